Context: an optimization exercise on an open-source flow, tuned for a short achievable clock period and few clock cycles per item. The choices shown serve that exercise and are no tape-out recipe.
RTL that was checked went through simulation tests only; none was proved equivalent to the original.
Runs are listed by start time; runs that overlapped did not see each other's results, and the first one shown may already differ from the original design.
Some runs may be left out. An edit can pass the tests and still lose a function that they never use.
Only the layout flow was run in runs 4 to 11 and 13 to 15; the RTL was not checked for function there.

$ cat flow/run.sh
#!/bin/bash
# synth_recipe.tcl (not shown) runs the flow's synth.tcl, then flattens the netlist and writes it again
# the make line also repeats each setting of config.mk as NAME=value (left out here)
make -C /OpenROAD-flow-scripts/flow DESIGN_CONFIG=/design/flow/config.mk WORK_HOME=/design/flow/orfs CLKGATE_MAP_FILE= SYNTH_SCRIPT=/design/flow/synth_recipe.tcl finish
$ cat flow/config.mk
export PLATFORM = sky130hd
export DESIGN_NAME = draw_fpv
export DESIGN_NICKNAME = draw_fpv
export VERILOG_FILES = /design/flow/design.v
export SDC_FILE = /design/flow/constraint.sdc
export NUM_CORES = 4
export LEC_CHECK = 0
export CAP_MARGIN = 20
export CORE_MARGIN = 2
export CORE_UTILIZATION = 40
export PLACE_DENSITY = 0.6
export SLEW_MARGIN = 20
export SYNTH_MEMORY_MAX_BITS = 16384
$ cat flow/constraint.sdc
create_clock -name core_clock -period 4.5 [get_ports {clock}]
set_input_delay 0.9000 -clock core_clock [delete_from_list [all_inputs] [get_ports {clock}]]
set_output_delay 0.9000 -clock core_clock [all_outputs]
set_load 0.01 [all_outputs]
$ cat flow/design.v
module coordinate_to_grid(coord_x, coord_y, grid_x, grid_y);
    input [13:0] coord_x;
    input [12:0] coord_y;
    assign grid_x = coord_x[13:8];
    assign grid_y = coord_y[12:8];
    output [5:0] grid_x;
    output [4:0] grid_y;
endmodule
module bytian_to_vector(bytian, x, y);
    input [7:0] bytian;
    output [14:0] x;
    output [13:0] y;
    reg [14:0] x;
    reg [13:0] y;
    always @(*) begin
        case (bytian)
        8'd0:
        begin
            x[14:0] = 15'd0;
            y[13:0] = 14'd50;
        end
        8'd1:
        begin
            x[14:0] = 15'd1;
            y[13:0] = 14'd49;
        end
        8'd2:
        begin
            x[14:0] = 15'd2;
            y[13:0] = 14'd49;
        end
        8'd3:
        begin
            x[14:0] = 15'd3;
            y[13:0] = 14'd49;
        end
        8'd4:
        begin
            x[14:0] = 15'd4;
            y[13:0] = 14'd49;
        end
        8'd5:
        begin
            x[14:0] = 15'd6;
            y[13:0] = 14'd49;
        end
        8'd6:
        begin
            x[14:0] = 15'd7;
            y[13:0] = 14'd49;
        end
        8'd7:
        begin
            x[14:0] = 15'd8;
            y[13:0] = 14'd49;
        end
        8'd8:
        begin
            x[14:0] = 15'd9;
            y[13:0] = 14'd49;
        end
        8'd9:
        begin
            x[14:0] = 15'd10;
            y[13:0] = 14'd48;
        end
        8'd10:
        begin
            x[14:0] = 15'd12;
            y[13:0] = 14'd48;
        end
        8'd11:
        begin
            x[14:0] = 15'd13;
            y[13:0] = 14'd48;
        end
        8'd12:
        begin
            x[14:0] = 15'd14;
            y[13:0] = 14'd47;
        end
        8'd13:
        begin
            x[14:0] = 15'd15;
            y[13:0] = 14'd47;
        end
        8'd14:
        begin
            x[14:0] = 15'd16;
            y[13:0] = 14'd47;
        end
        8'd15:
        begin
            x[14:0] = 15'd17;
            y[13:0] = 14'd46;
        end
        8'd16:
        begin
            x[14:0] = 15'd19;
            y[13:0] = 14'd46;
        end
        8'd17:
        begin
            x[14:0] = 15'd20;
            y[13:0] = 14'd45;
        end
        8'd18:
        begin
            x[14:0] = 15'd21;
            y[13:0] = 14'd45;
        end
        8'd19:
        begin
            x[14:0] = 15'd22;
            y[13:0] = 14'd44;
        end
        8'd20:
        begin
            x[14:0] = 15'd23;
            y[13:0] = 14'd44;
        end
        8'd21:
        begin
            x[14:0] = 15'd24;
            y[13:0] = 14'd43;
        end
        8'd22:
        begin
            x[14:0] = 15'd25;
            y[13:0] = 14'd42;
        end
        8'd23:
        begin
            x[14:0] = 15'd26;
            y[13:0] = 14'd42;
        end
        8'd24:
        begin
            x[14:0] = 15'd27;
            y[13:0] = 14'd41;
        end
        8'd25:
        begin
            x[14:0] = 15'd28;
            y[13:0] = 14'd40;
        end
        8'd26:
        begin
            x[14:0] = 15'd29;
            y[13:0] = 14'd40;
        end
        8'd27:
        begin
            x[14:0] = 15'd30;
            y[13:0] = 14'd39;
        end
        8'd28:
        begin
            x[14:0] = 15'd31;
            y[13:0] = 14'd38;
        end
        8'd29:
        begin
            x[14:0] = 15'd32;
            y[13:0] = 14'd37;
        end
        8'd30:
        begin
            x[14:0] = 15'd33;
            y[13:0] = 14'd37;
        end
        8'd31:
        begin
            x[14:0] = 15'd34;
            y[13:0] = 14'd36;
        end
        8'd32:
        begin
            x[14:0] = 15'd35;
            y[13:0] = 14'd35;
        end
        8'd33:
        begin
            x[14:0] = 15'd36;
            y[13:0] = 14'd34;
        end
        8'd34:
        begin
            x[14:0] = 15'd37;
            y[13:0] = 14'd33;
        end
        8'd35:
        begin
            x[14:0] = 15'd37;
            y[13:0] = 14'd32;
        end
        8'd36:
        begin
            x[14:0] = 15'd38;
            y[13:0] = 14'd31;
        end
        8'd37:
        begin
            x[14:0] = 15'd39;
            y[13:0] = 14'd30;
        end
        8'd38:
        begin
            x[14:0] = 15'd40;
            y[13:0] = 14'd29;
        end
        8'd39:
        begin
            x[14:0] = 15'd40;
            y[13:0] = 14'd28;
        end
        8'd40:
        begin
            x[14:0] = 15'd41;
            y[13:0] = 14'd27;
        end
        8'd41:
        begin
            x[14:0] = 15'd42;
            y[13:0] = 14'd26;
        end
        8'd42:
        begin
            x[14:0] = 15'd42;
            y[13:0] = 14'd25;
        end
        8'd43:
        begin
            x[14:0] = 15'd43;
            y[13:0] = 14'd24;
        end
        8'd44:
        begin
            x[14:0] = 15'd44;
            y[13:0] = 14'd23;
        end
        8'd45:
        begin
            x[14:0] = 15'd44;
            y[13:0] = 14'd22;
        end
        8'd46:
        begin
            x[14:0] = 15'd45;
            y[13:0] = 14'd21;
        end
        8'd47:
        begin
            x[14:0] = 15'd45;
            y[13:0] = 14'd20;
        end
        8'd48:
        begin
            x[14:0] = 15'd46;
            y[13:0] = 14'd19;
        end
        8'd49:
        begin
            x[14:0] = 15'd46;
            y[13:0] = 14'd17;
        end
        8'd50:
        begin
            x[14:0] = 15'd47;
            y[13:0] = 14'd16;
        end
        8'd51:
        begin
            x[14:0] = 15'd47;
            y[13:0] = 14'd15;
        end
        8'd52:
        begin
            x[14:0] = 15'd47;
            y[13:0] = 14'd14;
        end
        8'd53:
        begin
            x[14:0] = 15'd48;
            y[13:0] = 14'd13;
        end
        8'd54:
        begin
            x[14:0] = 15'd48;
            y[13:0] = 14'd12;
        end
        8'd55:
        begin
            x[14:0] = 15'd48;
            y[13:0] = 14'd10;
        end
        8'd56:
        begin
            x[14:0] = 15'd49;
            y[13:0] = 14'd9;
        end
        8'd57:
        begin
            x[14:0] = 15'd49;
            y[13:0] = 14'd8;
        end
        8'd58:
        begin
            x[14:0] = 15'd49;
            y[13:0] = 14'd7;
        end
        8'd59:
        begin
            x[14:0] = 15'd49;
            y[13:0] = 14'd6;
        end
        8'd60:
        begin
            x[14:0] = 15'd49;
            y[13:0] = 14'd4;
        end
        8'd61:
        begin
            x[14:0] = 15'd49;
            y[13:0] = 14'd3;
        end
        8'd62:
        begin
            x[14:0] = 15'd49;
            y[13:0] = 14'd2;
        end
        8'd63:
        begin
            x[14:0] = 15'd49;
            y[13:0] = 14'd1;
        end
        8'd64:
        begin
            x[14:0] = 15'd50;
            y[13:0] = 14'd0;
        end
        8'd65:
        begin
            x[14:0] = 15'd49;
            y[13:0] = -14'd1;
        end
        8'd66:
        begin
            x[14:0] = 15'd49;
            y[13:0] = -14'd2;
        end
        8'd67:
        begin
            x[14:0] = 15'd49;
            y[13:0] = -14'd3;
        end
        8'd68:
        begin
            x[14:0] = 15'd49;
            y[13:0] = -14'd4;
        end
        8'd69:
        begin
            x[14:0] = 15'd49;
            y[13:0] = -14'd6;
        end
        8'd70:
        begin
            x[14:0] = 15'd49;
            y[13:0] = -14'd7;
        end
        8'd71:
        begin
            x[14:0] = 15'd49;
            y[13:0] = -14'd8;
        end
        8'd72:
        begin
            x[14:0] = 15'd49;
            y[13:0] = -14'd9;
        end
        8'd73:
        begin
            x[14:0] = 15'd48;
            y[13:0] = -14'd10;
        end
        8'd74:
        begin
            x[14:0] = 15'd48;
            y[13:0] = -14'd12;
        end
        8'd75:
        begin
            x[14:0] = 15'd48;
            y[13:0] = -14'd13;
        end
        8'd76:
        begin
            x[14:0] = 15'd47;
            y[13:0] = -14'd14;
        end
        8'd77:
        begin
            x[14:0] = 15'd47;
            y[13:0] = -14'd15;
        end
        8'd78:
        begin
            x[14:0] = 15'd47;
            y[13:0] = -14'd16;
        end
        8'd79:
        begin
            x[14:0] = 15'd46;
            y[13:0] = -14'd17;
        end
        8'd80:
        begin
            x[14:0] = 15'd46;
            y[13:0] = -14'd19;
        end
        8'd81:
        begin
            x[14:0] = 15'd45;
            y[13:0] = -14'd20;
        end
        8'd82:
        begin
            x[14:0] = 15'd45;
            y[13:0] = -14'd21;
        end
        8'd83:
        begin
            x[14:0] = 15'd44;
            y[13:0] = -14'd22;
        end
        8'd84:
        begin
            x[14:0] = 15'd44;
            y[13:0] = -14'd23;
        end
        8'd85:
        begin
            x[14:0] = 15'd43;
            y[13:0] = -14'd24;
        end
        8'd86:
        begin
            x[14:0] = 15'd42;
            y[13:0] = -14'd25;
        end
        8'd87:
        begin
            x[14:0] = 15'd42;
            y[13:0] = -14'd26;
        end
        8'd88:
        begin
            x[14:0] = 15'd41;
            y[13:0] = -14'd27;
        end
        8'd89:
        begin
            x[14:0] = 15'd40;
            y[13:0] = -14'd28;
        end
        8'd90:
        begin
            x[14:0] = 15'd40;
            y[13:0] = -14'd29;
        end
        8'd91:
        begin
            x[14:0] = 15'd39;
            y[13:0] = -14'd30;
        end
        8'd92:
        begin
            x[14:0] = 15'd38;
            y[13:0] = -14'd31;
        end
        8'd93:
        begin
            x[14:0] = 15'd37;
            y[13:0] = -14'd32;
        end
        8'd94:
        begin
            x[14:0] = 15'd37;
            y[13:0] = -14'd33;
        end
        8'd95:
        begin
            x[14:0] = 15'd36;
            y[13:0] = -14'd34;
        end
        8'd96:
        begin
            x[14:0] = 15'd35;
            y[13:0] = -14'd35;
        end
        8'd97:
        begin
            x[14:0] = 15'd34;
            y[13:0] = -14'd36;
        end
        8'd98:
        begin
            x[14:0] = 15'd33;
            y[13:0] = -14'd37;
        end
        8'd99:
        begin
            x[14:0] = 15'd32;
            y[13:0] = -14'd37;
        end
        8'd100:
        begin
            x[14:0] = 15'd31;
            y[13:0] = -14'd38;
        end
        8'd101:
        begin
            x[14:0] = 15'd30;
            y[13:0] = -14'd39;
        end
        8'd102:
        begin
            x[14:0] = 15'd29;
            y[13:0] = -14'd40;
        end
        8'd103:
        begin
            x[14:0] = 15'd28;
            y[13:0] = -14'd40;
        end
        8'd104:
        begin
            x[14:0] = 15'd27;
            y[13:0] = -14'd41;
        end
        8'd105:
        begin
            x[14:0] = 15'd26;
            y[13:0] = -14'd42;
        end
        8'd106:
        begin
            x[14:0] = 15'd25;
            y[13:0] = -14'd42;
        end
        8'd107:
        begin
            x[14:0] = 15'd24;
            y[13:0] = -14'd43;
        end
        8'd108:
        begin
            x[14:0] = 15'd23;
            y[13:0] = -14'd44;
        end
        8'd109:
        begin
            x[14:0] = 15'd22;
            y[13:0] = -14'd44;
        end
        8'd110:
        begin
            x[14:0] = 15'd21;
            y[13:0] = -14'd45;
        end
        8'd111:
        begin
            x[14:0] = 15'd20;
            y[13:0] = -14'd45;
        end
        8'd112:
        begin
            x[14:0] = 15'd19;
            y[13:0] = -14'd46;
        end
        8'd113:
        begin
            x[14:0] = 15'd17;
            y[13:0] = -14'd46;
        end
        8'd114:
        begin
            x[14:0] = 15'd16;
            y[13:0] = -14'd47;
        end
        8'd115:
        begin
            x[14:0] = 15'd15;
            y[13:0] = -14'd47;
        end
        8'd116:
        begin
            x[14:0] = 15'd14;
            y[13:0] = -14'd47;
        end
        8'd117:
        begin
            x[14:0] = 15'd13;
            y[13:0] = -14'd48;
        end
        8'd118:
        begin
            x[14:0] = 15'd12;
            y[13:0] = -14'd48;
        end
        8'd119:
        begin
            x[14:0] = 15'd10;
            y[13:0] = -14'd48;
        end
        8'd120:
        begin
            x[14:0] = 15'd9;
            y[13:0] = -14'd49;
        end
        8'd121:
        begin
            x[14:0] = 15'd8;
            y[13:0] = -14'd49;
        end
        8'd122:
        begin
            x[14:0] = 15'd7;
            y[13:0] = -14'd49;
        end
        8'd123:
        begin
            x[14:0] = 15'd6;
            y[13:0] = -14'd49;
        end
        8'd124:
        begin
            x[14:0] = 15'd4;
            y[13:0] = -14'd49;
        end
        8'd125:
        begin
            x[14:0] = 15'd3;
            y[13:0] = -14'd49;
        end
        8'd126:
        begin
            x[14:0] = 15'd2;
            y[13:0] = -14'd49;
        end
        8'd127:
        begin
            x[14:0] = 15'd1;
            y[13:0] = -14'd49;
        end
        8'd128:
        begin
            x[14:0] = 15'd0;
            y[13:0] = -14'd50;
        end
        8'd129:
        begin
            x[14:0] = -15'd1;
            y[13:0] = -14'd49;
        end
        8'd130:
        begin
            x[14:0] = -15'd2;
            y[13:0] = -14'd49;
        end
        8'd131:
        begin
            x[14:0] = -15'd3;
            y[13:0] = -14'd49;
        end
        8'd132:
        begin
            x[14:0] = -15'd4;
            y[13:0] = -14'd49;
        end
        8'd133:
        begin
            x[14:0] = -15'd6;
            y[13:0] = -14'd49;
        end
        8'd134:
        begin
            x[14:0] = -15'd7;
            y[13:0] = -14'd49;
        end
        8'd135:
        begin
            x[14:0] = -15'd8;
            y[13:0] = -14'd49;
        end
        8'd136:
        begin
            x[14:0] = -15'd9;
            y[13:0] = -14'd49;
        end
        8'd137:
        begin
            x[14:0] = -15'd10;
            y[13:0] = -14'd48;
        end
        8'd138:
        begin
            x[14:0] = -15'd12;
            y[13:0] = -14'd48;
        end
        8'd139:
        begin
            x[14:0] = -15'd13;
            y[13:0] = -14'd48;
        end
        8'd140:
        begin
            x[14:0] = -15'd14;
            y[13:0] = -14'd47;
        end
        8'd141:
        begin
            x[14:0] = -15'd15;
            y[13:0] = -14'd47;
        end
        8'd142:
        begin
            x[14:0] = -15'd16;
            y[13:0] = -14'd47;
        end
        8'd143:
        begin
            x[14:0] = -15'd17;
            y[13:0] = -14'd46;
        end
        8'd144:
        begin
            x[14:0] = -15'd19;
            y[13:0] = -14'd46;
        end
        8'd145:
        begin
            x[14:0] = -15'd20;
            y[13:0] = -14'd45;
        end
        8'd146:
        begin
            x[14:0] = -15'd21;
            y[13:0] = -14'd45;
        end
        8'd147:
        begin
            x[14:0] = -15'd22;
            y[13:0] = -14'd44;
        end
        8'd148:
        begin
            x[14:0] = -15'd23;
            y[13:0] = -14'd44;
        end
        8'd149:
        begin
            x[14:0] = -15'd24;
            y[13:0] = -14'd43;
        end
        8'd150:
        begin
            x[14:0] = -15'd25;
            y[13:0] = -14'd42;
        end
        8'd151:
        begin
            x[14:0] = -15'd26;
            y[13:0] = -14'd42;
        end
        8'd152:
        begin
            x[14:0] = -15'd27;
            y[13:0] = -14'd41;
        end
        8'd153:
        begin
            x[14:0] = -15'd28;
            y[13:0] = -14'd40;
        end
        8'd154:
        begin
            x[14:0] = -15'd29;
            y[13:0] = -14'd40;
        end
        8'd155:
        begin
            x[14:0] = -15'd30;
            y[13:0] = -14'd39;
        end
        8'd156:
        begin
            x[14:0] = -15'd31;
            y[13:0] = -14'd38;
        end
        8'd157:
        begin
            x[14:0] = -15'd32;
            y[13:0] = -14'd37;
        end
        8'd158:
        begin
            x[14:0] = -15'd33;
            y[13:0] = -14'd37;
        end
        8'd159:
        begin
            x[14:0] = -15'd34;
            y[13:0] = -14'd36;
        end
        8'd160:
        begin
            x[14:0] = -15'd35;
            y[13:0] = -14'd35;
        end
        8'd161:
        begin
            x[14:0] = -15'd36;
            y[13:0] = -14'd34;
        end
        8'd162:
        begin
            x[14:0] = -15'd37;
            y[13:0] = -14'd33;
        end
        8'd163:
        begin
            x[14:0] = -15'd37;
            y[13:0] = -14'd32;
        end
        8'd164:
        begin
            x[14:0] = -15'd38;
            y[13:0] = -14'd31;
        end
        8'd165:
        begin
            x[14:0] = -15'd39;
            y[13:0] = -14'd30;
        end
        8'd166:
        begin
            x[14:0] = -15'd40;
            y[13:0] = -14'd29;
        end
        8'd167:
        begin
            x[14:0] = -15'd40;
            y[13:0] = -14'd28;
        end
        8'd168:
        begin
            x[14:0] = -15'd41;
            y[13:0] = -14'd27;
        end
        8'd169:
        begin
            x[14:0] = -15'd42;
            y[13:0] = -14'd26;
        end
        8'd170:
        begin
            x[14:0] = -15'd42;
            y[13:0] = -14'd25;
        end
        8'd171:
        begin
            x[14:0] = -15'd43;
            y[13:0] = -14'd24;
        end
        8'd172:
        begin
            x[14:0] = -15'd44;
            y[13:0] = -14'd23;
        end
        8'd173:
        begin
            x[14:0] = -15'd44;
            y[13:0] = -14'd22;
        end
        8'd174:
        begin
            x[14:0] = -15'd45;
            y[13:0] = -14'd21;
        end
        8'd175:
        begin
            x[14:0] = -15'd45;
            y[13:0] = -14'd20;
        end
        8'd176:
        begin
            x[14:0] = -15'd46;
            y[13:0] = -14'd19;
        end
        8'd177:
        begin
            x[14:0] = -15'd46;
            y[13:0] = -14'd17;
        end
        8'd178:
        begin
            x[14:0] = -15'd47;
            y[13:0] = -14'd16;
        end
        8'd179:
        begin
            x[14:0] = -15'd47;
            y[13:0] = -14'd15;
        end
        8'd180:
        begin
            x[14:0] = -15'd47;
            y[13:0] = -14'd14;
        end
        8'd181:
        begin
            x[14:0] = -15'd48;
            y[13:0] = -14'd13;
        end
        8'd182:
        begin
            x[14:0] = -15'd48;
            y[13:0] = -14'd12;
        end
        8'd183:
        begin
            x[14:0] = -15'd48;
            y[13:0] = -14'd10;
        end
        8'd184:
        begin
            x[14:0] = -15'd49;
            y[13:0] = -14'd9;
        end
        8'd185:
        begin
            x[14:0] = -15'd49;
            y[13:0] = -14'd8;
        end
        8'd186:
        begin
            x[14:0] = -15'd49;
            y[13:0] = -14'd7;
        end
        8'd187:
        begin
            x[14:0] = -15'd49;
            y[13:0] = -14'd6;
        end
        8'd188:
        begin
            x[14:0] = -15'd49;
            y[13:0] = -14'd4;
        end
        8'd189:
        begin
            x[14:0] = -15'd49;
            y[13:0] = -14'd3;
        end
        8'd190:
        begin
            x[14:0] = -15'd49;
            y[13:0] = -14'd2;
        end
        8'd191:
        begin
            x[14:0] = -15'd49;
            y[13:0] = -14'd1;
        end
        8'd192:
        begin
            x[14:0] = -15'd50;
            y[13:0] = 14'd0;
        end
        8'd193:
        begin
            x[14:0] = -15'd49;
            y[13:0] = 14'd1;
        end
        8'd194:
        begin
            x[14:0] = -15'd49;
            y[13:0] = 14'd2;
        end
        8'd195:
        begin
            x[14:0] = -15'd49;
            y[13:0] = 14'd3;
        end
        8'd196:
        begin
            x[14:0] = -15'd49;
            y[13:0] = 14'd4;
        end
        8'd197:
        begin
            x[14:0] = -15'd49;
            y[13:0] = 14'd6;
        end
        8'd198:
        begin
            x[14:0] = -15'd49;
            y[13:0] = 14'd7;
        end
        8'd199:
        begin
            x[14:0] = -15'd49;
            y[13:0] = 14'd8;
        end
        8'd200:
        begin
            x[14:0] = -15'd49;
            y[13:0] = 14'd9;
        end
        8'd201:
        begin
            x[14:0] = -15'd48;
            y[13:0] = 14'd10;
        end
        8'd202:
        begin
            x[14:0] = -15'd48;
            y[13:0] = 14'd12;
        end
        8'd203:
        begin
            x[14:0] = -15'd48;
            y[13:0] = 14'd13;
        end
        8'd204:
        begin
            x[14:0] = -15'd47;
            y[13:0] = 14'd14;
        end
        8'd205:
        begin
            x[14:0] = -15'd47;
            y[13:0] = 14'd15;
        end
        8'd206:
        begin
            x[14:0] = -15'd47;
            y[13:0] = 14'd16;
        end
        8'd207:
        begin
            x[14:0] = -15'd46;
            y[13:0] = 14'd17;
        end
        8'd208:
        begin
            x[14:0] = -15'd46;
            y[13:0] = 14'd19;
        end
        8'd209:
        begin
            x[14:0] = -15'd45;
            y[13:0] = 14'd20;
        end
        8'd210:
        begin
            x[14:0] = -15'd45;
            y[13:0] = 14'd21;
        end
        8'd211:
        begin
            x[14:0] = -15'd44;
            y[13:0] = 14'd22;
        end
        8'd212:
        begin
            x[14:0] = -15'd44;
            y[13:0] = 14'd23;
        end
        8'd213:
        begin
            x[14:0] = -15'd43;
            y[13:0] = 14'd24;
        end
        8'd214:
        begin
            x[14:0] = -15'd42;
            y[13:0] = 14'd25;
        end
        8'd215:
        begin
            x[14:0] = -15'd42;
            y[13:0] = 14'd26;
        end
        8'd216:
        begin
            x[14:0] = -15'd41;
            y[13:0] = 14'd27;
        end
        8'd217:
        begin
            x[14:0] = -15'd40;
            y[13:0] = 14'd28;
        end
        8'd218:
        begin
            x[14:0] = -15'd40;
            y[13:0] = 14'd29;
        end
        8'd219:
        begin
            x[14:0] = -15'd39;
            y[13:0] = 14'd30;
        end
        8'd220:
        begin
            x[14:0] = -15'd38;
            y[13:0] = 14'd31;
        end
        8'd221:
        begin
            x[14:0] = -15'd37;
            y[13:0] = 14'd32;
        end
        8'd222:
        begin
            x[14:0] = -15'd37;
            y[13:0] = 14'd33;
        end
        8'd223:
        begin
            x[14:0] = -15'd36;
            y[13:0] = 14'd34;
        end
        8'd224:
        begin
            x[14:0] = -15'd35;
            y[13:0] = 14'd35;
        end
        8'd225:
        begin
            x[14:0] = -15'd34;
            y[13:0] = 14'd36;
        end
        8'd226:
        begin
            x[14:0] = -15'd33;
            y[13:0] = 14'd37;
        end
        8'd227:
        begin
            x[14:0] = -15'd32;
            y[13:0] = 14'd37;
        end
        8'd228:
        begin
            x[14:0] = -15'd31;
            y[13:0] = 14'd38;
        end
        8'd229:
        begin
            x[14:0] = -15'd30;
            y[13:0] = 14'd39;
        end
        8'd230:
        begin
            x[14:0] = -15'd29;
            y[13:0] = 14'd40;
        end
        8'd231:
        begin
            x[14:0] = -15'd28;
            y[13:0] = 14'd40;
        end
        8'd232:
        begin
            x[14:0] = -15'd27;
            y[13:0] = 14'd41;
        end
        8'd233:
        begin
            x[14:0] = -15'd26;
            y[13:0] = 14'd42;
        end
        8'd234:
        begin
            x[14:0] = -15'd25;
            y[13:0] = 14'd42;
        end
        8'd235:
        begin
            x[14:0] = -15'd24;
            y[13:0] = 14'd43;
        end
        8'd236:
        begin
            x[14:0] = -15'd23;
            y[13:0] = 14'd44;
        end
        8'd237:
        begin
            x[14:0] = -15'd22;
            y[13:0] = 14'd44;
        end
        8'd238:
        begin
            x[14:0] = -15'd21;
            y[13:0] = 14'd45;
        end
        8'd239:
        begin
            x[14:0] = -15'd20;
            y[13:0] = 14'd45;
        end
        8'd240:
        begin
            x[14:0] = -15'd19;
            y[13:0] = 14'd46;
        end
        8'd241:
        begin
            x[14:0] = -15'd17;
            y[13:0] = 14'd46;
        end
        8'd242:
        begin
            x[14:0] = -15'd16;
            y[13:0] = 14'd47;
        end
        8'd243:
        begin
            x[14:0] = -15'd15;
            y[13:0] = 14'd47;
        end
        8'd244:
        begin
            x[14:0] = -15'd14;
            y[13:0] = 14'd47;
        end
        8'd245:
        begin
            x[14:0] = -15'd13;
            y[13:0] = 14'd48;
        end
        8'd246:
        begin
            x[14:0] = -15'd12;
            y[13:0] = 14'd48;
        end
        8'd247:
        begin
            x[14:0] = -15'd10;
            y[13:0] = 14'd48;
        end
        8'd248:
        begin
            x[14:0] = -15'd9;
            y[13:0] = 14'd49;
        end
        8'd249:
        begin
            x[14:0] = -15'd8;
            y[13:0] = 14'd49;
        end
        8'd250:
        begin
            x[14:0] = -15'd7;
            y[13:0] = 14'd49;
        end
        8'd251:
        begin
            x[14:0] = -15'd6;
            y[13:0] = 14'd49;
        end
        8'd252:
        begin
            x[14:0] = -15'd4;
            y[13:0] = 14'd49;
        end
        8'd253:
        begin
            x[14:0] = -15'd3;
            y[13:0] = 14'd49;
        end
        8'd254:
        begin
            x[14:0] = -15'd2;
            y[13:0] = 14'd49;
        end
        8'd255:
        begin
            x[14:0] = -15'd1;
            y[13:0] = 14'd49;
        end
        default:
        begin
            x[14:0] = 15'd0;
            y[13:0] = 14'd50;
        end
        endcase
    end
endmodule
module raytracer(clock, reset,
                 start, done,
                 x, y, angle,
                 result_x, result_y, result_dir,
                 grid_x, grid_y, grid_out);
    input clock;
    input reset;
    input start;
    output done;
    input [13:0] x;
    input [12:0] y;
    input [7:0] angle;
    output [5:0] result_x;
    output [4:0] result_y;
    output result_dir;
    output [5:0] grid_x;
    output [4:0] grid_y;
    input [2:0] grid_out;
    wire load_values, go_to_next_pos, on_obstacle;
    _raytracer_fsm rf0 (.clock(clock),
                        .reset(reset),
                        .start(start),
                        .done(done),
                        .load_values(load_values),
                        .go_to_next_pos(go_to_next_pos),
                        .on_obstacle(on_obstacle));
    _raytracer_datapath rd0 (.clock(clock),
                             .reset(reset),
                             .x(x),
                             .y(y),
                             .angle(angle),
                             .grid_x(grid_x),
                             .grid_y(grid_y),
                             .grid_out(grid_out),
                             .result_x(result_x),
                             .result_y(result_y),
                             .result_dir(result_dir),
                             .load_values(load_values),
                             .go_to_next_pos(go_to_next_pos),
                             .on_obstacle(on_obstacle));
endmodule
module _raytracer_fsm(clock, reset,
                      start, done,
                      load_values, go_to_next_pos, on_obstacle);
    input clock;
    input reset;
    input start;
    output done;
    output load_values;
    output go_to_next_pos;
    input on_obstacle;
    reg [2:0] state;
    localparam WAIT            = 3'd0,
               INITIALIZE      = 3'd1,
               CHECK_OBSTACLE  = 3'd2,
               GO_TO_NEXT_POS  = 3'd3,
               DONE            = 3'd4;
    always @(posedge clock) begin
        if (reset)
            state <= WAIT;
        else begin
            case (state)
                WAIT:            state <= start ? INITIALIZE : WAIT;
                INITIALIZE:      state <= CHECK_OBSTACLE;
                CHECK_OBSTACLE:  state <= on_obstacle ? DONE : GO_TO_NEXT_POS;
                GO_TO_NEXT_POS:  state <= CHECK_OBSTACLE;
                DONE:            state <= WAIT;
                default:         state <= WAIT;
            endcase
        end
    end
    assign load_values = state == INITIALIZE;
    assign go_to_next_pos = state == GO_TO_NEXT_POS;
    assign done = state == DONE;
endmodule
module _raytracer_datapath(clock, reset,
                           x, y, angle,
                           grid_x, grid_y, grid_out,
                           result_x, result_y, result_dir,
                           load_values, go_to_next_pos, on_obstacle);
    input clock;
    input reset;
    output [5:0] grid_x;
    output [4:0] grid_y;
    input [2:0] grid_out;
    input [13:0] x;
    input [12:0] y;
    input [7:0] angle;
    output [5:0] result_x;
    output [4:0] result_y;
    output result_dir;
    input load_values;
    input go_to_next_pos;
    output on_obstacle;
    reg [14:0] dir_x;
    reg [13:0] dir_y;
    reg [13:0] pos_x;
    reg [12:0] pos_y;
    reg [13:0] prev_pos_x;
    reg [12:0] prev_pos_y;
    wire [14:0] angle_vector_x;
    wire [13:0] angle_vector_y;
    bytian_to_vector btv0 (.bytian(angle),
                           .x(angle_vector_x),
                           .y(angle_vector_y));
    wire [5:0] grid_coord_x;
    wire [4:0] grid_coord_y;
    coordinate_to_grid ctg0 (.coord_x(pos_x),
                             .coord_y(pos_y),
                             .grid_x(grid_coord_x),
                             .grid_y(grid_coord_y));
    wire [5:0] prev_grid_coord_x;
    wire [4:0] prev_grid_coord_y;
    coordinate_to_grid ctg1 (.coord_x(prev_pos_x),
                             .coord_y(prev_pos_y),
                             .grid_x(prev_grid_coord_x),
                             .grid_y(prev_grid_coord_y));
    wire [14:0] next_pos_x;
    wire [13:0] next_pos_y;
    assign next_pos_x = {1'b0, pos_x} + dir_x;
    assign next_pos_y = {1'b0, pos_y} + dir_y;
    always @(posedge clock) begin
        if (reset) begin
            dir_x <= 15'b0;
            dir_y <= 14'b0;
            pos_x <= 14'b0;
            pos_y <= 13'b0;
            prev_pos_x <= 14'b0;
            prev_pos_y <= 13'b0;
        end
        else begin
            if (load_values) begin
                pos_x <= x;
                pos_y <= y;
                prev_pos_x <= x;
                prev_pos_y <= y;
                dir_x <= angle_vector_x;
                dir_y <= angle_vector_y;
            end
            if (go_to_next_pos) begin
                pos_x <= next_pos_x[13:0];
                pos_y <= next_pos_y[12:0];
                prev_pos_x <= pos_x;
                prev_pos_y <= pos_y;
            end
        end
    end
    assign result_x = grid_coord_x;
    assign result_y = grid_coord_y;
    assign grid_x = grid_coord_x;
    assign grid_y = grid_coord_y;
    assign on_obstacle = grid_out != 3'b0;
    wire [14:0] abs_dir_x;
    wire [13:0] abs_dir_y;
    assign abs_dir_x = dir_x[14] ? (-dir_x) : dir_x;
    assign abs_dir_y = dir_y[13] ? (-dir_y) : dir_y;
    assign result_dir = ((prev_grid_coord_x != grid_coord_x & prev_grid_coord_y == grid_coord_y) |
                         (prev_grid_coord_x != grid_coord_x & prev_grid_coord_y != grid_coord_y & abs_dir_x > {1'b0, abs_dir_y}) |
                         (prev_grid_coord_x == grid_coord_x & prev_grid_coord_y == grid_coord_y & abs_dir_x > {1'b0, abs_dir_y}));
endmodule
module draw_vertical_line(clock, reset,
                          start, done,
                          x, min_y, max_y, colour,
                          vga_x, vga_y, vga_colour, vga_write);
    input clock;
    input reset;
    input start;
    output done;
    input [7:0] x;         
    input [6:0] max_y;     
    input [6:0] min_y;     
    input [17:0] colour;   
    output reg [7:0] vga_x;
    output reg [6:0] vga_y;
    output reg [17:0] vga_colour;
    output vga_write;
    reg [2:0] state;
    localparam WAIT          = 3'd0,
               INITIALIZE    = 3'd1,
               UPDATE        = 3'd2,  
               DRAW          = 3'd3,
               INCREMENT     = 3'd4,  
               DONE          = 3'd5;
    always @(posedge clock) begin
        if (reset)
            state <= WAIT;
        else begin
            case (state)
                WAIT:            state <= start ? INITIALIZE : WAIT;
                INITIALIZE:      state <= UPDATE;
                UPDATE:          state <= DRAW;
                DRAW:            state <= INCREMENT;
                INCREMENT:       state <= (curr_y < max_y) ? UPDATE : DONE;
                DONE:            state <= WAIT;
                default:         state <= WAIT;
            endcase
        end
    end
    reg [6:0] curr_y;
    assign done = state == DONE;
    assign vga_write = state == DRAW;
    always @(posedge clock) begin
        case (state)
        INITIALIZE:
            begin
                curr_y <= min_y;
            end
        UPDATE:
            begin
                vga_x[7:0] <= x;
                vga_y[6:0] <= curr_y;
                vga_colour <= colour;
            end
        INCREMENT:
            begin
                 curr_y <= curr_y + 1;
            end
        default:
            begin
                vga_x <= x;
                vga_y <= curr_y;
                vga_colour <= colour;
            end
        endcase
    end
endmodule
module draw_fpv(clock, reset,
                start, done,
                player_pos_x, player_pos_y, player_angle,
                grid_x, grid_y, grid_out,
                vga_x, vga_y, vga_colour, vga_write);
    input clock;
    input reset;
    input start;
    output done;
    input [13:0] player_pos_x;
    input [12:0] player_pos_y;
    input [7:0] player_angle;
    output [5:0] grid_x;
    output [4:0] grid_y;
    input [2:0] grid_out;
    output [7:0] vga_x;
    output [6:0] vga_y;
    output [17:0] vga_colour;
    output vga_write;
    wire draw_line_start;
    wire draw_line_done;
    wire raytracer_start;
    wire raytracer_done;
    wire reset_x;
    wire increment_x;
    wire x_at_max;
    wire rt_grid_access;
    draw_fpv_fsm dfpvfsm0 (.clock(clock),
                           .reset(reset),
                           .start(start),
                           .done(done),
                           .draw_line_start(draw_line_start),
                           .draw_line_done(draw_line_done),
                           .raytracer_start(raytracer_start),
                           .raytracer_done(raytracer_done),
                           .reset_x(reset_x),
                           .increment_x(increment_x),
                           .x_at_max(x_at_max),
                           .rt_grid_access(rt_grid_access));
    draw_fpv_datapath dfpvdp0 (.clock(clock),
                               .reset(reset),
                               .draw_line_start(draw_line_start),
                               .draw_line_done(draw_line_done),
                               .raytracer_start(raytracer_start),
                               .raytracer_done(raytracer_done),
                               .reset_x(reset_x),
                               .increment_x(increment_x),
                               .x_at_max(x_at_max),
                               .rt_grid_access(rt_grid_access),
                               .player_pos_x(player_pos_x),
                               .player_pos_y(player_pos_y),
                               .player_angle(player_angle),
                               .grid_x(grid_x),
                               .grid_y(grid_y),
                               .grid_out(grid_out),
                               .vga_x(vga_x),
                               .vga_y(vga_y),
                               .vga_colour(vga_colour),
                               .vga_write(vga_write));
endmodule
module draw_fpv_fsm(clock, reset,
                    start, done,
                    draw_line_start, draw_line_done, raytracer_start, raytracer_done,
                    reset_x, increment_x, x_at_max, rt_grid_access);
    input clock;
    input reset;
    input start;
    output done;
    output draw_line_start;
    input draw_line_done;
    output raytracer_start;
    input raytracer_done;
    output reset_x;
    output increment_x;
    input x_at_max;
    output rt_grid_access;
    reg [2:0] state;
    localparam WAIT                    = 3'd0,
               INITIALIZE              = 3'd1,
               RAYTRACER               = 3'd2,
               WAIT_FOR_RAYTRACER_DONE = 3'd3,
               DRAW_LINE               = 3'd4,
               WAIT_FOR_DRAW_LINE_DONE = 3'd5,
               INCREMENT_X             = 3'd6,
               DONE                    = 3'd7;
    always @(posedge clock) begin
        if (reset)
            state <= WAIT;
        else begin
            case (state)
                WAIT:                     state <= start ? INITIALIZE : WAIT;
                INITIALIZE:               state <= RAYTRACER;
                RAYTRACER:                state <= WAIT_FOR_RAYTRACER_DONE;
                WAIT_FOR_RAYTRACER_DONE:  state <= raytracer_done ? DRAW_LINE : WAIT_FOR_RAYTRACER_DONE;
                DRAW_LINE:                state <= WAIT_FOR_DRAW_LINE_DONE;
                WAIT_FOR_DRAW_LINE_DONE:  state <= draw_line_done ? (x_at_max ? DONE : INCREMENT_X) : WAIT_FOR_DRAW_LINE_DONE;
                INCREMENT_X:              state <= RAYTRACER;
                DONE:                     state <= WAIT;
                default:                  state <= WAIT;
            endcase
        end
    end
    assign raytracer_start = state == RAYTRACER;
    assign draw_line_start = state == DRAW_LINE;
    assign reset_x = state == INITIALIZE;
    assign increment_x = state == INCREMENT_X;
    assign rt_grid_access = (state == RAYTRACER) | (state == WAIT_FOR_RAYTRACER_DONE);
    assign done = state == DONE;
endmodule
module draw_fpv_datapath(clock, reset,
                         draw_line_start, draw_line_done, raytracer_start, raytracer_done,
                         reset_x, increment_x, x_at_max, rt_grid_access,
                         player_pos_x, player_pos_y, player_angle,
                         grid_x, grid_y, grid_out,
                         vga_x, vga_y, vga_colour, vga_write);
    input clock;
    input reset;
    input [13:0] player_pos_x;
    input [12:0] player_pos_y;
    input [7:0] player_angle;
    output reg [5:0] grid_x;
    output reg [4:0] grid_y;
    input [2:0] grid_out;
    output [7:0] vga_x;
    output [6:0] vga_y;
    output [17:0] vga_colour;
    output vga_write;
    input draw_line_start;
    output draw_line_done;
    input raytracer_start;
    output raytracer_done;
    input reset_x;
    input increment_x;
    output x_at_max;
    input rt_grid_access;
    reg [7:0] x;
    reg [17:0] colour;
    draw_vertical_line dvl0 (.clock(clock),
                             .reset(reset),
                             .start(draw_line_start),
                             .done(draw_line_done),
                             .x(x),
                             .min_y(7'd0),
                             .max_y(7'd119),
                             .colour(colour),
                             .vga_x(vga_x),
                             .vga_y(vga_y),
                             .vga_colour(vga_colour),
                             .vga_write(vga_write));
    wire [7:0] angle;
    wire [5:0] rt_grid_x;
    wire [4:0] rt_grid_y;
    wire [5:0] rt_result_x;
    wire [4:0] rt_result_y;
    wire vertical;
    raytracer rt1 (.clock(clock),
                   .reset(reset),
                   .start(raytracer_start),
                   .done(raytracer_done),
                   .x(player_pos_x),
                   .y(player_pos_y),
                   .angle(angle),
                   .result_x(rt_result_x),
                   .result_y(rt_result_y),
                   .result_dir(vertical),
                   .grid_x(rt_grid_x),
                   .grid_y(rt_grid_y),
                   .grid_out(grid_out));
    wire [8:0] angle_base;
    wire [8:0] angle_base_signed = {1'b0, x} - 9'd80;
    assign angle_base = angle_base_signed[8] ? (angle_base_signed + 9'd256) : angle_base_signed;
    assign angle = angle_base[7:0] + player_angle;
    always @(posedge clock) begin
        if (reset | reset_x)
            x <= 8'b0;
        else if (increment_x)
            x <= x + 1;
    end
    assign x_at_max = x == 8'd119;
    always @(*) begin
        if (rt_grid_access) begin
            grid_x = rt_grid_x;
            grid_y = rt_grid_y;
        end
        else begin
            grid_x = rt_result_x;
            grid_y = rt_result_y;
        end
    end
    always @(*) begin
        if (vertical)
            colour = { {6{grid_out[2]}} , {6{grid_out[1]}} , {6{grid_out[0]}} };
        else
            colour = { {2{grid_out[2]}},4'b0 , {2{grid_out[1]}},4'b0 , {2{grid_out[0]}},4'b0 };
    end
endmodule
==> summary.txt, run 1 <==
Status: complete, no violations
Core area: 0.01946 mm^2
DR top layer: met4
Critical-path cell list: clkdlybuf4s50_1, ha_1, fa_1, clkinv_1, ha_1, nor4_1, nor3_1, nor4b_2, a211oi_1, mux4_2, a22o_1
Synth Warn #: 6
Diode count: 0
Cell accounting for the most synthesized area: dfxtp_1
I/O pins: 87
Cell Rows: 51
Port-buffer cells: 86
Vert. Die Dim: 144.7 um
Wirelength per Cell: 16.34 um
Post-synthesis sequential area ratio: 0.2807
CP max stage delay: 0.53 ns
Grt ovf: 0
Setup TNS: 0 ns
CTS resizes: 0
Async SR Flop Fraction: 0
CTS sink count: 97
Seq cells post-synth: 97
Max frequency: 248.7 MHz
Final setup fails: 0
H-tree Lvls: 3
Drt first pass iters: 7
Hold-fix buffers, CTS: 0
Yosys cell types: 85
Clock Skew: 0.01266 ns
Root Driver: clkbuf_16
Arr. time, crit path: 4.28 ns
Clk Latency, worst-skew pair: 0.36 ns
Crit. End Element: flop
Ys flop type: dfxtp_1
DRT antenna net count: 0
Area Growth Syn to Fin: 18.43%
Netlist Area Pre-Place: 0.007915 mm^2
Critical Path RT: 4.76 ns
Largest net degree at the start of global routing: 72
Worst min path class: flop to flop
Clock transition at the registers of the reported paths: 0.07 ns
RSZ-0062 raised after global routing: no
CTS Buf Count: 9
Worst-Margin Slew: 1.001 ns
Nets: 1141
Routed vias/inst: 5.589
Max-slew violation count: 0
Fraction of layout cells with a size suffix above 1: 0.08189
Die ar.: 0.02093 mm^2
Initial core utilization: 0.4067
First-pass GRT wire length: 34.52 mm
DRC viols: 0
Top cell type's share of synthesized area: 0.1745
Slowest cell on crit path: fa_1
Final Hold Viols: 0
Max FO, Critical Path: 5
Mapped Avg Cell Area: 8.202 um^2
Vias in the first global route: 6734
Die Width: 144.7 um
Startpoint Class: primary input
M1 WL: 10.01 mm
Min Tclk post-route: 4.020 ns
Initial antenna violation count: 0
Clock Tree Buf Depth: 2
GR Util All Layers: 0.2058
Post-route clock period utilization: 0.8934
Mapped Cells: 965
Buf/Inv on CP: 2
WL met2: 9.836 mm
Critical path's top delay family: adder cells
Wire length on met3: 961 um
First DRT Iteration DRCs: 332
Max_slew headroom: 0.3268
GP Congestion: 0.9151
Routed WL: 21.29 mm
Routed via count: 7282
CTS tree: yes
Critical path's most frequent cell: ha_1
Postcts setup bufs: 0
Synth top area cells: dfxtp_1 (17%), edfxtp_1 (11%), ha_1 (10%), a21oi_1 (5.5%), nor2_1 (4.3%)
Post-synth EDFFs: 28
Kind of critical path: primary input to flop
Max Cap Violations: 0
DP HPWL: 15.55 mm
## worst paths after layout
kind / slack [ns] / end / cells after the start / from
max reg2reg: 1.00 / dfpvdp0.rt1.rd0.dir_x[1] / 10 / dfpvdp0.x[0]
max: 0.48 / dfpvdp0.rt1.rd0.dir_x[1] / 11 / player_angle[0]
min: 0.51 / dfpvdp0.rt1.rd0.pos_x[4] / 2 / dfpvdp0.rt1.rd0.pos_x[4]
min reg2reg: 0.51 / dfpvdp0.rt1.rd0.pos_x[4] / 2 / dfpvdp0.rt1.rd0.pos_x[4]
## cell usage after synthesis (all sizes together) (4+ instances only)
cell,instances
nand2,70
o211ai,14
nor2,90
o21bai,4
o21a,10
clkbuf,35
a2111oi,12
nand4,5
nand2b,8
inv,34
o21ai,59
edfxtp,28
mux2i,23
dfxtp,69
ha,64
nand3,20
a32oi,4
a221oi,8
a211oi,30
o2111ai,6
buf,44
o221ai,4
a21oi,87
nor3,38
xor2,18
a31oi,13
or3,10
a21o,12
nor2b,14
o31ai,15
or2,4
and3,10
xnor2,38
## worst register-to-register path: cells and delay by family, from the launching register on
kind | cells | cell delay, ns
AO/OA/AOI/OAI | 5 | 0.97
adder cells (fa/ha/maj) | 3 | 1.21
buffers and inverters | 1 | 0.23
flip-flops | 1 | 0.46
multiplexers | 1 | 0.52
## layout make-up
| class | count | area [um^2] |
|---|---|---|
| clock buffer | 10 | 250.2 |
| clock inverter | 6 | 55.05 |
| fill | 1903 | 10090 |
| inverter | 36 | 137.6 |
| multi-input combinational | 761 | 5187 |
| sequential | 97 | 2223 |
| tap | 265 | 331.6 |
| timing repair buffer | 128 | 1189 |
## stage by stage
stage	setup WS [ns]	cells	utilization	hold slack (ns)	area, um^2
after floorplan	0.2373	973	-	0.4594	7945
after global placement	0.2103	1287	0.4660	0.4926	9069
after detailed placement	0.1379	1287	0.4660	0.4968	9069
after CTS	0.5174	1303	0.4816	0.5069	9374
after global routing	0.2911	1303	0.4816	0.5319	9374
final	0.4796	1303	0.4816	0.5062	9374
## registers in the layout, summed over array words and instances (netlist names), 7 cells and up
signal,flops
dfpvdp0.dvl0.vga_y,7
dfpvdp0.rt1.rd0.pos_y,13
dfpvdp0.rt1.rd0.dir_x,7
dfpvdp0.dvl0.vga_x,8
dfpvdp0.rt1.rd0.dir_y,7
dfpvdp0.dvl0.curr_y,7
dfpvdp0.rt1.rd0.pos_x,14
dfpvdp0.x,8
## placed cells by master, fill, tap and decap left out, types with 12 or more instances in the layout
master and n:
o31ai_1 15, o21ai_0 58, a211oi_1 29, a21oi_1 87
nor2b_1 13, edfxtp_1 28, nand2_1 69, nor3_1 35
dfxtp_1 68, inv_1 32, buf_4 41, mux2i_1 23
nand3_1 20, xor2_1 18, ha_1 64, clkdlybuf4s50_1 86
a31oi_1 13, nor2_1 90, o211ai_1 14, a21o_1 12
xnor2_1 37
## cells by family (layout without fill, tap and decap cells)
family	Yosys count	after routing	synth area share
AND/OR/NAND/NOR	285	285	0.1726
flip-flops	97	97	0.2807
XOR/XNOR	56	56	0.06292
buffers and inverters	115	180	0.06861
multiplexers	26	26	0.03762
adder cells (fa/ha/maj)	67	67	0.1088
AO/OA/AOI/OAI	317	317	0.2678
other	2	10	0.0009488
## per-layer routing
| layer | global-route usage | vias up |
|---|---|---|
| met1 | 0.2826 | 3361 |
| met2 | 0.3350 | 198 |
| met5 | 0 | - |
| met3 | 0.01941 | 35 |
| met4 | 0.08074 | 0 |
| li1 | - | 3688 |
Testbench counts, summed over its fixed seeds: cycles 3,214,074, frames 64.
Power of run 1 is not shown: the default activity estimate is doubtful for this run.
==> run 2: changes to the inputs <==
==> flow/design.v (replaced) <==
module coordinate_to_grid(coord_x, coord_y, grid_x, grid_y);
    input [13:0] coord_x;
    input [12:0] coord_y;
    output [5:0] grid_x;
    output [4:0] grid_y;
    assign grid_x = coord_x[13:8];
    assign grid_y = coord_y[12:8];
endmodule
module bytian_to_vector(bytian, dx, dy, wide);
    input [7:0] bytian;
    output reg [6:0] dx;
    output reg [6:0] dy;
    output reg wide;
    always @(*) begin
        case (bytian)
        8'd0: begin dx = 7'h00; dy = 7'h32; wide = 1'b0; end
        8'd1: begin dx = 7'h01; dy = 7'h31; wide = 1'b0; end
        8'd2: begin dx = 7'h02; dy = 7'h31; wide = 1'b0; end
        8'd3: begin dx = 7'h03; dy = 7'h31; wide = 1'b0; end
        8'd4: begin dx = 7'h04; dy = 7'h31; wide = 1'b0; end
        8'd5: begin dx = 7'h06; dy = 7'h31; wide = 1'b0; end
        8'd6: begin dx = 7'h07; dy = 7'h31; wide = 1'b0; end
        8'd7: begin dx = 7'h08; dy = 7'h31; wide = 1'b0; end
        8'd8: begin dx = 7'h09; dy = 7'h31; wide = 1'b0; end
        8'd9: begin dx = 7'h0a; dy = 7'h30; wide = 1'b0; end
        8'd10: begin dx = 7'h0c; dy = 7'h30; wide = 1'b0; end
        8'd11: begin dx = 7'h0d; dy = 7'h30; wide = 1'b0; end
        8'd12: begin dx = 7'h0e; dy = 7'h2f; wide = 1'b0; end
        8'd13: begin dx = 7'h0f; dy = 7'h2f; wide = 1'b0; end
        8'd14: begin dx = 7'h10; dy = 7'h2f; wide = 1'b0; end
        8'd15: begin dx = 7'h11; dy = 7'h2e; wide = 1'b0; end
        8'd16: begin dx = 7'h13; dy = 7'h2e; wide = 1'b0; end
        8'd17: begin dx = 7'h14; dy = 7'h2d; wide = 1'b0; end
        8'd18: begin dx = 7'h15; dy = 7'h2d; wide = 1'b0; end
        8'd19: begin dx = 7'h16; dy = 7'h2c; wide = 1'b0; end
        8'd20: begin dx = 7'h17; dy = 7'h2c; wide = 1'b0; end
        8'd21: begin dx = 7'h18; dy = 7'h2b; wide = 1'b0; end
        8'd22: begin dx = 7'h19; dy = 7'h2a; wide = 1'b0; end
        8'd23: begin dx = 7'h1a; dy = 7'h2a; wide = 1'b0; end
        8'd24: begin dx = 7'h1b; dy = 7'h29; wide = 1'b0; end
        8'd25: begin dx = 7'h1c; dy = 7'h28; wide = 1'b0; end
        8'd26: begin dx = 7'h1d; dy = 7'h28; wide = 1'b0; end
        8'd27: begin dx = 7'h1e; dy = 7'h27; wide = 1'b0; end
        8'd28: begin dx = 7'h1f; dy = 7'h26; wide = 1'b0; end
        8'd29: begin dx = 7'h20; dy = 7'h25; wide = 1'b0; end
        8'd30: begin dx = 7'h21; dy = 7'h25; wide = 1'b0; end
        8'd31: begin dx = 7'h22; dy = 7'h24; wide = 1'b0; end
        8'd32: begin dx = 7'h23; dy = 7'h23; wide = 1'b0; end
        8'd33: begin dx = 7'h24; dy = 7'h22; wide = 1'b1; end
        8'd34: begin dx = 7'h25; dy = 7'h21; wide = 1'b1; end
        8'd35: begin dx = 7'h25; dy = 7'h20; wide = 1'b1; end
        8'd36: begin dx = 7'h26; dy = 7'h1f; wide = 1'b1; end
        8'd37: begin dx = 7'h27; dy = 7'h1e; wide = 1'b1; end
        8'd38: begin dx = 7'h28; dy = 7'h1d; wide = 1'b1; end
        8'd39: begin dx = 7'h28; dy = 7'h1c; wide = 1'b1; end
        8'd40: begin dx = 7'h29; dy = 7'h1b; wide = 1'b1; end
        8'd41: begin dx = 7'h2a; dy = 7'h1a; wide = 1'b1; end
        8'd42: begin dx = 7'h2a; dy = 7'h19; wide = 1'b1; end
        8'd43: begin dx = 7'h2b; dy = 7'h18; wide = 1'b1; end
        8'd44: begin dx = 7'h2c; dy = 7'h17; wide = 1'b1; end
        8'd45: begin dx = 7'h2c; dy = 7'h16; wide = 1'b1; end
        8'd46: begin dx = 7'h2d; dy = 7'h15; wide = 1'b1; end
        8'd47: begin dx = 7'h2d; dy = 7'h14; wide = 1'b1; end
        8'd48: begin dx = 7'h2e; dy = 7'h13; wide = 1'b1; end
        8'd49: begin dx = 7'h2e; dy = 7'h11; wide = 1'b1; end
        8'd50: begin dx = 7'h2f; dy = 7'h10; wide = 1'b1; end
        8'd51: begin dx = 7'h2f; dy = 7'h0f; wide = 1'b1; end
        8'd52: begin dx = 7'h2f; dy = 7'h0e; wide = 1'b1; end
        8'd53: begin dx = 7'h30; dy = 7'h0d; wide = 1'b1; end
        8'd54: begin dx = 7'h30; dy = 7'h0c; wide = 1'b1; end
        8'd55: begin dx = 7'h30; dy = 7'h0a; wide = 1'b1; end
        8'd56: begin dx = 7'h31; dy = 7'h09; wide = 1'b1; end
        8'd57: begin dx = 7'h31; dy = 7'h08; wide = 1'b1; end
        8'd58: begin dx = 7'h31; dy = 7'h07; wide = 1'b1; end
        8'd59: begin dx = 7'h31; dy = 7'h06; wide = 1'b1; end
        8'd60: begin dx = 7'h31; dy = 7'h04; wide = 1'b1; end
        8'd61: begin dx = 7'h31; dy = 7'h03; wide = 1'b1; end
        8'd62: begin dx = 7'h31; dy = 7'h02; wide = 1'b1; end
        8'd63: begin dx = 7'h31; dy = 7'h01; wide = 1'b1; end
        8'd64: begin dx = 7'h32; dy = 7'h00; wide = 1'b1; end
        8'd65: begin dx = 7'h31; dy = 7'h7f; wide = 1'b1; end
        8'd66: begin dx = 7'h31; dy = 7'h7e; wide = 1'b1; end
        8'd67: begin dx = 7'h31; dy = 7'h7d; wide = 1'b1; end
        8'd68: begin dx = 7'h31; dy = 7'h7c; wide = 1'b1; end
        8'd69: begin dx = 7'h31; dy = 7'h7a; wide = 1'b1; end
        8'd70: begin dx = 7'h31; dy = 7'h79; wide = 1'b1; end
        8'd71: begin dx = 7'h31; dy = 7'h78; wide = 1'b1; end
        8'd72: begin dx = 7'h31; dy = 7'h77; wide = 1'b1; end
        8'd73: begin dx = 7'h30; dy = 7'h76; wide = 1'b1; end
        8'd74: begin dx = 7'h30; dy = 7'h74; wide = 1'b1; end
        8'd75: begin dx = 7'h30; dy = 7'h73; wide = 1'b1; end
        8'd76: begin dx = 7'h2f; dy = 7'h72; wide = 1'b1; end
        8'd77: begin dx = 7'h2f; dy = 7'h71; wide = 1'b1; end
        8'd78: begin dx = 7'h2f; dy = 7'h70; wide = 1'b1; end
        8'd79: begin dx = 7'h2e; dy = 7'h6f; wide = 1'b1; end
        8'd80: begin dx = 7'h2e; dy = 7'h6d; wide = 1'b1; end
        8'd81: begin dx = 7'h2d; dy = 7'h6c; wide = 1'b1; end
        8'd82: begin dx = 7'h2d; dy = 7'h6b; wide = 1'b1; end
        8'd83: begin dx = 7'h2c; dy = 7'h6a; wide = 1'b1; end
        8'd84: begin dx = 7'h2c; dy = 7'h69; wide = 1'b1; end
        8'd85: begin dx = 7'h2b; dy = 7'h68; wide = 1'b1; end
        8'd86: begin dx = 7'h2a; dy = 7'h67; wide = 1'b1; end
        8'd87: begin dx = 7'h2a; dy = 7'h66; wide = 1'b1; end
        8'd88: begin dx = 7'h29; dy = 7'h65; wide = 1'b1; end
        8'd89: begin dx = 7'h28; dy = 7'h64; wide = 1'b1; end
        8'd90: begin dx = 7'h28; dy = 7'h63; wide = 1'b1; end
        8'd91: begin dx = 7'h27; dy = 7'h62; wide = 1'b1; end
        8'd92: begin dx = 7'h26; dy = 7'h61; wide = 1'b1; end
        8'd93: begin dx = 7'h25; dy = 7'h60; wide = 1'b1; end
        8'd94: begin dx = 7'h25; dy = 7'h5f; wide = 1'b1; end
        8'd95: begin dx = 7'h24; dy = 7'h5e; wide = 1'b1; end
        8'd96: begin dx = 7'h23; dy = 7'h5d; wide = 1'b0; end
        8'd97: begin dx = 7'h22; dy = 7'h5c; wide = 1'b0; end
        8'd98: begin dx = 7'h21; dy = 7'h5b; wide = 1'b0; end
        8'd99: begin dx = 7'h20; dy = 7'h5b; wide = 1'b0; end
        8'd100: begin dx = 7'h1f; dy = 7'h5a; wide = 1'b0; end
        8'd101: begin dx = 7'h1e; dy = 7'h59; wide = 1'b0; end
        8'd102: begin dx = 7'h1d; dy = 7'h58; wide = 1'b0; end
        8'd103: begin dx = 7'h1c; dy = 7'h58; wide = 1'b0; end
        8'd104: begin dx = 7'h1b; dy = 7'h57; wide = 1'b0; end
        8'd105: begin dx = 7'h1a; dy = 7'h56; wide = 1'b0; end
        8'd106: begin dx = 7'h19; dy = 7'h56; wide = 1'b0; end
        8'd107: begin dx = 7'h18; dy = 7'h55; wide = 1'b0; end
        8'd108: begin dx = 7'h17; dy = 7'h54; wide = 1'b0; end
        8'd109: begin dx = 7'h16; dy = 7'h54; wide = 1'b0; end
        8'd110: begin dx = 7'h15; dy = 7'h53; wide = 1'b0; end
        8'd111: begin dx = 7'h14; dy = 7'h53; wide = 1'b0; end
        8'd112: begin dx = 7'h13; dy = 7'h52; wide = 1'b0; end
        8'd113: begin dx = 7'h11; dy = 7'h52; wide = 1'b0; end
        8'd114: begin dx = 7'h10; dy = 7'h51; wide = 1'b0; end
        8'd115: begin dx = 7'h0f; dy = 7'h51; wide = 1'b0; end
        8'd116: begin dx = 7'h0e; dy = 7'h51; wide = 1'b0; end
        8'd117: begin dx = 7'h0d; dy = 7'h50; wide = 1'b0; end
        8'd118: begin dx = 7'h0c; dy = 7'h50; wide = 1'b0; end
        8'd119: begin dx = 7'h0a; dy = 7'h50; wide = 1'b0; end
        8'd120: begin dx = 7'h09; dy = 7'h4f; wide = 1'b0; end
        8'd121: begin dx = 7'h08; dy = 7'h4f; wide = 1'b0; end
        8'd122: begin dx = 7'h07; dy = 7'h4f; wide = 1'b0; end
        8'd123: begin dx = 7'h06; dy = 7'h4f; wide = 1'b0; end
        8'd124: begin dx = 7'h04; dy = 7'h4f; wide = 1'b0; end
        8'd125: begin dx = 7'h03; dy = 7'h4f; wide = 1'b0; end
        8'd126: begin dx = 7'h02; dy = 7'h4f; wide = 1'b0; end
        8'd127: begin dx = 7'h01; dy = 7'h4f; wide = 1'b0; end
        8'd128: begin dx = 7'h00; dy = 7'h4e; wide = 1'b0; end
        8'd129: begin dx = 7'h7f; dy = 7'h4f; wide = 1'b0; end
        8'd130: begin dx = 7'h7e; dy = 7'h4f; wide = 1'b0; end
        8'd131: begin dx = 7'h7d; dy = 7'h4f; wide = 1'b0; end
        8'd132: begin dx = 7'h7c; dy = 7'h4f; wide = 1'b0; end
        8'd133: begin dx = 7'h7a; dy = 7'h4f; wide = 1'b0; end
        8'd134: begin dx = 7'h79; dy = 7'h4f; wide = 1'b0; end
        8'd135: begin dx = 7'h78; dy = 7'h4f; wide = 1'b0; end
        8'd136: begin dx = 7'h77; dy = 7'h4f; wide = 1'b0; end
        8'd137: begin dx = 7'h76; dy = 7'h50; wide = 1'b0; end
        8'd138: begin dx = 7'h74; dy = 7'h50; wide = 1'b0; end
        8'd139: begin dx = 7'h73; dy = 7'h50; wide = 1'b0; end
        8'd140: begin dx = 7'h72; dy = 7'h51; wide = 1'b0; end
        8'd141: begin dx = 7'h71; dy = 7'h51; wide = 1'b0; end
        8'd142: begin dx = 7'h70; dy = 7'h51; wide = 1'b0; end
        8'd143: begin dx = 7'h6f; dy = 7'h52; wide = 1'b0; end
        8'd144: begin dx = 7'h6d; dy = 7'h52; wide = 1'b0; end
        8'd145: begin dx = 7'h6c; dy = 7'h53; wide = 1'b0; end
        8'd146: begin dx = 7'h6b; dy = 7'h53; wide = 1'b0; end
        8'd147: begin dx = 7'h6a; dy = 7'h54; wide = 1'b0; end
        8'd148: begin dx = 7'h69; dy = 7'h54; wide = 1'b0; end
        8'd149: begin dx = 7'h68; dy = 7'h55; wide = 1'b0; end
        8'd150: begin dx = 7'h67; dy = 7'h56; wide = 1'b0; end
        8'd151: begin dx = 7'h66; dy = 7'h56; wide = 1'b0; end
        8'd152: begin dx = 7'h65; dy = 7'h57; wide = 1'b0; end
        8'd153: begin dx = 7'h64; dy = 7'h58; wide = 1'b0; end
        8'd154: begin dx = 7'h63; dy = 7'h58; wide = 1'b0; end
        8'd155: begin dx = 7'h62; dy = 7'h59; wide = 1'b0; end
        8'd156: begin dx = 7'h61; dy = 7'h5a; wide = 1'b0; end
        8'd157: begin dx = 7'h60; dy = 7'h5b; wide = 1'b0; end
        8'd158: begin dx = 7'h5f; dy = 7'h5b; wide = 1'b0; end
        8'd159: begin dx = 7'h5e; dy = 7'h5c; wide = 1'b0; end
        8'd160: begin dx = 7'h5d; dy = 7'h5d; wide = 1'b0; end
        8'd161: begin dx = 7'h5c; dy = 7'h5e; wide = 1'b1; end
        8'd162: begin dx = 7'h5b; dy = 7'h5f; wide = 1'b1; end
        8'd163: begin dx = 7'h5b; dy = 7'h60; wide = 1'b1; end
        8'd164: begin dx = 7'h5a; dy = 7'h61; wide = 1'b1; end
        8'd165: begin dx = 7'h59; dy = 7'h62; wide = 1'b1; end
        8'd166: begin dx = 7'h58; dy = 7'h63; wide = 1'b1; end
        8'd167: begin dx = 7'h58; dy = 7'h64; wide = 1'b1; end
        8'd168: begin dx = 7'h57; dy = 7'h65; wide = 1'b1; end
        8'd169: begin dx = 7'h56; dy = 7'h66; wide = 1'b1; end
        8'd170: begin dx = 7'h56; dy = 7'h67; wide = 1'b1; end
        8'd171: begin dx = 7'h55; dy = 7'h68; wide = 1'b1; end
        8'd172: begin dx = 7'h54; dy = 7'h69; wide = 1'b1; end
        8'd173: begin dx = 7'h54; dy = 7'h6a; wide = 1'b1; end
        8'd174: begin dx = 7'h53; dy = 7'h6b; wide = 1'b1; end
        8'd175: begin dx = 7'h53; dy = 7'h6c; wide = 1'b1; end
        8'd176: begin dx = 7'h52; dy = 7'h6d; wide = 1'b1; end
        8'd177: begin dx = 7'h52; dy = 7'h6f; wide = 1'b1; end
        8'd178: begin dx = 7'h51; dy = 7'h70; wide = 1'b1; end
        8'd179: begin dx = 7'h51; dy = 7'h71; wide = 1'b1; end
        8'd180: begin dx = 7'h51; dy = 7'h72; wide = 1'b1; end
        8'd181: begin dx = 7'h50; dy = 7'h73; wide = 1'b1; end
        8'd182: begin dx = 7'h50; dy = 7'h74; wide = 1'b1; end
        8'd183: begin dx = 7'h50; dy = 7'h76; wide = 1'b1; end
        8'd184: begin dx = 7'h4f; dy = 7'h77; wide = 1'b1; end
        8'd185: begin dx = 7'h4f; dy = 7'h78; wide = 1'b1; end
        8'd186: begin dx = 7'h4f; dy = 7'h79; wide = 1'b1; end
        8'd187: begin dx = 7'h4f; dy = 7'h7a; wide = 1'b1; end
        8'd188: begin dx = 7'h4f; dy = 7'h7c; wide = 1'b1; end
        8'd189: begin dx = 7'h4f; dy = 7'h7d; wide = 1'b1; end
        8'd190: begin dx = 7'h4f; dy = 7'h7e; wide = 1'b1; end
        8'd191: begin dx = 7'h4f; dy = 7'h7f; wide = 1'b1; end
        8'd192: begin dx = 7'h4e; dy = 7'h00; wide = 1'b1; end
        8'd193: begin dx = 7'h4f; dy = 7'h01; wide = 1'b1; end
        8'd194: begin dx = 7'h4f; dy = 7'h02; wide = 1'b1; end
        8'd195: begin dx = 7'h4f; dy = 7'h03; wide = 1'b1; end
        8'd196: begin dx = 7'h4f; dy = 7'h04; wide = 1'b1; end
        8'd197: begin dx = 7'h4f; dy = 7'h06; wide = 1'b1; end
        8'd198: begin dx = 7'h4f; dy = 7'h07; wide = 1'b1; end
        8'd199: begin dx = 7'h4f; dy = 7'h08; wide = 1'b1; end
        8'd200: begin dx = 7'h4f; dy = 7'h09; wide = 1'b1; end
        8'd201: begin dx = 7'h50; dy = 7'h0a; wide = 1'b1; end
        8'd202: begin dx = 7'h50; dy = 7'h0c; wide = 1'b1; end
        8'd203: begin dx = 7'h50; dy = 7'h0d; wide = 1'b1; end
        8'd204: begin dx = 7'h51; dy = 7'h0e; wide = 1'b1; end
        8'd205: begin dx = 7'h51; dy = 7'h0f; wide = 1'b1; end
        8'd206: begin dx = 7'h51; dy = 7'h10; wide = 1'b1; end
        8'd207: begin dx = 7'h52; dy = 7'h11; wide = 1'b1; end
        8'd208: begin dx = 7'h52; dy = 7'h13; wide = 1'b1; end
        8'd209: begin dx = 7'h53; dy = 7'h14; wide = 1'b1; end
        8'd210: begin dx = 7'h53; dy = 7'h15; wide = 1'b1; end
        8'd211: begin dx = 7'h54; dy = 7'h16; wide = 1'b1; end
        8'd212: begin dx = 7'h54; dy = 7'h17; wide = 1'b1; end
        8'd213: begin dx = 7'h55; dy = 7'h18; wide = 1'b1; end
        8'd214: begin dx = 7'h56; dy = 7'h19; wide = 1'b1; end
        8'd215: begin dx = 7'h56; dy = 7'h1a; wide = 1'b1; end
        8'd216: begin dx = 7'h57; dy = 7'h1b; wide = 1'b1; end
        8'd217: begin dx = 7'h58; dy = 7'h1c; wide = 1'b1; end
        8'd218: begin dx = 7'h58; dy = 7'h1d; wide = 1'b1; end
        8'd219: begin dx = 7'h59; dy = 7'h1e; wide = 1'b1; end
        8'd220: begin dx = 7'h5a; dy = 7'h1f; wide = 1'b1; end
        8'd221: begin dx = 7'h5b; dy = 7'h20; wide = 1'b1; end
        8'd222: begin dx = 7'h5b; dy = 7'h21; wide = 1'b1; end
        8'd223: begin dx = 7'h5c; dy = 7'h22; wide = 1'b1; end
        8'd224: begin dx = 7'h5d; dy = 7'h23; wide = 1'b0; end
        8'd225: begin dx = 7'h5e; dy = 7'h24; wide = 1'b0; end
        8'd226: begin dx = 7'h5f; dy = 7'h25; wide = 1'b0; end
        8'd227: begin dx = 7'h60; dy = 7'h25; wide = 1'b0; end
        8'd228: begin dx = 7'h61; dy = 7'h26; wide = 1'b0; end
        8'd229: begin dx = 7'h62; dy = 7'h27; wide = 1'b0; end
        8'd230: begin dx = 7'h63; dy = 7'h28; wide = 1'b0; end
        8'd231: begin dx = 7'h64; dy = 7'h28; wide = 1'b0; end
        8'd232: begin dx = 7'h65; dy = 7'h29; wide = 1'b0; end
        8'd233: begin dx = 7'h66; dy = 7'h2a; wide = 1'b0; end
        8'd234: begin dx = 7'h67; dy = 7'h2a; wide = 1'b0; end
        8'd235: begin dx = 7'h68; dy = 7'h2b; wide = 1'b0; end
        8'd236: begin dx = 7'h69; dy = 7'h2c; wide = 1'b0; end
        8'd237: begin dx = 7'h6a; dy = 7'h2c; wide = 1'b0; end
        8'd238: begin dx = 7'h6b; dy = 7'h2d; wide = 1'b0; end
        8'd239: begin dx = 7'h6c; dy = 7'h2d; wide = 1'b0; end
        8'd240: begin dx = 7'h6d; dy = 7'h2e; wide = 1'b0; end
        8'd241: begin dx = 7'h6f; dy = 7'h2e; wide = 1'b0; end
        8'd242: begin dx = 7'h70; dy = 7'h2f; wide = 1'b0; end
        8'd243: begin dx = 7'h71; dy = 7'h2f; wide = 1'b0; end
        8'd244: begin dx = 7'h72; dy = 7'h2f; wide = 1'b0; end
        8'd245: begin dx = 7'h73; dy = 7'h30; wide = 1'b0; end
        8'd246: begin dx = 7'h74; dy = 7'h30; wide = 1'b0; end
        8'd247: begin dx = 7'h76; dy = 7'h30; wide = 1'b0; end
        8'd248: begin dx = 7'h77; dy = 7'h31; wide = 1'b0; end
        8'd249: begin dx = 7'h78; dy = 7'h31; wide = 1'b0; end
        8'd250: begin dx = 7'h79; dy = 7'h31; wide = 1'b0; end
        8'd251: begin dx = 7'h7a; dy = 7'h31; wide = 1'b0; end
        8'd252: begin dx = 7'h7c; dy = 7'h31; wide = 1'b0; end
        8'd253: begin dx = 7'h7d; dy = 7'h31; wide = 1'b0; end
        8'd254: begin dx = 7'h7e; dy = 7'h31; wide = 1'b0; end
        8'd255: begin dx = 7'h7f; dy = 7'h31; wide = 1'b0; end
        default: begin dx = 7'h00; dy = 7'h00; wide = 1'b0; end
        endcase
    end
endmodule
module raytracer(clock, reset,
                 start, pos_x, pos_y, angle,
                 grid_x, grid_y, grid_out,
                 room, push, push_cell, push_vert);
    input clock;
    input reset;
    input start;
    input [13:0] pos_x;
    input [12:0] pos_y;
    input [7:0] angle;
    output [5:0] grid_x;
    output [4:0] grid_y;
    input [2:0] grid_out;
    input room;                  
    output push;                 
    output [2:0] push_cell;      
    output push_vert;            
    reg [13:0] p0x;
    reg [12:0] p0y;
    reg running;
    reg [6:0] ncols;             
    reg [7:0] an;
    reg [6:0] dnx, dny;
    reg wn;
    reg dn_ok;
    wire [6:0] rom_dx, rom_dy;
    wire rom_wide;
    bytian_to_vector btv0 (.bytian(an), .dx(rom_dx), .dy(rom_dy), .wide(rom_wide));
    reg act;                     
    reg [6:0] dx, dy;
    reg wide;
    reg [13:0] px;
    reg [12:0] py;
    reg [5:0] ptx;               
    reg [4:0] pty;
    reg rv;
    reg [2:0] gq;
    reg exq, eyq;
    wire [5:0] tx;
    wire [4:0] ty;
    coordinate_to_grid ctg0 (.coord_x(px), .coord_y(py), .grid_x(tx), .grid_y(ty));
    assign grid_x = tx;
    assign grid_y = ty;
    wire hit = rv & (gq != 3'd0);
    wire free = ~act | hit;
    wire cstart = free & running & (ncols != 7'd120) & room & dn_ok;
    assign push = hit;
    assign push_cell = gq;
    assign push_vert = (exq & ~eyq) | (wide & ~(exq ^ eyq));
    always @(posedge clock) begin
        dnx <= rom_dx;
        dny <= rom_dy;
        wn <= rom_wide;
        if (reset) begin
            running <= 1'b0;
            act <= 1'b0;
            rv <= 1'b0;
            dn_ok <= 1'b0;
        end
        else if (start) begin
            p0x <= pos_x;
            p0y <= pos_y;
            an <= angle + 8'd176;
            running <= 1'b1;
            ncols <= 7'd0;
            act <= 1'b0;
            rv <= 1'b0;
            dn_ok <= 1'b0;
        end
        else begin
            dn_ok <= ~cstart;
            if (cstart) begin
                px <= p0x;
                py <= p0y;
                ptx <= p0x[13:8];
                pty <= p0y[12:8];
                dx <= dnx;
                dy <= dny;
                wide <= wn;
                an <= an + 8'd1;
                ncols <= ncols + 7'd1;
                act <= 1'b1;
                rv <= 1'b0;
            end
            else if (act & ~hit) begin
                px <= px + {{7{dx[6]}}, dx};
                py <= py + {{6{dy[6]}}, dy};
                ptx <= tx;
                pty <= ty;
                rv <= 1'b1;
                gq <= grid_out;
                exq <= tx != ptx;
                eyq <= ty != pty;
            end
            else begin
                act <= 1'b0;
                rv <= 1'b0;
            end
        end
    end
endmodule
module draw_vertical_line(clock, reset,
                          start, have, wcell, vert, pop,
                          done, vga_x, vga_y, vga_colour, vga_write);
    input clock;
    input reset;
    input start;
    input have;                  
    input [2:0] wcell;            
    input vert;                  
    output pop;                  
    output reg done;
    output reg [7:0] vga_x;
    output reg [6:0] vga_y;
    output reg [17:0] vga_colour;
    output reg vga_write;
    reg [6:0] wcol;
    reg [6:0] wy;
    wire col_end = wy == 7'd119;
    assign pop = have & col_end;
    always @(posedge clock) begin
        vga_x <= {1'b0, wcol};
        vga_y <= wy;
        if (vert)
            vga_colour <= { {6{wcell[2]}}, {6{wcell[1]}}, {6{wcell[0]}} };
        else
            vga_colour <= { {2{wcell[2]}}, 4'b0, {2{wcell[1]}}, 4'b0, {2{wcell[0]}}, 4'b0 };
        if (reset | start) begin
            wcol <= 7'd0;
            wy <= 7'd0;
            vga_write <= 1'b0;
            done <= 1'b0;
        end
        else begin
            vga_write <= have;
            done <= pop & (wcol == 7'd119);
            if (have) begin
                if (col_end) begin
                    wy <= 7'd0;
                    wcol <= wcol + 7'd1;
                end
                else
                    wy <= wy + 7'd1;
            end
        end
    end
endmodule
module draw_fpv(clock, reset,
                start, done,
                player_pos_x, player_pos_y, player_angle,
                grid_x, grid_y, grid_out,
                vga_x, vga_y, vga_colour, vga_write);
    input clock;
    input reset;
    input start;
    output done;
    input [13:0] player_pos_x;
    input [12:0] player_pos_y;
    input [7:0] player_angle;
    output [5:0] grid_x;
    output [4:0] grid_y;
    input [2:0] grid_out;
    output [7:0] vga_x;
    output [6:0] vga_y;
    output [17:0] vga_colour;
    output vga_write;
    reg [3:0] q [0:7];
    reg [2:0] wp, rp;
    reg [3:0] cnt;
    wire push, pop;
    wire [2:0] push_cell;
    wire push_vert;
    wire room = cnt < 4'd7;
    wire have = cnt != 4'd0;
    wire [3:0] head = q[rp];
    raytracer rt0 (.clock(clock),
                   .reset(reset),
                   .start(start),
                   .pos_x(player_pos_x),
                   .pos_y(player_pos_y),
                   .angle(player_angle),
                   .grid_x(grid_x),
                   .grid_y(grid_y),
                   .grid_out(grid_out),
                   .room(room),
                   .push(push),
                   .push_cell(push_cell),
                   .push_vert(push_vert));
    draw_vertical_line dvl0 (.clock(clock),
                             .reset(reset),
                             .start(start),
                             .have(have),
                             .wcell(head[3:1]),
                             .vert(head[0]),
                             .pop(pop),
                             .done(done),
                             .vga_x(vga_x),
                             .vga_y(vga_y),
                             .vga_colour(vga_colour),
                             .vga_write(vga_write));
    always @(posedge clock) begin
        if (push)
            q[wp] <= {push_cell, push_vert};
        if (reset | start) begin
            wp <= 3'd0;
            rp <= 3'd0;
            cnt <= 4'd0;
        end
        else begin
            if (push)
                wp <= wp + 3'd1;
            if (pop)
                rp <= rp + 3'd1;
            cnt <= cnt + {3'd0, push} - {3'd0, pop};
        end
    end
endmodule
==> run 2 against run 1 <==
  * Still clean
  * Count of clock-buffer cells in the layout increased by 9
  * Clock skew grew 0.0029 ns
  * Largest cell class is now registers
  * Fmax up 40%
  * Core utilization is 1.1 points lower
  * Wire length fell by 4.3%
==> summary.txt, run 2 <==
Routed via count: 6886
Grt ovf: 0
Core area: 0.02518 mm^2
Slowest cell on crit path: o311a_1
Synth top area cells: edfxtp_1 (39%), dfxtp_1 (13%), ha_1 (7.6%), nand2_1 (3.8%), nor2_1 (3.1%)
Die Width: 164.1 um
DRT antenna net count: 0
Port-buffer cells: 85
Hold-fix buffers, CTS: 0
Post-synthesis sequential area ratio: 0.5191
Status: complete, no violations
Place WS: 1.371 ns
CTS Buf Count: 17
Vias in the first global route: 6520
Hold_sp: dvl0.wcol[6]
DP Cell Count: 1301
RSZ-0062 raised after global routing: no
I/O pins: 87
Clock transition at the registers of the reported paths: 0.07 ns
Final Hold Viols: 0
Largest regs: q: 32 flops, rt0.p0x: 14 flops, rt0.px: 14 flops
Initial antenna violation count: 0
Max-slew violation count: 0
Flop-to-flop setup slack: 1.63 ns
Worst min path class: flop to flop
Clock Skew: 0.01555 ns
Fraction of layout cells with a size suffix above 1: 0.07577
DRC viols: 0
CTS resizes: 0
Critical-path cell list: o31a_1, inv_1, nand2_1, o311a_1, nor2_1, nor2_1, buf_4
Initial core utilization: 0.4074
Met3 track demand over resource: 0.02753
Nets: 1096
Critical Path Stages: 7
H-tree Lvls: 4
Routed vias/inst: 5.166
Arr. time, crit path: 3.00 ns
Setup TNS: 0 ns
Min Tclk post-route: 2.875 ns
Reg2reg path depth: 7
Ys flop type: edfxtp_1
Most frequent cell after synthesis: edfxtp_1
Post-Layout Cell Count: 1333
Clk Latency, worst-skew pair: 0.44 ns
Drt first pass iters: 5
Root Driver: clkbuf_16
Post-synth top cells: edfxtp_1 (132), nand2_1 (104), nor2_1 (86)
Global-route met1 utilization: 0.2162
Wirelength per Cell: 15.28 um
Netlist Area Pre-Place: 0.01026 mm^2
Max_slew headroom: 0.3293
Diode count: 0
Cell Rows: 58
Max FO, Critical Path: 24
CTS tree: yes
Post-route clock period utilization: 0.6389
Most used routing layer: met2
Yosys cell types: 66
Max frequency: 347.8 MHz
Die ar.: 0.02694 mm^2
Mapped Avg Cell Area: 10.91 um^2
DP HPWL: 14.21 mm
Post-synth EDFFs: 132
Max Cap Violations: 0
Routed WL: 20.37 mm
Worst hold stages: 0
Async SR Flop Fraction: 0
Cell accounting for the most synthesized area: edfxtp_1
Seq cells post-synth: 200
Final setup fails: 0
Max FFs per register: 32
CP max stage delay: 0.89 ns
Area Growth Syn to Fin: 15.44%
Synth Warn #: 4
Worst r2r src: rt0.gq[0]
Setup ws final: 1.625 ns
GP Congestion: 0.8918
Most frequent cells in the layout: edfxtp_1 (132), nand2_1 (104), nor2_1 (86)
Largest net degree at the start of global routing: 49
Hold Path End: dvl0.vga_x[6]
First-pass GRT wire length: 33.15 mm
Mapped Cells: 940
Kind of critical path: flop to flop
GR Util All Layers: 0.1557
Worst-Margin Slew: 1.006 ns
Startpoint Class: flop
CTS sink count: 200
Critical path's top delay family: compound AO/OA/AOI/OAI gates
Buf/Inv on CP: 2
First DRT Iteration DRCs: 516
Crit. End Element: flop
Vert. Die Dim: 164.1 um
Postcts setup bufs: 0
GR Util met2: 0.2436
Critical Path RT: 4.63 ns
Top cell type's share of synthesized area: 0.3864
Most common cell after layout, fill and taps aside: edfxtp_1
Capturing point of the worst reg2reg path: rt0.an[0]
Largest Register: q
Clock Tree Buf Depth: 2
Critical path's most frequent cell: nor2_1
run 2: worst max-delay path by stage:
stage / slack, ns / to / from
after global placement: 1.38 / rt0.pty[0] / start
after floorplan: 0.62 / rt0.ptx[0] / start
after CTS: 1.61 / rt0.an[2] / rt0.gq[0]
after detailed placement: 1.37 / rt0.py[8] / start
after global routing: 1.35 / rt0.an[7] / rt0.gq[1]
final: 1.63 / rt0.an[0] / rt0.gq[0]
run 2: area by class of cell:
cell class / instances / area (um^2)
flip-flops and latches: 200 / 5325
clock inverters: 13 / 115.1
repair buffers: 100 / 963.4
fillers: 2315 / 13340
clock buffers: 19 / 454.2
multi-input cells: 642 / 4463
inverters: 29 / 108.9
well taps: 330 / 412.9
run 2: logic make-up (layout without fill, tap and decap cells):
logic type | Yosys count | count (layout) | synth area share
flops | 200 | 200 | 0.5191
mux | 36 | 36 | 0.05257
xor+xnor | 64 | 64 | 0.05464
simple gates | 279 | 279 | 0.1212
compound gates | 197 | 197 | 0.1221
other cells | 1 | 1 | 0.0003655
buf+inv | 98 | 161 | 0.04854
fa+ha+maj | 65 | 65 | 0.08147
run 2: metal layers:
metal / routed length (um) / up-vias / share of wire
li1: - / 3466 / -
met1: 9848 / 3246 / 0.48
met2: 9281 / 153 / 0.46
met3: 885 / 21 / 0.043
met4: 356 / 0 / 0.017
met5: 0 / - / 0
run 2: metrics by stage:
stage                       util  hold WS (ns)  area, um^2
after CTS                 0.4703        0.3680       11840
final                     0.4703        0.3620       11840
after global routing      0.4703        0.3684       11840
after detailed placement  0.4477        0.3575       11270
after global placement    0.4477        0.3466       11270
after floorplan                -        0.3308       10260
Testbench counts for the RTL of run 2, summed over its fixed seeds: cycles 923,563, frames 64.
Power of run 2 is not shown: the default activity estimate is doubtful for this run.
==> run 3: changes to the inputs <==
--- a/flow/config.mk
+++ b/flow/config.mk
@@ -5,9 +5,11 @@
 export SDC_FILE = /design/flow/constraint.sdc
 export NUM_CORES = 4
 export LEC_CHECK = 0
+export ABC_CLOCK_PERIOD_IN_PS = 1800
 export CAP_MARGIN = 20
 export CORE_MARGIN = 2
 export CORE_UTILIZATION = 40
 export PLACE_DENSITY = 0.6
+export SETUP_SLACK_MARGIN = 2.7
 export SLEW_MARGIN = 20
 export SYNTH_MEMORY_MAX_BITS = 16384
==> run 3 against run 2 <==
  * Still clean
  * Register-to-register slack improved by 0.54 ns
  * Sequential share of layout area decreased by 8.9 points
  * Count of clock-buffer cells in the layout unchanged
  * Final area increased by 25%
  * Die area unchanged
  * Cell count increased by 13%
  * Global-route usage increased by 4.0 points
  * Clock skew decreased by 0.0013 ns
  * Critical path depth increased by 5
  * Worst setup slack improved by 0.54 ns
==> summary.txt, run 3 <==
Worst min path class: flop to flop
Drt first pass iters: 6
Largest regs: q: 32 flops, rt0.p0x: 14 flops, rt0.px: 14 flops
Post-synthesis sequential area ratio: 0.5191
Wirelength per Cell: 17.89 um
Mapped Avg Cell Area: 10.91 um^2
I/O pins: 87
Core area: 0.02518 mm^2
Final Hold Viols: 0
Clock Skew: 0.01423 ns
Vias in the first global route: 7597
Buf/Inv on CP: 5
CTS tree: yes
RSZ-0062 raised after global routing: yes
Top cell type's share of synthesized area: 0.3864
CTS Buf Count: 17
Netlist Area Pre-Place: 0.01026 mm^2
Grt ovf: 0
Routed vias/inst: 5.387
Kind of critical path: flop to flop
Min Tclk post-route: 2.336 ns
Routed WL: 26.86 mm
Status: complete, no violations
Yosys cell types: 66
H-tree Lvls: 4
Largest Register: q
Critical path's most frequent cell: buf_6
Post-synth top cells: edfxtp_1 (132), nand2_1 (104), nor2_1 (86)
Cell Rows: 58
Most frequent cell after synthesis: edfxtp_1
Critical Path RT: 4.82 ns
Setup ws final: 2.164 ns
GR Util All Layers: 0.1960
Fraction of layout cells with a size suffix above 1: 0.3848
Critical path's top delay family: buffers and inverters
Hold-fix buffers, CTS: 0
Die ar.: 0.02694 mm^2
Synth top area cells: edfxtp_1 (39%), dfxtp_1 (13%), ha_1 (7.6%), nand2_1 (3.8%), nor2_1 (3.1%)
Critical-path cell list: buf_6, inv_8, ha_4, buf_6, buf_12, ha_1, mux2i_1, a21oi_1, nor2_1, a21oi_4, buf_4, a221o_1
Most used routing layer: met2
Arr. time, crit path: 2.65 ns
GP Congestion: 0.8491
Post-route clock period utilization: 0.5192
Nets: 1265
GR Util met2: 0.3250
Clock Tree Buf Depth: 2
Mapped Cells: 940
Max frequency: 428.0 MHz
Global-route met1 utilization: 0.2481
Most frequent cells in the layout: edfxtp_1 (132), buf_4 (99), nor2_1 (76)
Post-synth EDFFs: 132
Root Driver: clkbuf_16
Slowest cell on crit path: edfxtp_1
Clk Latency, worst-skew pair: 0.44 ns
Max FFs per register: 32
Clock transition at the registers of the reported paths: 0.08 ns
Max FO, Critical Path: 5
Ys flop type: edfxtp_1
Most common cell after layout, fill and taps aside: edfxtp_1
Largest net degree at the start of global routing: 49
Cell accounting for the most synthesized area: edfxtp_1
Met3 track demand over resource: 0.04747
First DRT Iteration DRCs: 654
DRT antenna net count: 0
Routed via count: 8091
Seq cells post-synth: 200
Post-Layout Cell Count: 1502
Max-slew violation count: 0
Port-buffer cells: 85
Max_slew headroom: 0.5503
Crit. End Element: flop
CP max stage delay: 0.42 ns
Initial core utilization: 0.4074
Area Growth Syn to Fin: 44.71%
CTS sink count: 200
DRC viols: 0
Diode count: 0
Startpoint Class: flop
Initial antenna violation count: 0
Final setup fails: 0
Place WS: 1.591 ns
DP Cell Count: 1297
Max Cap Violations: 0
First-pass GRT wire length: 40.48 mm
Post-route cell area: 0.01485 mm^2
Placed inst area: 0.01156 mm^2
Async SR Flop Fraction: 0
Die Width: 164.1 um
Synth Warn #: 4
Worst-Margin Slew: 0.6745 ns
DP HPWL: 14.25 mm
Vert. Die Dim: 164.1 um
Setup TNS: 0 ns
run 3: cell counts after synthesis:
Identical to the previous run, type by type.
run 3: path summary, 6_finish.rpt:
path / to / slack, ns / cells past startpoint / start
max: rt0.dny[1] / 2.16 / 12 / rt0.an[0]
max reg2reg: rt0.dny[1] / 2.16 / 12 / rt0.an[0]
min reg2reg: dvl0.vga_x[6] / 0.35 / 0 / dvl0.wcol[6]
min: dvl0.vga_x[6] / 0.35 / 0 / dvl0.wcol[6]
run 3: stage by stage:
stage | hold slack [ns] | util
2_1_floorplan | 0.3308 | -
3_3_place_gp | 0.3425 | 0.4590
3_5_place_dp | 0.3531 | 0.4590
4_1_cts | 0.3614 | 0.5586
5_1_grt | 0.3646 | 0.5895
6_report | 0.3533 | 0.5895
run 3: cells by family after synthesis:
| logic type | synth area share |
|---|---|
| simple gates | 0.1212 |
| flops | 0.5191 |
| compound gates | 0.1221 |
| buf+inv | 0.04854 |
| fa+ha+maj | 0.08147 |
| xor+xnor | 0.05464 |
| mux | 0.05257 |
| other cells | 0.0003655 |
run 3: cell type report:
cell class	count	area, um^2
Timing Repair Buffer	265	2887
Fill cell	1948	10340
Sequential cell	200	5349
Tap cell	330	412.9
Inverter	29	133.9
Multi-Input combinational cell	646	5492
Clock buffer	19	442.9
Clock inverter	13	128.9
run 3: worst register-to-register path, delay by kind of cell, from the launching register on:
family	cells	cell delay (ns)
mux	1	0.16
buf+inv	5	0.57
flops	1	0.42
fa+ha+maj	2	0.38
simple gates	1	0.24
compound gates	3	0.43
run 3: layer usage:
layer | share of wire | wire, um
met3 | 0.053 | 1434
met5 | 0 | 0
met2 | 0.50 | 13310
met1 | 0.42 | 11340
met4 | 0.029 | 772
run 3: timing repair:
| action | CTS | global route |
|---|---|---|
| setup endpoints to repair | 228 | 212 |
| cloned | 19 | 1 |
| setup buffers | 119 | 34 |
| pin swaps | 68 | 73 |
| resized for setup | 362 | 111 |
Power of run 3 is not shown: the default activity estimate is doubtful for this run.
==> run 4: changes to the inputs <==
--- a/flow/design.v
+++ b/flow/design.v
@@ -294,10 +294,10 @@
     reg [12:0] p0y;
     reg running;
     reg [6:0] ncols;             
+    reg okr;                     
     reg [7:0] an;
     reg [6:0] dnx, dny;
     reg wn;
-    reg dn_ok;
     wire [6:0] rom_dx, rom_dy;
     wire rom_wide;
     bytian_to_vector btv0 (.bytian(an), .dx(rom_dx), .dy(rom_dy), .wide(rom_wide));
@@ -317,8 +317,7 @@
     assign grid_x = tx;
     assign grid_y = ty;
     wire hit = rv & (gq != 3'd0);
-    wire free = ~act | hit;
-    wire cstart = free & running & (ncols != 7'd120) & room & dn_ok;
+    wire cstart = okr & (~act | hit);
     assign push = hit;
     assign push_cell = gq;
     assign push_vert = (exq & ~eyq) | (wide & ~(exq ^ eyq));
@@ -326,11 +325,29 @@
         dnx <= rom_dx;
         dny <= rom_dy;
         wn <= rom_wide;
+        gq <= grid_out;
+        exq <= tx != ptx;
+        eyq <= ty != pty;
+        if (cstart) begin
+            px <= p0x;
+            py <= p0y;
+            ptx <= p0x[13:8];
+            pty <= p0y[12:8];
+            dx <= dnx;
+            dy <= dny;
+            wide <= wn;
+        end
+        else begin
+            px <= px + {{7{dx[6]}}, dx};
+            py <= py + {{6{dy[6]}}, dy};
+            ptx <= tx;
+            pty <= ty;
+        end
         if (reset) begin
             running <= 1'b0;
             act <= 1'b0;
             rv <= 1'b0;
-            dn_ok <= 1'b0;
+            okr <= 1'b0;
         end
         else if (start) begin
             p0x <= pos_x;
@@ -340,37 +357,16 @@
             ncols <= 7'd0;
             act <= 1'b0;
             rv <= 1'b0;
-            dn_ok <= 1'b0;
+            okr <= 1'b0;
         end
         else begin
-            dn_ok <= ~cstart;
             if (cstart) begin
-                px <= p0x;
-                py <= p0y;
-                ptx <= p0x[13:8];
-                pty <= p0y[12:8];
-                dx <= dnx;
-                dy <= dny;
-                wide <= wn;
                 an <= an + 8'd1;
                 ncols <= ncols + 7'd1;
-                act <= 1'b1;
-                rv <= 1'b0;
-            end
-            else if (act & ~hit) begin
-                px <= px + {{7{dx[6]}}, dx};
-                py <= py + {{6{dy[6]}}, dy};
-                ptx <= tx;
-                pty <= ty;
-                rv <= 1'b1;
-                gq <= grid_out;
-                exq <= tx != ptx;
-                eyq <= ty != pty;
-            end
-            else begin
-                act <= 1'b0;
-                rv <= 1'b0;
             end
+            act <= cstart | (act & ~hit);
+            rv <= act & ~hit;
+            okr <= running & (ncols != 7'd120) & room;
         end
     end
 endmodule
@@ -445,7 +441,7 @@
     wire push, pop;
     wire [2:0] push_cell;
     wire push_vert;
-    wire room = cnt < 4'd7;
+    wire room = cnt < 4'd6;
     wire have = cnt != 4'd0;
     wire [3:0] head = q[rp];
     raytracer rt0 (.clock(clock),
==> run 4 against run 3 <==
  * Highest routed layer unchanged
  * Fmax grew 1.1%
  * Core utilization shrank 1.8 points
  * Clock skew is essentially flat
  * Flip-flop and latch count is the same
  * Critical path depth shrank 4
==> summary.txt, run 4 <==
Cell Rows: 57
Die Width: 161.0 um
Largest Register: q
GR Util met2: 0.3057
Startpoint Class: flop
Slowest cell on crit path: edfxtp_1
Ys flop type: dfxtp_1
Wirelength per Cell: 17.21 um
Max Cap Violations: 0
DRT antenna net count: 0
Initial core utilization: 0.4063
Crit. End Element: flop
Capturing point of the worst reg2reg path: rt0.py[12]
Worst Setup SP: rt0.dy[0]
Max FO, Critical Path: 2
Max_slew headroom: 0.5958
GP Congestion: 0.8774
Arr. time, crit path: 2.63 ns
Top cell type's share of synthesized area: 0.2712
Final Hold Viols: 0
RSZ-0062 raised after global routing: yes
Max FFs per register: 32
Routed vias/inst: 5.261
Yosys cell types: 73
GR Util All Layers: 0.1819
Critical-path cell list: ha_4, fa_2, a211oi_2, nor2_2, or3_4, a311o_1, xnor2_1, a21oi_1
Setup ws final: 2.189 ns
Largest regs: q: 32 flops, rt0.p0x: 14 flops, rt0.px: 14 flops
Mapped Avg Cell Area: 10.52 um^2
Vias in the first global route: 7364
Worst r2r src: rt0.dy[0]
Critical Path RT: 4.82 ns
Worst-Margin Slew: 0.6013 ns
Routed WL: 25.22 mm
Diode count: 0
Reg2reg path depth: 8
Area Growth Syn to Fin: 40.74%
Root Driver: clkbuf_16
Post-synthesis sequential area ratio: 0.4968
DP HPWL: 13.30 mm
First DRT Iteration DRCs: 538
Fraction of layout cells with a size suffix above 1: 0.3672
Post-synth EDFFs: 89
Core area: 0.02425 mm^2
CTS Buf Count: 17
DRC viols: 0
Initial antenna violation count: 0
I/O pins: 87
Max frequency: 432.8 MHz
CTS sink count: 200
Nets: 1233
Drt first pass iters: 6
Met3 track demand over resource: 0.03306
Port-buffer cells: 85
Vert. Die Dim: 161.0 um
Clock transition at the registers of the reported paths: 0.08 ns
Final setup fails: 0
Max-slew violation count: 0
Netlist Area Pre-Place: 0.009853 mm^2
Final hold slack: 0.3885 ns
Status: complete, no violations
Most used routing layer: met2
Flop-to-flop setup slack: 2.19 ns
Clk Latency, worst-skew pair: 0.44 ns
Place WS: 1.645 ns
Largest net degree at the start of global routing: 47
First-pass GRT wire length: 37.55 mm
Worst min path class: flop to flop
CTS tree: yes
CP max stage delay: 0.42 ns
Clock Tree Buf Depth: 2
Cell accounting for the most synthesized area: edfxtp_1
Post-synth top cells: dfxtp_1 (111), nand2_1 (98), edfxtp_1 (89)
Setup TNS: 0 ns
Synth top area cells: edfxtp_1 (27%), dfxtp_1 (23%), ha_1 (7.7%), nand2_1 (3.7%), o21ai_0 (3.1%)
Most frequent cell after synthesis: dfxtp_1
Seq cells post-synth: 200
H-tree Lvls: 4
Synth Warn #: 4
Async SR Flop Fraction: 0
Most frequent cells in the layout: nand2_1 (93), buf_4 (93), edfxtp_1 (89)
Min Tclk post-route: 2.311 ns
Worst Setup EP: rt0.py[12]
Global-route met1 utilization: 0.2359
Post-route clock period utilization: 0.5135
Kind of critical path: flop to flop
Mapped Cells: 937
Routed via count: 7707
Clock Skew: 0.01414 ns
Die ar.: 0.02590 mm^2
Grt ovf: 0
run 4: worst min-delay path by stage:
stage,cells past startpoint,slack (ns),from,to
after CTS,0,0.38,dvl0.wy[1],dvl0.vga_y[1]
after global placement,0,0.37,dvl0.wcol[6],dvl0.vga_x[6]
after floorplan,0,0.35,dvl0.wcol[6],dvl0.vga_x[6]
final,0,0.39,dvl0.wy[6],dvl0.vga_y[6]
after global routing,0,0.40,dvl0.wcol[6],dvl0.vga_x[6]
after detailed placement,0,0.37,dvl0.wcol[6],dvl0.vga_x[6]
run 4: routing by layer:
metal | vias to the layer above | wire (um)
met5 | - | 0
met4 | 0 | 575
met3 | 42 | 1011
met2 | 228 | 12600
met1 | 3707 | 11030
li1 | 3730 | -
run 4: cell type report:
class                   instances  area [um^2]
fillers                      2013        10380
multi-input cells             636         5304
flip-flops and latches        200         4952
repair buffers                240         2412
clock buffers                  19        452.9
well taps                     324        405.4
inverters                      32        180.2
clock inverters                13        151.4
repair inverters                1        8.758
run 4: through the flow:
stage,utilization,area [um^2],std cells
6_report,0.5719,13870,1465
5_1_grt,0.5719,13870,1465
4_1_cts,0.5400,13090,1423
3_5_place_dp,0.4525,10970,1280
3_3_place_gp,0.4525,10970,1280
2_1_floorplan,-,10140,937
run 4: critical path: cells and delay by family, from the launching register on:
family,cells,cell delay [ns]
AOI/OAI and AO/OA,3,0.67
xor gates and xnor gates,1,0.15
adders and majority gates,2,0.55
DFF,1,0.42
and+or+nand+nor,2,0.41
run 4: kinds of logic (layout without fill, tap and decap cells):
group                      Yosys count  in the layout  share of synthesized area
DFF                                200            200                     0.4968
muxes                               42             42                    0.05740
and+or+nand+nor                    251            255                     0.1162
other                                1              1                  0.0003806
buffers and inverters              105            305                    0.05308
xor gates and xnor gates            60             60                    0.05333
adders and majority gates           65             65                    0.08457
AOI/OAI and AO/OA                  213            213                     0.1383
run 4: what timing repair did:
| item | 4_1_cts | 5_1_grt |
|---|---|---|
| endpoints found under the hold margin | 0 | 0 |
| gates resized for setup | 362 | 98 |
| endpoints found under the setup margin | 196 | 114 |
| hold buffers | 0 | 0 |
| pin swaps | 61 | 71 |
| gates cloned | 7 | 5 |
| buffers inserted | 104 | 37 |
Power of run 4 is not shown: the default activity estimate is doubtful for this run.
==> run 5: changes to the inputs <==
==> flow/design.v (replaced) <==
module coordinate_to_grid(coord_x, coord_y, grid_x, grid_y);
    input [13:0] coord_x;
    input [12:0] coord_y;
    output [5:0] grid_x;
    output [4:0] grid_y;
    assign grid_x = coord_x[13:8];
    assign grid_y = coord_y[12:8];
endmodule
module bytian_to_vector(r, px, py, nx, ny, w0, w1);
    input [5:0] r;
    output reg [6:0] px, py, nx, ny;
    output reg w0, w1;
    always @(*) begin
        case (r)
        6'd0: begin px = 7'h00; py = 7'h32; nx = 7'h00; ny = 7'h4e; w0 = 1'b0; w1 = 1'b1; end
        6'd1: begin px = 7'h01; py = 7'h31; nx = 7'h7f; ny = 7'h4f; w0 = 1'b0; w1 = 1'b1; end
        6'd2: begin px = 7'h02; py = 7'h31; nx = 7'h7e; ny = 7'h4f; w0 = 1'b0; w1 = 1'b1; end
        6'd3: begin px = 7'h03; py = 7'h31; nx = 7'h7d; ny = 7'h4f; w0 = 1'b0; w1 = 1'b1; end
        6'd4: begin px = 7'h04; py = 7'h31; nx = 7'h7c; ny = 7'h4f; w0 = 1'b0; w1 = 1'b1; end
        6'd5: begin px = 7'h06; py = 7'h31; nx = 7'h7a; ny = 7'h4f; w0 = 1'b0; w1 = 1'b1; end
        6'd6: begin px = 7'h07; py = 7'h31; nx = 7'h79; ny = 7'h4f; w0 = 1'b0; w1 = 1'b1; end
        6'd7: begin px = 7'h08; py = 7'h31; nx = 7'h78; ny = 7'h4f; w0 = 1'b0; w1 = 1'b1; end
        6'd8: begin px = 7'h09; py = 7'h31; nx = 7'h77; ny = 7'h4f; w0 = 1'b0; w1 = 1'b1; end
        6'd9: begin px = 7'h0a; py = 7'h30; nx = 7'h76; ny = 7'h50; w0 = 1'b0; w1 = 1'b1; end
        6'd10: begin px = 7'h0c; py = 7'h30; nx = 7'h74; ny = 7'h50; w0 = 1'b0; w1 = 1'b1; end
        6'd11: begin px = 7'h0d; py = 7'h30; nx = 7'h73; ny = 7'h50; w0 = 1'b0; w1 = 1'b1; end
        6'd12: begin px = 7'h0e; py = 7'h2f; nx = 7'h72; ny = 7'h51; w0 = 1'b0; w1 = 1'b1; end
        6'd13: begin px = 7'h0f; py = 7'h2f; nx = 7'h71; ny = 7'h51; w0 = 1'b0; w1 = 1'b1; end
        6'd14: begin px = 7'h10; py = 7'h2f; nx = 7'h70; ny = 7'h51; w0 = 1'b0; w1 = 1'b1; end
        6'd15: begin px = 7'h11; py = 7'h2e; nx = 7'h6f; ny = 7'h52; w0 = 1'b0; w1 = 1'b1; end
        6'd16: begin px = 7'h13; py = 7'h2e; nx = 7'h6d; ny = 7'h52; w0 = 1'b0; w1 = 1'b1; end
        6'd17: begin px = 7'h14; py = 7'h2d; nx = 7'h6c; ny = 7'h53; w0 = 1'b0; w1 = 1'b1; end
        6'd18: begin px = 7'h15; py = 7'h2d; nx = 7'h6b; ny = 7'h53; w0 = 1'b0; w1 = 1'b1; end
        6'd19: begin px = 7'h16; py = 7'h2c; nx = 7'h6a; ny = 7'h54; w0 = 1'b0; w1 = 1'b1; end
        6'd20: begin px = 7'h17; py = 7'h2c; nx = 7'h69; ny = 7'h54; w0 = 1'b0; w1 = 1'b1; end
        6'd21: begin px = 7'h18; py = 7'h2b; nx = 7'h68; ny = 7'h55; w0 = 1'b0; w1 = 1'b1; end
        6'd22: begin px = 7'h19; py = 7'h2a; nx = 7'h67; ny = 7'h56; w0 = 1'b0; w1 = 1'b1; end
        6'd23: begin px = 7'h1a; py = 7'h2a; nx = 7'h66; ny = 7'h56; w0 = 1'b0; w1 = 1'b1; end
        6'd24: begin px = 7'h1b; py = 7'h29; nx = 7'h65; ny = 7'h57; w0 = 1'b0; w1 = 1'b1; end
        6'd25: begin px = 7'h1c; py = 7'h28; nx = 7'h64; ny = 7'h58; w0 = 1'b0; w1 = 1'b1; end
        6'd26: begin px = 7'h1d; py = 7'h28; nx = 7'h63; ny = 7'h58; w0 = 1'b0; w1 = 1'b1; end
        6'd27: begin px = 7'h1e; py = 7'h27; nx = 7'h62; ny = 7'h59; w0 = 1'b0; w1 = 1'b1; end
        6'd28: begin px = 7'h1f; py = 7'h26; nx = 7'h61; ny = 7'h5a; w0 = 1'b0; w1 = 1'b1; end
        6'd29: begin px = 7'h20; py = 7'h25; nx = 7'h60; ny = 7'h5b; w0 = 1'b0; w1 = 1'b1; end
        6'd30: begin px = 7'h21; py = 7'h25; nx = 7'h5f; ny = 7'h5b; w0 = 1'b0; w1 = 1'b1; end
        6'd31: begin px = 7'h22; py = 7'h24; nx = 7'h5e; ny = 7'h5c; w0 = 1'b0; w1 = 1'b1; end
        6'd32: begin px = 7'h23; py = 7'h23; nx = 7'h5d; ny = 7'h5d; w0 = 1'b0; w1 = 1'b0; end
        6'd33: begin px = 7'h24; py = 7'h22; nx = 7'h5c; ny = 7'h5e; w0 = 1'b1; w1 = 1'b0; end
        6'd34: begin px = 7'h25; py = 7'h21; nx = 7'h5b; ny = 7'h5f; w0 = 1'b1; w1 = 1'b0; end
        6'd35: begin px = 7'h25; py = 7'h20; nx = 7'h5b; ny = 7'h60; w0 = 1'b1; w1 = 1'b0; end
        6'd36: begin px = 7'h26; py = 7'h1f; nx = 7'h5a; ny = 7'h61; w0 = 1'b1; w1 = 1'b0; end
        6'd37: begin px = 7'h27; py = 7'h1e; nx = 7'h59; ny = 7'h62; w0 = 1'b1; w1 = 1'b0; end
        6'd38: begin px = 7'h28; py = 7'h1d; nx = 7'h58; ny = 7'h63; w0 = 1'b1; w1 = 1'b0; end
        6'd39: begin px = 7'h28; py = 7'h1c; nx = 7'h58; ny = 7'h64; w0 = 1'b1; w1 = 1'b0; end
        6'd40: begin px = 7'h29; py = 7'h1b; nx = 7'h57; ny = 7'h65; w0 = 1'b1; w1 = 1'b0; end
        6'd41: begin px = 7'h2a; py = 7'h1a; nx = 7'h56; ny = 7'h66; w0 = 1'b1; w1 = 1'b0; end
        6'd42: begin px = 7'h2a; py = 7'h19; nx = 7'h56; ny = 7'h67; w0 = 1'b1; w1 = 1'b0; end
        6'd43: begin px = 7'h2b; py = 7'h18; nx = 7'h55; ny = 7'h68; w0 = 1'b1; w1 = 1'b0; end
        6'd44: begin px = 7'h2c; py = 7'h17; nx = 7'h54; ny = 7'h69; w0 = 1'b1; w1 = 1'b0; end
        6'd45: begin px = 7'h2c; py = 7'h16; nx = 7'h54; ny = 7'h6a; w0 = 1'b1; w1 = 1'b0; end
        6'd46: begin px = 7'h2d; py = 7'h15; nx = 7'h53; ny = 7'h6b; w0 = 1'b1; w1 = 1'b0; end
        6'd47: begin px = 7'h2d; py = 7'h14; nx = 7'h53; ny = 7'h6c; w0 = 1'b1; w1 = 1'b0; end
        6'd48: begin px = 7'h2e; py = 7'h13; nx = 7'h52; ny = 7'h6d; w0 = 1'b1; w1 = 1'b0; end
        6'd49: begin px = 7'h2e; py = 7'h11; nx = 7'h52; ny = 7'h6f; w0 = 1'b1; w1 = 1'b0; end
        6'd50: begin px = 7'h2f; py = 7'h10; nx = 7'h51; ny = 7'h70; w0 = 1'b1; w1 = 1'b0; end
        6'd51: begin px = 7'h2f; py = 7'h0f; nx = 7'h51; ny = 7'h71; w0 = 1'b1; w1 = 1'b0; end
        6'd52: begin px = 7'h2f; py = 7'h0e; nx = 7'h51; ny = 7'h72; w0 = 1'b1; w1 = 1'b0; end
        6'd53: begin px = 7'h30; py = 7'h0d; nx = 7'h50; ny = 7'h73; w0 = 1'b1; w1 = 1'b0; end
        6'd54: begin px = 7'h30; py = 7'h0c; nx = 7'h50; ny = 7'h74; w0 = 1'b1; w1 = 1'b0; end
        6'd55: begin px = 7'h30; py = 7'h0a; nx = 7'h50; ny = 7'h76; w0 = 1'b1; w1 = 1'b0; end
        6'd56: begin px = 7'h31; py = 7'h09; nx = 7'h4f; ny = 7'h77; w0 = 1'b1; w1 = 1'b0; end
        6'd57: begin px = 7'h31; py = 7'h08; nx = 7'h4f; ny = 7'h78; w0 = 1'b1; w1 = 1'b0; end
        6'd58: begin px = 7'h31; py = 7'h07; nx = 7'h4f; ny = 7'h79; w0 = 1'b1; w1 = 1'b0; end
        6'd59: begin px = 7'h31; py = 7'h06; nx = 7'h4f; ny = 7'h7a; w0 = 1'b1; w1 = 1'b0; end
        6'd60: begin px = 7'h31; py = 7'h04; nx = 7'h4f; ny = 7'h7c; w0 = 1'b1; w1 = 1'b0; end
        6'd61: begin px = 7'h31; py = 7'h03; nx = 7'h4f; ny = 7'h7d; w0 = 1'b1; w1 = 1'b0; end
        6'd62: begin px = 7'h31; py = 7'h02; nx = 7'h4f; ny = 7'h7e; w0 = 1'b1; w1 = 1'b0; end
        6'd63: begin px = 7'h31; py = 7'h01; nx = 7'h4f; ny = 7'h7f; w0 = 1'b1; w1 = 1'b0; end
        default: begin px = 7'h00; py = 7'h00; nx = 7'h00; ny = 7'h00; w0 = 1'b0; w1 = 1'b0; end
        endcase
    end
endmodule
module raytracer(clock, reset,
                 start, pos_x, pos_y, angle,
                 grid_x, grid_y, grid_out,
                 room, push, push_cell, push_vert);
    input clock;
    input reset;
    input start;
    input [13:0] pos_x;
    input [12:0] pos_y;
    input [7:0] angle;
    output [5:0] grid_x;
    output [4:0] grid_y;
    input [2:0] grid_out;
    input room;                  
    output push;                 
    output [2:0] push_cell;      
    output push_vert;            
    reg [13:0] p0x;
    reg [12:0] p0y;
    reg running;
    reg [6:0] ncols;             
    reg okr;                     
    reg [7:0] an;
    reg [6:0] rx, ry, rnx, rny;
    reg rw0, rw1;
    wire [6:0] rom_x, rom_y, rom_nx, rom_ny;
    wire rom_w0, rom_w1;
    bytian_to_vector btv0 (.r(an[5:0]), .px(rom_x), .py(rom_y), .nx(rom_nx), .ny(rom_ny),
                           .w0(rom_w0), .w1(rom_w1));
    reg [6:0] ndx, ndy;
    reg nwide;
    always @(*) begin
        case (an[7:6])
            2'd0: begin ndx = rx;  ndy = ry;  end
            2'd1: begin ndx = ry;  ndy = rnx; end
            2'd2: begin ndx = rnx; ndy = rny; end
            default: begin ndx = rny; ndy = rx; end
        endcase
        nwide = an[6] ? rw1 : rw0;
    end
    reg act;                     
    reg [6:0] dx, dy;
    reg wide;
    reg [13:0] px;
    reg [12:0] py;
    reg [5:0] ptx;               
    reg [4:0] pty;
    reg rv;
    reg [2:0] gq;
    reg exq, eyq;
    wire [5:0] tx;
    wire [4:0] ty;
    coordinate_to_grid ctg0 (.coord_x(px), .coord_y(py), .grid_x(tx), .grid_y(ty));
    assign grid_x = tx;
    assign grid_y = ty;
    wire [8:0] sumx = {1'b0, px[7:0]} + {1'b0, dx[6], dx};
    wire [8:0] sumy = {1'b0, py[7:0]} + {1'b0, dy[6], dy};
    wire [7:0] nlx = sumx[7:0];
    wire [7:0] nly = sumy[7:0];
    wire [5:0] tx_inc = tx + 6'd1;
    wire [5:0] tx_dec = tx - 6'd1;
    wire [4:0] ty_inc = ty + 5'd1;
    wire [4:0] ty_dec = ty - 5'd1;
    wire [5:0] nhx = (sumx[8] == dx[6]) ? tx : (sumx[8] ? tx_inc : tx_dec);
    wire [4:0] nhy = (sumy[8] == dy[6]) ? ty : (sumy[8] ? ty_inc : ty_dec);
    wire hit = rv & (gq != 3'd0);
    wire cstart = okr & (~act | hit);
    assign push = hit;
    assign push_cell = gq;
    assign push_vert = (exq & ~eyq) | (wide & ~(exq ^ eyq));
    always @(posedge clock) begin
        rx <= rom_x;
        ry <= rom_y;
        rnx <= rom_nx;
        rny <= rom_ny;
        rw0 <= rom_w0;
        rw1 <= rom_w1;
        gq <= grid_out;
        exq <= tx != ptx;
        eyq <= ty != pty;
        if (cstart) begin
            px <= p0x;
            py <= p0y;
            ptx <= p0x[13:8];
            pty <= p0y[12:8];
            dx <= ndx;
            dy <= ndy;
            wide <= nwide;
        end
        else begin
            px <= {nhx, nlx};
            py <= {nhy, nly};
            ptx <= tx;
            pty <= ty;
        end
        if (reset) begin
            running <= 1'b0;
            act <= 1'b0;
            rv <= 1'b0;
            okr <= 1'b0;
        end
        else if (start) begin
            p0x <= pos_x;
            p0y <= pos_y;
            an <= angle + 8'd176;
            running <= 1'b1;
            ncols <= 7'd0;
            act <= 1'b0;
            rv <= 1'b0;
            okr <= 1'b0;
        end
        else begin
            if (cstart) begin
                an <= an + 8'd1;
                ncols <= ncols + 7'd1;
            end
            act <= cstart | (act & ~hit);
            rv <= act & ~hit;
            okr <= running & (ncols != 7'd120) & room;
        end
    end
endmodule
module draw_vertical_line(clock, reset,
                          start, have, wcell, vert, pop,
                          done, vga_x, vga_y, vga_colour, vga_write);
    input clock;
    input reset;
    input start;
    input have;                  
    input [2:0] wcell;            
    input vert;                  
    output pop;                  
    output reg done;
    output reg [7:0] vga_x;
    output reg [6:0] vga_y;
    output reg [17:0] vga_colour;
    output reg vga_write;
    reg [6:0] wcol;
    reg [6:0] wy;
    wire col_end = wy == 7'd119;
    assign pop = have & col_end;
    always @(posedge clock) begin
        vga_x <= {1'b0, wcol};
        vga_y <= wy;
        if (vert)
            vga_colour <= { {6{wcell[2]}}, {6{wcell[1]}}, {6{wcell[0]}} };
        else
            vga_colour <= { {2{wcell[2]}}, 4'b0, {2{wcell[1]}}, 4'b0, {2{wcell[0]}}, 4'b0 };
        if (reset | start) begin
            wcol <= 7'd0;
            wy <= 7'd0;
            vga_write <= 1'b0;
            done <= 1'b0;
        end
        else begin
            vga_write <= have;
            done <= pop & (wcol == 7'd119);
            if (have) begin
                if (col_end) begin
                    wy <= 7'd0;
                    wcol <= wcol + 7'd1;
                end
                else
                    wy <= wy + 7'd1;
            end
        end
    end
endmodule
module draw_fpv(clock, reset,
                start, done,
                player_pos_x, player_pos_y, player_angle,
                grid_x, grid_y, grid_out,
                vga_x, vga_y, vga_colour, vga_write);
    input clock;
    input reset;
    input start;
    output done;
    input [13:0] player_pos_x;
    input [12:0] player_pos_y;
    input [7:0] player_angle;
    output [5:0] grid_x;
    output [4:0] grid_y;
    input [2:0] grid_out;
    output [7:0] vga_x;
    output [6:0] vga_y;
    output [17:0] vga_colour;
    output vga_write;
    reg [3:0] q [0:7];
    reg [2:0] wp, rp;
    reg [3:0] cnt;
    wire push, pop;
    wire [2:0] push_cell;
    wire push_vert;
    wire room = cnt < 4'd6;
    wire have = cnt != 4'd0;
    wire [3:0] head = q[rp];
    raytracer rt0 (.clock(clock),
                   .reset(reset),
                   .start(start),
                   .pos_x(player_pos_x),
                   .pos_y(player_pos_y),
                   .angle(player_angle),
                   .grid_x(grid_x),
                   .grid_y(grid_y),
                   .grid_out(grid_out),
                   .room(room),
                   .push(push),
                   .push_cell(push_cell),
                   .push_vert(push_vert));
    draw_vertical_line dvl0 (.clock(clock),
                             .reset(reset),
                             .start(start),
                             .have(have),
                             .wcell(head[3:1]),
                             .vert(head[0]),
                             .pop(pop),
                             .done(done),
                             .vga_x(vga_x),
                             .vga_y(vga_y),
                             .vga_colour(vga_colour),
                             .vga_write(vga_write));
    always @(posedge clock) begin
        if (push)
            q[wp] <= {push_cell, push_vert};
        if (reset | start) begin
            wp <= 3'd0;
            rp <= 3'd0;
            cnt <= 4'd0;
        end
        else begin
            if (push)
                wp <= wp + 3'd1;
            if (pop)
                rp <= rp + 3'd1;
            cnt <= cnt + {3'd0, push} - {3'd0, pop};
        end
    end
endmodule
==> run 5 against run 4 <==
  * Wire length shrank 14%
  * Worst setup slack lost 0.57 ns
  * Final area shrank 3.5%
  * Global-route usage shrank 2.2 points
  * Count of clock-buffer cells in the layout grew 13
  * Still clean
  * Register-to-register slack lost 0.57 ns
  * Synthesized cell count shrank 5.1%
  * Clock skew is essentially flat
  * Sequential share of layout area grew 3.5 points
==> summary.txt, run 5 <==
Arr. time, crit path: 3.13 ns
Hold-fix buffers, CTS: 0
Initial antenna violation count: 0
First-pass GRT wire length: 33.55 mm
Core area: 0.02425 mm^2
Clock Skew: 0.01441 ns
RSZ-0062 raised after global routing: yes
Post-route clock period utilization: 0.6402
Diode count: 0
First DRT Iteration DRCs: 469
Largest net degree at the start of global routing: 51
Top cell type's share of synthesized area: 0.3042
Min Tclk post-route: 2.881 ns
Vias in the first global route: 6453
Routed WL: 21.70 mm
Mapped Avg Cell Area: 11.10 um^2
Clk Latency, worst-skew pair: 0.51 ns
DP HPWL: 12.51 mm
Grt ovf: 0
GR Util All Layers: 0.1596
Ys flop type: dfxtp_1
Port-buffer cells: 85
Max Cap Violations: 0
Fillcell total: 2067
Mapped Cells: 889
Die ar.: 0.02595 mm^2
CTS tree: yes
Max_slew headroom: 0.6101
Setup ws final: 1.619 ns
Nets: 1160
Vert. Die Dim: 161.1 um
Yosys cell types: 59
Post-synth EDFFs: 100
Startpoint Class: flop
Setup TNS: 0 ns
I/O pins: 87
Kind of critical path: flop to flop
Status: complete, no violations
CTS sink count: 210
Die Width: 161.1 um
Routed vias/inst: 5.011
Synth top area cells: edfxtp_1 (30%), dfxtp_1 (22%), ha_1 (7.6%), mux4_2 (4.6%), nand2_1 (4.1%)
DRC viols: 0
Area Growth Syn to Fin: 35.50%
Clock transition at the registers of the reported paths: 0.06 ns
Fraction of layout cells with a size suffix above 1: 0.3324
Seq cells post-synth: 210
DP Cell Count: 1241
Most common cell after layout, fill and taps aside: nand2_1
Clock Tree Buf Depth: 3
Largest Register: q
Post-synthesis sequential area ratio: 0.5272
H-tree Lvls: 1
Max FO, Critical Path: 5
Max FFs per register: 32
Wirelength per Cell: 15.55 um
Flop-to-flop setup slack: 1.62 ns
Most frequent cells in the layout: nand2_1 (102), edfxtp_1 (100), dfxtp_1 (86)
Final setup fails: 0
Async SR Flop Fraction: 0
Root Driver: clkbuf_16
Post-Layout Cell Count: 1395
CTS Buf Count: 23
Largest regs: q: 32 flops, rt0.p0x: 14 flops, rt0.px: 14 flops
Critical Path RT: 4.75 ns
Max-slew violation count: 0
Max frequency: 347.1 MHz
Routed via count: 6990
Worst min path class: flop to flop
Crit. End Element: flop
DRT antenna net count: 0
Place WS: 1.369 ns
Post-synth top cells: dfxtp_1 (110), nand2_1 (107), edfxtp_1 (100)
Most frequent cell after synthesis: dfxtp_1
Netlist Area Pre-Place: 0.009872 mm^2
Cell Rows: 57
Cell accounting for the most synthesized area: edfxtp_1
Worst-Margin Slew: 0.5848 ns
Initial core utilization: 0.4071
Final Hold Viols: 0
Drt first pass iters: 6
Final hold slack: 0.3714 ns
GP Congestion: 0.7690
Synth Warn #: 4
run 5: changes by cell type in the layout (fill, tap and decap cells not counted), sizes merged, moves of 7 or more:
cell,delta
buf,-36
xnor2,-8
o211ai,+7
o31ai,-7
mux2i,-8
nor2,-10
mux4,+9
clkbuf,+13
o21a,-7
edfxtp,+11
nand2,+7
run 5: worst max-delay path, cell delays in order, from the launching register on:
cell and delay [ns]:
edfxtp_1 0.33, ha_2 0.19, fa_2 0.21, a21o_1 0.16, a41oi_2 0.12, and3_4 0.20
or2_4 0.27, fa_2 0.43, a21o_1 0.18, a21oi_2 0.14, xor2_1 0.20, nand2b_1 0.13
o211ai_1 0.08
run 5: final cells by class:
| cell class | instances | area [um^2] | share of cell area |
|---|---|---|---|
| clock inverters | 10 | 63.81 | 0.004770 |
| flip-flops and latches | 210 | 5250 | 0.3925 |
| clock buffers | 32 | 649.4 | 0.04855 |
| repair buffers | 203 | 1962 | 0.1467 |
| well taps | 324 | 405.4 | 0.03031 |
| multi-input cells | 579 | 4875 | 0.3644 |
| inverters | 37 | 171.4 | 0.01281 |
run 5: final timing paths:
path,from,endpoint,cells after the start
worst max-delay path,rt0.dy[0],rt0.py[12],12
worst min-delay path,dvl0.wcol[5],dvl0.vga_x[5],0
worst max register to register,rt0.dy[0],rt0.py[12],12
worst min register to register,dvl0.wcol[5],dvl0.vga_x[5],0
run 5: what timing repair did:
action,4_1_cts,5_1_grt
pin swaps,29,33
setup endpoints to repair,229,148
buffers inserted,69,36
hold endpoints to repair,0,0
gates resized for setup,274,84
gates cloned,4,3
run 5: stage by stage:
stage,util,cell area [um^2]
final,0.5517,13380
after global routing,0.5517,13380
after CTS,0.5231,12680
after detailed placement,0.4598,11150
after global placement,0.4598,11150
after floorplan,-,10270
run 5: cells by family (layout without fill, tap and decap cells):
group                    after synthesis  after routing  share of synthesized area
multiplexers                          48             48                    0.07541
other                                  1              1                  0.0003799
flip-flops                           210            210                     0.5272
AO/OA/AOI/OAI                        162            162                     0.1006
buffers and inverters                103            282                    0.04943
XOR/XNOR                              57             57                    0.05209
AND/OR/NAND/NOR                      243            246                     0.1086
adder cells (fa/ha/maj)               65             65                    0.08619
run 5: layer usage:
layer  up-vias  global-route usage  routed length [um]
met1      3346              0.2183                9741
met4         0             0.03612                 342
met3        21             0.02363                 971
met5         -                   0                   0
met2       157              0.2698               10640
li1       3466                   -                   -
Power of run 5 is not shown: the default activity estimate is doubtful for this run.
==> run 6: changes to the inputs <==
--- a/flow/design.v
+++ b/flow/design.v
@@ -209,7 +209,7 @@
     input reset;
     input start;
     input have;                  
-    input [2:0] wcell;            
+    input [2:0] wcell;           
     input vert;                  
     output pop;                  
     output reg done;
@@ -219,7 +219,8 @@
     output reg vga_write;
     reg [6:0] wcol;
     reg [6:0] wy;
-    wire col_end = wy == 7'd119;
+    reg col_end;                 
+    reg last_col;                
     assign pop = have & col_end;
     always @(posedge clock) begin
         vga_x <= {1'b0, wcol};
@@ -231,19 +232,25 @@
         if (reset | start) begin
             wcol <= 7'd0;
             wy <= 7'd0;
+            col_end <= 1'b0;
+            last_col <= 1'b0;
             vga_write <= 1'b0;
             done <= 1'b0;
         end
         else begin
             vga_write <= have;
-            done <= pop & (wcol == 7'd119);
+            done <= pop & last_col;
             if (have) begin
                 if (col_end) begin
                     wy <= 7'd0;
+                    col_end <= 1'b0;
                     wcol <= wcol + 7'd1;
+                    last_col <= wcol == 7'd118;
                 end
-                else
+                else begin
                     wy <= wy + 7'd1;
+                    col_end <= wy == 7'd118;
+                end
             end
         end
     end
@@ -269,12 +276,12 @@
     output vga_write;
     reg [3:0] q [0:7];
     reg [2:0] wp, rp;
-    reg [3:0] cnt;
+    reg [7:0] occ;               
     wire push, pop;
     wire [2:0] push_cell;
     wire push_vert;
-    wire room = cnt < 4'd6;
-    wire have = cnt != 4'd0;
+    wire room = ~occ[5];
+    wire have = occ[0];
     wire [3:0] head = q[rp];
     raytracer rt0 (.clock(clock),
                    .reset(reset),
@@ -307,14 +314,17 @@
         if (reset | start) begin
             wp <= 3'd0;
             rp <= 3'd0;
-            cnt <= 4'd0;
+            occ <= 8'd0;
         end
         else begin
             if (push)
                 wp <= wp + 3'd1;
             if (pop)
                 rp <= rp + 3'd1;
-            cnt <= cnt + {3'd0, push} - {3'd0, pop};
+            if (push & ~pop)
+                occ <= {occ[6:0], 1'b1};
+            else if (pop & ~push)
+                occ <= {1'b0, occ[7:1]};
         end
     end
 endmodule
==> run 6 against run 5 <==
  * First-iteration DRC count down 16%
  * Critical path type unchanged
  * Worst hold slack better by 0.0048 ns
  * Synthesized area up 1.7%
  * Core utilization down 1.5 points
  * Synthesized cell count up 3.0%
  * Critical endpoint is now rt0.px[13]
  * Flip-flop and latch count up 6
  * Non-clock buffer count down 36
  * Wire length down 1.4%
  * Clock skew up 0.0043 ns
  * Register-to-register slack worse by 0.07 ns
==> summary.txt, run 6 <==
Arr. time, crit path: 3.32 ns
Max-slew violation count: 0
Register area: 0.005350 mm^2
First-pass GRT wire length: 34.49 mm
Worst-Margin Slew: 0.5647 ns
Status: complete, no violations
First DRT Iteration DRCs: 394
Mapped Avg Cell Area: 10.96 um^2
Root Driver: clkbuf_16
Routed via count: 6947
Grt ovf: 0
Initial core utilization: 0.4104
Max frequency: 338.7 MHz
Routed vias/inst: 5.012
Setup TNS: 0 ns
Final setup fails: 0
RSZ-0062 raised after global routing: yes
DRC viols: 0
Post-synthesis sequential area ratio: 0.5304
Slowest cell on crit path: edfxtp_1
I/O pins: 87
Max_slew headroom: 0.6235
Clock Tree Buf Depth: 3
Crit. End Element: flop
Startpoint Class: flop
Most frequent cells in the layout: nand2_1 (101), edfxtp_1 (100), dfxtp_1 (98)
Netlist Area Pre-Place: 0.01004 mm^2
Hold-fix buffers, CTS: 0
Placed inst area: 0.01119 mm^2
Post-route clock period utilization: 0.6562
Ys flop type: dfxtp_1
Kind of critical path: flop to flop
Max FFs per register: 32
Max Cap Violations: 0
Mapped Cells: 916
Largest regs: q: 32 flops, rt0.p0x: 14 flops, rt0.px: 14 flops
Most frequent cell after synthesis: dfxtp_1
Synth top area cells: edfxtp_1 (30%), dfxtp_1 (23%), ha_1 (7.4%), mux4_2 (4.7%), nand2_1 (4.0%)
Seq cells post-synth: 216
CTS tree: yes
CTS sink count: 216
Clock Skew: 0.01872 ns
Port-buffer cells: 85
Clk Latency, worst-skew pair: 0.52 ns
Die ar.: 0.02638 mm^2
Nets: 1148
Vert. Die Dim: 162.4 um
Largest Register: q
Critical Path RT: 4.87 ns
DP HPWL: 13.12 mm
Min Tclk post-route: 2.953 ns
Initial antenna violation count: 0
Max FO, Critical Path: 5
Wirelength per Cell: 15.43 um
Cell accounting for the most synthesized area: edfxtp_1
Diode count: 0
CP max stage delay: 0.40 ns
Core area: 0.02446 mm^2
Critical-path cell list: ha_4, fa_2, a211oi_4, nor4b_4, a2111oi_4, buf_4, ha_4, a211oi_2, o21bai_1, a21oi_1, xor3_1, a21oi_1
Top cell type's share of synthesized area: 0.2991
Final Hold Viols: 0
Drt first pass iters: 5
Post-synth EDFFs: 100
Async SR Flop Fraction: 0
Die Width: 162.4 um
Post-route cell area: 0.01312 mm^2
Fraction of layout cells with a size suffix above 1: 0.2919
Most common cell after layout, fill and taps aside: nand2_1
Largest net degree at the start of global routing: 56
Worst min path class: flop to flop
Cell Rows: 57
GR Util All Layers: 0.1607
Routed WL: 21.39 mm
Vias in the first global route: 6863
Clock transition at the registers of the reported paths: 0.06 ns
Area Growth Syn to Fin: 30.65%
DRT antenna net count: 0
Synth Warn #: 4
CTS Buf Count: 24
Fillcell total: 2068
GP Congestion: 0.7855
Post-synth top cells: dfxtp_1 (116), nand2_1 (106), edfxtp_1 (100)
Area of the multi-input gates: 0.004882 mm^2
H-tree Lvls: 1
Yosys cell types: 54
[run 6: cell types whose count changed after synthesis, sizes merged, moves of 5 or more]
cell,delta
a211oi,+6
a21oi,+17
nor2,+24
dfxtp,+6
nand3,-5
nand2b,+6
[run 6: cells by family (layout without fill, tap and decap cells)]
kind of cell,after synthesis,in the layout,synth area share
and+or+nand+nor,260,262,0.1118
DFF,216,216,0.5304
AOI/OAI and AO/OA,178,178,0.1073
buffers and inverters,97,241,0.04624
adders and majority gates,63,63,0.08151
xor gates and xnor gates,55,55,0.04948
muxes,46,46,0.07291
other,1,1,0.0003735
[run 6: through the flow]
stage	hold slack, ns	utilization	setup WS, ns	cells
after global placement	0.3726	0.4574	1.397	1265
after floorplan	0.3520	-	1.601	916
after CTS	0.3818	0.5181	1.486	1373
final	0.3763	0.5362	1.547	1386
after global routing	0.3898	0.5362	1.380	1386
after detailed placement	0.3754	0.4574	1.326	1265
[run 6: cell type report]
type / instances / area share
Sequential cell: 216 / 0.4079
Clock inverter: 9 / 0.004865
Multi-Input combinational cell: 605 / 0.3722
Tap cell: 324 / 0.03091
Timing Repair Buffer: 167 / 0.1203
Clock buffer: 35 / 0.05371
Inverter: 30 / 0.01011
[run 6: worst paths after layout]
path / from / to / slack [ns] / depth (start not counted)
setup / recovery: rt0.dx[0] / rt0.px[13] / 1.55 / 12
hold / removal: dvl0.wcol[6] / dvl0.vga_x[6] / 0.38 / 0
setup reg to reg: rt0.dx[0] / rt0.px[13] / 1.55 / 12
hold reg to reg: dvl0.wcol[6] / dvl0.vga_x[6] / 0.38 / 0
[run 6: critical path, delay by kind of cell, from the launching register on]
kind	cells	cell delay (ns)
buffers and inverters	1	0.20
adders and majority gates	3	0.79
DFF	1	0.40
and+or+nand+nor	1	0.08
AOI/OAI and AO/OA	6	1.10
xor gates and xnor gates	1	0.23
[run 6: layer usage]
metal	GRT usage	share of wire	wire length [um]	up-vias
met5	0	0	0	-
met4	0.04586	0.025	534	0
met3	0.02979	0.054	1155	39
met2	0.2741	0.48	10210	149
met1	0.2097	0.44	9484	3290
li1	-	-	-	3469
[run 6: what timing repair did]
| item | in CTS | in global routing |
|---|---|---|
| gates resized for setup | 271 | 84 |
| gates cloned | 2 | 1 |
| setup buffers | 62 | 12 |
| pin swaps | 33 | 25 |
| setup endpoints to repair | 216 | 145 |
Power of run 6 is not shown: the default activity estimate is doubtful for this run.
==> run 7: changes to the inputs <==
--- a/flow/design.v
+++ b/flow/design.v
@@ -6,6 +6,34 @@
     assign grid_x = coord_x[13:8];
     assign grid_y = coord_y[12:8];
 endmodule
+module ks_adder(a, b, sum, cout);
+    parameter W = 8;
+    input [W-1:0] a, b;
+    output [W-1:0] sum;
+    output cout;
+    localparam L = $clog2(W);
+    wire [W-1:0] g [0:L];
+    wire [W-1:0] p [0:L];
+    assign g[0] = a & b;
+    assign p[0] = a ^ b;
+    genvar i, k;
+    generate
+        for (k = 0; k < L; k = k + 1) begin : lvl
+            for (i = 0; i < W; i = i + 1) begin : bi
+                if (i >= (1 << k)) begin : comb
+                    assign g[k+1][i] = g[k][i] | (p[k][i] & g[k][i - (1 << k)]);
+                    assign p[k+1][i] = p[k][i] & p[k][i - (1 << k)];
+                end
+                else begin : thru
+                    assign g[k+1][i] = g[k][i];
+                    assign p[k+1][i] = p[k][i];
+                end
+            end
+        end
+    endgenerate
+    assign sum = p[0] ^ {g[L][W-2:0], 1'b0};
+    assign cout = g[L][W-1];
+endmodule
 module bytian_to_vector(r, px, py, nx, ny, w0, w1);
     input [5:0] r;
     output reg [6:0] px, py, nx, ny;
@@ -135,16 +163,11 @@
     coordinate_to_grid ctg0 (.coord_x(px), .coord_y(py), .grid_x(tx), .grid_y(ty));
     assign grid_x = tx;
     assign grid_y = ty;
-    wire [8:0] sumx = {1'b0, px[7:0]} + {1'b0, dx[6], dx};
-    wire [8:0] sumy = {1'b0, py[7:0]} + {1'b0, dy[6], dy};
-    wire [7:0] nlx = sumx[7:0];
-    wire [7:0] nly = sumy[7:0];
-    wire [5:0] tx_inc = tx + 6'd1;
-    wire [5:0] tx_dec = tx - 6'd1;
-    wire [4:0] ty_inc = ty + 5'd1;
-    wire [4:0] ty_dec = ty - 5'd1;
-    wire [5:0] nhx = (sumx[8] == dx[6]) ? tx : (sumx[8] ? tx_inc : tx_dec);
-    wire [4:0] nhy = (sumy[8] == dy[6]) ? ty : (sumy[8] ? ty_inc : ty_dec);
+    wire [13:0] nx;
+    wire [12:0] ny;
+    wire ncx, ncy;
+    ks_adder #(.W(14)) addx (.a(px), .b({{7{dx[6]}}, dx}), .sum(nx), .cout(ncx));
+    ks_adder #(.W(13)) addy (.a(py), .b({{6{dy[6]}}, dy}), .sum(ny), .cout(ncy));
     wire hit = rv & (gq != 3'd0);
     wire cstart = okr & (~act | hit);
     assign push = hit;
@@ -170,8 +193,8 @@
             wide <= nwide;
         end
         else begin
-            px <= {nhx, nlx};
-            py <= {nhy, nly};
+            px <= nx;
+            py <= ny;
             ptx <= tx;
             pty <= ty;
         end
==> run 7 against run 6 <==
  * Synthesized cell count up 5.0%
  * Register-to-register slack improved by 0.99 ns
  * Worst setup slack improved by 0.99 ns
  * Critical path depth decreased by 5
  * Count of clock-buffer cells in the layout fell by 8
  * Sequential share of layout area down 1.9 points
  * Via count grew 6.9%
  * Core utilization up 0.46 points
  * Critical path type unchanged
  * Largest cell class unchanged
==> summary.txt, run 7 <==
Wirelength per Cell: 15.55 um
Crit. End Element: flop
Arr. time, crit path: 2.36 ns
Mapped Cells: 962
Clock transition at the registers of the reported paths: 0.06 ns
Ys flop type: dfxtp_1
Worst-Margin Slew: 0.6320 ns
Grt ovf: 0
Routed WL: 22.49 mm
Cell Rows: 58
Startpoint Class: flop
Cell accounting for the most synthesized area: edfxtp_1
CTS tree: yes
Initial antenna violation count: 1
Post-route clock period utilization: 0.4370
First DRT Iteration DRCs: 320
Worst min path class: flop to flop
Clock Tree Buf Depth: 3
Status: complete, no violations
Synth top area cells: edfxtp_1 (26%), dfxtp_1 (25%), ha_1 (7.1%), mux4_2 (4.4%), nand2_1 (3.9%)
Most common cell after layout, fill and taps aside: nand2_1
Async SR Flop Fraction: 0
Diode count: 0
Min Tclk post-route: 1.966 ns
Die Width: 163.5 um
Final setup fails: 0
Most frequent cell after synthesis: dfxtp_1
Initial core utilization: 0.4051
Core area: 0.02511 mm^2
Fraction of layout cells with a size suffix above 1: 0.3020
Routed via count: 7428
Max Cap Violations: 0
CP max stage delay: 0.42 ns
Hold-fix buffers, CTS: 0
Root Driver: clkbuf_16
GP Congestion: 0.8129
Port-buffer cells: 85
Mapped Avg Cell Area: 10.57 um^2
Routed vias/inst: 5.137
Drt first pass iters: 5
Yosys cell types: 63
Max frequency: 508.6 MHz
H-tree Lvls: 1
CTS sink count: 216
Largest Register: q
Clk Latency, worst-skew pair: 0.52 ns
Largest regs: q: 32 flops, rt0.p0x: 14 flops, rt0.px: 14 flops
Netlist Area Pre-Place: 0.01017 mm^2
Die ar.: 0.02672 mm^2
Synth Warn #: 6
GR Util All Layers: 0.1662
Critical-path cell list: ha_4, fa_2, a211oi_4, o21ai_2, a31oi_1, xor2_1, o21ai_0
RSZ-0062 raised after global routing: yes
First-pass GRT wire length: 35.96 mm
Top cell type's share of synthesized area: 0.2628
Max FFs per register: 32
Final Hold Viols: 0
Vert. Die Dim: 163.5 um
Seq cells post-synth: 216
Post-synth top cells: dfxtp_1 (127), nand2_1 (105), edfxtp_1 (89)
Critical Path RT: 4.89 ns
Post-synth EDFFs: 89
DP HPWL: 13.64 mm
DRC viols: 0
Nets: 1199
Largest net degree at the start of global routing: 48
Kind of critical path: flop to flop
Clock Skew: 0.02298 ns
CTS Buf Count: 24
Post-synthesis sequential area ratio: 0.5127
Area Growth Syn to Fin: 33.51%
I/O pins: 87
Slowest cell on crit path: edfxtp_1
Max FO, Critical Path: 3
Most frequent cells in the layout: nand2_1 (102), dfxtp_1 (99), edfxtp_1 (89)
Max_slew headroom: 0.5787
Max-slew violation count: 0
DRT antenna net count: 0
Setup TNS: 0 ns
Vias in the first global route: 7109
run 7: final timing paths:
| kind | cells past startpoint | endpoint | start | slack, ns |
|---|---|---|---|---|
| min reg2reg | 0 | dvl0.vga_x[5] | dvl0.wcol[5] | 0.38 |
| min | 0 | dvl0.vga_x[5] | dvl0.wcol[5] | 0.38 |
| max reg2reg | 7 | rt0.px[8] | rt0.dx[0] | 2.53 |
| max | 7 | rt0.px[8] | rt0.dx[0] | 2.53 |
run 7: kinds of logic (layout without fill, tap and decap cells):
group	count (synthesis)	in the layout	share of synthesized area
mux	49	49	0.07369
simple gates	288	289	0.1262
fa+ha+maj	60	60	0.07529
compound gates	200	200	0.1236
buf+inv	100	253	0.04675
other cells	1	1	0.0003687
flops	216	216	0.5127
xor+xnor	48	48	0.04133
run 7: through the flow:
step           setup WS [ns]    util  cells  instance area (um^2)  hold WS (ns)
2_1_floorplan          2.620       -    962                 10370        0.3520
3_3_place_gp           1.657  0.4469   1311                 11220        0.3744
3_5_place_dp           1.635  0.4469   1311                 11220        0.3681
4_1_cts                2.557  0.5169   1419                 12980        0.3741
5_1_grt                2.449  0.5408   1446                 13580        0.3843
6_report               2.534  0.5408   1446                 13580        0.3793
run 7: repair_timing:
action | CTS | global route
pin swaps | 27 | 39
cloned | 3 | 1
gates resized for setup | 325 | 86
endpoints found under the setup margin | 206 | 150
buffers inserted | 61 | 26
run 7: area by class of cell:
type / count / area (um^2)
Clock buffer: 27 / 621.8
Clock inverter: 17 / 201.4
Fill cell: 2179 / 11530
Inverter: 27 / 130.1
Multi-Input combinational cell: 647 / 5190
Sequential cell: 216 / 5283
Tap cell: 330 / 412.9
Timing Repair Buffer: 180 / 1728
Timing Repair inverter: 2 / 12.51
run 7: layer usage:
layer | vias to the layer above | share of wire | global-route usage
met5 | - | 0.00053 | 0
met4 | 2 | 0.022 | 0.05144
met3 | 36 | 0.041 | 0.02666
met2 | 149 | 0.47 | 0.2699
met1 | 3519 | 0.47 | 0.2284
li1 | 3722 | - | -
run 7: critical path: cells and delay by family, from the launching register on:
| family | cells | cell delay, ns |
|---|---|---|
| AO/OA/AOI/OAI | 4 | 0.67 |
| adder cells (fa/ha/maj) | 2 | 0.59 |
| flip-flops | 1 | 0.42 |
| XOR/XNOR | 1 | 0.17 |
Power of run 7 is not shown: the default activity estimate is doubtful for this run.
==> run 8: changes to the inputs <==
==> flow/design.v (replaced) <==
module coordinate_to_grid(coord_x, coord_y, grid_x, grid_y);
    input [13:0] coord_x;
    input [12:0] coord_y;
    output [5:0] grid_x;
    output [4:0] grid_y;
    assign grid_x = coord_x[13:8];
    assign grid_y = coord_y[12:8];
endmodule
module ks_adder(a, b, sum, cout);
    parameter W = 8;
    input [W-1:0] a, b;
    output [W-1:0] sum;
    output cout;
    localparam L = $clog2(W);
    wire [W-1:0] g [0:L];
    wire [W-1:0] p [0:L];
    assign g[0] = a & b;
    assign p[0] = a ^ b;
    genvar i, k;
    generate
        for (k = 0; k < L; k = k + 1) begin : lvl
            for (i = 0; i < W; i = i + 1) begin : bi
                if (i >= (1 << k)) begin : comb
                    assign g[k+1][i] = g[k][i] | (p[k][i] & g[k][i - (1 << k)]);
                    assign p[k+1][i] = p[k][i] & p[k][i - (1 << k)];
                end
                else begin : thru
                    assign g[k+1][i] = g[k][i];
                    assign p[k+1][i] = p[k][i];
                end
            end
        end
    endgenerate
    assign sum = p[0] ^ {g[L][W-2:0], 1'b0};
    assign cout = g[L][W-1];
endmodule
module step_one(a, up, dn);
    parameter W = 7;
    input [W-1:0] a;
    output [W-1:0] up, dn;
    genvar i;
    generate
        for (i = 0; i < W; i = i + 1) begin : bi
            if (i == 0) begin : b0
                assign up[0] = ~a[0];
                assign dn[0] = ~a[0];
            end
            else begin : bn
                assign up[i] = a[i] ^ (&a[i-1:0]);
                assign dn[i] = a[i] ^ ~(|a[i-1:0]);
            end
        end
    endgenerate
endmodule
module bytian_to_vector(hi, lo, px, py, nx, ny, w0, w1);
    input [7:0] hi, lo;
    output [6:0] px, py, nx, ny;
    output w0, w1;
    wire [29:0] v;
    assign {w1, w0, ny, nx, py, px} = v;
    assign v[0] = (hi[0] & (lo[1] | lo[3] | lo[6])) |
                  (hi[1] & (lo[0] | lo[3] | lo[5] | lo[7])) |
                  (hi[2] & (lo[0] | lo[2] | lo[4] | lo[6])) |
                  (hi[3] & (lo[0] | lo[2] | lo[4] | lo[6])) |
                  (hi[4] & (lo[0] | lo[2] | lo[3] | lo[5])) |
                  (hi[5] & (lo[0] | lo[3] | lo[6] | lo[7])) |
                  (hi[6] & (lo[2] | lo[3] | lo[4])) |
                  hi[7];
    assign v[1] = (hi[0] & (lo[2] | lo[3] | lo[5] | lo[6])) |
                  (hi[1] & (lo[1] | lo[4] | lo[5])) |
                  (hi[2] & (lo[0] | lo[3] | lo[4] | lo[7])) |
                  (hi[3] & (lo[0] | lo[3] | lo[4] | lo[7])) |
                  (hi[4] & (lo[0] | lo[4] | lo[5])) |
                  (hi[5] & (lo[1] | lo[2] | lo[3])) |
                  (hi[6] & (lo[0] | lo[1] | lo[2] | lo[3] | lo[4]));
    assign v[2] = (hi[0] & (lo[4] | lo[5] | lo[6])) |
                  (hi[1] & (lo[2] | lo[3] | lo[4] | lo[5])) |
                  (hi[2] & (lo[1] | lo[2] | lo[3] | lo[4])) |
                  (hi[3] & (lo[1] | lo[2] | lo[3] | lo[4])) |
                  (hi[4] & (lo[1] | lo[2] | lo[3] | lo[4] | lo[5])) |
                  (hi[5] & (lo[4] | lo[5] | lo[6] | lo[7])) |
                  (hi[6] & (lo[0] | lo[1] | lo[2] | lo[3] | lo[4]));
    assign v[3] = (hi[0] & (lo[7])) |
                  (hi[1] & (lo[0] | lo[1] | lo[2] | lo[3] | lo[4] | lo[5])) |
                  (hi[2] & (lo[5] | lo[6] | lo[7])) |
                  (hi[3] & (lo[0] | lo[1] | lo[2] | lo[3] | lo[4])) |
                  (hi[4] & (lo[6] | lo[7])) |
                  hi[5] |
                  (hi[6] & (lo[0] | lo[1] | lo[2] | lo[3] | lo[4]));
    assign v[4] = (hi[1] & (lo[6] | lo[7])) |
                  hi[2] |
                  (hi[3] & (lo[0] | lo[1] | lo[2] | lo[3] | lo[4])) |
                  (hi[6] & (lo[5] | lo[6] | lo[7])) |
                  hi[7];
    assign v[5] = (hi[3] & (lo[5] | lo[6] | lo[7])) |
                  hi[4] |
                  hi[5] |
                  hi[6] |
                  hi[7];
    assign v[6] = 1'b0;
    assign v[7] = (hi[0] & (lo[1] | lo[2] | lo[3] | lo[4] | lo[5] | lo[6] | lo[7])) |
                  (hi[1] & (lo[0] | lo[4] | lo[5] | lo[6])) |
                  (hi[2] & (lo[1] | lo[2] | lo[5])) |
                  (hi[3] & (lo[0] | lo[3] | lo[5] | lo[6])) |
                  (hi[4] & (lo[0] | lo[2] | lo[4] | lo[6])) |
                  (hi[5] & (lo[0] | lo[2] | lo[4] | lo[6])) |
                  (hi[6] & (lo[0] | lo[1] | lo[3] | lo[5])) |
                  (hi[7] & (lo[0] | lo[2] | lo[5] | lo[7]));
    assign v[8] = (hi[0] & (lo[0])) |
                  (hi[1] & (lo[4] | lo[5] | lo[6] | lo[7])) |
                  (hi[2] & (lo[0] | lo[5] | lo[6] | lo[7])) |
                  (hi[3] & (lo[3] | lo[4])) |
                  (hi[4] & (lo[0] | lo[1] | lo[4] | lo[5])) |
                  (hi[5] & (lo[0] | lo[1] | lo[4] | lo[5])) |
                  (hi[6] & (lo[0] | lo[3] | lo[4] | lo[7])) |
                  (hi[7] & (lo[2] | lo[3] | lo[5] | lo[6]));
    assign v[9] = (hi[1] & (lo[4] | lo[5] | lo[6] | lo[7])) |
                  (hi[2] & (lo[0] | lo[1] | lo[2] | lo[3] | lo[4])) |
                  (hi[3] & (lo[3] | lo[4] | lo[5] | lo[6] | lo[7])) |
                  (hi[4] & (lo[4] | lo[5] | lo[6] | lo[7])) |
                  (hi[5] & (lo[4] | lo[5] | lo[6] | lo[7])) |
                  (hi[6] & (lo[3] | lo[4] | lo[5] | lo[6])) |
                  (hi[7] & (lo[2] | lo[3] | lo[4]));
    assign v[10] = (hi[1] & (lo[4] | lo[5] | lo[6] | lo[7])) |
                  hi[2] |
                  (hi[3] & (lo[0] | lo[1] | lo[2])) |
                  (hi[4] & (lo[4] | lo[5] | lo[6] | lo[7])) |
                  (hi[5] & (lo[0] | lo[1] | lo[2] | lo[3])) |
                  (hi[6] & (lo[3] | lo[4] | lo[5] | lo[6] | lo[7])) |
                  (hi[7] & (lo[0] | lo[1]));
    assign v[11] = hi[0] |
                  (hi[1] & (lo[0] | lo[1] | lo[2] | lo[3])) |
                  (hi[4] & (lo[4] | lo[5] | lo[6] | lo[7])) |
                  hi[5] |
                  (hi[6] & (lo[0] | lo[1] | lo[2]));
    assign v[12] = hi[0] |
                  hi[1] |
                  hi[2] |
                  hi[3] |
                  (hi[4] & (lo[0] | lo[1] | lo[2] | lo[3]));
    assign v[13] = 1'b0;
    assign v[14] = (hi[0] & (lo[1] | lo[3] | lo[6])) |
                  (hi[1] & (lo[0] | lo[3] | lo[5] | lo[7])) |
                  (hi[2] & (lo[0] | lo[2] | lo[4] | lo[6])) |
                  (hi[3] & (lo[0] | lo[2] | lo[4] | lo[6])) |
                  (hi[4] & (lo[0] | lo[2] | lo[3] | lo[5])) |
                  (hi[5] & (lo[0] | lo[3] | lo[6] | lo[7])) |
                  (hi[6] & (lo[2] | lo[3] | lo[4])) |
                  hi[7];
    assign v[15] = (hi[0] & (lo[1] | lo[2] | lo[5])) |
                  (hi[1] & (lo[0] | lo[1] | lo[3] | lo[4] | lo[7])) |
                  (hi[2] & (lo[2] | lo[3] | lo[6] | lo[7])) |
                  (hi[3] & (lo[2] | lo[3] | lo[6] | lo[7])) |
                  (hi[4] & (lo[2] | lo[3] | lo[4])) |
                  (hi[5] & (lo[0] | lo[1] | lo[2] | lo[6] | lo[7])) |
                  (hi[6] & (lo[0] | lo[1])) |
                  hi[7];
    assign v[16] = (hi[0] & (lo[1] | lo[2] | lo[3] | lo[4])) |
                  (hi[1] & (lo[0] | lo[1] | lo[2] | lo[7])) |
                  (hi[2] & (lo[0] | lo[1] | lo[6] | lo[7])) |
                  (hi[3] & (lo[0] | lo[1] | lo[6] | lo[7])) |
                  (hi[4] & (lo[0] | lo[1])) |
                  (hi[5] & (lo[0] | lo[1] | lo[2] | lo[3] | lo[4] | lo[5])) |
                  hi[7];
    assign v[17] = (hi[0] & (lo[1] | lo[2] | lo[3] | lo[4] | lo[5] | lo[6] | lo[7])) |
                  (hi[1] & (lo[7])) |
                  (hi[2] & (lo[0] | lo[1] | lo[2] | lo[3] | lo[4] | lo[5])) |
                  (hi[3] & (lo[6] | lo[7])) |
                  hi[4] |
                  hi[7];
    assign v[18] = (hi[0] & (lo[1] | lo[2] | lo[3] | lo[4] | lo[5] | lo[6] | lo[7])) |
                  (hi[1] & (lo[0] | lo[1] | lo[2] | lo[3] | lo[4] | lo[5] | lo[6])) |
                  (hi[3] & (lo[6] | lo[7])) |
                  hi[4] |
                  hi[5] |
                  hi[6];
    assign v[19] = (hi[0] & (lo[1] | lo[2] | lo[3] | lo[4] | lo[5] | lo[6] | lo[7])) |
                  hi[1] |
                  hi[2] |
                  (hi[3] & (lo[0] | lo[1] | lo[2] | lo[3] | lo[4] | lo[5]));
    assign v[20] = (hi[0] & (lo[1] | lo[2] | lo[3] | lo[4] | lo[5] | lo[6] | lo[7])) |
                  hi[1] |
                  hi[2] |
                  hi[3] |
                  hi[4] |
                  hi[5] |
                  hi[6] |
                  hi[7];
    assign v[21] = (hi[0] & (lo[1] | lo[2] | lo[3] | lo[4] | lo[5] | lo[6] | lo[7])) |
                  (hi[1] & (lo[0] | lo[4] | lo[5] | lo[6])) |
                  (hi[2] & (lo[1] | lo[2] | lo[5])) |
                  (hi[3] & (lo[0] | lo[3] | lo[5] | lo[6])) |
                  (hi[4] & (lo[0] | lo[2] | lo[4] | lo[6])) |
                  (hi[5] & (lo[0] | lo[2] | lo[4] | lo[6])) |
                  (hi[6] & (lo[0] | lo[1] | lo[3] | lo[5])) |
                  (hi[7] & (lo[0] | lo[2] | lo[5] | lo[7]));
    assign v[22] = hi[0] |
                  (hi[1] & (lo[0] | lo[7])) |
                  (hi[2] & (lo[0] | lo[1] | lo[2] | lo[6] | lo[7])) |
                  (hi[3] & (lo[0] | lo[4] | lo[5] | lo[6])) |
                  (hi[4] & (lo[1] | lo[2] | lo[5] | lo[6])) |
                  (hi[5] & (lo[1] | lo[2] | lo[5] | lo[6])) |
                  (hi[6] & (lo[1] | lo[4] | lo[5] | lo[7])) |
                  (hi[7] & (lo[0] | lo[3] | lo[6] | lo[7]));
    assign v[23] = hi[0] |
                  (hi[1] & (lo[0])) |
                  (hi[2] & (lo[3] | lo[4] | lo[5] | lo[6] | lo[7])) |
                  (hi[3] & (lo[0] | lo[7])) |
                  (hi[4] & (lo[0] | lo[1] | lo[2] | lo[7])) |
                  (hi[5] & (lo[0] | lo[1] | lo[2] | lo[7])) |
                  (hi[6] & (lo[0] | lo[1] | lo[6] | lo[7])) |
                  (hi[7] & (lo[0] | lo[4] | lo[5] | lo[6] | lo[7]));
    assign v[24] = hi[0] |
                  (hi[1] & (lo[0])) |
                  (hi[3] & (lo[1] | lo[2] | lo[3] | lo[4] | lo[5] | lo[6] | lo[7])) |
                  (hi[4] & (lo[0] | lo[1] | lo[2])) |
                  (hi[5] & (lo[3] | lo[4] | lo[5] | lo[6] | lo[7])) |
                  (hi[6] & (lo[0] | lo[1])) |
                  (hi[7] & (lo[1] | lo[2] | lo[3] | lo[4] | lo[5] | lo[6] | lo[7]));
    assign v[25] = (hi[1] & (lo[1] | lo[2] | lo[3] | lo[4] | lo[5] | lo[6] | lo[7])) |
                  hi[2] |
                  hi[3] |
                  (hi[4] & (lo[0] | lo[1] | lo[2])) |
                  (hi[6] & (lo[2] | lo[3] | lo[4] | lo[5] | lo[6] | lo[7])) |
                  hi[7];
    assign v[26] = (hi[4] & (lo[3] | lo[4] | lo[5] | lo[6] | lo[7])) |
                  hi[5] |
                  hi[6] |
                  hi[7];
    assign v[27] = hi[0] |
                  hi[1] |
                  hi[2] |
                  hi[3] |
                  hi[4] |
                  hi[5] |
                  hi[6] |
                  hi[7];
    assign v[28] = (hi[4] & (lo[1] | lo[2] | lo[3] | lo[4] | lo[5] | lo[6] | lo[7])) |
                  hi[5] |
                  hi[6] |
                  hi[7];
    assign v[29] = hi[0] |
                  hi[1] |
                  hi[2] |
                  hi[3];
endmodule
module raytracer(clock, reset,
                 start, pos_x, pos_y, angle,
                 grid_x, grid_y, grid_out,
                 room, push, push_cell, push_vert);
    input clock;
    input reset;
    input start;
    input [13:0] pos_x;
    input [12:0] pos_y;
    input [7:0] angle;
    output [5:0] grid_x;
    output [4:0] grid_y;
    input [2:0] grid_out;
    input room;                  
    output push;                 
    output [2:0] push_cell;      
    output push_vert;            
    reg [13:0] p0x;
    reg [12:0] p0y;
    reg [7:0] a0;
    reg boot;                    
    reg running;
    reg [6:0] ncols;             
    reg okr;                     
    reg [1:0] aq;
    reg [7:0] ah, al;
    reg [6:0] rx, ry, rnx, rny;
    reg rw0, rw1;
    wire [6:0] rom_x, rom_y, rom_nx, rom_ny;
    wire rom_w0, rom_w1;
    bytian_to_vector btv0 (.hi(ah), .lo(al), .px(rom_x), .py(rom_y), .nx(rom_nx), .ny(rom_ny),
                           .w0(rom_w0), .w1(rom_w1));
    reg [6:0] ndx, ndy;
    reg nwide;
    always @(*) begin
        case (aq)
            2'd0: begin ndx = rx;  ndy = ry;  end
            2'd1: begin ndx = ry;  ndy = rnx; end
            2'd2: begin ndx = rnx; ndy = rny; end
            default: begin ndx = rny; ndy = rx; end
        endcase
        nwide = aq[0] ? rw1 : rw0;
    end
    wire [7:0] afirst = a0 + 8'd176;     
    reg act;                     
    reg [6:0] dx, dy;
    reg wide;
    reg [6:0] xa, ya;            
    reg incx, decx;              
    reg incy, decy;
    reg [6:0] xb;                
    reg [5:0] yb;                
    reg [5:0] ptx;               
    reg [4:0] pty;
    reg rv;
    reg [2:0] gq;
    reg wq;                      
    reg exq, eyq;
    wire [5:0] tx = xb[6:1];
    wire [4:0] ty = yb[5:1];
    assign grid_x = tx;
    assign grid_y = ty;
    wire [6:0] nxa, nya;
    wire ncxa, ncya;
    ks_adder #(.W(7)) addxa (.a(xa), .b(dx), .sum(nxa), .cout(ncxa));
    ks_adder #(.W(7)) addya (.a(ya), .b(dy), .sum(nya), .cout(ncya));
    wire [6:0] xb_up, xb_dn;
    wire [5:0] yb_up, yb_dn;
    step_one #(.W(7)) sox (.a(xb), .up(xb_up), .dn(xb_dn));
    step_one #(.W(6)) soy (.a(yb), .up(yb_up), .dn(yb_dn));
    wire [6:0] nxb = incx ? xb_up : (decx ? xb_dn : xb);
    wire [5:0] nyb = incy ? yb_up : (decy ? yb_dn : yb);
    wire hit = rv & wq;
    wire cstart = okr & (~act | hit);
    assign push = hit;
    assign push_cell = gq;
    assign push_vert = (exq & ~eyq) | (wide & ~(exq ^ eyq));
    always @(posedge clock) begin
        rx <= rom_x;
        ry <= rom_y;
        rnx <= rom_nx;
        rny <= rom_ny;
        rw0 <= rom_w0;
        rw1 <= rom_w1;
        gq <= grid_out;
        wq <= grid_out != 3'd0;
        exq <= tx != ptx;
        eyq <= ty != pty;
        if (cstart) begin
            xa <= p0x[6:0];
            ya <= p0y[6:0];
            xb <= p0x[13:7];
            yb <= p0y[12:7];
            incx <= 1'b0;
            decx <= 1'b0;
            incy <= 1'b0;
            decy <= 1'b0;
            ptx <= p0x[13:8];
            pty <= p0y[12:8];
            dx <= ndx;
            dy <= ndy;
            wide <= nwide;
        end
        else begin
            xa <= nxa;
            ya <= nya;
            incx <= ncxa & ~dx[6];
            decx <= ~ncxa & dx[6];
            incy <= ncya & ~dy[6];
            decy <= ~ncya & dy[6];
            xb <= nxb;
            yb <= nyb;
            ptx <= tx;
            pty <= ty;
        end
        if (boot) begin
            aq <= afirst[7:6];
            ah <= 8'd1 << afirst[5:3];
            al <= 8'd1 << afirst[2:0];
        end
        else if (cstart) begin
            al <= {al[6:0], al[7]};
            if (al[7])
                ah <= {ah[6:0], ah[7]};
            if (al[7] & ah[7])
                aq <= aq + 2'd1;
        end
        if (reset) begin
            running <= 1'b0;
            boot <= 1'b0;
            act <= 1'b0;
            rv <= 1'b0;
            okr <= 1'b0;
        end
        else if (start) begin
            p0x <= pos_x;
            p0y <= pos_y;
            a0 <= angle;
            boot <= 1'b1;
            running <= 1'b1;
            ncols <= 7'd0;
            act <= 1'b0;
            rv <= 1'b0;
            okr <= 1'b0;
        end
        else begin
            boot <= 1'b0;
            if (cstart)
                ncols <= ncols + 7'd1;
            act <= cstart | (act & ~hit);
            rv <= act & ~hit;
            okr <= running & ~boot & (ncols != 7'd120) & room;
        end
    end
endmodule
module draw_vertical_line(clock, reset,
                          start, have, wcell, vert, pop,
                          done, vga_x, vga_y, vga_colour, vga_write);
    input clock;
    input reset;
    input start;
    input have;                  
    input [2:0] wcell;           
    input vert;                  
    output pop;                  
    output reg done;
    output reg [7:0] vga_x;
    output reg [6:0] vga_y;
    output reg [17:0] vga_colour;
    output reg vga_write;
    reg [6:0] wcol;
    reg [6:0] wy;
    reg col_end;                 
    reg last_col;                
    assign pop = have & col_end;
    always @(posedge clock) begin
        vga_x <= {1'b0, wcol};
        vga_y <= wy;
        if (vert)
            vga_colour <= { {6{wcell[2]}}, {6{wcell[1]}}, {6{wcell[0]}} };
        else
            vga_colour <= { {2{wcell[2]}}, 4'b0, {2{wcell[1]}}, 4'b0, {2{wcell[0]}}, 4'b0 };
        if (reset | start) begin
            wcol <= 7'd0;
            wy <= 7'd0;
            col_end <= 1'b0;
            last_col <= 1'b0;
            vga_write <= 1'b0;
            done <= 1'b0;
        end
        else begin
            vga_write <= have;
            done <= pop & last_col;
            if (have) begin
                if (col_end) begin
                    wy <= 7'd0;
                    col_end <= 1'b0;
                    wcol <= wcol + 7'd1;
                    last_col <= wcol == 7'd118;
                end
                else begin
                    wy <= wy + 7'd1;
                    col_end <= wy == 7'd118;
                end
            end
        end
    end
endmodule
module draw_fpv(clock, reset,
                start, done,
                player_pos_x, player_pos_y, player_angle,
                grid_x, grid_y, grid_out,
                vga_x, vga_y, vga_colour, vga_write);
    input clock;
    input reset;
    input start;
    output done;
    input [13:0] player_pos_x;
    input [12:0] player_pos_y;
    input [7:0] player_angle;
    output [5:0] grid_x;
    output [4:0] grid_y;
    input [2:0] grid_out;
    output [7:0] vga_x;
    output [6:0] vga_y;
    output [17:0] vga_colour;
    output vga_write;
    reg [3:0] q [0:7];
    reg [2:0] wp, rp;
    reg [7:0] occ;               
    wire push, pop;
    wire [2:0] push_cell;
    wire push_vert;
    wire room = ~occ[5];
    wire have = occ[0];
    wire [3:0] head = q[rp];
    raytracer rt0 (.clock(clock),
                   .reset(reset),
                   .start(start),
                   .pos_x(player_pos_x),
                   .pos_y(player_pos_y),
                   .angle(player_angle),
                   .grid_x(grid_x),
                   .grid_y(grid_y),
                   .grid_out(grid_out),
                   .room(room),
                   .push(push),
                   .push_cell(push_cell),
                   .push_vert(push_vert));
    draw_vertical_line dvl0 (.clock(clock),
                             .reset(reset),
                             .start(start),
                             .have(have),
                             .wcell(head[3:1]),
                             .vert(head[0]),
                             .pop(pop),
                             .done(done),
                             .vga_x(vga_x),
                             .vga_y(vga_y),
                             .vga_colour(vga_colour),
                             .vga_write(vga_write));
    always @(posedge clock) begin
        if (push)
            q[wp] <= {push_cell, push_vert};
        if (reset | start) begin
            wp <= 3'd0;
            rp <= 3'd0;
            occ <= 8'd0;
        end
        else begin
            if (push)
                wp <= wp + 3'd1;
            if (pop)
                rp <= rp + 3'd1;
            if (push & ~pop)
                occ <= {occ[6:0], 1'b1};
            else if (pop & ~push)
                occ <= {1'b0, occ[7:1]};
        end
    end
endmodule
==> run 8 against run 7 <==
  * Still clean
  * Via count rose by 1.8%
  * Final area down 3.0%
  * Core utilization shrank 3.4 points
  * Cell count decreased by 0.97%
==> summary.txt, run 8 <==
Status: complete, no violations
DRC viols: 0
Die ar.: 0.02772 mm^2
Netlist Area Pre-Place: 0.01056 mm^2
Synth top area cells: edfxtp_1 (34%), dfxtp_1 (23%), ha_1 (3.4%), nand2_1 (3.2%), nor2_1 (3.2%)
H-tree Lvls: 1
Multiplexer share of the synthesized area: 0.04407
Max FFs per register: 32
Hold-fix buffers, CTS: 0
Cell accounting for the most synthesized area: edfxtp_1
Synth Area in Compound Gates: 0.1127
Vert. Die Dim: 166.5 um
Mapped Cells: 975
Yosys cell types: 62
Register area: 0.006051 mm^2
Root Driver: clkbuf_16
RSZ-0062 raised after global routing: yes
Post-synth EDFFs: 120
Fillcell total: 2328
First DRT Iteration DRCs: 738
Worst min path class: flop to flop
Post-Layout Cell Count: 1432
Largest Register: q
Clock Skew: 0.01176 ns
CP max stage delay: 0.41 ns
Post-route clock period utilization: 0.4479
Most common cell after layout, fill and taps aside: edfxtp_1
CTS Buf Count: 27
Routed via count: 7558
Critical path's top delay family: flip-flops
Core area: 0.02598 mm^2
Post-synth top cells: dfxtp_1 (121), edfxtp_1 (120), nand2_1 (91)
Synth Warn #: 4
Worst-Margin Slew: 0.6887 ns
Arr. time, crit path: 1.12 ns
Async SR Flop Fraction: 0
CTS sink count: 241
Clock transition at the registers of the reported paths: 0.06 ns
I/O pins: 87
Max Cap Violations: 0
Min Tclk post-route: 2.016 ns
Fraction of layout cells with a size suffix above 1: 0.2215
Slowest cell on crit path: edfxtp_1
Cell Rows: 59
Kind of critical path: flop to output pin
First-pass GRT wire length: 36.85 mm
Mapped Avg Cell Area: 10.83 um^2
Max_slew headroom: 0.5409
Clock Tree Buf Depth: 3
Routed WL: 22.98 mm
Wirelength per Cell: 16.05 um
Initial antenna violation count: 0
Largest net degree at the start of global routing: 43
DRT antenna net count: 0
Most frequent cells in the layout: edfxtp_1 (120), dfxtp_1 (107), nand2_1 (89)
Crit. End Element: output pin
Port-buffer cells: 85
Largest family of logic cells by synthesized area: simple AND/OR/NAND/NOR gates
Startpoint Class: flop
Nets: 1148
Ys flop type: dfxtp_1
CTS tree: yes
Die Width: 166.5 um
Synth Area in Simple Gates: 0.1391
GP Congestion: 0.8978
Area Growth Syn to Fin: 24.71%
Largest regs: q: 32 flops, rt0.p0x: 14 flops, rt0.p0y: 13 flops
GR Util All Layers: 0.1602
Critical-path cell list: buf_2
Vias in the first global route: 7277
Buf/Inv on CP: 1
Drt first pass iters: 8
Final Hold Viols: 0
Final setup fails: 0
Synth Area in Adders: 0.03815
Most frequent cell after synthesis: dfxtp_1
Routed vias/inst: 5.278
Diode count: 0
Initial core utilization: 0.4064
Max frequency: 496.1 MHz
Max-slew violation count: 0
Max FO, Critical Path: 2
DP Cell Count: 1317
Setup TNS: 0 ns
Post-synthesis sequential area ratio: 0.5705
Grt ovf: 0
Top cell type's share of synthesized area: 0.3412
DP HPWL: 14.35 mm
Critical Path RT: 3.60 ns
Clk Latency, worst-skew pair: 0.54 ns
Seq cells post-synth: 241
Xor/xnor share of the synthesized area: 0.03732
Flop-to-flop setup slack: 2.59 ns
Area of the multi-input gates: 0.004163 mm^2
[run 8: final timing paths]
check | startpoint | to | depth (start not counted)
max reg2reg | rt0.xb[2] | rt0.xb[4] | 6
max | rt0.xb[2] | grid_x[1] | 1
min reg2reg | dvl0.wcol[6] | dvl0.vga_x[6] | 0
min | dvl0.wcol[6] | dvl0.vga_x[6] | 0
[run 8: through the flow]
step                      utilization  cell area, um^2  hold slack, ns  worst slack [ns]
after floorplan                     -            10600          0.3560             2.499
after global placement         0.4406            11450          0.3730             1.474
after detailed placement       0.4406            11450          0.3768             1.432
after CTS                      0.4957            12880          0.3911             2.462
after global routing           0.5069            13170          0.3967             2.445
final                          0.5069            13170          0.3870             2.484
[run 8: logic make-up after synthesis]
kind of cell | Yosys count
compound gates | 177
mux | 36
other cells | 1
xor+xnor | 45
fa+ha+maj | 31
buf+inv | 134
simple gates | 310
flops | 241
[run 8: timing repair]
item,4_1_cts,5_1_grt
resized for setup,245,42
pin swaps,16,21
setup buffers,47,15
endpoints found under the setup margin,214,121
gates cloned,3,0
[run 8: routing by layer]
layer / track usage / wire length [um] / share of wire / up-vias
met5: 0 / 0 / 0 / -
met4: 0.04648 / 552 / 0.024 / 0
met3: 0.03066 / 1471 / 0.064 / 55
met2: 0.2733 / 10990 / 0.48 / 271
met1: 0.2080 / 9963 / 0.43 / 3548
li1: - / - / - / 3684
[run 8: final cells by class]
class,instances,area share
clock buffer,40,0.06374
clock inverter,10,0.009024
inverter,54,0.01662
multi-input combinational,601,0.3160
sequential,241,0.4594
tap,335,0.03182
timing repair buffer,151,0.1034
Power of run 8 is not shown: the default activity estimate is doubtful for this run.
==> run 9: changes to the inputs <==
--- a/flow/design.v
+++ b/flow/design.v
@@ -34,24 +34,6 @@
     assign sum = p[0] ^ {g[L][W-2:0], 1'b0};
     assign cout = g[L][W-1];
 endmodule
-module step_one(a, up, dn);
-    parameter W = 7;
-    input [W-1:0] a;
-    output [W-1:0] up, dn;
-    genvar i;
-    generate
-        for (i = 0; i < W; i = i + 1) begin : bi
-            if (i == 0) begin : b0
-                assign up[0] = ~a[0];
-                assign dn[0] = ~a[0];
-            end
-            else begin : bn
-                assign up[i] = a[i] ^ (&a[i-1:0]);
-                assign dn[i] = a[i] ^ ~(|a[i-1:0]);
-            end
-        end
-    endgenerate
-endmodule
 module bytian_to_vector(hi, lo, px, py, nx, ny, w0, w1);
     input [7:0] hi, lo;
     output [6:0] px, py, nx, ny;
@@ -261,33 +243,30 @@
     output push;                 
     output [2:0] push_cell;      
     output push_vert;            
-    reg [13:0] p0x;
-    reg [12:0] p0y;
-    reg [7:0] a0;
     reg boot;                    
     reg running;
     reg [6:0] ncols;             
     reg okr;                     
     reg [1:0] aq;
     reg [7:0] ah, al;
-    reg [6:0] rx, ry, rnx, rny;
-    reg rw0, rw1;
     wire [6:0] rom_x, rom_y, rom_nx, rom_ny;
     wire rom_w0, rom_w1;
     bytian_to_vector btv0 (.hi(ah), .lo(al), .px(rom_x), .py(rom_y), .nx(rom_nx), .ny(rom_ny),
                            .w0(rom_w0), .w1(rom_w1));
-    reg [6:0] ndx, ndy;
-    reg nwide;
+    reg [6:0] qdx, qdy;
+    reg qwide;
     always @(*) begin
         case (aq)
-            2'd0: begin ndx = rx;  ndy = ry;  end
-            2'd1: begin ndx = ry;  ndy = rnx; end
-            2'd2: begin ndx = rnx; ndy = rny; end
-            default: begin ndx = rny; ndy = rx; end
+            2'd0: begin qdx = rom_x;  qdy = rom_y;  end
+            2'd1: begin qdx = rom_y;  qdy = rom_nx; end
+            2'd2: begin qdx = rom_nx; qdy = rom_ny; end
+            default: begin qdx = rom_ny; qdy = rom_x; end
         endcase
-        nwide = aq[0] ? rw1 : rw0;
+        qwide = aq[0] ? rom_w1 : rom_w0;
     end
-    wire [7:0] afirst = a0 + 8'd176;     
+    reg [6:0] ndx, ndy;
+    reg nwide;
+    wire [7:0] afirst = angle + 8'd176;     
     reg act;                     
     reg [6:0] dx, dy;
     reg wide;
@@ -310,39 +289,35 @@
     wire ncxa, ncya;
     ks_adder #(.W(7)) addxa (.a(xa), .b(dx), .sum(nxa), .cout(ncxa));
     ks_adder #(.W(7)) addya (.a(ya), .b(dy), .sum(nya), .cout(ncya));
-    wire [6:0] xb_up, xb_dn;
-    wire [5:0] yb_up, yb_dn;
-    step_one #(.W(7)) sox (.a(xb), .up(xb_up), .dn(xb_dn));
-    step_one #(.W(6)) soy (.a(yb), .up(yb_up), .dn(yb_dn));
-    wire [6:0] nxb = incx ? xb_up : (decx ? xb_dn : xb);
-    wire [5:0] nyb = incy ? yb_up : (decy ? yb_dn : yb);
+    wire [6:0] nxb;
+    wire [5:0] nyb;
+    wire unused_cx, unused_cy;
+    ks_adder #(.W(7)) addxb (.a(xb), .b({{6{decx}}, incx | decx}), .sum(nxb), .cout(unused_cx));
+    ks_adder #(.W(6)) addyb (.a(yb), .b({{5{decy}}, incy | decy}), .sum(nyb), .cout(unused_cy));
     wire hit = rv & wq;
     wire cstart = okr & (~act | hit);
     assign push = hit;
     assign push_cell = gq;
     assign push_vert = (exq & ~eyq) | (wide & ~(exq ^ eyq));
     always @(posedge clock) begin
-        rx <= rom_x;
-        ry <= rom_y;
-        rnx <= rom_nx;
-        rny <= rom_ny;
-        rw0 <= rom_w0;
-        rw1 <= rom_w1;
+        ndx <= qdx;
+        ndy <= qdy;
+        nwide <= qwide;
         gq <= grid_out;
         wq <= grid_out != 3'd0;
         exq <= tx != ptx;
         eyq <= ty != pty;
         if (cstart) begin
-            xa <= p0x[6:0];
-            ya <= p0y[6:0];
-            xb <= p0x[13:7];
-            yb <= p0y[12:7];
+            xa <= pos_x[6:0];
+            ya <= pos_y[6:0];
+            xb <= pos_x[13:7];
+            yb <= pos_y[12:7];
             incx <= 1'b0;
             decx <= 1'b0;
             incy <= 1'b0;
             decy <= 1'b0;
-            ptx <= p0x[13:8];
-            pty <= p0y[12:8];
+            ptx <= pos_x[13:8];
+            pty <= pos_y[12:8];
             dx <= ndx;
             dy <= ndy;
             wide <= nwide;
@@ -379,9 +354,6 @@
             okr <= 1'b0;
         end
         else if (start) begin
-            p0x <= pos_x;
-            p0y <= pos_y;
-            a0 <= angle;
             boot <= 1'b1;
             running <= 1'b1;
             ncols <= 7'd0;
==> run 9 against run 8 <==
  * Sequential share of layout area is 6.9 points lower
  * Via count down 4.5%
  * First-iteration DRC count decreased by 15%
  * Core utilization increased by 2.2 points
  * Wire length decreased by 8.3%
  * Largest cell class unchanged
  * Critical path type is now flop to flop
  * Final area is 9.1% lower
  * Critical endpoint is now rt0.ndy[3]
  * Synthesized cell count down 4.0%
  * Still clean on timing, DRC and antenna
  * Count of clock-buffer cells in the layout fell by 22
==> summary.txt, run 9 <==
Status: complete, no violations
Routed WL: 21.08 mm
Arr. time, crit path: 2.30 ns
Max_slew headroom: 0.4194
Routed vias/inst: 5.310
Max-slew violation count: 0
Clock transition at the registers of the reported paths: 0.07 ns
Synth Warn #: 5
Die ar.: 0.02428 mm^2
DRC viols: 0
Kind of critical path: flop to flop
Final setup fails: 0
Port-buffer cells: 85
Final Hold Viols: 0
Setup ws final: 2.451 ns
First-pass GRT wire length: 34.19 mm
DP HPWL: 13.22 mm
H-tree Lvls: 4
Worst-Margin Slew: 0.8709 ns
Largest Register: q
Post-synth top cells: dfxtp_1 (123), nand2_1 (98), nor2_1 (90)
Nets: 1146
Post-synth EDFFs: 72
Initial antenna violation count: 0
Most common cell after layout, fill and taps aside: dfxtp_1
Grt ovf: 0
Seq cells post-synth: 195
Ys flop type: dfxtp_1
Crit. End Element: flop
Mapped Cells: 936
Post-route cell area: 0.01197 mm^2
CTS Buf Count: 17
Final hold slack: 0.3895 ns
Setup TNS: 0 ns
Wirelength per Cell: 15.51 um
Initial core utilization: 0.4072
Root Driver: clkbuf_16
Async SR Flop Fraction: 0
Post-route clock period utilization: 0.4553
Top cell type's share of synthesized area: 0.2671
CTS sink count: 195
Critical Path RT: 4.75 ns
Mapped Avg Cell Area: 9.849 um^2
Slowest cell on crit path: or4_4
Largest net degree at the start of global routing: 59
Place WS: 1.980 ns
Post-synthesis sequential area ratio: 0.5016
Routed via count: 7216
DRT antenna net count: 0
Max FO, Critical Path: 4
Clock Tree Buf Depth: 2
Cell accounting for the most synthesized area: dfxtp_1
Min Tclk post-route: 2.049 ns
Clock Skew: 0.01359 ns
Area Growth Syn to Fin: 29.83%
Vias in the first global route: 7017
Die Width: 155.8 um
RSZ-0062 raised after global routing: yes
Clk Latency, worst-skew pair: 0.43 ns
Worst min path class: flop to flop
Max Cap Violations: 0
Max frequency: 488.1 MHz
Most frequent cell after synthesis: dfxtp_1
I/O pins: 87
GR Util All Layers: 0.1755
First DRT Iteration DRCs: 627
CTS tree: yes
Core area: 0.02264 mm^2
CP max stage delay: 0.55 ns
Vert. Die Dim: 155.8 um
Yosys cell types: 71
Diode count: 0
Startpoint Class: flop
Hold-fix buffers, CTS: 0
Fraction of layout cells with a size suffix above 1: 0.2896
Most frequent cells in the layout: dfxtp_1 (98), nand2_1 (94), nor2_1 (81)
Netlist Area Pre-Place: 0.009219 mm^2
Placed inst area: 0.01008 mm^2
Critical-path cell list: buf_6, or4_4, nor2_4, buf_4, nor2_2, a2111oi_4, nand2b_1, a32oi_1
Drt first pass iters: 6
Cell Rows: 55
Synth top area cells: dfxtp_1 (27%), edfxtp_1 (23%), ha_1 (5.4%), nand2_1 (4.0%), nor2_1 (3.7%)
Max FFs per register: 32
GP Congestion: 0.9332
## run 9: changes by cell type after synthesis, sizes merged, moves of 8 or more
cell and delta:
nand2 +8, nand3 -17, ha +11, a21oi +12, edfxtp -48, mux2i -10
o21ai +18, clkbuf -10, a222oi -13
## run 9: per-stage QoR
| step | instances | util |
|---|---|---|
| 6_report | 1359 | 0.5287 |
| 5_1_grt | 1359 | 0.5287 |
| 4_1_cts | 1347 | 0.5109 |
| 3_5_place_dp | 1234 | 0.4452 |
| 3_3_place_gp | 1234 | 0.4452 |
| 2_1_floorplan | 936 | - |
## run 9: metal layers
layer | up-vias | track usage | routed length, um
li1 | 3549 | - | -
met1 | 3317 | 0.2368 | 9761
met2 | 289 | 0.2771 | 9514
met3 | 61 | 0.03611 | 1279
met4 | 0 | 0.07034 | 521
met5 | - | 0 | 0
## run 9: worst paths after layout
check / start / end / slack, ns / cells after the start
min: dvl0.wy[6] / dvl0.vga_y[6] / 0.39 / 0
min reg2reg: dvl0.wy[6] / dvl0.vga_y[6] / 0.39 / 0
max reg2reg: rt0.al[4] / rt0.ndy[3] / 2.45 / 8
max: rt0.al[4] / rt0.ndy[3] / 2.45 / 8
## run 9: area by class of cell
type,count,area (um^2)
Clock inverter,14,145.1
Tap cell,285,356.6
Sequential cell,195,4676
Multi-Input combinational cell,611,4496
Inverter,58,250.2
Fill cell,2019,10670
Timing Repair Buffer,178,1607
Clock buffer,18,439.2
## run 9: cells by family (layout without fill, tap and decap cells)
| logic type | count (synthesis) | in the layout | synth area share |
|---|---|---|---|
| AND/OR/NAND/NOR | 296 | 297 | 0.1519 |
| AO/OA/AOI/OAI | 203 | 203 | 0.1414 |
| flip-flops | 195 | 195 | 0.5016 |
| buffers and inverters | 131 | 268 | 0.06460 |
| adder cells (fa/ha/maj) | 44 | 44 | 0.06298 |
| XOR/XNOR | 42 | 42 | 0.03990 |
| multiplexers | 24 | 24 | 0.03719 |
| other | 1 | 1 | 0.0004068 |
## run 9: critical path: cells and delay by family (launching register included)
family	cells	cell delay, ns
and+or+nand+nor	4	0.87
DFF	1	0.41
AOI/OAI and AO/OA	2	0.30
buffers and inverters	2	0.28
## run 9: repair_timing
action                     in CTS  in global routing
setup endpoints to repair     182                110
pin swaps                      46                 30
gates cloned                    0                  1
resized for setup             311                 76
buffers inserted               81                 11
hold endpoints to repair        0                  0
Power of run 9 is not shown: the default activity estimate is doubtful for this run.
==> run 10: changes to the inputs <==
==> flow/design.v (replaced) <==
module coordinate_to_grid(coord_x, coord_y, grid_x, grid_y);
    input [13:0] coord_x;
    input [12:0] coord_y;
    output [5:0] grid_x;
    output [4:0] grid_y;
    assign grid_x = coord_x[13:8];
    assign grid_y = coord_y[12:8];
endmodule
module ks_adder(a, b, sum, cout);
    parameter W = 8;
    input [W-1:0] a, b;
    output [W-1:0] sum;
    output cout;
    localparam L = $clog2(W);
    wire [W-1:0] g [0:L];
    wire [W-1:0] p [0:L];
    assign g[0] = a & b;
    assign p[0] = a ^ b;
    genvar i, k;
    generate
        for (k = 0; k < L; k = k + 1) begin : lvl
            for (i = 0; i < W; i = i + 1) begin : bi
                if (i >= (1 << k)) begin : comb
                    assign g[k+1][i] = g[k][i] | (p[k][i] & g[k][i - (1 << k)]);
                    assign p[k+1][i] = p[k][i] & p[k][i - (1 << k)];
                end
                else begin : thru
                    assign g[k+1][i] = g[k][i];
                    assign p[k+1][i] = p[k][i];
                end
            end
        end
    endgenerate
    assign sum = p[0] ^ {g[L][W-2:0], 1'b0};
    assign cout = g[L][W-1];
endmodule
module step_one(a, inc, dec, y);
    parameter W = 7;
    input [W-1:0] a;
    input inc, dec;
    output [W-1:0] y;
    genvar i;
    generate
        for (i = 0; i < W; i = i + 1) begin : bi
            if (i == 0) begin : b0
                assign y[0] = a[0] ^ (inc | dec);
            end
            else begin : bn
                assign y[i] = a[i] ^ ((inc & (&a[i-1:0])) | (dec & ~(|a[i-1:0])));
            end
        end
    endgenerate
endmodule
module negate(a, y);
    parameter W = 7;
    input [W-1:0] a;
    output [W-1:0] y;
    genvar i;
    generate
        for (i = 0; i < W; i = i + 1) begin : bi
            if (i == 0) begin : b0
                assign y[0] = a[0];
            end
            else begin : bn
                assign y[i] = a[i] ^ (|a[i-1:0]);
            end
        end
    endgenerate
endmodule
module bytian_to_vector(r, x, y, w0, w1);
    input [5:0] r;
    output reg [5:0] x, y;
    output reg w0, w1;
    always @(*) begin
        case (r)
        6'd0: begin x = 6'd0; y = 6'd50; w0 = 1'b0; w1 = 1'b1; end
        6'd1: begin x = 6'd1; y = 6'd49; w0 = 1'b0; w1 = 1'b1; end
        6'd2: begin x = 6'd2; y = 6'd49; w0 = 1'b0; w1 = 1'b1; end
        6'd3: begin x = 6'd3; y = 6'd49; w0 = 1'b0; w1 = 1'b1; end
        6'd4: begin x = 6'd4; y = 6'd49; w0 = 1'b0; w1 = 1'b1; end
        6'd5: begin x = 6'd6; y = 6'd49; w0 = 1'b0; w1 = 1'b1; end
        6'd6: begin x = 6'd7; y = 6'd49; w0 = 1'b0; w1 = 1'b1; end
        6'd7: begin x = 6'd8; y = 6'd49; w0 = 1'b0; w1 = 1'b1; end
        6'd8: begin x = 6'd9; y = 6'd49; w0 = 1'b0; w1 = 1'b1; end
        6'd9: begin x = 6'd10; y = 6'd48; w0 = 1'b0; w1 = 1'b1; end
        6'd10: begin x = 6'd12; y = 6'd48; w0 = 1'b0; w1 = 1'b1; end
        6'd11: begin x = 6'd13; y = 6'd48; w0 = 1'b0; w1 = 1'b1; end
        6'd12: begin x = 6'd14; y = 6'd47; w0 = 1'b0; w1 = 1'b1; end
        6'd13: begin x = 6'd15; y = 6'd47; w0 = 1'b0; w1 = 1'b1; end
        6'd14: begin x = 6'd16; y = 6'd47; w0 = 1'b0; w1 = 1'b1; end
        6'd15: begin x = 6'd17; y = 6'd46; w0 = 1'b0; w1 = 1'b1; end
        6'd16: begin x = 6'd19; y = 6'd46; w0 = 1'b0; w1 = 1'b1; end
        6'd17: begin x = 6'd20; y = 6'd45; w0 = 1'b0; w1 = 1'b1; end
        6'd18: begin x = 6'd21; y = 6'd45; w0 = 1'b0; w1 = 1'b1; end
        6'd19: begin x = 6'd22; y = 6'd44; w0 = 1'b0; w1 = 1'b1; end
        6'd20: begin x = 6'd23; y = 6'd44; w0 = 1'b0; w1 = 1'b1; end
        6'd21: begin x = 6'd24; y = 6'd43; w0 = 1'b0; w1 = 1'b1; end
        6'd22: begin x = 6'd25; y = 6'd42; w0 = 1'b0; w1 = 1'b1; end
        6'd23: begin x = 6'd26; y = 6'd42; w0 = 1'b0; w1 = 1'b1; end
        6'd24: begin x = 6'd27; y = 6'd41; w0 = 1'b0; w1 = 1'b1; end
        6'd25: begin x = 6'd28; y = 6'd40; w0 = 1'b0; w1 = 1'b1; end
        6'd26: begin x = 6'd29; y = 6'd40; w0 = 1'b0; w1 = 1'b1; end
        6'd27: begin x = 6'd30; y = 6'd39; w0 = 1'b0; w1 = 1'b1; end
        6'd28: begin x = 6'd31; y = 6'd38; w0 = 1'b0; w1 = 1'b1; end
        6'd29: begin x = 6'd32; y = 6'd37; w0 = 1'b0; w1 = 1'b1; end
        6'd30: begin x = 6'd33; y = 6'd37; w0 = 1'b0; w1 = 1'b1; end
        6'd31: begin x = 6'd34; y = 6'd36; w0 = 1'b0; w1 = 1'b1; end
        6'd32: begin x = 6'd35; y = 6'd35; w0 = 1'b0; w1 = 1'b0; end
        6'd33: begin x = 6'd36; y = 6'd34; w0 = 1'b1; w1 = 1'b0; end
        6'd34: begin x = 6'd37; y = 6'd33; w0 = 1'b1; w1 = 1'b0; end
        6'd35: begin x = 6'd37; y = 6'd32; w0 = 1'b1; w1 = 1'b0; end
        6'd36: begin x = 6'd38; y = 6'd31; w0 = 1'b1; w1 = 1'b0; end
        6'd37: begin x = 6'd39; y = 6'd30; w0 = 1'b1; w1 = 1'b0; end
        6'd38: begin x = 6'd40; y = 6'd29; w0 = 1'b1; w1 = 1'b0; end
        6'd39: begin x = 6'd40; y = 6'd28; w0 = 1'b1; w1 = 1'b0; end
        6'd40: begin x = 6'd41; y = 6'd27; w0 = 1'b1; w1 = 1'b0; end
        6'd41: begin x = 6'd42; y = 6'd26; w0 = 1'b1; w1 = 1'b0; end
        6'd42: begin x = 6'd42; y = 6'd25; w0 = 1'b1; w1 = 1'b0; end
        6'd43: begin x = 6'd43; y = 6'd24; w0 = 1'b1; w1 = 1'b0; end
        6'd44: begin x = 6'd44; y = 6'd23; w0 = 1'b1; w1 = 1'b0; end
        6'd45: begin x = 6'd44; y = 6'd22; w0 = 1'b1; w1 = 1'b0; end
        6'd46: begin x = 6'd45; y = 6'd21; w0 = 1'b1; w1 = 1'b0; end
        6'd47: begin x = 6'd45; y = 6'd20; w0 = 1'b1; w1 = 1'b0; end
        6'd48: begin x = 6'd46; y = 6'd19; w0 = 1'b1; w1 = 1'b0; end
        6'd49: begin x = 6'd46; y = 6'd17; w0 = 1'b1; w1 = 1'b0; end
        6'd50: begin x = 6'd47; y = 6'd16; w0 = 1'b1; w1 = 1'b0; end
        6'd51: begin x = 6'd47; y = 6'd15; w0 = 1'b1; w1 = 1'b0; end
        6'd52: begin x = 6'd47; y = 6'd14; w0 = 1'b1; w1 = 1'b0; end
        6'd53: begin x = 6'd48; y = 6'd13; w0 = 1'b1; w1 = 1'b0; end
        6'd54: begin x = 6'd48; y = 6'd12; w0 = 1'b1; w1 = 1'b0; end
        6'd55: begin x = 6'd48; y = 6'd10; w0 = 1'b1; w1 = 1'b0; end
        6'd56: begin x = 6'd49; y = 6'd9; w0 = 1'b1; w1 = 1'b0; end
        6'd57: begin x = 6'd49; y = 6'd8; w0 = 1'b1; w1 = 1'b0; end
        6'd58: begin x = 6'd49; y = 6'd7; w0 = 1'b1; w1 = 1'b0; end
        6'd59: begin x = 6'd49; y = 6'd6; w0 = 1'b1; w1 = 1'b0; end
        6'd60: begin x = 6'd49; y = 6'd4; w0 = 1'b1; w1 = 1'b0; end
        6'd61: begin x = 6'd49; y = 6'd3; w0 = 1'b1; w1 = 1'b0; end
        6'd62: begin x = 6'd49; y = 6'd2; w0 = 1'b1; w1 = 1'b0; end
        6'd63: begin x = 6'd49; y = 6'd1; w0 = 1'b1; w1 = 1'b0; end
        default: begin x = 6'd0; y = 6'd0; w0 = 1'b0; w1 = 1'b0; end
        endcase
    end
endmodule
module raytracer(clock, reset,
                 start, pos_x, pos_y, angle,
                 grid_x, grid_y, grid_out,
                 room, push, push_cell, push_vert);
    input clock;
    input reset;
    input start;
    input [13:0] pos_x;
    input [12:0] pos_y;
    input [7:0] angle;
    output [5:0] grid_x;
    output [4:0] grid_y;
    input [2:0] grid_out;
    input room;                  
    output push;                 
    output [2:0] push_cell;      
    output push_vert;            
    reg boot;                    
    reg running;
    reg [6:0] ncols;             
    reg okr;                     
    reg c1;                      
    reg [7:0] an;
    reg [5:0] rx, ry;
    reg rw0, rw1;
    wire [5:0] rom_x, rom_y;
    wire rom_w0, rom_w1;
    bytian_to_vector btv0 (.r(an[5:0]), .x(rom_x), .y(rom_y), .w0(rom_w0), .w1(rom_w1));
    wire [6:0] px = {1'b0, rx};
    wire [6:0] py = {1'b0, ry};
    wire [6:0] mx, my;
    negate #(.W(7)) ngx (.a(px), .y(mx));
    negate #(.W(7)) ngy (.a(py), .y(my));
    reg [6:0] qdx, qdy;
    always @(*) begin
        case (an[7:6])
            2'd0: begin qdx = px; qdy = py; end
            2'd1: begin qdx = py; qdy = mx; end
            2'd2: begin qdx = mx; qdy = my; end
            default: begin qdx = my; qdy = px; end
        endcase
    end
    reg [6:0] ndx, ndy;
    reg nwide;
    reg act;                     
    reg [6:0] dx, dy;
    reg wide;
    reg [6:0] xa, ya;            
    reg incx, decx;              
    reg incy, decy;
    reg [6:0] xb;                
    reg [5:0] yb;                
    reg tcx, tcy;                
    reg rv;
    reg [2:0] gq;
    reg wq;                      
    reg exq, eyq;
    assign grid_x = xb[6:1];
    assign grid_y = yb[5:1];
    wire [6:0] nxa, nya;
    wire ncxa, ncya;
    ks_adder #(.W(7)) addxa (.a(xa), .b(dx), .sum(nxa), .cout(ncxa));
    ks_adder #(.W(7)) addya (.a(ya), .b(dy), .sum(nya), .cout(ncya));
    wire [6:0] nxb;
    wire [5:0] nyb;
    step_one #(.W(7)) sox (.a(xb), .inc(incx), .dec(decx), .y(nxb));
    step_one #(.W(6)) soy (.a(yb), .inc(incy), .dec(decy), .y(nyb));
    wire hit = rv & wq;
    wire cstart = okr & (~act | hit);
    assign push = hit;
    assign push_cell = gq;
    assign push_vert = (exq & ~eyq) | (wide & ~(exq ^ eyq));
    always @(posedge clock) begin
        rx <= rom_x;
        ry <= rom_y;
        rw0 <= rom_w0;
        rw1 <= rom_w1;
        ndx <= qdx;
        ndy <= qdy;
        nwide <= an[6] ? rw1 : rw0;
        gq <= grid_out;
        wq <= grid_out != 3'd0;
        exq <= tcx;
        eyq <= tcy;
        if (cstart) begin
            xa <= pos_x[6:0];
            ya <= pos_y[6:0];
            xb <= pos_x[13:7];
            yb <= pos_y[12:7];
            incx <= 1'b0;
            decx <= 1'b0;
            incy <= 1'b0;
            decy <= 1'b0;
            tcx <= 1'b0;
            tcy <= 1'b0;
            dx <= ndx;
            dy <= ndy;
            wide <= nwide;
        end
        else begin
            xa <= nxa;
            ya <= nya;
            incx <= ncxa & ~dx[6];
            decx <= ~ncxa & dx[6];
            incy <= ncya & ~dy[6];
            decy <= ~ncya & dy[6];
            xb <= nxb;
            yb <= nyb;
            tcx <= (incx & xb[0]) | (decx & ~xb[0]);
            tcy <= (incy & yb[0]) | (decy & ~yb[0]);
        end
        if (start)
            an <= angle + 8'd176;        
        else if (cstart)
            an <= an + 8'd1;
        if (reset) begin
            running <= 1'b0;
            boot <= 1'b0;
            act <= 1'b0;
            rv <= 1'b0;
            okr <= 1'b0;
            c1 <= 1'b0;
        end
        else if (start) begin
            boot <= 1'b1;
            running <= 1'b1;
            ncols <= 7'd0;
            act <= 1'b0;
            rv <= 1'b0;
            okr <= 1'b0;
            c1 <= 1'b0;
        end
        else begin
            boot <= 1'b0;
            c1 <= cstart;
            if (cstart)
                ncols <= ncols + 7'd1;
            act <= cstart | (act & ~hit);
            rv <= act & ~hit;
            okr <= running & ~boot & ~c1 & (ncols != 7'd120) & room;
        end
    end
endmodule
module draw_vertical_line(clock, reset,
                          start, have, wcell, vert, pop,
                          done, vga_x, vga_y, vga_colour, vga_write);
    input clock;
    input reset;
    input start;
    input have;                  
    input [2:0] wcell;           
    input vert;                  
    output pop;                  
    output reg done;
    output reg [7:0] vga_x;
    output reg [6:0] vga_y;
    output reg [17:0] vga_colour;
    output reg vga_write;
    reg [6:0] wcol;
    reg [6:0] wy;
    reg col_end;                 
    reg last_col;                
    assign pop = have & col_end;
    always @(posedge clock) begin
        vga_x <= {1'b0, wcol};
        vga_y <= wy;
        if (vert)
            vga_colour <= { {6{wcell[2]}}, {6{wcell[1]}}, {6{wcell[0]}} };
        else
            vga_colour <= { {2{wcell[2]}}, 4'b0, {2{wcell[1]}}, 4'b0, {2{wcell[0]}}, 4'b0 };
        if (reset | start) begin
            wcol <= 7'd0;
            wy <= 7'd0;
            col_end <= 1'b0;
            last_col <= 1'b0;
            vga_write <= 1'b0;
            done <= 1'b0;
        end
        else begin
            vga_write <= have;
            done <= pop & last_col;
            if (have) begin
                if (col_end) begin
                    wy <= 7'd0;
                    col_end <= 1'b0;
                    wcol <= wcol + 7'd1;
                    last_col <= wcol == 7'd118;
                end
                else begin
                    wy <= wy + 7'd1;
                    col_end <= wy == 7'd118;
                end
            end
        end
    end
endmodule
module draw_fpv(clock, reset,
                start, done,
                player_pos_x, player_pos_y, player_angle,
                grid_x, grid_y, grid_out,
                vga_x, vga_y, vga_colour, vga_write);
    input clock;
    input reset;
    input start;
    output done;
    input [13:0] player_pos_x;
    input [12:0] player_pos_y;
    input [7:0] player_angle;
    output [5:0] grid_x;
    output [4:0] grid_y;
    input [2:0] grid_out;
    output [7:0] vga_x;
    output [6:0] vga_y;
    output [17:0] vga_colour;
    output vga_write;
    reg [3:0] q [0:7];
    reg [2:0] wp, rp;
    reg [7:0] occ;               
    wire push, pop;
    wire [2:0] push_cell;
    wire push_vert;
    wire room = ~occ[5];
    wire have = occ[0];
    wire [3:0] head = q[rp];
    raytracer rt0 (.clock(clock),
                   .reset(reset),
                   .start(start),
                   .pos_x(player_pos_x),
                   .pos_y(player_pos_y),
                   .angle(player_angle),
                   .grid_x(grid_x),
                   .grid_y(grid_y),
                   .grid_out(grid_out),
                   .room(room),
                   .push(push),
                   .push_cell(push_cell),
                   .push_vert(push_vert));
    draw_vertical_line dvl0 (.clock(clock),
                             .reset(reset),
                             .start(start),
                             .have(have),
                             .wcell(head[3:1]),
                             .vert(head[0]),
                             .pop(pop),
                             .done(done),
                             .vga_x(vga_x),
                             .vga_y(vga_y),
                             .vga_colour(vga_colour),
                             .vga_write(vga_write));
    always @(posedge clock) begin
        if (push)
            q[wp] <= {push_cell, push_vert};
        if (reset | start) begin
            wp <= 3'd0;
            rp <= 3'd0;
            occ <= 8'd0;
        end
        else begin
            if (push)
                wp <= wp + 3'd1;
            if (pop)
                rp <= rp + 3'd1;
            if (push & ~pop)
                occ <= {occ[6:0], 1'b1};
            else if (pop & ~push)
                occ <= {1'b0, occ[7:1]};
        end
    end
endmodule
==> run 10 against run 9 <==
  * Still clean
  * Worst hold slack worse by 0.061 ns
  * Synthesized area down 4.8%
  * Synthesized cell count decreased by 11%
  * Fmax up 6.3%
  * Core utilization shrank 2.8 points
  * Wire length shrank 20%
  * Die area fell by 4.7%
  * First-iteration DRC count decreased by 42%
  * Via count down 16%
  * Final area is 9.3% lower
  * Highest routed layer unchanged
==> summary.txt, run 10 <==
Root Driver: clkbuf_16
Min Tclk post-route: 1.927 ns
Max_slew headroom: 0.4990
GR Util All Layers: 0.1493
Max-slew violation count: 0
Clk Latency, worst-skew pair: 0.44 ns
Status: complete, no violations
Fraction of layout cells with a size suffix above 1: 0.2269
DRC viols: 0
Largest Register: q
Post-route clock period utilization: 0.4282
Post-synthesis sequential area ratio: 0.5066
Post-synth EDFFs: 62
Netlist Area Pre-Place: 0.008772 mm^2
Arr. time, crit path: 1.03 ns
Die Width: 152.1 um
Max FO, Critical Path: 4
Max FFs per register: 32
Die ar.: 0.02313 mm^2
Post-synth top cells: dfxtp_1 (129), nand2_1 (81), nor2_1 (78)
First-pass GRT wire length: 28.30 mm
Clock transition at the registers of the reported paths: 0.07 ns
Mapped Cells: 837
Largest regs: q: 32 flops, occ: 8 flops, rt0.an: 8 flops
CTS Buf Count: 17
Worst Setup SP: dvl0.vga_colour[3]
Slowest cell on crit path: dfxtp_4
Critical path's most frequent cell: buf_6
Cell Rows: 54
Routed WL: 16.90 mm
Hold_sp: rt0.tcx
Critical-path cell list: buf_6, buf_6
DRT antenna net count: 0
Mapped Avg Cell Area: 10.48 um^2
Initial antenna violation count: 0
Synth Warn #: 5
Startpoint Class: flop
Cell accounting for the most synthesized area: dfxtp_1
Most common cell after layout, fill and taps aside: dfxtp_1
Top cell type's share of synthesized area: 0.2944
Area Growth Syn to Fin: 23.71%
Final hold slack: 0.3284 ns
Setup TNS: 0 ns
Clock Skew: 0.01297 ns
CTS tree: yes
Vias in the first global route: 5816
Synth top area cells: dfxtp_1 (29%), edfxtp_1 (21%), ha_1 (7.3%), mux4_2 (3.6%), nand2_1 (3.5%)
GP Congestion: 0.8357
RSZ-0062 raised after global routing: yes
Worst-Margin Slew: 0.7458 ns
Hold-fix buffers, CTS: 0
Final setup fails: 0
Drt first pass iters: 5
Yosys cell types: 68
Async SR Flop Fraction: 0
Worst Setup EP: vga_colour[1]
Most frequent cells in the layout: dfxtp_1 (105), nand2_1 (81), nor2_1 (74)
Flop-to-flop setup slack: 2.71 ns
Diode count: 0
Nets: 1011
CP max stage delay: 0.37 ns
Max Cap Violations: 0
Core area: 0.02169 mm^2
Port-buffer cells: 85
DP HPWL: 10.83 mm
Max frequency: 519.0 MHz
I/O pins: 87
Crit. End Element: output pin
Kind of critical path: flop to output pin
Capturing point of the worst reg2reg path: rt0.ya[6]
Most frequent cell after synthesis: dfxtp_1
H-tree Lvls: 4
First DRT Iteration DRCs: 361
Clock Tree Buf Depth: 2
Vert. Die Dim: 152.1 um
Initial core utilization: 0.4045
Routed vias/inst: 5.031
Largest net degree at the start of global routing: 62
Routed via count: 6087
Worst hold stages: 0
Reg2reg path depth: 6
Grt ovf: 0
Critical Path RT: 3.60 ns
Seq cells post-synth: 191
Wirelength per Cell: 13.97 um
CTS sink count: 191
Worst min path class: flop to flop
Final Hold Viols: 0
Ys flop type: dfxtp_1
Worst r2r src: rt0.dy[0]
## run 10: cell count changes after synthesis, moves of 7 or more
cell / delta
a21oi_1: -16
nor2_1: -12
o22ai_1: -11
nor4_1: -7
mux2i_1: +10
clkbuf_1: -11
a211oi_1: +8
ha_1: +11
nand2_1: -17
edfxtp_1: -10
xor2_1: -10
inv_1: -27
xnor2_1: +9
## run 10: what timing repair did
action                                  in CTS  in global routing
gates cloned                                 3                  0
buffers inserted                            27                  8
pin swaps                                   14                 11
endpoints found under the setup margin     154                 89
gates resized for setup                    255                 40
## run 10: per-stage QoR
stage | cell area [um^2] | setup slack (ns) | util | instances
after floorplan | 8862 | 2.722 | - | 837
after detailed placement | 9691 | 2.149 | 0.4468 | 1140
final | 10850 | 2.573 | 0.5003 | 1210
after global placement | 9691 | 2.169 | 0.4468 | 1140
after global routing | 10850 | 2.540 | 0.5003 | 1210
after CTS | 10620 | 2.519 | 0.4898 | 1202
## run 10: cells by family after synthesis
kind of cell / Yosys count / synth area share
muxes: 42 / 0.06846
DFF: 191 / 0.5066
other: 1 / 0.0004275
xor gates and xnor gates: 41 / 0.04094
and+or+nand+nor: 263 / 0.1451
adders and majority gates: 53 / 0.07731
AOI/OAI and AO/OA: 150 / 0.1073
buffers and inverters: 96 / 0.05391
## run 10: worst min path at each step
stage	end	slack, ns
after floorplan	rt0.exq	0.31
after global placement	rt0.exq	0.31
after detailed placement	rt0.exq	0.32
after CTS	rt0.exq	0.33
after global routing	rt0.exq	0.33
final	rt0.exq	0.33
## run 10: area by class of cell
| type | count | area, um^2 |
|---|---|---|
| inverter | 32 | 136.4 |
| timing repair buffer | 123 | 1174 |
| multi-input combinational | 552 | 4095 |
| fill | 1998 | 10840 |
| sequential | 191 | 4494 |
| clock inverter | 12 | 133.9 |
| tap | 280 | 350.3 |
| clock buffer | 20 | 467.9 |
## run 10: metal layers
layer  track usage  share of wire  wire length, um
met1        0.1959           0.48             8096
met2        0.2426           0.47             7881
met3       0.03622          0.039              656
met4       0.05073          0.016              264
met5             0              0                0
## run 10: worst max-delay path, delay by kind of cell (launching register included)
kind,cells,cell delay [ns]
flip-flops,1,0.37
buffers and inverters,2,0.22
Power of run 10 is not shown: the default activity estimate is doubtful for this run.
==> run 11: changes to the inputs <==
--- a/flow/config.mk
+++ b/flow/config.mk
@@ -9,6 +9,7 @@
 export CAP_MARGIN = 20
 export CORE_MARGIN = 2
 export CORE_UTILIZATION = 40
+export CTS_BUF_LIST = sky130_fd_sc_hd__clkbuf_8
 export PLACE_DENSITY = 0.6
 export SETUP_SLACK_MARGIN = 2.7
 export SLEW_MARGIN = 20
==> run 11 against run 10 <==
  * Final area fell by 2.2%
  * Synthesized cell count did not move
  * Register-to-register slack barely moved
  * Critical path depth did not move
  * Worst hold slack improved by 0.0057 ns
  * Via count fell by 1.2%
  * Die area did not move
  * Non-clock buffer count fell by 3
  * Sequential share of layout area rose by 0.94 points
  * Core utilization fell by 1.1 points
  * Count of clock-buffer cells in the layout fell by 2
==> summary.txt, run 11 <==
Status: complete, no violations
Capturing point of the worst reg2reg path: rt0.ya[6]
Clk Latency, worst-skew pair: 0.47 ns
Routed vias/inst: 4.984
Kind of critical path: flop to output pin
Arr. time, crit path: 1.05 ns
Initial antenna violation count: 0
Yosys cell types: 68
Die Width: 152.1 um
Startpoint Class: flop
Die ar.: 0.02313 mm^2
I/O pins: 87
H-tree Lvls: 4
Routed WL: 16.71 mm
Buf/Inv on CP: 2
Top cell type's share of synthesized area: 0.2944
Most frequent cell after synthesis: dfxtp_1
Worst r2r src: rt0.dy[0]
Root Driver: clkbuf_8
Min Tclk post-route: 1.951 ns
Worst hold stages: 0
DR top layer: met4
Post-layout util: 0.4892
Port-buffer cells: 85
Hold-fix buffers, CTS: 0
Max-slew violation count: 0
Worst-Margin Slew: 0.7309 ns
M1 WL: 8.127 mm
Post-route clock period utilization: 0.4336
Post-Layout Cell Count: 1207
Max FFs per register: 32
Fraction of layout cells with a size suffix above 1: 0.2244
Final Hold Viols: 0
Worst min path class: flop to flop
DP Cell Count: 1140
Clock Tree Buf Depth: 2
Seq cells post-synth: 191
Drt first pass iters: 5
GP Congestion: 0.8357
Clock transition at the registers of the reported paths: 0.10 ns
Core area: 0.02169 mm^2
Synth Warn #: 5
Max Cap Violations: 0
Routed via count: 6016
Diode count: 0
Wire length on met3: 576 um
Vert. Die Dim: 152.1 um
DRC viols: 0
Most frequent cells in the layout: dfxtp_1 (105), nand2_1 (80), nor2_1 (74)
Clock Skew: 0.01270 ns
Max FO, Critical Path: 4
Wirelength per Cell: 13.85 um
Ys flop type: dfxtp_1
Crit. End Element: output pin
Mapped Cells: 837
Nets: 1008
Critical-path cell list: buf_6, buf_6
Setup TNS: 0 ns
Critical Path RT: 3.60 ns
Most common cell after layout, fill and taps aside: dfxtp_1
Vias in the first global route: 5761
Largest net degree at the start of global routing: 62
RSZ-0062 raised after global routing: yes
Critical path's top delay family: flip-flops
GR Util All Layers: 0.1463
CTS tree: yes
Critical Path Stages: 2
Hold_sp: rt0.tcx
WL met2: 7.771 mm
Post-synth top cells: dfxtp_1 (129), nand2_1 (81), nor2_1 (78)
Netlist Area Pre-Place: 0.008772 mm^2
Post-synth EDFFs: 62
CTS Buf Count: 17
Initial core utilization: 0.4045
Final setup fails: 0
Cell Rows: 54
First DRT Iteration DRCs: 354
DRT antenna net count: 0
First-pass GRT wire length: 27.85 mm
Largest Register: q
Max_slew headroom: 0.5090
Area Growth Syn to Fin: 20.95%
Async SR Flop Fraction: 0
DP HPWL: 10.83 mm
Flop-to-flop setup slack: 2.71 ns
Critical path's most frequent cell: buf_6
CTS sink count: 191
Grt ovf: 0
Slowest cell on crit path: dfxtp_4
Largest regs: q: 32 flops, occ: 8 flops, rt0.an: 8 flops
Mapped Avg Cell Area: 10.48 um^2
Reg2reg path depth: 6
CP max stage delay: 0.37 ns
Synth top area cells: dfxtp_1 (29%), edfxtp_1 (21%), ha_1 (7.3%), mux4_2 (3.6%), nand2_1 (3.5%)
Cell accounting for the most synthesized area: dfxtp_1
Max frequency: 512.5 MHz
Post-synthesis sequential area ratio: 0.5066
Hold Path End: rt0.exq
## run 11: cell counts after synthesis
Identical to the previous run, type by type.
## run 11: stage by stage
step / setup WS [ns] / area [um^2] / hold slack, ns
global route: 2.488 / 10610 / 0.3375
global placement: 2.169 / 9691 / 0.3103
detailed placement: 2.149 / 9691 / 0.3151
CTS: 2.503 / 10370 / 0.3368
floorplan: 2.722 / 8862 / 0.3096
finish: 2.549 / 10610 / 0.3341
## run 11: final cells by class
cell class                      instances  area, um^2
Clock buffer                           18       247.7
Clock inverter                         14       167.7
Fill cell                            2022       11080
Inverter                               32       136.4
Multi-Input combinational cell        552        4101
Sequential cell                       191        4494
Tap cell                              280       350.3
Timing Repair Buffer                  120        1112
## run 11: cells by family (layout without fill, tap and decap cells)
logic type / count (synthesis) / count (layout) / synth area share
compound gates: 150 / 150 / 0.1073
fa+ha+maj: 53 / 53 / 0.07731
simple gates: 263 / 265 / 0.1451
mux: 42 / 42 / 0.06846
flops: 191 / 191 / 0.5066
buf+inv: 96 / 184 / 0.05391
xor+xnor: 41 / 41 / 0.04094
other cells: 1 / 1 / 0.0004275
## run 11: worst max-delay path by stage
| stage | slack (ns) | endpoint | from |
|---|---|---|---|
| 3_3_place_gp | 2.17 | rt0.rx[2] | rt0.an[2] |
| 4_1_cts | 2.50 | vga_colour[16] | dvl0.vga_colour[16] |
| 5_1_grt | 2.49 | vga_colour[9] | dvl0.vga_colour[9] |
| 3_5_place_dp | 2.15 | dvl0.wcol[1] | start |
| 6_report | 2.55 | vga_colour[9] | dvl0.vga_colour[9] |
| 2_1_floorplan | 2.72 | rt0.ry[1] | rt0.an[0] |
## run 11: per-layer routing
metal,vias up,track usage
met5,-,0
met4,0,0.04628
met3,21,0.03851
met2,114,0.2357
met1,2800,0.1932
li1,3081,-
## run 11: repair_timing
item                                    CTS  global route
resized for setup                       231            60
setup buffers                            27             6
pin swaps                                14            10
gates cloned                              1             1
endpoints found under the hold margin     0             0
endpoints found under the setup margin  128            96
Power of run 11 is not shown: the default activity estimate is doubtful for this run.
==> run 12: changes to the inputs <==
--- a/flow/design.v
+++ b/flow/design.v
@@ -11,7 +11,7 @@
     input [W-1:0] a, b;
     output [W-1:0] sum;
     output cout;
-    localparam L = $clog2(W);
+    localparam L = (W > 16) ? 5 : (W > 8) ? 4 : (W > 4) ? 3 : (W > 2) ? 2 : 1;
     wire [W-1:0] g [0:L];
     wire [W-1:0] p [0:L];
     assign g[0] = a & b;
--- a/flow/config.mk
+++ b/flow/config.mk
@@ -9,7 +9,6 @@
 export CAP_MARGIN = 20
 export CORE_MARGIN = 2
 export CORE_UTILIZATION = 40
-export CTS_BUF_LIST = sky130_fd_sc_hd__clkbuf_8
 export PLACE_DENSITY = 0.6
 export SETUP_SLACK_MARGIN = 2.7
 export SLEW_MARGIN = 20
==> run 12 against run 11 <==
  * Clock skew about the same
  * Non-clock buffer count up 3
  * Worst setup slack better by 0.024 ns
  * Core utilization up 1.1 points
  * Die area unchanged
  * Synthesized area unchanged
  * Cell count up 0.25%
  * Sequential share of layout area down 0.94 points
  * Fmax up 1.3%
  * Highest routed layer unchanged
==> summary.txt, run 12 <==
Largest net degree at the start of global routing: 62
Place WS: 2.149 ns
Startpoint Class: flop
CTS sink count: 191
CTS tree: yes
Post-route clock period utilization: 0.4282
DRC viols: 0
Fillcell total: 1998
Die ar.: 0.02313 mm^2
Slowest cell on crit path: dfxtp_4
Async SR Flop Fraction: 0
Drt first pass iters: 5
Largest regs: q: 32 flops, occ: 8 flops, rt0.an: 8 flops
DRT antenna net count: 0
Diode count: 0
Setup TNS: 0 ns
Vert. Die Dim: 152.1 um
Worst r2r src: rt0.dy[0]
GP Congestion: 0.8357
Die Width: 152.1 um
CP max stage delay: 0.37 ns
Post-synthesis sequential area ratio: 0.5066
Worst-Margin Slew: 0.7458 ns
Grt ovf: 0
Wirelength per Cell: 13.97 um
H-tree Lvls: 4
Routed WL: 16.90 mm
Final setup fails: 0
Max Cap Violations: 0
Hold_sp: rt0.tcx
Synth top area cells: dfxtp_1 (29%), edfxtp_1 (21%), ha_1 (7.3%), mux4_2 (3.6%), nand2_1 (3.5%)
Worst min path class: flop to flop
Clock Skew: 0.01297 ns
Yosys cell types: 68
Max-slew violation count: 0
Max_slew headroom: 0.4990
I/O pins: 87
Netlist Area Pre-Place: 0.008772 mm^2
Area Growth Syn to Fin: 23.71%
Most used routing layer: met2
Clk Latency, worst-skew pair: 0.44 ns
First-pass GRT wire length: 28.30 mm
Mapped Cells: 837
Initial core utilization: 0.4045
Port-buffer cells: 85
Routed vias/inst: 5.031
Ys flop type: dfxtp_1
Seq cells post-synth: 191
Max FFs per register: 32
Setup ws final: 2.573 ns
Register area: 0.004494 mm^2
Root Driver: clkbuf_16
Worst Setup SP: dvl0.vga_colour[3]
Hold-fix buffers, CTS: 0
Vias in the first global route: 5816
Post-synth EDFFs: 62
Met3 track demand over resource: 0.03622
Most frequent cells in the layout: dfxtp_1 (105), nand2_1 (81), nor2_1 (74)
Post-synth top cells: dfxtp_1 (129), nand2_1 (81), nor2_1 (78)
Area of the multi-input gates: 0.004095 mm^2
RSZ-0062 raised after global routing: yes
Cell accounting for the most synthesized area: dfxtp_1
Cell Rows: 54
DP HPWL: 10.83 mm
Nets: 1011
Largest Register: q
Crit. End Element: output pin
Final Hold Viols: 0
GR Util met2: 0.2426
Global-route met1 utilization: 0.1959
Status: complete, no violations
Min Tclk post-route: 1.927 ns
Critical path's top delay family: flip-flops
Buf/Inv on CP: 2
Critical path's most frequent cell: buf_6
Critical-path cell list: buf_6, buf_6
Core area: 0.02169 mm^2
GR Util All Layers: 0.1493
Fraction of layout cells with a size suffix above 1: 0.2269
Arr. time, crit path: 1.03 ns
Clock Tree Buf Depth: 2
Max frequency: 519.0 MHz
Most frequent cell after synthesis: dfxtp_1
Most common cell after layout, fill and taps aside: dfxtp_1
Clock transition at the registers of the reported paths: 0.07 ns
Max FO, Critical Path: 4
First DRT Iteration DRCs: 361
Critical Path RT: 3.60 ns
Routed via count: 6087
Initial antenna violation count: 0
Mapped Avg Cell Area: 10.48 um^2
Synth Warn #: 5
CTS Buf Count: 17
Kind of critical path: flop to output pin
Top cell type's share of synthesized area: 0.2944
-- run 12: cell counts after synthesis --
No cell type changed its count.
-- run 12: kinds of logic (layout without fill, tap and decap cells) --
kind of cell / after synthesis / in the layout / share of synthesized area
buffers and inverters: 96 / 187 / 0.05391
AND/OR/NAND/NOR: 263 / 265 / 0.1451
multiplexers: 42 / 42 / 0.06846
flip-flops: 191 / 191 / 0.5066
adder cells (fa/ha/maj): 53 / 53 / 0.07731
XOR/XNOR: 41 / 41 / 0.04094
AO/OA/AOI/OAI: 150 / 150 / 0.1073
other: 1 / 1 / 0.0004275
-- run 12: path summary, 6_finish.rpt --
check	end	slack (ns)	cells after the start
hold / removal	rt0.exq	0.33	0
hold reg to reg	rt0.exq	0.33	0
setup / recovery	vga_colour[1]	2.57	2
setup reg to reg	rt0.ya[6]	2.71	6
-- run 12: metal layers --
| layer | vias up | wire, um |
|---|---|---|
| li1 | 3097 | - |
| met4 | 0 | 264 |
| met5 | - | 0 |
| met1 | 2843 | 8096 |
| met3 | 21 | 656 |
| met2 | 126 | 7881 |
-- run 12: timing repair --
| action | in CTS | in global routing |
|---|---|---|
| endpoints found under the setup margin | 154 | 89 |
| pin swaps | 14 | 11 |
| cloned | 3 | 0 |
| setup buffers | 27 | 8 |
| endpoints found under the hold margin | 0 | 0 |
| gates resized for setup | 255 | 40 |
-- run 12: cell type report --
class | count | area share
clock inverter | 12 | 0.01234
tap | 280 | 0.03228
inverter | 32 | 0.01257
clock buffer | 20 | 0.04312
sequential | 191 | 0.4142
timing repair buffer | 123 | 0.1082
multi-input combinational | 552 | 0.3774
-- run 12: stage by stage --
stage                     instance area (um^2)    util  instances  hold slack [ns]
after floorplan                           8862       -        837           0.3096
after global placement                    9691  0.4468       1140           0.3103
after detailed placement                  9691  0.4468       1140           0.3151
after CTS                                10620  0.4898       1202           0.3306
after global routing                     10850  0.5003       1210           0.3313
final                                    10850  0.5003       1210           0.3284
Testbench counts for the RTL of run 12, summed over its fixed seeds: cycles 923,715, frames 64.
Power of run 12 is not shown: the default activity estimate is doubtful for this run.
==> run 13: changes to the inputs <==
--- a/flow/design.v
+++ b/flow/design.v
@@ -158,11 +158,9 @@
     output push;                 
     output [2:0] push_cell;      
     output push_vert;            
-    reg boot;                    
-    reg running;
     reg [6:0] ncols;             
     reg okr;                     
-    reg c1;                      
+    reg h1;                      
     reg [7:0] an;
     reg [5:0] rx, ry;
     reg rw0, rw1;
@@ -198,8 +196,10 @@
     reg [2:0] gq;
     reg wq;                      
     reg exq, eyq;
-    assign grid_x = xb[6:1];
-    assign grid_y = yb[5:1];
+    reg [5:0] gx;
+    reg [4:0] gy;
+    assign grid_x = gx;
+    assign grid_y = gy;
     wire [6:0] nxa, nya;
     wire ncxa, ncya;
     ks_adder #(.W(7)) addxa (.a(xa), .b(dx), .sum(nxa), .cout(ncxa));
@@ -210,6 +210,7 @@
     step_one #(.W(6)) soy (.a(yb), .inc(incy), .dec(decy), .y(nyb));
     wire hit = rv & wq;
     wire cstart = okr & (~act | hit);
+    wire act_next = cstart | (act & ~hit);
     assign push = hit;
     assign push_cell = gq;
     assign push_vert = (exq & ~eyq) | (wide & ~(exq ^ eyq));
@@ -252,35 +253,39 @@
             tcx <= (incx & xb[0]) | (decx & ~xb[0]);
             tcy <= (incy & yb[0]) | (decy & ~yb[0]);
         end
+        if (reset | ~act_next) begin
+            gx <= 6'd0;
+            gy <= 5'd0;
+        end
+        else begin
+            gx <= cstart ? pos_x[13:8] : nxb[6:1];
+            gy <= cstart ? pos_y[12:8] : nyb[5:1];
+        end
         if (start)
             an <= angle + 8'd176;        
         else if (cstart)
             an <= an + 8'd1;
         if (reset) begin
-            running <= 1'b0;
-            boot <= 1'b0;
+            ncols <= 7'd120;
             act <= 1'b0;
             rv <= 1'b0;
             okr <= 1'b0;
-            c1 <= 1'b0;
+            h1 <= 1'b0;
         end
         else if (start) begin
-            boot <= 1'b1;
-            running <= 1'b1;
             ncols <= 7'd0;
             act <= 1'b0;
             rv <= 1'b0;
             okr <= 1'b0;
-            c1 <= 1'b0;
+            h1 <= 1'b1;
         end
         else begin
-            boot <= 1'b0;
-            c1 <= cstart;
+            h1 <= cstart;
             if (cstart)
                 ncols <= ncols + 7'd1;
-            act <= cstart | (act & ~hit);
+            act <= act_next;
             rv <= act & ~hit;
-            okr <= running & ~boot & ~c1 & (ncols != 7'd120) & room;
+            okr <= ~h1 & (ncols != 7'd120) & room;
         end
     end
 endmodule
==> run 13 against run 12 <==
  * First-iteration DRC count shrank 3.9%
  * Count of clock-buffer cells in the layout grew 2
  * Critical path depth is the same
  * Clock skew grew 0.0046 ns
  * Core utilization shrank 0.10 points
  * Worst hold slack lost 0.0035 ns
  * Synthesized cell count grew 2.5%
  * Global-route usage is essentially flat
  * Largest cell class unchanged
==> summary.txt, run 13 <==
Status: complete, no violations
Routed WL: 17.47 mm
Critical Path RT: 3.60 ns
Final setup fails: 0
Global-route met1 utilization: 0.2111
DRC viols: 0
Post-synth top cells: dfxtp_1 (145), nor2_1 (84), nand2_1 (78)
Setup TNS: 0 ns
Vert. Die Dim: 152.8 um
GR Util All Layers: 0.1490
Hold-fix buffers, CTS: 0
Port-buffer cells: 85
Post-synth EDFFs: 55
Area Growth Syn to Fin: 22.64%
Worst r2r src: rt0.dy[0]
Flop-to-flop setup slack: 2.66 ns
Die ar.: 0.02335 mm^2
Max frequency: 524.5 MHz
Initial antenna violation count: 0
Max_slew headroom: 0.4467
Cell Rows: 54
H-tree Lvls: 4
Worst min path class: flop to flop
Final Hold Viols: 0
Synth Warn #: 5
Largest family of logic cells by synthesized area: simple AND/OR/NAND/NOR gates
Vias in the first global route: 5826
Max-slew violation count: 0
Cell accounting for the most synthesized area: dfxtp_1
CTS tree: yes
GR Util met2: 0.2257
Largest Register: q
Most frequent cell after synthesis: dfxtp_1
Die Width: 152.8 um
Netlist Area Pre-Place: 0.008857 mm^2
Min Tclk post-route: 1.907 ns
Grt ovf: 0
I/O pins: 87
Met3 track demand over resource: 0.03441
Largest regs: q: 32 flops, occ: 8 flops, rt0.an: 8 flops
First DRT Iteration DRCs: 347
Max Cap Violations: 0
Initial core utilization: 0.4071
Synth Area in Adders: 0.07656
Async SR Flop Fraction: 0
Max FFs per register: 32
Worst hold stages: 0
Fraction of layout cells with a size suffix above 1: 0.1985
Mapped Avg Cell Area: 10.32 um^2
First-pass GRT wire length: 28.60 mm
Post-layout util: 0.4993
Clock Skew: 0.01754 ns
Yosys cell types: 55
Clock transition at the registers of the reported paths: 0.07 ns
Capturing point of the worst reg2reg path: rt0.ya[6]
CTS Buf Count: 17
Diode count: 0
Largest net degree at the start of global routing: 36
Most used routing layer: met2
Startpoint Class: flop
Synth Area in Simple Gates: 0.1408
Clock Tree Buf Depth: 2
Wirelength per Cell: 14.12 um
Root Driver: clkbuf_16
Nets: 1038
Clk Latency, worst-skew pair: 0.43 ns
Synth top area cells: dfxtp_1 (33%), edfxtp_1 (19%), ha_1 (7.2%), mux4_2 (3.6%), nor2_1 (3.6%)
Most frequent cells in the layout: dfxtp_1 (122), nor2_1 (84), nand2_1 (78)
Multiplexer share of the synthesized area: 0.06442
Hold Path End: rt0.eyq
DRT antenna net count: 0
Reg2reg path depth: 6
Xor/xnor share of the synthesized area: 0.05043
Drt first pass iters: 4
CTS sink count: 200
RSZ-0062 raised after global routing: yes
Max FO, Critical Path: 4
DP HPWL: 11.45 mm
Arr. time, crit path: 1.01 ns
Post-synthesis sequential area ratio: 0.5142
Most common cell after layout, fill and taps aside: dfxtp_1
Mapped Cells: 858
Routed vias/inst: 4.973
Routed via count: 6151
Crit. End Element: output pin
Kind of critical path: flop to output pin
Top cell type's share of synthesized area: 0.3277
Worst-Margin Slew: 0.8226 ns
Post-route clock period utilization: 0.4237
Seq cells post-synth: 200
Hold_sp: rt0.tcy
Core area: 0.02176 mm^2
GP Congestion: 0.8491
Synth Area in Compound Gates: 0.1076
Ys flop type: dfxtp_1
==> run 13: changes by cell type in the layout (fill, tap and decap cells not counted), sizes merged, moves of 7 or more <==
cell    previous run  this run
a21oi             41        49
dfxtp            129       145
nand3             13        20
edfxtp            62        55
xnor2             25        32
==> run 13: cells by family (layout without fill, tap and decap cells) <==
kind of cell             count (synthesis)  count (layout)
flip-flops                             200             200
multiplexers                            39              39
other                                    1               1
AND/OR/NAND/NOR                        264             264
buffers and inverters                   93             192
AO/OA/AOI/OAI                          157             157
XOR/XNOR                                51              51
adder cells (fa/ha/maj)                 53              53
==> run 13: routing by layer <==
layer	vias to the layer above	wire length, um
li1	3154	-
met1	2847	8767
met2	128	7768
met3	22	695
met4	0	238
met5	-	0
==> run 13: area by class of cell <==
cell class                 instances  area, um^2
fill                            1987       10890
sequential                       200        4588
multi-input combinational        565        4058
timing repair buffer             124        1156
clock buffer                      22       465.4
tap                              280       350.3
inverter                          36       148.9
clock inverter                    10       96.34
==> run 13: repair_timing <==
action / 4_1_cts / 5_1_grt
gates resized for setup: 219 / 70
setup endpoints to repair: 161 / 85
buffers inserted: 12 / 22
gates cloned: 0 / 1
pin swaps: 5 / 9
==> run 13: worst max-delay path, stage by stage (launching register included) <==
cell     delay [ns]
dfxtp_2        0.34
buf_4          0.13
buf_6          0.11
==> run 13: per-stage QoR <==
| stage | setup WS (ns) | hold slack [ns] | instance area [um^2] | instances |
|---|---|---|---|---|
| floorplan | 2.588 | 0.3096 | 8876 | 858 |
| global placement | 1.665 | 0.3124 | 9833 | 1170 |
| detailed placement | 1.663 | 0.3143 | 9833 | 1170 |
| CTS | 2.572 | 0.3290 | 10380 | 1214 |
| global route | 2.541 | 0.3324 | 10860 | 1237 |
| finish | 2.593 | 0.3249 | 10860 | 1237 |
==> run 13: worst max-delay path by stage <==
| stage | startpoint | endpoint | slack (ns) | cells past startpoint |
|---|---|---|---|---|
| 3_5_place_dp | start | rt0.okr | 1.66 | 3 |
| 2_1_floorplan | rt0.an[1] | rt0.ry[1] | 2.59 | 8 |
| 4_1_cts | dvl0.vga_colour[9] | vga_colour[6] | 2.57 | 2 |
| 5_1_grt | dvl0.vga_colour[9] | vga_colour[6] | 2.54 | 2 |
| 6_report | dvl0.vga_colour[9] | vga_colour[6] | 2.59 | 2 |
| 3_3_place_gp | start | rt0.okr | 1.66 | 3 |
Power of run 13 is not shown: the default activity estimate is doubtful for this run.
==> run 14: changes to the inputs <==
--- a/flow/config.mk
+++ b/flow/config.mk
@@ -10,6 +10,6 @@
 export CORE_MARGIN = 2
 export CORE_UTILIZATION = 40
 export PLACE_DENSITY = 0.6
-export SETUP_SLACK_MARGIN = 2.7
+export SETUP_SLACK_MARGIN = 2.6
 export SLEW_MARGIN = 20
 export SYNTH_MEMORY_MAX_BITS = 16384
==> run 14 against run 13 <==
  * Final area fell by 2.5%
  * Clock skew fell by 0.0055 ns
  * Cell count fell by 0.73%
  * First-iteration DRC count fell by 5.2%
  * Fmax rose by 1.6%
  * Non-clock buffer count fell by 12
==> summary.txt, run 14 <==
Most frequent cell after synthesis: dfxtp_1
Most common cell after layout, fill and taps aside: dfxtp_1
Root Driver: clkbuf_16
Crit. End Element: output pin
Async SR Flop Fraction: 0
DP HPWL: 11.38 mm
Most frequent cells in the layout: dfxtp_1 (136), nor2_1 (84), nand2_1 (78)
Max_slew headroom: 0.3694
Ys flop type: dfxtp_1
CTS tree: yes
Mapped Cells: 858
Post-synthesis sequential area ratio: 0.5142
Clock Skew: 0.01205 ns
Max frequency: 533.1 MHz
Post-route clock period utilization: 0.4169
Post-synth top cells: dfxtp_1 (145), nor2_1 (84), nand2_1 (78)
H-tree Lvls: 4
GR Util All Layers: 0.1465
Mapped Avg Cell Area: 10.32 um^2
Startpoint Class: flop
Synth Warn #: 5
Initial antenna violation count: 1
Yosys cell types: 55
Largest Register: q
Final Hold Viols: 0
Largest regs: q: 32 flops, occ: 8 flops, rt0.an: 8 flops
Hold_sp: rt0.tcy
Arr. time, crit path: 0.98 ns
Area Growth Syn to Fin: 19.57%
DRC viols: 0
Setup TNS: 0 ns
Hold Path End: rt0.eyq
CTS Buf Count: 17
Flop-to-flop setup slack: 2.64 ns
Kind of critical path: flop to output pin
Fraction of layout cells with a size suffix above 1: 0.1753
First DRT Iteration DRCs: 329
Final setup fails: 0
Cell Rows: 54
DRT antenna net count: 0
Clock transition at the registers of the reported paths: 0.07 ns
Post-synth EDFFs: 55
Synth top area cells: dfxtp_1 (33%), edfxtp_1 (19%), ha_1 (7.2%), mux4_2 (3.6%), nor2_1 (3.6%)
Critical Path RT: 3.60 ns
I/O pins: 87
Max Cap Violations: 0
Routed via count: 6136
Clock Tree Buf Depth: 2
Clk Latency, worst-skew pair: 0.43 ns
Port-buffer cells: 85
Routed WL: 17.56 mm
Min Tclk post-route: 1.876 ns
Status: complete, no violations
Vert. Die Dim: 152.8 um
CTS sink count: 200
Cell accounting for the most synthesized area: dfxtp_1
Routed vias/inst: 4.997
Seq cells post-synth: 200
Vias in the first global route: 5694
Worst hold stages: 0
Max FFs per register: 32
Largest net degree at the start of global routing: 41
Worst r2r src: rt0.dy[0]
Drt first pass iters: 4
GP Congestion: 0.7788
Core area: 0.02176 mm^2
Grt ovf: 0
Hold-fix buffers, CTS: 0
Top cell type's share of synthesized area: 0.3277
Wirelength per Cell: 14.30 um
RSZ-0062 raised after global routing: yes
Nets: 1028
Worst-Margin Slew: 0.9373 ns
Reg2reg path depth: 6
Die Width: 152.8 um
Netlist Area Pre-Place: 0.008857 mm^2
Initial core utilization: 0.4071
First-pass GRT wire length: 27.90 mm
Capturing point of the worst reg2reg path: rt0.ya[6]
Die ar.: 0.02335 mm^2
Worst min path class: flop to flop
Max FO, Critical Path: 3
Max-slew violation count: 0
==> run 14: stage by stage <==
stage	instances	hold slack [ns]	utilization	instance area (um^2)	worst slack, ns
6_report	1228	0.3302	0.4868	10590	2.624
3_3_place_gp	1169	0.3100	0.4511	9813	1.681
2_1_floorplan	858	0.3096	-	8862	2.493
5_1_grt	1228	0.3347	0.4868	10590	2.537
4_1_cts	1210	0.3297	0.4825	10500	2.455
3_5_place_dp	1169	0.3135	0.4511	9813	1.632
==> run 14: layer usage <==
metal | part of all wire | vias up | GRT usage | routed length (um)
li1 | - | 3153 | - | -
met4 | 0.0097 | 0 | 0.03924 | 171
met5 | 0 | - | 0 | 0
met3 | 0.040 | 7 | 0.03356 | 701
met2 | 0.46 | 113 | 0.2332 | 8058
met1 | 0.49 | 2863 | 0.2018 | 8628
==> run 14: worst max-delay path by stage <==
stage | slack (ns) | endpoint | startpoint
after floorplan | 2.49 | rt0.ry[1] | rt0.an[2]
after global placement | 1.68 | rt0.okr | start
after detailed placement | 1.63 | rt0.okr | start
after CTS | 2.45 | rt0.ya[6] | rt0.dy[0]
after global routing | 2.54 | rt0.ya[6] | rt0.dy[0]
final | 2.62 | vga_colour[9] | dvl0.vga_colour[9]
==> run 14: repair_timing <==
item,4_1_cts,5_1_grt
pin swaps,1,6
setup buffers,8,15
cloned,1,2
endpoints found under the setup margin,162,60
resized for setup,149,66
==> run 14: cells by family (layout without fill, tap and decap cells) <==
kind of cell | after synthesis | in the layout | synth area share
AND/OR/NAND/NOR | 264 | 266 | 0.1408
other | 1 | 2 | 0.0004234
AO/OA/AOI/OAI | 157 | 157 | 0.1076
XOR/XNOR | 51 | 51 | 0.05043
flip-flops | 200 | 200 | 0.5142
adder cells (fa/ha/maj) | 53 | 53 | 0.07656
buffers and inverters | 93 | 180 | 0.04549
multiplexers | 39 | 39 | 0.06442
==> run 14: final cells by class <==
| class | instances | area [um^2] |
|---|---|---|
| antenna | 1 | 2.502 |
| clock buffer | 21 | 484.2 |
| clock inverter | 11 | 95.09 |
| fill | 2042 | 11170 |
| inverter | 36 | 148.9 |
| multi-input combinational | 567 | 4038 |
| sequential | 200 | 4566 |
| tap | 280 | 350.3 |
| timing repair buffer | 112 | 905.9 |
==> run 14: critical path: stages (launching register included) <==
cell	delay, ns
dfxtp_2	0.33
buf_6	0.11
buf_6	0.11
Power of run 14 is not shown: the default activity estimate is doubtful for this run.
==> run 15: changes to the inputs <==
--- a/flow/config.mk
+++ b/flow/config.mk
@@ -10,6 +10,6 @@
 export CORE_MARGIN = 2
 export CORE_UTILIZATION = 40
 export PLACE_DENSITY = 0.6
-export SETUP_SLACK_MARGIN = 2.6
+export SETUP_SLACK_MARGIN = 3.0
 export SLEW_MARGIN = 20
 export SYNTH_MEMORY_MAX_BITS = 16384
==> run 15 against run 14 <==
  * Wire length rose by 12%
  * Non-clock buffer count rose by 61
  * Global-route usage rose by 1.8 points
  * Synthesized area did not move
  * Count of clock-buffer cells in the layout fell by 2
  * Critical path depth rose by 6
  * Sequential share of layout area fell by 4.8 points
  * Largest cell class unchanged
==> summary.txt, run 15 <==
Initial core utilization: 0.4071
Largest regs: q: 32 flops, occ: 8 flops, rt0.an: 8 flops
Max_slew headroom: 0.6148
Max FFs per register: 32
Drt first pass iters: 5
Clk Latency, worst-skew pair: 0.43 ns
Largest net degree at the start of global routing: 31
H-tree Lvls: 4
Hold-fix buffers, CTS: 0
Wirelength per Cell: 15.21 um
Die ar.: 0.02335 mm^2
First DRT Iteration DRCs: 347
Area of the multi-input gates: 0.004616 mm^2
Cell Rows: 54
Largest Register: q
CTS Buf Count: 17
Diode count: 0
Yosys cell types: 55
Nets: 1092
GP Congestion: 0.8008
Most frequent cell after synthesis: dfxtp_1
Min Tclk post-route: 1.845 ns
Setup ws final: 2.655 ns
I/O pins: 87
Area Growth Syn to Fin: 36.15%
Synth Warn #: 5
Max-slew violation count: 0
Core area: 0.02176 mm^2
Synth top area cells: dfxtp_1 (33%), edfxtp_1 (19%), ha_1 (7.2%), mux4_2 (3.6%), nor2_1 (3.6%)
Routed via count: 6480
Critical-path cell list: inv_2, buf_4, buf_6, buf_6, ha_4, o221ai_2, o31ai_1, a221oi_1
Place WS: 1.805 ns
Final Hold Viols: 0
Setup TNS: 0 ns
Routed vias/inst: 5.019
Top cell type's share of synthesized area: 0.3277
Routed WL: 19.63 mm
Slowest cell on crit path: edfxtp_1
Post-Layout Cell Count: 1291
Most common cell after layout, fill and taps aside: dfxtp_1
Clock Skew: 0.008454 ns
Critical path's top delay family: compound AO/OA/AOI/OAI gates
Die Width: 152.8 um
Most frequent cells in the layout: dfxtp_1 (107), nor2_1 (80), nand2_1 (73)
Final setup fails: 0
Cell accounting for the most synthesized area: dfxtp_1
Clock Tree Buf Depth: 2
Port-buffer cells: 85
CP max stage delay: 0.45 ns
Post-route clock period utilization: 0.4100
CTS sink count: 200
Mapped Avg Cell Area: 10.32 um^2
Max FO, Critical Path: 9
Fillcell total: 1837
Critical Path RT: 4.82 ns
Max Cap Violations: 0
Post-synth top cells: dfxtp_1 (145), nor2_1 (84), nand2_1 (78)
GR Util All Layers: 0.1645
Netlist Area Pre-Place: 0.008857 mm^2
Register area: 0.004622 mm^2
Mapped Cells: 858
Vias in the first global route: 6134
Kind of critical path: flop to flop
Buf/Inv on CP: 4
Root Driver: clkbuf_16
Post-layout util: 0.5543
Post-synth EDFFs: 55
Initial antenna violation count: 0
Grt ovf: 0
CTS tree: yes
DRT antenna net count: 0
First-pass GRT wire length: 31.02 mm
Max frequency: 542.1 MHz
Seq cells post-synth: 200
Fraction of layout cells with a size suffix above 1: 0.3373
Status: complete, no violations
Post-synthesis sequential area ratio: 0.5142
RSZ-0062 raised after global routing: yes
DP HPWL: 11.47 mm
Vert. Die Dim: 152.8 um
DRC viols: 0
DP Cell Count: 1168
Startpoint Class: flop
Clock transition at the registers of the reported paths: 0.07 ns
Async SR Flop Fraction: 0
Ys flop type: dfxtp_1
Worst min path class: flop to flop
Crit. End Element: flop
Critical path's most frequent cell: buf_6
Worst-Margin Slew: 0.5778 ns
Arr. time, crit path: 2.16 ns
==> run 15: cell counts after synthesis <==
No cell type changed its count.
==> run 15: metal layers <==
layer,vias up,routed length [um],GRT usage
met5,-,0,0
met4,0,268,0.05115
met3,18,799,0.03441
met2,141,9058,0.2620
met1,3027,9502,0.2257
li1,3294,-,-
==> run 15: cells by family (layout without fill, tap and decap cells) <==
family,count (synthesis),after routing,synth area share
AOI/OAI and AO/OA,157,157,0.1076
xor gates and xnor gates,51,51,0.05043
adders and majority gates,53,53,0.07656
buffers and inverters,93,243,0.04549
DFF,200,200,0.5142
muxes,39,39,0.06442
other,1,1,0.0004234
and+or+nand+nor,264,267,0.1408
==> run 15: what timing repair did <==
action                                  4_1_cts  5_1_grt
endpoints found under the setup margin      215      161
gates cloned                                  5        1
pin swaps                                    34       41
gates resized for setup                     310      117
setup buffers                                49       36
==> run 15: area by class of cell <==
| class | instances | area share |
|---|---|---|
| Inverter | 36 | 0.01525 |
| Sequential cell | 200 | 0.3833 |
| Tap cell | 280 | 0.02905 |
| Clock buffer | 19 | 0.03943 |
| Timing Repair Buffer | 173 | 0.1382 |
| Clock inverter | 13 | 0.01038 |
| Multi-Input combinational cell | 568 | 0.3828 |
| Timing Repair inverter | 2 | 0.001660 |
==> run 15: path summary, 6_finish.rpt <==
check,start,end,slack [ns],cells past startpoint
max reg2reg,rt0.an[1],rt0.ry[1],2.66,8
min reg2reg,rt0.tcy,rt0.eyq,0.33,0
min,rt0.tcy,rt0.eyq,0.33,0
max,rt0.an[1],rt0.ry[1],2.66,8
==> run 15: metrics by stage <==
| stage | hold WS (ns) | area, um^2 |
|---|---|---|
| floorplan | 0.3096 | 9183 |
| global route | 0.3476 | 12060 |
| global placement | 0.3134 | 9986 |
| finish | 0.3327 | 12060 |
| CTS | 0.3380 | 11260 |
| detailed placement | 0.3212 | 9986 |
Power of run 15 is not shown: the default activity estimate is doubtful for this run.
==> run 16: changes to the inputs <==
--- a/flow/design.v
+++ b/flow/design.v
@@ -361,7 +361,8 @@
     output [6:0] vga_y;
     output [17:0] vga_colour;
     output vga_write;
-    reg [3:0] q [0:7];
+    reg [31:0] q;                
+    integer i;
     reg [2:0] wp, rp;
     reg [7:0] occ;               
     wire push, pop;
@@ -369,7 +370,7 @@
     wire push_vert;
     wire room = ~occ[5];
     wire have = occ[0];
-    wire [3:0] head = q[rp];
+    wire [3:0] head = q[{rp, 2'b00} +: 4];
     raytracer rt0 (.clock(clock),
                    .reset(reset),
                    .start(start),
@@ -396,8 +397,9 @@
                              .vga_colour(vga_colour),
                              .vga_write(vga_write));
     always @(posedge clock) begin
-        if (push)
-            q[wp] <= {push_cell, push_vert};
+        for (i = 0; i < 8; i = i + 1)
+            if (push && wp == i)
+                q[4*i +: 4] <= {push_cell, push_vert};
         if (reset | start) begin
             wp <= 3'd0;
             rp <= 3'd0;
==> flow/flow/run.sh (new file) <==
#!/bin/bash
# The standard layout (standard.sh, every step), with the platform's
# full and half adder cells added to DONT_USE_CELLS: synthesis then leaves
# adders as plain gates for abc to map for speed, and no later step places
# an adder cell. Registers are synthesized exactly as in the standard flow.
set -euo pipefail
PLATFORM_CONFIG="$FLOW_HOME/platforms/$FLOW_PLATFORM/config.mk"
# the platform's own list: the words after "export DONT_USE_CELLS +=" up to
# the end of that continued line
PLATFORM_DONT_USE=$(awk '/^export DONT_USE_CELLS/{f=1} f{print} f && !/\\$/{exit}' "$PLATFORM_CONFIG" \
    | sed 's/export DONT_USE_CELLS += //; s/\\//g' | tr -s ' \n' ' ')
ADDERS="sky130_fd_sc_hd__fa_1 sky130_fd_sc_hd__fa_2 sky130_fd_sc_hd__fa_4 sky130_fd_sc_hd__fah_1 sky130_fd_sc_hd__fahcin_1 sky130_fd_sc_hd__fahcon_1 sky130_fd_sc_hd__ha_1 sky130_fd_sc_hd__ha_2 sky130_fd_sc_hd__ha_4"
echo "DONT_USE_CELLS=$PLATFORM_DONT_USE $ADDERS" > dont_use.log
bash standard.sh "DONT_USE_CELLS=$PLATFORM_DONT_USE $ADDERS" finish > standard.log 2>&1
==> flow/standard.sh (new file) <==
#!/bin/bash
# synth_recipe.tcl (not shown) runs the flow's synth.tcl, then flattens the netlist and writes it again
# the make line also repeats each setting of config.mk as NAME=value (left out here)
make -C /OpenROAD-flow-scripts/flow DESIGN_CONFIG=/design/flow/config.mk WORK_HOME=/design/flow/orfs CLKGATE_MAP_FILE= SYNTH_SCRIPT=/design/flow/synth_recipe.tcl "${@:-finish}"
--- a/flow/config.mk
+++ b/flow/config.mk
@@ -10,6 +10,6 @@
 export CORE_MARGIN = 2
 export CORE_UTILIZATION = 40
 export PLACE_DENSITY = 0.6
-export SETUP_SLACK_MARGIN = 3.0
+export SETUP_SLACK_MARGIN = 2.6
 export SLEW_MARGIN = 20
 export SYNTH_MEMORY_MAX_BITS = 16384
removed: flow/run.sh
==> run 16 against run 15 <==
  * Still clean
  * Synthesized cell count down 3.1%
  * Fmax fell by 1.5%
  * Flip-flop and latch count is 3 lower
  * Core utilization shrank 6.6 points
  * Critical path type is now flop to output pin
  * Highest routed layer unchanged
==> summary.txt, run 16 <==
Worst hold stages: 0
Clock transition at the registers of the reported paths: 0.07 ns
Worst-Margin Slew: 0.8519 ns
Mapped Cells: 831
Area of the multi-input gates: 0.003497 mm^2
Mapped Avg Cell Area: 9.996 um^2
Crit. End Element: output pin
First-pass GRT wire length: 26.36 mm
Async SR Flop Fraction: 0
Routed WL: 15.93 mm
Largest regs: q: 32 flops, occ: 8 flops, rt0.an: 8 flops
Max frequency: 534.1 MHz
Clk Latency, worst-skew pair: 0.43 ns
Final setup fails: 0
Kind of critical path: flop to output pin
GR Util All Layers: 0.1476
Place WS: 2.015 ns
Worst Setup SP: dvl0.vga_colour[3]
Final Hold Viols: 0
Synth top area cells: dfxtp_1 (34%), edfxtp_1 (20%), xnor2_1 (5.8%), nand2_1 (3.9%), nor2_1 (3.9%)
Post-synth EDFFs: 55
Drt first pass iters: 5
Most common cell after layout, fill and taps aside: dfxtp_1
First DRT Iteration DRCs: 539
Max-slew violation count: 0
Die ar.: 0.02194 mm^2
Fillcell total: 1918
DP HPWL: 10.22 mm
Routed via count: 5918
Cell Rows: 52
Post-route cell area: 0.009911 mm^2
Post-synthesis sequential area ratio: 0.5410
Max Cap Violations: 0
Synth Area in Simple Gates: 0.1577
Clock Tree Buf Depth: 2
Initial core utilization: 0.4092
Seq cells post-synth: 197
Area Growth Syn to Fin: 19.31%
Xor/xnor share of the synthesized area: 0.08857
I/O pins: 87
Setup TNS: 0 ns
Register area: 0.004506 mm^2
Initial antenna violation count: 0
GP Congestion: 0.8251
Arr. time, crit path: 0.97 ns
Wirelength per Cell: 13.47 um
Ys flop type: dfxtp_1
Largest family of logic cells by synthesized area: simple AND/OR/NAND/NOR gates
Startpoint Class: flop
Reg2reg path depth: 5
Synth Area in Adders: 0.002410
Capturing point of the worst reg2reg path: rt0.ry[0]
Min Tclk post-route: 1.872 ns
Max FFs per register: 32
DRT antenna net count: 0
Max FO, Critical Path: 3
Synth Warn #: 5
Vias in the first global route: 5401
Fraction of layout cells with a size suffix above 1: 0.1490
Post-route clock period utilization: 0.4161
Post-synth top cells: dfxtp_1 (142), nand2_1 (87), nor2_1 (87)
H-tree Lvls: 4
Largest Register: q
Worst Setup EP: vga_colour[3]
Setup ws final: 2.628 ns
Grt ovf: 0
Status: complete, no violations
Routed vias/inst: 5.003
Yosys cell types: 65
Diode count: 0
Largest net degree at the start of global routing: 32
Core area: 0.02030 mm^2
RSZ-0062 raised after global routing: yes
Nets: 941
CTS tree: yes
Max_slew headroom: 0.4321
Vert. Die Dim: 148.1 um
Placed inst area: 0.009230 mm^2
Die Width: 148.1 um
CTS sink count: 197
Netlist Area Pre-Place: 0.008307 mm^2
CTS Buf Count: 17
Port-buffer cells: 85
Critical Path RT: 3.60 ns
Root Driver: clkbuf_16
Most frequent cell after synthesis: dfxtp_1
Clock Skew: 0.01390 ns
Worst min path class: flop to flop
Top cell type's share of synthesized area: 0.3422
Most frequent cells in the layout: dfxtp_1 (133), nand2_1 (87), nor2_1 (87)
Synth Area in Compound Gates: 0.1199
Flop-to-flop setup slack: 2.69 ns
DRC viols: 0
Worst r2r src: rt0.an[3]
Cell accounting for the most synthesized area: dfxtp_1
Multiplexer share of the synthesized area: 0.04669
==> run 16: logic make-up after synthesis <==
| logic type | after synthesis |
|---|---|
| compound gates | 162 |
| xor+xnor | 84 |
| fa+ha+maj | 2 |
| simple gates | 280 |
| buf+inv | 78 |
| flops | 197 |
| other cells | 1 |
| mux | 27 |
==> run 16: layout make-up <==
| cell class | instances | area share |
|---|---|---|
| clock buffer | 18 | 0.04545 |
| clock inverter | 14 | 0.01831 |
| inverter | 19 | 0.007954 |
| multi-input combinational | 557 | 0.3529 |
| sequential | 197 | 0.4546 |
| tap | 270 | 0.03409 |
| timing repair buffer | 108 | 0.08673 |
==> run 16: timing repair <==
item	4_1_cts	5_1_grt
cloned	0	1
hold buffers	0	0
resized for setup	137	40
setup endpoints to repair	126	73
setup buffers	6	14
hold endpoints to repair	0	0
==> run 16: layer usage <==
metal / global-route usage / share of wire / vias to the layer above
met1: 0.2100 / 0.50 / 2704
met3: 0.03344 / 0.046 / 23
li1: - / - / 3027
met2: 0.2222 / 0.44 / 164
met5: 0 / 0 / -
met4: 0.05190 / 0.014 / 0
==> run 16: worst max-delay path: stages, from the launching register on <==
cell and delay, ns:
dfxtp_2 0.33, buf_6 0.11, buf_6 0.11
==> run 16: worst min-delay path by stage <==
stage          startpoint      end  slack, ns
6_report          rt0.tcx  rt0.exq       0.33
5_1_grt           rt0.tcx  rt0.exq       0.35
2_1_floorplan     rt0.tcx  rt0.exq       0.31
4_1_cts           rt0.tcx  rt0.exq       0.33
3_3_place_gp      rt0.tcx  rt0.exq       0.31
3_5_place_dp      rt0.tcx  rt0.exq       0.32
==> run 16: per-stage QoR <==
| step | utilization | instances | hold WS, ns |
|---|---|---|---|
| after CTS | 0.4865 | 1168 | 0.3318 |
| after global placement | 0.4547 | 1130 | 0.3123 |
| after global routing | 0.4882 | 1183 | 0.3484 |
| after floorplan | - | 831 | 0.3096 |
| final | 0.4882 | 1183 | 0.3305 |
| after detailed placement | 0.4547 | 1130 | 0.3157 |
Testbench counts for the RTL of run 16, summed over its fixed seeds: cycles 923,715, frames 64.
Power of run 16 is not shown: the default activity estimate is doubtful for this run.
==> run 17: changes to the inputs <==
==> flow/run.sh (new file) <==
#!/bin/bash
# synth_recipe.tcl (not shown) runs the flow's synth.tcl, then flattens the netlist and writes it again
# the make line also repeats each setting of config.mk as NAME=value (left out here)
make -C /OpenROAD-flow-scripts/flow DESIGN_CONFIG=/design/flow/config.mk WORK_HOME=/design/flow/orfs CLKGATE_MAP_FILE= SYNTH_SCRIPT=/design/flow/synth_recipe.tcl finish
removed: flow/flow/run.sh
removed: flow/standard.sh
==> run 17 against run 16 <==
  * Critical path type is now flop to flop
  * Still clean on timing, DRC and antenna
  * Wire length rose by 6.3%
  * Register-to-register slack got worse by 0.08 ns
  * Sequential share of layout area fell by 2.4 points
  * Critical endpoint is now rt0.ya[6]
  * Clock skew down 0.0025 ns
==> summary.txt, run 17 <==
Status: complete, no violations
Die Width: 152.4 um
Critical path's top delay family: adder cells
DP Cell Count: 1150
Worst-Margin Slew: 0.8350 ns
Area Growth Syn to Fin: 18.78%
GR Util All Layers: 0.1527
Most frequent cells in the layout: dfxtp_1 (129), nand2_1 (71), nor2_1 (69)
Wirelength per Cell: 14.10 um
Nets: 1006
Kind of critical path: flop to flop
Max FO, Critical Path: 3
Top cell type's share of synthesized area: 0.3225
Clock Skew: 0.01142 ns
Mapped Avg Cell Area: 10.58 um^2
Die ar.: 0.02324 mm^2
Arr. time, crit path: 2.26 ns
Cell Rows: 54
Crit. End Element: flop
Cell accounting for the most synthesized area: dfxtp_1
Routed WL: 16.93 mm
Yosys cell types: 64
H-tree Lvls: 4
Fraction of layout cells with a size suffix above 1: 0.1783
Port-buffer cells: 85
RSZ-0062 raised after global routing: yes
Slowest cell on crit path: or4_1
Routed vias/inst: 5.027
I/O pins: 87
First-pass GRT wire length: 29.53 mm
Max FFs per register: 32
Setup TNS: 0 ns
CP max stage delay: 0.40 ns
Post-synthesis sequential area ratio: 0.5099
Max Cap Violations: 0
Largest Register: q
Routed via count: 6038
Critical-path cell list: ha_1, fa_2, a211oi_2, o21ai_1, or4_1, nand3_1
First DRT Iteration DRCs: 317
Post-Layout Cell Count: 1201
Initial antenna violation count: 1
Worst min path class: flop to flop
Vias in the first global route: 5977
Most common cell after layout, fill and taps aside: dfxtp_1
Grt ovf: 0
Final setup fails: 0
Synth top area cells: dfxtp_1 (32%), edfxtp_1 (19%), ha_1 (7.9%), mux4_2 (4.1%), nand2_1 (3.0%)
Max frequency: 529.0 MHz
Max-slew violation count: 0
Ys flop type: dfxtp_1
Drt first pass iters: 4
CTS tree: yes
DRT antenna net count: 0
Synth Warn #: 5
Min Tclk post-route: 1.890 ns
Largest net degree at the start of global routing: 59
Final Hold Viols: 0
Vert. Die Dim: 152.4 um
Netlist Area Pre-Place: 0.008815 mm^2
DRC viols: 0
Post-route clock period utilization: 0.4200
Initial core utilization: 0.4052
CTS sink count: 197
Clk Latency, worst-skew pair: 0.43 ns
Core area: 0.02176 mm^2
Async SR Flop Fraction: 0
Post-synth EDFFs: 55
Clock Tree Buf Depth: 2
CTS Buf Count: 17
Critical Path RT: 4.87 ns
Startpoint Class: flop
Clock transition at the registers of the reported paths: 0.07 ns
Post-synth top cells: dfxtp_1 (142), nand2_1 (71), nor2_1 (70)
Hold-fix buffers, CTS: 0
Root Driver: clkbuf_16
Buf/Inv on CP: 0
DP HPWL: 11.35 mm
Max_slew headroom: 0.4433
Seq cells post-synth: 197
Largest regs: q: 32 flops, occ: 8 flops, rt0.an: 8 flops
GP Congestion: 0.8045
Mapped Cells: 833
Most frequent cell after synthesis: dfxtp_1
==> run 17: logic make-up (layout without fill, tap and decap cells) <==
group,count (synthesis),after routing,share of synthesized area
compound gates,154,154,0.1104
xor+xnor,47,47,0.04670
fa+ha+maj,58,58,0.08403
buf+inv,92,178,0.04485
flops,197,197,0.5099
mux,40,40,0.06870
other cells,1,2,0.0004254
simple gates,244,245,0.1350
==> run 17: final timing paths <==
path	depth (start not counted)	end	from	slack [ns]
worst max-delay path	6	rt0.ya[6]	rt0.dy[0]	2.61
worst min-delay path	0	rt0.exq	rt0.tcx	0.33
worst max register to register	6	rt0.ya[6]	rt0.dy[0]	2.61
worst min register to register	0	rt0.exq	rt0.tcx	0.33
==> run 17: per-stage QoR <==
stage	util	cell area (um^2)	hold WS, ns	setup slack (ns)
floorplan	-	8837	0.3096	2.618
global placement	0.4514	9821	0.3113	1.937
detailed placement	0.4514	9821	0.3138	1.917
CTS	0.4818	10480	0.3297	2.539
global route	0.4813	10470	0.3374	2.493
finish	0.4813	10470	0.3283	2.610
==> run 17: area by class of cell <==
type | instances | area (um^2)
Fill cell | 2061 | 11290
Sequential cell | 197 | 4513
Timing Repair Buffer | 106 | 847.1
Antenna cell | 1 | 2.502
Multi-Input combinational cell | 545 | 4039
Clock inverter | 14 | 118.9
Clock buffer | 18 | 429.2
Inverter | 40 | 170.2
Tap cell | 280 | 350.3
==> run 17: timing repair <==
| action | CTS | global route |
|---|---|---|
| pin swaps | 10 | 5 |
| cloned | 1 | 0 |
| setup endpoints to repair | 145 | 70 |
| buffers inserted | 12 | 5 |
| endpoints found under the hold margin | 0 | 0 |
| resized for setup | 166 | 49 |
==> run 17: routing by layer <==
layer	up-vias	wire (um)	track usage
met2	87	7455	0.2340
met5	-	0	0
met1	2842	8704	0.2166
met3	17	515	0.03242
li1	3092	-	-
met4	0	257	0.05026
Power of run 17 is not shown: the default activity estimate is doubtful for this run.
==> run 18: changes to the inputs <==
==> flow/flow/run.sh (new file) <==
#!/bin/bash
# The standard layout (standard.sh, every step), with the platform's
# full and half adder cells added to DONT_USE_CELLS: synthesis then leaves
# adders as plain gates for abc to map for speed, and no later step places
# an adder cell. Registers are synthesized exactly as in the standard flow.
set -euo pipefail
PLATFORM_CONFIG="$FLOW_HOME/platforms/$FLOW_PLATFORM/config.mk"
# the platform's own list: the words after "export DONT_USE_CELLS +=" up to
# the end of that continued line
PLATFORM_DONT_USE=$(awk '/^export DONT_USE_CELLS/{f=1} f{print} f && !/\\$/{exit}' "$PLATFORM_CONFIG" \
    | sed 's/export DONT_USE_CELLS += //; s/\\//g' | tr -s ' \n' ' ')
ADDERS="sky130_fd_sc_hd__fa_1 sky130_fd_sc_hd__fa_2 sky130_fd_sc_hd__fa_4 sky130_fd_sc_hd__fah_1 sky130_fd_sc_hd__fahcin_1 sky130_fd_sc_hd__fahcon_1 sky130_fd_sc_hd__ha_1 sky130_fd_sc_hd__ha_2 sky130_fd_sc_hd__ha_4"
echo "DONT_USE_CELLS=$PLATFORM_DONT_USE $ADDERS" > dont_use.log
bash standard.sh "DONT_USE_CELLS=$PLATFORM_DONT_USE $ADDERS" MATCH_CELL_FOOTPRINT=0 finish > standard.log 2>&1
==> flow/standard.sh (new file) <==
#!/bin/bash
# synth_recipe.tcl (not shown) runs the flow's synth.tcl, then flattens the netlist and writes it again
# the make line also repeats each setting of config.mk as NAME=value (left out here)
make -C /OpenROAD-flow-scripts/flow DESIGN_CONFIG=/design/flow/config.mk WORK_HOME=/design/flow/orfs CLKGATE_MAP_FILE= SYNTH_SCRIPT=/design/flow/synth_recipe.tcl "${@:-finish}"
removed: flow/run.sh
==> run 18 against run 17 <==
  * Still clean
  * Die area down 5.6%
  * Final area down 3.1%
  * Worst setup slack better by 0.041 ns
  * Wire length down 5.3%
  * Fmax up 2.2%
  * Worst hold slack better by 0.0022 ns
  * Global-route usage down 0.44 points
  * Count of clock-buffer cells in the layout unchanged
  * Clock skew down 0.0033 ns
  * Critical path depth down 5
==> summary.txt, run 18 <==
Kind of critical path: flop to output pin
RSZ-0062 raised after global routing: yes
Max_slew headroom: 0.4222
Root Driver: clkbuf_16
Critical Path RT: 3.60 ns
Clock Tree Buf Depth: 2
CTS Buf Count: 17
Drt first pass iters: 5
Top cell type's share of synthesized area: 0.3422
Largest net degree at the start of global routing: 32
Routed WL: 16.03 mm
Final Hold Viols: 0
Post-synthesis sequential area ratio: 0.5410
Setup TNS: 0 ns
Vert. Die Dim: 148.1 um
CTS sink count: 197
Netlist Area Pre-Place: 0.008307 mm^2
Yosys cell types: 65
Port-buffer cells: 85
Post-synth top cells: dfxtp_1 (142), nand2_1 (87), nor2_1 (87)
Max frequency: 540.9 MHz
Startpoint Class: flop
Mapped Avg Cell Area: 9.996 um^2
Area Growth Syn to Fin: 22.19%
Grt ovf: 0
Nets: 940
Arr. time, crit path: 0.95 ns
Post-route clock period utilization: 0.4109
Wirelength per Cell: 13.56 um
Diode count: 0
Final setup fails: 0
DP HPWL: 10.22 mm
Most common cell after layout, fill and taps aside: dfxtp_1
Critical-path cell list: dlymetal6s2s_1
CP max stage delay: 0.34 ns
Max Cap Violations: 0
Clock transition at the registers of the reported paths: 0.07 ns
GP Congestion: 0.8251
Buf/Inv on CP: 1
Fraction of layout cells with a size suffix above 1: 0.1020
First DRT Iteration DRCs: 553
Max-slew violation count: 0
Status: complete, no violations
Synth top area cells: dfxtp_1 (34%), edfxtp_1 (20%), xnor2_1 (5.8%), nand2_1 (3.9%), nor2_1 (3.9%)
Flop-to-flop setup slack: 2.66 ns
Initial core utilization: 0.4092
Cell Rows: 52
Largest Register: q
Min Tclk post-route: 1.849 ns
Seq cells post-synth: 197
Ys flop type: dfxtp_1
Crit. End Element: output pin
CTS tree: yes
Clock Skew: 0.008162 ns
Largest regs: q: 32 flops, occ: 8 flops, rt0.an: 8 flops
Most frequent cells in the layout: dfxtp_1 (139), nand2_1 (87), nor2_1 (87)
Max FFs per register: 32
Post-synth EDFFs: 55
Die Width: 148.1 um
Slowest cell on crit path: dfxtp_1
Clk Latency, worst-skew pair: 0.43 ns
DRC viols: 0
Async SR Flop Fraction: 0
Initial antenna violation count: 0
H-tree Lvls: 4
Synth Warn #: 5
Critical path's top delay family: flip-flops
Most frequent cell after synthesis: dfxtp_1
Routed via count: 5916
DRT antenna net count: 0
First-pass GRT wire length: 26.46 mm
Worst-Margin Slew: 0.8667 ns
Vias in the first global route: 5432
Worst min path class: flop to flop
I/O pins: 87
Core area: 0.02030 mm^2
Mapped Cells: 831
Die ar.: 0.02194 mm^2
Max FO, Critical Path: 1
GR Util All Layers: 0.1483
Routed vias/inst: 5.005
Cell accounting for the most synthesized area: dfxtp_1
Fillcell total: 1873
==> run 18: cell count changes in the layout (fill, tap and decap cells not counted), sizes merged, moves of 17 or more <==
cell	before	now
nor2	70	87
xnor2	24	55
buf	48	22
ha	56	0
inv	44	25
o21ai	42	59
dlymetal6s2s	0	41
==> run 18: kinds of logic (layout without fill, tap and decap cells) <==
| logic type | after synthesis | after routing | share of synthesized area |
|---|---|---|---|
| simple gates | 280 | 281 | 0.1577 |
| flops | 197 | 197 | 0.5410 |
| compound gates | 162 | 162 | 0.1199 |
| xor+xnor | 84 | 84 | 0.08857 |
| buf+inv | 78 | 158 | 0.04323 |
| mux | 27 | 27 | 0.04669 |
| fa+ha+maj | 2 | 2 | 0.002410 |
| other cells | 1 | 1 | 0.0004514 |
==> run 18: worst paths after layout <==
| kind | from | endpoint | depth (start not counted) |
|---|---|---|---|
| setup / recovery | dvl0.vga_x[5] | vga_x[5] | 1 |
| hold / removal | rt0.tcx | rt0.exq | 0 |
| setup reg to reg | rt0.an[3] | rt0.ry[0] | 5 |
| hold reg to reg | rt0.tcx | rt0.exq | 0 |
==> run 18: per-layer routing <==
metal  track usage  share of wire  vias up
met4       0.05190          0.014        0
met2        0.2243           0.44      179
met1        0.2098           0.49     2692
li1              -              -     3026
met3       0.03436          0.056       19
met5             0              0        -
==> run 18: metrics by stage <==
step	util	area, um^2	setup WS, ns	instances	hold slack (ns)
after floorplan	-	8307	2.827	831	0.3096
after global placement	0.4547	9230	2.059	1130	0.3123
after detailed placement	0.4547	9230	2.015	1130	0.3157
after CTS	0.4938	10020	2.455	1167	0.3318
after global routing	0.5000	10150	2.549	1182	0.3484
final	0.5000	10150	2.651	1182	0.3305
==> run 18: cell type report <==
type | instances | area [um^2] | area share
well taps | 270 | 337.8 | 0.03328
repair buffers | 107 | 1106 | 0.1090
clock inverters | 14 | 181.4 | 0.01787
flip-flops and latches | 197 | 4498 | 0.4432
multi-input cells | 557 | 3497 | 0.3446
inverters | 19 | 78.83 | 0.007766
clock buffers | 18 | 450.4 | 0.04438
==> run 18: repair_timing <==
item / CTS / global route
buffers inserted: 5 / 14
setup endpoints to repair: 126 / 55
pin swaps: 0 / 0
resized for setup: 50 / 14
hold buffers: 0 / 0
gates cloned: 0 / 1
Power of run 18 is not shown: the default activity estimate is doubtful for this run.
==> run 19: changes to the inputs <==
--- a/flow/flow/run.sh
+++ b/flow/flow/run.sh
@@ -11,4 +11,4 @@
     | sed 's/export DONT_USE_CELLS += //; s/\\//g' | tr -s ' \n' ' ')
 ADDERS="sky130_fd_sc_hd__fa_1 sky130_fd_sc_hd__fa_2 sky130_fd_sc_hd__fa_4 sky130_fd_sc_hd__fah_1 sky130_fd_sc_hd__fahcin_1 sky130_fd_sc_hd__fahcon_1 sky130_fd_sc_hd__ha_1 sky130_fd_sc_hd__ha_2 sky130_fd_sc_hd__ha_4"
 echo "DONT_USE_CELLS=$PLATFORM_DONT_USE $ADDERS" > dont_use.log
-bash standard.sh "DONT_USE_CELLS=$PLATFORM_DONT_USE $ADDERS" MATCH_CELL_FOOTPRINT=0 finish > standard.log 2>&1
+bash standard.sh "DONT_USE_CELLS=$PLATFORM_DONT_USE $ADDERS" MATCH_CELL_FOOTPRINT=0 "BUFFER_PORTS_ARGS=-buffer_cell sky130_fd_sc_hd__buf_6" finish > standard.log 2>&1
==> run 19 against run 18 <==
  * Flip-flop and latch count is the same
  * Core utilization down 0.75 points
  * Synthesized cell count unchanged
  * Still clean on timing, DRC and antenna
  * Register-to-register slack improved by 0.02 ns
  * Worst setup slack improved by 0.025 ns
  * Count of clock-buffer cells in the layout up 3
==> summary.txt, run 19 <==
Routed vias/inst: 5.006
Root Driver: clkbuf_16
Clock transition at the registers of the reported paths: 0.07 ns
Post-synth EDFFs: 55
Final setup fails: 0
Worst min path class: flop to flop
Grt ovf: 0
Crit. End Element: flop
Ys flop type: dfxtp_1
Buf/Inv on CP: 1
I/O pins: 87
Hold_sp: rt0.tcx
Synth top area cells: dfxtp_1 (34%), edfxtp_1 (20%), xnor2_1 (5.8%), nand2_1 (3.9%), nor2_1 (3.9%)
Largest net degree at the start of global routing: 61
H-tree Lvls: 4
CP max stage delay: 0.62 ns
Die Width: 148.1 um
Nets: 924
Cell Rows: 52
Max FFs per register: 32
CTS sink count: 197
Setup TNS: 0 ns
Cell accounting for the most synthesized area: dfxtp_1
Startpoint Class: flop
Clock Tree Buf Depth: 2
Mapped Cells: 831
Async SR Flop Fraction: 0
Port-buffer cells: 85
Seq cells post-synth: 197
Max Cap Violations: 0
Critical Path RT: 4.80 ns
Largest regs: q: 32 flops, occ: 8 flops, rt0.an: 8 flops
Yosys cell types: 65
Fillcell total: 1868
First DRT Iteration DRCs: 330
Area Growth Syn to Fin: 20.35%
DRT antenna net count: 0
Initial core utilization: 0.4092
Top cell type's share of synthesized area: 0.3422
Wirelength per Cell: 13.63 um
Core area: 0.02030 mm^2
Final Hold Viols: 0
GP Congestion: 0.8177
Most common cell after layout, fill and taps aside: dfxtp_1
Setup ws final: 2.677 ns
Synth Warn #: 5
Diode count: 0
GR Util All Layers: 0.1456
Most frequent cells in the layout: dfxtp_1 (138), nand2_1 (87), nor2_1 (87)
Slowest cell on crit path: edfxtp_1
Max_slew headroom: 0.4274
Arr. time, crit path: 2.13 ns
Vert. Die Dim: 148.1 um
Critical-path cell list: inv_1, nor2_1, a31oi_1, o32ai_1, a211o_1
Final hold slack: 0.3281 ns
Vias in the first global route: 5312
Initial antenna violation count: 0
Placed inst area: 0.009321 mm^2
Post-route clock period utilization: 0.4052
Drt first pass iters: 5
CTS tree: yes
Max-slew violation count: 0
Routed WL: 15.89 mm
Routed via count: 5837
Status: complete, no violations
Clk Latency, worst-skew pair: 0.43 ns
Worst Setup SP: rt0.an[5]
Kind of critical path: flop to flop
RSZ-0062 raised after global routing: yes
Min Tclk post-route: 1.823 ns
Die ar.: 0.02194 mm^2
CTS Buf Count: 17
First-pass GRT wire length: 25.94 mm
DRC viols: 0
Netlist Area Pre-Place: 0.008307 mm^2
Worst r2r src: rt0.an[5]
Clock Skew: 0.01180 ns
Post-synthesis sequential area ratio: 0.5410
Largest Register: q
Post-synth top cells: dfxtp_1 (142), nand2_1 (87), nor2_1 (87)
Worst-Margin Slew: 0.8588 ns
Max FO, Critical Path: 15
Mapped Avg Cell Area: 9.996 um^2
Max frequency: 548.4 MHz
Most frequent cell after synthesis: dfxtp_1
DP HPWL: 10.50 mm
Place WS: 2.143 ns
Post-route cell area: 0.009997 mm^2
Fraction of layout cells with a size suffix above 1: 0.1719
Critical path's top delay family: flip-flops
run 19: cell counts after synthesis:
No cell type changed its count.
run 19: layout make-up:
cell class / count / area [um^2] / area share
clock buffer: 21 / 450.4 / 0.04506
clock inverter: 11 / 126.4 / 0.01264
inverter: 19 / 82.58 / 0.008260
multi-input combinational: 556 / 3478 / 0.3479
sequential: 197 / 4499 / 0.4501
tap: 270 / 337.8 / 0.03379
timing repair buffer: 92 / 1022 / 0.1023
run 19: worst paths after layout:
path,slack [ns],cells past startpoint,endpoint
setup / recovery,2.68,5,rt0.ry[1]
hold / removal,0.33,0,rt0.exq
hold reg to reg,0.33,0,rt0.exq
setup reg to reg,2.68,5,rt0.ry[1]
run 19: worst register-to-register path, cell delays in order (launching register included):
cell      delay (ns)
edfxtp_1        0.62
inv_1           0.42
nor2_1          0.09
a31oi_1         0.14
o32ai_1         0.10
a211o_1         0.33
run 19: through the flow:
stage	util	std cells
floorplan	-	831
global placement	0.4592	1128
detailed placement	0.4592	1128
CTS	0.4906	1164
global route	0.4925	1166
finish	0.4925	1166
run 19: per-layer routing:
layer | vias to the layer above | share of wire | GRT usage
li1 | 2995 | - | -
met1 | 2680 | 0.49 | 0.2040
met2 | 143 | 0.44 | 0.2243
met3 | 19 | 0.051 | 0.03098
met4 | 0 | 0.014 | 0.05143
met5 | - | 0 | 0
run 19: cells by family (layout without fill, tap and decap cells):
group | after synthesis | after routing | synth area share
and+or+nand+nor | 280 | 280 | 0.1577
DFF | 197 | 197 | 0.5410
muxes | 27 | 27 | 0.04669
xor gates and xnor gates | 84 | 84 | 0.08857
buffers and inverters | 78 | 143 | 0.04323
adders and majority gates | 2 | 2 | 0.002410
other | 1 | 1 | 0.0004514
AOI/OAI and AO/OA | 162 | 162 | 0.1199
run 19: timing repair:
| item | 4_1_cts | 5_1_grt |
|---|---|---|
| setup buffers | 4 | 2 |
| endpoints found under the setup margin | 82 | 32 |
| hold buffers | 0 | 0 |
| gates resized for setup | 10 | 7 |
Power of run 19 is not shown: the default activity estimate is doubtful for this run.
==> run 20: changes to the inputs <==
--- a/flow/design.v
+++ b/flow/design.v
@@ -194,7 +194,6 @@
     reg tcx, tcy;                
     reg rv;
     reg [2:0] gq;
-    reg wq;                      
     reg exq, eyq;
     reg [5:0] gx;
     reg [4:0] gy;
@@ -208,9 +207,13 @@
     wire [5:0] nyb;
     step_one #(.W(7)) sox (.a(xb), .inc(incx), .dec(decx), .y(nxb));
     step_one #(.W(6)) soy (.a(yb), .inc(incy), .dec(decy), .y(nyb));
-    wire hit = rv & wq;
-    wire cstart = okr & (~act | hit);
+    reg hit;                     
+    reg cstart;
     wire act_next = cstart | (act & ~hit);
+    wire rv_next = act & ~hit;
+    wire okr_next = ~h1 & (ncols != 7'd120) & room;
+    wire hit_next = rv_next & (grid_out != 3'd0);
+    wire cstart_next = okr_next & (~act_next | hit_next);
     assign push = hit;
     assign push_cell = gq;
     assign push_vert = (exq & ~eyq) | (wide & ~(exq ^ eyq));
@@ -223,7 +226,6 @@
         ndy <= qdy;
         nwide <= an[6] ? rw1 : rw0;
         gq <= grid_out;
-        wq <= grid_out != 3'd0;
         exq <= tcx;
         eyq <= tcy;
         if (cstart) begin
@@ -261,16 +263,15 @@
             gx <= cstart ? pos_x[13:8] : nxb[6:1];
             gy <= cstart ? pos_y[12:8] : nyb[5:1];
         end
-        if (start)
-            an <= angle + 8'd176;        
-        else if (cstart)
-            an <= an + 8'd1;
+        an <= start ? angle + 8'd176 : an + {7'd0, cstart};     
         if (reset) begin
             ncols <= 7'd120;
             act <= 1'b0;
             rv <= 1'b0;
             okr <= 1'b0;
             h1 <= 1'b0;
+            hit <= 1'b0;
+            cstart <= 1'b0;
         end
         else if (start) begin
             ncols <= 7'd0;
@@ -278,14 +279,17 @@
             rv <= 1'b0;
             okr <= 1'b0;
             h1 <= 1'b1;
+            hit <= 1'b0;
+            cstart <= 1'b0;
         end
         else begin
             h1 <= cstart;
-            if (cstart)
-                ncols <= ncols + 7'd1;
+            ncols <= ncols + {6'd0, cstart};
             act <= act_next;
-            rv <= act & ~hit;
-            okr <= ~h1 & (ncols != 7'd120) & room;
+            rv <= rv_next;
+            okr <= okr_next;
+            hit <= hit_next;
+            cstart <= cstart_next;
         end
     end
 endmodule
==> run 20 against run 19 <==
  * Clock skew about the same
  * Sequential share of layout area shrank 0.82 points
  * Worst setup slack got worse by 0.025 ns
  * Synthesized area increased by 0.78%
  * Fmax is 1.3% lower
  * Via count shrank 0.94%
  * First-iteration DRC count grew 28%
  * Wire length grew 0.28%
  * Non-clock buffer count decreased by 5
  * Core utilization decreased by 0.13 points
  * Flip-flop and latch count decreased by 1
  * Die area rose by 0.76%
==> summary.txt, run 20 <==
Status: complete, no violations
Initial core utilization: 0.4111
Clk Latency, worst-skew pair: 0.43 ns
Post-synth EDFFs: 47
Async SR Flop Fraction: 0
Diode count: 0
Setup TNS: 0 ns
Max FO, Critical Path: 1
Clock Tree Buf Depth: 2
Kind of critical path: flop to output pin
Mapped Cells: 855
Routed vias/inst: 4.904
Drt first pass iters: 5
H-tree Lvls: 4
Critical-path cell list: buf_6
Cell Rows: 52
RSZ-0062 raised after global routing: no
GR Util All Layers: 0.1484
Post-route clock period utilization: 0.4107
Critical path's top delay family: flip-flops
Clock Skew: 0.01146 ns
First DRT Iteration DRCs: 422
Max frequency: 541.1 MHz
Vias in the first global route: 5324
CTS tree: yes
Largest regs: q: 32 flops, occ: 8 flops, rt0.an: 8 flops
Initial antenna violation count: 0
Root Driver: clkbuf_16
Wirelength per Cell: 13.51 um
Final setup fails: 0
GP Congestion: 0.8215
Grt ovf: 0
Post-layout util: 0.4912
Routed WL: 15.93 mm
DRC viols: 0
Clock transition at the registers of the reported paths: 0.07 ns
Max_slew headroom: 0.5143
Routed via count: 5782
Synth Warn #: 5
Yosys cell types: 57
Die ar.: 0.02210 mm^2
Crit. End Element: output pin
Worst-Margin Slew: 0.7230 ns
Max FFs per register: 32
Core area: 0.02036 mm^2
Max Cap Violations: 0
Vert. Die Dim: 148.7 um
Final hold slack: 0.3342 ns
Buf/Inv on CP: 1
Max-slew violation count: 0
CTS sink count: 196
Critical Path RT: 3.60 ns
Die Width: 148.7 um
Ys flop type: dfxtp_1
DP HPWL: 10.31 mm
Largest Register: q
Fraction of layout cells with a size suffix above 1: 0.1749
Slowest cell on crit path: dfxtp_1
CTS Buf Count: 17
Seq cells post-synth: 196
Synth top area cells: dfxtp_1 (36%), edfxtp_1 (17%), xor2_1 (4.4%), xnor2_1 (4.2%), nand2_1 (4.2%)
Arr. time, crit path: 0.95 ns
Top cell type's share of synthesized area: 0.3563
Most frequent cells in the layout: dfxtp_1 (136), nand2_1 (93), nor2_1 (87)
Port-buffer cells: 85
Post-synthesis sequential area ratio: 0.5249
I/O pins: 87
Nets: 937
Final Hold Viols: 0
Min Tclk post-route: 1.848 ns
Most frequent cell after synthesis: dfxtp_1
Cell accounting for the most synthesized area: dfxtp_1
Netlist Area Pre-Place: 0.008372 mm^2
CP max stage delay: 0.40 ns
Most common cell after layout, fill and taps aside: dfxtp_1
First-pass GRT wire length: 26.52 mm
Area Growth Syn to Fin: 19.49%
Startpoint Class: flop
Post-synth top cells: dfxtp_1 (149), nand2_1 (93), nor2_1 (87)
Largest net degree at the start of global routing: 50
DRT antenna net count: 0
Mapped Avg Cell Area: 9.792 um^2
Worst min path class: flop to flop
==> run 20: area by class of cell <==
cell class / instances / area, um^2
clock buffers: 17 / 425.4
clock inverters: 15 / 142.6
fillers: 1890 / 10360
inverters: 17 / 63.81
multi-input cells: 577 / 3616
flip-flops and latches: 196 / 4420
well taps: 270 / 337.8
repair buffers: 87 / 997.2
==> run 20: worst paths after layout <==
kind | from | end | slack (ns) | cells past startpoint
max | rt0.gx[0] | grid_x[0] | 2.65 | 1
min | rt0.tcx | rt0.exq | 0.33 | 0
max reg2reg | rt0.rx[1] | rt0.ndx[6] | 2.78 | 4
min reg2reg | rt0.tcx | rt0.exq | 0.33 | 0
==> run 20: through the flow <==
| step | area (um^2) | setup WS, ns | std cells |
|---|---|---|---|
| floorplan | 8373 | 2.565 | 855 |
| global placement | 9363 | 2.405 | 1145 |
| finish | 10000 | 2.652 | 1179 |
| CTS | 9972 | 2.622 | 1178 |
| global route | 10000 | 2.617 | 1179 |
| detailed placement | 9363 | 2.312 | 1145 |
==> run 20: what timing repair did <==
item	CTS	global route
hold endpoints to repair	0	0
setup endpoints to repair	42	18
setup buffers	1	1
pin swaps	0	0
hold buffers	0	0
gates resized for setup	12	6
==> run 20: metal layers <==
layer	GRT usage	routed length, um	share of wire	up-vias
li1	-	-	-	3033
met1	0.2233	8494	0.53	2618
met2	0.2116	6613	0.42	119
met3	0.03497	665	0.042	12
met4	0.04333	161	0.010	0
met5	0	0	0	-
==> run 20: worst register-to-register path: cells and delay by family (launching register included) <==
kind | cells | cell delay (ns)
flops | 1 | 0.37
mux | 1 | 0.13
simple gates | 3 | 1.12
==> run 20: logic make-up (layout without fill, tap and decap cells) <==
kind of cell,Yosys count,after routing,synth area share
and+or+nand+nor,291,291,0.1629
DFF,196,196,0.5249
AOI/OAI and AO/OA,163,163,0.1178
xor gates and xnor gates,82,82,0.08579
buffers and inverters,82,136,0.04439
muxes,35,35,0.05784
adders and majority gates,5,5,0.005978
other,1,1,0.0004479
Testbench counts for the RTL of run 20, summed over its fixed seeds: cycles 923,715, frames 64.
Power of run 20 is not shown: the default activity estimate is doubtful for this run.
==> run 21: changes to the inputs <==
--- a/flow/config.mk
+++ b/flow/config.mk
@@ -10,6 +10,6 @@
 export CORE_MARGIN = 2
 export CORE_UTILIZATION = 40
 export PLACE_DENSITY = 0.6
-export SETUP_SLACK_MARGIN = 2.6
+export SETUP_SLACK_MARGIN = 3.2
 export SLEW_MARGIN = 20
 export SYNTH_MEMORY_MAX_BITS = 16384
==> run 21 against run 20 <==
  * Still clean on timing, DRC and antenna
  * Global-route usage grew 1.4 points
  * Synthesized cell count unchanged
  * Critical endpoint is now vga_colour[14]
  * Synthesized area stayed put
  * Flip-flop and latch count unchanged
  * Non-clock buffer count up 90
==> summary.txt, run 21 <==
Status: complete, no violations
Synth Warn #: 5
Most common cell after layout, fill and taps aside: buf_6
Clock Tree Buf Depth: 2
GR Util All Layers: 0.1628
M1 WL: 9.088 mm
Wirelength per Cell: 15.17 um
Seq cells post-synth: 196
Max frequency: 553.6 MHz
DR top layer: met4
Critical-path cell list: buf_6
Mapped Avg Cell Area: 9.792 um^2
Initial core utilization: 0.4111
Xor/xnor share of the synthesized area: 0.08579
RSZ-0062 raised after global routing: yes
Async SR Flop Fraction: 0
Mapped Cells: 855
Synth Area in Simple Gates: 0.1629
Routed via count: 6458
Max-slew violation count: 0
Vias in the first global route: 5730
Yosys cell types: 57
Top cell type's share of synthesized area: 0.3563
Synth Area in Compound Gates: 0.1178
Nets: 1028
CP max stage delay: 0.36 ns
Max Cap Violations: 0
Buf/Inv on CP: 1
Final hold slack: 0.3304 ns
Max FO, Critical Path: 4
Area of the multi-input gates: 0.004320 mm^2
Synth Area in Adders: 0.005978
Drt first pass iters: 6
Max FFs per register: 32
DRT antenna net count: 0
Cell Rows: 52
GP Congestion: 0.7799
Worst Setup SP: dvl0.vga_colour[12]
Hold_sp: rt0.tcx
Kind of critical path: flop to output pin
DRC viols: 0
Area Growth Syn to Fin: 39.14%
Critical path's top delay family: flip-flops
First-pass GRT wire length: 28.64 mm
Most frequent cells in the layout: buf_6 (103), nand2_1 (86), dfxtp_1 (86)
Fraction of layout cells with a size suffix above 1: 0.4110
Synth top area cells: dfxtp_1 (36%), edfxtp_1 (17%), xor2_1 (4.4%), xnor2_1 (4.2%), nand2_1 (4.2%)
CTS tree: yes
Clk Latency, worst-skew pair: 0.43 ns
Vert. Die Dim: 148.7 um
Register area: 0.004523 mm^2
Grt ovf: 0
Startpoint Class: flop
Netlist Area Pre-Place: 0.008372 mm^2
Post-synth EDFFs: 47
Ys flop type: dfxtp_1
Critical Path RT: 3.60 ns
Die ar.: 0.02210 mm^2
Fillcell total: 1716
Crit. End Element: output pin
Post-synthesis sequential area ratio: 0.5249
First DRT Iteration DRCs: 448
Clock Skew: 0.008525 ns
Post-route clock period utilization: 0.4014
Routed WL: 19.27 mm
Largest regs: q: 32 flops, occ: 8 flops, rt0.an: 8 flops
Largest family of logic cells by synthesized area: simple AND/OR/NAND/NOR gates
Core area: 0.02036 mm^2
Initial antenna violation count: 0
Cell accounting for the most synthesized area: dfxtp_1
Final Hold Viols: 0
Worst min path class: flop to flop
Setup TNS: 0 ns
Min Tclk post-route: 1.806 ns
Arr. time, crit path: 0.91 ns
WL met2: 8.544 mm
Routed vias/inst: 5.085
Setup ws final: 2.694 ns
Slowest cell on crit path: dfxtp_4
Wire length on met3: 1.250 mm
Multiplexer share of the synthesized area: 0.05784
DP HPWL: 10.46 mm
Flop-to-flop setup slack: 2.86 ns
Diode count: 0
Die Width: 148.7 um
CTS sink count: 196
Largest Register: q
Port-buffer cells: 85
Root Driver: clkbuf_16
CTS Buf Count: 17
I/O pins: 87
Hold-fix buffers, CTS: 0
Place WS: 2.397 ns
Largest net degree at the start of global routing: 48
Clock transition at the registers of the reported paths: 0.07 ns
Most frequent cell after synthesis: dfxtp_1
Worst r2r src: rt0.xb[2]
Final setup fails: 0
Post-synth top cells: dfxtp_1 (149), nand2_1 (93), nor2_1 (87)
H-tree Lvls: 4
run 21: cell families after synthesis:
| logic type | count (synthesis) |
|---|---|
| adder cells (fa/ha/maj) | 5 |
| other | 1 |
| buffers and inverters | 82 |
| AND/OR/NAND/NOR | 291 |
| multiplexers | 35 |
| AO/OA/AOI/OAI | 163 |
| flip-flops | 196 |
| XOR/XNOR | 82 |
run 21: repair_timing:
item                       4_1_cts  5_1_grt
buffers inserted                44       46
resized for setup              120      144
pin swaps                       27       57
setup endpoints to repair      213      140
gates cloned                     1        1
run 21: routing by layer:
layer	global-route usage	up-vias
met5	0	-
li1	-	3222
met2	0.2463	238
met3	0.04141	49
met4	0.05048	0
met1	0.2299	2949
run 21: cell type report:
class / count / share of cell area
Clock buffer: 20 / 0.04006
Multi-Input combinational cell: 578 / 0.3709
Tap cell: 270 / 0.02900
Timing Repair Buffer: 177 / 0.1577
Clock inverter: 12 / 0.008056
Sequential cell: 196 / 0.3883
Inverter: 17 / 0.006015
run 21: final timing paths:
kind                         end  cells past startpoint
setup / recovery  vga_colour[14]                      1
hold reg to reg          rt0.exq                      0
setup reg to reg       rt0.gx[3]                      5
hold / removal           rt0.exq                      0
run 21: per-stage QoR:
| stage | instance area (um^2) | cells | util |
|---|---|---|---|
| after floorplan | 8606 | 855 | - |
| final | 11650 | 1270 | 0.5720 |
| after detailed placement | 9483 | 1146 | 0.4657 |
| after global routing | 11650 | 1270 | 0.5720 |
| after CTS | 10740 | 1223 | 0.5273 |
| after global placement | 9483 | 1146 | 0.4657 |
Power of run 21 is not shown: the default activity estimate is doubtful for this run.
==> run 22: changes to the inputs <==
--- a/flow/config.mk
+++ b/flow/config.mk
@@ -10,6 +10,6 @@
 export CORE_MARGIN = 2
 export CORE_UTILIZATION = 40
 export PLACE_DENSITY = 0.6
-export SETUP_SLACK_MARGIN = 3.2
+export SETUP_SLACK_MARGIN = 2.9
 export SLEW_MARGIN = 20
 export SYNTH_MEMORY_MAX_BITS = 16384
==> run 22 against run 21 <==
  * Cell count is 6.1% lower
  * Still clean
  * Clock skew is 0.0049 ns higher
  * Register-to-register slack got worse by 0.03 ns
  * Critical endpoint is now vga_colour[3]
  * Critical path type unchanged
  * Final area is 11% lower
  * Die area unchanged
  * Highest routed layer unchanged
  * Synthesized cell count is the same
==> summary.txt, run 22 <==
Nets: 950
Cell Rows: 52
Worst hold stages: 0
Cell accounting for the most synthesized area: dfxtp_1
Largest net degree at the start of global routing: 48
Fraction of layout cells with a size suffix above 1: 0.2625
Largest regs: q: 32 flops, occ: 8 flops, rt0.an: 8 flops
Clk Latency, worst-skew pair: 0.43 ns
Arr. time, crit path: 0.90 ns
DRT antenna net count: 0
Synth Warn #: 5
Initial core utilization: 0.4111
Critical-path cell list: buf_6
Core area: 0.02036 mm^2
Ys flop type: dfxtp_1
Post-synth EDFFs: 47
Max FFs per register: 32
DP HPWL: 10.43 mm
Routed WL: 16.83 mm
Synth top area cells: dfxtp_1 (36%), edfxtp_1 (17%), xor2_1 (4.4%), xnor2_1 (4.2%), nand2_1 (4.2%)
Mapped Avg Cell Area: 9.792 um^2
Wirelength per Cell: 14.11 um
Critical Path RT: 3.60 ns
Kind of critical path: flop to output pin
Capturing point of the worst reg2reg path: rt0.ya[6]
Root Driver: clkbuf_16
Yosys cell types: 57
Hold Path End: rt0.eyq
Diode count: 0
Mapped Cells: 855
Async SR Flop Fraction: 0
CTS sink count: 196
Buf/Inv on CP: 1
Crit. End Element: output pin
Area of the multi-input gates: 0.003805 mm^2
Reg2reg path depth: 5
GR Util All Layers: 0.1505
Clock transition at the registers of the reported paths: 0.07 ns
Die ar.: 0.02210 mm^2
First DRT Iteration DRCs: 445
Slowest cell on crit path: dfxtp_4
Critical path's top delay family: flip-flops
Grt ovf: 0
Clock Tree Buf Depth: 2
Post-synth top cells: dfxtp_1 (149), nand2_1 (93), nor2_1 (87)
Max frequency: 555.2 MHz
Status: complete, no violations
Max-slew violation count: 0
RSZ-0062 raised after global routing: yes
Most common cell after layout, fill and taps aside: dfxtp_1
I/O pins: 87
Min Tclk post-route: 1.801 ns
Netlist Area Pre-Place: 0.008372 mm^2
Top cell type's share of synthesized area: 0.3563
CTS tree: yes
Largest Register: q
Drt first pass iters: 5
Vias in the first global route: 5384
Flop-to-flop setup slack: 2.83 ns
Clock Skew: 0.01342 ns
Area Growth Syn to Fin: 23.66%
Post-synthesis sequential area ratio: 0.5249
Max FO, Critical Path: 4
CP max stage delay: 0.36 ns
Fillcell total: 1875
Port-buffer cells: 85
Startpoint Class: flop
Post-Layout Cell Count: 1192
DRC viols: 0
CTS Buf Count: 17
Final setup fails: 0
Routed vias/inst: 5.026
Most frequent cell after synthesis: dfxtp_1
Worst min path class: flop to flop
Post-route clock period utilization: 0.4003
GP Congestion: 0.7999
H-tree Lvls: 4
Max Cap Violations: 0
Worst r2r src: rt0.dy[1]
Hold_sp: rt0.tcy
Register area: 0.004488 mm^2
Final Hold Viols: 0
Most frequent cells in the layout: dfxtp_1 (98), nand2_1 (92), buf_6 (85)
Routed via count: 5991
Die Width: 148.7 um
Seq cells post-synth: 196
First-pass GRT wire length: 26.86 mm
Initial antenna violation count: 0
Vert. Die Dim: 148.7 um
DP Cell Count: 1146
Setup TNS: 0 ns
==> run 22: cell counts after synthesis <==
Identical to the previous run, type by type.
==> run 22: through the flow <==
| step | hold WS [ns] | util | worst slack (ns) | instance area (um^2) |
|---|---|---|---|---|
| final | 0.3273 | 0.5084 | 2.699 | 10350 |
| after floorplan | 0.3096 | - | 2.740 | 8413 |
| after CTS | 0.3307 | 0.4973 | 2.678 | 10130 |
| after global routing | 0.3348 | 0.5084 | 2.660 | 10350 |
| after global placement | 0.3112 | 0.4607 | 2.433 | 9383 |
| after detailed placement | 0.3196 | 0.4607 | 2.367 | 9383 |
==> run 22: worst max path at each step <==
stage	start	endpoint	slack, ns	cells after the start
6_report	dvl0.vga_colour[3]	vga_colour[3]	2.70	1
5_1_grt	dvl0.vga_colour[3]	vga_colour[2]	2.66	1
4_1_cts	dvl0.vga_colour[9]	vga_colour[8]	2.68	1
3_5_place_dp	rt0.an[2]	rt0.an[7]	2.37	5
3_3_place_gp	rt0.an[1]	rt0.ry[0]	2.43	5
2_1_floorplan	reset	rt0.cstart	2.74	5
==> run 22: final cells by class <==
cell class / instances / share of cell area
Clock inverter: 13 / 0.009306
Inverter: 17 / 0.006164
Timing Repair Buffer: 100 / 0.1070
Multi-Input combinational cell: 577 / 0.3675
Clock buffer: 19 / 0.04387
Sequential cell: 196 / 0.4335
Tap cell: 270 / 0.03263
==> run 22: worst register-to-register path: stages, from the launching register on <==
cell and delay (ns):
edfxtp_1 0.42, o211ai_2 0.28, a31oi_4 0.13, a211o_1 0.35
and3_1 0.19, o31ai_1 0.21
==> run 22: cell families (layout without fill, tap and decap cells) <==
| logic type | Yosys count | after routing | synth area share |
|---|---|---|---|
| other | 1 | 1 | 0.0004479 |
| buffers and inverters | 82 | 149 | 0.04439 |
| XOR/XNOR | 82 | 82 | 0.08579 |
| AND/OR/NAND/NOR | 291 | 291 | 0.1629 |
| adder cells (fa/ha/maj) | 5 | 5 | 0.005978 |
| AO/OA/AOI/OAI | 163 | 163 | 0.1178 |
| flip-flops | 196 | 196 | 0.5249 |
| multiplexers | 35 | 35 | 0.05784 |
==> run 22: what timing repair did <==
item                                    in CTS  in global routing
hold buffers                                 0                  0
gates resized for setup                     61                 51
pin swaps                                    5                 16
endpoints found under the setup margin     139                 97
setup buffers                                4                 10
==> run 22: layer usage <==
| layer | up-vias | global-route usage | share of wire |
|---|---|---|---|
| li1 | 3055 | - | - |
| met1 | 2785 | 0.2230 | 0.51 |
| met2 | 142 | 0.2211 | 0.43 |
| met3 | 9 | 0.03313 | 0.052 |
| met4 | 0 | 0.04286 | 0.010 |
| met5 | - | 0 | 0 |
Power of run 22 is not shown: the default activity estimate is doubtful for this run.
==> run 23: changes to the inputs <==
--- a/flow/config.mk
+++ b/flow/config.mk
@@ -8,8 +8,8 @@
 export ABC_CLOCK_PERIOD_IN_PS = 1800
 export CAP_MARGIN = 20
 export CORE_MARGIN = 2
-export CORE_UTILIZATION = 40
-export PLACE_DENSITY = 0.6
+export CORE_UTILIZATION = 65
+export PLACE_DENSITY = 0.8
 export SETUP_SLACK_MARGIN = 2.9
 export SLEW_MARGIN = 20
 export SYNTH_MEMORY_MAX_BITS = 16384
==> run 23 against run 22 <==
  * Still clean
  * Synthesized area did not move
  * Core utilization increased by 30 points
  * Wire length increased by 6.5%
  * Cell count down 8.2%
  * First-iteration DRC count grew 5.8%
  * Synthesized cell count is the same
  * Final area fell by 0.93%
  * Worst setup slack got worse by 0.0088 ns
  * Count of clock-buffer cells in the layout is 1 lower
  * Critical path depth unchanged
  * Sequential share of layout area grew 0.46 points
  * Via count is 6.2% higher
  * Critical path type unchanged
  * Highest routed layer unchanged
==> summary.txt, run 23 <==
Diode count: 0
Post-synth top cells: dfxtp_1 (149), nand2_1 (93), nor2_1 (87)
Vias in the first global route: 5981
Area Growth Syn to Fin: 22.51%
Final setup fails: 0
CTS sink count: 196
Die Width: 117.5 um
Synth Warn #: 5
Mapped Avg Cell Area: 9.792 um^2
Post-synth EDFFs: 47
Max_slew headroom: 0.6064
Core area: 0.01262 mm^2
Largest regs: q: 32 flops, occ: 8 flops, rt0.an: 8 flops
DRC viols: 0
Critical Path RT: 3.60 ns
Drt first pass iters: 5
Clock Tree Buf Depth: 2
Clock Skew: 0.01078 ns
Arr. time, crit path: 0.91 ns
Die ar.: 0.01380 mm^2
Ys flop type: dfxtp_1
Worst min path class: flop to flop
GP Congestion: 0.8594
Routed WL: 17.91 mm
First-pass GRT wire length: 28.37 mm
Largest net degree at the start of global routing: 45
Initial antenna violation count: 0
Final Hold Viols: 0
CP max stage delay: 0.36 ns
Yosys cell types: 57
Synth Area in Adders: 0.005978
Max frequency: 552.5 MHz
Most frequent cells in the layout: dfxtp_1 (98), nand2_1 (92), buf_6 (86)
Capturing point of the worst reg2reg path: rt0.decx
Xor/xnor share of the synthesized area: 0.08579
CTS Buf Count: 17
Min Tclk post-route: 1.810 ns
Max FFs per register: 32
Worst r2r src: rt0.dx[4]
First DRT Iteration DRCs: 471
Multiplexer share of the synthesized area: 0.05784
Top cell type's share of synthesized area: 0.3563
Worst Setup EP: vga_colour[3]
Port-buffer cells: 85
Vert. Die Dim: 117.5 um
Critical-path cell list: buf_6
Max Cap Violations: 0
Startpoint Class: flop
H-tree Lvls: 4
GR Util All Layers: 0.2522
Seq cells post-synth: 196
Cell accounting for the most synthesized area: dfxtp_1
Routed vias/inst: 5.815
CTS tree: yes
Largest family of logic cells by synthesized area: simple AND/OR/NAND/NOR gates
Synth Area in Compound Gates: 0.1178
Max FO, Critical Path: 4
Critical Path Stages: 1
Largest Register: q
Crit. End Element: output pin
Status: complete, no violations
Nets: 950
Clk Latency, worst-skew pair: 0.44 ns
DP HPWL: 11.30 mm
Synth top area cells: dfxtp_1 (36%), edfxtp_1 (17%), xor2_1 (4.4%), xnor2_1 (4.2%), nand2_1 (4.2%)
RSZ-0062 raised after global routing: yes
Fraction of layout cells with a size suffix above 1: 0.2592
Clock transition at the registers of the reported paths: 0.07 ns
Post-route clock period utilization: 0.4022
Mapped Cells: 855
Worst Setup SP: dvl0.vga_colour[3]
Buf/Inv on CP: 1
Routed via count: 6362
I/O pins: 87
Max-slew violation count: 0
Grt ovf: 0
Netlist Area Pre-Place: 0.008372 mm^2
Cell Rows: 41
Critical path's top delay family: flip-flops
Most common cell after layout, fill and taps aside: dfxtp_1
Most frequent cell after synthesis: dfxtp_1
Kind of critical path: flop to output pin
Flop-to-flop setup slack: 2.86 ns
DRT antenna net count: 0
Root Driver: clkbuf_16
Initial core utilization: 0.6634
Wirelength per Cell: 16.37 um
Fillcell total: 790
Reg2reg path depth: 5
Async SR Flop Fraction: 0
Slowest cell on crit path: dfxtp_4
Post-synthesis sequential area ratio: 0.5249
Worst-Margin Slew: 0.5896 ns
Synth Area in Simple Gates: 0.1629
Setup TNS: 0 ns
run 23: cell counts after synthesis:
No cell type changed its count.
run 23: kinds of logic after synthesis:
kind of cell,Yosys count
flops,196
mux,35
other cells,1
xor+xnor,82
buf+inv,82
fa+ha+maj,5
compound gates,163
simple gates,291
run 23: worst min-delay path by stage:
stage	start	endpoint	slack [ns]	cells past startpoint
final	rt0.tcx	rt0.exq	0.33	0
after global routing	rt0.tcx	rt0.exq	0.33	0
after CTS	rt0.tcx	rt0.exq	0.33	0
after detailed placement	rt0.tcx	rt0.exq	0.31	0
after global placement	rt0.tcx	rt0.exq	0.31	0
after floorplan	rt0.tcx	rt0.exq	0.31	0
run 23: area by class of cell:
class / count / area (um^2) / share of cell area
tap: 172 / 215.2 / 0.02098
inverter: 17 / 63.81 / 0.006222
clock inverter: 14 / 112.6 / 0.01098
clock buffer: 18 / 450.4 / 0.04392
timing repair buffer: 100 / 1112 / 0.1085
multi-input combinational: 577 / 3809 / 0.3714
sequential: 196 / 4493 / 0.4381
run 23: per-layer routing:
metal / track usage / share of wire / wire (um)
met2: 0.4072 / 0.49 / 8844
met1: 0.3287 / 0.43 / 7662
met4: 0.08886 / 0.019 / 344
met3: 0.06928 / 0.059 / 1062
met5: 0 / 0 / 0
run 23: metrics by stage:
| step | util | area, um^2 | worst slack (ns) | std cells | hold slack (ns) |
|---|---|---|---|---|---|
| 2_1_floorplan | - | 8413 | 2.740 | 855 | 0.3096 |
| 3_5_place_dp | 0.7336 | 9258 | 2.347 | 1048 | 0.3121 |
| 6_report | 0.8127 | 10260 | 2.690 | 1094 | 0.3288 |
| 5_1_grt | 0.8127 | 10260 | 2.656 | 1094 | 0.3316 |
| 4_1_cts | 0.7975 | 10060 | 2.667 | 1089 | 0.3280 |
| 3_3_place_gp | 0.7336 | 9258 | 2.444 | 1048 | 0.3135 |
run 23: repair_timing:
action | CTS | global route
endpoints found under the hold margin | 0 | 0
resized for setup | 70 | 42
setup endpoints to repair | 161 | 93
pin swaps | 8 | 8
buffers inserted | 9 | 5
hold buffers | 0 | 0
Power of run 23 is not shown: the default activity estimate is doubtful for this run.
==> run 24: changes to the inputs <==
--- a/flow/flow/run.sh
+++ b/flow/flow/run.sh
@@ -11,4 +11,4 @@
     | sed 's/export DONT_USE_CELLS += //; s/\\//g' | tr -s ' \n' ' ')
 ADDERS="sky130_fd_sc_hd__fa_1 sky130_fd_sc_hd__fa_2 sky130_fd_sc_hd__fa_4 sky130_fd_sc_hd__fah_1 sky130_fd_sc_hd__fahcin_1 sky130_fd_sc_hd__fahcon_1 sky130_fd_sc_hd__ha_1 sky130_fd_sc_hd__ha_2 sky130_fd_sc_hd__ha_4"
 echo "DONT_USE_CELLS=$PLATFORM_DONT_USE $ADDERS" > dont_use.log
-bash standard.sh "DONT_USE_CELLS=$PLATFORM_DONT_USE $ADDERS" MATCH_CELL_FOOTPRINT=0 "BUFFER_PORTS_ARGS=-buffer_cell sky130_fd_sc_hd__buf_6" finish > standard.log 2>&1
+bash standard.sh "DONT_USE_CELLS=$PLATFORM_DONT_USE $ADDERS" MATCH_CELL_FOOTPRINT=0 "BUFFER_PORTS_ARGS=-buffer_cell sky130_fd_sc_hd__buf_4" finish > standard.log 2>&1
--- a/flow/config.mk
+++ b/flow/config.mk
@@ -8,8 +8,8 @@
 export ABC_CLOCK_PERIOD_IN_PS = 1800
 export CAP_MARGIN = 20
 export CORE_MARGIN = 2
-export CORE_UTILIZATION = 65
-export PLACE_DENSITY = 0.8
+export CORE_UTILIZATION = 40
+export PLACE_DENSITY = 0.6
 export SETUP_SLACK_MARGIN = 2.9
 export SLEW_MARGIN = 20
 export SYNTH_MEMORY_MAX_BITS = 16384
==> run 24 against run 23 <==
  * Critical path type unchanged
  * Die area up 60%
  * Flip-flop and latch count stayed put
  * Critical path depth unchanged
  * Count of clock-buffer cells in the layout fell by 1
  * Still clean on timing, DRC and antenna
  * Core utilization is 31 points lower
  * Synthesized cell count stayed put
==> summary.txt, run 24 <==
Hold-fix buffers, CTS: 0
CP max stage delay: 0.36 ns
Kind of critical path: flop to output pin
I/O pins: 87
DRT antenna net count: 0
Vias in the first global route: 5334
Routed WL: 16.39 mm
Final Hold Viols: 0
DRC viols: 0
Nets: 949
Cell accounting for the most synthesized area: dfxtp_1
Post-route clock period utilization: 0.4011
Post-synth EDFFs: 47
CTS tree: yes
Setup TNS: 0 ns
Max Cap Violations: 0
Status: complete, no violations
GP Congestion: 0.8593
Largest regs: q: 32 flops, occ: 8 flops, rt0.an: 8 flops
Slowest cell on crit path: dfxtp_4
Most frequent cells in the layout: dfxtp_1 (101), nand2_1 (92), nor2_1 (85)
Routed vias/inst: 5.018
Cell Rows: 52
Yosys cell types: 57
Startpoint Class: flop
GR Util All Layers: 0.1491
Die Width: 148.7 um
Final setup fails: 0
Synth Warn #: 5
Core area: 0.02036 mm^2
Die ar.: 0.02210 mm^2
Critical Path RT: 3.60 ns
Grt ovf: 0
Max FFs per register: 32
Fillcell total: 1866
Max frequency: 554.1 MHz
Arr. time, crit path: 0.90 ns
Mapped Avg Cell Area: 9.792 um^2
Clk Latency, worst-skew pair: 0.43 ns
Critical-path cell list: buf_6
RSZ-0062 raised after global routing: yes
Largest net degree at the start of global routing: 48
Worst min path class: flop to flop
CTS sink count: 196
Max-slew violation count: 0
Clock Tree Buf Depth: 2
Area Growth Syn to Fin: 21.98%
Synth top area cells: dfxtp_1 (36%), edfxtp_1 (17%), xor2_1 (4.4%), xnor2_1 (4.2%), nand2_1 (4.2%)
Clock transition at the registers of the reported paths: 0.07 ns
Final hold slack: 0.3280 ns
Critical path's top delay family: flip-flops
Async SR Flop Fraction: 0
Seq cells post-synth: 196
First DRT Iteration DRCs: 415
Port-buffer cells: 85
Ys flop type: dfxtp_1
Most frequent cell after synthesis: dfxtp_1
Min Tclk post-route: 1.805 ns
Diode count: 0
Setup ws final: 2.695 ns
Initial antenna violation count: 0
CTS Buf Count: 17
H-tree Lvls: 4
Top cell type's share of synthesized area: 0.3563
Fraction of layout cells with a size suffix above 1: 0.2649
Drt first pass iters: 5
Routed via count: 5977
Netlist Area Pre-Place: 0.008372 mm^2
Post-synthesis sequential area ratio: 0.5249
Max FO, Critical Path: 4
Post-synth top cells: dfxtp_1 (149), nand2_1 (93), nor2_1 (87)
Buf/Inv on CP: 1
Wirelength per Cell: 13.76 um
First-pass GRT wire length: 26.39 mm
Crit. End Element: output pin
Root Driver: clkbuf_16
Largest Register: q
DP HPWL: 10.30 mm
Place WS: 2.357 ns
Initial core utilization: 0.4111
Vert. Die Dim: 148.7 um
Mapped Cells: 855
Clock Skew: 0.01143 ns
Most common cell after layout, fill and taps aside: dfxtp_1
-- run 24: cell types whose count changed in the layout (fill, tap and decap cells not counted), moves of 3 or more --
cell,delta
buf_4,+47
inv_4,+3
inv_6,-6
a21oi_1,-3
dfxtp_1,+3
dfxtp_4,-4
a21oi_2,+3
buf_6,-47
-- run 24: path summary, 6_finish.rpt --
| kind | from | to | slack [ns] | cells after the start |
|---|---|---|---|---|
| setup reg to reg | rt0.xb[0] | rt0.gx[3] | 2.85 | 5 |
| hold / removal | rt0.tcx | rt0.exq | 0.33 | 0 |
| hold reg to reg | rt0.tcx | rt0.exq | 0.33 | 0 |
| setup / recovery | dvl0.vga_colour[3] | vga_colour[2] | 2.70 | 1 |
-- run 24: final cells by class --
type	count	area, um^2	area share
sequential	196	4479	0.4386
multi-input combinational	577	3845	0.3765
timing repair buffer	99	914.6	0.08956
clock buffer	17	425.4	0.04166
tap	270	337.8	0.03308
clock inverter	15	142.6	0.01397
inverter	17	67.56	0.006616
-- run 24: logic make-up after synthesis --
| logic type | count (synthesis) | synth area share |
|---|---|---|
| other | 1 | 0.0004479 |
| buffers and inverters | 82 | 0.04439 |
| xor gates and xnor gates | 82 | 0.08579 |
| AOI/OAI and AO/OA | 163 | 0.1178 |
| and+or+nand+nor | 291 | 0.1629 |
| DFF | 196 | 0.5249 |
| muxes | 35 | 0.05784 |
| adders and majority gates | 5 | 0.005978 |
-- run 24: what timing repair did --
item / 4_1_cts / 5_1_grt
pin swaps: 4 / 7
resized for setup: 91 / 56
hold endpoints to repair: 0 / 0
buffers inserted: 5 / 8
endpoints found under the setup margin: 142 / 87
-- run 24: per-layer routing --
| layer | global-route usage | share of wire | vias up |
|---|---|---|---|
| met2 | 0.2227 | 0.44 | 133 |
| li1 | - | - | 3071 |
| met5 | 0 | 0 | - |
| met4 | 0.05286 | 0.011 | 0 |
| met3 | 0.02945 | 0.045 | 13 |
| met1 | 0.2159 | 0.50 | 2760 |
-- run 24: through the flow --
stage,utilization,instances,area (um^2)
finish,0.5015,1191,10210
global route,0.5015,1191,10210
CTS,0.4887,1183,9952
detailed placement,0.4451,1146,9064
global placement,0.4451,1146,9064
floorplan,-,855,8413
Power of run 24 is not shown: the default activity estimate is doubtful for this run.
==> run 25: changes to the inputs <==
--- a/flow/flow/run.sh
+++ b/flow/flow/run.sh
@@ -11,4 +11,4 @@
     | sed 's/export DONT_USE_CELLS += //; s/\\//g' | tr -s ' \n' ' ')
 ADDERS="sky130_fd_sc_hd__fa_1 sky130_fd_sc_hd__fa_2 sky130_fd_sc_hd__fa_4 sky130_fd_sc_hd__fah_1 sky130_fd_sc_hd__fahcin_1 sky130_fd_sc_hd__fahcon_1 sky130_fd_sc_hd__ha_1 sky130_fd_sc_hd__ha_2 sky130_fd_sc_hd__ha_4"
 echo "DONT_USE_CELLS=$PLATFORM_DONT_USE $ADDERS" > dont_use.log
-bash standard.sh "DONT_USE_CELLS=$PLATFORM_DONT_USE $ADDERS" MATCH_CELL_FOOTPRINT=0 "BUFFER_PORTS_ARGS=-buffer_cell sky130_fd_sc_hd__buf_4" finish > standard.log 2>&1
+bash standard.sh "DONT_USE_CELLS=$PLATFORM_DONT_USE $ADDERS" MATCH_CELL_FOOTPRINT=0 "BUFFER_PORTS_ARGS=-buffer_cell sky130_fd_sc_hd__buf_6" finish > standard.log 2>&1
--- a/flow/config.mk
+++ b/flow/config.mk
@@ -9,7 +9,7 @@
 export CAP_MARGIN = 20
 export CORE_MARGIN = 2
 export CORE_UTILIZATION = 40
-export PLACE_DENSITY = 0.6
-export SETUP_SLACK_MARGIN = 2.9
+export PLACE_DENSITY = 0.7
+export SETUP_SLACK_MARGIN = 3.0
 export SLEW_MARGIN = 20
 export SYNTH_MEMORY_MAX_BITS = 16384
==> run 25 against run 24 <==
  * Sequential share of layout area shrank 2.6 points
  * Register-to-register slack got worse by 0.07 ns
  * Still clean on timing, DRC and antenna
  * Fmax shrank 0.42%
  * Via count is 4.9% higher
  * Synthesized area stayed put
  * Highest routed layer unchanged
  * Global-route usage rose by 0.46 points
  * Critical path depth stayed put
  * Worst setup slack lost 0.0077 ns
  * Non-clock buffer count is 33 higher
  * Wire length is 7.9% higher
  * Critical endpoint is now vga_colour[1]
  * Flip-flop and latch count is the same
  * Worst hold slack gained 0.0025 ns
==> summary.txt, run 25 <==
Initial core utilization: 0.4111
DP HPWL: 10.31 mm
Synth top area cells: dfxtp_1 (36%), edfxtp_1 (17%), xor2_1 (4.4%), xnor2_1 (4.2%), nand2_1 (4.2%)
Clk Latency, worst-skew pair: 0.43 ns
Post-route cell area: 0.01090 mm^2
Root Driver: clkbuf_16
Area Growth Syn to Fin: 30.14%
Post-synthesis sequential area ratio: 0.5249
Port-buffer cells: 85
Max Cap Violations: 0
I/O pins: 87
Nets: 983
Ys flop type: dfxtp_1
Cell accounting for the most synthesized area: dfxtp_1
Critical path's top delay family: flip-flops
Hold_sp: rt0.tcy
Max FFs per register: 32
H-tree Lvls: 4
Clock transition at the registers of the reported paths: 0.07 ns
Mapped Cells: 855
Final Hold Viols: 0
Post-synth top cells: dfxtp_1 (149), nand2_1 (93), nor2_1 (87)
Buf/Inv on CP: 1
Vert. Die Dim: 148.7 um
Largest regs: q: 32 flops, occ: 8 flops, rt0.an: 8 flops
Final setup fails: 0
First DRT Iteration DRCs: 507
GP Congestion: 0.8364
Max FO, Critical Path: 4
DRC viols: 0
Most frequent cell after synthesis: dfxtp_1
Cell Rows: 52
Slowest cell on crit path: dfxtp_4
Synth Area in Compound Gates: 0.1178
Core area: 0.02036 mm^2
Most common cell after layout, fill and taps aside: dfxtp_1
First-pass GRT wire length: 27.23 mm
Most frequent cells in the layout: dfxtp_1 (100), buf_6 (93), nand2_1 (89)
CTS tree: yes
Routed WL: 17.68 mm
Initial antenna violation count: 0
Critical-path cell list: buf_6
Routed vias/inst: 5.116
Crit. End Element: output pin
Diode count: 0
Multiplexer share of the synthesized area: 0.05784
Vias in the first global route: 5551
Largest family of logic cells by synthesized area: simple AND/OR/NAND/NOR gates
Startpoint Class: flop
Critical Path RT: 3.60 ns
Worst hold stages: 0
Largest Register: q
Clock Tree Buf Depth: 2
Status: complete, no violations
Xor/xnor share of the synthesized area: 0.08579
Grt ovf: 0
Netlist Area Pre-Place: 0.008372 mm^2
Post-synth EDFFs: 47
RSZ-0062 raised after global routing: yes
Capturing point of the worst reg2reg path: rt0.decy
Clock Skew: 0.01100 ns
Worst min path class: flop to flop
Top cell type's share of synthesized area: 0.3563
DRT antenna net count: 0
CTS sink count: 196
CP max stage delay: 0.36 ns
Async SR Flop Fraction: 0
Synth Warn #: 5
Post-layout util: 0.5350
Die ar.: 0.02210 mm^2
Post-route clock period utilization: 0.4028
Fraction of layout cells with a size suffix above 1: 0.3047
Drt first pass iters: 6
Hold Path End: rt0.eyq
Min Tclk post-route: 1.813 ns
Largest net degree at the start of global routing: 48
Max frequency: 551.7 MHz
Wirelength per Cell: 14.43 um
Yosys cell types: 57
Reg2reg path depth: 6
Setup TNS: 0 ns
GR Util All Layers: 0.1538
Flop-to-flop setup slack: 2.78 ns
CTS Buf Count: 17
Worst r2r src: rt0.dy[1]
Kind of critical path: flop to output pin
Seq cells post-synth: 196
Placed inst area: 0.009422 mm^2
Arr. time, crit path: 0.91 ns
Synth Area in Simple Gates: 0.1629
Synth Area in Adders: 0.005978
Mapped Avg Cell Area: 9.792 um^2
Routed via count: 6267
Die Width: 148.7 um
Max-slew violation count: 0
## run 25: how the worst max path moves through the flow
stage	slack (ns)	to	startpoint	cells past startpoint
final	2.69	vga_colour[1]	dvl0.vga_colour[3]	1
after global placement	2.46	rt0.an[7]	rt0.an[2]	5
after CTS	2.66	vga_colour[1]	dvl0.vga_colour[3]	1
after global routing	2.65	vga_colour[12]	dvl0.vga_colour[12]	1
after floorplan	2.74	rt0.cstart	reset	5
after detailed placement	2.40	rt0.an[7]	rt0.an[2]	5
## run 25: cell families (layout without fill, tap and decap cells)
logic type	after synthesis	count (layout)
and+or+nand+nor	291	292
DFF	196	196
AOI/OAI and AO/OA	163	163
xor gates and xnor gates	82	82
buffers and inverters	82	181
muxes	35	35
adders and majority gates	5	5
other	1	1
## run 25: metrics by stage
step                hold slack (ns)  instances  setup WS (ns)
detailed placement           0.3138       1146          2.399
floorplan                    0.3096        855          2.739
finish                       0.3305       1225          2.687
global route                 0.3402       1225          2.649
global placement             0.3131       1146          2.460
CTS                          0.3302       1200          2.663
## run 25: worst reg2reg max path: cells and delay by family (launching register included)
family	cells	cell delay [ns]
buffers and inverters	1	0.15
DFF	1	0.43
and+or+nand+nor	2	0.40
AOI/OAI and AO/OA	3	0.64
## run 25: area by class of cell
class / instances / area, um^2
Timing Repair Buffer: 132 / 1409
Fill cell: 1702 / 9469
Clock inverter: 5 / 43.79
Inverter: 17 / 67.56
Multi-Input combinational cell: 578 / 3960
Tap cell: 270 / 337.8
Clock buffer: 27 / 579.3
Sequential cell: 196 / 4498
## run 25: repair_timing
action                     CTS  global route
setup endpoints to repair  157           122
setup buffers               22            24
resized for setup           84            62
gates cloned                 0             1
pin swaps                   18            22
hold buffers                 0             0
## run 25: per-layer routing
metal | vias to the layer above | wire [um] | track usage
met5 | - | 0 | 0
met4 | 0 | 226 | 0.04429
met3 | 22 | 956 | 0.03773
met2 | 194 | 8217 | 0.2400
met1 | 2922 | 8277 | 0.2131
li1 | 3129 | - | -
Power of run 25 is not shown: the default activity estimate is doubtful for this run.
==> run 26: changes to the inputs <==
--- a/flow/config.mk
+++ b/flow/config.mk
@@ -9,7 +9,8 @@
 export CAP_MARGIN = 20
 export CORE_MARGIN = 2
 export CORE_UTILIZATION = 40
-export PLACE_DENSITY = 0.7
-export SETUP_SLACK_MARGIN = 3.0
+export CTS_BUF_LIST = sky130_fd_sc_hd__clkbuf_4 sky130_fd_sc_hd__clkbuf_16
+export PLACE_DENSITY = 0.6
+export SETUP_SLACK_MARGIN = 2.9
 export SLEW_MARGIN = 20
 export SYNTH_MEMORY_MAX_BITS = 16384
==> run 26 against run 25 <==
  * Worst setup slack gained 0.011 ns
  * Still clean on timing, DRC and antenna
  * Count of clock-buffer cells in the layout fell by 8
  * Synthesized cell count did not move
  * Final area down 4.9%
  * Register-to-register slack improved by 0.05 ns
  * Wire length decreased by 4.9%
  * Flip-flop and latch count unchanged
  * Highest routed layer unchanged
  * Sequential share of layout area rose by 2.1 points
==> summary.txt, run 26 <==
Routed via count: 5989
Post-route cell area: 0.01036 mm^2
Clock Tree Buf Depth: 2
Post-synth EDFFs: 47
Setup TNS: 0 ns
Flop-to-flop setup slack: 2.83 ns
Hold Path End: rt0.eyq
Final setup fails: 0
Largest net degree at the start of global routing: 48
First DRT Iteration DRCs: 445
Post-synthesis sequential area ratio: 0.5249
Largest regs: q: 32 flops, occ: 8 flops, rt0.an: 8 flops
Seq cells post-synth: 196
Reg2reg path depth: 5
DRC viols: 0
Most frequent cell after synthesis: dfxtp_1
Root Driver: clkbuf_16
Fillcell total: 1873
Final hold slack: 0.3273 ns
Slowest cell on crit path: dfxtp_4
Wirelength per Cell: 14.11 um
H-tree Lvls: 4
Worst r2r src: rt0.dy[1]
Startpoint Class: flop
Min Tclk post-route: 1.801 ns
Fraction of layout cells with a size suffix above 1: 0.2636
Ys flop type: dfxtp_1
CTS Buf Count: 17
Capturing point of the worst reg2reg path: rt0.ya[6]
Port-buffer cells: 85
Routed vias/inst: 5.024
Max FFs per register: 32
Clk Latency, worst-skew pair: 0.43 ns
Core area: 0.02036 mm^2
Largest Register: q
Placed inst area: 0.009383 mm^2
Mapped Avg Cell Area: 9.792 um^2
Cell accounting for the most synthesized area: dfxtp_1
Most frequent cells in the layout: dfxtp_1 (98), nand2_1 (92), buf_6 (85)
Routed WL: 16.81 mm
Drt first pass iters: 5
Final Hold Viols: 0
CP max stage delay: 0.36 ns
RSZ-0062 raised after global routing: yes
Netlist Area Pre-Place: 0.008372 mm^2
Yosys cell types: 57
Critical Path RT: 3.60 ns
Initial antenna violation count: 0
I/O pins: 87
Hold_sp: rt0.tcy
Mapped Cells: 855
GP Congestion: 0.7999
Max-slew violation count: 0
Worst min path class: flop to flop
GR Util All Layers: 0.1505
Clock transition at the registers of the reported paths: 0.07 ns
Arr. time, crit path: 0.90 ns
CTS sink count: 196
DP HPWL: 10.43 mm
Post-synth top cells: dfxtp_1 (149), nand2_1 (93), nor2_1 (87)
Grt ovf: 0
Max frequency: 555.2 MHz
Vias in the first global route: 5384
Kind of critical path: flop to output pin
Critical-path cell list: buf_6
Area Growth Syn to Fin: 23.70%
CTS tree: yes
Die Width: 148.7 um
Max FO, Critical Path: 4
Nets: 950
First-pass GRT wire length: 26.86 mm
Worst hold stages: 0
Top cell type's share of synthesized area: 0.3563
Die ar.: 0.02210 mm^2
Post-route clock period utilization: 0.4003
Clock Skew: 0.01342 ns
Synth Warn #: 5
Synth top area cells: dfxtp_1 (36%), edfxtp_1 (17%), xor2_1 (4.4%), xnor2_1 (4.2%), nand2_1 (4.2%)
DRT antenna net count: 0
Cell Rows: 52
Vert. Die Dim: 148.7 um
Status: complete, no violations
Async SR Flop Fraction: 0
Buf/Inv on CP: 1
Initial core utilization: 0.4111
Max Cap Violations: 0
Most common cell after layout, fill and taps aside: dfxtp_1
Critical path's top delay family: flip-flops
Crit. End Element: output pin
Diode count: 0
## run 26: cell types whose count changed in the layout (fill, tap and decap cells not counted), sizes merged
| cell | delta |
|---|---|
| inv | +1 |
| or2 | -1 |
| clkbuf | -7 |
| clkinv | +7 |
| buf | -33 |
## run 26: worst max-delay path by stage
stage / from / end / slack (ns) / depth (start not counted)
2_1_floorplan: reset / rt0.cstart / 2.74 / 5
3_3_place_gp: rt0.an[1] / rt0.ry[0] / 2.43 / 5
3_5_place_dp: rt0.an[2] / rt0.an[7] / 2.37 / 5
4_1_cts: dvl0.vga_colour[9] / vga_colour[8] / 2.68 / 1
5_1_grt: dvl0.vga_colour[3] / vga_colour[2] / 2.66 / 1
6_report: dvl0.vga_colour[3] / vga_colour[3] / 2.70 / 1
## run 26: logic make-up (layout without fill, tap and decap cells)
kind of cell | Yosys count | count (layout) | synth area share
simple gates | 291 | 291 | 0.1629
flops | 196 | 196 | 0.5249
compound gates | 163 | 163 | 0.1178
xor+xnor | 82 | 82 | 0.08579
buf+inv | 82 | 149 | 0.04439
mux | 35 | 35 | 0.05784
fa+ha+maj | 5 | 5 | 0.005978
other cells | 1 | 1 | 0.0004479
## run 26: area by class of cell
class	count	area [um^2]	share of cell area
clock buffers	19	457.9	0.04422
clock inverters	13	96.34	0.009303
inverters	17	63.81	0.006162
multi-input cells	577	3805	0.3674
flip-flops and latches	196	4488	0.4334
well taps	270	337.8	0.03262
repair buffers	100	1107	0.1069
## run 26: stage by stage
stage,setup slack [ns],utilization,std cells
after global routing,2.660,0.5085,1192
after CTS,2.678,0.4975,1182
after floorplan,2.740,-,855
after detailed placement,2.367,0.4607,1146
final,2.699,0.5085,1192
after global placement,2.433,0.4607,1146
## run 26: per-layer routing
metal,routed length (um),vias up,share of wire,GRT usage
met5,0,-,0,0
met4,171,0,0.010,0.04286
met3,859,9,0.051,0.03313
met2,7281,140,0.43,0.2211
met1,8502,2785,0.51,0.2230
li1,-,3055,-,-
## run 26: what timing repair did
action	4_1_cts	5_1_grt
buffers inserted	4	10
hold buffers	0	0
resized for setup	61	51
setup endpoints to repair	139	97
pin swaps	5	16
Power of run 26 is not shown: the default activity estimate is doubtful for this run.
==> run 27: changes to the inputs <==
--- a/flow/config.mk
+++ b/flow/config.mk
@@ -9,7 +9,7 @@
 export CAP_MARGIN = 20
 export CORE_MARGIN = 2
 export CORE_UTILIZATION = 40
-export CTS_BUF_LIST = sky130_fd_sc_hd__clkbuf_4 sky130_fd_sc_hd__clkbuf_16
+export CTS_BUF_LIST = sky130_fd_sc_hd__clkbuf_8 sky130_fd_sc_hd__clkbuf_16
 export PLACE_DENSITY = 0.6
 export SETUP_SLACK_MARGIN = 2.9
 export SLEW_MARGIN = 20
==> run 27 against run 26 <==
  * Wire length about the same
  * Synthesized cell count unchanged
  * Via count about the same
  * Non-clock buffer count is the same
  * Global-route usage is the same
  * Register-to-register slack about the same
  * First-iteration DRC count unchanged
  * Largest cell class unchanged
  * Still clean
  * Clock skew unchanged
  * Core utilization about the same
  * Worst setup slack did not move
  * Worst hold slack is the same
  * Final area about the same
==> summary.txt, run 27 <==
Max Cap Violations: 0
Post-synth EDFFs: 47
Status: complete, no violations
Most frequent cell after synthesis: dfxtp_1
Kind of critical path: flop to output pin
Startpoint Class: flop
Area Growth Syn to Fin: 23.66%
Setup TNS: 0 ns
Routed vias/inst: 5.026
Die Width: 148.7 um
Final Hold Viols: 0
CTS Buf Count: 17
RSZ-0062 raised after global routing: yes
Vias in the first global route: 5384
Clock Skew: 0.01342 ns
Crit. End Element: output pin
Diode count: 0
Slowest cell on crit path: dfxtp_4
Nets: 950
DRT antenna net count: 0
Largest net degree at the start of global routing: 48
Post-route clock period utilization: 0.4003
Vert. Die Dim: 148.7 um
DP HPWL: 10.43 mm
Die ar.: 0.02210 mm^2
Max FFs per register: 32
Clk Latency, worst-skew pair: 0.43 ns
GR Util All Layers: 0.1505
Initial core utilization: 0.4111
Wirelength per Cell: 14.11 um
Clock Tree Buf Depth: 2
Grt ovf: 0
Port-buffer cells: 85
Initial antenna violation count: 0
First-pass GRT wire length: 26.86 mm
Mapped Avg Cell Area: 9.792 um^2
Synth top area cells: dfxtp_1 (36%), edfxtp_1 (17%), xor2_1 (4.4%), xnor2_1 (4.2%), nand2_1 (4.2%)
Core area: 0.02036 mm^2
Max FO, Critical Path: 4
Cell accounting for the most synthesized area: dfxtp_1
Seq cells post-synth: 196
Most frequent cells in the layout: dfxtp_1 (98), nand2_1 (92), buf_6 (85)
Netlist Area Pre-Place: 0.008372 mm^2
Max frequency: 555.2 MHz
Mapped Cells: 855
Largest regs: q: 32 flops, occ: 8 flops, rt0.an: 8 flops
Final setup fails: 0
Arr. time, crit path: 0.90 ns
I/O pins: 87
Post-synthesis sequential area ratio: 0.5249
Cell Rows: 52
Post-synth top cells: dfxtp_1 (149), nand2_1 (93), nor2_1 (87)
Root Driver: clkbuf_16
Fillcell total: 1875
Routed WL: 16.82 mm
Drt first pass iters: 5
Routed via count: 5991
Async SR Flop Fraction: 0
Synth Warn #: 5
GP Congestion: 0.7999
Min Tclk post-route: 1.801 ns
Buf/Inv on CP: 1
Critical Path RT: 3.60 ns
CTS tree: yes
Yosys cell types: 57
Critical-path cell list: buf_6
H-tree Lvls: 4
CTS sink count: 196
Worst min path class: flop to flop
Clock transition at the registers of the reported paths: 0.07 ns
Hold-fix buffers, CTS: 0
CP max stage delay: 0.36 ns
Ys flop type: dfxtp_1
Critical path's top delay family: flip-flops
Max-slew violation count: 0
Largest Register: q
Top cell type's share of synthesized area: 0.3563
DRC viols: 0
Fraction of layout cells with a size suffix above 1: 0.2625
Most common cell after layout, fill and taps aside: dfxtp_1
First DRT Iteration DRCs: 445
[run 27: cell types whose count changed in the layout (fill, tap and decap cells not counted), sizes merged]
cell,before,now
inv,21,22
clkbuf,21,20
[run 27: worst paths after layout]
check | from | end | slack (ns) | depth (start not counted)
hold / removal | rt0.tcy | rt0.eyq | 0.33 | 0
setup / recovery | dvl0.vga_colour[3] | vga_colour[3] | 2.70 | 1
hold reg to reg | rt0.tcy | rt0.eyq | 0.33 | 0
setup reg to reg | rt0.dy[1] | rt0.ya[6] | 2.83 | 5
[run 27: area by class of cell]
class | instances | area (um^2) | share of cell area
flip-flops and latches | 196 | 4488 | 0.4335
multi-input cells | 577 | 3805 | 0.3675
repair buffers | 100 | 1107 | 0.1070
clock buffers | 18 | 450.4 | 0.04351
well taps | 270 | 337.8 | 0.03263
clock inverters | 14 | 100.1 | 0.009669
inverters | 17 | 63.81 | 0.006164
[run 27: what timing repair did]
| item | CTS | global route |
|---|---|---|
| setup buffers | 4 | 10 |
| pin swaps | 5 | 16 |
| resized for setup | 61 | 51 |
| endpoints found under the setup margin | 139 | 97 |
| gates cloned | 0 | 0 |
[run 27: cells by family after synthesis]
family | Yosys count | share of synthesized area
AND/OR/NAND/NOR | 291 | 0.1629
flip-flops | 196 | 0.5249
AO/OA/AOI/OAI | 163 | 0.1178
XOR/XNOR | 82 | 0.08579
buffers and inverters | 82 | 0.04439
multiplexers | 35 | 0.05784
adder cells (fa/ha/maj) | 5 | 0.005978
other | 1 | 0.0004479
[run 27: per-stage QoR]
stage | instance area, um^2 | setup WS, ns | utilization | cells | hold slack [ns]
global placement | 9383 | 2.433 | 0.4607 | 1146 | 0.3112
CTS | 10130 | 2.678 | 0.4973 | 1182 | 0.3307
finish | 10350 | 2.699 | 0.5084 | 1192 | 0.3273
detailed placement | 9383 | 2.367 | 0.4607 | 1146 | 0.3196
floorplan | 8413 | 2.740 | - | 855 | 0.3096
global route | 10350 | 2.660 | 0.5084 | 1192 | 0.3348
[run 27: per-layer routing]
metal	wire length (um)	GRT usage	vias up
met5	0	0	-
met4	171	0.04286	0
met3	859	0.03313	9
met2	7289	0.2211	140
met1	8496	0.2230	2787
li1	-	-	3055
Power of run 27 is not shown: the default activity estimate is doubtful for this run.
==> run 28: changes to the inputs <==
--- a/flow/config.mk
+++ b/flow/config.mk
@@ -9,7 +9,7 @@
 export CAP_MARGIN = 20
 export CORE_MARGIN = 2
 export CORE_UTILIZATION = 40
-export CTS_BUF_LIST = sky130_fd_sc_hd__clkbuf_8 sky130_fd_sc_hd__clkbuf_16
+export CTS_CLUSTER_SIZE = 50
 export PLACE_DENSITY = 0.6
 export SETUP_SLACK_MARGIN = 2.9
 export SLEW_MARGIN = 20
==> run 28 against run 27 <==
  * Still clean on timing, DRC and antenna
  * Sequential share of layout area is the same
  * Global-route usage is the same
  * Flip-flop and latch count is the same
  * Die area is the same
  * Via count is the same
  * Non-clock buffer count is the same
  * Count of clock-buffer cells in the layout grew 1
  * Cell count is the same
  * Largest cell class unchanged
==> summary.txt, run 28 <==
Post-synth EDFFs: 47
Max-slew violation count: 0
Cell Rows: 52
Die Width: 148.7 um
Routed WL: 16.83 mm
GR Util All Layers: 0.1505
Most common cell after layout, fill and taps aside: dfxtp_1
Critical Path RT: 3.60 ns
Worst min path class: flop to flop
Kind of critical path: flop to output pin
Min Tclk post-route: 1.801 ns
Root Driver: clkbuf_16
Largest regs: q: 32 flops, occ: 8 flops, rt0.an: 8 flops
Initial antenna violation count: 0
DP Cell Count: 1146
Largest Register: q
Most frequent cells in the layout: dfxtp_1 (98), nand2_1 (92), buf_6 (85)
Routed vias/inst: 5.026
Mapped Avg Cell Area: 9.792 um^2
Clk Latency, worst-skew pair: 0.43 ns
Area Growth Syn to Fin: 23.66%
Port-buffer cells: 85
I/O pins: 87
Post-synthesis sequential area ratio: 0.5249
Arr. time, crit path: 0.90 ns
Clock Tree Buf Depth: 2
Hold-fix buffers, CTS: 0
Fraction of layout cells with a size suffix above 1: 0.2625
Synth top area cells: dfxtp_1 (36%), edfxtp_1 (17%), xor2_1 (4.4%), xnor2_1 (4.2%), nand2_1 (4.2%)
Max Cap Violations: 0
Max FFs per register: 32
Critical path's top delay family: flip-flops
RSZ-0062 raised after global routing: yes
Async SR Flop Fraction: 0
First DRT Iteration DRCs: 445
Synth Warn #: 5
Post-synth top cells: dfxtp_1 (149), nand2_1 (93), nor2_1 (87)
Crit. End Element: output pin
Critical-path cell list: buf_6
DRT antenna net count: 0
Die ar.: 0.02210 mm^2
Startpoint Class: flop
CP max stage delay: 0.36 ns
Nets: 950
Post-route clock period utilization: 0.4003
Routed via count: 5991
Grt ovf: 0
Wirelength per Cell: 14.11 um
Drt first pass iters: 5
Diode count: 0
Seq cells post-synth: 196
DRC viols: 0
Max FO, Critical Path: 4
Clock transition at the registers of the reported paths: 0.07 ns
GP Congestion: 0.7999
Max frequency: 555.2 MHz
Initial core utilization: 0.4111
Core area: 0.02036 mm^2
H-tree Lvls: 4
Status: complete, no violations
First-pass GRT wire length: 26.86 mm
Buf/Inv on CP: 1
DP HPWL: 10.43 mm
Setup TNS: 0 ns
Slowest cell on crit path: dfxtp_4
Vias in the first global route: 5384
Final Hold Viols: 0
Cell accounting for the most synthesized area: dfxtp_1
Vert. Die Dim: 148.7 um
Clock Skew: 0.01342 ns
Yosys cell types: 57
Top cell type's share of synthesized area: 0.3563
Most frequent cell after synthesis: dfxtp_1
CTS Buf Count: 17
Largest net degree at the start of global routing: 48
Fillcell total: 1875
Final setup fails: 0
Ys flop type: dfxtp_1
Post-route cell area: 0.01035 mm^2
CTS tree: yes
Netlist Area Pre-Place: 0.008372 mm^2
Mapped Cells: 855
Placed inst area: 0.009383 mm^2
CTS sink count: 196
Post-Layout Cell Count: 1192
==> run 28: cell counts after synthesis <==
Identical to the previous run, type by type.
==> run 28: through the flow <==
stage,util,hold WS [ns],setup WS [ns]
6_report,0.5084,0.3273,2.699
3_5_place_dp,0.4607,0.3196,2.367
3_3_place_gp,0.4607,0.3112,2.433
4_1_cts,0.4973,0.3307,2.678
5_1_grt,0.5084,0.3348,2.660
2_1_floorplan,-,0.3096,2.740
==> run 28: logic make-up after synthesis <==
kind of cell	after synthesis	synth area share
AND/OR/NAND/NOR	291	0.1629
flip-flops	196	0.5249
AO/OA/AOI/OAI	163	0.1178
XOR/XNOR	82	0.08579
other	1	0.0004479
buffers and inverters	82	0.04439
multiplexers	35	0.05784
adder cells (fa/ha/maj)	5	0.005978
==> run 28: area by class of cell <==
| cell class | instances | area, um^2 | area share |
|---|---|---|---|
| clock buffer | 19 | 454.2 | 0.04387 |
| clock inverter | 13 | 96.34 | 0.009306 |
| inverter | 17 | 63.81 | 0.006164 |
| multi-input combinational | 577 | 3805 | 0.3675 |
| sequential | 196 | 4488 | 0.4335 |
| tap | 270 | 337.8 | 0.03263 |
| timing repair buffer | 100 | 1107 | 0.1070 |
==> run 28: final timing paths <==
| path | from | endpoint | slack, ns | cells after the start |
|---|---|---|---|---|
| setup / recovery | dvl0.vga_colour[3] | vga_colour[3] | 2.70 | 1 |
| hold / removal | rt0.tcy | rt0.eyq | 0.33 | 0 |
| setup reg to reg | rt0.dy[1] | rt0.ya[6] | 2.83 | 5 |
| hold reg to reg | rt0.tcy | rt0.eyq | 0.33 | 0 |
==> run 28: timing repair <==
item	in CTS	in global routing
hold endpoints to repair	0	0
resized for setup	61	51
endpoints found under the setup margin	139	97
pin swaps	5	16
buffers inserted	4	10
cloned	0	0
==> run 28: layer usage <==
metal | track usage | share of wire | vias to the layer above | routed length [um]
met1 | 0.2230 | 0.51 | 2785 | 8501
met4 | 0.04286 | 0.010 | 0 | 171
met5 | 0 | 0 | - | 0
li1 | - | - | 3055 | -
met3 | 0.03313 | 0.052 | 9 | 869
met2 | 0.2211 | 0.43 | 142 | 7282
Power of run 28 is not shown: the default activity estimate is doubtful for this run.
==> run 29: changes to the inputs <==
--- a/flow/config.mk
+++ b/flow/config.mk
@@ -9,7 +9,7 @@
 export CAP_MARGIN = 20
 export CORE_MARGIN = 2
 export CORE_UTILIZATION = 40
-export CTS_CLUSTER_SIZE = 50
+export CTS_CLUSTER_SIZE = 30
 export PLACE_DENSITY = 0.6
 export SETUP_SLACK_MARGIN = 2.9
 export SLEW_MARGIN = 20
==> run 29 against run 28 <==
  * Flip-flop and latch count is the same
  * Global-route usage unchanged
  * Largest cell class unchanged
  * Final area did not move
  * Clock skew is the same
  * Die area stayed put
  * Via count unchanged
  * Sequential share of layout area did not move
==> summary.txt, run 29 <==
Yosys cell types: 57
CTS Buf Count: 17
Status: complete, no violations
CP max stage delay: 0.36 ns
Drt first pass iters: 5
Vias in the first global route: 5384
Routed via count: 5991
Top cell type's share of synthesized area: 0.3563
Most common cell after layout, fill and taps aside: dfxtp_1
Crit. End Element: output pin
Core area: 0.02036 mm^2
Seq cells post-synth: 196
Post-route cell area: 0.01035 mm^2
Clock transition at the registers of the reported paths: 0.07 ns
Port-buffer cells: 85
DP HPWL: 10.43 mm
First DRT Iteration DRCs: 445
Clock Tree Buf Depth: 2
Fraction of layout cells with a size suffix above 1: 0.2625
GP Congestion: 0.7999
Flop-to-flop setup slack: 2.83 ns
Initial antenna violation count: 0
Routed WL: 16.83 mm
Hold_sp: rt0.tcy
Final setup fails: 0
Post-synth EDFFs: 47
Routed vias/inst: 5.026
Max-slew violation count: 0
Max Cap Violations: 0
DR top layer: met4
Netlist Area Pre-Place: 0.008372 mm^2
Nets: 950
Critical path's top delay family: flip-flops
Final Hold Viols: 0
Post-synthesis sequential area ratio: 0.5249
Die Width: 148.7 um
I/O pins: 87
First-pass GRT wire length: 26.86 mm
DRT antenna net count: 0
GR Util All Layers: 0.1505
CTS sink count: 196
Buf/Inv on CP: 1
CTS tree: yes
Vert. Die Dim: 148.7 um
Diode count: 0
Most frequent cells in the layout: dfxtp_1 (98), nand2_1 (92), buf_6 (85)
Cell accounting for the most synthesized area: dfxtp_1
DRC viols: 0
Grt ovf: 0
Die ar.: 0.02210 mm^2
Critical-path cell list: buf_6
RSZ-0062 raised after global routing: yes
WL met2: 7.282 mm
Hold Path End: rt0.eyq
Root Driver: clkbuf_16
Arr. time, crit path: 0.90 ns
Synth top area cells: dfxtp_1 (36%), edfxtp_1 (17%), xor2_1 (4.4%), xnor2_1 (4.2%), nand2_1 (4.2%)
Reg2reg path depth: 5
Worst r2r src: rt0.dy[1]
Area Growth Syn to Fin: 23.66%
Mapped Avg Cell Area: 9.792 um^2
Mapped Cells: 855
Largest net degree at the start of global routing: 48
Slowest cell on crit path: dfxtp_4
Clk Latency, worst-skew pair: 0.43 ns
Async SR Flop Fraction: 0
Placed inst area: 0.009383 mm^2
Hold-fix buffers, CTS: 0
Kind of critical path: flop to output pin
Min Tclk post-route: 1.801 ns
Post-route clock period utilization: 0.4003
H-tree Lvls: 4
Largest Register: q
Max FFs per register: 32
Critical Path RT: 3.60 ns
Clock Skew: 0.01342 ns
Max FO, Critical Path: 4
Setup TNS: 0 ns
Worst min path class: flop to flop
M1 WL: 8.501 mm
Worst hold stages: 0
Initial core utilization: 0.4111
Largest regs: q: 32 flops, occ: 8 flops, rt0.an: 8 flops
Synth Warn #: 5
Wirelength per Cell: 14.11 um
Cell Rows: 52
Ys flop type: dfxtp_1
Wire length on met3: 869 um
Post-synth top cells: dfxtp_1 (149), nand2_1 (93), nor2_1 (87)
Most frequent cell after synthesis: dfxtp_1
Capturing point of the worst reg2reg path: rt0.ya[6]
Max frequency: 555.2 MHz
Startpoint Class: flop
run 29: worst max-delay path by stage:
stage / slack, ns / start / endpoint / depth (start not counted)
after floorplan: 2.74 / reset / rt0.cstart / 5
after global placement: 2.43 / rt0.an[1] / rt0.ry[0] / 5
after detailed placement: 2.37 / rt0.an[2] / rt0.an[7] / 5
after CTS: 2.68 / dvl0.vga_colour[9] / vga_colour[8] / 1
after global routing: 2.66 / dvl0.vga_colour[3] / vga_colour[2] / 1
final: 2.70 / dvl0.vga_colour[3] / vga_colour[3] / 1
run 29: layout make-up:
| class | instances | area (um^2) |
|---|---|---|
| Clock buffer | 19 | 454.2 |
| Timing Repair Buffer | 100 | 1107 |
| Inverter | 17 | 63.81 |
| Multi-Input combinational cell | 577 | 3805 |
| Tap cell | 270 | 337.8 |
| Clock inverter | 13 | 96.34 |
| Fill cell | 1875 | 10010 |
| Sequential cell | 196 | 4488 |
run 29: routing by layer:
layer  GRT usage  vias up
met1      0.2230     2785
met5           0        -
li1            -     3055
met4     0.04286        0
met3     0.03313        9
met2      0.2211      142
run 29: kinds of logic after synthesis:
kind of cell | after synthesis | share of synthesized area
other | 1 | 0.0004479
adders and majority gates | 5 | 0.005978
buffers and inverters | 82 | 0.04439
DFF | 196 | 0.5249
AOI/OAI and AO/OA | 163 | 0.1178
muxes | 35 | 0.05784
and+or+nand+nor | 291 | 0.1629
xor gates and xnor gates | 82 | 0.08579
run 29: metrics by stage:
step	hold slack, ns	utilization	instances	worst slack, ns
2_1_floorplan	0.3096	-	855	2.740
3_3_place_gp	0.3112	0.4607	1146	2.433
3_5_place_dp	0.3196	0.4607	1146	2.367
4_1_cts	0.3307	0.4973	1182	2.678
5_1_grt	0.3348	0.5084	1192	2.660
6_report	0.3273	0.5084	1192	2.699
run 29: what timing repair did:
| action | in CTS | in global routing |
|---|---|---|
| gates cloned | 0 | 0 |
| setup buffers | 4 | 10 |
| pin swaps | 5 | 16 |
| endpoints found under the setup margin | 139 | 97 |
| resized for setup | 61 | 51 |
Power of run 29 is not shown: the default activity estimate is doubtful for this run.
==> run 30: changes to the inputs <==
--- a/flow/flow/run.sh
+++ b/flow/flow/run.sh
@@ -11,4 +11,4 @@
     | sed 's/export DONT_USE_CELLS += //; s/\\//g' | tr -s ' \n' ' ')
 ADDERS="sky130_fd_sc_hd__fa_1 sky130_fd_sc_hd__fa_2 sky130_fd_sc_hd__fa_4 sky130_fd_sc_hd__fah_1 sky130_fd_sc_hd__fahcin_1 sky130_fd_sc_hd__fahcon_1 sky130_fd_sc_hd__ha_1 sky130_fd_sc_hd__ha_2 sky130_fd_sc_hd__ha_4"
 echo "DONT_USE_CELLS=$PLATFORM_DONT_USE $ADDERS" > dont_use.log
-bash standard.sh "DONT_USE_CELLS=$PLATFORM_DONT_USE $ADDERS" MATCH_CELL_FOOTPRINT=0 "BUFFER_PORTS_ARGS=-buffer_cell sky130_fd_sc_hd__buf_6" finish > standard.log 2>&1
+bash standard.sh "DONT_USE_CELLS=$PLATFORM_DONT_USE $ADDERS" MATCH_CELL_FOOTPRINT=0 "CTS_ARGS=-repair_clock_nets" "BUFFER_PORTS_ARGS=-buffer_cell sky130_fd_sc_hd__buf_6" finish > standard.log 2>&1
--- a/flow/config.mk
+++ b/flow/config.mk
@@ -9,7 +9,6 @@
 export CAP_MARGIN = 20
 export CORE_MARGIN = 2
 export CORE_UTILIZATION = 40
-export CTS_CLUSTER_SIZE = 30
 export PLACE_DENSITY = 0.6
 export SETUP_SLACK_MARGIN = 2.9
 export SLEW_MARGIN = 20
==> run 30 against run 29 <==
  * Synthesized area stayed put
  * Flip-flop and latch count stayed put
  * First-iteration DRC count is the same
  * Via count stayed put
  * Cell count did not move
  * Largest cell class unchanged
  * Clock skew is the same
  * Worst setup slack unchanged
  * Final area is the same
  * Synthesized cell count is the same
==> summary.txt, run 30 <==
Status: complete, no violations
Post-synth EDFFs: 47
Hold_sp: rt0.tcy
Port-buffer cells: 85
Synth top area cells: dfxtp_1 (36%), edfxtp_1 (17%), xor2_1 (4.4%), xnor2_1 (4.2%), nand2_1 (4.2%)
Fraction of layout cells with a size suffix above 1: 0.2625
Clock transition at the registers of the reported paths: 0.07 ns
Largest net degree at the start of global routing: 48
I/O pins: 87
Vert. Die Dim: 148.7 um
Largest regs: q: 32 flops, occ: 8 flops, rt0.an: 8 flops
Wire length on met3: 869 um
RSZ-0062 raised after global routing: yes
Min Tclk post-route: 1.801 ns
Max FO, Critical Path: 4
Routed vias/inst: 5.026
Die ar.: 0.02210 mm^2
Die Width: 148.7 um
Root Driver: clkbuf_16
WL met2: 7.282 mm
Worst r2r src: rt0.dy[1]
Routed via count: 5991
Slowest cell on crit path: dfxtp_4
Initial core utilization: 0.4111
Mapped Avg Cell Area: 9.792 um^2
Post-synth top cells: dfxtp_1 (149), nand2_1 (93), nor2_1 (87)
DP HPWL: 10.43 mm
Final Hold Viols: 0
Crit. End Element: output pin
Async SR Flop Fraction: 0
DRT antenna net count: 0
Routed WL: 16.83 mm
DRC viols: 0
Most frequent cells in the layout: dfxtp_1 (98), nand2_1 (92), buf_6 (85)
Final hold slack: 0.3273 ns
Drt first pass iters: 5
Seq cells post-synth: 196
Core area: 0.02036 mm^2
Area of the multi-input gates: 0.003805 mm^2
M1 WL: 8.501 mm
CP max stage delay: 0.36 ns
Critical-path cell list: buf_6
Max frequency: 555.2 MHz
Mapped Cells: 855
Most frequent cell after synthesis: dfxtp_1
Clk Latency, worst-skew pair: 0.43 ns
Max Cap Violations: 0
Diode count: 0
Vias in the first global route: 5384
Clock Tree Buf Depth: 2
Kind of critical path: flop to output pin
Hold-fix buffers, CTS: 0
Most common cell after layout, fill and taps aside: dfxtp_1
Yosys cell types: 57
Ys flop type: dfxtp_1
DR top layer: met4
Critical Path RT: 3.60 ns
Area Growth Syn to Fin: 23.66%
Wirelength per Cell: 14.11 um
Post-route clock period utilization: 0.4003
Nets: 950
Critical path's top delay family: flip-flops
CTS Buf Count: 17
Register area: 0.004488 mm^2
Clock Skew: 0.01342 ns
Netlist Area Pre-Place: 0.008372 mm^2
GP Congestion: 0.7999
Worst min path class: flop to flop
Cell accounting for the most synthesized area: dfxtp_1
Max-slew violation count: 0
Post-synthesis sequential area ratio: 0.5249
Cell Rows: 52
Buf/Inv on CP: 1
Largest Register: q
Worst Setup SP: dvl0.vga_colour[3]
Top cell type's share of synthesized area: 0.3563
Setup TNS: 0 ns
First-pass GRT wire length: 26.86 mm
Initial antenna violation count: 0
Arr. time, crit path: 0.90 ns
H-tree Lvls: 4
GR Util All Layers: 0.1505
Final setup fails: 0
Fillcell total: 1875
Grt ovf: 0
Startpoint Class: flop
CTS sink count: 196
First DRT Iteration DRCs: 445
Synth Warn #: 5
CTS tree: yes
Max FFs per register: 32
[run 30: cell counts after synthesis]
Identical to the previous run, type by type.
[run 30: cells by family (layout without fill, tap and decap cells)]
logic type | Yosys count | after routing | synth area share
and+or+nand+nor | 291 | 291 | 0.1629
DFF | 196 | 196 | 0.5249
AOI/OAI and AO/OA | 163 | 163 | 0.1178
xor gates and xnor gates | 82 | 82 | 0.08579
buffers and inverters | 82 | 149 | 0.04439
muxes | 35 | 35 | 0.05784
adders and majority gates | 5 | 5 | 0.005978
other | 1 | 1 | 0.0004479
[run 30: metrics by stage]
stage / util / cells / area (um^2) / setup WS (ns)
after floorplan: - / 855 / 8413 / 2.740
after global placement: 0.4607 / 1146 / 9383 / 2.433
after detailed placement: 0.4607 / 1146 / 9383 / 2.367
after CTS: 0.4973 / 1182 / 10130 / 2.678
after global routing: 0.5084 / 1192 / 10350 / 2.660
final: 0.5084 / 1192 / 10350 / 2.699
[run 30: repair_timing]
item | 4_1_cts | 5_1_grt
setup buffers | 4 | 10
gates resized for setup | 61 | 51
pin swaps | 5 | 16
hold endpoints to repair | 0 | 0
endpoints found under the setup margin | 139 | 97
[run 30: path summary, 6_finish.rpt]
| path | slack [ns] | to | cells past startpoint |
|---|---|---|---|
| hold reg to reg | 0.33 | rt0.eyq | 0 |
| setup / recovery | 2.70 | vga_colour[3] | 1 |
| hold / removal | 0.33 | rt0.eyq | 0 |
| setup reg to reg | 2.83 | rt0.ya[6] | 5 |
[run 30: cell type report]
type                    instances  area share
inverters                      17    0.006164
multi-input cells             577      0.3675
well taps                     270     0.03263
repair buffers                100      0.1070
clock inverters                13    0.009306
flip-flops and latches        196      0.4335
clock buffers                  19     0.04387
[run 30: per-layer routing]
metal  up-vias  track usage
li1       3055            -
met2       142       0.2211
met5         -            0
met3         9      0.03313
met4         0      0.04286
met1      2785       0.2230
Power of run 30 is not shown: the default activity estimate is doubtful for this run.
==> run 31: changes to the inputs <==
--- a/flow/flow/run.sh
+++ b/flow/flow/run.sh
@@ -11,4 +11,4 @@
     | sed 's/export DONT_USE_CELLS += //; s/\\//g' | tr -s ' \n' ' ')
 ADDERS="sky130_fd_sc_hd__fa_1 sky130_fd_sc_hd__fa_2 sky130_fd_sc_hd__fa_4 sky130_fd_sc_hd__fah_1 sky130_fd_sc_hd__fahcin_1 sky130_fd_sc_hd__fahcon_1 sky130_fd_sc_hd__ha_1 sky130_fd_sc_hd__ha_2 sky130_fd_sc_hd__ha_4"
 echo "DONT_USE_CELLS=$PLATFORM_DONT_USE $ADDERS" > dont_use.log
-bash standard.sh "DONT_USE_CELLS=$PLATFORM_DONT_USE $ADDERS" MATCH_CELL_FOOTPRINT=0 "CTS_ARGS=-repair_clock_nets" "BUFFER_PORTS_ARGS=-buffer_cell sky130_fd_sc_hd__buf_6" finish > standard.log 2>&1
+bash standard.sh "DONT_USE_CELLS=$PLATFORM_DONT_USE $ADDERS" MATCH_CELL_FOOTPRINT=0 "CTS_ARGS=-repair_clock_nets -sink_clustering_enable -sink_clustering_size 24 -sink_clustering_max_diameter 80 -sink_clustering_levels 1" "BUFFER_PORTS_ARGS=-buffer_cell sky130_fd_sc_hd__buf_6" finish > standard.log 2>&1
==> run 31 against run 30 <==
  * Synthesized cell count did not move
  * Critical path depth did not move
  * Worst hold slack did not move
  * Highest routed layer unchanged
  * Die area did not move
  * Core utilization did not move
  * Global-route usage did not move
  * Clock skew did not move
==> summary.txt, run 31 <==
Largest regs: q: 32 flops, occ: 8 flops, rt0.an: 8 flops
Post-layout util: 0.5084
Die ar.: 0.02210 mm^2
Top cell type's share of synthesized area: 0.3563
GR Util met2: 0.2211
Root Driver: clkbuf_16
Netlist Area Pre-Place: 0.008372 mm^2
Nets: 950
Area Growth Syn to Fin: 23.66%
Worst min path class: flop to flop
Final Hold Viols: 0
CTS Buf Count: 17
Mapped Cells: 855
Vias in the first global route: 5384
Routed via count: 5991
DRT antenna net count: 0
Synth Area in Adders: 0.005978
Largest net degree at the start of global routing: 48
I/O pins: 87
Min Tclk post-route: 1.801 ns
Clk Latency, worst-skew pair: 0.43 ns
H-tree Lvls: 4
Max frequency: 555.2 MHz
Slowest cell on crit path: dfxtp_4
Drt first pass iters: 5
Vert. Die Dim: 148.7 um
Grt ovf: 0
Post-synth EDFFs: 47
Synth Area in Compound Gates: 0.1178
Worst r2r src: rt0.dy[1]
Clock Skew: 0.01342 ns
Ys flop type: dfxtp_1
Capturing point of the worst reg2reg path: rt0.ya[6]
CTS sink count: 196
Placed inst area: 0.009383 mm^2
First-pass GRT wire length: 26.86 mm
Buf/Inv on CP: 1
Routed vias/inst: 5.026
Clock Tree Buf Depth: 2
CTS tree: yes
Hold_sp: rt0.tcy
Most common cell after layout, fill and taps aside: dfxtp_1
Status: complete, no violations
GR Util All Layers: 0.1505
Die Width: 148.7 um
Synth Warn #: 5
Hold Path End: rt0.eyq
Final hold slack: 0.3273 ns
Largest family of logic cells by synthesized area: simple AND/OR/NAND/NOR gates
Diode count: 0
Synth Area in Simple Gates: 0.1629
Critical-path cell list: buf_6
Xor/xnor share of the synthesized area: 0.08579
Initial core utilization: 0.4111
Cell Rows: 52
Multiplexer share of the synthesized area: 0.05784
Worst hold stages: 0
Yosys cell types: 57
Hold-fix buffers, CTS: 0
Post-route cell area: 0.01035 mm^2
RSZ-0062 raised after global routing: yes
Max FO, Critical Path: 4
Max-slew violation count: 0
Startpoint Class: flop
Critical Path RT: 3.60 ns
Crit. End Element: output pin
Post-synth top cells: dfxtp_1 (149), nand2_1 (93), nor2_1 (87)
Max FFs per register: 32
Synth top area cells: dfxtp_1 (36%), edfxtp_1 (17%), xor2_1 (4.4%), xnor2_1 (4.2%), nand2_1 (4.2%)
Largest Register: q
Fraction of layout cells with a size suffix above 1: 0.2625
Arr. time, crit path: 0.90 ns
Most used routing layer: met1
Reg2reg path depth: 5
Mapped Avg Cell Area: 9.792 um^2
Cell accounting for the most synthesized area: dfxtp_1
Seq cells post-synth: 196
Flop-to-flop setup slack: 2.83 ns
Critical path's top delay family: flip-flops
DP HPWL: 10.43 mm
CP max stage delay: 0.36 ns
Clock transition at the registers of the reported paths: 0.07 ns
First DRT Iteration DRCs: 445
Post-synthesis sequential area ratio: 0.5249
Most frequent cell after synthesis: dfxtp_1
Core area: 0.02036 mm^2
Most frequent cells in the layout: dfxtp_1 (98), nand2_1 (92), buf_6 (85)
Post-route clock period utilization: 0.4003
Wirelength per Cell: 14.11 um
Final setup fails: 0
GP Congestion: 0.7999
Port-buffer cells: 85
Routed WL: 16.83 mm
DRC viols: 0
Initial antenna violation count: 0
Met3 track demand over resource: 0.03313
Async SR Flop Fraction: 0
Setup TNS: 0 ns
Global-route met1 utilization: 0.2230
Kind of critical path: flop to output pin
Max Cap Violations: 0
run 31: cell counts after synthesis:
Identical to the previous run, type by type.
run 31: cell type report:
cell class / count / area (um^2)
Inverter: 17 / 63.81
Multi-Input combinational cell: 577 / 3805
Tap cell: 270 / 337.8
Clock inverter: 13 / 96.34
Timing Repair Buffer: 100 / 1107
Fill cell: 1875 / 10010
Sequential cell: 196 / 4488
Clock buffer: 19 / 454.2
run 31: stage by stage:
| stage | std cells | setup slack (ns) |
|---|---|---|
| global placement | 1146 | 2.433 |
| floorplan | 855 | 2.740 |
| detailed placement | 1146 | 2.367 |
| global route | 1192 | 2.660 |
| CTS | 1182 | 2.678 |
| finish | 1192 | 2.699 |
run 31: layer usage:
metal	vias up	part of all wire	routed length, um
met1	2785	0.51	8501
li1	3055	-	-
met5	-	0	0
met3	9	0.052	869
met4	0	0.010	171
met2	142	0.43	7282
run 31: worst max path at each step:
| stage | endpoint | from | slack (ns) | depth (start not counted) |
|---|---|---|---|---|
| floorplan | rt0.cstart | reset | 2.74 | 5 |
| global placement | rt0.ry[0] | rt0.an[1] | 2.43 | 5 |
| detailed placement | rt0.an[7] | rt0.an[2] | 2.37 | 5 |
| CTS | vga_colour[8] | dvl0.vga_colour[9] | 2.68 | 1 |
| global route | vga_colour[2] | dvl0.vga_colour[3] | 2.66 | 1 |
| finish | vga_colour[3] | dvl0.vga_colour[3] | 2.70 | 1 |
run 31: kinds of logic after synthesis:
family | Yosys count
AO/OA/AOI/OAI | 163
XOR/XNOR | 82
adder cells (fa/ha/maj) | 5
buffers and inverters | 82
flip-flops | 196
multiplexers | 35
other | 1
AND/OR/NAND/NOR | 291
run 31: timing repair:
item                                    4_1_cts  5_1_grt
cloned                                        0        0
gates resized for setup                      61       51
endpoints found under the setup margin      139       97
buffers inserted                              4       10
pin swaps                                     5       16
Power of run 31 is not shown: the default activity estimate is doubtful for this run.
==> run 32: changes to the inputs <==
==> flow/run.sh (new file) <==
#!/bin/bash
# synth_recipe.tcl (not shown) runs the flow's synth.tcl, then flattens the netlist and writes it again
# the make line also repeats each setting of config.mk as NAME=value (left out here)
make -C /OpenROAD-flow-scripts/flow DESIGN_CONFIG=/design/flow/config.mk WORK_HOME=/design/flow/orfs CLKGATE_MAP_FILE= SYNTH_SCRIPT=/design/flow/synth_recipe.tcl finish
removed: flow/flow/run.sh
removed: flow/standard.sh
==> run 32 against run 31 <==
  * Core utilization shrank 0.42 points
  * Largest cell class unchanged
  * Register-to-register slack lost 0.09 ns
  * Synthesized cell count shrank 2.5%
  * Critical path type unchanged
==> summary.txt, run 32 <==
Largest family of logic cells by synthesized area: simple AND/OR/NAND/NOR gates
Top cell type's share of synthesized area: 0.3382
Final setup fails: 0
DRC viols: 0
Synth Area in Simple Gates: 0.1387
DRT antenna net count: 0
Drt first pass iters: 4
Cell Rows: 54
Synth Area in Adders: 0.08397
DP HPWL: 11.06 mm
Max FO, Critical Path: 4
Max Cap Violations: 0
Slowest cell on crit path: dfxtp_4
Startpoint Class: flop
Final Hold Viols: 0
Async SR Flop Fraction: 0
Capturing point of the worst reg2reg path: rt0.ndy[5]
Synth Warn #: 5
Die Width: 152.5 um
Clock transition at the registers of the reported paths: 0.07 ns
Arr. time, crit path: 0.92 ns
Critical Path Stages: 1
Cell accounting for the most synthesized area: dfxtp_1
Worst Setup EP: vga_colour[13]
Most frequent cell after synthesis: dfxtp_1
Max_slew headroom: 0.5061
H-tree Lvls: 4
Fillcell total: 1941
Clock Skew: 0.01035 ns
Reg2reg path depth: 7
CP max stage delay: 0.37 ns
Worst-Margin Slew: 0.7398 ns
Critical path's top delay family: flip-flops
Die ar.: 0.02326 mm^2
Seq cells post-synth: 196
Worst Setup SP: dvl0.vga_colour[12]
Yosys cell types: 59
Routed WL: 17.49 mm
GR Util All Layers: 0.1503
Core area: 0.02176 mm^2
Largest regs: q: 32 flops, occ: 8 flops, rt0.an: 8 flops
Initial core utilization: 0.4055
Max frequency: 548.5 MHz
Clock Tree Buf Depth: 2
Hold-fix buffers, CTS: 0
Ys flop type: dfxtp_1
Post-synth EDFFs: 47
Area of the multi-input gates: 0.004383 mm^2
Root Driver: clkbuf_16
Xor/xnor share of the synthesized area: 0.03972
Diode count: 0
Register area: 0.004459 mm^2
Synth Area in Compound Gates: 0.1156
Mapped Cells: 834
First DRT Iteration DRCs: 311
I/O pins: 87
Post-route clock period utilization: 0.4052
Critical Path RT: 3.60 ns
Routed vias/inst: 5.060
Buf/Inv on CP: 1
Worst min path class: flop to flop
Vias in the first global route: 5701
Initial antenna violation count: 0
CTS Buf Count: 17
Grt ovf: 0
Netlist Area Pre-Place: 0.008821 mm^2
Nets: 1015
Port-buffer cells: 85
Vert. Die Dim: 152.5 um
Mapped Avg Cell Area: 10.58 um^2
CTS sink count: 196
RSZ-0062 raised after global routing: yes
Crit. End Element: output pin
Multiplexer share of the synthesized area: 0.07986
Post-layout util: 0.5041
Area Growth Syn to Fin: 24.34%
Synth top area cells: dfxtp_1 (34%), edfxtp_1 (16%), ha_1 (7.9%), mux4_2 (4.3%), o21ai_0 (3.1%)
Routed via count: 6117
Most common cell after layout, fill and taps aside: dfxtp_1
Flop-to-flop setup slack: 2.74 ns
Largest Register: q
Setup ws final: 2.677 ns
Setup TNS: 0 ns
Max-slew violation count: 0
Kind of critical path: flop to output pin
Min Tclk post-route: 1.823 ns
Post-synthesis sequential area ratio: 0.4982
Most frequent cells in the layout: dfxtp_1 (115), nor2_1 (69), nand2_1 (63)
CTS tree: yes
Post-synth top cells: dfxtp_1 (149), nor2_1 (72), nand2_1 (64)
Place WS: 1.938 ns
Wirelength per Cell: 14.47 um
Critical-path cell list: buf_6
Clk Latency, worst-skew pair: 0.44 ns
Max FFs per register: 32
Fraction of layout cells with a size suffix above 1: 0.2530
GP Congestion: 0.7638
Largest net degree at the start of global routing: 40
Worst r2r src: rt0.ry[1]
Status: complete, no violations
First-pass GRT wire length: 28.55 mm
==> run 32: changes by cell type after synthesis, sizes merged, moves of 7 or more <==
cell    delta
nand2     -29
nor2      -15
xor2      -22
xnor2     -20
o21ai      -9
clkbuf    -17
inv       +13
a21oi     -16
a211oi    +15
ha        +56
mux4       +7
nor3      -12
o22ai      +7
==> run 32: worst min-delay path by stage <==
stage | start | to | depth (start not counted)
after floorplan | rt0.tcx | rt0.exq | 0
after global placement | rt0.tcy | rt0.eyq | 0
after detailed placement | rt0.tcy | rt0.eyq | 0
after CTS | rt0.tcx | rt0.exq | 0
after global routing | rt0.tcy | rt0.eyq | 0
final | rt0.tcx | rt0.exq | 0
==> run 32: what timing repair did <==
action,4_1_cts,5_1_grt
cloned,3,1
setup endpoints to repair,135,93
pin swaps,13,22
gates resized for setup,264,71
buffers inserted,14,9
==> run 32: cell type report <==
type / instances / area share
tap: 280 / 0.03194
inverter: 31 / 0.01278
sequential: 196 / 0.4066
timing repair buffer: 115 / 0.09879
multi-input combinational: 555 / 0.3996
clock buffer: 18 / 0.03913
clock inverter: 14 / 0.01118
==> run 32: metal layers <==
metal / GRT usage / share of wire
met5: 0 / 0
met3: 0.03982 / 0.034
met4: 0.04674 / 0.012
met1: 0.2009 / 0.48
met2: 0.2400 / 0.48
==> run 32: cells by family (layout without fill, tap and decap cells) <==
group           after synthesis  count (layout)
xor+xnor                     40              40
simple gates                246             247
fa+ha+maj                    58              58
other cells                   1               1
mux                          48              48
flops                       196             196
buf+inv                      84             178
compound gates              161             161
==> run 32: through the flow <==
step / hold WS (ns) / instances / instance area, um^2
floorplan: 0.3096 / 834 / 8920
global placement: 0.3141 / 1150 / 9856
detailed placement: 0.3197 / 1150 / 9856
CTS: 0.3375 / 1199 / 10590
global route: 0.3487 / 1209 / 10970
finish: 0.3329 / 1209 / 10970
Power of run 32 is not shown: the default activity estimate is doubtful for this run.
==> run 33: changes to the inputs <==
==> flow/flow/run.sh (new file) <==
#!/bin/bash
set -euo pipefail
PLATFORM_CONFIG="$FLOW_HOME/platforms/$FLOW_PLATFORM/config.mk"
# the platform's own list: the words after "export DONT_USE_CELLS +=" up to
# the end of that continued line
PLATFORM_DONT_USE=$(awk '/^export DONT_USE_CELLS/{f=1} f{print} f && !/\\$/{exit}' "$PLATFORM_CONFIG" \
    | sed 's/export DONT_USE_CELLS += //; s/\\//g' | tr -s ' \n' ' ')
ADDERS="sky130_fd_sc_hd__fa_1 sky130_fd_sc_hd__fa_2 sky130_fd_sc_hd__fa_4 sky130_fd_sc_hd__fah_1 sky130_fd_sc_hd__fahcin_1 sky130_fd_sc_hd__fahcon_1 sky130_fd_sc_hd__ha_1 sky130_fd_sc_hd__ha_2 sky130_fd_sc_hd__ha_4"
echo "DONT_USE_CELLS=$PLATFORM_DONT_USE $ADDERS" > dont_use.log
bash standard.sh "DONT_USE_CELLS=$PLATFORM_DONT_USE $ADDERS" MATCH_CELL_FOOTPRINT=0 \
    "BUFFER_PORTS_ARGS=-buffer_cell sky130_fd_sc_hd__buf_6" finish > standard.log 2>&1
==> flow/standard.sh (new file) <==
#!/bin/bash
# synth_recipe.tcl (not shown) runs the flow's synth.tcl, then flattens the netlist and writes it again
# the make line also repeats each setting of config.mk as NAME=value (left out here)
make -C /OpenROAD-flow-scripts/flow DESIGN_CONFIG=/design/flow/config.mk WORK_HOME=/design/flow/orfs CLKGATE_MAP_FILE= SYNTH_SCRIPT=/design/flow/synth_recipe.tcl "${@:-finish}"
removed: flow/run.sh
==> run 33 against run 32 <==
  * Worst hold slack worse by 0.0056 ns
  * Sequential share of layout area increased by 2.7 points
  * Flip-flop and latch count is the same
  * Worst setup slack better by 0.022 ns
  * Register-to-register slack improved by 0.09 ns
  * Cell count decreased by 1.4%
  * Fmax grew 1.2%
==> summary.txt, run 33 <==
Post-synthesis sequential area ratio: 0.5249
CTS tree: yes
Largest family of logic cells by synthesized area: simple AND/OR/NAND/NOR gates
Synth Area in Compound Gates: 0.1178
Placed inst area: 0.009383 mm^2
Crit. End Element: output pin
Top cell type's share of synthesized area: 0.3563
Critical-path cell list: buf_6
Arr. time, crit path: 0.90 ns
Netlist Area Pre-Place: 0.008372 mm^2
Mapped Avg Cell Area: 9.792 um^2
Kind of critical path: flop to output pin
Slowest cell on crit path: dfxtp_4
Post-synth EDFFs: 47
Ys flop type: dfxtp_1
Cell Rows: 52
Post-synth top cells: dfxtp_1 (149), nand2_1 (93), nor2_1 (87)
Status: complete, no violations
First-pass GRT wire length: 26.86 mm
Area Growth Syn to Fin: 23.66%
Most frequent cells in the layout: dfxtp_1 (98), nand2_1 (92), buf_6 (85)
Drt first pass iters: 5
Synth Area in Simple Gates: 0.1629
Max frequency: 555.2 MHz
Final setup fails: 0
H-tree Lvls: 4
Routed vias/inst: 5.026
RSZ-0062 raised after global routing: yes
First DRT Iteration DRCs: 445
Max Cap Violations: 0
Yosys cell types: 57
GP Congestion: 0.7999
Most frequent cell after synthesis: dfxtp_1
Routed via count: 5991
Clock Tree Buf Depth: 2
Port-buffer cells: 85
DRT antenna net count: 0
Max-slew violation count: 0
Setup TNS: 0 ns
Synth Warn #: 5
Core area: 0.02036 mm^2
Die ar.: 0.02210 mm^2
Vert. Die Dim: 148.7 um
GR Util All Layers: 0.1505
Wirelength per Cell: 14.11 um
Initial core utilization: 0.4111
Initial antenna violation count: 0
Post-route clock period utilization: 0.4003
Most common cell after layout, fill and taps aside: dfxtp_1
Vias in the first global route: 5384
Mapped Cells: 855
Hold-fix buffers, CTS: 0
Worst min path class: flop to flop
DRC viols: 0
Xor/xnor share of the synthesized area: 0.08579
Post-route cell area: 0.01035 mm^2
Final Hold Viols: 0
Synth Area in Adders: 0.005978
Largest Register: q
Async SR Flop Fraction: 0
Seq cells post-synth: 196
Die Width: 148.7 um
Largest regs: q: 32 flops, occ: 8 flops, rt0.an: 8 flops
Largest net degree at the start of global routing: 48
Root Driver: clkbuf_16
Clock Skew: 0.01342 ns
Diode count: 0
DP Cell Count: 1146
Fraction of layout cells with a size suffix above 1: 0.2625
Max FFs per register: 32
Final hold slack: 0.3273 ns
Critical Path RT: 3.60 ns
Grt ovf: 0
DP HPWL: 10.43 mm
Multiplexer share of the synthesized area: 0.05784
Routed WL: 16.83 mm
Clock transition at the registers of the reported paths: 0.07 ns
Cell accounting for the most synthesized area: dfxtp_1
CP max stage delay: 0.36 ns
Post-Layout Cell Count: 1192
Clk Latency, worst-skew pair: 0.43 ns
Buf/Inv on CP: 1
Startpoint Class: flop
I/O pins: 87
Nets: 950
Critical path's top delay family: flip-flops
CTS Buf Count: 17
Max FO, Critical Path: 4
CTS sink count: 196
Synth top area cells: dfxtp_1 (36%), edfxtp_1 (17%), xor2_1 (4.4%), xnor2_1 (4.2%), nand2_1 (4.2%)
Min Tclk post-route: 1.801 ns
run 33: changes by cell type after synthesis, sizes merged, moves of 12 or more:
cell    delta
a211oi    -15
a21oi     +16
clkbuf    +17
ha        -56
inv       -13
nand2     +29
nor2      +15
nor3      +12
xnor2     +20
xor2      +22
run 33: stage by stage:
stage	util	worst slack, ns
2_1_floorplan	-	2.740
3_3_place_gp	0.4607	2.433
3_5_place_dp	0.4607	2.367
4_1_cts	0.4973	2.678
5_1_grt	0.5084	2.660
6_report	0.5084	2.699
run 33: final timing paths:
check / start / endpoint / slack (ns) / cells past startpoint
worst max-delay path: dvl0.vga_colour[3] / vga_colour[3] / 2.70 / 1
worst min-delay path: rt0.tcy / rt0.eyq / 0.33 / 0
worst max register to register: rt0.dy[1] / rt0.ya[6] / 2.83 / 5
worst min register to register: rt0.tcy / rt0.eyq / 0.33 / 0
run 33: logic make-up (layout without fill, tap and decap cells):
family	count (synthesis)	in the layout
buffers and inverters	82	149
xor gates and xnor gates	82	82
AOI/OAI and AO/OA	163	163
and+or+nand+nor	291	291
other	1	1
muxes	35	35
DFF	196	196
adders and majority gates	5	5
run 33: layer usage:
| metal | GRT usage | part of all wire | vias up |
|---|---|---|---|
| met1 | 0.2230 | 0.51 | 2785 |
| li1 | - | - | 3055 |
| met5 | 0 | 0 | - |
| met4 | 0.04286 | 0.010 | 0 |
| met3 | 0.03313 | 0.052 | 9 |
| met2 | 0.2211 | 0.43 | 142 |
run 33: layout make-up:
class	count	area (um^2)
tap	270	337.8
sequential	196	4488
timing repair buffer	100	1107
fill	1875	10010
clock buffer	19	454.2
multi-input combinational	577	3805
clock inverter	13	96.34
inverter	17	63.81
run 33: timing repair:
item	4_1_cts	5_1_grt
pin swaps	5	16
endpoints found under the hold margin	0	0
setup endpoints to repair	139	97
buffers inserted	4	10
gates cloned	0	0
gates resized for setup	61	51
Power of run 33 is not shown: the default activity estimate is doubtful for this run.

[separate check: timing with driven ports]
The results above use ideal ports. As a check the final layouts listed here were re-extracted and re-timed, cells and wires unchanged. Step 1 (the two cells are an assumption about what drives the block):
set clk [get_ports {clock}]
set_driving_cell -lib_cell sky130_fd_sc_hd__clkbuf_16 $clk
set_driving_cell -lib_cell sky130_fd_sc_hd__buf_2 [delete_from_list [all_inputs] $clk]
Step 2 adds t to the input delays and takes it off the output delays; t is the mean of the earliest and latest rising clock arrival at the registers after step 1. Input paths then give back, and output paths get back, about the clock's delay inside the block. Three values: no drivers, after step 1, after step 2; two values: the first two.
run	t, ns	setup slack, ns	worst hold slack (ns)	slew at the worst register clock pin (ns)	pins driven straight from the clock port
run 1	0.393	0.480 / 0.491 / 0.098	0.506 / 0.506 / 0.506	0.08 / 0.08	1
run 2	0.479	1.625 / 1.625 / 1.388	0.362 / 0.362 / 0.362	0.08 / 0.08	1
run 3	0.476	2.164 / 2.164 / 2.164	0.353 / 0.353 / 0.353	0.08 / 0.08	1
run 4	0.478	2.189 / 2.189 / 2.189	0.389 / 0.389 / 0.389	0.08 / 0.08	1
run 5	0.554	1.619 / 1.619 / 1.619	0.371 / 0.371 / 0.371	0.06 / 0.06	1
run 6	0.553	1.547 / 1.547 / 1.547	0.376 / 0.376 / 0.376	0.06 / 0.06	1
run 7	0.561	2.534 / 2.534 / 2.211	0.379 / 0.379 / 0.379	0.06 / 0.06	1
run 8	0.583	2.484 / 2.440 / 2.277	0.387 / 0.387 / 0.387	0.06 / 0.06	1
run 9	0.468	2.451 / 2.451 / 2.280	0.390 / 0.390 / 0.390	0.08 / 0.08	1
run 10	0.477	2.573 / 2.529 / 2.325	0.328 / 0.328 / 0.328	0.08 / 0.08	1
run 11	0.499	2.549 / 2.509 / 2.200	0.334 / 0.334 / 0.334	0.10 / 0.10	1
run 12	0.477	2.573 / 2.529 / 2.325	0.328 / 0.328 / 0.328	0.08 / 0.08	1
run 13	0.465	2.593 / 2.547 / 2.282	0.325 / 0.325 / 0.325	0.07 / 0.07	1
run 14	0.468	2.624 / 2.578 / 2.288	0.330 / 0.330 / 0.330	0.08 / 0.08	1
run 15	0.471	2.655 / 2.650 / 2.597	0.333 / 0.333 / 0.333	0.08 / 0.08	1
run 16	0.468	2.628 / 2.587 / 2.248	0.331 / 0.331 / 0.331	0.07 / 0.07	1
run 17	0.472	2.610 / 2.576 / 2.240	0.328 / 0.328 / 0.328	0.08 / 0.08	1
run 18	0.468	2.651 / 2.610 / 2.249	0.330 / 0.330 / 0.330	0.07 / 0.07	1
run 19	0.466	2.677 / 2.640 / 2.502	0.328 / 0.328 / 0.328	0.07 / 0.07	1
run 20	0.465	2.652 / 2.610 / 2.402	0.334 / 0.334 / 0.334	0.08 / 0.08	1
run 21	0.469	2.694 / 2.651 / 2.712	0.330 / 0.330 / 0.330	0.07 / 0.07	1
run 22	0.459	2.699 / 2.658 / 2.583	0.327 / 0.327 / 0.327	0.07 / 0.07	1
run 23	0.473	2.690 / 2.647 / 2.569	0.329 / 0.329 / 0.329	0.08 / 0.08	1
run 24	0.465	2.695 / 2.653 / 2.560	0.328 / 0.328 / 0.328	0.07 / 0.07	1
run 25	0.469	2.687 / 2.645 / 2.657	0.331 / 0.331 / 0.331	0.07 / 0.07	1
run 26	0.459	2.699 / 2.658 / 2.583	0.327 / 0.327 / 0.327	0.07 / 0.07	1
run 27	0.459	2.699 / 2.658 / 2.583	0.327 / 0.327 / 0.327	0.07 / 0.07	1
run 28	0.459	2.699 / 2.658 / 2.583	0.327 / 0.327 / 0.327	0.07 / 0.07	1
run 29	0.459	2.699 / 2.658 / 2.583	0.327 / 0.327 / 0.327	0.07 / 0.07	1
run 30	0.459	2.699 / 2.658 / 2.583	0.327 / 0.327 / 0.327	0.07 / 0.07	1
run 31	0.459	2.699 / 2.658 / 2.583	0.327 / 0.327 / 0.327	0.07 / 0.07	1
run 32	0.474	2.677 / 2.634 / 2.507	0.333 / 0.333 / 0.333	0.07 / 0.07	1
run 33	0.459	2.699 / 2.658 / 2.583	0.327 / 0.327 / 0.327	0.07 / 0.07	1
After both steps every run listed still meets setup and hold. For run 18, which loses most, drivers alone change the setup slack by -0.041 ns; drivers and shift together by -0.402 ns.
